Background: an optimization exercise with open tools, aiming at small area and a short achievable clock period. Do not read the settings as production practice. Where RTL was checked, it was by simulation tests only, not by an equivalence proof against the original. The runs stand in the order in which they began. Some may have run side by side, so a run need not build on the results above it, and the first need not be the original design. Some runs may be left out. An edit can pass the tests and still lose a function that they never use. The RTL of runs 25 and 31 was laid out without a check of its function. Power is estimated from default activity; no workload was simulated.

--- flow/constraint.sdc ---
create_clock -name core_clock -period 8.5 [get_ports {clk}]
set_input_delay 1.7000 -clock core_clock [delete_from_list [all_inputs] [get_ports {clk}]]
set_output_delay 1.7000 -clock core_clock [all_outputs]
set_load 0.01 [all_outputs]
--- flow/run.sh ---
#!/bin/bash
# synth_recipe.tcl (not shown) runs the flow's synth.tcl, then flattens the netlist and writes it again
# the make line also repeats each setting of config.mk as NAME=value (left out here)
make -C /OpenROAD-flow-scripts/flow DESIGN_CONFIG=/design/flow/config.mk WORK_HOME=/design/flow/orfs CLKGATE_MAP_FILE= SYNTH_SCRIPT=/design/flow/synth_recipe.tcl finish
--- flow/design.v ---
`timescale 1ns / 1ps
module alu (input [7:0] b, a,
            input [3:0] opcode,
            output reg [7:0] y);
reg [7:0] o, an, n, x, add, sub, rsn;
always @* 
begin
    o   = a | b;
    an  = a & b;
    n   = ~a;
    x   = a ^ b;
    add = a + b;
    sub = a - b;
    rsn = a >> b;
    case (opcode)
        4'h0  :   y    = o;
        4'h1  :   y   = an;
        4'h2  :   y   = n;
        4'h3  :   y   = x;
        4'h4  :   y   = add;
        4'h5  :   y   = sub;
        4'h6  : y      = b;
        4'h7  : y = rsn;
        default: y            = 8'b0;
    endcase
end
endmodule 
`timescale 1ns / 1ps
module pc(input clk, reset, jump, freeze,
          input [7:0] jmpaddr,
          output reg [7:0] data);
always @(posedge clk)
begin
    if (reset == 1)
    begin
        data <= 8'b0;
    end
    else if (reset == 0)
    begin
        if (jump == 1)
            data <= jmpaddr;
        else
            data <= freeze? data : data + 1;
    end
end
endmodule
`timescale 1ns / 1ps
module regfile (input [1:0] readreg1, readreg2, writereg,
                input [7:0] data,
                input clk, reset, regwrite,
                output [7:0] read1, read2, v1, v2);
reg [7:0] registerfile [3:0];  
always @(negedge clk)
begin
    if (reset == 1)
    begin
        registerfile[2'd0] <= 8'b0;
        registerfile[2'd1] <= 8'b0;
        registerfile[2'd2] <= 8'b0;
        registerfile[2'd3] <= 8'b0;
    end
    else if (regwrite == 1)
        registerfile[writereg] <= data;
end
assign read1 = (regwrite && readreg1 == writereg)? data: registerfile[readreg1];
assign read2 = (regwrite && readreg2 == writereg)? data: registerfile[readreg2];
assign v1    = registerfile[0];
assign v2    = registerfile[1];
endmodule
`timescale 1ns / 1ps
module control (input clk, reset, interrupt,
                input [7:0] datamem_data, datamem_address, regfile_out1,
                input [7:0] regfile_out2, alu_out, usermem_data_in,
                output reg [3:0] alu_opcode,
                output reg [7:0] regfile_data, usermem_data_out,
                output reg [1:0] regfile_read1, regfile_read2, regfile_writereg,
                output reg [7:0] usermem_address, pc_jmpaddr,
                output reg rw, regfile_regwrite, pc_jump, pc_freeze);
    parameter state0 = 3'h0;
    parameter state1 = 3'h1;
    parameter state2 = 3'h2;
    parameter state3 = 3'h3;
    parameter state4 = 3'h4;
    parameter state5 = 3'h5;
    parameter state6 = 3'h6;
    reg [2:0] stage;
    reg [7:0] instruction_c;
    reg [7:0] instruction;
    reg [7:0] sp;
    reg is_onecyc, is_alu;
    reg eq;
    always @(*) 
    begin
        instruction_c = datamem_data;
        is_alu        = (instruction_c[7:4] <=  4'h7);
        is_onecyc     = (instruction_c[7:4] <=  4'hd);
        alu_opcode    = instruction_c[7:4];
        regfile_read1 = (stage == state0) ? instruction_c[3:2] : instruction[3:2];
        regfile_read2 = (stage == state0) ? instruction_c[1:0] : instruction[1:0];
        regfile_writereg = instruction[1:0];
        eq  = (regfile_out1 == regfile_out2);
        pc_freeze = (stage >= state4) ? 1 : 0;
    end
    always @(posedge clk) 
    begin
        regfile_regwrite <= 0;
        if (interrupt == 1)
        begin
            pc_jump    <= 1;
            pc_jmpaddr <= 8'hfd;
            stage      <= state2;
        end
        else if (reset == 1)
        begin
            sp                                                             <= 0;
            {instruction, regfile_data, usermem_data_out, usermem_address} <= 8'b0;
            {rw, regfile_regwrite}                                         <= 1'b0;
            pc_jump                                                        <= 1;
            pc_jmpaddr                                                     <= 8'b0;
            stage                                                          <= state2;
        end
        else if (stage == state0)
        begin
            rw          <= 0;
            instruction <= datamem_data;
            if (is_alu)
            begin
                rw               <= 0;
                regfile_regwrite <= 1;
                regfile_data     <= alu_out;
                stage            <= state0;
            end
            else if (is_alu == 0) 
            begin
                case (instruction_c[7:4])
                    4'h9  :
                    begin
                        pc_jmpaddr       <= regfile_out2;
                        regfile_regwrite <= 0;
                        pc_jump          <= 1;
                        stage            <= state2;
                    end
                    4'ha  :
                    begin
                        rw               <= 1;
                        sp               <= sp + 1;
                        usermem_address  <= sp;
                        usermem_data_out <= datamem_address;
                        pc_jmpaddr       <= regfile_out2;
                        regfile_regwrite <= 0;
                        pc_jump          <= 1;
                        stage            <= state2;
                    end
                    4'hb  :
                    begin
                        if (instruction_c[3:0] == 4'h0) 
                        begin
                            pc_jump          <= 1;
                            sp               <= sp - 1;
                            usermem_address  <= sp;
                            regfile_regwrite <= 0;
                            stage            <= state4;
                        end
                        else if (instruction_c[3:0] == 4'h1) 
                        begin
                            regfile_regwrite <= 1;
                            regfile_data     <= sp;
                            stage            <= state0;
                        end
                        else if (instruction_c[3:0] == 4'h2) 
                        begin
                            sp               <= sp - 1;
                            usermem_address  <= sp;
                            regfile_regwrite <= 1;
                            regfile_regwrite <= 0;
                            stage            <= state6;
                        end
                        else if (instruction_c[3:0] == 4'h4) 
                        begin
                            regfile_regwrite <= 0;
                            sp               <= regfile_out1;
                            stage            <= state0;
                        end
                        else if (instruction_c[3:0] == 4'h8) 
                        begin
                            rw               <= 1;
                            sp               <= sp + 1;
                            usermem_address  <= sp + 1;
                            usermem_data_out <= regfile_out1;
                            stage            <= state0;
                        end
                    end
                    4'hc  :
                    begin
                        regfile_regwrite <= 0;
                        if (eq)
                        begin
                            stage <= state3;
                        end
                        else
                            stage <= state0;
                    end
                    4'hd  :
                    begin
                        regfile_regwrite <= 0;
                        if (eq == 0)
                        begin
                            stage <= state3;
                        end
                        else
                            stage <= state0;
                    end
                    default:  stage <= state1;
                endcase
            end
        end
        else if (stage == state1)
        begin
            case (instruction[7:4])
                4'h8  :
                begin
                    rw               <= 0;
                    regfile_regwrite <= 1;
                    regfile_data     <= datamem_data;
                    stage            <= state0;
                end
                4'he  :
                begin
                    rw               <= 1;
                    regfile_regwrite <= 0;
                    usermem_address  <= datamem_data;
                    usermem_data_out <= regfile_out1;
                    stage            <= state0;
                end
                4'hf  :
                begin
                    rw               <= 0;
                    usermem_address  <= datamem_data;
                    regfile_regwrite <= 1;
                    stage            <= state5;
                end
            endcase
        end
        else if (stage == state2)
        begin
            rw          <= 0;
            instruction <= datamem_data;
            pc_jump     <= 0;
            stage       <= state0;
        end
        else if (stage == state3)
        begin
            if (is_onecyc)
                stage <= state0;
            else
                stage <= state2;
        end
        else if (stage == state4)
        begin
            rw         <= 0;
            pc_jmpaddr <= usermem_data_in;
            stage      <= state2;
        end
        else if (stage == state5)
        begin
            instruction  <= datamem_data;
            regfile_data <= usermem_data_in;
            stage        <= state0;
        end
        else if (stage == state6)
        begin
            instruction  <= datamem_data;
            regfile_data <= usermem_data_in;
            stage        <= state0;
        end
    end
endmodule 
`timescale 1ns / 1ps
module cpu(input clk, reset, interrupt,
           input [7:0] datamem_data, usermem_data_in,
           output [7:0] datamem_address, usermem_address, usermem_data_out,
           output rw,
           output [7:0] v1, v2);
    wire [1:0] regfile_read1, regfile_read2, regfile_writereg;
    wire [7:0] pc_jumpaddr, regfile_data, regfile_out1, regfile_out2;
    wire [7:0] alu_out;
    wire [3:0] alu_opcode;
    pc pc0(clk, reset, pc_jump, pc_freeze, pc_jumpaddr, datamem_address);
    regfile reg0(regfile_read1, regfile_read2, regfile_writereg,
                regfile_data, clk, reset, regfile_regwrite,regfile_out1, 
                regfile_out2,v1,v2);
    alu alu0(regfile_out1, regfile_out2, alu_opcode, alu_out);
    control cntrl0(clk, reset, interrupt, datamem_data, datamem_address, regfile_out1, regfile_out2,
                   alu_out, usermem_data_in, alu_opcode, regfile_data, usermem_data_out, 
                   regfile_read1, regfile_read2, regfile_writereg, usermem_address,
                   pc_jumpaddr, rw, regfile_regwrite, pc_jump, pc_freeze);
endmodule
--- flow/config.mk ---
export PLATFORM = sky130hd
export DESIGN_NAME = cpu
export DESIGN_NICKNAME = cpu
export VERILOG_FILES = /design/flow/design.v
export SDC_FILE = /design/flow/constraint.sdc
export NUM_CORES = 4
export LEC_CHECK = 0
export CAP_MARGIN = 20
export CORE_MARGIN = 2
export CORE_UTILIZATION = 40
export SLEW_MARGIN = 20
==> results of run 1 <==
==> stage by stage <==
step / instances / worst slack (ns) / utilization, % / area (um^2)
finish: 1145 / 0.630 / 48.0 / 8650
global route: 1145 / 0.415 / 48.0 / 8650
CTS: 1145 / 0.731 / 48.0 / 8650
detailed placement: 1098 / 0.772 / 45.7 / 8230
global placement: 1098 / 0.799 / 45.7 / 8230
floorplan: 837 / 0.986 / - / 7360
==> sequential cells by signal (all words and copies together) (netlist names), 3 cells and up <==
register,flops
cntrl0.instruction,8
cntrl0.pc_jmpaddr,8
cntrl0.regfile_data,8
cntrl0.sp,8
cntrl0.stage,3
cntrl0.usermem_address,8
cntrl0.usermem_data_out,8
pc0.data,8
reg0.registerfile,32
==> cells in the mapped netlist (5+ instances only) <==
library cell / n
clkbuf_1: 48
mux4_2: 7
nor2b_1: 18
xor2_1: 14
a31oi_1: 7
a221oi_1: 10
mux2i_1: 25
a21o_1: 7
edfxtp_1: 73
nand2_1: 69
buf_2: 6
o211ai_1: 8
a311oi_1: 9
o31ai_1: 5
a32oi_1: 9
or2_2: 6
ha_1: 27
nand2b_1: 5
nand4_1: 5
xnor2_1: 15
a21oi_1: 55
o21bai_1: 8
inv_1: 33
o21ai_0: 56
nor2_1: 88
a211oi_1: 20
dfxtp_1: 21
nand3_1: 26
or3_1: 5
o22ai_1: 8
and3_1: 17
nor3_1: 19
and2_1: 37
==> routing by layer <==
metal / up-vias / global-route usage, % / part of all wire (%) / wire [um]
met5: - / 0 / 0 / 0
met4: 0 / 9.84 / 3.3 / 810
met3: 50 / 4.96 / 8.0 / 1950
met2: 366 / 38.3 / 44 / 10800
met1: 3278 / 35.0 / 44 / 10900
li1: 3223 / - / - / -
==> kinds of logic (layout without fill, tap and decap cells) <==
family	Yosys count	count (layout)	share of synthesized area, %
flops	94	94	35.5
simple gates	316	316	21.6
compound gates	228	228	20.5
mux	42	42	8.23
fa+ha+maj	29	29	5.14
buf+inv	99	178	5.63
xor+xnor	29	29	3.45
==> power breakdown <==
part	internal (mW)	switching, mW	leakage (nW)
logic	0.154	0.226	2.19
registers	0.522	0.0272	0.904
clock network	0.240	0.238	0.317
total	0.916	0.492	3.41
==> cell type report <==
| cell class | instances | area (um^2) |
|---|---|---|
| flip-flops and latches | 94 | 2610 |
| clock inverters | 38 | 173 |
| well taps | 229 | 287 |
| clock buffers | 10 | 250 |
| multi-input cells | 644 | 4340 |
| fillers | 1760 | 9370 |
| repair buffers | 94 | 848 |
| inverters | 36 | 140 |
==> tightest hold or removal path, cell delays in order (launching register included) <==
cell and delay (ns):
dfxtp_1 0.33, a21oi_1 0.07, nor2_1 0.07
==> worst paths after layout <==
| path | to | slack, ns | from |
|---|---|---|---|
| worst max-delay path | cntrl0.regfile_data[6] | 0.63 | reg0.registerfile[2][0] |
| worst max register to register | cntrl0.regfile_data[6] | 0.63 | reg0.registerfile[2][0] |
| worst min register to register | pc0.data[5] | 0.50 | cntrl0.pc_jmpaddr[5] |
| worst min-delay path | pc0.data[5] | 0.50 | cntrl0.pc_jmpaddr[5] |
==> qor_table.md, run 1 <==
| Stage | Parameter | Reported |
|---|---|---|
| yosys | Distinct cells, synth | 73 |
| floorplanning | Standard-cell row count | 49 |
| yosys | Ys Warns | 7 |
| yosys | Area of the mapped netlist | 7360 um^2 |
| grt | Total track usage | 25.0% |
| run status | Result of the run | no timing/DRC/antenna violations |
| floorplanning | Starting utilization of the core area | 40.8% |
| floorplanning | Standard cell core area | 18000 um^2 |
| final layout | Leading cell type in the layout, fill and taps excluded | nor2_1 |
| worst hold path | Hold path depth | 2 |
| drt | DRT antenna net count | 0 |
| clock tree | Number of buffers added to fix hold violations after cts | 0 |
| sta | Actual transition at the worst max-transition pin | 1.10 ns |
| grt | Pin count of the biggest net entering global routing | 48 |
| floorplanning | Die Wd | 140 um |
| clock tree | Number of buffers added by the clock tree synthesis step | 9 |
| sta | RSZ-0062 raised after global routing | false |
| drt | Routed wire length per instance | 21.4 um |
| clock tree | H-tree Lvls | 3 |
| grt | Initial antenna violation count | 0 |
| floorplanning | Ports | 60 |
| yosys | Main area contributors after synthesis | edfxtp_1, dfxtp_1, ha_1, nor2_1, o21ai_0 |
| critical path | Critical path depth | 16 |
| yosys | #FFs+latches synth | 94 |
| power and ir drop | Leakage Power | 3.41 nW |
| floorplanning | Die Outline Area | 19500 um^2 |
| critical path | Largest fanout of any net on the critical path | 3 |
| drt | Count of vias placed by the detailed router | 6917 |
| yosys | Synthesized area divided by synthesized cell count | 8.79 um^2 |
| critical path | Worst path top cell family by delay | compound AO/OA/AOI/OAI gates |
| yosys | Top flip-flop cell by instance count after synthesis | edfxtp_1 |
| drt | Violation count after the first detailed-route iteration | 747 |
| sta | Worst max-slew margin expressed relative to the limit | 26.9% |
| power and ir drop | Worst-case vdd ir drop | 0.000111 V |
| drt | DRC violations left | 0 |
| worst hold path | Worst Hold Class | flip-flop to flip-flop |
| clock tree | Post-CTS setup buffers | 0 |
| critical path | Worst path buffer plus inverter count | 1 |
| sta | Worst clock skew | 0.0591 ns |
| yosys | Count of mapped cells out of synthesis | 837 |
| placement | Port Buf Inserts | 59 |
| grt | Total global routing overflow | 0 |
| clock tree | Worst skew pair latency | 0.42 ns |
| critical path | Data arrival time of the worst path | 7.98 ns |
| final layout | Area Overhead vs Synth | 17.6% |
| yosys | Number of flops mapped to enable cells by yosys | 73 |
| clock tree | Clock tree root buffer cell | clkbuf_16 |
| final layout | # diodes | 0 |
| flow run | Number of max-cap violations | 0 |
| drt | Wire length after detailed routing | 24.5 mm |
| yosys | Number of nets produced by synthesis | 885 |
| sta | Setup_tns | 0 ns |
| clock tree | Sink Count | 94 |
| sta | Final setup violation count | 0 |
| critical path | Depth of the most critical reg-to-reg path | 16 |
| critical path | Delay of the slowest cell on the worst path | 0.47 ns |
| power and ir drop | Power density normalized to cell area | 163 nW/um^2 |
| final layout | Commonest non-fill, non-tap cells in the layout | nor2_1, edfxtp_1, nand2_1 |
| yosys | Post-synthesis sequential area ratio | 35.5% |
| yosys | Area leader, netlist | edfxtp_1 |
| power and ir drop | Final Total Pwr | 1.41 mW |
| placement | Total half-perimeter wirelength after legalization and detailed placement | 17.8 mm |
| yosys | Area fraction of the dominant cell type after synthesis | 29.8% |
| clock tree | Clock transition at path regs | 0.08 ns |
| critical path | Crit path cell chain | and3_1 > a211oi_1 > a311oi_1 > a21oi_1 > ha_1 > inv_1 > fa_1 > a21o_1 > a21oi_1 > nor2b_1 > o21a_1 > o21ai_0 > o31ai_1 > xnor2_1 > a221oi_1 > a311oi_1 |
| floorplanning | Die Y | 140 um |
| sta | Final count of hold timing violations | 0 |
| drt | Pre-antenna DRT Iters | 5 |
| sta | Max Transition Viols Final | 0 |
| final layout | Share of post-route cells with drive strength above 1 | 9.72% |
| clock tree | Clock Path Buffers | 2 |
| critical path | Startpoint type of the worst setup path | flip-flop |
| critical path | Worst setup path category | flip-flop to flip-flop |
| drt | Vias per Instance | 6.04 |
| clock tree | Clock tree from TritonCTS | yes |
| critical path | CP endpoint kind | flip-flop |
| placement | Final Wtd Congestion | 0.929 |
| critical path | Required time of the critical path | 8.61 ns |
| critical path | Critical path's slowest cell | fa_1 |
| yosys | Async S/R FF share, synth | 0% |
| clock tree | Number of resized instances in the post-cts repair step | 0 |
| final layout | Number of nets in the layout | 959 |
| grt | Wire length of the first global-routing pass | 37.6 mm |
| grt | Vias in the first global route | 6467 |
| sta | Worst hold slack | 0.497 ns |
==> run 2, diff against run 1 <==
==> flow/design.v (replaced) <==
module alu (input [7:0] b, a,
            input [2:0] op,
            output reg [7:0] y);
wire [7:0] rsn = (|b[7:3]) ? 8'b0 : (a >> b[2:0]);
always @*
begin
    case (op)
        3'd0: y = a | b;
        3'd1: y = a & b;
        3'd2: y = ~a;
        3'd3: y = a ^ b;
        3'd4: y = a + b;
        3'd5: y = a - b;
        3'd6: y = b;
        default: y = rsn;
    endcase
end
endmodule
module pc (input clk, reset, jump, freeze,
           input [7:0] jmpaddr,
           output reg [7:0] data);
always @(posedge clk)
begin
    if (reset)
        data <= 8'b0;
    else if (jump)
        data <= jmpaddr;
    else if (!freeze)
        data <= data + 8'd1;
end
endmodule
module regfile (input clk, reset, we,
                input [1:0] wsel, rsel1, rsel2,
                input [7:0] wdata,
                output [7:0] read1, read2, v1, v2);
reg [7:0] r0, r1, r2, r3;
always @(posedge clk)
begin
    if (reset)
    begin
        r0 <= 8'b0;
        r1 <= 8'b0;
        r2 <= 8'b0;
        r3 <= 8'b0;
    end
    else if (we)
    begin
        case (wsel)
            2'd0: r0 <= wdata;
            2'd1: r1 <= wdata;
            2'd2: r2 <= wdata;
            default: r3 <= wdata;
        endcase
    end
end
function [7:0] sel4(input [1:0] s, input [7:0] x0, x1, x2, x3);
    case (s)
        2'd0: sel4 = x0;
        2'd1: sel4 = x1;
        2'd2: sel4 = x2;
        default: sel4 = x3;
    endcase
endfunction
assign read1 = sel4(rsel1, r0, r1, r2, r3);
assign read2 = sel4(rsel2, r0, r1, r2, r3);
assign v1    = reset ? 8'b0 : r0;
assign v2    = reset ? 8'b0 : r1;
endmodule
module control (input clk, reset, interrupt,
                input [7:0] datamem_data, datamem_address, usermem_data_in,
                input [7:0] read1, read2, alu_out,
                output [1:0] rsel1, rsel2, wsel,
                output reg we,
                output reg [7:0] wdata,
                output reg [7:0] usermem_address, usermem_data_out, pc_jmpaddr,
                output reg rw,
                output pc_jump, pc_freeze);
localparam S0   = 3'd0;   
localparam S1   = 3'd1;   
localparam S2J  = 3'd2;   
localparam S2S  = 3'd3;   
localparam S3   = 3'd4;   
localparam S4   = 3'd5;   
localparam S56  = 3'd6;   
reg [2:0] stage;
reg [7:0] sp;
reg [7:0] regdata;           
reg [3:0] ins;               
wire [7:0] dd = datamem_data;
wire s0  = (stage == S0);
wire s1  = (stage == S1);
wire [3:0] hi = dd[7:4];
wire eq = (read1 == read2);
wire ins_ld     = (ins[3:2] == 2'b00);
wire ins_st     = (ins[3:2] == 2'b10);
assign rsel1 = dd[3:2];
assign rsel2 = dd[1:0];
assign wsel  = s0 ? dd[1:0] : ins[1:0];
assign pc_jump   = (stage == S2J) || (stage == S4);
assign pc_freeze = (stage == S56);
always @*
begin
    we    = 1'b0;
    wdata = alu_out;
    if (!interrupt && !reset)
    begin
        if (s0)
        begin
            if (!dd[7])
                we = 1'b1;
            else if (dd == 8'hb1)
            begin
                we    = 1'b1;
                wdata = sp;
            end
        end
        else if (s1)
        begin
            we    = ins_ld || (ins[3:2] == 2'b11);
            wdata = ins_ld ? dd : regdata;
        end
    end
end
always @(posedge clk)
begin
    ins <= {dd[5:4], dd[1:0]};
    if (interrupt)
    begin
        pc_jmpaddr <= 8'hfd;
        stage      <= S2J;
    end
    else if (reset)
    begin
        sp               <= 8'b0;
        regdata          <= 8'b0;
        usermem_data_out <= 8'b0;
        usermem_address  <= 8'b0;
        rw               <= 1'b0;
        pc_jmpaddr       <= 8'b0;
        stage            <= S2J;
    end
    else
    begin
        case (stage)
        S0:
        begin
            rw <= 1'b0;
            usermem_data_out <= (!dd[6] && !dd[4]) ? datamem_address : read1;
            if (!dd[7])
            begin
                regdata <= alu_out;
                stage   <= S0;
            end
            else
            case (hi)
            4'h9:
            begin
                pc_jmpaddr <= read2;
                stage      <= S2J;
            end
            4'ha:
            begin
                rw              <= 1'b1;
                sp              <= sp + 8'd1;
                usermem_address <= sp;
                pc_jmpaddr      <= read2;
                stage           <= S2J;
            end
            4'hb:
            begin
                case (dd[3:0])
                4'h0:
                begin
                    sp              <= sp - 8'd1;
                    usermem_address <= sp;
                    stage           <= S4;
                end
                4'h1:
                begin
                    regdata <= sp;
                    stage   <= S0;
                end
                4'h2:
                begin
                    sp              <= sp - 8'd1;
                    usermem_address <= sp;
                    stage           <= S56;
                end
                4'h4:
                begin
                    sp    <= read1;
                    stage <= S0;
                end
                4'h8:
                begin
                    rw              <= 1'b1;
                    sp              <= sp + 8'd1;
                    usermem_address <= sp + 8'd1;
                    stage           <= S0;
                end
                default: stage <= S0;
                endcase
            end
            4'hc: stage <= eq ? S3 : S0;
            4'hd: stage <= eq ? S0 : S3;
            default: stage <= S1;
            endcase
        end
        S1:
        begin
            rw    <= ins_st;
            stage <= (ins[3:2] == 2'b11) ? S56 : S0;
            if (ins_ld)
                regdata <= dd;
            else
                usermem_address <= dd;
        end
        S3:
            stage <= (hi <= 4'hd) ? S0 : S2S;
        S4:
        begin
            rw         <= 1'b0;
            pc_jmpaddr <= usermem_data_in;
            stage      <= S2J;
        end
        S56:
        begin
            regdata <= usermem_data_in;
            stage   <= S0;
        end
        default:     
        begin
            rw    <= 1'b0;
            stage <= S0;
        end
        endcase
    end
end
endmodule
module cpu(input clk, reset, interrupt,
           input [7:0] datamem_data, usermem_data_in,
           output [7:0] datamem_address, usermem_address, usermem_data_out,
           output rw,
           output [7:0] v1, v2);
    wire [1:0] rsel1, rsel2, wsel;
    wire [7:0] pc_jumpaddr, wdata, read1, read2, alu_out;
    wire we, pc_jump, pc_freeze;
    pc pc0(clk, reset, pc_jump, pc_freeze, pc_jumpaddr, datamem_address);
    regfile reg0(clk, reset, we, wsel, rsel1, rsel2, wdata, read1, read2, v1, v2);
    alu alu0(read1, read2, datamem_data[6:4], alu_out);
    control cntrl0(clk, reset, interrupt, datamem_data, datamem_address, usermem_data_in,
                   read1, read2, alu_out, rsel1, rsel2, wsel, we, wdata,
                   usermem_address, usermem_data_out, pc_jumpaddr, rw, pc_jump, pc_freeze);
endmodule
==> run 2 against run 1 <==
Against the previous run: still clean; first-iteration DRC count rose by 4.0%; clock skew is 0.049 ns lower; utilization fell by 1.8 points; die area is 5.9% lower; via count is 3.1% lower; critical endpoint is now reg0.r1[1]; largest cell class unchanged.
==> qor_table.md, run 2 <==
| Stage | Parameter | Reported |
|---|---|---|
| critical path | Worst path buffer plus inverter count | 3 |
| clock tree | Clock transition at path regs | 0.07 ns |
| clock tree | H-tree Lvls | 3 |
| sta | Setup_tns | 0 ns |
| critical path | Required time of the critical path | 8.71 ns |
| placement | Port Buf Inserts | 59 |
| grt | Wire length of the first global-routing pass | 36.9 mm |
| drt | DRC violations left | 0 |
| final layout | Share of post-route cells with drive strength above 1 | 9.46% |
| yosys | Commonest cells in the netlist | nor2_1, nand2_1, a21oi_1 |
| yosys | Post-synthesis simple-gate area fraction | 21.3% |
| final layout | # diodes | 0 |
| floorplanning | Standard-cell row count | 48 |
| grt | Pin count of the biggest net entering global routing | 49 |
| yosys | Mux contribution to synthesized area | 11.4% |
| final layout | Final Core Density | 46.2% |
| drt | Count of vias placed by the detailed router | 6706 |
| final layout | Number of filler instances in the final layout | 1724 |
| yosys | Async S/R FF share, synth | 0% |
| placement | Inst Count DP | 1076 |
| drt | Routed wire length per instance | 21.9 um |
| yosys | Top flip-flop cell by instance count after synthesis | dfxtp_1 |
| flow run | Number of max-cap violations | 0 |
| drt | DRT antenna net count | 0 |
| yosys | Ys Warns | 4 |
| floorplanning | Ports | 60 |
| run status | Result of the run | no timing/DRC/antenna violations |
| critical path | Critical path's slowest cell | clkdlybuf4s50_1 |
| floorplanning | Standard cell core area | 17100 um^2 |
| yosys | Fraction of synthesized cell area in xor and xnor cells | 2.41% |
| yosys | Distinct cells, synth | 69 |
| final layout | Number of nets in the layout | 913 |
| critical path | Worst path top cell family by delay | multiplexers |
| critical path | Startpoint type of the worst setup path | primary input |
| yosys | Count of mapped cells out of synthesis | 844 |
| yosys | Main area contributors after synthesis | dfxtp_1, edfxtp_1, mux4_2, ha_1, nor2_1 |
| yosys | Library cell with the highest instance count after synthesis | nor2_1 |
| yosys | Share of synthesized cell area in full adder, half adder and majority cells | 6.01% |
| sta | Final worst-path cycle share | 67.5% |
| final layout | Non-Filler Instances | 1092 |
| yosys | Number of nets produced by synthesis | 895 |
| floorplanning | Starting utilization of the core area | 40.4% |
| yosys | #FFs+latches synth | 88 |
| yosys | Area fraction of the dominant cell type after synthesis | 15.9% |
| power and ir drop | Power density normalized to cell area | 131 nW/um^2 |
| sta | Final count of hold timing violations | 0 |
| grt | Vias in the first global route | 6190 |
| critical path | Worst setup path category | primary input to flip-flop |
| final layout | Leading cell type in the layout, fill and taps excluded | nor2_1 |
| yosys | Compound-Gate Fraction of Synth Area | 22.3% |
| critical path | Delay of the slowest cell on the worst path | 1.13 ns |
| drt | Pre-antenna DRT Iters | 5 |
| power and ir drop | Leakage Power | 2.80 nW |
| critical path | Largest fanout of any net on the critical path | 18 |
| sta | Actual transition at the worst max-transition pin | 1.00 ns |
| clock tree | Number of buffers added to fix hold violations after cts | 0 |
| clock tree | Worst skew pair latency | 0.36 ns |
| clock tree | Clock tree root buffer cell | clkbuf_16 |
| grt | Total global routing overflow | 0 |
| clock tree | Number of buffers added by the clock tree synthesis step | 9 |
| power and ir drop | Worst-case vdd ir drop | 0.0000989 V |
| floorplanning | Die Wd | 135 um |
| sta | Max Freq | 174 MHz |
| drt | Wire length after detailed routing | 24.0 mm |
| drt | Violation count after the first detailed-route iteration | 777 |
| critical path | Data arrival time of the worst path | 5.95 ns |
| yosys | Area of the mapped netlist | 6910 um^2 |
| floorplanning | Die Y | 135 um |
| final layout | Commonest non-fill, non-tap cells in the layout | nor2_1, nand2_1, a21oi_1 |
| placement | Final Wtd Congestion | 0.997 |
| critical path | CP endpoint kind | flip-flop |
| sta | Final setup violation count | 0 |
| sta | Max Transition Viols Final | 0 |
| yosys | Number of flops mapped to enable cells by yosys | 33 |
| drt | Vias per Instance | 6.14 |
| grt | Total track usage | 26.5% |
| sta | Worst max-slew margin expressed relative to the limit | 33.1% |
| clock tree | Clock tree from TritonCTS | yes |
| critical path | Crit path cell chain | clkdlybuf4s50_1 > mux4_2 > inv_1 > ha_1 > inv_1 > fa_1 > mux2_2 > mux4_2 > o311ai_1 > o21ai_0 |
| floorplanning | Die Outline Area | 18300 um^2 |
| clock tree | Post-CTS setup buffers | 0 |
| clock tree | Number of resized instances in the post-cts repair step | 0 |
| grt | Initial antenna violation count | 0 |
| worst hold path | Worst Hold Class | flip-flop to flip-flop |
| clock tree | Clock Path Buffers | 2 |
| yosys | Combinational family with the most area after synthesis | compound AO/OA/AOI/OAI gates |
| yosys | Synthesized area divided by synthesized cell count | 8.19 um^2 |
| placement | Total half-perimeter wirelength after legalization and detailed placement | 17.3 mm |
| sta | Worst clock skew | 0.0104 ns |
| yosys | Area leader, netlist | dfxtp_1 |
| sta | RSZ-0062 raised after global routing | false |
| sta | Time the worst path needs with I/O delays and setup | 5.74 ns |
| final layout | Area Overhead vs Synth | 14.4% |
| clock tree | Sink Count | 88 |
| yosys | Post-synthesis sequential area ratio | 30.3% |
==> run 2: cell count changes in the layout (fill, tap and decap cells not counted), moves of 13 or more <==
cell	before	now
and2_1	37	1
buf_4	35	13
mux4_2	7	20
inv_1	64	45
edfxtp_1	73	33
dfxtp_1	21	55
nand2_1	69	82
==> run 2: path summary, 6_finish.rpt <==
path / startpoint / slack, ns / to / cells after the start
hold / removal: reg0.r2[2] / 0.48 / reg0.r2[2] / 2
hold reg to reg: reg0.r2[2] / 0.48 / reg0.r2[2] / 2
setup / recovery: datamem_data[0] / 2.76 / reg0.r1[1] / 10
setup reg to reg: reg0.r3[1] / 4.95 / reg0.r1[3] / 10
==> run 2: where the power goes <==
part | total (mW) | internal, mW | switching [mW]
clock | 0.409 | 0.226 | 0.184
sequential | 0.468 | 0.454 | 0.0148
combinational | 0.156 | 0.0604 | 0.0959
==> run 2: stage by stage <==
stage	power [mW]	setup slack, ns	hold WS [ns]	area [um^2]
after floorplan	0.569	3.71	0.446	6910
after global placement	0.631	2.48	0.459	7610
after detailed placement	0.630	2.36	0.474	7610
after CTS	1.03	2.73	0.483	7910
after global routing	1.07	2.51	0.509	7910
final	1.03	2.76	0.482	7910
==> run 2: cell type report <==
| cell class | count | area, um^2 | share of cell area (%) |
|---|---|---|---|
| Tap cell | 225 | 282 | 3.56 |
| Inverter | 45 | 169 | 2.14 |
| Timing Repair Buffer | 72 | 678 | 8.57 |
| Clock inverter | 5 | 35.0 | 0.443 |
| Clock buffer | 11 | 264 | 3.34 |
| Sequential cell | 88 | 2090 | 26.5 |
| Multi-Input combinational cell | 646 | 4390 | 55.5 |
==> run 2: logic make-up (layout without fill, tap and decap cells) <==
| group | Yosys count | after routing |
|---|---|---|
| AND/OR/NAND/NOR | 305 | 305 |
| AO/OA/AOI/OAI | 238 | 238 |
| buffers and inverters | 110 | 133 |
| flip-flops | 88 | 88 |
| multiplexers | 52 | 52 |
| adder cells (fa/ha/maj) | 32 | 32 |
| XOR/XNOR | 19 | 19 |
==> run 2: routing by layer <==
| layer | track usage (%) | up-vias | wire, um |
|---|---|---|---|
| li1 | - | 3114 | - |
| met4 | 10.0 | 0 | 922 |
| met5 | 0 | - | 0 |
| met3 | 5.27 | 57 | 1980 |
| met1 | 36.9 | 3207 | 10600 |
| met2 | 40.6 | 328 | 10500 |
==> run 2: worst register-to-register path: stages, from the launching register on <==
cell and delay [ns]:
dfxtp_1 0.33, mux4_2 0.68, inv_1 0.27, ha_1 0.31, nor3b_1 0.27, nor4_1 0.11
a21o_1 0.18, a2111oi_0 0.58, nor3_1 0.17, o32a_1 0.40, o21ai_0 0.18
==> run 3, diff against run 2 <==
--- a/flow/config.mk
+++ b/flow/config.mk
@@ -8,4 +8,5 @@
 export CAP_MARGIN = 20
 export CORE_MARGIN = 2
 export CORE_UTILIZATION = 40
+export SETUP_SLACK_MARGIN = 4.0
 export SLEW_MARGIN = 20
==> run 3 against run 2 <==
Against the previous run: first-iteration DRC count is 2.8% lower; fmax is 30% higher; sequential share of layout area is 0.90 points lower; setup slack better by 1.3 ns; design area is 3.5% higher; clock power hardly changed; critical path type unchanged.
==> qor_table.md, run 3 <==
| Stage | Parameter | Reported |
|---|---|---|
| flow run | Number of max-cap violations | 0 |
| floorplanning | Ports | 60 |
| yosys | Top flip-flop cell by instance count after synthesis | dfxtp_1 |
| clock tree | Clock tree from TritonCTS | yes |
| power and ir drop | Power density normalized to cell area | 127 nW/um^2 |
| drt | Vias per Instance | 6.17 |
| floorplanning | Standard-cell row count | 48 |
| drt | Routed wire length per instance | 22.2 um |
| placement | Area of placed instances | 7620 um^2 |
| placement | Port Buf Inserts | 59 |
| yosys | Ys Warns | 4 |
| drt | Pre-antenna DRT Iters | 5 |
| final layout | Multi-input logic area | 4510 um^2 |
| clock tree | Clock transition at path regs | 0.08 ns |
| grt | Initial antenna violation count | 0 |
| yosys | Number of nets produced by synthesis | 895 |
| clock tree | H-tree Lvls | 3 |
| grt | Wire length of the first global-routing pass | 37.4 mm |
| critical path | Required time of the critical path | 8.72 ns |
| sta | Worst clock skew | 0.00991 ns |
| sta | Max Freq | 227 MHz |
| final layout | # diodes | 0 |
| yosys | Distinct cells, synth | 69 |
| drt | Wire length after detailed routing | 24.5 mm |
| yosys | Area leader, netlist | dfxtp_1 |
| final layout | Post-Layout Inst Area | 8190 um^2 |
| critical path | Largest fanout of any net on the critical path | 26 |
| final layout | Commonest non-fill, non-tap cells in the layout | nor2_1, nand2_1, a21oi_1 |
| yosys | Count of mapped cells out of synthesis | 844 |
| sta | Time the worst path needs with I/O delays and setup | 4.40 ns |
| drt | Count of vias placed by the detailed router | 6821 |
| yosys | Area of the mapped netlist | 6910 um^2 |
| clock tree | Worst skew pair latency | 0.37 ns |
| floorplanning | Die Y | 135 um |
| final layout | Area Overhead vs Synth | 18.5% |
| floorplanning | Starting utilization of the core area | 40.4% |
| yosys | #FFs+latches synth | 88 |
| sta | Max Transition Viols Final | 0 |
| drt | DRT antenna net count | 0 |
| drt | DRC violations left | 0 |
| yosys | Main area contributors after synthesis | dfxtp_1, edfxtp_1, mux4_2, ha_1, nor2_1 |
| grt | Vias in the first global route | 6261 |
| clock tree | Clock Path Buffers | 2 |
| run status | Result of the run | no timing/DRC/antenna violations |
| sta | Final count of hold timing violations | 0 |
| yosys | Synthesized area divided by synthesized cell count | 8.19 um^2 |
| final layout | Number of filler instances in the final layout | 1708 |
| final layout | Register cell area after layout | 2090 um^2 |
| sta | Worst max-slew margin expressed relative to the limit | 26.1% |
| critical path | Data arrival time of the worst path | 4.63 ns |
| worst hold path | Worst Hold Class | flip-flop to flip-flop |
| placement | Total half-perimeter wirelength after legalization and detailed placement | 17.4 mm |
| sta | Setup_tns | 0 ns |
| power and ir drop | Leakage Power | 3.02 nW |
| clock tree | Sink Count | 88 |
| sta | Final setup violation count | 0 |
| sta | Actual transition at the worst max-transition pin | 1.11 ns |
| grt | Total track usage | 27.2% |
| clock tree | Clock tree root buffer cell | clkbuf_16 |
| critical path | Worst setup path category | primary input to flip-flop |
| sta | RSZ-0062 raised after global routing | true |
| clock tree | Number of buffers added by the clock tree synthesis step | 9 |
| final layout | Share of post-route cells with drive strength above 1 | 14.0% |
| yosys | Commonest cells in the netlist | nor2_1, nand2_1, a21oi_1 |
| placement | Final Wtd Congestion | 1.00 |
| yosys | Post-synthesis sequential area ratio | 30.3% |
| yosys | Async S/R FF share, synth | 0% |
| critical path | Startpoint type of the worst setup path | primary input |
| final layout | Number of nets in the layout | 927 |
| yosys | Library cell with the highest instance count after synthesis | nor2_1 |
| yosys | Number of flops mapped to enable cells by yosys | 33 |
| floorplanning | Die Wd | 135 um |
| floorplanning | Die Outline Area | 18300 um^2 |
| sta | Final worst-path cycle share | 51.8% |
| yosys | Area fraction of the dominant cell type after synthesis | 15.9% |
| drt | Violation count after the first detailed-route iteration | 755 |
| grt | Total global routing overflow | 0 |
| power and ir drop | Worst-case vdd ir drop | 0.000108 V |
| final layout | Leading cell type in the layout, fill and taps excluded | nor2_1 |
| critical path | CP endpoint kind | flip-flop |
| grt | Pin count of the biggest net entering global routing | 49 |
| floorplanning | Standard cell core area | 17100 um^2 |
[run 3: kinds of logic (layout without fill, tap and decap cells)]
logic type                 Yosys count  in the layout  synth area share (%)
and+or+nand+nor                    305            305                  21.3
muxes                               52             52                  11.4
DFF                                 88             88                  30.3
buffers and inverters              110            147                  6.26
xor gates and xnor gates            19             19                  2.41
AOI/OAI and AO/OA                  238            238                  22.3
adders and majority gates           32             32                  6.01
[run 3: path summary, 6_finish.rpt]
path / from / to / slack [ns] / depth (start not counted)
max: datamem_data[6] / cntrl0.regdata[1] / 4.10 / 9
min: reg0.r2[2] / reg0.r2[2] / 0.49 / 2
max reg2reg: reg0.r0[4] / reg0.r3[5] / 5.35 / 9
min reg2reg: reg0.r2[2] / reg0.r2[2] / 0.49 / 2
[run 3: layout make-up]
type / instances / area share (%)
clock buffer: 9 / 2.75
clock inverter: 7 / 0.749
inverter: 45 / 2.09
multi-input combinational: 646 / 55.1
sequential: 88 / 25.6
tap: 225 / 3.44
timing repair buffer: 86 / 10.3
[run 3: routing by layer]
metal	vias up	GRT usage, %	routed length (um)
met5	-	0	0
met4	0	13.4	1180
met3	78	5.99	2090
met2	333	40.9	10700
met1	3266	37.0	10500
li1	3144	-	-
[run 3: where the power goes]
part / switching [mW] / internal, mW
Clock: 0.202 / 0.205
Sequential: 0.0148 / 0.453
Combinational: 0.0988 / 0.0658
Total: 0.315 / 0.724
[run 3: metrics by stage]
stage | hold slack, ns | setup slack [ns] | cells | power [mW] | util (%)
after floorplan | 0.446 | 4.00 | 844 | 0.571 | -
after global placement | 0.457 | 2.63 | 1075 | 0.631 | 44.5
after detailed placement | 0.476 | 2.55 | 1075 | 0.631 | 44.5
after CTS | 0.486 | 4.01 | 1102 | 1.04 | 47.1
after global routing | 0.526 | 3.96 | 1106 | 1.07 | 47.8
final | 0.485 | 4.10 | 1106 | 1.04 | 47.8
[run 3: critical path: stages]
cell	delay, ns
clkdlybuf4s50_1	0.45
buf_4	0.33
inv_1	0.39
nor3_1	0.35
nand2_1	0.15
nor4_1	0.72
nor3_1	0.13
a211o_1	0.26
a21oi_1	0.13
[run 3: repair_timing]
action / in CTS / in global routing
hold buffers: 0 / 0
hold endpoints to repair: 0 / 0
resized for setup: 49 / 24
pin swaps: 1 / 6
setup buffers: 10 / 4
endpoints found under the setup margin: 81 / 57
cloned: 1 / 0
==> run 4, diff against run 3 <==
==> flow/design.v (replaced) <==
module alu (input [7:0] b, a,
            input [2:0] op,
            output reg [7:0] y);
wire       sub = op[0];
wire [7:0] bx  = b ^ {8{sub}};
wire [7:0] sum = a + bx + {7'b0, sub};
wire [7:0] rsn = (|b[7:3]) ? 8'b0 : (a >> b[2:0]);
always @*
begin
    case (op)
        3'd0: y = a | b;
        3'd1: y = a & b;
        3'd2: y = ~a;
        3'd3: y = a ^ b;
        3'd4, 3'd5: y = sum;
        3'd6: y = b;
        default: y = rsn;
    endcase
end
endmodule
module pc (input clk, reset, jump, freeze,
           input [7:0] jmpaddr,
           output reg [7:0] data);
always @(posedge clk)
begin
    if (reset)
        data <= 8'b0;
    else if (jump)
        data <= jmpaddr;
    else if (!freeze)
        data <= data + 8'd1;
end
endmodule
module regfile (input clk, reset, we,
                input [1:0] wsel, rsel1, rsel2,
                input [7:0] wdata,
                output [7:0] read1, read2, v1, v2);
reg [7:0] r0, r1, r2, r3;
wire [7:0] d = reset ? 8'b0 : wdata;
always @(posedge clk)
begin
    if (reset || (we && wsel == 2'd0)) r0 <= d;
    if (reset || (we && wsel == 2'd1)) r1 <= d;
    if (reset || (we && wsel == 2'd2)) r2 <= d;
    if (reset || (we && wsel == 2'd3)) r3 <= d;
end
function [7:0] sel4(input [1:0] s, input [7:0] x0, x1, x2, x3);
    case (s)
        2'd0: sel4 = x0;
        2'd1: sel4 = x1;
        2'd2: sel4 = x2;
        default: sel4 = x3;
    endcase
endfunction
assign read1 = sel4(rsel1, r0, r1, r2, r3);
assign read2 = sel4(rsel2, r0, r1, r2, r3);
assign v1    = reset ? 8'b0 : r0;
assign v2    = reset ? 8'b0 : r1;
endmodule
module control (input clk, reset, interrupt,
                input [7:0] datamem_data, datamem_address, usermem_data_in,
                input [7:0] read1, read2, alu_out,
                output [1:0] rsel1, rsel2, wsel,
                output we,
                output [7:0] wdata,
                output reg [7:0] usermem_address, usermem_data_out, pc_jmpaddr,
                output reg rw,
                output pc_jump, pc_freeze);
localparam S0   = 3'd0;   
localparam S1   = 3'd1;   
localparam S2J  = 3'd2;   
localparam S2S  = 3'd3;   
localparam S3   = 3'd4;   
localparam S4   = 3'd5;   
localparam S56  = 3'd6;   
reg [2:0] stage;
reg [7:0] sp;
reg [7:0] regdata;           
reg [3:0] ins;               
wire [7:0] dd = datamem_data;
wire [3:0] hi = dd[7:4];
wire s0  = (stage == S0);
wire s1  = (stage == S1);
wire s4  = (stage == S4);
wire s56 = (stage == S56);
wire run = !interrupt && !reset;
wire rst = !interrupt && reset;   
wire eq  = (read1 == read2);
wire op_alu  = !dd[7];
wire op_jmp  = (hi == 4'h9);
wire op_call = (hi == 4'ha);
wire op_b    = (hi == 4'hb);
wire op_rts  = op_b && dd[3:0] == 4'h0;
wire op_stsp = op_b && dd[3:0] == 4'h1;
wire op_pop  = op_b && dd[3:0] == 4'h2;
wire op_ldsp = op_b && dd[3:0] == 4'h4;
wire op_push = op_b && dd[3:0] == 4'h8;
wire op_ieq  = (hi == 4'hc);
wire op_ine  = (hi == 4'hd);
wire op_two  = dd[7] && !dd[4] && !dd[5] && !dd[6] || (hi == 4'he) || (hi == 4'hf);
wire ins_ld  = (ins[3:2] == 2'b00);
wire ins_st  = (ins[3:2] == 2'b10);
wire ins_lum = (ins[3:2] == 2'b11);
assign rsel1 = dd[3:2];
assign rsel2 = dd[1:0];
assign wsel  = s1 ? ins[1:0] : dd[1:0];
assign pc_jump   = (stage == S2J) || s4;
assign pc_freeze = s56;
assign we    = !interrupt && ((s0 && (op_alu || op_stsp)) || (s1 && !ins_st));
assign wdata = s1 ? (ins_ld ? dd : regdata) : (dd[7] ? sp : alu_out);
wire       sp_dec = dd[4] && !dd[3];         
wire [7:0] sp_pm  = sp + {{7{sp_dec}}, 1'b1};
always @(posedge clk)
begin
    ins <= {dd[5:4], dd[1:0]};
    if (!interrupt && s0)
        usermem_data_out <= (!dd[6] && !dd[4]) ? datamem_address : read1;
    if (interrupt || reset || (s0 && (op_jmp || op_call)) || s4)
        pc_jmpaddr <= interrupt ? 8'hfd : reset ? 8'h00 : s4 ? usermem_data_in : read2;
    if (rst || (run && ((s0 && (op_alu || op_stsp)) || (s1 && ins_ld) || s56)))
        regdata <= reset ? 8'h00 : s56 ? usermem_data_in : wdata;
    if (rst || (run && s0 && (op_call || op_rts || op_pop || op_push || op_ldsp)))
        sp <= reset ? 8'h00 : op_ldsp ? read1 : sp_pm;
    if (rst || (run && ((s0 && (op_call || op_rts || op_pop || op_push)) || (s1 && !ins_ld))))
        usermem_address <= reset ? 8'h00 : s1 ? dd : op_push ? sp_pm : sp;
    if (!interrupt)
        rw <= !reset && ((s0 && (op_call || op_push)) || (s1 && ins_st));
    if (interrupt || reset)
        stage <= S2J;
    else
        case (stage)
        S0:
            if (op_jmp || op_call)                stage <= S2J;
            else if (op_rts)                      stage <= S4;
            else if (op_pop)                      stage <= S56;
            else if ((op_ieq && eq) || (op_ine && !eq)) stage <= S3;
            else if (op_two)                      stage <= S1;
            else                                  stage <= S0;
        S1:  stage <= ins_lum ? S56 : S0;
        S3:  stage <= (hi <= 4'hd) ? S0 : S2S;
        S4:  stage <= S2J;
        default: stage <= S0;     
        endcase
end
endmodule
module cpu(input clk, reset, interrupt,
           input [7:0] datamem_data, usermem_data_in,
           output [7:0] datamem_address, usermem_address, usermem_data_out,
           output rw,
           output [7:0] v1, v2);
    wire [1:0] rsel1, rsel2, wsel;
    wire [7:0] pc_jumpaddr, wdata, read1, read2, alu_out;
    wire we, pc_jump, pc_freeze;
    pc pc0(clk, reset, pc_jump, pc_freeze, pc_jumpaddr, datamem_address);
    regfile reg0(clk, reset, we, wsel, rsel1, rsel2, wdata, read1, read2, v1, v2);
    alu alu0(read1, read2, datamem_data[6:4], alu_out);
    control cntrl0(clk, reset, interrupt, datamem_data, datamem_address, usermem_data_in,
                   read1, read2, alu_out, rsel1, rsel2, wsel, we, wdata,
                   usermem_address, usermem_data_out, pc_jumpaddr, rw, pc_jump, pc_freeze);
endmodule
--- a/flow/config.mk
+++ b/flow/config.mk
@@ -8,5 +8,4 @@
 export CAP_MARGIN = 20
 export CORE_MARGIN = 2
 export CORE_UTILIZATION = 40
-export SETUP_SLACK_MARGIN = 4.0
 export SLEW_MARGIN = 20
==> run 4 against run 3 <==
Against the previous run: sequential share of layout area grew 8.6 points; clock skew shrank 0.00099 ns; design area shrank 11%; first-iteration DRC count shrank 19%; routed wire length shrank 17%; critical endpoint is now reg0.r1[6]; setup slack lost 1.3 ns; clock power shrank 3%.
==> qor_table.md, run 4 <==
| Stage | Parameter | Reported |
|---|---|---|
| critical path | CP endpoint kind | flip-flop |
| sta | Max Freq | 176 MHz |
| run status | Result of the run | no timing/DRC/antenna violations |
| grt | Total track usage | 24.9% |
| drt | Wire length after detailed routing | 20.4 mm |
| critical path | Critical path's slowest cell | clkdlybuf4s50_1 |
| drt | Routed wire length per instance | 22.7 um |
| drt | DRT antenna net count | 0 |
| final layout | Non-Filler Instances | 899 |
| power and ir drop | Logic gate share of total power | 28.5% |
| yosys | Fraction of synthesized cell area in xor and xnor cells | 2.63% |
| sta | Worst hold slack | 0.537 ns |
| clock tree | Worst skew pair latency | 0.35 ns |
| grt | Total global routing overflow | 0 |
| sta | Final count of hold timing violations | 0 |
| power and ir drop | Clock group share of total power | 30.5% |
| yosys | Library cell with the highest instance count after synthesis | edfxtp_1 |
| critical path | Crit path cell chain | clkdlybuf4s50_1 > mux4_1 > xnor2_1 > inv_1 > fa_1 > nand2b_1 > a21oi_1 > o22ai_1 > xnor2_1 > a211oi_1 > o22a_1 > nor2_1 |
| critical path | Delay of the slowest cell on the worst path | 0.99 ns |
| sta | Time the worst path needs with I/O delays and setup | 5.68 ns |
| yosys | Distinct cells, synth | 66 |
| sta | Final setup violation count | 0 |
| yosys | Number of flops mapped to enable cells by yosys | 73 |
| drt | Count of vias placed by the detailed router | 5427 |
| drt | Vias per Instance | 6.04 |
| critical path | Required time of the critical path | 8.55 ns |
| clock tree | Post-CTS setup buffers | 0 |
| sta | Worst max-slew margin expressed relative to the limit | 22.5% |
| sta | Setup_tns | 0 ns |
| critical path | Data arrival time of the worst path | 5.73 ns |
| power and ir drop | Sequential fraction of design power | 41.0% |
| clock tree | Number of buffers added to fix hold violations after cts | 0 |
| clock tree | Clock Path Buffers | 2 |
| yosys | Area fraction of the dominant cell type after synthesis | 34.6% |
| power and ir drop | Power density normalized to cell area | 177 nW/um^2 |
| yosys | Compound-Gate Fraction of Synth Area | 17.2% |
| floorplanning | Standard-cell row count | 45 |
| final layout | Leading cell type in the layout, fill and taps excluded | edfxtp_1 |
| flow run | Number of max-cap violations | 0 |
| final layout | # diodes | 0 |
| yosys | Main area contributors after synthesis | edfxtp_1, ha_1, mux2i_1, dfxtp_1, mux4_2 |
| drt | DRC violations left | 0 |
| sta | Max Transition Viols Final | 0 |
| yosys | Area leader, netlist | edfxtp_1 |
| yosys | Ys Warns | 4 |
| final layout | Number of filler instances in the final layout | 1445 |
| critical path | Startpoint type of the worst setup path | primary input |
| yosys | Post-synthesis sequential area ratio | 39.4% |
| critical path | Largest fanout of any net on the critical path | 14 |
| grt | Pin count of the biggest net entering global routing | 64 |
| power and ir drop | Internal portion of total power | 874 uW |
| worst hold path | Worst Hold Class | flip-flop to flip-flop |
| yosys | Count of mapped cells out of synthesis | 653 |
| clock tree | Sink Count | 88 |
| critical path | Library cell appearing most often on the critical path | xnor2_1 |
| power and ir drop | Net switching power of the design | 418 uW |
| clock tree | Number of resized instances in the post-cts repair step | 0 |
| sta | Actual transition at the worst max-transition pin | 1.16 ns |
| clock tree | Number of buffers added by the clock tree synthesis step | 9 |
| yosys | Async S/R FF share, synth | 0% |
| placement | Port Buf Inserts | 59 |
| final layout | Register cell area after layout | 2490 um^2 |
| final layout | Share of post-route cells with drive strength above 1 | 7.99% |
| placement | Inst Count DP | 883 |
| yosys | Combinational family with the most area after synthesis | simple AND/OR/NAND/NOR gates |
| floorplanning | Starting utilization of the core area | 41.3% |
| final layout | Multi-input logic area | 3530 um^2 |
| yosys | Post-synthesis simple-gate area fraction | 17.5% |
| sta | RSZ-0062 raised after global routing | false |
| floorplanning | Die Wd | 130 um |
| clock tree | Clock tree from TritonCTS | yes |
| clock tree | Clock tree root buffer cell | clkbuf_16 |
| yosys | Commonest cells in the netlist | edfxtp_1, nand2_1, o21ai_0 |
| grt | Initial antenna violation count | 0 |
| power and ir drop | Worst-case vdd ir drop | 0.000108 V |
| yosys | #FFs+latches synth | 88 |
| drt | Violation count after the first detailed-route iteration | 609 |
| power and ir drop | Final Total Pwr | 1.29 mW |
| final layout | Area Overhead vs Synth | 15.5% |
| final layout | Number of nets in the layout | 733 |
| yosys | Number of nets produced by synthesis | 703 |
| yosys | Mux contribution to synthesized area | 11.9% |
| final layout | Commonest non-fill, non-tap cells in the layout | edfxtp_1, clkdlybuf4s50_1, nand2_1 |
| grt | Wire length of the first global-routing pass | 31.2 mm |
| clock tree | Clock transition at path regs | 0.07 ns |
| power and ir drop | Switching Share | 32.4% |
| floorplanning | Die Outline Area | 16800 um^2 |
| grt | Vias in the first global route | 5213 |
| yosys | Synthesized area divided by synthesized cell count | 9.69 um^2 |
| drt | Pre-antenna DRT Iters | 7 |
| critical path | Worst setup path category | primary input to flip-flop |
| yosys | Area of the mapped netlist | 6330 um^2 |
| yosys | Top flip-flop cell by instance count after synthesis | edfxtp_1 |
| sta | Worst clock skew | 0.00892 ns |
| floorplanning | Die Y | 130 um |
| power and ir drop | Leakage Power | 2.73 nW |
| placement | Total half-perimeter wirelength after legalization and detailed placement | 14.4 mm |
| floorplanning | Standard cell core area | 15300 um^2 |
| floorplanning | Ports | 60 |
| yosys | Share of synthesized cell area in full adder, half adder and majority cells | 6.37% |
| final layout | Final Core Density | 47.7% |
| clock tree | H-tree Lvls | 3 |
| placement | Final Wtd Congestion | 0.930 |
| sta | Final worst-path cycle share | 66.8% |
==> run 4: final cells by class <==
type	count	share of cell area, %
well taps	211	3.61
clock buffers	12	3.53
multi-input cells	490	48.3
flip-flops and latches	88	34.1
repair buffers	66	8.67
inverters	28	1.44
clock inverters	4	0.343
==> run 4: cell families after synthesis <==
logic type	Yosys count
AO/OA/AOI/OAI	172
flip-flops	88
XOR/XNOR	19
multiplexers	51
AND/OR/NAND/NOR	217
buffers and inverters	75
adder cells (fa/ha/maj)	31
==> run 4: stage by stage <==
stage / setup WS (ns) / cell area, um^2
after floorplan: 3.72 / 6330
after global placement: 2.61 / 7020
after detailed placement: 2.51 / 7020
after CTS: 2.87 / 7310
after global routing: 2.54 / 7310
final: 2.82 / 7310
==> run 4: worst paths after layout <==
check / start / end / slack (ns) / cells after the start
hold reg to reg: pc0.data[7] / pc0.data[7] / 0.54 / 2
setup / recovery: datamem_data[2] / reg0.r1[6] / 2.82 / 12
setup reg to reg: reg0.r1[1] / reg0.r1[6] / 4.86 / 11
hold / removal: pc0.data[7] / pc0.data[7] / 0.54 / 2
==> run 4: layer usage <==
metal  share of wire [%]  vias up  track usage, %
li1                    -     2495               -
met1                  45     2641            36.4
met2                  45      268            38.3
met3                 7.8       23            4.67
met4                 1.7        0            6.64
met5                   0        -               0
==> run 4: power by group through the flow <==
stage | clock [mW] | sequential (mW) | combinational (mW)
3_3_place_gp | 0 | 0.536 | 0.357
6_report | 0.395 | 0.530 | 0.368
4_1_cts | 0.399 | 0.529 | 0.363
5_1_grt | 0.414 | 0.533 | 0.401
2_1_floorplan | 0 | 0.531 | 0.251
3_5_place_dp | 0 | 0.538 | 0.361
==> run 4: worst max-delay path: cells and delay by family <==
kind / cells / cell delay, ns
buffers and inverters: 2 / 1.10
AOI/OAI and AO/OA: 4 / 0.78
muxes: 1 / 0.95
adders and majority gates: 1 / 0.46
and+or+nand+nor: 2 / 0.29
xor gates and xnor gates: 2 / 0.44
==> run 5, diff against run 4 <==
--- a/flow/config.mk
+++ b/flow/config.mk
@@ -8,4 +8,5 @@
 export CAP_MARGIN = 20
 export CORE_MARGIN = 2
 export CORE_UTILIZATION = 40
+export SETUP_SLACK_MARGIN = 5.0
 export SLEW_MARGIN = 20
==> run 5 against run 4 <==
Against the previous run: still clean on timing, DRC and antenna; sequential share of layout area fell by 6.0 points; first-iteration DRC count fell by 11%; via count rose by 7.6%; clock power fell by 6.1%; sequential power barely moved; die area did not move; largest power group is now combinational logic.
==> qor_table.md, run 5 <==
| Stage | Parameter | Reported |
|---|---|---|
| final layout | Final Core Density | 57.9% |
| yosys | Area of the mapped netlist | 6330 um^2 |
| critical path | Crit path launch | datamem_data[2] |
| drt | Wire length after detailed routing | 22.7 mm |
| clock tree | H-tree Lvls | 3 |
| yosys | Number of nets produced by synthesis | 703 |
| sta | RSZ-0062 raised after global routing | true |
| floorplanning | Starting utilization of the core area | 41.3% |
| yosys | Number of flops mapped to enable cells by yosys | 73 |
| sta | Final setup violation count | 0 |
| critical path | Library cell appearing most often on the critical path | o311a_1 |
| sta | Final count of hold timing violations | 0 |
| critical path | Crit path cell chain | buf_16 > mux4_2 > xnor2_2 > inv_1 > fa_2 > o22ai_2 > a21oi_2 > o311a_1 > o31ai_2 > o311a_1 |
| placement | Inst Count DP | 884 |
| placement | Final Wtd Congestion | 0.937 |
| sta | Actual transition at the worst max-transition pin | 1.03 ns |
| drt | Count of vias placed by the detailed router | 5838 |
| grt | Pin count of the biggest net entering global routing | 45 |
| final layout | Non-Filler Instances | 966 |
| grt | Initial antenna violation count | 0 |
| final layout | Leading cell type in the layout, fill and taps excluded | edfxtp_1 |
| final layout | Post-Layout Inst Area | 8870 um^2 |
| yosys | Ys Warns | 4 |
| yosys | Async S/R FF share, synth | 0% |
| critical path | Delay of the slowest cell on the worst path | 0.56 ns |
| critical path | Largest fanout of any net on the critical path | 5 |
| drt | Routed wire length per instance | 23.5 um |
| clock tree | Number of buffers added by the clock tree synthesis step | 9 |
| floorplanning | Die Wd | 130 um |
| drt | Pre-antenna DRT Iters | 5 |
| critical path | Data arrival time of the worst path | 4.10 ns |
| sta | Max Freq | 249 MHz |
| run status | Result of the run | no timing/DRC/antenna violations |
| critical path | Setup crit end | reg0.r0[1] |
| placement | Worst slack after detailed placement | 2.80 ns |
| sta | Setup_tns | 0 ns |
| floorplanning | Die Outline Area | 16800 um^2 |
| critical path | Critical path depth | 10 |
| grt | Vias in the first global route | 5672 |
| final layout | Commonest non-fill, non-tap cells in the layout | edfxtp_1, buf_4, nand2_1 |
| critical path | End of the worst register-to-register path | reg0.r0[1] |
| power and ir drop | Leakage Power | 3.40 nW |
| yosys | Synthesized area divided by synthesized cell count | 9.69 um^2 |
| yosys | Library cell with the highest instance count after synthesis | edfxtp_1 |
| grt | Total global routing overflow | 0 |
| final layout | Share of post-route cells with drive strength above 1 | 31.8% |
| clock tree | Clock transition at path regs | 0.06 ns |
| yosys | Post-synthesis sequential area ratio | 39.4% |
| placement | Total half-perimeter wirelength after legalization and detailed placement | 14.5 mm |
| floorplanning | Ports | 60 |
| sta | Time the worst path needs with I/O delays and setup | 4.02 ns |
| yosys | #FFs+latches synth | 88 |
| drt | Vias per Instance | 6.04 |
| critical path | CP endpoint kind | flip-flop |
| yosys | Area fraction of the dominant cell type after synthesis | 34.6% |
| sta | Worst max-slew margin expressed relative to the limit | 31.4% |
| drt | Violation count after the first detailed-route iteration | 543 |
| final layout | # diodes | 0 |
| yosys | Area leader, netlist | edfxtp_1 |
| flow run | Number of max-cap violations | 0 |
| floorplanning | Standard-cell row count | 45 |
| clock tree | Sink Count | 88 |
| sta | Final Worst Setup Slack | 4.48 ns |
| clock tree | Clock Path Buffers | 2 |
| floorplanning | Standard cell core area | 15300 um^2 |
| grt | Total track usage | 27.8% |
| sta | Worst clock skew | 0.00595 ns |
| placement | Area of placed instances | 7330 um^2 |
| sta | Final worst-path cycle share | 47.3% |
| clock tree | Clock tree from TritonCTS | yes |
| drt | DRT antenna net count | 0 |
| critical path | Worst path buffer plus inverter count | 2 |
| clock tree | Clock tree root buffer cell | clkbuf_16 |
| critical path | Reg-to-reg startpoint | reg0.r0[1] |
| yosys | Commonest cells in the netlist | edfxtp_1, nand2_1, o21ai_0 |
| worst hold path | Worst Hold Class | flip-flop to flip-flop |
| critical path | Startpoint type of the worst setup path | primary input |
| clock tree | Worst skew pair latency | 0.35 ns |
| critical path | Critical path's slowest cell | mux4_2 |
| yosys | Top flip-flop cell by instance count after synthesis | edfxtp_1 |
| grt | Wire length of the first global-routing pass | 34.5 mm |
| critical path | Required time of the critical path | 8.58 ns |
| sta | Max Transition Viols Final | 0 |
| power and ir drop | Final Total Pwr | 1.44 mW |
| critical path | Worst setup path category | primary input to flip-flop |
| final layout | Area Overhead vs Synth | 40.3% |
| critical path | Depth of the most critical reg-to-reg path | 9 |
| final layout | Number of nets in the layout | 800 |
| yosys | Count of mapped cells out of synthesis | 653 |
| placement | Port Buf Inserts | 59 |
| critical path | Worst path top cell family by delay | compound AO/OA/AOI/OAI gates |
| yosys | Main area contributors after synthesis | edfxtp_1, ha_1, mux2i_1, dfxtp_1, mux4_2 |
| floorplanning | Die Y | 130 um |
| power and ir drop | Worst-case vdd ir drop | 0.000115 V |
| yosys | Distinct cells, synth | 66 |
| power and ir drop | Power density normalized to cell area | 162 nW/um^2 |
| critical path | Worst-case register-to-register setup slack | 5.53 ns |
| drt | DRC violations left | 0 |
| sta | Worst hold slack | 0.550 ns |
-- run 5: timing repair --
action,CTS,global route
cloned,7,2
gates resized for setup,196,36
pin swaps,37,31
buffers inserted,41,16
setup endpoints to repair,156,116
hold buffers,0,0
-- run 5: cell type report --
| cell class | instances | area, um^2 |
|---|---|---|
| clock inverter | 7 | 47.5 |
| fill | 1351 | 6440 |
| clock buffer | 9 | 225 |
| timing repair buffer | 133 | 1550 |
| multi-input combinational | 490 | 4180 |
| inverter | 28 | 115 |
| tap | 211 | 264 |
| sequential | 88 | 2490 |
-- run 5: report_power, final --
part	leakage (nW)	internal (mW)	switching, mW
registers	0.848	0.507	0.0234
clock network	0.133	0.198	0.173
logic	2.42	0.258	0.283
total	3.40	0.963	0.479
-- run 5: cell families (layout without fill, tap and decap cells) --
logic type	count (synthesis)	in the layout	share of synthesized area (%)
AO/OA/AOI/OAI	172	172	17.2
XOR/XNOR	19	19	2.63
adder cells (fa/ha/maj)	31	31	6.37
buffers and inverters	75	177	4.98
flip-flops	88	88	39.4
multiplexers	51	51	11.9
AND/OR/NAND/NOR	217	217	17.5
-- run 5: worst min path at each step --
stage          slack, ns         from  cells after the start          end
3_3_place_gp        0.53  pc0.data[7]                      2  pc0.data[7]
6_report            0.55  pc0.data[7]                      2  pc0.data[7]
5_1_grt             0.60  pc0.data[7]                      2  pc0.data[7]
3_5_place_dp        0.54  pc0.data[7]                      2  pc0.data[7]
2_1_floorplan       0.52  pc0.data[7]                      2  pc0.data[7]
4_1_cts             0.55  pc0.data[7]                      2  pc0.data[7]
-- run 5: metal layers --
layer	GRT usage [%]	up-vias	wire length (um)
met5	0	-	0
met4	10.9	0	1040
met3	4.63	68	1810
met2	45.6	309	10700
met1	36.9	2825	9140
li1	-	2636	-
-- run 5: tightest hold or removal path, stage by stage, from the launching register on --
cell	delay [ns]
dfxtp_1	0.35
o21ai_0	0.09
a21oi_1	0.06
==> run 6, diff against run 5 <==
--- a/flow/config.mk
+++ b/flow/config.mk
@@ -8,5 +8,5 @@
 export CAP_MARGIN = 20
 export CORE_MARGIN = 2
 export CORE_UTILIZATION = 40
-export SETUP_SLACK_MARGIN = 5.0
+export SETUP_SLACK_MARGIN = 4.0
 export SLEW_MARGIN = 20
==> run 6 against run 5 <==
Against the previous run: global-route usage down 2.3 points; highest routed layer unchanged; still clean on timing, DRC and antenna; synthesized cell count unchanged; utilization down 8.8 points.
==> qor_table.md, run 6 <==
| Stage | Parameter | Reported |
|---|---|---|
| clock tree | Worst skew pair latency | 0.36 ns |
| yosys | Async S/R FF share, synth | 0% |
| sta | Final count of hold timing violations | 0 |
| drt | Pre-antenna DRT Iters | 5 |
| power and ir drop | Worst-case vdd ir drop | 0.000138 V |
| grt | Initial antenna violation count | 0 |
| sta | Max Freq | 223 MHz |
| grt | Wire length of the first global-routing pass | 31.8 mm |
| sta | Setup_tns | 0 ns |
| final layout | Leading cell type in the layout, fill and taps excluded | edfxtp_1 |
| clock tree | Clock tree from TritonCTS | yes |
| yosys | Library cell with the highest instance count after synthesis | edfxtp_1 |
| critical path | Largest fanout of any net on the critical path | 63 |
| floorplanning | Starting utilization of the core area | 41.3% |
| final layout | Commonest non-fill, non-tap cells in the layout | edfxtp_1, nand2_1, o21ai_0 |
| drt | Vias per Instance | 6.08 |
| clock tree | H-tree Lvls | 3 |
| floorplanning | Standard-cell row count | 45 |
| sta | Final worst-path cycle share | 52.6% |
| power and ir drop | Power density normalized to cell area | 175 nW/um^2 |
| grt | Vias in the first global route | 5252 |
| yosys | #FFs+latches synth | 88 |
| critical path | Delay of the slowest cell on the worst path | 0.56 ns |
| floorplanning | Ports | 60 |
| clock tree | Number of buffers added by the clock tree synthesis step | 9 |
| yosys | Top flip-flop cell by instance count after synthesis | edfxtp_1 |
| critical path | Worst path top cell family by delay | buffers and inverters |
| final layout | Number of nets in the layout | 749 |
| final layout | Share of post-route cells with drive strength above 1 | 12.4% |
| critical path | Critical path's slowest cell | clkdlybuf4s50_1 |
| worst hold path | Worst Hold Class | flip-flop to flip-flop |
| sta | Worst max-slew margin expressed relative to the limit | 30.6% |
| drt | Wire length after detailed routing | 21.0 mm |
| drt | Violation count after the first detailed-route iteration | 614 |
| final layout | Number of filler instances in the final layout | 1441 |
| sta | Final Worst Setup Slack | 4.02 ns |
| critical path | Startpoint type of the worst setup path | primary input |
| clock tree | Clock transition at path regs | 0.06 ns |
| drt | DRT antenna net count | 0 |
| critical path | Data arrival time of the worst path | 2.78 ns |
| grt | Total global routing overflow | 0 |
| sta | Worst clock skew | 0.00783 ns |
| placement | Total half-perimeter wirelength after legalization and detailed placement | 14.8 mm |
| yosys | Commonest cells in the netlist | edfxtp_1, nand2_1, o21ai_0 |
| yosys | Post-synthesis sequential area ratio | 39.4% |
| final layout | Final Core Density | 49.2% |
| drt | DRC violations left | 0 |
| critical path | Worst setup path category | primary input to primary output |
| critical path | CP endpoint kind | primary output |
| drt | Routed wire length per instance | 23.0 um |
| run status | Result of the run | no timing/DRC/antenna violations |
| clock tree | Clock tree root buffer cell | clkbuf_16 |
| critical path | Crit path cell chain | buf_2 > buf_12 > nor2b_1 > clkdlybuf4s50_1 |
| placement | Worst slack after detailed placement | 2.71 ns |
| yosys | Area fraction of the dominant cell type after synthesis | 34.6% |
| yosys | Number of flops mapped to enable cells by yosys | 73 |
| critical path | Critical path depth | 4 |
| grt | Total track usage | 25.5% |
| sta | Actual transition at the worst max-transition pin | 1.04 ns |
| sta | RSZ-0062 raised after global routing | false |
| power and ir drop | Leakage Power | 2.90 nW |
| clock tree | Sink Count | 88 |
| drt | Count of vias placed by the detailed router | 5561 |
| yosys | Number of nets produced by synthesis | 703 |
| flow run | Number of max-cap violations | 0 |
| floorplanning | Die Wd | 130 um |
| floorplanning | Die Outline Area | 16800 um^2 |
| yosys | Area of the mapped netlist | 6330 um^2 |
| floorplanning | Standard cell core area | 15300 um^2 |
| clock tree | Clock Path Buffers | 2 |
| grt | Pin count of the biggest net entering global routing | 64 |
| final layout | Area Overhead vs Synth | 19.1% |
| placement | Port Buf Inserts | 59 |
| critical path | Depth of the most critical reg-to-reg path | 10 |
| placement | Final Wtd Congestion | 0.918 |
| final layout | # diodes | 0 |
| yosys | Count of mapped cells out of synthesis | 653 |
| yosys | Area leader, netlist | edfxtp_1 |
| critical path | Required time of the critical path | 6.80 ns |
| yosys | Synthesized area divided by synthesized cell count | 9.69 um^2 |
| sta | Max Transition Viols Final | 0 |
| sta | Final setup violation count | 0 |
| worst hold path | Hold path depth | 2 |
| floorplanning | Die Y | 130 um |
| critical path | Worst path buffer plus inverter count | 3 |
| yosys | Main area contributors after synthesis | edfxtp_1, ha_1, mux2i_1, dfxtp_1, mux4_2 |
| yosys | Ys Warns | 4 |
| yosys | Distinct cells, synth | 66 |
| sta | Time the worst path needs with I/O delays and setup | 4.48 ns |
==> run 6: cell counts after synthesis <==
No cell type changed its count.
==> run 6: cell type report <==
class	count	area, um^2	area share (%)
Clock inverter	7	63.8	0.847
Inverter	28	108	1.43
Multi-Input combinational cell	490	3570	47.3
Sequential cell	88	2490	33.1
Tap cell	211	264	3.50
Clock buffer	9	225	2.99
Timing Repair Buffer	82	815	10.8
==> run 6: logic make-up after synthesis <==
logic type,after synthesis,share of synthesized area [%]
compound gates,172,17.2
xor+xnor,19,2.63
simple gates,217,17.5
buf+inv,75,4.98
flops,88,39.4
fa+ha+maj,31,6.37
mux,51,11.9
==> run 6: power by group <==
part / internal, mW / total [mW] / switching, mW
Combinational: 0.166 / 0.398 / 0.232
Clock: 0.204 / 0.389 / 0.186
Sequential: 0.507 / 0.530 / 0.0228
==> run 6: metal layers <==
metal  GRT usage [%]  vias up  share of wire, %
met5               0        -                 0
met4            8.86        0               3.0
met3            5.33       36               8.5
met2            38.7      295                45
met1            36.3     2703                43
li1                -     2527                 -
==> run 6: repair_timing <==
item	in CTS	in global routing
gates resized for setup	25	16
pin swaps	1	3
endpoints found under the setup margin	78	43
hold buffers	0	0
setup buffers	5	8
cloned	0	1
==> run 6: per-stage QoR <==
step	cells	hold slack, ns	cell area, um^2	total power, mW
2_1_floorplan	653	0.523	6360	0.790
3_3_place_gp	884	0.508	7050	0.908
3_5_place_dp	884	0.547	7050	0.913
4_1_cts	905	0.558	7400	1.30
5_1_grt	915	0.584	7530	1.38
6_report	915	0.562	7530	1.32
==> run 6: worst min-delay path, delay by kind of cell, from the launching register on <==
family | cells | cell delay (ns)
compound gates | 2 | 0.17
flops | 1 | 0.34
==> run 6: final timing paths <==
check,start,endpoint,slack [ns]
max,reset,v1[2],4.02
min,pc0.data[7],pc0.data[7],0.56
max reg2reg,reg0.r0[2],reg0.r3[7],5.35
min reg2reg,pc0.data[7],pc0.data[7],0.56
==> run 7, diff against run 6 <==
--- a/flow/config.mk
+++ b/flow/config.mk
@@ -8,5 +8,5 @@
 export CAP_MARGIN = 20
 export CORE_MARGIN = 2
 export CORE_UTILIZATION = 40
-export SETUP_SLACK_MARGIN = 4.0
+export SETUP_SLACK_MARGIN = 4.4
 export SLEW_MARGIN = 20
==> run 7 against run 6 <==
Against the previous run: design area grew 6.6%; still clean; area after synthesis stayed put; critical endpoint is now cntrl0.regdata[5]; critical path depth grew 9; clock skew is 0.0034 ns higher; fmax is 7.3% higher.
==> qor_table.md, run 7 <==
| Stage | Parameter | Reported |
|---|---|---|
| drt | Count of vias placed by the detailed router | 5708 |
| grt | Wire length of the first global-routing pass | 32.4 mm |
| final layout | # diodes | 0 |
| final layout | Number of nets in the layout | 772 |
| yosys | Area fraction of the dominant cell type after synthesis | 34.6% |
| sta | Actual transition at the worst max-transition pin | 0.967 ns |
| power and ir drop | Worst-case vdd ir drop | 0.000122 V |
| final layout | Non-Filler Instances | 937 |
| final layout | Area Overhead vs Synth | 26.9% |
| placement | Total half-perimeter wirelength after legalization and detailed placement | 14.3 mm |
| floorplanning | Standard-cell row count | 45 |
| critical path | Data arrival time of the worst path | 4.26 ns |
| sta | Time the worst path needs with I/O delays and setup | 4.17 ns |
| worst hold path | Hold path depth | 2 |
| sta | Worst clock skew | 0.0113 ns |
| grt | Total global routing overflow | 0 |
| grt | Vias in the first global route | 5501 |
| grt | Initial antenna violation count | 0 |
| critical path | Critical path depth | 13 |
| run status | Result of the run | no timing/DRC/antenna violations |
| clock tree | Clock tree from TritonCTS | yes |
| yosys | Synthesized area divided by synthesized cell count | 9.69 um^2 |
| critical path | Critical path's slowest cell | mux4_2 |
| final layout | Number of filler instances in the final layout | 1387 |
| sta | Max Freq | 240 MHz |
| yosys | Number of nets produced by synthesis | 703 |
| drt | Violation count after the first detailed-route iteration | 598 |
| clock tree | Number of buffers added by the clock tree synthesis step | 9 |
| yosys | Distinct cells, synth | 66 |
| critical path | Worst setup path category | primary input to flip-flop |
| placement | Final Wtd Congestion | 0.949 |
| critical path | Required time of the critical path | 8.60 ns |
| placement | Port Buf Inserts | 59 |
| clock tree | Sink Count | 88 |
| yosys | Count of mapped cells out of synthesis | 653 |
| drt | Routed wire length per instance | 22.7 um |
| sta | Worst max-slew margin expressed relative to the limit | 35.3% |
| placement | Inst Count DP | 884 |
| critical path | CP endpoint kind | flip-flop |
| final layout | Commonest non-fill, non-tap cells in the layout | edfxtp_1, o21ai_0, nand2_1 |
| sta | RSZ-0062 raised after global routing | true |
| yosys | #FFs+latches synth | 88 |
| critical path | Delay of the slowest cell on the worst path | 0.57 ns |
| yosys | Commonest cells in the netlist | edfxtp_1, nand2_1, o21ai_0 |
| grt | Pin count of the biggest net entering global routing | 34 |
| clock tree | Clock Path Buffers | 2 |
| critical path | Library cell appearing most often on the critical path | nand3_1 |
| sta | Final setup violation count | 0 |
| yosys | Async S/R FF share, synth | 0% |
| sta | Final worst-path cycle share | 49.1% |
| drt | Pre-antenna DRT Iters | 5 |
| drt | DRT antenna net count | 0 |
| clock tree | H-tree Lvls | 3 |
| yosys | Library cell with the highest instance count after synthesis | edfxtp_1 |
| critical path | Worst path buffer plus inverter count | 4 |
| floorplanning | Die Outline Area | 16800 um^2 |
| power and ir drop | Leakage Power | 3.07 nW |
| grt | Total track usage | 25.7% |
| yosys | Number of flops mapped to enable cells by yosys | 73 |
| drt | Vias per Instance | 6.09 |
| clock tree | Worst skew pair latency | 0.35 ns |
| clock tree | Clock transition at path regs | 0.06 ns |
| yosys | Main area contributors after synthesis | edfxtp_1, ha_1, mux2i_1, dfxtp_1, mux4_2 |
| floorplanning | Die Wd | 130 um |
| yosys | Top flip-flop cell by instance count after synthesis | edfxtp_1 |
| final layout | Leading cell type in the layout, fill and taps excluded | edfxtp_1 |
| critical path | Worst path top cell family by delay | compound AO/OA/AOI/OAI gates |
| drt | Wire length after detailed routing | 21.3 mm |
| critical path | Startpoint type of the worst setup path | primary input |
| worst hold path | Worst Hold Class | flip-flop to flip-flop |
| power and ir drop | Power density normalized to cell area | 171 nW/um^2 |
| critical path | Crit path cell chain | buf_16 > buf_8 > buf_6 > mux4_2 > buf_4 > ha_1 > nand2b_1 > a32oi_1 > o211ai_1 > a211oi_1 > nand3_1 > nand3_1 > a21oi_1 |
| clock tree | Clock tree root buffer cell | clkbuf_16 |
| drt | DRC violations left | 0 |
| sta | Setup_tns | 0 ns |
| flow run | Number of max-cap violations | 0 |
| yosys | Area leader, netlist | edfxtp_1 |
| critical path | Depth of the most critical reg-to-reg path | 9 |
| yosys | Post-synthesis sequential area ratio | 39.4% |
| sta | Final count of hold timing violations | 0 |
| final layout | Share of post-route cells with drive strength above 1 | 22.7% |
| floorplanning | Die Y | 130 um |
| critical path | Largest fanout of any net on the critical path | 6 |
| floorplanning | Standard cell core area | 15300 um^2 |
| sta | Max Transition Viols Final | 0 |
| floorplanning | Starting utilization of the core area | 41.3% |
| yosys | Ys Warns | 4 |
| yosys | Area of the mapped netlist | 6330 um^2 |
| floorplanning | Ports | 60 |
-- run 7: cell counts after synthesis --
Identical to the previous run, type by type.
-- run 7: kinds of logic (layout without fill, tap and decap cells) --
logic type	count (synthesis)	count (layout)	synth area share [%]
adders and majority gates	31	31	6.37
DFF	88	88	39.4
xor gates and xnor gates	19	19	2.63
muxes	51	51	11.9
buffers and inverters	75	148	4.98
AOI/OAI and AO/OA	172	172	17.2
and+or+nand+nor	217	217	17.5
-- run 7: worst paths after layout --
| kind | startpoint | endpoint | slack, ns |
|---|---|---|---|
| max | datamem_data[2] | cntrl0.regdata[5] | 4.33 |
| min | pc0.data[7] | pc0.data[7] | 0.55 |
| max reg2reg | reg0.r1[1] | reg0.r1[1] | 5.45 |
| min reg2reg | pc0.data[7] | pc0.data[7] | 0.55 |
-- run 7: layout make-up --
cell class,count,area [um^2],share of cell area (%)
inverters,28,108,1.34
well taps,211,264,3.29
clock inverters,1,7.51,0.0935
clock buffers,14,254,3.16
multi-input cells,490,3860,48.1
repair buffers,105,1040,12.9
flip-flops and latches,88,2490,31.0
-- run 7: stage by stage --
stage / util [%] / total power [mW] / hold WS [ns] / cell area (um^2) / setup slack (ns)
6_report: 52.4 / 1.37 / 0.549 / 8030 / 4.33
5_1_grt: 52.4 / 1.43 / 0.590 / 8030 / 4.30
4_1_cts: 50.2 / 1.31 / 0.561 / 7680 / 4.39
3_5_place_dp: 46.6 / 0.923 / 0.551 / 7130 / 2.86
3_3_place_gp: 46.6 / 0.918 / 0.547 / 7130 / 2.91
2_1_floorplan: - / 0.805 / 0.523 / 6460 / 4.08
-- run 7: worst min-delay path, stage by stage (launching register included) --
cell and delay [ns]:
dfxtp_1 0.35, o21ai_0 0.09, a21oi_1 0.06
-- run 7: per-layer routing --
metal | vias up | share of wire (%) | track usage (%)
li1 | 2575 | - | -
met1 | 2779 | 41 | 33.9
met2 | 293 | 47 | 41.4
met3 | 61 | 8.3 | 5.54
met4 | 0 | 4.1 | 10.6
met5 | - | 0 | 0
-- run 7: power breakdown --
group / internal, mW / switching [mW]
clock: 0.205 / 0.159
combinational: 0.218 / 0.261
sequential: 0.507 / 0.0226
total: 0.930 / 0.443
-- run 7: what timing repair did --
| action | 4_1_cts | 5_1_grt |
|---|---|---|
| pin swaps | 4 | 22 |
| hold endpoints to repair | 0 | 0 |
| hold buffers | 0 | 0 |
| buffers inserted | 12 | 23 |
| endpoints found under the setup margin | 123 | 97 |
| gates cloned | 3 | 0 |
| resized for setup | 92 | 59 |
==> run 8, diff against run 7 <==
--- a/flow/config.mk
+++ b/flow/config.mk
@@ -7,6 +7,6 @@
 export LEC_CHECK = 0
 export CAP_MARGIN = 20
 export CORE_MARGIN = 2
-export CORE_UTILIZATION = 40
-export SETUP_SLACK_MARGIN = 4.4
+export CORE_UTILIZATION = 65
+export SETUP_SLACK_MARGIN = 4.0
 export SLEW_MARGIN = 20
==> run 8 against run 7 <==
Against the previous run: sequential power barely moved; worst hold slack improved by 0.0016 ns; count of clock-buffer cells in the layout fell by 4; critical endpoint is now v2[5]; non-clock buffer count is 35 lower; routed wire length fell by 11%; critical path depth decreased by 9; largest cell class unchanged; area after synthesis unchanged; via count shrank 0.39%; power is 12% lower.
==> qor_table.md, run 8 <==
| Stage | Parameter | Reported |
|---|---|---|
| sta | Max Freq | 223 MHz |
| power and ir drop | Switching Share | 33.5% |
| yosys | Main area contributors after synthesis | edfxtp_1, ha_1, mux2i_1, dfxtp_1, mux4_2 |
| yosys | Area fraction of the dominant cell type after synthesis | 34.6% |
| power and ir drop | Clock group share of total power | 24.5% |
| grt | Total track usage | 36.6% |
| drt | DRC violations left | 0 |
| grt | Total global routing overflow | 0 |
| yosys | Synthesized area divided by synthesized cell count | 9.69 um^2 |
| yosys | Mux contribution to synthesized area | 11.9% |
| placement | Total half-perimeter wirelength after legalization and detailed placement | 13.6 mm |
| grt | Initial antenna violation count | 0 |
| sta | Actual transition at the worst max-transition pin | 1.01 ns |
| floorplanning | Die Wd | 103 um |
| floorplanning | Die Outline Area | 10500 um^2 |
| placement | Inst Count DP | 804 |
| yosys | Commonest cells in the netlist | edfxtp_1, nand2_1, o21ai_0 |
| sta | Final setup violation count | 0 |
| power and ir drop | Power density normalized to cell area | 167 nW/um^2 |
| floorplanning | Die Y | 103 um |
| power and ir drop | Sequential fraction of design power | 43.9% |
| drt | Count of vias placed by the detailed router | 5686 |
| yosys | Async S/R FF share, synth | 0% |
| critical path | Required time of the critical path | 6.80 ns |
| yosys | Distinct cells, synth | 66 |
| yosys | Share of synthesized cell area in full adder, half adder and majority cells | 6.37% |
| drt | DRT antenna net count | 0 |
| drt | Violation count after the first detailed-route iteration | 744 |
| clock tree | Worst skew pair latency | 0.37 ns |
| final layout | Leading cell type in the layout, fill and taps excluded | edfxtp_1 |
| sta | Time the worst path needs with I/O delays and setup | 4.48 ns |
| floorplanning | Standard-cell row count | 36 |
| sta | Max Transition Viols Final | 0 |
| sta | Setup_tns | 0 ns |
| drt | Vias per Instance | 6.89 |
| yosys | Post-synthesis sequential area ratio | 39.4% |
| final layout | Commonest non-fill, non-tap cells in the layout | edfxtp_1, nand2_1, o21ai_0 |
| sta | RSZ-0062 raised after global routing | true |
| power and ir drop | Worst-case vdd ir drop | 0.000128 V |
| sta | Worst clock skew | 0.0154 ns |
| power and ir drop | Internal portion of total power | 801 uW |
| clock tree | Number of buffers added by the clock tree synthesis step | 9 |
| flow run | Number of max-cap violations | 0 |
| final layout | # diodes | 0 |
| final layout | Final Core Density | 75.2% |
| critical path | Worst setup path category | primary input to primary output |
| final layout | Area Overhead vs Synth | 14.0% |
| critical path | Crit path cell chain | buf_2 > buf_12 > nor2b_1 > clkdlybuf4s50_1 |
| clock tree | Clock Path Buffers | 2 |
| critical path | Largest fanout of any net on the critical path | 63 |
| yosys | #FFs+latches synth | 88 |
| clock tree | H-tree Lvls | 3 |
| placement | Port Buf Inserts | 59 |
| yosys | Compound-Gate Fraction of Synth Area | 17.2% |
| clock tree | Clock tree root buffer cell | clkbuf_8 |
| yosys | Count of mapped cells out of synthesis | 653 |
| run status | Result of the run | no timing/DRC/antenna violations |
| critical path | Startpoint type of the worst setup path | primary input |
| yosys | Area of the mapped netlist | 6330 um^2 |
| yosys | Library cell with the highest instance count after synthesis | edfxtp_1 |
| critical path | CP endpoint kind | primary output |
| drt | Pre-antenna DRT Iters | 5 |
| grt | Wire length of the first global-routing pass | 28.8 mm |
| clock tree | Clock transition at path regs | 0.09 ns |
| yosys | Post-synthesis simple-gate area fraction | 17.5% |
| placement | Final Wtd Congestion | 1.04 |
| critical path | Delay of the slowest cell on the worst path | 0.57 ns |
| clock tree | Clock tree from TritonCTS | yes |
| final layout | Number of nets in the layout | 737 |
| yosys | Number of flops mapped to enable cells by yosys | 73 |
| yosys | Combinational family with the most area after synthesis | simple AND/OR/NAND/NOR gates |
| sta | Final count of hold timing violations | 0 |
| drt | Routed wire length per instance | 23.0 um |
| final layout | Share of post-route cells with drive strength above 1 | 10.4% |
| final layout | Non-Filler Instances | 825 |
| power and ir drop | Leakage Power | 2.77 nW |
| floorplanning | Ports | 60 |
| drt | Wire length after detailed routing | 19.0 mm |
| floorplanning | Starting utilization of the core area | 65.9% |
| clock tree | Number of buffers added to fix hold violations after cts | 0 |
| critical path | Data arrival time of the worst path | 2.78 ns |
| grt | Vias in the first global route | 5202 |
| yosys | Top flip-flop cell by instance count after synthesis | edfxtp_1 |
| power and ir drop | Net switching power of the design | 404 uW |
| sta | Final worst-path cycle share | 52.7% |
| power and ir drop | Logic gate share of total power | 31.6% |
| yosys | Area leader, netlist | edfxtp_1 |
| grt | Pin count of the biggest net entering global routing | 64 |
| floorplanning | Standard cell core area | 9590 um^2 |
| clock tree | Sink Count | 88 |
| critical path | Critical path's slowest cell | clkdlybuf4s50_1 |
| sta | Worst max-slew margin expressed relative to the limit | 32.7% |
| yosys | Fraction of synthesized cell area in xor and xnor cells | 2.63% |
| worst hold path | Worst Hold Class | flip-flop to flip-flop |
| yosys | Number of nets produced by synthesis | 703 |
| yosys | Ys Warns | 4 |
==> run 8: cell counts after synthesis <==
Identical to the previous run, type by type.
==> run 8: path summary, 6_finish.rpt <==
check,start,endpoint,slack (ns),cells past startpoint
worst max-delay path,reset,v2[5],4.02,4
worst min-delay path,pc0.data[7],pc0.data[7],0.55,2
worst max register to register,reg0.r1[0],cntrl0.regdata[1],5.39,9
worst min register to register,pc0.data[7],pc0.data[7],0.55,2
==> run 8: stage by stage <==
step / power [mW] / area [um^2] / hold slack [ns] / worst slack, ns
6_report: 1.21 / 7210 / 0.551 / 4.02
5_1_grt: 1.25 / 7210 / 0.590 / 3.97
4_1_cts: 1.19 / 7180 / 0.544 / 4.00
3_5_place_dp: 0.902 / 6940 / 0.530 / 2.85
3_3_place_gp: 0.891 / 6940 / 0.519 / 2.90
2_1_floorplan: 0.790 / 6360 / 0.523 / 4.01
==> run 8: area by class of cell <==
| cell class | count | area, um^2 |
|---|---|---|
| flip-flops and latches | 88 | 2490 |
| clock buffers | 10 | 128 |
| well taps | 133 | 166 |
| fillers | 699 | 2380 |
| inverters | 28 | 105 |
| clock inverters | 6 | 66.3 |
| multi-input cells | 490 | 3570 |
| repair buffers | 70 | 691 |
==> run 8: repair_timing <==
item / 4_1_cts / 5_1_grt
buffers inserted: 4 / 1
endpoints found under the setup margin: 73 / 61
cloned: 0 / 0
resized for setup: 20 / 12
pin swaps: 0 / 0
==> run 8: routing by layer <==
| metal | vias up | routed length (um) | global-route usage, % |
|---|---|---|---|
| met5 | - | 0 | 0 |
| met4 | 0 | 740 | 15.1 |
| met3 | 58 | 2120 | 7.12 |
| met2 | 431 | 8960 | 58.6 |
| met1 | 2704 | 7130 | 49.1 |
| li1 | 2493 | - | - |
==> run 8: cells by family (layout without fill, tap and decap cells) <==
| logic type | Yosys count | after routing |
|---|---|---|
| AOI/OAI and AO/OA | 172 | 172 |
| buffers and inverters | 75 | 114 |
| and+or+nand+nor | 217 | 217 |
| muxes | 51 | 51 |
| DFF | 88 | 88 |
| adders and majority gates | 31 | 31 |
| xor gates and xnor gates | 19 | 19 |
==> run 8: power groups by stage <==
stage / logic (mW) / registers, mW / clock network (mW)
2_1_floorplan: 0.259 / 0.531 / 0
3_3_place_gp: 0.356 / 0.535 / 0
3_5_place_dp: 0.364 / 0.538 / 0
4_1_cts: 0.371 / 0.528 / 0.292
5_1_grt: 0.409 / 0.532 / 0.306
6_report: 0.380 / 0.529 / 0.295
==> run 8: critical path, delay by kind of cell <==
| kind | cells | cell delay, ns |
|---|---|---|
| simple gates | 1 | 0.16 |
| buf+inv | 3 | 0.88 |
==> run 9, diff against run 8 <==
--- a/flow/config.mk
+++ b/flow/config.mk
@@ -5,6 +5,7 @@
 export SDC_FILE = /design/flow/constraint.sdc
 export NUM_CORES = 4
 export LEC_CHECK = 0
+export ABC_AREA = 1
 export CAP_MARGIN = 20
 export CORE_MARGIN = 2
 export CORE_UTILIZATION = 65
==> run 9 against run 8 <==
Against the previous run: clock skew down 0.0016 ns; sequential power about the same; flip-flop and latch count unchanged; critical endpoint is now reg0.r2[5].
==> qor_table.md, run 9 <==
| Stage | Parameter | Reported |
|---|---|---|
| yosys | Area leader, netlist | edfxtp_1 |
| sta | Final count of hold timing violations | 0 |
| clock tree | Number of buffers added by the clock tree synthesis step | 9 |
| drt | DRT antenna net count | 0 |
| placement | Final Wtd Congestion | 1.06 |
| critical path | Critical path's slowest cell | ha_1 |
| yosys | Combinational family with the most area after synthesis | simple AND/OR/NAND/NOR gates |
| power and ir drop | Worst-case vdd ir drop | 0.000104 V |
| drt | Violation count after the first detailed-route iteration | 777 |
| drt | Total routed wire length on the met1 layer | 7.67 mm |
| floorplanning | Die Outline Area | 10500 um^2 |
| clock tree | Sink Count | 88 |
| critical path | Worst setup path category | primary input to flip-flop |
| drt | Count of vias placed by the detailed router | 6611 |
| final layout | Number of nets in the layout | 947 |
| drt | Vias per Instance | 6.39 |
| placement | Area of placed instances | 6950 um^2 |
| final layout | Commonest non-fill, non-tap cells in the layout | nand2_1, inv_1, o21ai_0 |
| critical path | Crit path cell chain | buf_6 > inv_2 > nor2_4 > buf_4 > nand2_1 > nand3_1 > nand2_1 > xor2_1 > ha_1 > nand2_1 > nor2_1 > nand3_1 > nand2_1 > a21oi_1 > o21ai_0 > nand3_1 > nand2_1 > a21oi_2 |
| sta | Max Freq | 226 MHz |
| power and ir drop | Switching Share | 36.1% |
| clock tree | Clock Path Buffers | 2 |
| yosys | Share of synthesized cell area in full adder, half adder and majority cells | 6.36% |
| power and ir drop | Sequential fraction of design power | 43.8% |
| clock tree | Clock transition at path regs | 0.10 ns |
| floorplanning | Standard cell core area | 9590 um^2 |
| drt | Uppermost routed layer | met4 |
| yosys | Number of nets produced by synthesis | 883 |
| power and ir drop | Internal portion of total power | 770 uW |
| yosys | Post-synthesis simple-gate area fraction | 23.8% |
| power and ir drop | Power density normalized to cell area | 163 nW/um^2 |
| sta | Setup_tns | 0 ns |
| yosys | Distinct cells, synth | 48 |
| final layout | Area Overhead vs Synth | 16.7% |
| sta | Worst max-slew margin expressed relative to the limit | 40.6% |
| grt | Pin count of the biggest net entering global routing | 49 |
| clock tree | Number of buffers added to fix hold violations after cts | 0 |
| yosys | Library cell with the highest instance count after synthesis | nand2_1 |
| power and ir drop | Final Total Pwr | 1.20 mW |
| power and ir drop | Leakage Power | 3.26 nW |
| final layout | Number of filler instances in the final layout | 680 |
| critical path | Startpoint type of the worst setup path | primary input |
| sta | Final setup violation count | 0 |
| grt | Initial antenna violation count | 0 |
| power and ir drop | Net switching power of the design | 434 uW |
| drt | Routed wire length per instance | 20.1 um |
| sta | Worst clock skew | 0.0137 ns |
| placement | Port Buf Inserts | 59 |
| yosys | Count of mapped cells out of synthesis | 833 |
| sta | RSZ-0062 raised after global routing | false |
| drt | Pre-antenna DRT Iters | 13 |
| grt | Vias in the first global route | 5853 |
| drt | Met2 wirelength from detailed routing | 9.34 mm |
| clock tree | Clock tree root buffer cell | clkbuf_8 |
| final layout | Post-Layout Inst Area | 7390 um^2 |
| yosys | Commonest cells in the netlist | nand2_1, inv_1, o21ai_0 |
| sta | Time the worst path needs with I/O delays and setup | 4.42 ns |
| sta | Actual transition at the worst max-transition pin | 0.889 ns |
| floorplanning | Die Y | 103 um |
| yosys | Synthesized area divided by synthesized cell count | 7.60 um^2 |
| yosys | Mux contribution to synthesized area | 0% |
| critical path | Worst path top cell family by delay | simple AND/OR/NAND/NOR gates |
| critical path | Worst path buffer plus inverter count | 3 |
| sta | Final worst-path cycle share | 52.0% |
| yosys | Post-synthesis sequential area ratio | 39.4% |
| placement | Total half-perimeter wirelength after legalization and detailed placement | 14.9 mm |
| critical path | Data arrival time of the worst path | 4.60 ns |
| clock tree | H-tree Lvls | 3 |
| sta | Max Transition Viols Final | 0 |
| yosys | Area of the mapped netlist | 6330 um^2 |
| yosys | Ys Warns | 4 |
| grt | Total global routing overflow | 0 |
| yosys | Area fraction of the dominant cell type after synthesis | 34.6% |
| clock tree | Clock tree from TritonCTS | yes |
| flow run | Number of max-cap violations | 0 |
| floorplanning | Ports | 60 |
| critical path | Delay of the slowest cell on the worst path | 0.35 ns |
| yosys | Number of flops mapped to enable cells by yosys | 73 |
| drt | Length of routed met3 wiring | 2.35 mm |
| floorplanning | Standard-cell row count | 36 |
| grt | Total track usage | 39.6% |
| yosys | #FFs+latches synth | 88 |
| final layout | Share of post-route cells with drive strength above 1 | 12.3% |
| power and ir drop | Clock group share of total power | 26.7% |
| final layout | # diodes | 0 |
| run status | Result of the run | no timing/DRC/antenna violations |
| yosys | Top flip-flop cell by instance count after synthesis | edfxtp_1 |
| drt | Wire length after detailed routing | 20.8 mm |
| critical path | Required time of the critical path | 8.68 ns |
| worst hold path | Worst Hold Class | flip-flop to flip-flop |
| yosys | Fraction of synthesized cell area in xor and xnor cells | 2.35% |
| power and ir drop | Logic gate share of total power | 29.5% |
| yosys | Compound-Gate Fraction of Synth Area | 18.1% |
| floorplanning | Starting utilization of the core area | 66.0% |
| critical path | Library cell appearing most often on the critical path | nand2_1 |
| yosys | Async S/R FF share, synth | 0% |
| clock tree | Worst skew pair latency | 0.39 ns |
| drt | DRC violations left | 0 |
| floorplanning | Die Wd | 103 um |
| grt | Wire length of the first global-routing pass | 31.0 mm |
| critical path | Largest fanout of any net on the critical path | 14 |
| critical path | CP endpoint kind | flip-flop |
| final layout | Leading cell type in the layout, fill and taps excluded | nand2_1 |
| yosys | Main area contributors after synthesis | edfxtp_1, nand2_1, o21ai_0, inv_1, ha_1 |
## run 9: cell count changes in the layout (fill, tap and decap cells not counted), moves of 16 or more
cell,change
nand2_1,+112
a21oi_1,+28
nand3_1,+39
inv_1,+81
nor2b_1,-25
a211oi_1,-16
o21ai_0,+32
mux2i_1,-31
## run 9: worst min-delay path, stage by stage (launching register included)
cell and delay (ns):
edfxtp_1 0.34, a21oi_1 0.06, a21oi_1 0.12
## run 9: layer usage
| layer | vias to the layer above | track usage, % |
|---|---|---|
| met4 | 0 | 22.2 |
| li1 | 2919 | - |
| met5 | - | 0 |
| met2 | 523 | 61.9 |
| met1 | 3044 | 50.9 |
| met3 | 125 | 8.88 |
## run 9: power by group through the flow
stage	Combinational, mW	Clock, mW	Sequential [mW]
2_1_floorplan	0.215	0	0.531
3_3_place_gp	0.314	0	0.535
3_5_place_dp	0.322	0	0.536
4_1_cts	0.329	0.315	0.527
5_1_grt	0.385	0.332	0.531
6_report	0.355	0.321	0.528
## run 9: worst paths after layout
check | start | endpoint | slack [ns] | cells after the start
worst max register to register | reg0.r2[1] | cntrl0.regdata[6] | 5.36 | 20
worst min-delay path | cntrl0.pc_jmpaddr[6] | pc0.data[6] | 0.55 | 2
worst min register to register | cntrl0.pc_jmpaddr[6] | pc0.data[6] | 0.55 | 2
worst max-delay path | datamem_data[2] | reg0.r2[5] | 4.08 | 18
## run 9: timing repair
action | CTS | global route
pin swaps | 2 | 6
cloned | 0 | 0
buffers inserted | 8 | 11
setup endpoints to repair | 75 | 55
resized for setup | 30 | 26
## run 9: final cells by class
type / instances / area, um^2 / share of cell area (%)
Clock inverter: 7 / 87.6 / 1.19
Clock buffer: 9 / 124 / 1.68
Tap cell: 133 / 166 / 2.25
Timing Repair Buffer: 82 / 754 / 10.2
Sequential cell: 88 / 2490 / 33.7
Multi-Input combinational cell: 592 / 3290 / 44.6
Inverter: 124 / 472 / 6.38
## run 9: kinds of logic (layout without fill, tap and decap cells)
| group | after synthesis | after routing |
|---|---|---|
| AND/OR/NAND/NOR | 338 | 338 |
| AO/OA/AOI/OAI | 206 | 206 |
| buffers and inverters | 153 | 222 |
| flip-flops | 88 | 88 |
| adder cells (fa/ha/maj) | 31 | 31 |
| XOR/XNOR | 17 | 17 |
## run 9: stage by stage
stage | util (%) | hold slack (ns) | instances | worst slack (ns)
3_5_place_dp | 72.4 | 0.525 | 1000 | 2.64
5_1_grt | 77.0 | 0.582 | 1035 | 3.91
4_1_cts | 75.5 | 0.542 | 1024 | 4.01
6_report | 77.0 | 0.555 | 1035 | 4.08
3_3_place_gp | 72.4 | 0.496 | 1000 | 2.83
2_1_floorplan | - | 0.484 | 833 | 4.12
==> run 10, diff against run 9 <==
==> flow/flow/run.sh (new file) <==
#!/bin/bash
# The standard layout (standard.sh, unchanged synthesis), with the
# port buffers inserted as plain buf cells instead of the default delay
# buffer cell. ORFS writes each step's full log under orfs/logs; the make
# output goes to layout.log here.
set -euo pipefail
bash standard.sh "BUFFER_PORTS_ARGS=-buffer_cell sky130_fd_sc_hd__buf_2" finish > layout.log 2>&1
==> flow/standard.sh (new file) <==
#!/bin/bash
# synth_recipe.tcl (not shown) runs the flow's synth.tcl, then flattens the netlist and writes it again
# the make line also repeats each setting of config.mk as NAME=value (left out here)
make -C /OpenROAD-flow-scripts/flow DESIGN_CONFIG=/design/flow/config.mk WORK_HOME=/design/flow/orfs CLKGATE_MAP_FILE= SYNTH_SCRIPT=/design/flow/synth_recipe.tcl "${@:-finish}"
--- a/flow/config.mk
+++ b/flow/config.mk
@@ -5,9 +5,8 @@
 export SDC_FILE = /design/flow/constraint.sdc
 export NUM_CORES = 4
 export LEC_CHECK = 0
-export ABC_AREA = 1
 export CAP_MARGIN = 20
 export CORE_MARGIN = 2
-export CORE_UTILIZATION = 65
+export CORE_UTILIZATION = 40
 export SETUP_SLACK_MARGIN = 4.0
 export SLEW_MARGIN = 20
removed: flow/run.sh
==> run 10 against run 9 <==
Against the previous run: synthesized cell count fell by 22%; die area rose by 60%; critical path depth down 9; still clean on timing, DRC and antenna; worst hold slack got worse by 0.024 ns.
==> qor_table.md, run 10 <==
| Stage | Parameter | Reported |
|---|---|---|
| run status | Result of the run | no timing/DRC/antenna violations |
| floorplanning | Die Wd | 130 um |
| sta | Actual transition at the worst max-transition pin | 1.06 ns |
| floorplanning | Standard-cell row count | 45 |
| floorplanning | Standard cell core area | 15300 um^2 |
| clock tree | Clock tree root buffer cell | clkbuf_16 |
| critical path | Largest fanout of any net on the critical path | 29 |
| placement | Inst Count DP | 882 |
| placement | Final Wtd Congestion | 0.973 |
| clock tree | Sink Count | 88 |
| grt | Wire length of the first global-routing pass | 29.9 mm |
| grt | Total track usage | 23.9% |
| clock tree | H-tree Lvls | 3 |
| drt | Met2 wirelength from detailed routing | 8.93 mm |
| placement | Port Buf Inserts | 59 |
| final layout | # diodes | 0 |
| yosys | Distinct cells, synth | 66 |
| final layout | Commonest non-fill, non-tap cells in the layout | edfxtp_1, buf_2, nand2_1 |
| critical path | CP endpoint kind | flip-flop |
| drt | Wire length after detailed routing | 19.8 mm |
| drt | DRC violations left | 0 |
| critical path | End of the worst register-to-register path | cntrl0.regdata[2] |
| yosys | Library cell with the highest instance count after synthesis | edfxtp_1 |
| final layout | Number of nets in the layout | 735 |
| final layout | Number of filler instances in the final layout | 1495 |
| sta | Final worst-path cycle share | 51.1% |
| critical path | Data arrival time of the worst path | 4.33 ns |
| sta | Worst max-slew margin expressed relative to the limit | 29.1% |
| sta | Max Transition Viols Final | 0 |
| sta | Final setup violation count | 0 |
| sta | Setup_tns | 0 ns |
| sta | RSZ-0062 raised after global routing | false |
| critical path | Worst setup path category | primary input to flip-flop |
| power and ir drop | Power density normalized to cell area | 181 nW/um^2 |
| sta | Worst hold slack | 0.530 ns |
| clock tree | Clock Path Buffers | 2 |
| yosys | Area leader, netlist | edfxtp_1 |
| critical path | Depth of the most critical reg-to-reg path | 10 |
| drt | Length of routed met3 wiring | 1.79 mm |
| final layout | Leading cell type in the layout, fill and taps excluded | edfxtp_1 |
| yosys | Number of flops mapped to enable cells by yosys | 73 |
| yosys | Async S/R FF share, synth | 0% |
| flow run | Number of max-cap violations | 0 |
| yosys | Post-synthesis sequential area ratio | 39.4% |
| drt | Violation count after the first detailed-route iteration | 556 |
| floorplanning | Die Outline Area | 16800 um^2 |
| floorplanning | Ports | 60 |
| yosys | Count of mapped cells out of synthesis | 653 |
| worst hold path | Hold path endpoint | pc0.data[7] |
| final layout | Non-Filler Instances | 901 |
| sta | Max Freq | 230 MHz |
| critical path | Required time of the critical path | 8.49 ns |
| grt | Pin count of the biggest net entering global routing | 48 |
| yosys | Top flip-flop cell by instance count after synthesis | edfxtp_1 |
| critical path | Worst-case register-to-register setup slack | 5.41 ns |
| placement | Total half-perimeter wirelength after legalization and detailed placement | 14.5 mm |
| clock tree | Number of buffers added to fix hold violations after cts | 0 |
| clock tree | Worst skew pair latency | 0.35 ns |
| yosys | Commonest cells in the netlist | edfxtp_1, nand2_1, o21ai_0 |
| grt | Total global routing overflow | 0 |
| power and ir drop | Worst-case vdd ir drop | 0.000117 V |
| drt | Uppermost routed layer | met4 |
| final layout | Area Overhead vs Synth | 11.9% |
| grt | Initial antenna violation count | 0 |
| yosys | Area of the mapped netlist | 6330 um^2 |
| power and ir drop | Final Total Pwr | 1.28 mW |
| critical path | Startpoint type of the worst setup path | primary input |
| yosys | Synthesized area divided by synthesized cell count | 9.69 um^2 |
| drt | Vias per Instance | 6.07 |
| drt | Total routed wire length on the met1 layer | 8.62 mm |
| drt | Count of vias placed by the detailed router | 5466 |
| drt | DRT antenna net count | 0 |
| worst hold path | Critical hold path startpoint | pc0.data[7] |
| sta | Final Worst Setup Slack | 4.16 ns |
| placement | Worst slack after detailed placement | 3.50 ns |
| yosys | Main area contributors after synthesis | edfxtp_1, ha_1, mux2i_1, dfxtp_1, mux4_2 |
| yosys | #FFs+latches synth | 88 |
| sta | Final count of hold timing violations | 0 |
| floorplanning | Starting utilization of the core area | 41.3% |
| worst hold path | Worst Hold Class | flip-flop to flip-flop |
| sta | Worst clock skew | 0.00781 ns |
| grt | Vias in the first global route | 5130 |
| yosys | Ys Warns | 4 |
| critical path | Reg-to-reg startpoint | reg0.r0[1] |
| power and ir drop | Leakage Power | 2.78 nW |
| clock tree | Clock tree from TritonCTS | yes |
| clock tree | Clock transition at path regs | 0.07 ns |
| yosys | Area fraction of the dominant cell type after synthesis | 34.6% |
| sta | Time the worst path needs with I/O delays and setup | 4.34 ns |
| drt | Pre-antenna DRT Iters | 5 |
| critical path | Crit path launch | datamem_data[4] |
| drt | Routed wire length per instance | 22.0 um |
| worst hold path | Hold path depth | 2 |
| yosys | Number of nets produced by synthesis | 703 |
| clock tree | Number of buffers added by the clock tree synthesis step | 9 |
| floorplanning | Die Y | 130 um |
| final layout | Share of post-route cells with drive strength above 1 | 18.1% |
-- run 10: cell type report --
class	instances	area [um^2]	share of cell area, %
clock buffers	10	229	3.23
multi-input cells	490	3560	50.3
clock inverters	6	58.8	0.831
flip-flops and latches	88	2490	35.2
inverters	28	105	1.48
repair buffers	68	368	5.20
well taps	211	264	3.73
-- run 10: kinds of logic after synthesis --
group / count (synthesis) / share of synthesized area (%)
buf+inv: 75 / 4.98
compound gates: 172 / 17.2
mux: 51 / 11.9
simple gates: 217 / 17.5
fa+ha+maj: 31 / 6.37
flops: 88 / 39.4
xor+xnor: 19 / 2.63
-- run 10: worst max-delay path by stage --
stage | end | slack, ns | cells past startpoint
final | cntrl0.sp[3] | 4.16 | 9
after global routing | cntrl0.sp[3] | 4.00 | 9
after CTS | reg0.r2[1] | 4.00 | 9
after detailed placement | cntrl0.regdata[2] | 3.50 | 10
after global placement | reg0.r2[2] | 3.63 | 10
after floorplan | reg0.r0[7] | 4.01 | 13
-- run 10: metal layers --
layer	track usage [%]	up-vias
li1	-	2499
met1	34.1	2637
met2	36.9	300
met3	4.10	30
met4	8.22	0
met5	0	-
-- run 10: stage by stage --
stage                     area (um^2)  utilization, %
final                            7080            46.2
after global routing             7080            46.2
after CTS                        7060            46.1
after detailed placement         6740            44.0
after global placement           6740            44.0
after floorplan                  6360               -
-- run 10: worst max-delay path, stage by stage --
cell and delay (ns):
buf_2 0.08, buf_4 0.32, nand2_1 0.23, nor4_1 0.36, nand3b_1 0.51, o21ai_0 0.34
nand2b_1 0.15, a21oi_1 0.12, a21oi_2 0.49
-- run 10: power breakdown --
part	total (mW)	switching (mW)	internal [mW]	leakage, nW
registers	0.528	0.0215	0.507	0.848
clock network	0.390	0.185	0.205	0.137
logic	0.363	0.222	0.141	1.79
total	1.28	0.429	0.853	2.78
-- run 10: what timing repair did --
action,CTS,global route
resized for setup,1,6
endpoints found under the setup margin,30,36
setup buffers,3,0
==> run 11, diff against run 10 <==
--- a/flow/config.mk
+++ b/flow/config.mk
@@ -8,5 +8,5 @@
 export CAP_MARGIN = 20
 export CORE_MARGIN = 2
 export CORE_UTILIZATION = 40
-export SETUP_SLACK_MARGIN = 4.0
+export SETUP_SLACK_MARGIN = 4.4
 export SLEW_MARGIN = 20
==> run 11 against run 10 <==
Against the previous run: critical path type unchanged; flip-flop and latch count unchanged; highest routed layer unchanged; register-to-register slack about the same; non-clock buffer count up 19; worst hold slack better by 0.032 ns; critical path depth up 3; first-iteration DRC count down 4.5%; power up 3.8%; largest power group unchanged.
==> qor_table.md, run 11 <==
| Stage | Parameter | Reported |
|---|---|---|
| run status | Result of the run | no timing/DRC/antenna violations |
| sta | Worst max-slew margin expressed relative to the limit | 32.3% |
| critical path | Data arrival time of the worst path | 4.22 ns |
| placement | Final Wtd Congestion | 1.00 |
| final layout | Area Overhead vs Synth | 17.7% |
| grt | Initial antenna violation count | 0 |
| clock tree | Clock Path Buffers | 2 |
| critical path | Required time of the critical path | 8.58 ns |
| grt | Total track usage | 24.6% |
| yosys | Library cell with the highest instance count after synthesis | edfxtp_1 |
| yosys | Post-synthesis sequential area ratio | 39.4% |
| sta | Setup_tns | 0 ns |
| yosys | Ys Warns | 4 |
| power and ir drop | Final Total Pwr | 1.33 mW |
| power and ir drop | Clock group share of total power | 28.7% |
| sta | Worst clock skew | 0.0106 ns |
| power and ir drop | Leakage Power | 2.92 nW |
| final layout | Register cell area after layout | 2490 um^2 |
| worst hold path | Critical hold path startpoint | pc0.data[1] |
| final layout | # diodes | 0 |
| critical path | Crit path launch | datamem_data[2] |
| floorplanning | Die Outline Area | 16800 um^2 |
| worst hold path | Hold path endpoint | pc0.data[1] |
| critical path | Reg-to-reg startpoint | reg0.r1[1] |
| sta | RSZ-0062 raised after global routing | true |
| grt | GR Util met3 | 4.80% |
| yosys | #FFs+latches synth | 88 |
| clock tree | Clock tree from TritonCTS | yes |
| floorplanning | Die Y | 130 um |
| critical path | End of the worst register-to-register path | cntrl0.regdata[7] |
| yosys | Count of mapped cells out of synthesis | 653 |
| grt | GR peak layer | met2 |
| critical path | Critical path's slowest cell | mux4_2 |
| yosys | Number of flops mapped to enable cells by yosys | 73 |
| yosys | Area of the mapped netlist | 6330 um^2 |
| power and ir drop | Logic gate share of total power | 31.6% |
| clock tree | H-tree Lvls | 3 |
| power and ir drop | Power density normalized to cell area | 179 nW/um^2 |
| clock tree | Number of buffers added to fix hold violations after cts | 0 |
| clock tree | Number of buffers added by the clock tree synthesis step | 9 |
| floorplanning | Die Wd | 130 um |
| floorplanning | Ports | 60 |
| sta | Final Worst Setup Slack | 4.36 ns |
| power and ir drop | Net switching power of the design | 450 uW |
| yosys | Distinct cells, synth | 66 |
| yosys | Synthesized area divided by synthesized cell count | 9.69 um^2 |
| critical path | Startpoint type of the worst setup path | primary input |
| yosys | Area fraction of the dominant cell type after synthesis | 34.6% |
| critical path | CP endpoint kind | flip-flop |
| yosys | Area leader, netlist | edfxtp_1 |
| placement | Worst slack after detailed placement | 3.48 ns |
| drt | Wire length after detailed routing | 20.6 mm |
| sta | Max Freq | 242 MHz |
| final layout | Number of filler instances in the final layout | 1457 |
| sta | Actual transition at the worst max-transition pin | 1.01 ns |
| critical path | Depth of the most critical reg-to-reg path | 11 |
| worst hold path | Hold path depth | 2 |
| yosys | Number of nets produced by synthesis | 703 |
| critical path | Largest fanout of any net on the critical path | 6 |
| critical path | Delay of the slowest cell on the worst path | 0.58 ns |
| yosys | Main area contributors after synthesis | edfxtp_1, ha_1, mux2i_1, dfxtp_1, mux4_2 |
| final layout | Share of post-route cells with drive strength above 1 | 24.3% |
| sta | Max Transition Viols Final | 0 |
| grt | Pin count of the biggest net entering global routing | 64 |
| power and ir drop | Worst-case vdd ir drop | 0.000137 V |
| critical path | Worst setup path category | primary input to flip-flop |
| sta | Final count of hold timing violations | 0 |
| drt | Vias per Instance | 6.12 |
| yosys | Commonest cells in the netlist | edfxtp_1, nand2_1, o21ai_0 |
| clock tree | Clock tree root buffer cell | clkbuf_16 |
| flow run | Number of max-cap violations | 0 |
| placement | Total half-perimeter wirelength after legalization and detailed placement | 14.1 mm |
| placement | Port Buf Inserts | 59 |
| critical path | Crit path cell chain | buf_16 > mux4_2 > xnor2_2 > buf_4 > ha_1 > a21oi_4 > a21o_1 > a21oi_2 > a311oi_2 > xnor2_1 > a211oi_2 > a21oi_1 |
| clock tree | Worst skew pair latency | 0.35 ns |
| final layout | Commonest non-fill, non-tap cells in the layout | edfxtp_1, buf_2, nand2_1 |
| drt | DRC violations left | 0 |
| floorplanning | Standard-cell row count | 45 |
| final layout | Multi-input logic area | 3730 um^2 |
| grt | GR met1 Demand/Resource | 32.6% |
| drt | Pre-antenna DRT Iters | 5 |
| power and ir drop | Internal portion of total power | 881 uW |
| yosys | Top flip-flop cell by instance count after synthesis | edfxtp_1 |
| floorplanning | Starting utilization of the core area | 41.3% |
| drt | Violation count after the first detailed-route iteration | 531 |
| sta | Final worst-path cycle share | 48.7% |
| floorplanning | Standard cell core area | 15300 um^2 |
| final layout | Number of nets in the layout | 754 |
| grt | Vias in the first global route | 5288 |
| clock tree | Sink Count | 88 |
| drt | DRT antenna net count | 0 |
| grt | Wire length of the first global-routing pass | 31.1 mm |
| grt | Met2 GRT Util | 39.5% |
| grt | Total global routing overflow | 0 |
| worst hold path | Worst Hold Class | flip-flop to flip-flop |
| clock tree | Clock transition at path regs | 0.07 ns |
| yosys | Async S/R FF share, synth | 0% |
| drt | Routed wire length per instance | 22.4 um |
| power and ir drop | Switching Share | 33.8% |
| drt | Count of vias placed by the detailed router | 5630 |
| final layout | Leading cell type in the layout, fill and taps excluded | edfxtp_1 |
| critical path | Worst-case register-to-register setup slack | 5.42 ns |
| sta | Time the worst path needs with I/O delays and setup | 4.14 ns |
| power and ir drop | Sequential fraction of design power | 39.7% |
| sta | Final setup violation count | 0 |
## run 11: worst max path at each step
stage / to / depth (start not counted)
floorplan: reg0.r0[1] / 12
global placement: reg0.r0[6] / 11
detailed placement: reg0.r0[6] / 11
CTS: reg0.r2[1] / 10
global route: reg0.r2[1] / 10
finish: cntrl0.regdata[7] / 12
## run 11: worst max-delay path, delay by kind of cell
family	cells	cell delay (ns)
buffers and inverters	2	0.26
adder cells (fa/ha/maj)	1	0.21
AO/OA/AOI/OAI	6	1.15
XOR/XNOR	2	0.32
multiplexers	1	0.58
## run 11: timing repair
item	in CTS	in global routing
cloned	0	0
buffers inserted	11	12
endpoints found under the setup margin	73	57
resized for setup	16	26
hold endpoints to repair	0	0
pin swaps	3	22
## run 11: stage by stage
stage               util (%)  cell area (um^2)  hold WS (ns)  cells
global placement        44.5              6820         0.541    881
CTS                     47.3              7240         0.575    908
floorplan                  -              6460         0.523    653
finish                  48.6              7450         0.562    920
detailed placement      44.5              6820         0.560    881
global route            48.6              7450         0.596    920
## run 11: area by class of cell
class / instances / share of cell area, %
clock buffers: 9 / 3.02
clock inverters: 7 / 0.723
inverters: 28 / 1.41
multi-input cells: 490 / 50.0
flip-flops and latches: 88 / 33.5
well taps: 211 / 3.55
repair buffers: 87 / 7.78
## run 11: cell families after synthesis
kind of cell / after synthesis / share of synthesized area [%]
AOI/OAI and AO/OA: 172 / 17.2
xor gates and xnor gates: 19 / 2.63
adders and majority gates: 31 / 6.37
buffers and inverters: 75 / 4.98
DFF: 88 / 39.4
muxes: 51 / 11.9
and+or+nand+nor: 217 / 17.5
## run 11: layer usage
layer,up-vias,share of wire (%)
li1,2542,-
met1,2715,41
met2,323,46
met3,50,8.6
met4,0,4.1
met5,-,0
## run 11: power by group through the flow
stage	Sequential, mW	Clock (mW)	Combinational [mW]
floorplan	0.531	0	0.274
global placement	0.536	0	0.365
detailed placement	0.537	0	0.369
CTS	0.528	0.385	0.389
global route	0.532	0.403	0.452
finish	0.528	0.381	0.421
==> run 12, diff against run 11 <==
--- a/flow/config.mk
+++ b/flow/config.mk
@@ -8,5 +8,6 @@
 export CAP_MARGIN = 20
 export CORE_MARGIN = 2
 export CORE_UTILIZATION = 40
-export SETUP_SLACK_MARGIN = 4.4
+export CTS_BUF_LIST = sky130_fd_sc_hd__clkbuf_8
+export SETUP_SLACK_MARGIN = 4.0
 export SLEW_MARGIN = 20
==> run 12 against run 11 <==
Against the previous run: setup slack worse by 0.18 ns; area after synthesis stayed put; still clean on timing, DRC and antenna; worst hold slack worse by 0.028 ns; combinational power is 14% lower; power is 12% lower; via count is 2.7% lower; final cell count is 2.0% lower.
==> qor_table.md, run 12 <==
| Stage | Parameter | Reported |
|---|---|---|
| final layout | Post-Layout Inst Area | 6980 um^2 |
| final layout | Number of nets in the layout | 736 |
| placement | Area of placed instances | 6740 um^2 |
| critical path | CP endpoint kind | flip-flop |
| floorplanning | Standard cell core area | 15300 um^2 |
| critical path | Worst-case register-to-register setup slack | 5.41 ns |
| sta | Worst max-slew margin expressed relative to the limit | 28.0% |
| final layout | Leading cell type in the layout, fill and taps excluded | edfxtp_1 |
| clock tree | H-tree Lvls | 3 |
| sta | Final count of hold timing violations | 0 |
| yosys | Area leader, netlist | edfxtp_1 |
| floorplanning | Ports | 60 |
| grt | Total global routing overflow | 0 |
| yosys | Distinct cells, synth | 66 |
| floorplanning | Die Outline Area | 16800 um^2 |
| yosys | Area of the mapped netlist | 6330 um^2 |
| drt | Pre-antenna DRT Iters | 6 |
| grt | Pin count of the biggest net entering global routing | 48 |
| clock tree | Number of buffers added by the clock tree synthesis step | 9 |
| yosys | Area fraction of the dominant cell type after synthesis | 34.6% |
| final layout | Share of post-route cells with drive strength above 1 | 18.2% |
| critical path | Depth of the most critical reg-to-reg path | 10 |
| critical path | End of the worst register-to-register path | cntrl0.regdata[2] |
| floorplanning | Die Y | 130 um |
| drt | Violation count after the first detailed-route iteration | 652 |
| yosys | Commonest cells in the netlist | edfxtp_1, nand2_1, o21ai_0 |
| grt | Initial antenna violation count | 0 |
| yosys | #FFs+latches synth | 88 |
| sta | Final worst-path cycle share | 50.7% |
| floorplanning | Standard-cell row count | 45 |
| placement | Port Buf Inserts | 59 |
| clock tree | Clock tree root buffer cell | clkbuf_8 |
| clock tree | Clock transition at path regs | 0.10 ns |
| yosys | Number of flops mapped to enable cells by yosys | 73 |
| yosys | Library cell with the highest instance count after synthesis | edfxtp_1 |
| sta | Worst clock skew | 0.0134 ns |
| clock tree | Clock Path Buffers | 2 |
| sta | Final Worst Setup Slack | 4.19 ns |
| yosys | Synthesized area divided by synthesized cell count | 9.69 um^2 |
| final layout | Commonest non-fill, non-tap cells in the layout | edfxtp_1, buf_2, nand2_1 |
| critical path | Startpoint type of the worst setup path | primary input |
| power and ir drop | Internal portion of total power | 760 uW |
| drt | Count of vias placed by the detailed router | 5480 |
| worst hold path | Critical hold path startpoint | pc0.data[7] |
| grt | Vias in the first global route | 5146 |
| yosys | Count of mapped cells out of synthesis | 653 |
| clock tree | Clock tree from TritonCTS | yes |
| power and ir drop | Switching Share | 35.4% |
| sta | Time the worst path needs with I/O delays and setup | 4.31 ns |
| yosys | Top flip-flop cell by instance count after synthesis | edfxtp_1 |
| worst hold path | Hold path depth | 2 |
| yosys | Number of nets produced by synthesis | 703 |
| sta | Actual transition at the worst max-transition pin | 1.08 ns |
| clock tree | Worst skew pair latency | 0.37 ns |
| floorplanning | Starting utilization of the core area | 41.3% |
| sta | Max Transition Viols Final | 0 |
| floorplanning | Die Wd | 130 um |
| yosys | Ys Warns | 4 |
| critical path | Library cell appearing most often on the critical path | o2111ai_1 |
| critical path | Reg-to-reg startpoint | reg0.r0[1] |
| power and ir drop | Logic gate share of total power | 30.9% |
| clock tree | Sink Count | 88 |
| final layout | Number of filler instances in the final layout | 1503 |
| critical path | Required time of the critical path | 8.64 ns |
| sta | Final setup violation count | 0 |
| drt | Wire length after detailed routing | 19.9 mm |
| placement | Worst slack after detailed placement | 3.50 ns |
| critical path | Data arrival time of the worst path | 4.45 ns |
| drt | DRC violations left | 0 |
| power and ir drop | Worst-case vdd ir drop | 0.000146 V |
| drt | Routed wire length per instance | 22.0 um |
| final layout | # diodes | 0 |
| power and ir drop | Leakage Power | 2.74 nW |
| sta | Max Freq | 232 MHz |
| grt | Wire length of the first global-routing pass | 30.0 mm |
| drt | DRT antenna net count | 0 |
| worst hold path | Worst Hold Class | flip-flop to flip-flop |
| flow run | Number of max-cap violations | 0 |
| critical path | Worst setup path category | primary input to flip-flop |
| yosys | Post-synthesis sequential area ratio | 39.4% |
| power and ir drop | Sequential fraction of design power | 44.8% |
| yosys | Main area contributors after synthesis | edfxtp_1, ha_1, mux2i_1, dfxtp_1, mux4_2 |
| critical path | Crit path cell chain | clkbuf_4 > mux4_2 > xnor2_2 > inv_1 > fa_2 > nand2b_4 > a31oi_1 > o2111ai_1 > o2111ai_1 > o211ai_1 > o21ba_2 |
| power and ir drop | Net switching power of the design | 417 uW |
| placement | Total half-perimeter wirelength after legalization and detailed placement | 14.5 mm |
| critical path | Critical path's slowest cell | mux4_2 |
| final layout | Area Overhead vs Synth | 10.4% |
| final layout | Register cell area after layout | 2490 um^2 |
| worst hold path | Hold path endpoint | pc0.data[7] |
| yosys | Async S/R FF share, synth | 0% |
| grt | Total track usage | 23.8% |
| sta | RSZ-0062 raised after global routing | false |
| sta | Setup_tns | 0 ns |
| critical path | Largest fanout of any net on the critical path | 13 |
| final layout | Multi-input logic area | 3560 um^2 |
| placement | Final Wtd Congestion | 0.973 |
| critical path | Delay of the slowest cell on the worst path | 0.60 ns |
| power and ir drop | Clock group share of total power | 24.2% |
| sta | Worst hold slack | 0.534 ns |
| power and ir drop | Power density normalized to cell area | 169 nW/um^2 |
| drt | Vias per Instance | 6.08 |
| run status | Result of the run | no timing/DRC/antenna violations |
run 12: worst max-delay path by stage:
stage                          from                 to  slack, ns  cells past startpoint
floorplan           datamem_data[2]         reg0.r0[7]       4.01                     13
global placement    datamem_data[2]         reg0.r2[2]       3.63                     10
detailed placement  datamem_data[2]  cntrl0.regdata[2]       3.50                     10
CTS                 datamem_data[4]       cntrl0.sp[3]       4.03                      9
global route        datamem_data[2]  cntrl0.regdata[2]       4.03                     11
finish              datamem_data[2]  cntrl0.regdata[2]       4.19                     11
run 12: logic make-up after synthesis:
kind of cell / after synthesis / synth area share [%]
and+or+nand+nor: 217 / 17.5
AOI/OAI and AO/OA: 172 / 17.2
DFF: 88 / 39.4
buffers and inverters: 75 / 4.98
muxes: 51 / 11.9
adders and majority gates: 31 / 6.37
xor gates and xnor gates: 19 / 2.63
run 12: timing repair:
item                                   in CTS  in global routing
setup endpoints to repair                  22                 38
gates resized for setup                     0                  6
hold buffers                                0                  0
buffers inserted                            4                  0
endpoints found under the hold margin       0                  0
run 12: layer usage:
layer	vias up	global-route usage [%]	share of wire (%)
met3	35	4.31	7.9
met5	-	0	0
li1	2490	-	-
met4	0	7.53	2.7
met1	2663	33.9	44
met2	292	37.2	45
run 12: critical path: cells and delay by family:
| kind | cells | cell delay, ns |
|---|---|---|
| muxes | 1 | 0.60 |
| and+or+nand+nor | 1 | 0.16 |
| adders and majority gates | 1 | 0.41 |
| buffers and inverters | 2 | 0.36 |
| xor gates and xnor gates | 1 | 0.17 |
| AOI/OAI and AO/OA | 5 | 1.05 |
run 12: area by class of cell:
class / count / share of cell area, %
clock inverters: 7 / 0.896
multi-input cells: 490 / 51.0
repair buffers: 69 / 5.37
flip-flops and latches: 88 / 35.7
inverters: 28 / 1.50
well taps: 211 / 3.78
clock buffers: 9 / 1.77
run 12: power by group through the flow:
| stage | clock network, mW | logic (mW) | registers [mW] |
|---|---|---|---|
| finish | 0.285 | 0.364 | 0.528 |
| global route | 0.305 | 0.396 | 0.531 |
| CTS | 0.289 | 0.358 | 0.527 |
| detailed placement | 0 | 0.352 | 0.537 |
| global placement | 0 | 0.346 | 0.536 |
| floorplan | 0 | 0.259 | 0.531 |
run 12: stage by stage:
step	std cells	total power [mW]	utilization, %
floorplan	653	0.790	-
global placement	882	0.882	44.0
detailed placement	882	0.889	44.0
CTS	902	1.17	45.4
global route	902	1.23	45.6
finish	902	1.18	45.6
==> run 13, diff against run 12 <==
--- a/flow/design.v
+++ b/flow/design.v
@@ -3,7 +3,44 @@
             output reg [7:0] y);
 wire       sub = op[0];
 wire [7:0] bx  = b ^ {8{sub}};
-wire [7:0] sum = a + bx + {7'b0, sub};
+wire [7:0] p0  = a ^ bx;
+wire [7:0] g0  = a & bx;
+wire [7:0] g1, p1, g2, p2, g3;
+assign g1[0] = g0[0] | (p0[0] & sub);
+assign p1[0] = 1'b0;
+genvar i;
+generate
+    for (i = 1; i < 8; i = i + 1)
+    begin : l1
+        assign g1[i] = g0[i] | (p0[i] & (i == 1 ? g1[0] : g0[i-1]));
+        assign p1[i] = p0[i] & p0[i-1];
+    end
+    for (i = 0; i < 8; i = i + 1)
+    begin : l2
+        if (i < 2)
+        begin : lo
+            assign g2[i] = g1[i];
+            assign p2[i] = 1'b0;
+        end
+        else
+        begin : hi
+            assign g2[i] = g1[i] | (p1[i] & g1[i-2]);
+            assign p2[i] = p1[i] & p1[i-2];
+        end
+    end
+    for (i = 0; i < 8; i = i + 1)
+    begin : l3
+        if (i < 4)
+        begin : lo
+            assign g3[i] = g2[i];
+        end
+        else
+        begin : hi
+            assign g3[i] = g2[i] | (p2[i] & g2[i-4]);
+        end
+    end
+endgenerate
+wire [7:0] sum = p0 ^ {g3[6:0], sub};
 wire [7:0] rsn = (|b[7:3]) ? 8'b0 : (a >> b[2:0]);
 always @*
 begin
@@ -109,7 +146,17 @@
 assign we    = !interrupt && ((s0 && (op_alu || op_stsp)) || (s1 && !ins_st));
 assign wdata = s1 ? (ins_ld ? dd : regdata) : (dd[7] ? sp : alu_out);
 wire       sp_dec = dd[4] && !dd[3];         
-wire [7:0] sp_pm  = sp + {{7{sp_dec}}, 1'b1};
+wire [7:0] sp_x   = sp ^ {8{sp_dec}};    
+wire [7:0] sp_t;
+assign sp_t[0] = 1'b1;
+genvar k;
+generate
+    for (k = 1; k < 8; k = k + 1)
+    begin : spt
+        assign sp_t[k] = sp_t[k-1] & sp_x[k-1];
+    end
+endgenerate
+wire [7:0] sp_pm  = sp ^ sp_t;
 always @(posedge clk)
 begin
     ins <= {dd[5:4], dd[1:0]};
--- a/flow/config.mk
+++ b/flow/config.mk
@@ -7,7 +7,7 @@
 export LEC_CHECK = 0
 export CAP_MARGIN = 20
 export CORE_MARGIN = 2
-export CORE_UTILIZATION = 40
+export CORE_UTILIZATION = 55
 export CTS_BUF_LIST = sky130_fd_sc_hd__clkbuf_8
 export SETUP_SLACK_MARGIN = 4.0
 export SLEW_MARGIN = 20
==> run 13 against run 12 <==
Against the previous run: still clean; via count shrank 0.86%; global-route usage grew 7.0 points; count of clock-buffer cells in the layout grew 2; flip-flop and latch count unchanged; power shrank 0.17%; clock skew is 0.0020 ns lower; final cell count down 6.4%; routed wire length decreased by 5.3%; first-iteration DRC count decreased by 0.61%; non-clock buffer count up 9; synthesized cell count increased by 1.1%; area after synthesis is 1.2% lower; critical path type unchanged.
==> qor_table.md, run 13 <==
| Stage | Parameter | Reported |
|---|---|---|
| critical path | Worst setup path category | primary input to flip-flop |
| yosys | Number of flops mapped to enable cells by yosys | 73 |
| power and ir drop | Power density normalized to cell area | 170 nW/um^2 |
| placement | Port Buf Inserts | 59 |
| power and ir drop | Clock group share of total power | 25.0% |
| critical path | Largest fanout of any net on the critical path | 13 |
| critical path | Setup crit end | reg0.r3[5] |
| floorplanning | Die Wd | 111 um |
| critical path | Depth of the most critical reg-to-reg path | 8 |
| clock tree | Number of buffers added by the clock tree synthesis step | 9 |
| run status | Result of the run | no timing/DRC/antenna violations |
| yosys | Commonest cells in the netlist | edfxtp_1, nor2_1, nand2_1 |
| drt | DRT antenna net count | 0 |
| clock tree | Clock tree root buffer cell | clkbuf_8 |
| clock tree | Worst skew pair latency | 0.37 ns |
| sta | Max Transition Viols Final | 0 |
| power and ir drop | Worst-case vdd ir drop | 0.000139 V |
| critical path | End of the worst register-to-register path | reg0.r3[5] |
| final layout | Leading cell type in the layout, fill and taps excluded | edfxtp_1 |
| sta | Max Freq | 228 MHz |
| critical path | Reg-to-reg startpoint | reg0.r1[5] |
| sta | Final worst-path cycle share | 51.6% |
| clock tree | Clock transition at path regs | 0.08 ns |
| power and ir drop | Switching Share | 32.4% |
| yosys | Library cell with the highest instance count after synthesis | edfxtp_1 |
| final layout | Number of nets in the layout | 742 |
| power and ir drop | Sequential fraction of design power | 44.9% |
| critical path | CP endpoint kind | flip-flop |
| final layout | Area Overhead vs Synth | 10.4% |
| yosys | Distinct cells, synth | 66 |
| final layout | # diodes | 0 |
| critical path | Startpoint type of the worst setup path | primary input |
| sta | Worst max-slew margin expressed relative to the limit | 33.1% |
| clock tree | Clock Path Buffers | 2 |
| clock tree | H-tree Lvls | 3 |
| yosys | Compound-Gate Fraction of Synth Area | 17.0% |
| grt | Pin count of the biggest net entering global routing | 44 |
| drt | Pre-antenna DRT Iters | 5 |
| final layout | Post-Layout Inst Area | 6910 um^2 |
| power and ir drop | Logic gate share of total power | 30.1% |
| yosys | Main area contributors after synthesis | edfxtp_1, mux4_2, mux2i_1, dfxtp_1, ha_1 |
| yosys | Synthesized area divided by synthesized cell count | 9.47 um^2 |
| yosys | Area leader, netlist | edfxtp_1 |
| floorplanning | Standard-cell row count | 38 |
| placement | Area of placed instances | 6570 um^2 |
| drt | Violation count after the first detailed-route iteration | 648 |
| flow run | Number of max-cap violations | 0 |
| yosys | Ys Warns | 4 |
| sta | Actual transition at the worst max-transition pin | 1.00 ns |
| worst hold path | Worst Hold Class | flip-flop to flip-flop |
| yosys | Count of mapped cells out of synthesis | 660 |
| critical path | Crit path launch | datamem_data[2] |
| clock tree | Sink Count | 88 |
| critical path | Data arrival time of the worst path | 4.47 ns |
| drt | Count of vias placed by the detailed router | 5433 |
| grt | Wire length of the first global-routing pass | 28.9 mm |
| grt | Vias in the first global route | 5123 |
| clock tree | Number of buffers added to fix hold violations after cts | 0 |
| yosys | Area fraction of the dominant cell type after synthesis | 35.1% |
| sta | Final count of hold timing violations | 0 |
| grt | Total global routing overflow | 0 |
| yosys | Combinational family with the most area after synthesis | simple AND/OR/NAND/NOR gates |
| power and ir drop | Net switching power of the design | 381 uW |
| sta | RSZ-0062 raised after global routing | false |
| floorplanning | Ports | 60 |
| floorplanning | Die Y | 111 um |
| drt | Wire length after detailed routing | 18.8 mm |
| floorplanning | Starting utilization of the core area | 56.9% |
| yosys | Area of the mapped netlist | 6250 um^2 |
| drt | DRC violations left | 0 |
| yosys | Post-synthesis simple-gate area fraction | 18.6% |
| yosys | #FFs+latches synth | 88 |
| floorplanning | Die Outline Area | 12200 um^2 |
| yosys | Mux contribution to synthesized area | 11.4% |
| grt | Initial antenna violation count | 1 |
| placement | Total half-perimeter wirelength after legalization and detailed placement | 13.5 mm |
| critical path | Worst-case register-to-register setup slack | 5.28 ns |
| sta | Final setup violation count | 0 |
| final layout | Non-Filler Instances | 844 |
| clock tree | Clock tree from TritonCTS | yes |
| sta | Worst clock skew | 0.0114 ns |
| placement | Final Wtd Congestion | 0.918 |
| power and ir drop | Internal portion of total power | 794 uW |
| final layout | Commonest non-fill, non-tap cells in the layout | edfxtp_1, nor2_1, nand2_1 |
| floorplanning | Standard cell core area | 11000 um^2 |
| yosys | Async S/R FF share, synth | 0% |
| yosys | Fraction of synthesized cell area in xor and xnor cells | 3.50% |
| power and ir drop | Leakage Power | 2.73 nW |
| drt | Vias per Instance | 6.44 |
| grt | Total track usage | 30.9% |
| placement | Inst Count DP | 813 |
| sta | Setup_tns | 0 ns |
| sta | Time the worst path needs with I/O delays and setup | 4.39 ns |
| yosys | Share of synthesized cell area in full adder, half adder and majority cells | 4.92% |
| yosys | Number of nets produced by synthesis | 703 |
| yosys | Top flip-flop cell by instance count after synthesis | edfxtp_1 |
| critical path | Required time of the critical path | 8.59 ns |
| yosys | Post-synthesis sequential area ratio | 39.9% |
| drt | Routed wire length per instance | 22.3 um |
| final layout | Share of post-route cells with drive strength above 1 | 19.0% |
-- run 13: cell families (layout without fill, tap and decap cells) --
group | Yosys count | after routing
compound gates | 164 | 164
xor+xnor | 25 | 25
fa+ha+maj | 24 | 24
buf+inv | 75 | 119
flops | 88 | 88
mux | 50 | 50
simple gates | 234 | 234
-- run 13: area by class of cell --
type | instances | area, um^2
flip-flops and latches | 88 | 2490
repair buffers | 78 | 453
clock inverters | 5 | 50.0
well taps | 140 | 175
clock buffers | 11 | 151
multi-input cells | 497 | 3490
inverters | 25 | 93.8
fillers | 931 | 4080
-- run 13: metrics by stage --
stage	worst slack, ns	hold WS [ns]	util, %	total power [mW]
floorplan	3.95	0.503	-	0.768
global placement	3.36	0.505	59.8	0.861
detailed placement	3.30	0.529	59.8	0.867
CTS	4.05	0.543	61.7	1.16
global route	4.02	0.593	62.9	1.23
finish	4.11	0.547	62.9	1.17
-- run 13: how the worst min path moves through the flow --
stage                     cells past startpoint     endpoint            startpoint
after floorplan                               2  pc0.data[0]  cntrl0.pc_jmpaddr[0]
after global placement                        2  pc0.data[7]           pc0.data[7]
after detailed placement                      2  pc0.data[7]           pc0.data[7]
after CTS                                     2  pc0.data[7]           pc0.data[7]
after global routing                          2  pc0.data[7]           pc0.data[7]
final                                         2  pc0.data[7]           pc0.data[7]
-- run 13: critical path, stage by stage --
cell,delay [ns]
buf_6,0.17
mux4_1,0.73
xor2_1,0.21
ha_1,0.40
mux2i_1,0.35
o221ai_1,0.17
o21ai_0,0.32
o211ai_1,0.20
nor2b_1,0.21
-- run 13: what timing repair did --
action / 4_1_cts / 5_1_grt
setup buffers: 1 / 14
gates cloned: 0 / 0
pin swaps: 0 / 1
gates resized for setup: 4 / 5
endpoints found under the setup margin: 44 / 47
-- run 13: per-layer routing --
| layer | vias to the layer above | global-route usage, % | routed length [um] |
|---|---|---|---|
| li1 | 2530 | - | - |
| met1 | 2623 | 42.5 | 8000 |
| met2 | 242 | 48.5 | 8800 |
| met3 | 38 | 7.41 | 1530 |
| met4 | 0 | 9.92 | 493 |
| met5 | - | 0 | 0 |
-- run 13: power by group through the flow --
stage	Combinational [mW]	Clock [mW]	Sequential (mW)
2_1_floorplan	0.238	0	0.530
3_3_place_gp	0.327	0	0.535
3_5_place_dp	0.331	0	0.536
4_1_cts	0.334	0.297	0.527
5_1_grt	0.383	0.315	0.531
6_report	0.353	0.294	0.527
==> run 14, diff against run 13 <==
--- a/flow/config.mk
+++ b/flow/config.mk
@@ -5,9 +5,10 @@
 export SDC_FILE = /design/flow/constraint.sdc
 export NUM_CORES = 4
 export LEC_CHECK = 0
+export ABC_AREA = 1
 export CAP_MARGIN = 20
 export CORE_MARGIN = 2
-export CORE_UTILIZATION = 55
+export CORE_UTILIZATION = 40
 export CTS_BUF_LIST = sky130_fd_sc_hd__clkbuf_8
 export SETUP_SLACK_MARGIN = 4.0
 export SLEW_MARGIN = 20
==> run 14 against run 13 <==
Against the previous run: critical path depth is 5 lower; utilization decreased by 16 points; still clean on timing, DRC and antenna; critical path type is now primary input to primary output; first-iteration DRC count is 3.4% higher.
==> qor_table.md, run 14 <==
| Stage | Parameter | Reported |
|---|---|---|
| worst hold path | Worst Hold Class | flip-flop to flip-flop |
| grt | Vias in the first global route | 5488 |
| drt | Count of vias placed by the detailed router | 6130 |
| yosys | Number of nets produced by synthesis | 874 |
| yosys | #FFs+latches synth | 88 |
| critical path | Worst-case register-to-register setup slack | 5.26 ns |
| clock tree | Number of buffers added to fix hold violations after cts | 0 |
| grt | GR peak layer | met2 |
| clock tree | Number of buffers added by the clock tree synthesis step | 9 |
| worst hold path | Critical hold path startpoint | cntrl0.pc_jmpaddr[6] |
| sta | Final worst-path cycle share | 50.7% |
| sta | Time the worst path needs with I/O delays and setup | 4.31 ns |
| critical path | Required time of the critical path | 6.80 ns |
| grt | Initial antenna violation count | 0 |
| worst hold path | Hold path depth | 2 |
| clock tree | Sink Count | 88 |
| final layout | Share of post-route cells with drive strength above 1 | 14.9% |
| clock tree | Worst skew pair latency | 0.38 ns |
| yosys | Mux contribution to synthesized area | 0% |
| critical path | Reg-to-reg startpoint | cntrl0.stage[0] |
| final layout | Number of nets in the layout | 945 |
| final layout | Leading cell type in the layout, fill and taps excluded | nand2_1 |
| sta | Setup_tns | 0 ns |
| critical path | Data arrival time of the worst path | 2.61 ns |
| drt | DRC violations left | 0 |
| yosys | Area fraction of the dominant cell type after synthesis | 35.5% |
| grt | Met2 GRT Util | 40.1% |
| yosys | Synthesized area divided by synthesized cell count | 7.44 um^2 |
| power and ir drop | Worst-case vdd ir drop | 0.000129 V |
| yosys | Distinct cells, synth | 48 |
| final layout | # diodes | 0 |
| sta | Actual transition at the worst max-transition pin | 1.03 ns |
| floorplanning | Die Y | 128 um |
| critical path | Largest fanout of any net on the critical path | 53 |
| final layout | Commonest non-fill, non-tap cells in the layout | nand2_1, inv_1, o21ai_0 |
| clock tree | Clock tree from TritonCTS | yes |
| yosys | Main area contributors after synthesis | edfxtp_1, nand2_1, inv_1, o21ai_0, nand3_1 |
| floorplanning | Starting utilization of the core area | 40.8% |
| sta | Max Freq | 232 MHz |
| yosys | Async S/R FF share, synth | 0% |
| power and ir drop | Power density normalized to cell area | 162 nW/um^2 |
| yosys | Area of the mapped netlist | 6180 um^2 |
| worst hold path | Hold path endpoint | pc0.data[6] |
| floorplanning | Die Outline Area | 16500 um^2 |
| yosys | Share of synthesized cell area in full adder, half adder and majority cells | 4.98% |
| floorplanning | Die Wd | 128 um |
| clock tree | H-tree Lvls | 3 |
| grt | GR met1 Demand/Resource | 33.6% |
| grt | Wire length of the first global-routing pass | 31.2 mm |
| drt | Wire length after detailed routing | 20.6 mm |
| yosys | Count of mapped cells out of synthesis | 831 |
| critical path | Worst setup path category | primary input to primary output |
| drt | Routed wire length per instance | 18.8 um |
| sta | Worst max-slew margin expressed relative to the limit | 31.1% |
| clock tree | Clock transition at path regs | 0.08 ns |
| critical path | Startpoint type of the worst setup path | primary input |
| yosys | Commonest cells in the netlist | nand2_1, inv_1, o21ai_0 |
| grt | Pin count of the biggest net entering global routing | 54 |
| placement | Total half-perimeter wirelength after legalization and detailed placement | 15.1 mm |
| yosys | Number of flops mapped to enable cells by yosys | 73 |
| critical path | End of the worst register-to-register path | reg0.r1[6] |
| grt | GR Util met3 | 5.05% |
| grt | Total track usage | 25.3% |
| floorplanning | Standard-cell row count | 45 |
| yosys | Compound-Gate Fraction of Synth Area | 18.0% |
| sta | Final count of hold timing violations | 0 |
| floorplanning | Standard cell core area | 15100 um^2 |
| placement | Port Buf Inserts | 59 |
| power and ir drop | Leakage Power | 3.29 nW |
| final layout | Area Overhead vs Synth | 14.3% |
| yosys | Top flip-flop cell by instance count after synthesis | edfxtp_1 |
| sta | Max Transition Viols Final | 0 |
| sta | RSZ-0062 raised after global routing | false |
| yosys | Library cell with the highest instance count after synthesis | nand2_1 |
| yosys | Fraction of synthesized cell area in xor and xnor cells | 2.69% |
| sta | Final Worst Setup Slack | 4.19 ns |
| sta | Worst clock skew | 0.0109 ns |
| yosys | Combinational family with the most area after synthesis | simple AND/OR/NAND/NOR gates |
| clock tree | Clock tree root buffer cell | clkbuf_8 |
| run status | Result of the run | no timing/DRC/antenna violations |
| drt | Pre-antenna DRT Iters | 5 |
| sta | Final setup violation count | 0 |
| yosys | Post-synthesis simple-gate area fraction | 23.7% |
| floorplanning | Ports | 60 |
| flow run | Number of max-cap violations | 0 |
| yosys | Ys Warns | 4 |
| drt | Violation count after the first detailed-route iteration | 670 |
| critical path | Depth of the most critical reg-to-reg path | 8 |
| yosys | Post-synthesis sequential area ratio | 40.3% |
| grt | Total global routing overflow | 0 |
| placement | Worst slack after detailed placement | 3.53 ns |
| clock tree | Clock Path Buffers | 2 |
| placement | Final Wtd Congestion | 0.998 |
| drt | DRT antenna net count | 0 |
| critical path | CP endpoint kind | primary output |
| yosys | Area leader, netlist | edfxtp_1 |
| drt | Vias per Instance | 5.60 |
[run 14: where the power goes]
| part | internal [mW] | leakage [nW] | total (mW) | switching [mW] |
|---|---|---|---|---|
| Sequential | 0.504 | 0.848 | 0.525 | 0.0211 |
| Clock | 0.143 | 0.106 | 0.304 | 0.161 |
| Combinational | 0.104 | 2.34 | 0.313 | 0.209 |
| Total | 0.751 | 3.29 | 1.14 | 0.391 |
[run 14: critical path: stages]
cell and delay [ns]:
buf_2 0.08, buf_4 0.49, nor2_1 0.12, buf_2 0.17
[run 14: layout make-up]
class,count,area (um^2)
clock inverter,6,60.1
timing repair buffer,85,512
fill,1569,8080
multi-input combinational,581,3110
clock buffer,10,138
tap,188,235
sequential,88,2490
inverter,137,517
[run 14: timing repair]
| action | 4_1_cts | 5_1_grt |
|---|---|---|
| endpoints found under the setup margin | 9 | 27 |
| pin swaps | 0 | 7 |
| gates cloned | 0 | 1 |
| buffers inserted | 0 | 19 |
| resized for setup | 2 | 19 |
[run 14: cells by family (layout without fill, tap and decap cells)]
family	count (synthesis)	count (layout)
simple gates	337	338
compound gates	200	200
buf+inv	163	238
flops	88	88
fa+ha+maj	24	24
xor+xnor	19	19
[run 14: metal layers]
layer / wire, um / vias to the layer above / share of wire, %
met4: 856 / 0 / 4.2
met2: 9410 / 313 / 46
met1: 8660 / 2831 / 42
li1: - / 2923 / -
met5: 0 / - / 0
met3: 1680 / 63 / 8.2
[run 14: stage by stage]
stage          hold WS (ns)  utilization (%)  cells  area, um^2  total power, mW
6_report              0.555             46.7   1095        7070             1.14
5_1_grt               0.594             46.7   1095        7070             1.20
4_1_cts               0.558             45.3   1075        6860             1.12
3_5_place_dp          0.540             43.9   1059        6650            0.823
3_3_place_gp          0.537             43.9   1059        6650            0.824
2_1_floorplan         0.495                -    831        6180            0.726
[run 14: worst max path at each step]
stage                               start           endpoint  slack (ns)
after CTS                 datamem_data[3]         reg0.r3[6]        4.07
after detailed placement  datamem_data[3]         reg0.r0[6]        3.53
after global placement    datamem_data[3]         reg0.r1[6]        3.57
after floorplan           datamem_data[2]  cntrl0.regdata[6]        4.10
after global routing      datamem_data[2]  cntrl0.regdata[6]        3.97
final                               reset              v2[5]        4.19
==> run 15, diff against run 14 <==
--- a/flow/config.mk
+++ b/flow/config.mk
@@ -5,7 +5,6 @@
 export SDC_FILE = /design/flow/constraint.sdc
 export NUM_CORES = 4
 export LEC_CHECK = 0
-export ABC_AREA = 1
 export CAP_MARGIN = 20
 export CORE_MARGIN = 2
 export CORE_UTILIZATION = 40
==> run 15 against run 14 <==
Against the previous run: utilization down 1.3 points; global-route usage down 1.6 points; sequential share of layout area up 0.71 points; area after synthesis up 1.2%; combinational power up 11%; synthesized cell count down 21%; non-clock buffer count down 17; final cell count down 17%; power up 4.3%; design area down 2.0%; flip-flop and latch count unchanged; sequential power about the same; largest cell class unchanged.
==> qor_table.md, run 15 <==
| Stage | Parameter | Reported |
|---|---|---|
| final layout | Share of post-route cells with drive strength above 1 | 18.2% |
| yosys | Library cell with the highest instance count after synthesis | edfxtp_1 |
| yosys | #FFs+latches synth | 88 |
| flow run | Number of max-cap violations | 0 |
| critical path | Crit path cell chain | buf_4 > buf_6 > nor2b_1 > buf_2 |
| critical path | Largest fanout of any net on the critical path | 38 |
| sta | Actual transition at the worst max-transition pin | 1.07 ns |
| power and ir drop | Power density normalized to cell area | 172 nW/um^2 |
| power and ir drop | Final Total Pwr | 1.19 mW |
| sta | Final setup violation count | 0 |
| clock tree | Clock Path Buffers | 2 |
| drt | DRT antenna net count | 0 |
| sta | Max Freq | 226 MHz |
| grt | Pin count of the biggest net entering global routing | 39 |
| grt | Initial antenna violation count | 0 |
| yosys | Main area contributors after synthesis | edfxtp_1, mux4_2, mux2i_1, dfxtp_1, ha_1 |
| yosys | Post-synthesis sequential area ratio | 39.9% |
| yosys | Distinct cells, synth | 66 |
| sta | Time the worst path needs with I/O delays and setup | 4.42 ns |
| final layout | Area Overhead vs Synth | 10.8% |
| drt | DRC violations left | 0 |
| critical path | Reg-to-reg startpoint | reg0.r1[2] |
| sta | Max Transition Viols Final | 0 |
| final layout | # diodes | 0 |
| floorplanning | Die Outline Area | 16700 um^2 |
| sta | Setup_tns | 0 ns |
| yosys | Number of flops mapped to enable cells by yosys | 73 |
| sta | Worst clock skew | 0.0138 ns |
| critical path | Worst setup path category | primary input to primary output |
| final layout | Number of nets in the layout | 732 |
| run status | Result of the run | no timing/DRC/antenna violations |
| placement | Final Wtd Congestion | 0.976 |
| yosys | Count of mapped cells out of synthesis | 660 |
| critical path | Worst-case register-to-register setup slack | 5.33 ns |
| clock tree | Sink Count | 88 |
| floorplanning | Die Wd | 129 um |
| placement | Port Buf Inserts | 59 |
| yosys | Area of the mapped netlist | 6250 um^2 |
| yosys | Number of nets produced by synthesis | 703 |
| clock tree | H-tree Lvls | 3 |
| critical path | End of the worst register-to-register path | cntrl0.regdata[6] |
| critical path | Startpoint type of the worst setup path | primary input |
| yosys | Top flip-flop cell by instance count after synthesis | edfxtp_1 |
| critical path | Depth of the most critical reg-to-reg path | 10 |
| final layout | Multi-input logic area | 3500 um^2 |
| critical path | Worst path top cell family by delay | buffers and inverters |
| yosys | Area leader, netlist | edfxtp_1 |
| power and ir drop | Leakage Power | 2.69 nW |
| power and ir drop | Worst-case vdd ir drop | 0.000112 V |
| critical path | Delay of the slowest cell on the worst path | 0.37 ns |
| drt | Vias per Instance | 5.99 |
| clock tree | Number of buffers added by the clock tree synthesis step | 9 |
| sta | Final worst-path cycle share | 52.0% |
| final layout | Commonest non-fill, non-tap cells in the layout | edfxtp_1, nor2_1, nand2_1 |
| worst hold path | Worst Hold Class | flip-flop to flip-flop |
| drt | Routed wire length per instance | 21.4 um |
| clock tree | Clock tree from TritonCTS | yes |
| floorplanning | Standard-cell row count | 45 |
| clock tree | Clock transition at path regs | 0.09 ns |
| drt | Count of vias placed by the detailed router | 5419 |
| critical path | Worst path buffer plus inverter count | 3 |
| drt | Wire length after detailed routing | 19.3 mm |
| critical path | Data arrival time of the worst path | 2.72 ns |
| grt | Vias in the first global route | 5121 |
| critical path | Required time of the critical path | 6.80 ns |
| sta | RSZ-0062 raised after global routing | false |
| drt | Violation count after the first detailed-route iteration | 508 |
| floorplanning | Standard cell core area | 15300 um^2 |
| grt | Wire length of the first global-routing pass | 29.9 mm |
| final layout | Register cell area after layout | 2490 um^2 |
| yosys | Area fraction of the dominant cell type after synthesis | 35.1% |
| critical path | CP endpoint kind | primary output |
| drt | Pre-antenna DRT Iters | 5 |
| floorplanning | Ports | 60 |
| yosys | Async S/R FF share, synth | 0% |
| placement | Total half-perimeter wirelength after legalization and detailed placement | 13.8 mm |
| clock tree | Clock tree root buffer cell | clkbuf_8 |
| clock tree | Worst skew pair latency | 0.38 ns |
| worst hold path | Hold path endpoint | pc0.data[7] |
| critical path | Critical path's slowest cell | buf_4 |
| floorplanning | Starting utilization of the core area | 41.0% |
| yosys | Synthesized area divided by synthesized cell count | 9.47 um^2 |
| sta | Worst max-slew margin expressed relative to the limit | 28.6% |
| worst hold path | Critical hold path startpoint | pc0.data[7] |
| yosys | Ys Warns | 4 |
| worst hold path | Hold path depth | 2 |
| grt | Total track usage | 23.7% |
| floorplanning | Die Y | 129 um |
| final layout | Leading cell type in the layout, fill and taps excluded | edfxtp_1 |
| yosys | Commonest cells in the netlist | edfxtp_1, nor2_1, nand2_1 |
| final layout | Number of filler instances in the final layout | 1469 |
| sta | Final count of hold timing violations | 0 |
| grt | Total global routing overflow | 0 |
-- run 15: changes by cell type in the layout (fill, tap and decap cells not counted), sizes merged, moves of 12 or more --
cell    previous run  this run
mux4               0        16
nor3               6        23
mux2i              0        31
nand3             67        15
a211oi             5        17
o22ai             14         2
nor2b              0        23
buf               84        68
nand2            178        58
inv              137        27
o21ai            101        44
-- run 15: layer usage --
| layer | wire length [um] | track usage [%] |
|---|---|---|
| met5 | 0 | 0 |
| met3 | 1540 | 4.21 |
| met2 | 8770 | 37.0 |
| met1 | 8290 | 32.7 |
| met4 | 745 | 9.53 |
-- run 15: worst min-delay path, cell delays in order (launching register included) --
cell     delay (ns)
dfxtp_1        0.35
o21ai_0        0.08
a21oi_1        0.06
-- run 15: repair_timing --
| action | 4_1_cts | 5_1_grt |
|---|---|---|
| endpoints found under the setup margin | 65 | 72 |
| setup buffers | 3 | 2 |
| hold buffers | 0 | 0 |
| pin swaps | 0 | 0 |
| cloned | 0 | 0 |
| gates resized for setup | 3 | 9 |
-- run 15: worst max-delay path by stage --
| stage | start | to | slack [ns] | cells after the start |
|---|---|---|---|---|
| 2_1_floorplan | datamem_data[2] | reg0.r0[6] | 3.95 | 12 |
| 3_3_place_gp | datamem_data[2] | cntrl0.regdata[6] | 3.44 | 11 |
| 3_5_place_dp | datamem_data[2] | reg0.r1[6] | 3.37 | 11 |
| 4_1_cts | datamem_data[4] | cntrl0.sp[1] | 3.97 | 8 |
| 5_1_grt | datamem_data[4] | reg0.r2[1] | 4.01 | 8 |
| 6_report | reset | v1[5] | 4.08 | 4 |
-- run 15: report_power, final --
| part | switching, mW | internal (mW) |
|---|---|---|
| clock network | 0.155 | 0.162 |
| logic | 0.215 | 0.133 |
| registers | 0.0215 | 0.505 |
-- run 15: per-stage QoR --
stage          hold slack [ns]  cell area [um^2]  std cells  worst slack [ns]  utilization, %
3_5_place_dp             0.511              6660        884              3.37            43.6
2_1_floorplan            0.503              6280        660              3.95               -
3_3_place_gp             0.507              6660        884              3.44            43.6
5_1_grt                  0.546              6930        905              4.01            45.4
4_1_cts                  0.523              6890        903              3.97            45.1
6_report                 0.530              6930        905              4.08            45.4
-- run 15: area by class of cell --
| cell class | count | area share (%) |
|---|---|---|
| clock buffers | 9 | 1.79 |
| well taps | 211 | 3.81 |
| inverters | 25 | 1.35 |
| repair buffers | 68 | 5.40 |
| flip-flops and latches | 88 | 36.0 |
| multi-input cells | 497 | 50.5 |
| clock inverters | 7 | 1.17 |
-- run 15: cells by family after synthesis --
family          synth area share, %
simple gates                   18.6
compound gates                 17.0
flops                          39.9
buf+inv                        4.70
mux                            11.4
xor+xnor                       3.50
fa+ha+maj                      4.92
==> run 16, diff against run 15 <==
--- a/flow/design.v
+++ b/flow/design.v
@@ -1,12 +1,8 @@
-module alu (input [7:0] b, a,
-            input [2:0] op,
-            output reg [7:0] y);
-wire       sub = op[0];
-wire [7:0] bx  = b ^ {8{sub}};
-wire [7:0] p0  = a ^ bx;
-wire [7:0] g0  = a & bx;
+module ksadd (input [7:0] a, b, input cin, output [7:0] s);
+wire [7:0] p0 = a ^ b;
+wire [7:0] g0 = a & b;
 wire [7:0] g1, p1, g2, p2, g3;
-assign g1[0] = g0[0] | (p0[0] & sub);
+assign g1[0] = g0[0] | (p0[0] & cin);
 assign p1[0] = 1'b0;
 genvar i;
 generate
@@ -40,7 +36,14 @@
         end
     end
 endgenerate
-wire [7:0] sum = p0 ^ {g3[6:0], sub};
+assign s = p0 ^ {g3[6:0], cin};
+endmodule
+module alu (input [7:0] b, a,
+            input [2:0] op,
+            output reg [7:0] y);
+wire [7:0] add, sub;
+ksadd add0(a, b, 1'b0, add);
+ksadd sub0(a, ~b, 1'b1, sub);
 wire [7:0] rsn = (|b[7:3]) ? 8'b0 : (a >> b[2:0]);
 always @*
 begin
@@ -49,7 +52,8 @@
         3'd1: y = a & b;
         3'd2: y = ~a;
         3'd3: y = a ^ b;
-        3'd4, 3'd5: y = sum;
+        3'd4: y = add;
+        3'd5: y = sub;
         3'd6: y = b;
         default: y = rsn;
     endcase
==> flow/flow/run.sh (replaced) <==
#!/bin/bash
# The standard layout (standard.sh) with two changes: the port
# buffers are plain buf cells instead of the default delay-buffer cell, and
# Yosys does not map adders to the library's fixed half/full-adder cells
# (ABC maps that logic with the rest). Registers are untouched. ORFS writes
# each step's full log under orfs/logs; make's output goes to layout.log.
set -euo pipefail
bash standard.sh "ADDER_MAP_FILE=" "BUFFER_PORTS_ARGS=-buffer_cell sky130_fd_sc_hd__buf_2" finish > layout.log 2>&1
==> run 16 against run 15 <==
Against the previous run: area after synthesis fell by 1.9%; final cell count fell by 4.4%; utilization rose by 0.23 points; still clean on timing, DRC and antenna; critical endpoint is now reg0.r1[5].
==> qor_table.md, run 16 <==
| Stage | Parameter | Reported |
|---|---|---|
| flow run | Number of max-cap violations | 0 |
| power and ir drop | Power density normalized to cell area | 175 nW/um^2 |
| clock tree | Clock tree root buffer cell | clkbuf_8 |
| sta | Worst clock skew | 0.0141 ns |
| sta | Final worst-path cycle share | 52.2% |
| floorplanning | Die Wd | 128 um |
| yosys | Area fraction of the dominant cell type after synthesis | 35.7% |
| grt | Total global routing overflow | 0 |
| worst hold path | Worst Hold Class | flip-flop to flip-flop |
| critical path | CP endpoint kind | flip-flop |
| final layout | Number of nets in the layout | 690 |
| yosys | Commonest cells in the netlist | edfxtp_1, nor2_1, a21oi_1 |
| clock tree | H-tree Lvls | 3 |
| grt | Wire length of the first global-routing pass | 29.4 mm |
| floorplanning | Die Y | 128 um |
| yosys | Area leader, netlist | edfxtp_1 |
| power and ir drop | Worst-case vdd ir drop | 0.000129 V |
| clock tree | Number of buffers added by the clock tree synthesis step | 9 |
| final layout | Area Overhead vs Synth | 12.2% |
| grt | Total track usage | 23.7% |
| sta | Final setup violation count | 0 |
| floorplanning | Standard cell core area | 15100 um^2 |
| sta | Max Transition Viols Final | 0 |
| yosys | #FFs+latches synth | 88 |
| drt | Violation count after the first detailed-route iteration | 629 |
| yosys | Distinct cells, synth | 64 |
| drt | Pre-antenna DRT Iters | 6 |
| yosys | Library cell with the highest instance count after synthesis | edfxtp_1 |
| yosys | Top flip-flop cell by instance count after synthesis | edfxtp_1 |
| drt | Wire length after detailed routing | 19.6 mm |
| yosys | Area of the mapped netlist | 6140 um^2 |
| critical path | Required time of the critical path | 8.64 ns |
| grt | Vias in the first global route | 5048 |
| placement | Worst slack after detailed placement | 3.27 ns |
| clock tree | Number of buffers added to fix hold violations after cts | 0 |
| sta | Worst max-slew margin expressed relative to the limit | 38.9% |
| critical path | Startpoint type of the worst setup path | primary input |
| final layout | Number of filler instances in the final layout | 1444 |
| yosys | Synthesized area divided by synthesized cell count | 9.60 um^2 |
| placement | Port Buf Inserts | 59 |
| sta | Final Worst Setup Slack | 4.07 ns |
| floorplanning | Die Outline Area | 16300 um^2 |
| power and ir drop | Final Total Pwr | 1.21 mW |
| clock tree | Clock tree from TritonCTS | yes |
| drt | DRT antenna net count | 0 |
| sta | Time the worst path needs with I/O delays and setup | 4.43 ns |
| drt | Vias per Instance | 6.36 |
| grt | Pin count of the biggest net entering global routing | 78 |
| critical path | Worst setup path category | primary input to flip-flop |
| sta | Setup_tns | 0 ns |
| clock tree | Clock transition at path regs | 0.09 ns |
| yosys | Async S/R FF share, synth | 0% |
| final layout | Non-Filler Instances | 865 |
| clock tree | Worst skew pair latency | 0.38 ns |
| drt | Count of vias placed by the detailed router | 5499 |
| run status | Result of the run | no timing/DRC/antenna violations |
| grt | Initial antenna violation count | 0 |
| yosys | Ys Warns | 4 |
| final layout | Share of post-route cells with drive strength above 1 | 20.9% |
| yosys | Count of mapped cells out of synthesis | 639 |
| power and ir drop | Leakage Power | 2.54 nW |
| clock tree | Clock Path Buffers | 2 |
| drt | DRC violations left | 0 |
| clock tree | Sink Count | 88 |
| floorplanning | Ports | 60 |
| placement | Inst Count DP | 834 |
| placement | Area of placed instances | 6440 um^2 |
| sta | Final count of hold timing violations | 0 |
| sta | Worst hold slack | 0.527 ns |
| yosys | Number of flops mapped to enable cells by yosys | 73 |
| yosys | Number of nets produced by synthesis | 658 |
| placement | Final Wtd Congestion | 0.936 |
| sta | Max Freq | 226 MHz |
| critical path | Largest fanout of any net on the critical path | 16 |
| drt | Routed wire length per instance | 22.7 um |
| floorplanning | Standard-cell row count | 45 |
| final layout | Post-Layout Inst Area | 6890 um^2 |
| yosys | Main area contributors after synthesis | edfxtp_1, mux4_2, dfxtp_1, mux2i_1, nor2_1 |
| sta | RSZ-0062 raised after global routing | false |
| yosys | Post-synthesis sequential area ratio | 40.6% |
| critical path | Data arrival time of the worst path | 4.58 ns |
| final layout | Final Core Density | 45.6% |
| floorplanning | Starting utilization of the core area | 40.7% |
| final layout | Leading cell type in the layout, fill and taps excluded | edfxtp_1 |
| placement | Total half-perimeter wirelength after legalization and detailed placement | 13.4 mm |
| sta | Actual transition at the worst max-transition pin | 0.913 ns |
| final layout | Commonest non-fill, non-tap cells in the layout | edfxtp_1, nor2_1, buf_2 |
run 16: changes by cell type in the layout (fill, tap and decap cells not counted), moves of 7 or more:
cell | before | now
a31o_2 | 7 | 0
inv_1 | 26 | 10
xnor2_1 | 11 | 24
nor3_1 | 23 | 13
ha_1 | 23 | 0
nand2_1 | 58 | 42
run 16: final cells by class:
| class | count | area (um^2) | share of cell area [%] |
|---|---|---|---|
| well taps | 188 | 235 | 3.42 |
| repair buffers | 74 | 429 | 6.23 |
| flip-flops and latches | 88 | 2490 | 36.2 |
| inverters | 10 | 41.3 | 0.600 |
| clock inverters | 5 | 78.8 | 1.14 |
| multi-input cells | 488 | 3460 | 50.2 |
| clock buffers | 11 | 151 | 2.20 |
| diodes | 1 | 2.50 | 0.0363 |
run 16: what timing repair did:
action	in CTS	in global routing
setup endpoints to repair	18	57
gates resized for setup	6	6
cloned	1	1
buffers inserted	4	8
pin swaps	0	1
run 16: power breakdown:
part           leakage (nW)  internal, mW  total, mW  switching (mW)
Sequential            0.848         0.504      0.527          0.0233
Clock                 0.121         0.181      0.340           0.159
Combinational          1.57         0.134      0.340           0.206
Total                  2.54         0.819       1.21           0.389
run 16: cells by family (layout without fill, tap and decap cells):
family	after synthesis	in the layout	synth area share, %
simple gates	219	219	18.0
compound gates	175	175	18.5
mux	53	55	12.5
buf+inv	65	100	4.67
fa+ha+maj	5	5	0.877
flops	88	88	40.6
other cells	0	1	0
xor+xnor	34	34	4.85
run 16: final timing paths:
kind                                 startpoint          end  slack, ns  cells past startpoint
worst max-delay path            datamem_data[0]   reg0.r1[5]       4.07                     10
worst min-delay path                pc0.data[7]  pc0.data[7]       0.53                      2
worst max register to register       reg0.r0[0]   reg0.r1[5]       5.23                      9
worst min register to register      pc0.data[7]  pc0.data[7]       0.53                      2
run 16: metal layers:
| metal | track usage (%) | vias up | routed length [um] |
|---|---|---|---|
| met5 | 0 | - | 0 |
| met4 | 9.24 | 0 | 514 |
| li1 | - | 2452 | - |
| met3 | 3.92 | 41 | 1760 |
| met1 | 33.5 | 2689 | 8460 |
| met2 | 36.5 | 317 | 8900 |
run 16: worst max-delay path, stage by stage:
cell	delay [ns]
buf_4	0.24
mux4_2	0.67
a221oi_1	0.34
a211oi_1	0.12
maj3_2	0.34
maj3_1	0.37
xnor2_1	0.13
o21ai_0	0.22
a31oi_2	0.10
nor3_2	0.35
==> run 17, diff against run 16 <==
--- a/flow/design.v
+++ b/flow/design.v
@@ -1,8 +1,12 @@
-module ksadd (input [7:0] a, b, input cin, output [7:0] s);
-wire [7:0] p0 = a ^ b;
-wire [7:0] g0 = a & b;
+module alu (input [7:0] b, a,
+            input [2:0] op,
+            output reg [7:0] y);
+wire       sub = op[0];
+wire [7:0] bx  = b ^ {8{sub}};
+wire [7:0] p0  = a ^ bx;
+wire [7:0] g0  = a & bx;
 wire [7:0] g1, p1, g2, p2, g3;
-assign g1[0] = g0[0] | (p0[0] & cin);
+assign g1[0] = g0[0] | (p0[0] & sub);
 assign p1[0] = 1'b0;
 genvar i;
 generate
@@ -36,14 +40,7 @@
         end
     end
 endgenerate
-assign s = p0 ^ {g3[6:0], cin};
-endmodule
-module alu (input [7:0] b, a,
-            input [2:0] op,
-            output reg [7:0] y);
-wire [7:0] add, sub;
-ksadd add0(a, b, 1'b0, add);
-ksadd sub0(a, ~b, 1'b1, sub);
+wire [7:0] sum = p0 ^ {g3[6:0], sub};
 wire [7:0] rsn = (|b[7:3]) ? 8'b0 : (a >> b[2:0]);
 always @*
 begin
@@ -52,8 +49,7 @@
         3'd1: y = a & b;
         3'd2: y = ~a;
         3'd3: y = a ^ b;
-        3'd4: y = add;
-        3'd5: y = sub;
+        3'd4, 3'd5: y = sum;
         3'd6: y = b;
         default: y = rsn;
     endcase
==> flow/flow/run.sh (replaced) <==
#!/bin/bash
# The standard layout (standard.sh, unchanged synthesis), with the
# port buffers inserted as plain buf cells instead of the default delay
# buffer cell. ORFS writes each step's full log under orfs/logs; the make
# output goes to layout.log here.
set -euo pipefail
bash standard.sh "BUFFER_PORTS_ARGS=-buffer_cell sky130_fd_sc_hd__buf_1" finish > layout.log 2>&1
--- a/flow/config.mk
+++ b/flow/config.mk
@@ -7,7 +7,8 @@
 export LEC_CHECK = 0
 export CAP_MARGIN = 20
 export CORE_MARGIN = 2
-export CORE_UTILIZATION = 40
+export CORE_UTILIZATION = 55
 export CTS_BUF_LIST = sky130_fd_sc_hd__clkbuf_8
+export CTS_CLUSTER_SIZE = 30
 export SETUP_SLACK_MARGIN = 4.0
 export SLEW_MARGIN = 20
==> run 17 against run 16 <==
Against the previous run: critical path depth grew 1; synthesized cell count grew 3.3%; final cell count decreased by 2.5%; first-iteration DRC count increased by 4.8%; flip-flop and latch count stayed put; combinational power grew 3%; clock skew increased by 0.00082 ns; non-clock buffer count is 3 higher; die area is 25% lower; utilization rose by 17 points; fmax increased by 0.22%; largest power group unchanged; highest routed layer unchanged.
==> qor_table.md, run 17 <==
| Stage | Parameter | Reported |
|---|---|---|
| drt | Met2 wirelength from detailed routing | 8.96 mm |
| critical path | Reg-to-reg startpoint | reg0.r0[2] |
| grt | Wire length of the first global-routing pass | 29.5 mm |
| yosys | Count of mapped cells out of synthesis | 660 |
| final layout | Share of post-route cells with drive strength above 1 | 11.0% |
| yosys | Area leader, netlist | edfxtp_1 |
| final layout | Commonest non-fill, non-tap cells in the layout | edfxtp_1, nor2_1, nand2_1 |
| sta | Max Freq | 226 MHz |
| grt | Vias in the first global route | 5201 |
| sta | RSZ-0062 raised after global routing | false |
| clock tree | Sink Count | 88 |
| sta | Worst clock skew | 0.0149 ns |
| yosys | Library cell with the highest instance count after synthesis | edfxtp_1 |
| critical path | Crit path launch | datamem_data[1] |
| clock tree | Number of buffers added to fix hold violations after cts | 0 |
| drt | Wire length after detailed routing | 19.2 mm |
| placement | Final Wtd Congestion | 0.945 |
| drt | Violation count after the first detailed-route iteration | 659 |
| floorplanning | Standard-cell row count | 38 |
| sta | Final setup violation count | 0 |
| clock tree | Clock transition at path regs | 0.09 ns |
| drt | Length of routed met3 wiring | 1.78 mm |
| final layout | # diodes | 0 |
| grt | Initial antenna violation count | 0 |
| worst hold path | Worst Hold Class | flip-flop to flip-flop |
| drt | DRC violations left | 0 |
| clock tree | Worst skew pair latency | 0.38 ns |
| yosys | Number of nets produced by synthesis | 703 |
| clock tree | Clock tree root buffer cell | clkbuf_8 |
| grt | Total global routing overflow | 0 |
| critical path | Data arrival time of the worst path | 4.49 ns |
| clock tree | H-tree Lvls | 3 |
| power and ir drop | Final Total Pwr | 1.18 mW |
| yosys | #FFs+latches synth | 88 |
| drt | Routed wire length per instance | 22.8 um |
| drt | Uppermost routed layer | met4 |
| yosys | Number of flops mapped to enable cells by yosys | 73 |
| sta | Worst max-slew margin expressed relative to the limit | 30.7% |
| power and ir drop | Leakage Power | 2.56 nW |
| yosys | Post-synthesis sequential area ratio | 39.9% |
| drt | Pre-antenna DRT Iters | 5 |
| critical path | Required time of the critical path | 8.56 ns |
| yosys | Main area contributors after synthesis | edfxtp_1, mux4_2, mux2i_1, dfxtp_1, ha_1 |
| flow run | Number of max-cap violations | 0 |
| worst hold path | Critical hold path startpoint | pc0.data[0] |
| final layout | Area Overhead vs Synth | 9.44% |
| sta | Setup_tns | 0 ns |
| sta | Final worst-path cycle share | 52.0% |
| critical path | Worst setup path category | primary input to flip-flop |
| yosys | Async S/R FF share, synth | 0% |
| run status | Result of the run | no timing/DRC/antenna violations |
| clock tree | Clock tree from TritonCTS | yes |
| critical path | Largest fanout of any net on the critical path | 16 |
| sta | Final count of hold timing violations | 0 |
| floorplanning | Standard cell core area | 11000 um^2 |
| final layout | Leading cell type in the layout, fill and taps excluded | edfxtp_1 |
| yosys | Distinct cells, synth | 66 |
| floorplanning | Starting utilization of the core area | 56.9% |
| placement | Port Buf Inserts | 59 |
| sta | Max Transition Viols Final | 0 |
| clock tree | Number of buffers added by the clock tree synthesis step | 9 |
| sta | Actual transition at the worst max-transition pin | 1.04 ns |
| yosys | Commonest cells in the netlist | edfxtp_1, nor2_1, nand2_1 |
| drt | Vias per Instance | 6.55 |
| critical path | CP endpoint kind | flip-flop |
| yosys | Synthesized area divided by synthesized cell count | 9.47 um^2 |
| critical path | Startpoint type of the worst setup path | primary input |
| floorplanning | Ports | 60 |
| final layout | Number of nets in the layout | 741 |
| grt | Pin count of the biggest net entering global routing | 76 |
| yosys | Top flip-flop cell by instance count after synthesis | edfxtp_1 |
| yosys | Area fraction of the dominant cell type after synthesis | 35.1% |
| floorplanning | Die Outline Area | 12200 um^2 |
| drt | Total routed wire length on the met1 layer | 7.94 mm |
| drt | DRT antenna net count | 0 |
| sta | Time the worst path needs with I/O delays and setup | 4.42 ns |
| floorplanning | Die Wd | 111 um |
| grt | Total track usage | 31.2% |
| power and ir drop | Power density normalized to cell area | 173 nW/um^2 |
| drt | Count of vias placed by the detailed router | 5518 |
| floorplanning | Die Y | 111 um |
| placement | Total half-perimeter wirelength after legalization and detailed placement | 13.5 mm |
| yosys | Ys Warns | 4 |
| yosys | Area of the mapped netlist | 6250 um^2 |
| clock tree | Clock Path Buffers | 2 |
| power and ir drop | Worst-case vdd ir drop | 0.000139 V |
==> run 17: cell types whose count changed after synthesis, sizes merged, moves of 7 or more <==
cell,change
a31o,+7
ha,+23
inv,+14
nand2,+16
nor3,+8
xnor2,-13
==> run 17: metal layers <==
metal / global-route usage (%) / vias to the layer above
met5: 0 / -
met4: 12.8 / 0
met3: 7.19 / 37
met2: 48.3 / 300
met1: 42.5 / 2653
li1: - / 2528
==> run 17: what timing repair did <==
item | 4_1_cts | 5_1_grt
gates resized for setup | 10 | 8
gates cloned | 0 | 0
pin swaps | 0 | 1
endpoints found under the setup margin | 41 | 49
buffers inserted | 2 | 10
==> run 17: logic make-up (layout without fill, tap and decap cells) <==
logic type	after synthesis	count (layout)	share of synthesized area, %
and+or+nand+nor	234	234	18.6
AOI/OAI and AO/OA	164	164	17.0
DFF	88	88	39.9
buffers and inverters	75	118	4.70
muxes	50	50	11.4
xor gates and xnor gates	25	25	3.50
adders and majority gates	24	24	4.92
==> run 17: final cells by class <==
type	instances	area, um^2
flip-flops and latches	88	2490
clock buffers	9	124
clock inverters	7	78.8
repair buffers	77	379
fillers	948	4140
well taps	140	175
inverters	25	93.8
multi-input cells	497	3500
==> run 17: worst paths after layout <==
kind | endpoint | slack [ns] | cells after the start
setup / recovery | reg0.r2[6] | 4.08 | 11
setup reg to reg | reg0.r2[6] | 5.31 | 10
hold / removal | pc0.data[0] | 0.55 | 2
hold reg to reg | pc0.data[0] | 0.55 | 2
==> run 17: metrics by stage <==
step           area, um^2  instances  setup WS, ns  utilization (%)  hold WS, ns
2_1_floorplan        6280        660          3.95                -        0.503
6_report             6840        843          4.08             62.3        0.548
3_3_place_gp         6520        815          2.99             59.4        0.512
4_1_cts              6750        833          4.02             61.5        0.546
3_5_place_dp         6520        815          2.91             59.4        0.533
5_1_grt              6840        843          4.01             62.3        0.585
==> run 17: where the power goes <==
part           internal [mW]  leakage, nW  total [mW]  switching [mW]
Sequential             0.505        0.848       0.527          0.0223
Clock                  0.161        0.108       0.309           0.148
Combinational          0.132         1.61       0.349           0.217
Total                  0.798         2.56        1.18           0.387
==> run 17: worst max-delay path: stages <==
cell and delay, ns:
clkdlybuf4s15_2 0.48, mux4_2 0.51, mux2i_1 0.24, fa_1 0.25
nor2b_1 0.06, o21a_1 0.19, o211a_1 0.22, or3_1 0.31
a31o_2 0.26, a21oi_2 0.16, nor2_1 0.10
==> run 18, diff against run 17 <==
--- a/flow/design.v
+++ b/flow/design.v
@@ -1,12 +1,8 @@
-module alu (input [7:0] b, a,
-            input [2:0] op,
-            output reg [7:0] y);
-wire       sub = op[0];
-wire [7:0] bx  = b ^ {8{sub}};
-wire [7:0] p0  = a ^ bx;
-wire [7:0] g0  = a & bx;
+module ksadd (input [7:0] a, b, input cin, output [7:0] s);
+wire [7:0] p0 = a ^ b;
+wire [7:0] g0 = a & b;
 wire [7:0] g1, p1, g2, p2, g3;
-assign g1[0] = g0[0] | (p0[0] & sub);
+assign g1[0] = g0[0] | (p0[0] & cin);
 assign p1[0] = 1'b0;
 genvar i;
 generate
@@ -40,7 +36,14 @@
         end
     end
 endgenerate
-wire [7:0] sum = p0 ^ {g3[6:0], sub};
+assign s = p0 ^ {g3[6:0], cin};
+endmodule
+module alu (input [7:0] b, a,
+            input [2:0] op,
+            output reg [7:0] y);
+wire [7:0] add, sub;
+ksadd add0(a, b, 1'b0, add);
+ksadd sub0(a, ~b, 1'b1, sub);
 wire [7:0] rsn = (|b[7:3]) ? 8'b0 : (a >> b[2:0]);
 always @*
 begin
@@ -49,7 +52,8 @@
         3'd1: y = a & b;
         3'd2: y = ~a;
         3'd3: y = a ^ b;
-        3'd4, 3'd5: y = sum;
+        3'd4: y = add;
+        3'd5: y = sub;
         3'd6: y = b;
         default: y = rsn;
     endcase
==> flow/flow/run.sh (replaced) <==
#!/bin/bash
# The standard layout (standard.sh) with two changes: the port
# buffers are plain buf cells instead of the default delay-buffer cell, and
# Yosys does not map adders to the library's fixed half/full-adder cells
# (ABC maps that logic with the rest). Registers are untouched. ORFS writes
# each step's full log under orfs/logs; make's output goes to layout.log.
set -euo pipefail
bash standard.sh "ADDER_MAP_FILE=" "BUFFER_PORTS_ARGS=-buffer_cell sky130_fd_sc_hd__buf_1" finish > layout.log 2>&1
==> run 18 against run 17 <==
Against the previous run: register-to-register slack gained 0.04 ns; utilization shrank 0.53 points; setup slack gained 0.0013 ns; routed wire length shrank 1.7%; count of clock-buffer cells in the layout is the same; area after synthesis shrank 1.9%; final cell count shrank 2.8%; sequential share of layout area grew 0.80 points; via count shrank 2.4%; largest power group unchanged.
==> qor_table.md, run 18 <==
| Stage | Parameter | Reported |
|---|---|---|
| flow run | Number of max-cap violations | 0 |
| critical path | Data arrival time of the worst path | 4.62 ns |
| critical path | Depth of the most critical reg-to-reg path | 7 |
| final layout | Commonest non-fill, non-tap cells in the layout | edfxtp_1, nor2_1, buf_1 |
| drt | Total routed wire length on the met1 layer | 8.23 mm |
| yosys | Async S/R FF share, synth | 0% |
| critical path | Required time of the critical path | 8.69 ns |
| sta | Final count of hold timing violations | 0 |
| sta | Final Worst Setup Slack | 4.08 ns |
| sta | Worst max-slew margin expressed relative to the limit | 27.3% |
| clock tree | Clock tree root buffer cell | clkbuf_8 |
| worst hold path | Hold path endpoint | pc0.data[4] |
| sta | Max Freq | 226 MHz |
| yosys | Library cell with the highest instance count after synthesis | edfxtp_1 |
| yosys | Post-synthesis sequential area ratio | 40.6% |
| yosys | Number of flops mapped to enable cells by yosys | 73 |
| sta | RSZ-0062 raised after global routing | true |
| drt | Met2 wirelength from detailed routing | 8.38 mm |
| yosys | Commonest cells in the netlist | edfxtp_1, nor2_1, a21oi_1 |
| grt | Pin count of the biggest net entering global routing | 47 |
| final layout | Share of post-route cells with drive strength above 1 | 12.5% |
| clock tree | Worst skew pair latency | 0.39 ns |
| yosys | Main area contributors after synthesis | edfxtp_1, mux4_2, dfxtp_1, mux2i_1, nor2_1 |
| final layout | Number of filler instances in the final layout | 926 |
| yosys | Synthesized area divided by synthesized cell count | 9.60 um^2 |
| worst hold path | Critical hold path startpoint | pc0.data[4] |
| drt | DRC violations left | 0 |
| floorplanning | Ports | 60 |
| sta | Time the worst path needs with I/O delays and setup | 4.42 ns |
| power and ir drop | Leakage Power | 2.36 nW |
| clock tree | Sink Count | 88 |
| drt | DRT antenna net count | 0 |
| critical path | Reg-to-reg startpoint | reg0.r3[0] |
| grt | Wire length of the first global-routing pass | 28.2 mm |
| drt | Length of routed met3 wiring | 1.63 mm |
| grt | Total track usage | 32.2% |
| critical path | Worst-case register-to-register setup slack | 5.35 ns |
| floorplanning | Die Wd | 110 um |
| critical path | Startpoint type of the worst setup path | primary input |
| final layout | # diodes | 0 |
| sta | Final setup violation count | 0 |
| grt | Total global routing overflow | 0 |
| yosys | Distinct cells, synth | 64 |
| run status | Result of the run | no timing/DRC/antenna violations |
| yosys | Area of the mapped netlist | 6140 um^2 |
| yosys | Number of nets produced by synthesis | 658 |
| drt | Count of vias placed by the detailed router | 5384 |
| placement | Total half-perimeter wirelength after legalization and detailed placement | 13.0 mm |
| placement | Final Wtd Congestion | 1.00 |
| floorplanning | Die Y | 110 um |
| final layout | Number of nets in the layout | 693 |
| clock tree | Clock Path Buffers | 2 |
| yosys | Area leader, netlist | edfxtp_1 |
| drt | Wire length after detailed routing | 18.9 mm |
| placement | Worst slack after detailed placement | 3.11 ns |
| sta | Actual transition at the worst max-transition pin | 1.09 ns |
| clock tree | Number of buffers added to fix hold violations after cts | 0 |
| worst hold path | Hold path depth | 2 |
| floorplanning | Standard-cell row count | 38 |
| grt | Initial antenna violation count | 0 |
| final layout | Area Overhead vs Synth | 9.16% |
| critical path | CP endpoint kind | flip-flop |
| critical path | End of the worst register-to-register path | reg0.r2[0] |
| power and ir drop | Power density normalized to cell area | 173 nW/um^2 |
| sta | Max Transition Viols Final | 0 |
| final layout | Leading cell type in the layout, fill and taps excluded | edfxtp_1 |
| grt | Vias in the first global route | 4873 |
| yosys | Top flip-flop cell by instance count after synthesis | edfxtp_1 |
| drt | Vias per Instance | 6.57 |
| sta | Setup_tns | 0 ns |
| drt | Uppermost routed layer | met4 |
| sta | Worst clock skew | 0.0153 ns |
| clock tree | H-tree Lvls | 3 |
| clock tree | Number of buffers added by the clock tree synthesis step | 9 |
| floorplanning | Starting utilization of the core area | 56.6% |
| power and ir drop | Worst-case vdd ir drop | 0.000149 V |
| yosys | Area fraction of the dominant cell type after synthesis | 35.7% |
| clock tree | Clock tree from TritonCTS | yes |
| yosys | Count of mapped cells out of synthesis | 639 |
| yosys | #FFs+latches synth | 88 |
| drt | Pre-antenna DRT Iters | 6 |
| worst hold path | Worst Hold Class | flip-flop to flip-flop |
| floorplanning | Standard cell core area | 10800 um^2 |
| floorplanning | Die Outline Area | 12000 um^2 |
| placement | Port Buf Inserts | 59 |
| drt | Violation count after the first detailed-route iteration | 570 |
| yosys | Ys Warns | 4 |
| critical path | Worst setup path category | primary input to flip-flop |
| drt | Routed wire length per instance | 23.1 um |
| clock tree | Clock transition at path regs | 0.09 ns |
| critical path | Largest fanout of any net on the critical path | 20 |
| sta | Final worst-path cycle share | 52.0% |
[run 18: cell count changes in the layout (fill, tap and decap cells not counted), moves of 6 or more]
cell and change:
xnor2_1 +13, inv_1 -15, nor3_1 -10, ha_1 -23
nand2_1 -16, mux2_2 +6, a31o_2 -7
[run 18: metal layers]
layer  GRT usage [%]  up-vias
met5               0        -
met4            13.8        0
met3            7.35       61
met2            47.9      292
met1            45.2     2565
li1                -     2466
[run 18: critical path: stages]
cell and delay (ns):
clkdlybuf4s15_2 0.48, mux4_2 0.63, a21oi_1 0.21, a211oi_1 0.12
maj3_2 0.34, maj3_1 0.37, xnor2_1 0.13, o21ai_0 0.16
a31oi_1 0.10, o41ai_2 0.37
[run 18: cell type report]
type | count | area (um^2) | area share [%]
clock inverter | 7 | 70.1 | 1.05
multi-input combinational | 487 | 3400 | 50.8
clock buffer | 9 | 124 | 1.85
tap | 140 | 175 | 2.62
inverter | 10 | 37.5 | 0.560
sequential | 88 | 2490 | 37.2
timing repair buffer | 78 | 398 | 5.94
[run 18: what timing repair did]
| item | CTS | global route |
|---|---|---|
| buffers inserted | 2 | 9 |
| endpoints found under the hold margin | 0 | 0 |
| cloned | 1 | 0 |
| endpoints found under the setup margin | 54 | 25 |
| gates resized for setup | 12 | 5 |
[run 18: how the worst max path moves through the flow]
stage / end / start / depth (start not counted) / slack, ns
2_1_floorplan: reg0.r0[7] / datamem_data[0] / 10 / 4.18
3_3_place_gp: reg0.r1[5] / datamem_data[2] / 10 / 3.21
3_5_place_dp: reg0.r0[5] / datamem_data[2] / 10 / 3.11
4_1_cts: cntrl0.regdata[5] / datamem_data[2] / 10 / 4.00
5_1_grt: cntrl0.regdata[5] / datamem_data[0] / 11 / 3.95
6_report: cntrl0.regdata[5] / datamem_data[3] / 10 / 4.08
[run 18: per-stage QoR]
step	power [mW]	cell area, um^2	utilization (%)	hold slack [ns]	instances
after detailed placement	0.841	6340	58.5	0.530	791
after global placement	0.839	6340	58.5	0.508	791
after floorplan	0.760	6140	-	0.503	639
after CTS	1.14	6620	61.0	0.545	810
final	1.16	6700	61.8	0.549	819
after global routing	1.20	6700	61.8	0.593	819
[run 18: power breakdown]
part           total, mW  internal (mW)  switching [mW]
clock network      0.302          0.136           0.165
registers          0.526          0.504          0.0226
logic              0.332          0.130           0.202
total               1.16          0.770           0.389
[run 18: logic make-up (layout without fill, tap and decap cells)]
logic type,after synthesis,count (layout),share of synthesized area (%)
compound gates,175,175,18.5
xor+xnor,34,34,4.85
fa+ha+maj,5,5,0.877
buf+inv,65,104,4.67
flops,88,88,40.6
mux,53,54,12.5
simple gates,219,219,18.0
==> run 19, diff against run 18 <==
--- a/flow/flow/run.sh
+++ b/flow/flow/run.sh
@@ -5,4 +5,4 @@
 # (ABC maps that logic with the rest). Registers are untouched. ORFS writes
 # each step's full log under orfs/logs; make's output goes to layout.log.
 set -euo pipefail
-bash standard.sh "ADDER_MAP_FILE=" "BUFFER_PORTS_ARGS=-buffer_cell sky130_fd_sc_hd__buf_1" finish > layout.log 2>&1
+bash standard.sh "ADDER_MAP_FILE=" "BUFFER_PORTS_ARGS=-buffer_cell sky130_fd_sc_hd__buf_2" finish > layout.log 2>&1
--- a/flow/config.mk
+++ b/flow/config.mk
@@ -9,6 +9,5 @@
 export CORE_MARGIN = 2
 export CORE_UTILIZATION = 55
 export CTS_BUF_LIST = sky130_fd_sc_hd__clkbuf_8
-export CTS_CLUSTER_SIZE = 30
-export SETUP_SLACK_MARGIN = 4.0
+export SETUP_SLACK_MARGIN = 4.3
 export SLEW_MARGIN = 20
==> run 19 against run 18 <==
Against the previous run: routed wire length increased by 1.1%; critical path depth down 2; clock power shrank 6.6%; combinational power is 13% higher; area after synthesis is the same; critical path type unchanged; critical endpoint is now reg0.r3[0].
==> qor_table.md, run 19 <==
| Stage | Parameter | Reported |
|---|---|---|
| critical path | Startpoint type of the worst setup path | primary input |
| worst hold path | Critical hold path startpoint | pc0.data[4] |
| final layout | Number of nets in the layout | 713 |
| drt | Wire length after detailed routing | 19.1 mm |
| yosys | Top flip-flop cell by instance count after synthesis | edfxtp_1 |
| grt | Total global routing overflow | 0 |
| floorplanning | Die Wd | 110 um |
| critical path | Largest fanout of any net on the critical path | 16 |
| sta | Final worst-path cycle share | 48.7% |
| clock tree | Sink Count | 88 |
| floorplanning | Ports | 60 |
| clock tree | Worst skew pair latency | 0.38 ns |
| yosys | Number of flops mapped to enable cells by yosys | 73 |
| placement | Total half-perimeter wirelength after legalization and detailed placement | 12.8 mm |
| power and ir drop | Leakage Power | 2.68 nW |
| drt | Violation count after the first detailed-route iteration | 668 |
| final layout | Commonest non-fill, non-tap cells in the layout | edfxtp_1, nor2_1, buf_2 |
| clock tree | H-tree Lvls | 3 |
| sta | Actual transition at the worst max-transition pin | 0.911 ns |
| final layout | Area Overhead vs Synth | 15.4% |
| final layout | # diodes | 0 |
| sta | Setup_tns | 0 ns |
| floorplanning | Die Outline Area | 12000 um^2 |
| drt | Count of vias placed by the detailed router | 5566 |
| yosys | Ys Warns | 4 |
| worst hold path | Worst Hold Class | flip-flop to flip-flop |
| sta | Max Transition Viols Final | 0 |
| critical path | Worst setup path category | primary input to flip-flop |
| drt | Pre-antenna DRT Iters | 5 |
| drt | Routed wire length per instance | 22.8 um |
| grt | Total track usage | 32.6% |
| grt | GR peak layer | met2 |
| clock tree | Number of buffers added by the clock tree synthesis step | 9 |
| grt | GR met1 Demand/Resource | 46.0% |
| floorplanning | Standard-cell row count | 38 |
| yosys | Area fraction of the dominant cell type after synthesis | 35.7% |
| clock tree | Clock tree root buffer cell | clkbuf_8 |
| critical path | Reg-to-reg startpoint | reg0.r3[1] |
| sta | Final Worst Setup Slack | 4.36 ns |
| drt | DRT antenna net count | 0 |
| sta | Worst clock skew | 0.0135 ns |
| run status | Result of the run | no timing/DRC/antenna violations |
| sta | Final setup violation count | 0 |
| sta | Worst max-slew margin expressed relative to the limit | 39.2% |
| final layout | Share of post-route cells with drive strength above 1 | 24.6% |
| yosys | Post-synthesis sequential area ratio | 40.6% |
| critical path | Required time of the critical path | 8.60 ns |
| power and ir drop | Worst-case vdd ir drop | 0.000162 V |
| floorplanning | Starting utilization of the core area | 56.6% |
| critical path | CP endpoint kind | flip-flop |
| worst hold path | Hold path depth | 2 |
| clock tree | Clock tree from TritonCTS | yes |
| critical path | Data arrival time of the worst path | 4.24 ns |
| floorplanning | Standard cell core area | 10800 um^2 |
| critical path | Worst-case register-to-register setup slack | 5.42 ns |
| placement | Final Wtd Congestion | 0.970 |
| yosys | Distinct cells, synth | 64 |
| worst hold path | Hold path endpoint | pc0.data[4] |
| grt | Met2 GRT Util | 48.1% |
| power and ir drop | Power density normalized to cell area | 167 nW/um^2 |
| grt | Wire length of the first global-routing pass | 28.6 mm |
| grt | Pin count of the biggest net entering global routing | 49 |
| clock tree | Clock transition at path regs | 0.08 ns |
| sta | Time the worst path needs with I/O delays and setup | 4.14 ns |
| grt | GR Util met3 | 7.11% |
| clock tree | Clock Path Buffers | 2 |
| yosys | Number of nets produced by synthesis | 658 |
| yosys | Main area contributors after synthesis | edfxtp_1, mux4_2, dfxtp_1, mux2i_1, nor2_1 |
| drt | Vias per Instance | 6.63 |
| power and ir drop | Final Total Pwr | 1.18 mW |
| clock tree | Number of buffers added to fix hold violations after cts | 0 |
| grt | Vias in the first global route | 4924 |
| yosys | Library cell with the highest instance count after synthesis | edfxtp_1 |
| floorplanning | Die Y | 110 um |
| grt | Initial antenna violation count | 0 |
| sta | Final count of hold timing violations | 0 |
| drt | DRC violations left | 0 |
| sta | Worst hold slack | 0.537 ns |
| yosys | Area leader, netlist | edfxtp_1 |
| yosys | Commonest cells in the netlist | edfxtp_1, nor2_1, a21oi_1 |
| yosys | #FFs+latches synth | 88 |
| yosys | Area of the mapped netlist | 6140 um^2 |
| placement | Port Buf Inserts | 59 |
| flow run | Number of max-cap violations | 0 |
| critical path | Depth of the most critical reg-to-reg path | 10 |
| sta | Max Freq | 242 MHz |
| final layout | Leading cell type in the layout, fill and taps excluded | edfxtp_1 |
| placement | Worst slack after detailed placement | 3.53 ns |
| yosys | Synthesized area divided by synthesized cell count | 9.60 um^2 |
| yosys | Count of mapped cells out of synthesis | 639 |
| yosys | Async S/R FF share, synth | 0% |
| critical path | End of the worst register-to-register path | reg0.r3[5] |
| sta | RSZ-0062 raised after global routing | true |
[run 19: cell counts after synthesis]
No cell type changed its count.
[run 19: worst max-delay path, cell delays in order]
cell and delay (ns):
buf_8 0.17, mux4_2 0.64, buf_12 0.19, mux2i_1 0.15
mux4_2 0.48, o211ai_1 0.19, o21ai_0 0.16, a311oi_1 0.56
[run 19: worst max path at each step]
stage / endpoint / slack, ns / startpoint
after global placement: reg0.r0[5] / 3.62 / datamem_data[2]
after global routing: reg0.r0[0] / 4.26 / datamem_data[2]
after detailed placement: reg0.r1[5] / 3.53 / datamem_data[2]
after CTS: reg0.r1[6] / 4.28 / datamem_data[0]
final: reg0.r3[0] / 4.36 / datamem_data[2]
after floorplan: reg0.r0[7] / 4.32 / datamem_data[0]
[run 19: cells by family (layout without fill, tap and decap cells)]
group	count (synthesis)	in the layout	synth area share, %
compound gates	175	175	18.5
xor+xnor	34	34	4.85
fa+ha+maj	5	5	0.877
buf+inv	65	123	4.67
flops	88	88	40.6
mux	53	55	12.5
simple gates	219	219	18.0
[run 19: final cells by class]
type | instances | area [um^2]
inverter | 10 | 41.3
timing repair buffer | 97 | 664
tap | 140 | 175
sequential | 88 | 2490
multi-input combinational | 488 | 3520
clock buffer | 9 | 124
clock inverter | 7 | 63.8
fill | 876 | 3760
[run 19: power by group]
group          internal (mW)  total, mW  leakage (nW)  switching, mW
Combinational          0.158      0.375          1.73          0.217
Clock                  0.133      0.282        0.0978          0.149
Sequential             0.504      0.526         0.848         0.0222
[run 19: what timing repair did]
| item | 4_1_cts | 5_1_grt |
|---|---|---|
| resized for setup | 10 | 23 |
| pin swaps | 0 | 2 |
| setup buffers | 16 | 18 |
| endpoints found under the setup margin | 61 | 100 |
| cloned | 2 | 1 |
[run 19: stage by stage]
stage	instances	area, um^2	util (%)
3_5_place_dp	786	6420	59.2
6_report	839	7080	65.3
2_1_floorplan	639	6180	-
4_1_cts	820	6830	63.0
3_3_place_gp	786	6420	59.2
5_1_grt	839	7080	65.3
[run 19: routing by layer]
| layer | up-vias | routed length (um) |
|---|---|---|
| li1 | 2502 | - |
| met1 | 2662 | 7780 |
| met2 | 341 | 8680 |
| met3 | 61 | 1850 |
| met4 | 0 | 790 |
| met5 | - | 0 |
==> run 20, diff against run 19 <==
--- a/flow/config.mk
+++ b/flow/config.mk
@@ -7,7 +7,8 @@
 export LEC_CHECK = 0
 export CAP_MARGIN = 20
 export CORE_MARGIN = 2
-export CORE_UTILIZATION = 55
+export CORE_UTILIZATION = 65
 export CTS_BUF_LIST = sky130_fd_sc_hd__clkbuf_8
+export CTS_CLUSTER_SIZE = 30
 export SETUP_SLACK_MARGIN = 4.3
 export SLEW_MARGIN = 20
==> run 20 against run 19 <==
Against the previous run: still clean; count of clock-buffer cells in the layout grew 1; highest routed layer unchanged; global-route usage grew 5.5 points; routed wire length increased by 1.6%; utilization grew 11 points; fmax decreased by 1.3%; clock power is 8.5% higher.
==> qor_table.md, run 20 <==
| Stage | Parameter | Reported |
|---|---|---|
| yosys | Ys Warns | 4 |
| sta | Time the worst path needs with I/O delays and setup | 4.20 ns |
| critical path | Crit path cell chain | buf_2 > mux4_2 > buf_4 > a31oi_1 > o21ai_0 > a21oi_1 > o211a_1 > xnor2_1 > o221a_1 > o22a_1 > a211oi_2 |
| power and ir drop | Leakage Power | 2.62 nW |
| critical path | Startpoint type of the worst setup path | primary input |
| final layout | Number of filler instances in the final layout | 630 |
| sta | Final count of hold timing violations | 0 |
| floorplanning | Die Y | 101 um |
| sta | RSZ-0062 raised after global routing | true |
| sta | Worst hold slack | 0.530 ns |
| grt | Wire length of the first global-routing pass | 29.1 mm |
| clock tree | Clock transition at path regs | 0.09 ns |
| clock tree | Clock Path Buffers | 2 |
| clock tree | Sink Count | 88 |
| critical path | Delay of the slowest cell on the worst path | 0.39 ns |
| yosys | Top flip-flop cell by instance count after synthesis | edfxtp_1 |
| placement | Total half-perimeter wirelength after legalization and detailed placement | 12.5 mm |
| worst hold path | Hold path depth | 2 |
| drt | Pre-antenna DRT Iters | 8 |
| yosys | Area leader, netlist | edfxtp_1 |
| floorplanning | Die Outline Area | 10200 um^2 |
| sta | Max Freq | 238 MHz |
| floorplanning | Die Wd | 101 um |
| floorplanning | Standard cell core area | 9200 um^2 |
| sta | Final setup violation count | 0 |
| placement | Worst slack after detailed placement | 3.59 ns |
| drt | Vias per Instance | 7.24 |
| yosys | Commonest cells in the netlist | edfxtp_1, nor2_1, a21oi_1 |
| clock tree | Clock tree root buffer cell | clkbuf_8 |
| final layout | Share of post-route cells with drive strength above 1 | 24.5% |
| critical path | Largest fanout of any net on the critical path | 16 |
| critical path | Critical path depth | 11 |
| drt | Routed wire length per instance | 24.2 um |
| floorplanning | Standard-cell row count | 35 |
| yosys | Library cell with the highest instance count after synthesis | edfxtp_1 |
| yosys | Count of mapped cells out of synthesis | 639 |
| clock tree | Worst skew pair latency | 0.37 ns |
| sta | Worst max-slew margin expressed relative to the limit | 34.8% |
| sta | Final worst-path cycle share | 49.4% |
| power and ir drop | Power density normalized to cell area | 173 nW/um^2 |
| drt | Count of vias placed by the detailed router | 5803 |
| critical path | Depth of the most critical reg-to-reg path | 10 |
| final layout | Leading cell type in the layout, fill and taps excluded | edfxtp_1 |
| clock tree | Number of buffers added to fix hold violations after cts | 0 |
| drt | DRC violations left | 0 |
| sta | Setup_tns | 0 ns |
| power and ir drop | Final Total Pwr | 1.21 mW |
| yosys | Post-synthesis sequential area ratio | 40.6% |
| final layout | # diodes | 0 |
| grt | Pin count of the biggest net entering global routing | 47 |
| clock tree | Clock tree from TritonCTS | yes |
| critical path | Critical path's slowest cell | mux4_2 |
| critical path | Worst setup path category | primary input to flip-flop |
| yosys | Area fraction of the dominant cell type after synthesis | 35.7% |
| yosys | #FFs+latches synth | 88 |
| floorplanning | Ports | 60 |
| yosys | Synthesized area divided by synthesized cell count | 9.60 um^2 |
| power and ir drop | Worst-case vdd ir drop | 0.000141 V |
| worst hold path | Worst Hold Class | flip-flop to flip-flop |
| critical path | CP endpoint kind | flip-flop |
| yosys | Area of the mapped netlist | 6140 um^2 |
| grt | Vias in the first global route | 5216 |
| floorplanning | Starting utilization of the core area | 66.7% |
| clock tree | H-tree Lvls | 3 |
| placement | Port Buf Inserts | 59 |
| drt | Violation count after the first detailed-route iteration | 756 |
| final layout | Area Overhead vs Synth | 14.0% |
| critical path | Worst path buffer plus inverter count | 2 |
| critical path | Worst path top cell family by delay | compound AO/OA/AOI/OAI gates |
| placement | Final Wtd Congestion | 1.00 |
| yosys | Main area contributors after synthesis | edfxtp_1, mux4_2, dfxtp_1, mux2i_1, nor2_1 |
| critical path | Required time of the critical path | 8.68 ns |
| sta | Worst clock skew | 0.0259 ns |
| sta | Actual transition at the worst max-transition pin | 0.977 ns |
| critical path | Data arrival time of the worst path | 4.38 ns |
| flow run | Number of max-cap violations | 0 |
| final layout | Commonest non-fill, non-tap cells in the layout | edfxtp_1, nor2_1, buf_2 |
| sta | Max Transition Viols Final | 0 |
| yosys | Number of nets produced by synthesis | 658 |
| run status | Result of the run | no timing/DRC/antenna violations |
| final layout | Number of nets in the layout | 705 |
| drt | DRT antenna net count | 0 |
| yosys | Async S/R FF share, synth | 0% |
| yosys | Number of flops mapped to enable cells by yosys | 73 |
| clock tree | Number of buffers added by the clock tree synthesis step | 9 |
| sta | Final Worst Setup Slack | 4.30 ns |
| grt | Total track usage | 38.1% |
| drt | Wire length after detailed routing | 19.4 mm |
| grt | Initial antenna violation count | 0 |
| yosys | Distinct cells, synth | 64 |
| grt | Total global routing overflow | 0 |
## run 20: cells by family (layout without fill, tap and decap cells)
kind of cell / Yosys count / count (layout) / synth area share [%]
xor+xnor: 34 / 34 / 4.85
fa+ha+maj: 5 / 5 / 0.877
simple gates: 219 / 219 / 18.0
buf+inv: 65 / 115 / 4.67
mux: 53 / 55 / 12.5
flops: 88 / 88 / 40.6
compound gates: 175 / 175 / 18.5
## run 20: final cells by class
class / instances / area, um^2 / share of cell area [%]
Timing Repair Buffer: 89 / 571 / 8.16
Clock inverter: 6 / 66.3 / 0.948
Clock buffer: 10 / 138 / 1.97
Sequential cell: 88 / 2490 / 35.6
Tap cell: 111 / 139 / 1.99
Multi-Input combinational cell: 488 / 3550 / 50.7
Inverter: 10 / 41.3 / 0.590
## run 20: report_power, final
group | internal, mW | switching, mW | total (mW)
Clock | 0.145 | 0.161 | 0.306
Combinational | 0.153 | 0.223 | 0.375
Sequential | 0.504 | 0.0241 | 0.528
Total | 0.801 | 0.408 | 1.21
## run 20: per-layer routing
metal,wire length [um],track usage (%),up-vias
li1,-,-,2488
met1,6850,51.6,2708
met2,8790,57.6,518
met3,2870,10.1,89
met4,896,18.2,0
met5,0,0,-
## run 20: worst paths after layout
| path | from | slack [ns] | endpoint |
|---|---|---|---|
| min | pc0.data[7] | 0.53 | pc0.data[7] |
| min reg2reg | pc0.data[7] | 0.53 | pc0.data[7] |
| max reg2reg | reg0.r0[2] | 5.39 | cntrl0.regdata[6] |
| max | datamem_data[3] | 4.30 | cntrl0.regdata[6] |
## run 20: per-stage QoR
step	cells	area, um^2	utilization [%]
3_3_place_gp	757	6380	69.4
4_1_cts	795	6870	74.7
3_5_place_dp	757	6380	69.4
6_report	802	6990	76.1
2_1_floorplan	639	6180	-
5_1_grt	802	6990	76.1
## run 20: repair_timing
action / 4_1_cts / 5_1_grt
pin swaps: 0 / 5
endpoints found under the setup margin: 96 / 60
buffers inserted: 20 / 7
gates resized for setup: 16 / 19
gates cloned: 2 / 0
endpoints found under the hold margin: 0 / 0
## run 20: worst register-to-register path: cells and delay by family, from the launching register on
family          cells  cell delay [ns]
compound gates      7             1.40
flops               1             0.49
mux                 1             0.60
buf+inv             1             0.19
xor+xnor            1             0.14
==> run 21, diff against run 20 <==
==> flow/flow/run.sh (replaced) <==
#!/bin/bash
set -euo pipefail
W=$(pwd)
cat > "$W/flow_synth.tcl" <<EOT
proc abc {args} {
  set i [lsearch -exact \$args -script]
  if {\$i >= 0} { set args [lreplace \$args \$i [expr {\$i + 1}] -script $W/flow/abc.script] }
  puts "flow: abc \$args"
  yosys abc {*}\$args
}
source $W/synth_recipe.tcl
EOT
bash standard.sh "SYNTH_SCRIPT=$W/flow_synth.tcl" "ADDER_MAP_FILE=" \
  "BUFFER_PORTS_ARGS=-buffer_cell sky130_fd_sc_hd__buf_2" finish > layout.log 2>&1
==> flow/flow/abc.script (new file) <==
strash
&get -n
&fraig -x
&put
scorr
dc2
strash
dch -f
&get -n
&nf -R 1000
&put
--- a/flow/config.mk
+++ b/flow/config.mk
@@ -7,7 +7,7 @@
 export LEC_CHECK = 0
 export CAP_MARGIN = 20
 export CORE_MARGIN = 2
-export CORE_UTILIZATION = 65
+export CORE_UTILIZATION = 55
 export CTS_BUF_LIST = sky130_fd_sc_hd__clkbuf_8
 export CTS_CLUSTER_SIZE = 30
 export SETUP_SLACK_MARGIN = 4.3
==> run 21 against run 20 <==
Against the previous run: critical endpoint is now reg0.r1[7]; still clean on timing, DRC and antenna; area after synthesis shrank 11%; register-to-register slack lost 0.54 ns; sequential share of layout area shrank 1.5 points; global-route usage shrank 0.44 points; die area grew 5.3%.
==> qor_table.md, run 21 <==
| Stage | Parameter | Reported |
|---|---|---|
| sta | RSZ-0062 raised after global routing | true |
| yosys | #FFs+latches synth | 88 |
| placement | Port Buf Inserts | 59 |
| clock tree | Clock Path Buffers | 2 |
| final layout | Share of post-route cells with drive strength above 1 | 29.6% |
| yosys | Number of flops mapped to enable cells by yosys | 73 |
| grt | Initial antenna violation count | 0 |
| final layout | Commonest non-fill, non-tap cells in the layout | nor2_1, buf_4, edfxtp_1 |
| grt | Total track usage | 37.7% |
| critical path | Crit path launch | datamem_data[0] |
| clock tree | Clock tree root buffer cell | clkbuf_8 |
| sta | Max Freq | 215 MHz |
| clock tree | Clock transition at path regs | 0.09 ns |
| sta | Final worst-path cycle share | 54.7% |
| sta | Worst max-slew margin expressed relative to the limit | 31.1% |
| critical path | Delay of the slowest cell on the worst path | 0.59 ns |
| yosys | Distinct cells, synth | 50 |
| critical path | Reg-to-reg startpoint | reg0.r1[1] |
| floorplanning | Ports | 60 |
| clock tree | Worst skew pair latency | 0.37 ns |
| drt | Pre-antenna DRT Iters | 10 |
| clock tree | Number of buffers added by the clock tree synthesis step | 9 |
| critical path | Required time of the critical path | 8.59 ns |
| drt | Vias per Instance | 6.74 |
| yosys | Number of nets produced by synthesis | 638 |
| final layout | Area Overhead vs Synth | 33.3% |
| floorplanning | Starting utilization of the core area | 56.3% |
| power and ir drop | Final Total Pwr | 1.27 mW |
| yosys | Post-synthesis sequential area ratio | 45.5% |
| critical path | Crit path cell chain | buf_12 > mux4_2 > xnor2_4 > or2_1 > nand2_2 > o21ai_2 > o21ai_2 > o21bai_1 > nand2b_4 > o21ai_2 > and2_4 > nor2_4 > o21ai_2 > xor2_1 > nand2_1 > nand3b_1 > a222oi_1 > nor2_1 |
| critical path | Largest fanout of any net on the critical path | 6 |
| yosys | Top flip-flop cell by instance count after synthesis | edfxtp_1 |
| critical path | Worst setup path category | primary input to flip-flop |
| clock tree | Clock tree from TritonCTS | yes |
| yosys | Count of mapped cells out of synthesis | 619 |
| yosys | Synthesized area divided by synthesized cell count | 8.85 um^2 |
| drt | Routed wire length per instance | 22.8 um |
| critical path | Data arrival time of the worst path | 4.74 ns |
| sta | Time the worst path needs with I/O delays and setup | 4.65 ns |
| grt | Pin count of the biggest net entering global routing | 75 |
| power and ir drop | Leakage Power | 2.85 nW |
| power and ir drop | Logic gate share of total power | 31.0% |
| drt | DRC violations left | 0 |
| flow run | Number of max-cap violations | 0 |
| final layout | # diodes | 0 |
| drt | DRT antenna net count | 0 |
| power and ir drop | Net switching power of the design | 407 uW |
| yosys | Commonest cells in the netlist | nor2_1, edfxtp_1, nand2_1 |
| drt | Violation count after the first detailed-route iteration | 886 |
| final layout | Leading cell type in the layout, fill and taps excluded | nor2_1 |
| floorplanning | Standard-cell row count | 36 |
| critical path | Startpoint type of the worst setup path | primary input |
| critical path | Critical path's slowest cell | mux4_2 |
| floorplanning | Standard cell core area | 9730 um^2 |
| power and ir drop | Sequential fraction of design power | 41.7% |
| critical path | Library cell appearing most often on the critical path | o21ai_2 |
| clock tree | Sink Count | 88 |
| placement | Total half-perimeter wirelength after legalization and detailed placement | 13.6 mm |
| grt | Wire length of the first global-routing pass | 31.2 mm |
| critical path | Worst path top cell family by delay | simple AND/OR/NAND/NOR gates |
| final layout | Final Core Density | 75.1% |
| power and ir drop | Power density normalized to cell area | 173 nW/um^2 |
| power and ir drop | Internal portion of total power | 860 uW |
| yosys | Area leader, netlist | edfxtp_1 |
| yosys | Area of the mapped netlist | 5480 um^2 |
| yosys | Main area contributors after synthesis | edfxtp_1, nor2_1, dfxtp_1, nand2_1, a21oi_1 |
| critical path | Worst path buffer plus inverter count | 1 |
| sta | Actual transition at the worst max-transition pin | 1.03 ns |
| sta | Worst clock skew | 0.0121 ns |
| placement | Final Wtd Congestion | 1.02 |
| final layout | Number of nets in the layout | 792 |
| sta | Setup_tns | 0 ns |
| yosys | Library cell with the highest instance count after synthesis | nor2_1 |
| yosys | Area fraction of the dominant cell type after synthesis | 40.0% |
| drt | Wire length after detailed routing | 20.8 mm |
| clock tree | H-tree Lvls | 3 |
| placement | Inst Count DP | 823 |
| worst hold path | Critical hold path startpoint | pc0.data[6] |
| run status | Result of the run | no timing/DRC/antenna violations |
| grt | Total global routing overflow | 0 |
| sta | Final count of hold timing violations | 0 |
| yosys | Ys Warns | 4 |
| sta | Worst hold slack | 0.537 ns |
| final layout | Non-Filler Instances | 911 |
| power and ir drop | Clock group share of total power | 27.3% |
| floorplanning | Die Y | 104 um |
| power and ir drop | Switching Share | 32.1% |
| floorplanning | Die Wd | 104 um |
| worst hold path | Worst Hold Class | flip-flop to flip-flop |
| critical path | CP endpoint kind | flip-flop |
| power and ir drop | Worst-case vdd ir drop | 0.000137 V |
| floorplanning | Die Outline Area | 10800 um^2 |
| yosys | Async S/R FF share, synth | 0% |
| grt | Vias in the first global route | 5630 |
| sta | Max Transition Viols Final | 0 |
| drt | Count of vias placed by the detailed router | 6141 |
| sta | Final setup violation count | 0 |
==> run 21: cell count changes after synthesis, moves of 7 or more <==
cell / delta
nor2_1: +51
clkinv_1: +16
mux4_2: -17
a222oi_1: +13
and2_0: +8
nand2_1: +30
mux2i_1: -16
buf_2: -7
clkbuf_1: -41
mux2_2: -9
inv_1: -10
xnor2_1: -13
==> run 21: cell families (layout without fill, tap and decap cells) <==
family,count (synthesis),in the layout,synth area share [%]
AND/OR/NAND/NOR,287,287,23.8
AO/OA/AOI/OAI,199,199,24.5
flip-flops,88,88,45.5
XOR/XNOR,17,17,2.72
buffers and inverters,16,175,1.10
multiplexers,12,12,2.44
==> run 21: repair_timing <==
item / CTS / global route
cloned: 0 / 0
hold buffers: 0 / 0
pin swaps: 31 / 31
setup endpoints to repair: 73 / 74
resized for setup: 71 / 42
setup buffers: 51 / 20
==> run 21: routing by layer <==
metal  track usage [%]  vias to the layer above  wire (um)
met5                 0                        -          0
met4              21.1                        0       1320
met3              9.06                      135       2600
met2              57.9                      534       9340
met1              48.9                     2806       7520
li1                  -                     2666          -
==> run 21: cell type report <==
| cell class | count | area [um^2] |
|---|---|---|
| multi-input combinational | 515 | 3310 |
| sequential | 88 | 2490 |
| fill | 730 | 2430 |
| timing repair buffer | 143 | 1030 |
| tap | 133 | 166 |
| clock buffer | 9 | 124 |
| clock inverter | 7 | 111 |
| inverter | 16 | 60.1 |
==> run 21: per-stage QoR <==
| stage | cell area [um^2] | worst slack (ns) |
|---|---|---|
| 4_1_cts | 6970 | 4.06 |
| 3_3_place_gp | 6090 | 2.94 |
| 3_5_place_dp | 6090 | 2.82 |
| 2_1_floorplan | 5540 | 3.79 |
| 6_report | 7300 | 3.85 |
| 5_1_grt | 7300 | 3.73 |
==> run 21: final timing paths <==
kind / end / slack (ns) / cells after the start
max: reg0.r1[7] / 3.85 / 18
min: pc0.data[6] / 0.54 / 2
max reg2reg: reg0.r1[7] / 4.85 / 17
min reg2reg: pc0.data[6] / 0.54 / 2
==> run 21: power by group through the flow <==
stage | Sequential [mW] | Clock [mW] | Combinational [mW]
2_1_floorplan | 0.530 | 0 | 0.160
3_3_place_gp | 0.535 | 0 | 0.260
3_5_place_dp | 0.535 | 0 | 0.262
4_1_cts | 0.527 | 0.346 | 0.333
5_1_grt | 0.531 | 0.361 | 0.411
6_report | 0.528 | 0.346 | 0.393
==> run 21: worst register-to-register path, delay by kind of cell (launching register included) <==
kind / cells / cell delay (ns)
xor gates and xnor gates: 2 / 0.35
muxes: 1 / 0.58
AOI/OAI and AO/OA: 6 / 0.91
and+or+nand+nor: 8 / 1.10
DFF: 1 / 0.44
==> run 22, diff against run 21 <==
==> flow/flow/abc.script (replaced) <==
strash
dch
&get -n
&dch -f
&nf -a
&put
==> run 22 against run 21 <==
Against the previous run: power rose by 0.50%; flip-flop and latch count unchanged; final cell count is 0.99% lower; design area is 3.8% higher; setup slack better by 0.35 ns; largest cell class unchanged; highest routed layer unchanged.
==> qor_table.md, run 22 <==
| Stage | Parameter | Reported |
|---|---|---|
| worst hold path | Worst Hold Class | flip-flop to flip-flop |
| grt | Vias in the first global route | 5482 |
| sta | Final Worst Setup Slack | 4.20 ns |
| drt | Count of vias placed by the detailed router | 6130 |
| clock tree | Worst skew pair latency | 0.38 ns |
| drt | DRC violations left | 0 |
| clock tree | Clock tree root buffer cell | clkbuf_8 |
| yosys | Ys Warns | 4 |
| drt | DRT antenna net count | 0 |
| floorplanning | Standard-cell row count | 37 |
| final layout | Leading cell type in the layout, fill and taps excluded | nor2_1 |
| sta | Setup_tns | 0 ns |
| final layout | Non-Filler Instances | 902 |
| drt | Vias per Instance | 6.80 |
| floorplanning | Die Outline Area | 11300 um^2 |
| floorplanning | Standard cell core area | 10200 um^2 |
| clock tree | Clock Path Buffers | 2 |
| sta | RSZ-0062 raised after global routing | true |
| sta | Max Freq | 232 MHz |
| yosys | Synthesized area divided by synthesized cell count | 9.12 um^2 |
| floorplanning | Ports | 60 |
| clock tree | Clock tree from TritonCTS | yes |
| final layout | Commonest non-fill, non-tap cells in the layout | nor2_1, edfxtp_1, buf_2 |
| sta | Time the worst path needs with I/O delays and setup | 4.30 ns |
| yosys | Top flip-flop cell by instance count after synthesis | edfxtp_1 |
| yosys | Area of the mapped netlist | 5750 um^2 |
| sta | Worst clock skew | 0.0137 ns |
| clock tree | Clock transition at path regs | 0.10 ns |
| power and ir drop | Worst-case vdd ir drop | 0.000152 V |
| yosys | Main area contributors after synthesis | edfxtp_1, nor2_1, dfxtp_1, a211oi_1, a21oi_1 |
| yosys | Commonest cells in the netlist | nor2_1, edfxtp_1, nand2_1 |
| clock tree | Number of buffers added by the clock tree synthesis step | 9 |
| flow run | Number of max-cap violations | 0 |
| grt | Pin count of the biggest net entering global routing | 45 |
| grt | Total global routing overflow | 0 |
| yosys | Library cell with the highest instance count after synthesis | nor2_1 |
| sta | Final worst-path cycle share | 50.6% |
| yosys | Async S/R FF share, synth | 0% |
| sta | Final count of hold timing violations | 0 |
| critical path | Largest fanout of any net on the critical path | 13 |
| grt | Wire length of the first global-routing pass | 30.6 mm |
| yosys | Area leader, netlist | edfxtp_1 |
| placement | Worst slack after detailed placement | 3.02 ns |
| final layout | Number of nets in the layout | 780 |
| drt | Pre-antenna DRT Iters | 9 |
| placement | Total half-perimeter wirelength after legalization and detailed placement | 13.0 mm |
| yosys | #FFs+latches synth | 88 |
| power and ir drop | Final Total Pwr | 1.27 mW |
| placement | Inst Count DP | 830 |
| drt | Violation count after the first detailed-route iteration | 923 |
| floorplanning | Starting utilization of the core area | 56.2% |
| clock tree | Number of buffers added to fix hold violations after cts | 0 |
| clock tree | Sink Count | 88 |
| placement | Area of placed instances | 6320 um^2 |
| final layout | Share of post-route cells with drive strength above 1 | 25.7% |
| sta | Worst max-slew margin expressed relative to the limit | 31.0% |
| critical path | Startpoint type of the worst setup path | primary input |
| yosys | Number of nets produced by synthesis | 650 |
| drt | Routed wire length per instance | 23.3 um |
| yosys | Distinct cells, synth | 55 |
| placement | Port Buf Inserts | 59 |
| drt | Wire length after detailed routing | 21.0 mm |
| critical path | Required time of the critical path | 8.69 ns |
| critical path | Worst setup path category | primary input to flip-flop |
| yosys | Count of mapped cells out of synthesis | 631 |
| floorplanning | Die Y | 106 um |
| sta | Actual transition at the worst max-transition pin | 1.03 ns |
| yosys | Number of flops mapped to enable cells by yosys | 73 |
| placement | Final Wtd Congestion | 1.03 |
| clock tree | H-tree Lvls | 3 |
| grt | Initial antenna violation count | 0 |
| run status | Result of the run | no timing/DRC/antenna violations |
| sta | Final setup violation count | 0 |
| power and ir drop | Leakage Power | 2.86 nW |
| sta | Max Transition Viols Final | 0 |
| final layout | Post-Layout Inst Area | 7580 um^2 |
| critical path | CP endpoint kind | flip-flop |
| final layout | Area Overhead vs Synth | 31.8% |
| yosys | Post-synthesis sequential area ratio | 43.3% |
| grt | Total track usage | 35.7% |
| yosys | Area fraction of the dominant cell type after synthesis | 38.1% |
| floorplanning | Die Wd | 106 um |
| critical path | Data arrival time of the worst path | 4.50 ns |
| final layout | # diodes | 0 |
| power and ir drop | Power density normalized to cell area | 168 nW/um^2 |
## run 22: kinds of logic after synthesis
logic type,synth area share [%]
flip-flops,43.3
multiplexers,4.39
buffers and inverters,1.17
AND/OR/NAND/NOR,22.9
XOR/XNOR,3.81
AO/OA/AOI/OAI,24.3
adder cells (fa/ha/maj),0.174
## run 22: critical path: stages
cell	delay (ns)
bufbuf_16	0.26
o21a_1	0.20
o32a_4	0.41
or4_4	0.62
a2111oi_2	0.34
a2111oi_1	0.10
a221oi_1	0.48
a221oi_2	0.10
nor2_1	0.27
## run 22: area by class of cell
type	count	area [um^2]
Tap cell	136	170
Clock inverter	7	76.3
Multi-Input combinational cell	525	3610
Clock buffer	9	124
Timing Repair Buffer	119	1040
Inverter	18	68.8
Fill cell	711	2650
Sequential cell	88	2490
## run 22: what timing repair did
action,4_1_cts,5_1_grt
setup endpoints to repair,69,56
setup buffers,34,15
cloned,3,4
gates resized for setup,72,29
pin swaps,22,13
## run 22: per-stage QoR
| step | util [%] | hold slack, ns |
|---|---|---|
| after floorplan | - | 0.492 |
| after global placement | 61.8 | 0.519 |
| after detailed placement | 61.8 | 0.523 |
| after CTS | 70.6 | 0.536 |
| after global routing | 74.1 | 0.577 |
| final | 74.1 | 0.538 |
## run 22: worst paths after layout
kind                            end            startpoint  cells past startpoint  slack, ns
setup / recovery         reg0.r2[2]       datamem_data[2]                      9       4.20
hold / removal          pc0.data[4]  cntrl0.pc_jmpaddr[4]                      2       0.54
setup reg to reg  cntrl0.regdata[5]            reg0.r0[1]                     11       5.23
hold reg to reg         pc0.data[4]  cntrl0.pc_jmpaddr[4]                      2       0.54
## run 22: per-layer routing
metal	GRT usage, %	vias up	share of wire (%)
met3	7.91	114	13
met2	53.7	488	44
met1	49.4	2826	38
li1	-	2702	-
met5	0	-	0
met4	16.3	0	5.5
## run 22: power breakdown
group	internal [mW]	switching [mW]	total [mW]	leakage, nW
registers	0.504	0.0239	0.527	0.848
logic	0.191	0.240	0.432	1.90
clock network	0.140	0.174	0.313	0.108
total	0.835	0.438	1.27	2.86
==> run 23, diff against run 22 <==
==> flow/flow/abc.script (replaced) <==
strash
dch
&get -n
&nf -R 1000
&put
==> run 23 against run 22 <==
Against the previous run: still clean on timing, DRC and antenna; utilization increased by 1.5 points; synthesized cell count increased by 4.0%; largest cell class unchanged; highest routed layer unchanged; non-clock buffer count increased by 1.
==> qor_table.md, run 23 <==
| Stage | Parameter | Reported |
|---|---|---|
| yosys | Async S/R FF share, synth | 0% |
| clock tree | Worst skew pair latency | 0.38 ns |
| power and ir drop | Net switching power of the design | 426 uW |
| yosys | Commonest cells in the netlist | nor2_1, nand2_1, edfxtp_1 |
| clock tree | Clock tree from TritonCTS | yes |
| yosys | Area of the mapped netlist | 5590 um^2 |
| yosys | Main area contributors after synthesis | edfxtp_1, nor2_1, nand2_1, dfxtp_1, a21oi_1 |
| yosys | Number of flops mapped to enable cells by yosys | 73 |
| floorplanning | Standard-cell row count | 36 |
| critical path | Largest fanout of any net on the critical path | 19 |
| drt | Violation count after the first detailed-route iteration | 847 |
| sta | Setup_tns | 0 ns |
| sta | Worst clock skew | 0.0115 ns |
| floorplanning | Standard cell core area | 9820 um^2 |
| yosys | Number of nets produced by synthesis | 675 |
| yosys | Ys Warns | 4 |
| clock tree | Clock transition at path regs | 0.09 ns |
| drt | Routed wire length per instance | 22.8 um |
| critical path | Depth of the most critical reg-to-reg path | 4 |
| clock tree | H-tree Lvls | 3 |
| floorplanning | Starting utilization of the core area | 57.0% |
| final layout | Number of filler instances in the final layout | 696 |
| power and ir drop | Switching Share | 34.7% |
| critical path | Setup crit end | cntrl0.regdata[6] |
| power and ir drop | Internal portion of total power | 802 uW |
| final layout | Leading cell type in the layout, fill and taps excluded | nor2_1 |
| critical path | Worst path buffer plus inverter count | 4 |
| drt | DRC violations left | 0 |
| critical path | Worst setup path category | primary input to flip-flop |
| grt | Initial antenna violation count | 0 |
| final layout | Commonest non-fill, non-tap cells in the layout | nor2_1, nand2_1, edfxtp_1 |
| placement | Total half-perimeter wirelength after legalization and detailed placement | 13.1 mm |
| yosys | Area leader, netlist | edfxtp_1 |
| sta | Worst max-slew margin expressed relative to the limit | 24.6% |
| power and ir drop | Power density normalized to cell area | 165 nW/um^2 |
| grt | Total track usage | 36.4% |
| sta | Final worst-path cycle share | 51.1% |
| run status | Result of the run | no timing/DRC/antenna violations |
| power and ir drop | Sequential fraction of design power | 43.0% |
| final layout | Number of nets in the layout | 807 |
| yosys | Count of mapped cells out of synthesis | 656 |
| yosys | Library cell with the highest instance count after synthesis | nor2_1 |
| critical path | Required time of the critical path | 8.60 ns |
| sta | Time the worst path needs with I/O delays and setup | 4.34 ns |
| drt | Length of routed met3 wiring | 2.81 mm |
| final layout | Multi-input logic area | 3620 um^2 |
| yosys | Distinct cells, synth | 46 |
| critical path | Critical path depth | 16 |
| sta | Final Worst Setup Slack | 4.16 ns |
| yosys | Area fraction of the dominant cell type after synthesis | 39.2% |
| placement | Final Wtd Congestion | 0.966 |
| yosys | Top flip-flop cell by instance count after synthesis | edfxtp_1 |
| critical path | Delay of the slowest cell on the worst path | 0.40 ns |
| sta | Max Freq | 230 MHz |
| sta | Max Transition Viols Final | 0 |
| grt | Pin count of the biggest net entering global routing | 75 |
| power and ir drop | Logic gate share of total power | 32.2% |
| final layout | # diodes | 0 |
| power and ir drop | Leakage Power | 2.74 nW |
| critical path | CP endpoint kind | flip-flop |
| drt | Pre-antenna DRT Iters | 9 |
| grt | Total global routing overflow | 0 |
| final layout | Share of post-route cells with drive strength above 1 | 28.1% |
| final layout | Register cell area after layout | 2490 um^2 |
| grt | Vias in the first global route | 5631 |
| worst hold path | Worst Hold Class | flip-flop to flip-flop |
| critical path | Worst-case register-to-register setup slack | 4.95 ns |
| yosys | Post-synthesis sequential area ratio | 44.6% |
| power and ir drop | Worst-case vdd ir drop | 0.000146 V |
| sta | Actual transition at the worst max-transition pin | 1.12 ns |
| clock tree | Clock Path Buffers | 2 |
| drt | DRT antenna net count | 0 |
| final layout | Area Overhead vs Synth | 32.7% |
| flow run | Number of max-cap violations | 0 |
| power and ir drop | Clock group share of total power | 24.8% |
| drt | Total routed wire length on the met1 layer | 7.82 mm |
| drt | Vias per Instance | 6.96 |
| clock tree | Clock tree root buffer cell | clkbuf_8 |
| placement | Worst slack after detailed placement | 2.72 ns |
| floorplanning | Die Outline Area | 11000 um^2 |
| floorplanning | Die Y | 105 um |
| critical path | Startpoint type of the worst setup path | primary input |
| critical path | End of the worst register-to-register path | cntrl0.regdata[5] |
| sta | Final setup violation count | 0 |
| clock tree | Number of buffers added by the clock tree synthesis step | 9 |
| critical path | Library cell appearing most often on the critical path | nand2_2 |
| floorplanning | Die Wd | 105 um |
| yosys | #FFs+latches synth | 88 |
| critical path | Reg-to-reg startpoint | cntrl0.stage[0] |
| critical path | Critical path's slowest cell | a222oi_1 |
| sta | Final count of hold timing violations | 0 |
| critical path | Crit path launch | datamem_data[1] |
| sta | RSZ-0062 raised after global routing | true |
| drt | Count of vias placed by the detailed router | 6448 |
| grt | Wire length of the first global-routing pass | 31.0 mm |
| placement | Port Buf Inserts | 59 |
| clock tree | Sink Count | 88 |
| floorplanning | Ports | 60 |
| drt | Met2 wirelength from detailed routing | 9.21 mm |
| critical path | Worst path top cell family by delay | compound AO/OA/AOI/OAI gates |
| drt | Wire length after detailed routing | 21.1 mm |
| drt | Uppermost routed layer | met4 |
| critical path | Crit path cell chain | buf_8 > nor2_4 > nand2_2 > a31oi_4 > buf_6 > inv_2 > nand2_2 > and2_4 > o21a_1 > nor3_2 > a311oi_2 > xnor2_1 > o2111ai_2 > a222oi_1 > buf_4 > a211oi_2 |
| critical path | Data arrival time of the worst path | 4.44 ns |
| yosys | Synthesized area divided by synthesized cell count | 8.53 um^2 |
## run 23: cell types whose count changed in the layout (fill, tap and decap cells not counted), sizes merged, moves of 8 or more
cell   before  now
a31oi       4   20
nand2      54   86
nor2      115  129
nor3b       9    0
o21a       11    3
o21ai      39   48
## run 23: kinds of logic after synthesis
kind of cell	count (synthesis)	share of synthesized area [%]
AND/OR/NAND/NOR	309	24.4
AO/OA/AOI/OAI	218	25.3
flip-flops	88	44.6
XOR/XNOR	18	2.82
multiplexers	12	2.26
buffers and inverters	11	0.738
## run 23: worst min path at each step
stage                                    start           to  slack (ns)  cells after the start
final                     cntrl0.pc_jmpaddr[4]  pc0.data[4]        0.54                      2
after global routing      cntrl0.pc_jmpaddr[4]  pc0.data[4]        0.55                      2
after CTS                 cntrl0.pc_jmpaddr[4]  pc0.data[4]        0.54                      2
after detailed placement           pc0.data[3]  pc0.data[3]        0.53                      2
after global placement             pc0.data[3]  pc0.data[3]        0.52                      2
after floorplan           cntrl0.pc_jmpaddr[2]  pc0.data[2]        0.49                      2
## run 23: per-layer routing
layer	GRT usage, %	vias to the layer above
li1	-	2769
met1	48.7	2975
met2	56.2	577
met3	8.61	127
met4	16.7	0
met5	0	-
## run 23: repair_timing
| item | CTS | global route |
|---|---|---|
| hold buffers | 0 | 0 |
| pin swaps | 23 | 32 |
| setup endpoints to repair | 73 | 58 |
| resized for setup | 81 | 43 |
| cloned | 1 | 0 |
| setup buffers | 35 | 18 |
## run 23: tightest hold or removal path: cells and delay by family (launching register included)
family,cells,cell delay (ns)
flops,1,0.36
simple gates,1,0.07
compound gates,1,0.06
## run 23: final cells by class
type | instances | share of cell area, %
inverter | 11 | 0.607
tap | 133 | 2.24
multi-input combinational | 558 | 48.8
clock inverter | 7 | 1.08
sequential | 88 | 33.6
timing repair buffer | 120 | 12.1
clock buffer | 9 | 1.67
## run 23: stage by stage
stage / util, % / hold slack [ns] / std cells / power, mW / cell area, um^2
6_report: 75.6 / 0.539 / 926 / 1.23 / 7420
5_1_grt: 75.6 / 0.550 / 926 / 1.26 / 7420
4_1_cts: 72.2 / 0.542 / 908 / 1.17 / 7090
3_5_place_dp: 63.7 / 0.527 / 856 / 0.810 / 6260
3_3_place_gp: 63.7 / 0.522 / 856 / 0.807 / 6260
2_1_floorplan: - / 0.489 / 656 / 0.708 / 5740
## run 23: power groups by stage
stage / Combinational, mW / Sequential, mW / Clock [mW]
5_1_grt: 0.414 / 0.530 / 0.319
3_3_place_gp: 0.273 / 0.534 / 0
4_1_cts: 0.342 / 0.525 / 0.304
6_report: 0.395 / 0.528 / 0.305
2_1_floorplan: 0.179 / 0.529 / 0
3_5_place_dp: 0.275 / 0.534 / 0
==> run 24, diff against run 23 <==
==> flow/flow/run.sh (replaced) <==
#!/bin/bash
# The standard layout (standard.sh) with two changes: the port
# buffers are plain buf cells instead of the default delay-buffer cell, and
# Yosys does not map adders to the library's fixed half/full-adder cells
# (ABC maps that logic with the rest). Registers are untouched. ORFS writes
# each step's full log under orfs/logs; make's output goes to layout.log.
set -euo pipefail
bash standard.sh "ADDER_MAP_FILE=" "BUFFER_PORTS_ARGS=-buffer_cell sky130_fd_sc_hd__buf_2" finish > layout.log 2>&1
--- a/flow/config.mk
+++ b/flow/config.mk
@@ -10,5 +10,6 @@
 export CORE_UTILIZATION = 55
 export CTS_BUF_LIST = sky130_fd_sc_hd__clkbuf_8
 export CTS_CLUSTER_SIZE = 30
+export PLACE_DENSITY = 0.8
 export SETUP_SLACK_MARGIN = 4.3
 export SLEW_MARGIN = 20
removed: flow/flow/abc.script
==> run 24 against run 23 <==
Against the previous run: critical endpoint is now reg0.r3[2]; setup slack improved by 0.16 ns; design area decreased by 5.5%; largest cell class unchanged; critical path depth decreased by 7; clock skew increased by 0.0060 ns; sequential share of layout area increased by 2.0 points.
==> qor_table.md, run 24 <==
| Stage | Parameter | Reported |
|---|---|---|
| worst hold path | Worst Hold Class | flip-flop to flip-flop |
| power and ir drop | Clock group share of total power | 26.5% |
| sta | Setup_tns | 0 ns |
| drt | Routed wire length per instance | 22.9 um |
| floorplanning | Die Outline Area | 12000 um^2 |
| critical path | Setup crit end | reg0.r3[2] |
| clock tree | Clock tree root buffer cell | clkbuf_8 |
| yosys | Ys Warns | 4 |
| yosys | Post-synthesis sequential area ratio | 40.6% |
| drt | Wire length after detailed routing | 19.0 mm |
| clock tree | Sink Count | 88 |
| critical path | End of the worst register-to-register path | reg0.r3[2] |
| critical path | CP endpoint kind | flip-flop |
| floorplanning | Standard cell core area | 10800 um^2 |
| clock tree | Clock tree from TritonCTS | yes |
| final layout | # diodes | 0 |
| sta | Actual transition at the worst max-transition pin | 0.953 ns |
| grt | Total track usage | 32.8% |
| yosys | Distinct cells, synth | 64 |
| clock tree | H-tree Lvls | 3 |
| final layout | Post-Layout Inst Area | 7020 um^2 |
| critical path | Largest fanout of any net on the critical path | 16 |
| final layout | Final Core Density | 64.7% |
| placement | Port Buf Inserts | 59 |
| drt | Vias per Instance | 6.81 |
| grt | Wire length of the first global-routing pass | 29.0 mm |
| power and ir drop | Net switching power of the design | 396 uW |
| power and ir drop | Power density normalized to cell area | 173 nW/um^2 |
| yosys | Commonest cells in the netlist | edfxtp_1, nor2_1, a21oi_1 |
| yosys | Top flip-flop cell by instance count after synthesis | edfxtp_1 |
| yosys | Area leader, netlist | edfxtp_1 |
| floorplanning | Die Wd | 110 um |
| yosys | Library cell with the highest instance count after synthesis | edfxtp_1 |
| sta | Time the worst path needs with I/O delays and setup | 4.18 ns |
| grt | Pin count of the biggest net entering global routing | 56 |
| sta | Worst max-slew margin expressed relative to the limit | 36.4% |
| sta | Final setup violation count | 0 |
| critical path | Required time of the critical path | 8.71 ns |
| clock tree | Clock Path Buffers | 2 |
| yosys | Number of nets produced by synthesis | 658 |
| clock tree | Worst skew pair latency | 0.39 ns |
| drt | DRC violations left | 0 |
| grt | Total global routing overflow | 0 |
| yosys | Main area contributors after synthesis | edfxtp_1, mux4_2, dfxtp_1, mux2i_1, nor2_1 |
| worst hold path | Critical hold path startpoint | pc0.data[7] |
| clock tree | Number of buffers added by the clock tree synthesis step | 9 |
| final layout | Share of post-route cells with drive strength above 1 | 24.1% |
| yosys | Async S/R FF share, synth | 0% |
| yosys | Number of flops mapped to enable cells by yosys | 73 |
| sta | Max Transition Viols Final | 0 |
| sta | Final worst-path cycle share | 49.2% |
| sta | RSZ-0062 raised after global routing | true |
| drt | Violation count after the first detailed-route iteration | 937 |
| placement | Total half-perimeter wirelength after legalization and detailed placement | 12.5 mm |
| critical path | Data arrival time of the worst path | 4.40 ns |
| sta | Max Freq | 239 MHz |
| power and ir drop | Leakage Power | 2.64 nW |
| final layout | Area Overhead vs Synth | 14.3% |
| final layout | Leading cell type in the layout, fill and taps excluded | edfxtp_1 |
| critical path | Crit path launch | datamem_data[3] |
| sta | Final count of hold timing violations | 0 |
| placement | Final Wtd Congestion | 1.01 |
| critical path | Startpoint type of the worst setup path | primary input |
| floorplanning | Die Y | 110 um |
| power and ir drop | Logic gate share of total power | 30.1% |
| final layout | Register cell area after layout | 2490 um^2 |
| power and ir drop | Worst-case vdd ir drop | 0.000139 V |
| drt | Count of vias placed by the detailed router | 5674 |
| yosys | Count of mapped cells out of synthesis | 639 |
| clock tree | Clock transition at path regs | 0.09 ns |
| sta | Worst clock skew | 0.0175 ns |
| final layout | Number of filler instances in the final layout | 885 |
| critical path | Reg-to-reg startpoint | reg0.r0[0] |
| flow run | Number of max-cap violations | 0 |
| placement | Area of placed instances | 6420 um^2 |
| final layout | Multi-input logic area | 3510 um^2 |
| floorplanning | Standard-cell row count | 38 |
| yosys | #FFs+latches synth | 88 |
| critical path | Depth of the most critical reg-to-reg path | 9 |
| floorplanning | Ports | 60 |
| yosys | Area of the mapped netlist | 6140 um^2 |
| power and ir drop | Switching Share | 32.6% |
| final layout | Commonest non-fill, non-tap cells in the layout | edfxtp_1, nor2_1, buf_2 |
| grt | Initial antenna violation count | 0 |
| drt | Pre-antenna DRT Iters | 6 |
| power and ir drop | Sequential fraction of design power | 43.4% |
| yosys | Synthesized area divided by synthesized cell count | 9.60 um^2 |
| critical path | Worst-case register-to-register setup slack | 5.41 ns |
| critical path | Worst setup path category | primary input to flip-flop |
| run status | Result of the run | no timing/DRC/antenna violations |
| power and ir drop | Internal portion of total power | 820 uW |
| final layout | Number of nets in the layout | 708 |
| drt | DRT antenna net count | 0 |
| grt | Vias in the first global route | 5317 |
| yosys | Area fraction of the dominant cell type after synthesis | 35.7% |
| floorplanning | Starting utilization of the core area | 56.6% |
==> run 24: cell types whose count changed after synthesis, sizes merged, moves of 14 or more <==
cell	change
nor2	-59
mux2i	+19
clkbuf	+41
buf	+14
mux4	+18
nand2	-44
==> run 24: final cells by class <==
| class | instances | share of cell area (%) |
|---|---|---|
| Multi-Input combinational cell | 488 | 50.0 |
| Inverter | 10 | 0.589 |
| Timing Repair Buffer | 92 | 8.40 |
| Sequential cell | 88 | 35.5 |
| Clock inverter | 6 | 1.19 |
| Clock buffer | 9 | 1.77 |
| Tap cell | 140 | 2.50 |
==> run 24: metrics by stage <==
stage / setup slack, ns / total power [mW] / hold slack (ns) / std cells
CTS: 4.30 / 1.19 / 0.527 / 820
floorplan: 4.32 / 0.765 / 0.503 / 639
global route: 4.29 / 1.26 / 0.566 / 833
finish: 4.32 / 1.22 / 0.531 / 833
global placement: 3.57 / 0.839 / 0.509 / 786
detailed placement: 3.54 / 0.847 / 0.513 / 786
==> run 24: cells by family (layout without fill, tap and decap cells) <==
group | count (synthesis) | count (layout) | share of synthesized area (%)
adder cells (fa/ha/maj) | 5 | 5 | 0.877
AND/OR/NAND/NOR | 219 | 219 | 18.0
buffers and inverters | 65 | 117 | 4.67
XOR/XNOR | 34 | 34 | 4.85
multiplexers | 53 | 55 | 12.5
AO/OA/AOI/OAI | 175 | 175 | 18.5
flip-flops | 88 | 88 | 40.6
==> run 24: worst max-delay path, stage by stage <==
cell,delay [ns]
buf_2,0.36
mux4_2,0.44
or4_4,0.58
nor2_4,0.13
nand3_2,0.11
o221ai_1,0.24
a21oi_1,0.11
a311oi_2,0.41
nor2b_2,0.30
==> run 24: per-layer routing <==
layer	vias to the layer above	share of wire, %	wire length, um	GRT usage, %
li1	2503	-	-	-
met5	-	0	0	0
met3	77	13	2420	10.8
met2	423	46	8830	50.8
met1	2671	37	7010	41.9
met4	0	4.1	784	14.4
==> run 24: power groups by stage <==
stage	clock, mW	sequential (mW)	combinational, mW
5_1_grt	0.340	0.530	0.390
2_1_floorplan	0	0.528	0.237
3_5_place_dp	0	0.534	0.313
6_report	0.322	0.528	0.366
3_3_place_gp	0	0.532	0.308
4_1_cts	0.323	0.526	0.337
==> run 24: how the worst min path moves through the flow <==
stage                       end  cells past startpoint
CTS                 pc0.data[7]                      2
global placement    pc0.data[0]                      2
global route        pc0.data[7]                      2
finish              pc0.data[7]                      2
detailed placement  pc0.data[7]                      2
floorplan           pc0.data[0]                      2
==> run 24: timing repair <==
action                                  in CTS  in global routing
setup buffers                               17                 13
pin swaps                                    0                  7
hold buffers                                 0                  0
gates resized for setup                     13                 15
cloned                                       2                  0
endpoints found under the setup margin      58                 92
==> run 25, diff against run 24 <==
--- a/flow/design.v
+++ b/flow/design.v
@@ -40,11 +40,12 @@
 endmodule
 module alu (input [7:0] b, a,
             input [2:0] op,
+            input b_big,         
             output reg [7:0] y);
 wire [7:0] add, sub;
 ksadd add0(a, b, 1'b0, add);
 ksadd sub0(a, ~b, 1'b1, sub);
-wire [7:0] rsn = (|b[7:3]) ? 8'b0 : (a >> b[2:0]);
+wire [7:0] rsn = b_big ? 8'b0 : (a >> b[2:0]);
 always @*
 begin
     case (op)
@@ -75,7 +76,8 @@
 module regfile (input clk, reset, we,
                 input [1:0] wsel, rsel1, rsel2,
                 input [7:0] wdata,
-                output [7:0] read1, read2, v1, v2);
+                output [7:0] read1, read2, v1, v2,
+                output read1_big);    
 reg [7:0] r0, r1, r2, r3;
 wire [7:0] d = reset ? 8'b0 : wdata;
 always @(posedge clk)
@@ -94,6 +96,8 @@
     endcase
 endfunction
 assign read1 = sel4(rsel1, r0, r1, r2, r3);
+wire [3:0] big = {|r3[7:3], |r2[7:3], |r1[7:3], |r0[7:3]};
+assign read1_big = big[rsel1];
 assign read2 = sel4(rsel2, r0, r1, r2, r3);
 assign v1    = reset ? 8'b0 : r0;
 assign v2    = reset ? 8'b0 : r1;
@@ -201,10 +205,10 @@
            output [7:0] v1, v2);
     wire [1:0] rsel1, rsel2, wsel;
     wire [7:0] pc_jumpaddr, wdata, read1, read2, alu_out;
-    wire we, pc_jump, pc_freeze;
+    wire we, pc_jump, pc_freeze, read1_big;
     pc pc0(clk, reset, pc_jump, pc_freeze, pc_jumpaddr, datamem_address);
-    regfile reg0(clk, reset, we, wsel, rsel1, rsel2, wdata, read1, read2, v1, v2);
-    alu alu0(read1, read2, datamem_data[6:4], alu_out);
+    regfile reg0(clk, reset, we, wsel, rsel1, rsel2, wdata, read1, read2, v1, v2, read1_big);
+    alu alu0(read1, read2, datamem_data[6:4], read1_big, alu_out);
     control cntrl0(clk, reset, interrupt, datamem_data, datamem_address, usermem_data_in,
                    read1, read2, alu_out, rsel1, rsel2, wsel, we, wdata,
                    usermem_address, usermem_data_out, pc_jumpaddr, rw, pc_jump, pc_freeze);
==> run 25 against run 24 <==
Against the previous run: fmax is 1.2% higher; die area is 3.8% higher; non-clock buffer count is 11 lower; clock skew is 0.0021 ns higher; count of clock-buffer cells in the layout stayed put; critical path type unchanged.
==> qor_table.md, run 25 <==
| Stage | Parameter | Reported |
|---|---|---|
| yosys | Number of flops mapped to enable cells by yosys | 73 |
| clock tree | Number of buffers added by the clock tree synthesis step | 9 |
| final layout | Area Overhead vs Synth | 12.3% |
| drt | Violation count after the first detailed-route iteration | 694 |
| worst hold path | Worst Hold Class | flip-flop to flip-flop |
| power and ir drop | Power density normalized to cell area | 171 nW/um^2 |
| yosys | Post-synthesis simple-gate area fraction | 19.6% |
| floorplanning | Standard cell core area | 11400 um^2 |
| yosys | Share of synthesized cell area in full adder, half adder and majority cells | 0.844% |
| yosys | Ys Warns | 4 |
| drt | Pre-antenna DRT Iters | 5 |
| final layout | Share of post-route cells with drive strength above 1 | 22.1% |
| power and ir drop | Leakage Power | 2.68 nW |
| final layout | Commonest non-fill, non-tap cells in the layout | edfxtp_1, nor2_1, buf_2 |
| critical path | Largest fanout of any net on the critical path | 19 |
| final layout | Leading cell type in the layout, fill and taps excluded | edfxtp_1 |
| yosys | #FFs+latches synth | 88 |
| final layout | # diodes | 0 |
| floorplanning | Starting utilization of the core area | 56.1% |
| final layout | Number of filler instances in the final layout | 977 |
| yosys | Distinct cells, synth | 74 |
| clock tree | Worst skew pair latency | 0.39 ns |
| drt | Wire length after detailed routing | 20.3 mm |
| critical path | Worst setup path category | primary input to flip-flop |
| final layout | Number of nets in the layout | 725 |
| sta | Setup_tns | 0 ns |
| final layout | Final Core Density | 63.0% |
| yosys | Count of mapped cells out of synthesis | 668 |
| placement | Port Buf Inserts | 59 |
| floorplanning | Ports | 60 |
| clock tree | Clock Path Buffers | 2 |
| clock tree | Clock tree from TritonCTS | yes |
| floorplanning | Standard-cell row count | 39 |
| yosys | Top flip-flop cell by instance count after synthesis | edfxtp_1 |
| placement | Final Wtd Congestion | 0.965 |
| critical path | Required time of the critical path | 8.61 ns |
| yosys | Post-synthesis sequential area ratio | 39.1% |
| clock tree | H-tree Lvls | 3 |
| grt | Pin count of the biggest net entering global routing | 76 |
| yosys | Fraction of synthesized cell area in xor and xnor cells | 4.65% |
| worst hold path | Critical hold path startpoint | pc0.data[4] |
| drt | DRT antenna net count | 0 |
| clock tree | Number of buffers added to fix hold violations after cts | 0 |
| final layout | Post-Layout Inst Area | 7160 um^2 |
| yosys | Area of the mapped netlist | 6370 um^2 |
| yosys | Library cell with the highest instance count after synthesis | edfxtp_1 |
| run status | Result of the run | no timing/DRC/antenna violations |
| placement | Area of placed instances | 6620 um^2 |
| sta | Final setup violation count | 0 |
| yosys | Compound-Gate Fraction of Synth Area | 17.4% |
| clock tree | Clock transition at path regs | 0.09 ns |
| critical path | Crit path launch | datamem_data[2] |
| yosys | Mux contribution to synthesized area | 13.5% |
| critical path | Startpoint type of the worst setup path | primary input |
| placement | Worst slack after detailed placement | 3.33 ns |
| clock tree | Sink Count | 88 |
| grt | Total track usage | 32.7% |
| sta | Final Worst Setup Slack | 4.37 ns |
| sta | Worst max-slew margin expressed relative to the limit | 38.9% |
| floorplanning | Die Outline Area | 12500 um^2 |
| power and ir drop | Worst-case vdd ir drop | 0.000147 V |
| yosys | Combinational family with the most area after synthesis | simple AND/OR/NAND/NOR gates |
| placement | Total half-perimeter wirelength after legalization and detailed placement | 13.9 mm |
| sta | Worst clock skew | 0.0196 ns |
| yosys | Commonest cells in the netlist | edfxtp_1, nor2_1, nand2_1 |
| sta | RSZ-0062 raised after global routing | false |
| grt | Initial antenna violation count | 1 |
| grt | Wire length of the first global-routing pass | 31.3 mm |
| floorplanning | Die Y | 112 um |
| clock tree | Clock tree root buffer cell | clkbuf_8 |
| yosys | Async S/R FF share, synth | 0% |
| sta | Final count of hold timing violations | 0 |
| grt | Total global routing overflow | 0 |
| floorplanning | Die Wd | 112 um |
| sta | Time the worst path needs with I/O delays and setup | 4.13 ns |
| drt | Vias per Instance | 6.87 |
| critical path | Reg-to-reg startpoint | reg0.r3[0] |
| grt | Vias in the first global route | 5570 |
| yosys | Synthesized area divided by synthesized cell count | 9.54 um^2 |
| sta | Final worst-path cycle share | 48.6% |
| drt | DRC violations left | 0 |
| yosys | Area fraction of the dominant cell type after synthesis | 34.4% |
| yosys | Number of nets produced by synthesis | 687 |
| yosys | Area leader, netlist | edfxtp_1 |
| yosys | Main area contributors after synthesis | edfxtp_1, mux4_2, mux2i_1, dfxtp_1, nor2_1 |
| drt | Count of vias placed by the detailed router | 5867 |
| flow run | Number of max-cap violations | 0 |
| critical path | CP endpoint kind | flip-flop |
| sta | Actual transition at the worst max-transition pin | 0.917 ns |
| critical path | Data arrival time of the worst path | 4.24 ns |
| sta | Max Transition Viols Final | 0 |
| power and ir drop | Final Total Pwr | 1.22 mW |
| sta | Max Freq | 242 MHz |
| drt | Routed wire length per instance | 23.8 um |
==> run 25: cell types whose count changed in the layout (fill, tap and decap cells not counted), sizes merged, moves of 6 or more <==
cell and delta:
nand2 +9, mux2i +8, or2 +7, buf -12, xnor2 -6, o21ai -6
==> run 25: worst max-delay path, stage by stage <==
cell and delay (ns):
buf_12 0.15, mux4_2 0.57, buf_4 0.20, mux2i_2 0.26, mux2i_1 0.19, mux2_2 0.30
a21oi_1 0.16, o21ai_0 0.13, a31oi_2 0.40, a211oi_1 0.17
==> run 25: worst paths after layout <==
kind / endpoint / slack (ns) / depth (start not counted)
hold reg to reg: pc0.data[4] / 0.55 / 2
hold / removal: pc0.data[4] / 0.55 / 2
setup / recovery: cntrl0.regdata[0] / 4.37 / 10
setup reg to reg: cntrl0.regdata[0] / 5.36 / 9
==> run 25: area by class of cell <==
cell class	instances	area [um^2]	area share [%]
tap	143	179	2.50
multi-input combinational	515	3750	52.3
timing repair buffer	81	503	7.03
clock buffer	9	124	1.73
clock inverter	7	72.6	1.01
inverter	11	41.3	0.577
sequential	88	2490	34.8
==> run 25: routing by layer <==
metal | global-route usage, % | routed length [um]
met1 | 43.2 | 7950
met3 | 8.00 | 2210
met2 | 52.1 | 9510
met5 | 0 | 0
met4 | 13.5 | 657
==> run 25: through the flow <==
stage | hold WS (ns) | cells
detailed placement | 0.541 | 818
finish | 0.551 | 854
CTS | 0.553 | 853
floorplan | 0.502 | 668
global route | 0.576 | 854
global placement | 0.513 | 818
==> run 25: timing repair <==
action                     in CTS  in global routing
gates cloned                    2                  0
resized for setup              13                 16
pin swaps                       1                  2
setup endpoints to repair      73                 70
buffers inserted               17                  1
==> run 25: logic make-up (layout without fill, tap and decap cells) <==
logic type / Yosys count / count (layout)
AO/OA/AOI/OAI: 168 / 168
AND/OR/NAND/NOR: 244 / 244
XOR/XNOR: 33 / 33
multiplexers: 63 / 65
buffers and inverters: 67 / 108
adder cells (fa/ha/maj): 5 / 5
flip-flops: 88 / 88
==> run 25: where the power goes <==
| part | switching [mW] | internal [mW] |
|---|---|---|
| combinational | 0.232 | 0.157 |
| sequential | 0.0290 | 0.505 |
| clock | 0.165 | 0.136 |
| total | 0.427 | 0.798 |
==> run 26, diff against run 25 <==
==> flow/design.v: back to that of run 13 <==
==> flow/flow/run.sh (replaced) <==
#!/bin/bash
set -euo pipefail
W=$(pwd)
cat > "$W/flow_synth.tcl" <<EOT
proc abc {args} {
  set i [lsearch -exact \$args -script]
  if {\$i >= 0} { set args [lreplace \$args \$i [expr {\$i + 1}] -script $W/flow/abc.script] }
  puts "flow: abc \$args"
  yosys abc {*}\$args
}
source $W/synth_recipe.tcl
EOT
bash standard.sh "SYNTH_SCRIPT=$W/flow_synth.tcl" "ADDER_MAP_FILE=" \
  "BUFFER_PORTS_ARGS=-buffer_cell sky130_fd_sc_hd__buf_2" finish > layout.log 2>&1
==> flow/flow/abc.script (new file) <==
strash
dch
map -D 2000
topo
buffer -p
upsize -D 2000
dnsize -D 2000
stime -p
==> run 26 against run 25 <==
Against the previous run: sequential power decreased by 3%; routed wire length shrank 3.9%; first-iteration DRC count fell by 0.14%; critical path depth up 10; global-route usage up 2.1 points; via count rose by 1.9%; utilization grew 5.9 points; clock skew up 0.0016 ns; clock power grew 4%; synthesized cell count rose by 10%; flip-flop and latch count stayed put; largest cell class unchanged; largest power group unchanged.
==> qor_table.md, run 26 <==
| Stage | Parameter | Reported |
|---|---|---|
| run status | Result of the run | no timing/DRC/antenna violations |
| critical path | Reg-to-reg startpoint | reg0.r2[1] |
| clock tree | Clock tree from TritonCTS | yes |
| sta | Worst clock skew | 0.0212 ns |
| yosys | Number of flops mapped to enable cells by yosys | 73 |
| clock tree | Clock transition at path regs | 0.10 ns |
| power and ir drop | Worst-case vdd ir drop | 0.000140 V |
| clock tree | Number of buffers added to fix hold violations after cts | 0 |
| placement | Port Buf Inserts | 59 |
| sta | Max Transition Viols Final | 0 |
| critical path | Setup crit end | reg0.r0[6] |
| yosys | Async S/R FF share, synth | 0% |
| final layout | Commonest non-fill, non-tap cells in the layout | o21ai_0, nand2_1, nor2_1, inv_1, edfxtp_1 |
| placement | Worst slack after detailed placement | 3.44 ns |
| yosys | Ys Warns | 4 |
| placement | Area of placed instances | 6120 um^2 |
| drt | DRC violations left | 0 |
| critical path | Delay of the slowest cell on the worst path | 0.29 ns |
| yosys | Post-synthesis sequential area ratio | 43.7% |
| yosys | Distinct cells, synth | 50 |
| grt | Wire length of the first global-routing pass | 29.5 mm |
| worst hold path | Critical hold path startpoint | pc0.data[4] |
| floorplanning | Standard cell core area | 10200 um^2 |
| drt | Pre-antenna DRT Iters | 8 |
| yosys | Synthesized area divided by synthesized cell count | 7.77 um^2 |
| sta | Final worst-path cycle share | 49.6% |
| critical path | Startpoint type of the worst setup path | primary input |
| critical path | Crit path cell chain | buf_8 > inv_2 > nor2_4 > buf_12 > nand2_1 > o211ai_1 > o21ai_1 > buf_4 > inv_2 > nand2_2 > inv_1 > nor2_1 > nand2_2 > o311ai_4 > a21oi_1 > o21ai_1 > o2111ai_1 > o221ai_1 > o221a_2 > nor2_1 |
| flow run | Number of max-cap violations | 0 |
| grt | Total global routing overflow | 0 |
| sta | Max Freq | 237 MHz |
| final layout | Post-Layout Inst Area | 7010 um^2 |
| critical path | Worst setup path category | primary input to flip-flop |
| yosys | Top flip-flop cell by instance count after synthesis | edfxtp_1 |
| critical path | Depth of the most critical reg-to-reg path | 18 |
| final layout | Share of post-route cells with drive strength above 1 | 23.3% |
| yosys | Number of nets produced by synthesis | 754 |
| placement | Inst Count DP | 911 |
| yosys | Main area contributors after synthesis | edfxtp_1, o21ai_0, nor2_1, nand2_1, inv_1 |
| final layout | Non-Filler Instances | 959 |
| critical path | Worst path top cell family by delay | compound AO/OA/AOI/OAI gates |
| critical path | Largest fanout of any net on the critical path | 13 |
| critical path | CP endpoint kind | flip-flop |
| grt | Total track usage | 34.8% |
| floorplanning | Die Outline Area | 11200 um^2 |
| final layout | # diodes | 0 |
| final layout | Leading cell type in the layout, fill and taps excluded | o21ai_0 |
| sta | Final setup violation count | 0 |
| worst hold path | Hold path depth | 2 |
| critical path | Crit path launch | datamem_data[0] |
| clock tree | Clock tree root buffer cell | clkbuf_8 |
| placement | Final Wtd Congestion | 1.07 |
| critical path | Critical path's slowest cell | o311ai_4 |
| critical path | Required time of the critical path | 8.59 ns |
| floorplanning | Die Wd | 106 um |
| worst hold path | Worst Hold Class | flip-flop to flip-flop |
| drt | Wire length after detailed routing | 19.5 mm |
| clock tree | Worst skew pair latency | 0.39 ns |
| grt | Pin count of the biggest net entering global routing | 44 |
| clock tree | Clock Path Buffers | 2 |
| drt | Routed wire length per instance | 20.4 um |
| critical path | Worst path buffer plus inverter count | 6 |
| power and ir drop | Leakage Power | 2.83 nW |
| drt | Vias per Instance | 6.23 |
| sta | Final Worst Setup Slack | 4.29 ns |
| clock tree | Sink Count | 88 |
| floorplanning | Die Y | 106 um |
| sta | Time the worst path needs with I/O delays and setup | 4.21 ns |
| yosys | Area fraction of the dominant cell type after synthesis | 38.4% |
| yosys | #FFs+latches synth | 88 |
| sta | Setup_tns | 0 ns |
| critical path | End of the worst register-to-register path | reg0.r0[5] |
| drt | DRT antenna net count | 0 |
| sta | Worst hold slack | 0.532 ns |
| sta | Worst max-slew margin expressed relative to the limit | 33.0% |
| sta | RSZ-0062 raised after global routing | true |
| sta | Actual transition at the worst max-transition pin | 1.00 ns |
| floorplanning | Starting utilization of the core area | 56.1% |
| yosys | Library cell with the highest instance count after synthesis | o21ai_0 |
| critical path | Data arrival time of the worst path | 4.31 ns |
| floorplanning | Standard-cell row count | 37 |
| drt | Count of vias placed by the detailed router | 5979 |
| placement | Total half-perimeter wirelength after legalization and detailed placement | 13.7 mm |
| critical path | Worst-case register-to-register setup slack | 5.44 ns |
| final layout | Number of nets in the layout | 837 |
| power and ir drop | Power density normalized to cell area | 167 nW/um^2 |
| yosys | Commonest cells in the netlist | o21ai_0, nor2_1, nand2_1 |
| grt | Initial antenna violation count | 0 |
| yosys | Area leader, netlist | edfxtp_1 |
| yosys | Area of the mapped netlist | 5710 um^2 |
| floorplanning | Ports | 60 |
| drt | Violation count after the first detailed-route iteration | 693 |
| sta | Final count of hold timing violations | 0 |
| yosys | Count of mapped cells out of synthesis | 735 |
| grt | Vias in the first global route | 5360 |
| clock tree | Number of buffers added by the clock tree synthesis step | 9 |
| clock tree | H-tree Lvls | 3 |
| critical path | Critical path depth | 20 |
| final layout | Area Overhead vs Synth | 22.8% |
-- run 26: metal layers --
layer  vias up  track usage [%]  part of all wire, %
met1      2751             44.6                   38
met3        69             8.16                   10
met4         0             19.9                  5.1
li1       2748                -                    -
met5         -                0                    0
met2       411             54.0                   47
-- run 26: how the worst min path moves through the flow --
stage | endpoint
after global placement | pc0.data[1]
after CTS | pc0.data[4]
final | pc0.data[4]
after global routing | pc0.data[4]
after floorplan | pc0.data[1]
after detailed placement | pc0.data[4]
-- run 26: repair_timing --
action	in CTS	in global routing
buffers inserted	12	19
pin swaps	5	19
resized for setup	26	73
gates cloned	0	1
setup endpoints to repair	80	64
-- run 26: cells by family (layout without fill, tap and decap cells) --
logic type,Yosys count,after routing,synth area share (%)
AO/OA/AOI/OAI,262,262,27.9
flip-flops,88,88,43.7
multiplexers,1,1,0.175
buffers and inverters,129,217,8.72
AND/OR/NAND/NOR,240,240,17.2
XOR/XNOR,15,15,2.30
-- run 26: tightest hold or removal path, stage by stage (launching register included) --
cell and delay, ns:
dfxtp_1 0.34, inv_1 0.07, a221oi_1 0.08
-- run 26: power by group --
group / internal (mW) / switching (mW) / leakage [nW] / total (mW)
sequential: 0.502 / 0.0167 / 0.849 / 0.519
clock: 0.142 / 0.171 / 0.100 / 0.313
combinational: 0.116 / 0.225 / 1.88 / 0.341
total: 0.760 / 0.413 / 2.83 / 1.17
-- run 26: stage by stage --
step	power [mW]	utilization, %
2_1_floorplan	0.706	-
3_3_place_gp	0.793	60.0
3_5_place_dp	0.796	60.0
4_1_cts	1.12	64.0
5_1_grt	1.22	68.8
6_report	1.17	68.8
-- run 26: layout make-up --
cell class / instances / area, um^2
clock buffers: 9 / 124
inverters: 103 / 399
multi-input cells: 518 / 3080
well taps: 136 / 170
repair buffers: 98 / 654
fillers: 849 / 3180
flip-flops and latches: 88 / 2490
clock inverters: 7 / 85.1
==> run 27, diff against run 26 <==
--- a/flow/design.v
+++ b/flow/design.v
@@ -1,12 +1,8 @@
-module alu (input [7:0] b, a,
-            input [2:0] op,
-            output reg [7:0] y);
-wire       sub = op[0];
-wire [7:0] bx  = b ^ {8{sub}};
-wire [7:0] p0  = a ^ bx;
-wire [7:0] g0  = a & bx;
+module ksadd (input [7:0] a, b, input cin, output [7:0] s);
+wire [7:0] p0 = a ^ b;
+wire [7:0] g0 = a & b;
 wire [7:0] g1, p1, g2, p2, g3;
-assign g1[0] = g0[0] | (p0[0] & sub);
+assign g1[0] = g0[0] | (p0[0] & cin);
 assign p1[0] = 1'b0;
 genvar i;
 generate
@@ -40,7 +36,14 @@
         end
     end
 endgenerate
-wire [7:0] sum = p0 ^ {g3[6:0], sub};
+assign s = p0 ^ {g3[6:0], cin};
+endmodule
+module alu (input [7:0] b, a,
+            input [2:0] op,
+            output reg [7:0] y);
+wire [7:0] add, sub;
+ksadd add0(a, b, 1'b0, add);
+ksadd sub0(a, ~b, 1'b1, sub);
 wire [7:0] rsn = (|b[7:3]) ? 8'b0 : (a >> b[2:0]);
 always @*
 begin
@@ -49,7 +52,8 @@
         3'd1: y = a & b;
         3'd2: y = ~a;
         3'd3: y = a ^ b;
-        3'd4, 3'd5: y = sum;
+        3'd4: y = add;
+        3'd5: y = sub;
         3'd6: y = b;
         default: y = rsn;
     endcase
==> run 27 against run 26 <==
Against the previous run: worst hold slack got worse by 0.015 ns; largest power group unchanged; count of clock-buffer cells in the layout did not move; critical path depth decreased by 2; fmax up 0.40%; flip-flop and latch count is the same; critical path type unchanged; critical endpoint is now reg0.r2[7]; synthesized cell count fell by 1.5%; sequential power is 0.8% higher; still clean; design area increased by 4.9%.
==> qor_table.md, run 27 <==
| Stage | Parameter | Reported |
|---|---|---|
| yosys | #FFs+latches synth | 88 |
| flow run | Number of max-cap violations | 0 |
| critical path | Startpoint type of the worst setup path | primary input |
| grt | Total global routing overflow | 0 |
| power and ir drop | Leakage Power | 2.95 nW |
| final layout | # diodes | 0 |
| final layout | Multi-input logic area | 3320 um^2 |
| power and ir drop | Power density normalized to cell area | 166 nW/um^2 |
| final layout | Number of nets in the layout | 844 |
| yosys | Area of the mapped netlist | 5880 um^2 |
| yosys | Top flip-flop cell by instance count after synthesis | edfxtp_1 |
| grt | Vias in the first global route | 5489 |
| critical path | Delay of the slowest cell on the worst path | 0.31 ns |
| critical path | Required time of the critical path | 8.62 ns |
| sta | Worst clock skew | 0.0206 ns |
| placement | Final Wtd Congestion | 1.07 |
| yosys | Post-synthesis sequential area ratio | 42.4% |
| grt | Pin count of the biggest net entering global routing | 44 |
| yosys | Async S/R FF share, synth | 0% |
| critical path | Library cell appearing most often on the critical path | nor2_4 |
| yosys | Area fraction of the dominant cell type after synthesis | 37.3% |
| drt | Routed wire length per instance | 22.3 um |
| sta | Time the worst path needs with I/O delays and setup | 4.20 ns |
| run status | Result of the run | no timing/DRC/antenna violations |
| sta | Actual transition at the worst max-transition pin | 0.870 ns |
| critical path | Worst setup path category | primary input to flip-flop |
| floorplanning | Standard-cell row count | 37 |
| sta | Final setup violation count | 0 |
| floorplanning | Ports | 60 |
| final layout | Area Overhead vs Synth | 25.1% |
| power and ir drop | Sequential fraction of design power | 42.8% |
| critical path | Worst path buffer plus inverter count | 5 |
| clock tree | Clock transition at path regs | 0.10 ns |
| clock tree | Number of buffers added by the clock tree synthesis step | 9 |
| worst hold path | Worst Hold Class | flip-flop to flip-flop |
| sta | Max Transition Viols Final | 0 |
| drt | Wire length after detailed routing | 21.5 mm |
| power and ir drop | Internal portion of total power | 758 uW |
| yosys | Distinct cells, synth | 48 |
| yosys | Library cell with the highest instance count after synthesis | o21ai_0 |
| sta | Max Freq | 238 MHz |
| critical path | Data arrival time of the worst path | 4.31 ns |
| critical path | Largest fanout of any net on the critical path | 8 |
| drt | DRC violations left | 0 |
| final layout | Number of filler instances in the final layout | 815 |
| sta | Final worst-path cycle share | 49.4% |
| floorplanning | Die Wd | 107 um |
| final layout | Share of post-route cells with drive strength above 1 | 30.7% |
| floorplanning | Standard cell core area | 10400 um^2 |
| final layout | Commonest non-fill, non-tap cells in the layout | o21ai_0, nand2_1, inv_1 |
| yosys | Number of nets produced by synthesis | 743 |
| critical path | CP endpoint kind | flip-flop |
| power and ir drop | Clock group share of total power | 24.2% |
| clock tree | Worst skew pair latency | 0.40 ns |
| placement | Total half-perimeter wirelength after legalization and detailed placement | 15.0 mm |
| drt | Pre-antenna DRT Iters | 9 |
| floorplanning | Die Y | 107 um |
| clock tree | H-tree Lvls | 3 |
| critical path | Critical path's slowest cell | a221oi_4 |
| yosys | Commonest cells in the netlist | o21ai_0, nand2_1, inv_1 |
| drt | Violation count after the first detailed-route iteration | 969 |
| placement | Port Buf Inserts | 59 |
| yosys | Number of flops mapped to enable cells by yosys | 73 |
| drt | Vias per Instance | 6.51 |
| sta | Worst max-slew margin expressed relative to the limit | 42.0% |
| clock tree | Clock Path Buffers | 2 |
| drt | Count of vias placed by the detailed router | 6291 |
| yosys | Main area contributors after synthesis | edfxtp_1, o21ai_0, nand2_1, inv_1, a21oi_1 |
| drt | DRT antenna net count | 0 |
| floorplanning | Starting utilization of the core area | 56.7% |
| power and ir drop | Logic gate share of total power | 33.0% |
| power and ir drop | Net switching power of the design | 463 uW |
| clock tree | Clock tree from TritonCTS | yes |
| grt | Wire length of the first global-routing pass | 30.5 mm |
| sta | RSZ-0062 raised after global routing | false |
| clock tree | Sink Count | 88 |
| yosys | Area leader, netlist | edfxtp_1 |
| sta | Final count of hold timing violations | 0 |
| yosys | Count of mapped cells out of synthesis | 724 |
| final layout | Final Core Density | 70.9% |
| grt | Total track usage | 35.0% |
| yosys | Synthesized area divided by synthesized cell count | 8.12 um^2 |
| grt | Initial antenna violation count | 0 |
| sta | Setup_tns | 0 ns |
| clock tree | Clock tree root buffer cell | clkbuf_8 |
| floorplanning | Die Outline Area | 11500 um^2 |
| critical path | Crit path cell chain | buf_6 > inv_4 > nor2_4 > buf_4 > a221oi_4 > o21ai_2 > inv_2 > nor2_4 > nor2_4 > inv_2 > nand2_1 > o2111ai_2 > xor2_1 > nand2_1 > o2111ai_2 > o221ai_1 > o221a_2 > nor2_2 |
| critical path | Worst path top cell family by delay | compound AO/OA/AOI/OAI gates |
| final layout | Register cell area after layout | 2490 um^2 |
| power and ir drop | Switching Share | 37.9% |
| yosys | Ys Warns | 4 |
| final layout | Leading cell type in the layout, fill and taps excluded | o21ai_0 |
| power and ir drop | Worst-case vdd ir drop | 0.000148 V |
## run 27: changes by cell type after synthesis, sizes merged, moves of 5 or more
cell / change
nor2: -12
o21ai: -20
a221oi: +5
buf: -5
a21oi: +9
a22oi: +8
o22ai: +5
## run 27: final cells by class
type,count,share of cell area (%)
tap,136,2.31
timing repair buffer,112,10.3
clock inverter,7,0.851
inverter,107,5.84
clock buffer,9,1.68
sequential,88,33.9
multi-input combinational,507,45.1
## run 27: repair_timing
action                                 in CTS  in global routing
hold buffers                                0                  0
pin swaps                                   4                 30
setup endpoints to repair                  61                 48
cloned                                      0                  0
resized for setup                          20                 90
buffers inserted                            9                 36
endpoints found under the hold margin       0                  0
## run 27: kinds of logic (layout without fill, tap and decap cells)
family	Yosys count	after routing	share of synthesized area (%)
AOI/OAI and AO/OA	271	271	29.9
muxes	1	1	0.170
and+or+nand+nor	222	222	17.2
buffers and inverters	129	235	8.37
xor gates and xnor gates	13	13	1.94
DFF	88	88	42.4
## run 27: metal layers
layer  GRT usage, %  share of wire [%]  vias to the layer above
li1               -                  -                     2777
met1           45.4                 37                     2901
met2           56.2                 45                      495
met3           8.41                 12                      118
met4           14.5                5.7                        0
met5              0                  0                        -
## run 27: through the flow
step                      setup WS (ns)  std cells  total power [mW]  area, um^2  hold slack [ns]
after floorplan                    4.51        724             0.729        5880            0.446
after detailed placement           3.53        905             0.826        6310            0.482
after global routing               4.20        966              1.26        7350            0.552
after global placement             3.44        905             0.827        6310            0.470
after CTS                          4.28        930              1.12        6650            0.519
final                              4.30        966              1.22        7350            0.517
## run 27: worst paths after layout
kind                        startpoint     endpoint  slack (ns)  cells past startpoint
hold reg to reg   cntrl0.pc_jmpaddr[1]  pc0.data[1]        0.52                      2
hold / removal    cntrl0.pc_jmpaddr[1]  pc0.data[1]        0.52                      2
setup / recovery       datamem_data[3]   reg0.r2[7]        4.30                     18
setup reg to reg            reg0.r2[1]   reg0.r3[6]        5.51                     13
## run 27: power groups by stage
stage                     combinational (mW)  clock [mW]  sequential [mW]
after CTS                              0.313       0.292            0.520
after detailed placement               0.296           0            0.529
after floorplan                        0.201           0            0.528
after global routing                   0.425       0.309            0.525
final                                  0.403       0.295            0.523
after global placement                 0.299           0            0.528
## run 27: worst min-delay path, cell delays in order (launching register included)
cell	delay [ns]
edfxtp_1	0.35
a21oi_1	0.06
nor2_1	0.07
==> run 28, diff against run 27 <==
==> flow/flow/run.sh (replaced) <==
#!/bin/bash
# The standard layout (standard.sh) with two changes: the port
# buffers are plain buf cells instead of the default delay-buffer cell, and
# Yosys does not map adders to the library's fixed half/full-adder cells
# (ABC maps that logic with the rest). Registers are untouched. ORFS writes
# each step's full log under orfs/logs; make's output goes to layout.log.
set -euo pipefail
bash standard.sh "ADDER_MAP_FILE=" "BUFFER_PORTS_ARGS=-buffer_cell sky130_fd_sc_hd__buf_2" finish > layout.log 2>&1
--- a/flow/config.mk
+++ b/flow/config.mk
@@ -11,5 +11,5 @@
 export CTS_BUF_LIST = sky130_fd_sc_hd__clkbuf_8
 export CTS_CLUSTER_SIZE = 30
 export PLACE_DENSITY = 0.8
-export SETUP_SLACK_MARGIN = 4.3
+export SETUP_SLACK_MARGIN = 4.5
 export SLEW_MARGIN = 20
removed: flow/flow/abc.script
==> run 28 against run 27 <==
Against the previous run: via count decreased by 5.6%; setup slack improved by 0.16 ns; clock power about the same; routed wire length decreased by 5.7%; final cell count decreased by 11%; synthesized cell count decreased by 12%; die area increased by 4.2%; sequential share of layout area decreased by 0.51 points; design area increased by 1.5%; power increased by 2.1%; critical endpoint is now cntrl0.regdata[7]; largest cell class unchanged; largest power group unchanged.
==> qor_table.md, run 28 <==
| Stage | Parameter | Reported |
|---|---|---|
| run status | Result of the run | no timing/DRC/antenna violations |
| clock tree | Sink Count | 88 |
| critical path | Reg-to-reg startpoint | reg0.r0[4] |
| floorplanning | Die Wd | 110 um |
| yosys | Count of mapped cells out of synthesis | 639 |
| yosys | Ys Warns | 4 |
| critical path | Crit path launch | datamem_data[3] |
| yosys | Area fraction of the dominant cell type after synthesis | 35.7% |
| placement | Total half-perimeter wirelength after legalization and detailed placement | 12.7 mm |
| drt | Routed wire length per instance | 23.6 um |
| floorplanning | Starting utilization of the core area | 56.6% |
| critical path | Data arrival time of the worst path | 4.21 ns |
| yosys | Async S/R FF share, synth | 0% |
| yosys | Library cell with the highest instance count after synthesis | edfxtp_1 |
| yosys | Commonest cells in the netlist | edfxtp_1, nor2_1, a21oi_1 |
| power and ir drop | Sequential fraction of design power | 42.4% |
| sta | Final worst-path cycle share | 47.5% |
| drt | Vias per Instance | 6.92 |
| critical path | CP endpoint kind | flip-flop |
| yosys | Area of the mapped netlist | 6140 um^2 |
| grt | Vias in the first global route | 5281 |
| power and ir drop | Clock group share of total power | 23.5% |
| sta | Worst max-slew margin expressed relative to the limit | 38.3% |
| final layout | Post-Layout Inst Area | 7470 um^2 |
| grt | Total global routing overflow | 0 |
| sta | Final setup violation count | 0 |
| floorplanning | Ports | 60 |
| drt | Wire length after detailed routing | 20.3 mm |
| flow run | Number of max-cap violations | 0 |
| sta | Worst clock skew | 0.0117 ns |
| floorplanning | Die Outline Area | 12000 um^2 |
| critical path | Worst setup path category | primary input to flip-flop |
| power and ir drop | Final Total Pwr | 1.25 mW |
| yosys | Number of flops mapped to enable cells by yosys | 73 |
| clock tree | Number of buffers added to fix hold violations after cts | 0 |
| critical path | Startpoint type of the worst setup path | primary input |
| sta | Worst hold slack | 0.540 ns |
| drt | DRT antenna net count | 0 |
| grt | Wire length of the first global-routing pass | 29.9 mm |
| sta | Max Freq | 248 MHz |
| yosys | Number of nets produced by synthesis | 658 |
| yosys | Post-synthesis sequential area ratio | 40.6% |
| floorplanning | Standard cell core area | 10800 um^2 |
| clock tree | Clock Path Buffers | 2 |
| clock tree | Number of buffers added by the clock tree synthesis step | 9 |
| sta | Final count of hold timing violations | 0 |
| drt | Count of vias placed by the detailed router | 5936 |
| sta | Max Transition Viols Final | 0 |
| clock tree | H-tree Lvls | 3 |
| final layout | Final Core Density | 68.9% |
| clock tree | Clock tree from TritonCTS | yes |
| yosys | Distinct cells, synth | 64 |
| placement | Port Buf Inserts | 59 |
| clock tree | Worst skew pair latency | 0.38 ns |
| final layout | Share of post-route cells with drive strength above 1 | 29.9% |
| clock tree | Clock transition at path regs | 0.09 ns |
| final layout | Area Overhead vs Synth | 21.7% |
| final layout | Leading cell type in the layout, fill and taps excluded | edfxtp_1 |
| final layout | # diodes | 0 |
| yosys | Top flip-flop cell by instance count after synthesis | edfxtp_1 |
| drt | Violation count after the first detailed-route iteration | 1033 |
| worst hold path | Critical hold path startpoint | pc0.data[7] |
| floorplanning | Die Y | 110 um |
| floorplanning | Standard-cell row count | 38 |
| worst hold path | Worst Hold Class | flip-flop to flip-flop |
| critical path | Largest fanout of any net on the critical path | 16 |
| yosys | Synthesized area divided by synthesized cell count | 9.60 um^2 |
| sta | Actual transition at the worst max-transition pin | 0.926 ns |
| final layout | Number of nets in the layout | 732 |
| placement | Final Wtd Congestion | 1.03 |
| sta | Setup_tns | 0 ns |
| clock tree | Clock tree root buffer cell | clkbuf_8 |
| sta | Final Worst Setup Slack | 4.47 ns |
| power and ir drop | Power density normalized to cell area | 167 nW/um^2 |
| power and ir drop | Logic gate share of total power | 34.0% |
| power and ir drop | Leakage Power | 2.84 nW |
| power and ir drop | Switching Share | 33.6% |
| final layout | Number of filler instances in the final layout | 800 |
| placement | Inst Count DP | 786 |
| placement | Area of placed instances | 6440 um^2 |
| power and ir drop | Internal portion of total power | 827 uW |
| power and ir drop | Net switching power of the design | 419 uW |
| yosys | Area leader, netlist | edfxtp_1 |
| final layout | Non-Filler Instances | 858 |
| grt | Total track usage | 33.8% |
| drt | Pre-antenna DRT Iters | 8 |
| yosys | #FFs+latches synth | 88 |
| sta | Time the worst path needs with I/O delays and setup | 4.03 ns |
| final layout | Commonest non-fill, non-tap cells in the layout | edfxtp_1, nor2_1, buf_2 |
| yosys | Main area contributors after synthesis | edfxtp_1, mux4_2, dfxtp_1, mux2i_1, nor2_1 |
| power and ir drop | Worst-case vdd ir drop | 0.000146 V |
| critical path | Required time of the critical path | 8.67 ns |
| drt | DRC violations left | 0 |
| sta | RSZ-0062 raised after global routing | true |
| placement | Worst slack after detailed placement | 3.57 ns |
| grt | Initial antenna violation count | 0 |
| grt | Pin count of the biggest net entering global routing | 39 |
-- run 28: cell types whose count changed after synthesis, sizes merged, moves of 12 or more --
| cell | change |
|---|---|
| a211oi | +12 |
| mux4 | +18 |
| a21oi | -19 |
| nor2b | +27 |
| inv | -97 |
| nor2 | -20 |
| o22ai | -12 |
| o21ai | -62 |
| nand2 | -57 |
| clkbuf | +20 |
| xnor2 | +24 |
| buf | +13 |
| mux2i | +25 |
-- run 28: per-layer routing --
| metal | GRT usage, % | part of all wire, % | vias to the layer above |
|---|---|---|---|
| li1 | - | - | 2544 |
| met1 | 43.5 | 35 | 2808 |
| met2 | 54.1 | 46 | 484 |
| met3 | 9.01 | 14 | 100 |
| met4 | 14.1 | 5.1 | 0 |
| met5 | 0 | 0 | - |
-- run 28: cells by family (layout without fill, tap and decap cells) --
group / Yosys count / after routing / share of synthesized area, %
flops: 88 / 88 / 40.6
mux: 53 / 55 / 12.5
buf+inv: 65 / 142 / 4.67
compound gates: 175 / 175 / 18.5
xor+xnor: 34 / 34 / 4.85
fa+ha+maj: 5 / 5 / 0.877
simple gates: 219 / 219 / 18.0
-- run 28: final timing paths --
path                                     endpoint  slack, ns  cells after the start
worst min register to register        pc0.data[7]       0.54                      2
worst max-delay path            cntrl0.regdata[7]       4.47                     10
worst min-delay path                  pc0.data[7]       0.54                      2
worst max register to register  cntrl0.regdata[7]       5.50                      9
-- run 28: final cells by class --
| class | instances | area (um^2) | share of cell area, % |
|---|---|---|---|
| Multi-Input combinational cell | 488 | 3660 | 49.1 |
| Sequential cell | 88 | 2490 | 33.4 |
| Timing Repair Buffer | 116 | 896 | 12.0 |
| Tap cell | 140 | 175 | 2.35 |
| Clock buffer | 9 | 124 | 1.66 |
| Clock inverter | 7 | 73.8 | 0.989 |
| Inverter | 10 | 41.3 | 0.553 |
-- run 28: power by group through the flow --
stage               Combinational, mW  Clock, mW  Sequential (mW)
finish                          0.424      0.293            0.529
global route                    0.446      0.308            0.531
CTS                             0.363      0.297            0.527
detailed placement              0.315          0            0.535
global placement                0.311          0            0.533
floorplan                       0.243          0            0.528
-- run 28: worst max-delay path, cell delays in order --
cell and delay (ns):
clkbuf_4 0.26, mux4_2 0.46, or4_4 0.56, nor2_4 0.17
nand3_4 0.12, nor2_4 0.19, a21oi_2 0.08, o211ai_1 0.15
nor3_4 0.11, o41ai_2 0.39
-- run 28: repair_timing --
action | CTS | global route
setup endpoints to repair | 113 | 95
buffers inserted | 32 | 19
pin swaps | 2 | 10
gates resized for setup | 16 | 42
gates cloned | 4 | 1
==> run 29, diff against run 28 <==
--- a/flow/config.mk
+++ b/flow/config.mk
@@ -11,5 +11,5 @@
 export CTS_BUF_LIST = sky130_fd_sc_hd__clkbuf_8
 export CTS_CLUSTER_SIZE = 30
 export PLACE_DENSITY = 0.8
-export SETUP_SLACK_MARGIN = 4.5
+export SETUP_SLACK_MARGIN = 4.7
 export SLEW_MARGIN = 20
==> run 29 against run 28 <==
Against the previous run: still clean on timing, DRC and antenna; non-clock buffer count fell by 5; global-route usage rose by 1.0 points; clock power fell by 7.5%; setup slack improved by 0.074 ns; sequential share of layout area fell by 0.92 points; critical path depth fell by 6; first-iteration DRC count fell by 20%; largest cell class unchanged.
==> qor_table.md, run 29 <==
| Stage | Parameter | Reported |
|---|---|---|
| run status | Result of the run | no timing/DRC/antenna violations |
| flow run | Number of max-cap violations | 0 |
| final layout | Area Overhead vs Synth | 25.1% |
| power and ir drop | Leakage Power | 2.88 nW |
| critical path | Largest fanout of any net on the critical path | 7 |
| sta | Actual transition at the worst max-transition pin | 0.968 ns |
| grt | Initial antenna violation count | 0 |
| grt | Total track usage | 34.8% |
| critical path | Data arrival time of the worst path | 2.26 ns |
| worst hold path | Worst Hold Class | flip-flop to flip-flop |
| yosys | Number of nets produced by synthesis | 658 |
| floorplanning | Die Outline Area | 12000 um^2 |
| drt | Count of vias placed by the detailed router | 5871 |
| grt | Vias in the first global route | 5520 |
| clock tree | Worst skew pair latency | 0.39 ns |
| final layout | Non-Filler Instances | 853 |
| sta | Max Freq | 252 MHz |
| yosys | Number of flops mapped to enable cells by yosys | 73 |
| clock tree | Clock tree root buffer cell | clkbuf_8 |
| critical path | Startpoint type of the worst setup path | primary input |
| floorplanning | Standard-cell row count | 38 |
| sta | RSZ-0062 raised after global routing | true |
| yosys | Main area contributors after synthesis | edfxtp_1, mux4_2, dfxtp_1, mux2i_1, nor2_1 |
| placement | Inst Count DP | 786 |
| yosys | Library cell with the highest instance count after synthesis | edfxtp_1 |
| sta | Max Transition Viols Final | 0 |
| yosys | Area leader, netlist | edfxtp_1 |
| yosys | Commonest cells in the netlist | edfxtp_1, nor2_1, a21oi_1 |
| final layout | Commonest non-fill, non-tap cells in the layout | edfxtp_1, nor2_1, buf_2 |
| drt | Routed wire length per instance | 23.8 um |
| drt | DRT antenna net count | 0 |
| grt | Wire length of the first global-routing pass | 30.8 mm |
| drt | DRC violations left | 0 |
| clock tree | Sink Count | 88 |
| sta | Final setup violation count | 0 |
| clock tree | Clock tree from TritonCTS | yes |
| sta | Final count of hold timing violations | 0 |
| critical path | CP endpoint kind | primary output |
| yosys | #FFs+latches synth | 88 |
| placement | Total half-perimeter wirelength after legalization and detailed placement | 12.5 mm |
| sta | Setup_tns | 0 ns |
| placement | Port Buf Inserts | 59 |
| yosys | Top flip-flop cell by instance count after synthesis | edfxtp_1 |
| clock tree | Number of buffers added by the clock tree synthesis step | 9 |
| yosys | Count of mapped cells out of synthesis | 639 |
| drt | Violation count after the first detailed-route iteration | 830 |
| yosys | Area of the mapped netlist | 6140 um^2 |
| final layout | Leading cell type in the layout, fill and taps excluded | edfxtp_1 |
| power and ir drop | Worst-case vdd ir drop | 0.000144 V |
| floorplanning | Starting utilization of the core area | 56.6% |
| grt | Total global routing overflow | 0 |
| clock tree | Clock transition at path regs | 0.10 ns |
| yosys | Distinct cells, synth | 64 |
| critical path | Worst setup path category | primary input to primary output |
| clock tree | Clock Path Buffers | 2 |
| grt | Pin count of the biggest net entering global routing | 39 |
| yosys | Synthesized area divided by synthesized cell count | 9.60 um^2 |
| yosys | Area fraction of the dominant cell type after synthesis | 35.7% |
| floorplanning | Die Y | 110 um |
| sta | Worst max-slew margin expressed relative to the limit | 35.5% |
| floorplanning | Ports | 60 |
| placement | Final Wtd Congestion | 0.988 |
| power and ir drop | Power density normalized to cell area | 162 nW/um^2 |
| sta | Worst clock skew | 0.0154 ns |
| final layout | Share of post-route cells with drive strength above 1 | 32.7% |
| yosys | Ys Warns | 4 |
| drt | Pre-antenna DRT Iters | 6 |
| drt | Wire length after detailed routing | 20.3 mm |
| yosys | Post-synthesis sequential area ratio | 40.6% |
| clock tree | H-tree Lvls | 3 |
| sta | Time the worst path needs with I/O delays and setup | 3.96 ns |
| drt | Vias per Instance | 6.88 |
| sta | Final worst-path cycle share | 46.6% |
| floorplanning | Standard cell core area | 10800 um^2 |
| final layout | Number of nets in the layout | 727 |
| yosys | Async S/R FF share, synth | 0% |
| critical path | Required time of the critical path | 6.80 ns |
| floorplanning | Die Wd | 110 um |
| final layout | # diodes | 0 |
## run 29: cell type report
type	count	area, um^2
multi-input combinational	488	3820
fill	784	3160
sequential	88	2490
timing repair buffer	111	978
tap	140	175
clock buffer	9	124
clock inverter	7	50.0
inverter	10	41.3
## run 29: path summary, 6_finish.rpt
check / startpoint / endpoint / slack (ns) / cells past startpoint
max reg2reg: reg0.r3[0] / cntrl0.regdata[6] / 5.51 / 10
max: reset / v1[2] / 4.54 / 4
min reg2reg: pc0.data[4] / pc0.data[4] / 0.56 / 2
min: pc0.data[4] / pc0.data[4] / 0.56 / 2
## run 29: where the power goes
group	switching, mW	total (mW)	leakage (nW)	internal [mW]
sequential	0.0250	0.529	0.848	0.504
clock	0.165	0.271	0.0860	0.106
combinational	0.246	0.446	1.95	0.200
## run 29: timing repair
item                                    in CTS  in global routing
endpoints found under the setup margin     113                109
resized for setup                           69                 41
setup buffers                               38                  6
gates cloned                                 7                  0
hold buffers                                 0                  0
pin swaps                                   24                 14
## run 29: per-layer routing
| layer | vias up | wire [um] | track usage (%) |
|---|---|---|---|
| li1 | 2535 | - | - |
| met5 | - | 0 | 0 |
| met1 | 2828 | 7700 | 45.6 |
| met2 | 411 | 9580 | 55.8 |
| met4 | 0 | 953 | 15.9 |
| met3 | 97 | 2120 | 7.11 |
## run 29: kinds of logic after synthesis
logic type	Yosys count	share of synthesized area, %
mux	53	12.5
flops	88	40.6
xor+xnor	34	4.85
fa+ha+maj	5	0.877
simple gates	219	18.0
buf+inv	65	4.67
compound gates	175	18.5
## run 29: worst max-delay path, stage by stage
cell	delay, ns
buf_12	0.12
buf_16	0.14
nor2b_1	0.14
buf_2	0.16
## run 29: through the flow
step,setup WS (ns),cell area [um^2],hold WS [ns],utilization (%),power [mW]
final,4.54,7680,0.557,70.8,1.25
after global routing,4.52,7680,0.584,70.8,1.29
after floorplan,4.37,6260,0.503,-,0.774
after global placement,3.63,6450,0.512,59.5,0.840
after detailed placement,3.55,6450,0.543,59.5,0.848
after CTS,4.60,7450,0.557,68.8,1.20
==> run 30, diff against run 29 <==
--- a/flow/design.v
+++ b/flow/design.v
@@ -1,8 +1,12 @@
-module ksadd (input [7:0] a, b, input cin, output [7:0] s);
-wire [7:0] p0 = a ^ b;
-wire [7:0] g0 = a & b;
+module alu (input [7:0] b, a,
+            input [2:0] op,
+            output reg [7:0] y);
+wire       sub = op[0];
+wire [7:0] bx  = b ^ {8{sub}};
+wire [7:0] p0  = a ^ bx;
+wire [7:0] g0  = a & bx;
 wire [7:0] g1, p1, g2, p2, g3;
-assign g1[0] = g0[0] | (p0[0] & cin);
+assign g1[0] = g0[0] | (p0[0] & sub);
 assign p1[0] = 1'b0;
 genvar i;
 generate
@@ -36,14 +40,7 @@
         end
     end
 endgenerate
-assign s = p0 ^ {g3[6:0], cin};
-endmodule
-module alu (input [7:0] b, a,
-            input [2:0] op,
-            output reg [7:0] y);
-wire [7:0] add, sub;
-ksadd add0(a, b, 1'b0, add);
-ksadd sub0(a, ~b, 1'b1, sub);
+wire [7:0] sum = p0 ^ {g3[6:0], sub};
 wire [7:0] rsn = (|b[7:3]) ? 8'b0 : (a >> b[2:0]);
 always @*
 begin
@@ -52,8 +49,7 @@
         3'd1: y = a & b;
         3'd2: y = ~a;
         3'd3: y = a ^ b;
-        3'd4: y = add;
-        3'd5: y = sub;
+        3'd4, 3'd5: y = sum;
         3'd6: y = b;
         default: y = rsn;
     endcase
--- a/flow/config.mk
+++ b/flow/config.mk
@@ -11,5 +11,5 @@
 export CTS_BUF_LIST = sky130_fd_sc_hd__clkbuf_8
 export CTS_CLUSTER_SIZE = 30
 export PLACE_DENSITY = 0.8
-export SETUP_SLACK_MARGIN = 4.7
+export SETUP_SLACK_MARGIN = 4.3
 export SLEW_MARGIN = 20
==> run 30 against run 29 <==
Against the previous run: utilization down 3.2 points; flip-flop and latch count unchanged; worst hold slack worse by 0.014 ns; combinational power down 6.3%; global-route usage down 3.0 points; critical path depth up 6; routed wire length about the same; sequential share of layout area up 1.1 points; fmax down 12%; design area down 3.2%; still clean; area after synthesis up 2.1%; register-to-register slack worse by 0.51 ns.
==> qor_table.md, run 30 <==
| Stage | Parameter | Reported |
|---|---|---|
| run status | Result of the run | no timing/DRC/antenna violations |
| clock tree | Clock tree root buffer cell | clkbuf_8 |
| sta | Worst clock skew | 0.0114 ns |
| grt | Vias in the first global route | 5337 |
| power and ir drop | Sequential fraction of design power | 40.6% |
| yosys | Area fraction of the dominant cell type after synthesis | 35.0% |
| critical path | CP endpoint kind | flip-flop |
| final layout | Multi-input logic area | 3720 um^2 |
| worst hold path | Hold path endpoint | pc0.data[7] |
| yosys | #FFs+latches synth | 88 |
| power and ir drop | Net switching power of the design | 429 uW |
| worst hold path | Critical hold path startpoint | pc0.data[7] |
| sta | Final count of hold timing violations | 0 |
| yosys | Distinct cells, synth | 66 |
| sta | RSZ-0062 raised after global routing | true |
| drt | Violation count after the first detailed-route iteration | 775 |
| final layout | Commonest non-fill, non-tap cells in the layout | edfxtp_1, nor2_1, nand2_1 |
| clock tree | Clock transition at path regs | 0.10 ns |
| critical path | Data arrival time of the worst path | 4.62 ns |
| final layout | Post-Layout Inst Area | 7430 um^2 |
| placement | Worst slack after detailed placement | 3.22 ns |
| sta | Actual transition at the worst max-transition pin | 0.923 ns |
| critical path | Worst-case register-to-register setup slack | 5.00 ns |
| sta | Setup_tns | 0 ns |
| power and ir drop | Power density normalized to cell area | 175 nW/um^2 |
| power and ir drop | Worst-case vdd ir drop | 0.000128 V |
| critical path | Worst setup path category | primary input to flip-flop |
| drt | DRT antenna net count | 0 |
| floorplanning | Die Wd | 111 um |
| yosys | Main area contributors after synthesis | edfxtp_1, mux4_2, dfxtp_1, nor2_1, a21oi_1 |
| sta | Final worst-path cycle share | 53.1% |
| floorplanning | Die Outline Area | 12300 um^2 |
| grt | Pin count of the biggest net entering global routing | 41 |
| power and ir drop | Logic gate share of total power | 32.2% |
| grt | Total track usage | 31.8% |
| grt | Total global routing overflow | 0 |
| clock tree | Number of buffers added to fix hold violations after cts | 0 |
| critical path | End of the worst register-to-register path | cntrl0.regdata[6] |
| power and ir drop | Internal portion of total power | 867 uW |
| drt | DRC violations left | 0 |
| final layout | Area Overhead vs Synth | 18.6% |
| critical path | Crit path cell chain | buf_16 > mux4_2 > a211oi_4 > nor3_4 > a31oi_1 > a21oi_2 > o32a_1 > or4_4 > a31oi_4 > a211oi_2 |
| floorplanning | Starting utilization of the core area | 57.0% |
| sta | Time the worst path needs with I/O delays and setup | 4.51 ns |
| floorplanning | Ports | 60 |
| final layout | Leading cell type in the layout, fill and taps excluded | edfxtp_1 |
| flow run | Number of max-cap violations | 0 |
| clock tree | Clock tree from TritonCTS | yes |
| final layout | Number of filler instances in the final layout | 863 |
| critical path | Startpoint type of the worst setup path | primary input |
| yosys | Synthesized area divided by synthesized cell count | 9.21 um^2 |
| critical path | Required time of the critical path | 8.61 ns |
| drt | Wire length after detailed routing | 20.3 mm |
| clock tree | Worst skew pair latency | 0.39 ns |
| critical path | Worst path buffer plus inverter count | 1 |
| critical path | Reg-to-reg startpoint | reg0.r1[0] |
| worst hold path | Worst Hold Class | flip-flop to flip-flop |
| grt | Initial antenna violation count | 0 |
| critical path | Delay of the slowest cell on the worst path | 0.64 ns |
| sta | Final setup violation count | 0 |
| yosys | Count of mapped cells out of synthesis | 680 |
| power and ir drop | Leakage Power | 2.76 nW |
| floorplanning | Die Y | 111 um |
| worst hold path | Hold path depth | 2 |
| power and ir drop | Final Total Pwr | 1.30 mW |
| critical path | Critical path depth | 10 |
| final layout | # diodes | 0 |
| critical path | Worst path top cell family by delay | compound AO/OA/AOI/OAI gates |
| critical path | Largest fanout of any net on the critical path | 7 |
| drt | Routed wire length per instance | 23.2 um |
| yosys | Number of nets produced by synthesis | 699 |
| clock tree | H-tree Lvls | 3 |
| yosys | Number of flops mapped to enable cells by yosys | 73 |
| power and ir drop | Switching Share | 33.1% |
| drt | Count of vias placed by the detailed router | 5931 |
| final layout | Register cell area after layout | 2490 um^2 |
| clock tree | Clock Path Buffers | 2 |
| sta | Max Transition Viols Final | 0 |
| clock tree | Number of buffers added by the clock tree synthesis step | 9 |
| critical path | Depth of the most critical reg-to-reg path | 9 |
| placement | Total half-perimeter wirelength after legalization and detailed placement | 13.4 mm |
| placement | Area of placed instances | 6600 um^2 |
| yosys | Post-synthesis sequential area ratio | 39.8% |
| sta | Final Worst Setup Slack | 3.99 ns |
| yosys | Area of the mapped netlist | 6260 um^2 |
| yosys | Commonest cells in the netlist | edfxtp_1, nor2_1, nand2_1 |
| yosys | Async S/R FF share, synth | 0% |
| floorplanning | Standard-cell row count | 38 |
| final layout | Share of post-route cells with drive strength above 1 | 26.0% |
| critical path | Critical path's slowest cell | mux4_2 |
| final layout | Number of nets in the layout | 753 |
| yosys | Area leader, netlist | edfxtp_1 |
| sta | Max Freq | 221 MHz |
| power and ir drop | Clock group share of total power | 27.2% |
| sta | Worst hold slack | 0.543 ns |
| clock tree | Sink Count | 88 |
| sta | Worst max-slew margin expressed relative to the limit | 38.2% |
| placement | Port Buf Inserts | 59 |
| placement | Final Wtd Congestion | 0.979 |
| yosys | Top flip-flop cell by instance count after synthesis | edfxtp_1 |
| floorplanning | Standard cell core area | 11000 um^2 |
| grt | Wire length of the first global-routing pass | 30.1 mm |
| yosys | Ys Warns | 4 |
| drt | Vias per Instance | 6.76 |
| yosys | Library cell with the highest instance count after synthesis | edfxtp_1 |
| drt | Pre-antenna DRT Iters | 6 |
-- run 30: cell count changes after synthesis, sizes merged, moves of 4 or more --
cell	delta
o21ai	-6
nor3	+4
a31o	+4
clkbuf	+8
mux2i	-11
a31oi	+4
nand2	+14
-- run 30: cells by family after synthesis --
family                     count (synthesis)  synth area share, %
and+or+nand+nor                          243                 19.3
adders and majority gates                  2                0.320
buffers and inverters                     76                 4.89
DFF                                       88                 39.8
xor gates and xnor gates                  38                 5.31
AOI/OAI and AO/OA                        191                 20.0
muxes                                     42                 10.4
-- run 30: final cells by class --
type | instances | share of cell area, %
Multi-Input combinational cell | 517 | 50.1
Clock inverter | 6 | 1.45
Timing Repair Buffer | 104 | 10.1
Tap cell | 140 | 2.36
Clock buffer | 9 | 1.67
Sequential cell | 88 | 33.5
Inverter | 14 | 0.842
-- run 30: what timing repair did --
item,CTS,global route
gates resized for setup,30,21
pin swaps,6,17
gates cloned,1,0
endpoints found under the setup margin,89,83
buffers inserted,13,30
-- run 30: through the flow --
stage	utilization [%]	instances
CTS	64.4	848
global placement	60.0	819
detailed placement	60.0	819
floorplan	-	680
finish	67.6	878
global route	67.6	878
-- run 30: worst max path at each step --
stage | startpoint | end | slack (ns)
global route | datamem_data[0] | cntrl0.regdata[6] | 4.01
CTS | datamem_data[0] | cntrl0.regdata[6] | 4.17
global placement | datamem_data[2] | cntrl0.regdata[6] | 3.33
floorplan | datamem_data[2] | reg0.r0[6] | 4.04
detailed placement | datamem_data[2] | cntrl0.regdata[6] | 3.22
finish | datamem_data[0] | cntrl0.regdata[6] | 3.99
-- run 30: tightest hold or removal path, cell delays in order (launching register included) --
cell and delay, ns:
dfxtp_1 0.36, o21ai_0 0.08, a21oi_1 0.06
-- run 30: layer usage --
layer / track usage, % / share of wire, % / vias up
li1: - / - / 2647
met4: 15.8 / 4.6 / 0
met3: 5.85 / 11 / 80
met1: 43.2 / 38 / 2789
met5: 0 / 0 / -
met2: 49.2 / 46 / 415
-- run 30: power groups by stage --
stage	Sequential, mW	Clock (mW)	Combinational, mW
3_3_place_gp	0.532	0	0.335
3_5_place_dp	0.535	0	0.340
5_1_grt	0.530	0.372	0.442
4_1_cts	0.526	0.353	0.370
2_1_floorplan	0.530	0	0.257
6_report	0.527	0.352	0.418
==> run 31, diff against run 30 <==
--- a/flow/design.v
+++ b/flow/design.v
@@ -1,7 +1,9 @@
 module alu (input [7:0] b, a,
             input [2:0] op,
-            output reg [7:0] y);
-wire       sub = op[0];
+            input cmp,           
+            output reg [7:0] y,
+            output eq);          
+wire       sub = op[0] | cmp;
 wire [7:0] bx  = b ^ {8{sub}};
 wire [7:0] p0  = a ^ bx;
 wire [7:0] g0  = a & bx;
@@ -40,6 +42,7 @@
         end
     end
 endgenerate
+assign eq = &p0;       
 wire [7:0] sum = p0 ^ {g3[6:0], sub};
 wire [7:0] rsn = (|b[7:3]) ? 8'b0 : (a >> b[2:0]);
 always @*
@@ -97,6 +100,7 @@
 module control (input clk, reset, interrupt,
                 input [7:0] datamem_data, datamem_address, usermem_data_in,
                 input [7:0] read1, read2, alu_out,
+                input eq,
                 output [1:0] rsel1, rsel2, wsel,
                 output we,
                 output [7:0] wdata,
@@ -122,7 +126,6 @@
 wire s56 = (stage == S56);
 wire run = !interrupt && !reset;
 wire rst = !interrupt && reset;   
-wire eq  = (read1 == read2);
 wire op_alu  = !dd[7];
 wire op_jmp  = (hi == 4'h9);
 wire op_call = (hi == 4'ha);
@@ -197,11 +200,11 @@
            output [7:0] v1, v2);
     wire [1:0] rsel1, rsel2, wsel;
     wire [7:0] pc_jumpaddr, wdata, read1, read2, alu_out;
-    wire we, pc_jump, pc_freeze;
+    wire we, pc_jump, pc_freeze, eq;
     pc pc0(clk, reset, pc_jump, pc_freeze, pc_jumpaddr, datamem_address);
     regfile reg0(clk, reset, we, wsel, rsel1, rsel2, wdata, read1, read2, v1, v2);
-    alu alu0(read1, read2, datamem_data[6:4], alu_out);
+    alu alu0(read1, read2, datamem_data[6:4], datamem_data[7], alu_out, eq);
     control cntrl0(clk, reset, interrupt, datamem_data, datamem_address, usermem_data_in,
-                   read1, read2, alu_out, rsel1, rsel2, wsel, we, wdata,
+                   read1, read2, alu_out, eq, rsel1, rsel2, wsel, we, wdata,
                    usermem_address, usermem_data_out, pc_jumpaddr, rw, pc_jump, pc_freeze);
 endmodule
==> run 31 against run 30 <==
Against the previous run: still clean; routed wire length increased by 0.32%; register-to-register slack improved by 0.39 ns; final cell count increased by 0.11%; non-clock buffer count decreased by 3; largest cell class unchanged.
==> qor_table.md, run 31 <==
| Stage | Parameter | Reported |
|---|---|---|
| final layout | Leading cell type in the layout, fill and taps excluded | nor2_1 |
| critical path | Crit path cell chain | buf_16 > buf_4 > mux4_2 > buf_6 > xor2_1 > or4_4 > nor3_4 > xnor2_2 > nor3_2 > o21ai_1 > a2111oi_2 |
| yosys | Combinational family with the most area after synthesis | simple AND/OR/NAND/NOR gates |
| worst hold path | Worst Hold Class | flip-flop to flip-flop |
| floorplanning | Die Y | 112 um |
| yosys | Area of the mapped netlist | 6370 um^2 |
| sta | Setup_tns | 0 ns |
| drt | Count of vias placed by the detailed router | 6009 |
| sta | RSZ-0062 raised after global routing | true |
| yosys | Compound-Gate Fraction of Synth Area | 16.9% |
| power and ir drop | Power density normalized to cell area | 177 nW/um^2 |
| yosys | Synthesized area divided by synthesized cell count | 9.40 um^2 |
| clock tree | Worst skew pair latency | 0.39 ns |
| placement | Total half-perimeter wirelength after legalization and detailed placement | 13.2 mm |
| final layout | Commonest non-fill, non-tap cells in the layout | nor2_1, edfxtp_1, nand2_1, buf_2, a21oi_1 |
| final layout | Non-Filler Instances | 879 |
| critical path | Data arrival time of the worst path | 4.45 ns |
| yosys | Post-synthesis simple-gate area fraction | 19.3% |
| clock tree | Number of buffers added by the clock tree synthesis step | 9 |
| yosys | Library cell with the highest instance count after synthesis | nor2_1 |
| drt | DRT antenna net count | 0 |
| sta | Max Freq | 240 MHz |
| sta | Final Worst Setup Slack | 4.34 ns |
| critical path | Critical path's slowest cell | mux4_2 |
| grt | Total global routing overflow | 0 |
| yosys | Commonest cells in the netlist | nor2_1, edfxtp_1, nand2_1 |
| final layout | Number of filler instances in the final layout | 938 |
| sta | Time the worst path needs with I/O delays and setup | 4.16 ns |
| critical path | Worst-case register-to-register setup slack | 5.39 ns |
| final layout | # diodes | 0 |
| clock tree | H-tree Lvls | 3 |
| sta | Final count of hold timing violations | 0 |
| sta | Worst max-slew margin expressed relative to the limit | 35.7% |
| floorplanning | Starting utilization of the core area | 56.1% |
| sta | Final worst-path cycle share | 48.9% |
| grt | Vias in the first global route | 5474 |
| placement | Final Wtd Congestion | 1.00 |
| floorplanning | Standard cell core area | 11400 um^2 |
| grt | Wire length of the first global-routing pass | 31.2 mm |
| floorplanning | Standard-cell row count | 39 |
| sta | Actual transition at the worst max-transition pin | 0.964 ns |
| grt | Total track usage | 32.3% |
| yosys | Ys Warns | 4 |
| yosys | Area fraction of the dominant cell type after synthesis | 34.4% |
| clock tree | Clock transition at path regs | 0.10 ns |
| placement | Port Buf Inserts | 59 |
| power and ir drop | Leakage Power | 2.75 nW |
| yosys | Mux contribution to synthesized area | 13.3% |
| clock tree | Sink Count | 88 |
| yosys | #FFs+latches synth | 88 |
| final layout | Register cell area after layout | 2490 um^2 |
| yosys | Count of mapped cells out of synthesis | 678 |
| grt | Pin count of the biggest net entering global routing | 78 |
| drt | Pre-antenna DRT Iters | 6 |
| drt | DRC violations left | 0 |
| critical path | Startpoint type of the worst setup path | primary input |
| yosys | Share of synthesized cell area in full adder, half adder and majority cells | 0% |
| critical path | CP endpoint kind | flip-flop |
| placement | Worst slack after detailed placement | 3.40 ns |
| floorplanning | Die Outline Area | 12500 um^2 |
| yosys | Distinct cells, synth | 68 |
| final layout | Area Overhead vs Synth | 14.1% |
| final layout | Share of post-route cells with drive strength above 1 | 24.2% |
| critical path | Worst setup path category | primary input to flip-flop |
| yosys | Fraction of synthesized cell area in xor and xnor cells | 6.56% |
| clock tree | Clock tree root buffer cell | clkbuf_8 |
| floorplanning | Die Wd | 112 um |
| yosys | Top flip-flop cell by instance count after synthesis | edfxtp_1 |
| drt | Wire length after detailed routing | 20.4 mm |
| drt | Vias per Instance | 6.84 |
| clock tree | Clock tree from TritonCTS | yes |
| floorplanning | Ports | 60 |
| drt | Violation count after the first detailed-route iteration | 764 |
| sta | Final setup violation count | 0 |
| final layout | Number of nets in the layout | 750 |
| power and ir drop | Worst-case vdd ir drop | 0.000135 V |
| sta | Worst clock skew | 0.0150 ns |
| yosys | Number of nets produced by synthesis | 697 |
| placement | Inst Count DP | 822 |
| grt | Initial antenna violation count | 0 |
| clock tree | Clock Path Buffers | 2 |
| run status | Result of the run | no timing/DRC/antenna violations |
| critical path | Required time of the critical path | 8.79 ns |
| yosys | Post-synthesis sequential area ratio | 39.1% |
| flow run | Number of max-cap violations | 0 |
| yosys | Area leader, netlist | edfxtp_1 |
| yosys | Main area contributors after synthesis | edfxtp_1, mux4_2, mux2i_1, dfxtp_1, nor2_1 |
| drt | Routed wire length per instance | 23.2 um |
| yosys | Number of flops mapped to enable cells by yosys | 73 |
| sta | Max Transition Viols Final | 0 |
| final layout | Multi-input logic area | 3700 um^2 |
| critical path | Largest fanout of any net on the critical path | 13 |
| yosys | Async S/R FF share, synth | 0% |
| critical path | Delay of the slowest cell on the worst path | 0.63 ns |
[run 31: cell families after synthesis]
family / Yosys count
muxes: 61
xor gates and xnor gates: 46
AOI/OAI and AO/OA: 167
DFF: 88
and+or+nand+nor: 244
buffers and inverters: 72
[run 31: what timing repair did]
item | in CTS | in global routing
gates resized for setup | 13 | 25
endpoints found under the setup margin | 81 | 71
hold buffers | 0 | 0
pin swaps | 2 | 12
setup buffers | 17 | 22
cloned | 2 | 0
[run 31: final timing paths]
check,start,end,cells past startpoint
max reg2reg,reg0.r0[0],reg0.r0[1],9
min reg2reg,pc0.data[7],pc0.data[7],2
max,datamem_data[2],cntrl0.stage[2],11
min,pc0.data[7],pc0.data[7],2
[run 31: metal layers]
layer / global-route usage, % / share of wire, %
met1: 42.5 / 38
met2: 50.5 / 46
met3: 8.27 / 12
met4: 14.8 / 4.3
met5: 0 / 0
[run 31: final cells by class]
cell class / count / share of cell area [%]
repair buffers: 101 / 9.08
inverters: 11 / 0.568
multi-input cells: 520 / 50.8
clock inverters: 7 / 1.08
flip-flops and latches: 88 / 34.3
clock buffers: 9 / 1.70
well taps: 143 / 2.46
[run 31: per-stage QoR]
stage | util, % | total power [mW] | cell area (um^2) | hold WS, ns
floorplan | - | 0.812 | 6370 | 0.502
global placement | 58.0 | 0.901 | 6600 | 0.500
detailed placement | 58.0 | 0.911 | 6600 | 0.513
CTS | 61.7 | 1.24 | 7010 | 0.527
global route | 64.0 | 1.33 | 7270 | 0.562
finish | 64.0 | 1.29 | 7270 | 0.531
[run 31: where the power goes]
group          switching [mW]  internal [mW]  leakage (nW)
registers              0.0255          0.507         0.848
logic                   0.259          0.186          1.80
clock network           0.171          0.140        0.0998
total                   0.456          0.833          2.75
[run 31: worst max-delay path: cells and delay by family]
kind,cells,cell delay (ns)
compound gates,2,0.42
xor+xnor,2,0.29
buf+inv,3,0.42
mux,1,0.63
simple gates,3,0.96
==> run 32, diff against run 31 <==
==> flow/design.v: back to that of run 16 <==
--- a/flow/config.mk
+++ b/flow/config.mk
@@ -11,5 +11,5 @@
 export CTS_BUF_LIST = sky130_fd_sc_hd__clkbuf_8
 export CTS_CLUSTER_SIZE = 30
 export PLACE_DENSITY = 0.8
-export SETUP_SLACK_MARGIN = 4.3
+export SETUP_SLACK_MARGIN = 4.2
 export SLEW_MARGIN = 20
==> run 32 against run 31 <==
Against the previous run: still clean; power shrank 6.1%; critical path depth is the same; final cell count shrank 6.0%; fmax shrank 3.3%; clock power grew 9.7%; global-route usage shrank 1.5 points; critical path type unchanged; highest routed layer unchanged.
==> qor_table.md, run 32 <==
| Stage | Parameter | Reported |
|---|---|---|
| power and ir drop | Net switching power of the design | 393 uW |
| sta | Final count of hold timing violations | 0 |
| critical path | Required time of the critical path | 8.63 ns |
| clock tree | Worst skew pair latency | 0.39 ns |
| drt | DRT antenna net count | 0 |
| power and ir drop | Sequential fraction of design power | 43.6% |
| yosys | Main area contributors after synthesis | edfxtp_1, mux4_2, dfxtp_1, mux2i_1, nor2_1 |
| drt | Pre-antenna DRT Iters | 6 |
| floorplanning | Die Wd | 110 um |
| power and ir drop | Power density normalized to cell area | 175 nW/um^2 |
| placement | Total half-perimeter wirelength after legalization and detailed placement | 12.6 mm |
| yosys | Async S/R FF share, synth | 0% |
| floorplanning | Die Outline Area | 12000 um^2 |
| clock tree | Number of buffers added by the clock tree synthesis step | 9 |
| drt | Wire length after detailed routing | 18.7 mm |
| sta | Final worst-path cycle share | 50.6% |
| sta | Actual transition at the worst max-transition pin | 0.938 ns |
| critical path | Startpoint type of the worst setup path | primary input |
| final layout | Share of post-route cells with drive strength above 1 | 22.3% |
| placement | Worst slack after detailed placement | 3.38 ns |
| yosys | Number of nets produced by synthesis | 658 |
| flow run | Number of max-cap violations | 0 |
| grt | Total global routing overflow | 0 |
| clock tree | Clock transition at path regs | 0.09 ns |
| sta | Final setup violation count | 0 |
| final layout | Number of nets in the layout | 700 |
| yosys | Post-synthesis sequential area ratio | 40.6% |
| floorplanning | Die Y | 110 um |
| grt | Wire length of the first global-routing pass | 27.4 mm |
| power and ir drop | Worst-case vdd ir drop | 0.000179 V |
| run status | Result of the run | no timing/DRC/antenna violations |
| clock tree | Clock Path Buffers | 2 |
| yosys | Library cell with the highest instance count after synthesis | edfxtp_1 |
| yosys | #FFs+latches synth | 88 |
| grt | Initial antenna violation count | 0 |
| floorplanning | Starting utilization of the core area | 56.6% |
| drt | Count of vias placed by the detailed router | 5594 |
| clock tree | Sink Count | 88 |
| power and ir drop | Clock group share of total power | 28.1% |
| drt | Routed wire length per instance | 22.6 um |
| critical path | Worst setup path category | primary input to flip-flop |
| sta | Worst max-slew margin expressed relative to the limit | 37.5% |
| grt | Total track usage | 30.8% |
| final layout | # diodes | 0 |
| floorplanning | Standard-cell row count | 38 |
| final layout | Commonest non-fill, non-tap cells in the layout | edfxtp_1, nor2_1, buf_2 |
| power and ir drop | Switching Share | 32.5% |
| drt | DRC violations left | 0 |
| clock tree | H-tree Lvls | 3 |
| yosys | Area of the mapped netlist | 6140 um^2 |
| sta | Max Transition Viols Final | 0 |
| yosys | Number of flops mapped to enable cells by yosys | 73 |
| placement | Port Buf Inserts | 59 |
| clock tree | Number of buffers added to fix hold violations after cts | 0 |
| placement | Final Wtd Congestion | 0.971 |
| final layout | Leading cell type in the layout, fill and taps excluded | edfxtp_1 |
| sta | Final Worst Setup Slack | 4.20 ns |
| sta | RSZ-0062 raised after global routing | true |
| yosys | Commonest cells in the netlist | edfxtp_1, nor2_1, a21oi_1 |
| yosys | Area fraction of the dominant cell type after synthesis | 35.7% |
| floorplanning | Standard cell core area | 10800 um^2 |
| final layout | Area Overhead vs Synth | 12.5% |
| final layout | Number of filler instances in the final layout | 900 |
| critical path | Data arrival time of the worst path | 4.43 ns |
| sta | Time the worst path needs with I/O delays and setup | 4.30 ns |
| yosys | Distinct cells, synth | 64 |
| yosys | Top flip-flop cell by instance count after synthesis | edfxtp_1 |
| critical path | Largest fanout of any net on the critical path | 16 |
| sta | Setup_tns | 0 ns |
| drt | Violation count after the first detailed-route iteration | 886 |
| clock tree | Clock tree from TritonCTS | yes |
| floorplanning | Ports | 60 |
| yosys | Area leader, netlist | edfxtp_1 |
| critical path | CP endpoint kind | flip-flop |
| yosys | Count of mapped cells out of synthesis | 639 |
| drt | Vias per Instance | 6.77 |
| sta | Worst clock skew | 0.0177 ns |
| sta | Max Freq | 233 MHz |
| clock tree | Clock tree root buffer cell | clkbuf_8 |
| yosys | Ys Warns | 4 |
| power and ir drop | Logic gate share of total power | 28.3% |
| power and ir drop | Internal portion of total power | 817 uW |
| grt | Pin count of the biggest net entering global routing | 78 |
| grt | Vias in the first global route | 4898 |
| worst hold path | Worst Hold Class | flip-flop to flip-flop |
| power and ir drop | Leakage Power | 2.59 nW |
| yosys | Synthesized area divided by synthesized cell count | 9.60 um^2 |
[run 32: cell types whose count changed after synthesis, sizes merged, moves of 6 or more]
cell / change
mux2i: -6
nand2: -13
nor2: -7
nor3: -8
o21ai: +6
xnor2: -11
[run 32: metrics by stage]
| step | util [%] | instance area (um^2) | total power [mW] | hold WS (ns) | cells |
|---|---|---|---|---|---|
| 6_report | 63.7 | 6900 | 1.21 | 0.543 | 826 |
| 5_1_grt | 63.7 | 6900 | 1.25 | 0.575 | 826 |
| 4_1_cts | 61.9 | 6720 | 1.18 | 0.544 | 808 |
| 3_5_place_dp | 58.9 | 6390 | 0.844 | 0.526 | 786 |
| 3_3_place_gp | 58.9 | 6390 | 0.838 | 0.506 | 786 |
| 2_1_floorplan | - | 6140 | 0.761 | 0.503 | 639 |
[run 32: worst paths after layout]
| kind | start | to | slack (ns) | cells past startpoint |
|---|---|---|---|---|
| worst min register to register | cntrl0.pc_jmpaddr[0] | pc0.data[0] | 0.54 | 2 |
| worst max-delay path | datamem_data[2] | reg0.r1[5] | 4.20 | 11 |
| worst min-delay path | cntrl0.pc_jmpaddr[0] | pc0.data[0] | 0.54 | 2 |
| worst max register to register | reg0.r3[1] | reg0.r1[5] | 5.32 | 10 |
[run 32: routing by layer]
metal / part of all wire, % / vias up / track usage, %
li1: - / 2472 / -
met1: 40 / 2639 / 42.5
met2: 45 / 431 / 47.8
met3: 11 / 52 / 6.64
met4: 3.4 / 0 / 11.4
met5: 0 / - / 0
[run 32: timing repair]
item | in CTS | in global routing
resized for setup | 8 | 9
buffers inserted | 5 | 17
pin swaps | 1 | 2
gates cloned | 1 | 1
setup endpoints to repair | 48 | 97
[run 32: critical path: stages]
cell	delay, ns
buf_6	0.19
mux4_2	0.61
a221oi_1	0.30
a211oi_1	0.12
maj3_2	0.35
maj3_1	0.37
xnor2_1	0.14
o21ai_0	0.10
a31oi_1	0.29
nor3_2	0.09
buf_4	0.17
[run 32: logic make-up (layout without fill, tap and decap cells)]
group,count (synthesis),count (layout),share of synthesized area (%)
XOR/XNOR,34,34,4.85
AO/OA/AOI/OAI,175,175,18.5
adder cells (fa/ha/maj),5,5,0.877
AND/OR/NAND/NOR,219,219,18.0
multiplexers,53,55,12.5
flip-flops,88,88,40.6
buffers and inverters,65,110,4.67
[run 32: layout make-up]
cell class	count	area, um^2	share of cell area (%)
Clock buffer	10	138	1.99
Clock inverter	6	92.6	1.34
Tap cell	140	175	2.54
Multi-Input combinational cell	488	3460	50.1
Sequential cell	88	2490	36.1
Timing Repair Buffer	84	503	7.29
Inverter	10	41.3	0.598
[run 32: power groups by stage]
stage,Clock (mW),Combinational [mW],Sequential [mW]
2_1_floorplan,0,0.232,0.528
4_1_cts,0.339,0.319,0.525
3_5_place_dp,0,0.310,0.534
3_3_place_gp,0,0.307,0.532
6_report,0.340,0.342,0.527
5_1_grt,0.358,0.363,0.530
==> run 33, diff against run 32 <==
--- a/flow/config.mk
+++ b/flow/config.mk
@@ -7,9 +7,9 @@
 export LEC_CHECK = 0
 export CAP_MARGIN = 20
 export CORE_MARGIN = 2
-export CORE_UTILIZATION = 55
+export CORE_UTILIZATION = 65
 export CTS_BUF_LIST = sky130_fd_sc_hd__clkbuf_8
 export CTS_CLUSTER_SIZE = 30
 export PLACE_DENSITY = 0.8
-export SETUP_SLACK_MARGIN = 4.2
+export SETUP_SLACK_MARGIN = 4.3
 export SLEW_MARGIN = 20
==> run 33 against run 32 <==
Against the previous run: still clean on timing, DRC and antenna; global-route usage rose by 8.1 points; utilization rose by 12 points; critical path depth fell by 3; combinational power rose by 6.4%; first-iteration DRC count fell by 22%; routed wire length rose by 5.3%; fmax rose by 2.6%.
==> qor_table.md, run 33 <==
| Stage | Parameter | Reported |
|---|---|---|
| sta | Final setup violation count | 0 |
| floorplanning | Ports | 60 |
| final layout | Leading cell type in the layout, fill and taps excluded | edfxtp_1 |
| placement | Total half-perimeter wirelength after legalization and detailed placement | 12.8 mm |
| power and ir drop | Leakage Power | 2.61 nW |
| floorplanning | Starting utilization of the core area | 66.7% |
| clock tree | Clock transition at path regs | 0.09 ns |
| flow run | Number of max-cap violations | 0 |
| critical path | Startpoint type of the worst setup path | primary input |
| critical path | Worst setup path category | primary input to flip-flop |
| yosys | Synthesized area divided by synthesized cell count | 9.60 um^2 |
| critical path | CP endpoint kind | flip-flop |
| yosys | Compound-Gate Fraction of Synth Area | 18.5% |
| sta | RSZ-0062 raised after global routing | true |
| yosys | Combinational family with the most area after synthesis | compound AO/OA/AOI/OAI gates |
| floorplanning | Standard-cell row count | 35 |
| drt | Wire length after detailed routing | 19.7 mm |
| clock tree | Worst skew pair latency | 0.37 ns |
| yosys | Top flip-flop cell by instance count after synthesis | edfxtp_1 |
| grt | Initial antenna violation count | 0 |
| final layout | Area Overhead vs Synth | 13.2% |
| sta | Max Freq | 239 MHz |
| yosys | #FFs+latches synth | 88 |
| yosys | Area of the mapped netlist | 6140 um^2 |
| critical path | Required time of the critical path | 8.61 ns |
| final layout | Commonest non-fill, non-tap cells in the layout | edfxtp_1, nor2_1, buf_2 |
| floorplanning | Standard cell core area | 9200 um^2 |
| power and ir drop | Final Total Pwr | 1.18 mW |
| drt | DRT antenna net count | 0 |
| yosys | Post-synthesis simple-gate area fraction | 18.0% |
| clock tree | Clock Path Buffers | 2 |
| final layout | Post-Layout Inst Area | 6940 um^2 |
| floorplanning | Die Wd | 101 um |
| sta | Setup_tns | 0 ns |
| floorplanning | Die Y | 101 um |
| grt | Total track usage | 38.8% |
| grt | Wire length of the first global-routing pass | 29.5 mm |
| yosys | Library cell with the highest instance count after synthesis | edfxtp_1 |
| drt | Count of vias placed by the detailed router | 5687 |
| critical path | Data arrival time of the worst path | 4.30 ns |
| drt | DRC violations left | 0 |
| sta | Final count of hold timing violations | 0 |
| drt | Routed wire length per instance | 24.6 um |
| final layout | Number of filler instances in the final layout | 655 |
| power and ir drop | Switching Share | 35.3% |
| yosys | Area leader, netlist | edfxtp_1 |
| sta | Actual transition at the worst max-transition pin | 1.03 ns |
| sta | Worst clock skew | 0.0158 ns |
| placement | Area of placed instances | 6390 um^2 |
| final layout | Share of post-route cells with drive strength above 1 | 24.3% |
| final layout | Non-Filler Instances | 802 |
| yosys | Ys Warns | 4 |
| worst hold path | Worst Hold Class | flip-flop to flip-flop |
| yosys | Count of mapped cells out of synthesis | 639 |
| sta | Worst max-slew margin expressed relative to the limit | 31.2% |
| clock tree | Number of buffers added to fix hold violations after cts | 0 |
| clock tree | Clock tree from TritonCTS | yes |
| yosys | Mux contribution to synthesized area | 12.5% |
| floorplanning | Die Outline Area | 10200 um^2 |
| sta | Max Transition Viols Final | 0 |
| power and ir drop | Power density normalized to cell area | 169 nW/um^2 |
| run status | Result of the run | no timing/DRC/antenna violations |
| placement | Port Buf Inserts | 59 |
| yosys | Share of synthesized cell area in full adder, half adder and majority cells | 0.877% |
| yosys | Area fraction of the dominant cell type after synthesis | 35.7% |
| yosys | Fraction of synthesized cell area in xor and xnor cells | 4.85% |
| placement | Inst Count DP | 758 |
| final layout | Number of nets in the layout | 705 |
| drt | Pre-antenna DRT Iters | 8 |
| final layout | # diodes | 0 |
| grt | Vias in the first global route | 5223 |
| critical path | Largest fanout of any net on the critical path | 17 |
| power and ir drop | Sequential fraction of design power | 45.0% |
| power and ir drop | Net switching power of the design | 415 uW |
| placement | Final Wtd Congestion | 1.01 |
| power and ir drop | Logic gate share of total power | 30.9% |
| yosys | Commonest cells in the netlist | edfxtp_1, nor2_1, a21oi_1 |
| clock tree | H-tree Lvls | 3 |
| yosys | Post-synthesis sequential area ratio | 40.6% |
| clock tree | Number of buffers added by the clock tree synthesis step | 9 |
| drt | Vias per Instance | 7.09 |
| grt | Total global routing overflow | 0 |
| sta | Final worst-path cycle share | 49.3% |
| yosys | Number of nets produced by synthesis | 658 |
| yosys | Async S/R FF share, synth | 0% |
| grt | Pin count of the biggest net entering global routing | 78 |
| drt | Violation count after the first detailed-route iteration | 690 |
| sta | Worst hold slack | 0.543 ns |
| power and ir drop | Clock group share of total power | 24.0% |
| yosys | Distinct cells, synth | 64 |
| sta | Time the worst path needs with I/O delays and setup | 4.19 ns |
| power and ir drop | Worst-case vdd ir drop | 0.000155 V |
| power and ir drop | Internal portion of total power | 761 uW |
| yosys | Main area contributors after synthesis | edfxtp_1, mux4_2, dfxtp_1, mux2i_1, nor2_1 |
| clock tree | Sink Count | 88 |
| clock tree | Clock tree root buffer cell | clkbuf_8 |
| yosys | Number of flops mapped to enable cells by yosys | 73 |
==> run 33: cell counts after synthesis <==
No cell type changed its count.
==> run 33: final cells by class <==
type	count	area [um^2]	share of cell area, %
multi-input cells	489	3540	51.0
flip-flops and latches	88	2490	35.9
repair buffers	88	553	7.97
well taps	111	139	2.00
clock buffers	9	124	1.78
clock inverters	7	55.1	0.793
inverters	10	41.3	0.595
==> run 33: critical path: stages <==
cell	delay [ns]
buf_8	0.18
mux4_2	0.65
buf_4	0.18
mux2i_1	0.12
mux4_2	0.46
o211ai_1	0.17
o21ai_0	0.28
a311oi_2	0.55
==> run 33: cell families (layout without fill, tap and decap cells) <==
logic type / count (synthesis) / count (layout)
buffers and inverters: 65 / 114
XOR/XNOR: 34 / 34
adder cells (fa/ha/maj): 5 / 5
flip-flops: 88 / 88
AND/OR/NAND/NOR: 219 / 219
AO/OA/AOI/OAI: 175 / 175
multiplexers: 53 / 56
==> run 33: repair_timing <==
item                       CTS  global route
setup endpoints to repair   72           112
gates cloned                 3             0
pin swaps                    0             6
setup buffers               14            11
resized for setup           10            19
==> run 33: per-layer routing <==
layer / GRT usage (%) / vias to the layer above / wire length, um
met5: 0 / - / 0
met2: 59.1 / 418 / 9090
met1: 54.8 / 2695 / 7280
met3: 9.04 / 79 / 2480
li1: - / 2495 / -
met4: 14.6 / 0 / 838
==> run 33: final timing paths <==
check	end	startpoint	slack, ns	cells after the start
worst max register to register	reg0.r1[0]	reg0.r3[0]	5.36	7
worst max-delay path	reg0.r1[0]	datamem_data[2]	4.31	8
worst min register to register	pc0.data[7]	pc0.data[7]	0.54	2
worst min-delay path	pc0.data[7]	pc0.data[7]	0.54	2
==> run 33: through the flow <==
stage	utilization [%]	worst slack, ns
CTS	73.8	4.26
detailed placement	69.5	3.59
floorplan	-	4.32
global route	75.5	4.27
global placement	69.5	3.63
finish	75.5	4.31
==> run 33: power by group through the flow <==
stage | Sequential [mW] | Clock [mW] | Combinational [mW]
final | 0.530 | 0.283 | 0.364
after global routing | 0.532 | 0.297 | 0.385
after CTS | 0.528 | 0.279 | 0.338
after detailed placement | 0.535 | 0 | 0.316
after global placement | 0.533 | 0 | 0.313
after floorplan | 0.528 | 0 | 0.237
==> run 34, diff against run 33 <==
--- a/flow/config.mk
+++ b/flow/config.mk
@@ -11,5 +11,5 @@
 export CTS_BUF_LIST = sky130_fd_sc_hd__clkbuf_8
 export CTS_CLUSTER_SIZE = 30
 export PLACE_DENSITY = 0.8
-export SETUP_SLACK_MARGIN = 4.3
+export SETUP_SLACK_MARGIN = 4.4
 export SLEW_MARGIN = 20
==> run 34 against run 33 <==
Against the previous run: routed wire length grew 2.5%; sequential power is essentially flat; count of clock-buffer cells in the layout is the same; design area grew 1.2%; area after synthesis is the same; final cell count grew 0.75%; largest cell class unchanged; die area is the same; synthesized cell count is the same; clock skew grew 0.0030 ns.
==> qor_table.md, run 34 <==
| Stage | Parameter | Reported |
|---|---|---|
| run status | Result of the run | no timing/DRC/antenna violations |
| drt | Wire length after detailed routing | 20.2 mm |
| grt | Initial antenna violation count | 0 |
| yosys | Area fraction of the dominant cell type after synthesis | 35.7% |
| critical path | Depth of the most critical reg-to-reg path | 9 |
| sta | Setup_tns | 0 ns |
| yosys | Count of mapped cells out of synthesis | 639 |
| placement | Final Wtd Congestion | 1.02 |
| power and ir drop | Power density normalized to cell area | 168 nW/um^2 |
| grt | Vias in the first global route | 5219 |
| critical path | Data arrival time of the worst path | 4.20 ns |
| sta | Final Worst Setup Slack | 4.40 ns |
| critical path | Reg-to-reg startpoint | reg0.r3[1] |
| sta | Final setup violation count | 0 |
| yosys | Main area contributors after synthesis | edfxtp_1, mux4_2, dfxtp_1, mux2i_1, nor2_1 |
| power and ir drop | Leakage Power | 2.64 nW |
| yosys | Area of the mapped netlist | 6140 um^2 |
| yosys | Async S/R FF share, synth | 0% |
| sta | RSZ-0062 raised after global routing | true |
| sta | Max Transition Viols Final | 0 |
| grt | Total track usage | 38.7% |
| critical path | Required time of the critical path | 8.60 ns |
| drt | Vias per Instance | 7.22 |
| clock tree | Number of buffers added by the clock tree synthesis step | 9 |
| clock tree | Sink Count | 88 |
| final layout | Final Core Density | 76.4% |
| placement | Total half-perimeter wirelength after legalization and detailed placement | 12.7 mm |
| critical path | CP endpoint kind | flip-flop |
| yosys | Number of nets produced by synthesis | 658 |
| yosys | #FFs+latches synth | 88 |
| critical path | Crit path cell chain | buf_12 > mux4_2 > nor3b_2 > a2bb2oi_2 > o211ai_1 > a31oi_2 > xor2_1 > o221a_1 > o22a_1 > a211oi_2 |
| final layout | Share of post-route cells with drive strength above 1 | 25.1% |
| floorplanning | Die Wd | 101 um |
| floorplanning | Die Y | 101 um |
| worst hold path | Critical hold path startpoint | pc0.data[7] |
| floorplanning | Starting utilization of the core area | 66.7% |
| critical path | Largest fanout of any net on the critical path | 17 |
| yosys | Distinct cells, synth | 64 |
| final layout | Post-Layout Inst Area | 7030 um^2 |
| final layout | # diodes | 0 |
| yosys | Top flip-flop cell by instance count after synthesis | edfxtp_1 |
| worst hold path | Worst Hold Class | flip-flop to flip-flop |
| drt | Violation count after the first detailed-route iteration | 806 |
| floorplanning | Standard-cell row count | 35 |
| clock tree | Clock Path Buffers | 2 |
| clock tree | Clock transition at path regs | 0.10 ns |
| drt | Count of vias placed by the detailed router | 5837 |
| placement | Worst slack after detailed placement | 3.63 ns |
| sta | Final count of hold timing violations | 0 |
| sta | Actual transition at the worst max-transition pin | 0.973 ns |
| yosys | Post-synthesis sequential area ratio | 40.6% |
| final layout | Commonest non-fill, non-tap cells in the layout | edfxtp_1, nor2_1, buf_2 |
| critical path | End of the worst register-to-register path | cntrl0.regdata[6] |
| drt | Pre-antenna DRT Iters | 7 |
| critical path | Worst-case register-to-register setup slack | 5.37 ns |
| yosys | Area leader, netlist | edfxtp_1 |
| drt | DRT antenna net count | 0 |
| placement | Port Buf Inserts | 59 |
| clock tree | Clock tree from TritonCTS | yes |
| worst hold path | Hold path depth | 2 |
| final layout | Number of nets in the layout | 711 |
| grt | Total global routing overflow | 0 |
| floorplanning | Die Outline Area | 10200 um^2 |
| yosys | Commonest cells in the netlist | edfxtp_1, nor2_1, a21oi_1 |
| power and ir drop | Worst-case vdd ir drop | 0.000143 V |
| grt | Wire length of the first global-routing pass | 29.8 mm |
| critical path | Delay of the slowest cell on the worst path | 0.61 ns |
| placement | Area of placed instances | 6390 um^2 |
| sta | Worst clock skew | 0.0187 ns |
| yosys | Synthesized area divided by synthesized cell count | 9.60 um^2 |
| clock tree | H-tree Lvls | 3 |
| sta | Worst hold slack | 0.508 ns |
| flow run | Number of max-cap violations | 0 |
| yosys | Number of flops mapped to enable cells by yosys | 73 |
| clock tree | Worst skew pair latency | 0.38 ns |
| drt | Routed wire length per instance | 25.0 um |
| grt | Pin count of the biggest net entering global routing | 78 |
| sta | Max Freq | 244 MHz |
| worst hold path | Hold path endpoint | pc0.data[7] |
| sta | Final worst-path cycle share | 48.3% |
| sta | Worst max-slew margin expressed relative to the limit | 35.1% |
| critical path | Startpoint type of the worst setup path | primary input |
| critical path | Worst setup path category | primary input to flip-flop |
| yosys | Ys Warns | 4 |
| final layout | Leading cell type in the layout, fill and taps excluded | edfxtp_1 |
| floorplanning | Standard cell core area | 9200 um^2 |
| power and ir drop | Final Total Pwr | 1.18 mW |
| clock tree | Number of buffers added to fix hold violations after cts | 0 |
| yosys | Library cell with the highest instance count after synthesis | edfxtp_1 |
| placement | Inst Count DP | 757 |
| critical path | Critical path's slowest cell | mux4_2 |
| final layout | Area Overhead vs Synth | 14.5% |
| sta | Time the worst path needs with I/O delays and setup | 4.10 ns |
| drt | DRC violations left | 0 |
| floorplanning | Ports | 60 |
| clock tree | Clock tree root buffer cell | clkbuf_8 |
| final layout | Non-Filler Instances | 808 |
-- run 34: cell counts after synthesis --
Identical to the previous run, type by type.
-- run 34: kinds of logic after synthesis --
| logic type | after synthesis | synth area share, % |
|---|---|---|
| AO/OA/AOI/OAI | 175 | 18.5 |
| adder cells (fa/ha/maj) | 5 | 0.877 |
| multiplexers | 53 | 12.5 |
| flip-flops | 88 | 40.6 |
| XOR/XNOR | 34 | 4.85 |
| AND/OR/NAND/NOR | 219 | 18.0 |
| buffers and inverters | 65 | 4.67 |
-- run 34: per-layer routing --
layer	GRT usage (%)	part of all wire [%]
met1	55.2	37
met2	57.5	44
met3	8.28	13
met4	17.3	5.7
met5	0	0
-- run 34: timing repair --
| action | 4_1_cts | 5_1_grt |
|---|---|---|
| cloned | 2 | 2 |
| pin swaps | 2 | 3 |
| setup endpoints to repair | 113 | 89 |
| buffers inserted | 24 | 7 |
| gates resized for setup | 11 | 25 |
-- run 34: critical path, delay by kind of cell --
family / cells / cell delay, ns
compound gates: 6 / 1.33
xor+xnor: 1 / 0.17
buf+inv: 1 / 0.15
mux: 1 / 0.61
simple gates: 1 / 0.24
-- run 34: worst max path at each step --
stage	end	slack, ns	depth (start not counted)	from
global route	cntrl0.regdata[6]	4.35	11	datamem_data[2]
detailed placement	reg0.r0[5]	3.63	9	datamem_data[4]
global placement	reg0.r3[5]	3.62	9	datamem_data[4]
floorplan	reg0.r0[5]	4.36	11	datamem_data[0]
CTS	reg0.r3[5]	4.25	10	datamem_data[2]
finish	cntrl0.regdata[6]	4.40	10	datamem_data[0]
-- run 34: final cells by class --
type	count	area, um^2
fill	630	2170
tap	111	139
clock inverter	7	48.8
sequential	88	2490
timing repair buffer	93	611
clock buffer	9	124
multi-input combinational	490	3570
inverter	10	41.3
-- run 34: where the power goes --
| part | internal [mW] | switching [mW] | leakage (nW) |
|---|---|---|---|
| sequential | 0.504 | 0.0259 | 0.848 |
| combinational | 0.155 | 0.221 | 1.71 |
| clock | 0.106 | 0.167 | 0.0847 |
| total | 0.766 | 0.413 | 2.64 |
==> run 35, diff against run 34 <==
--- a/flow/config.mk
+++ b/flow/config.mk
@@ -7,9 +7,9 @@
 export LEC_CHECK = 0
 export CAP_MARGIN = 20
 export CORE_MARGIN = 2
-export CORE_UTILIZATION = 65
+export CORE_UTILIZATION = 75
 export CTS_BUF_LIST = sky130_fd_sc_hd__clkbuf_8
 export CTS_CLUSTER_SIZE = 30
-export PLACE_DENSITY = 0.8
+export PLACE_DENSITY = 0.85
 export SETUP_SLACK_MARGIN = 4.4
 export SLEW_MARGIN = 20
==> run 35 against run 34 <==
Against the previous run: area after synthesis is the same; synthesized cell count is the same; the run now fails in global routing.
==> qor_table.md, run 35 <==
| Stage | Parameter | Reported |
|---|---|---|
| yosys | Commonest cells in the netlist | edfxtp_1, nor2_1, a21oi_1 |
| yosys | Area fraction of the dominant cell type after synthesis | 35.7% |
| run status | Result of the run | aborted with a tool error |
| grt | Pin count of the biggest net entering global routing | 41 |
| placement | Port Buf Inserts | 59 |
| yosys | Fraction of synthesized cell area in xor and xnor cells | 4.85% |
| sta | Pin category terminating the worst setup path after the last repair | register input |
| floorplanning | Standard-cell row count | 32 |
| yosys | #FFs+latches synth | 88 |
| yosys | Ys Warns | 4 |
| yosys | Top flip-flop cell by instance count after synthesis | edfxtp_1 |
| yosys | Async S/R FF share, synth | 0% |
| clock tree | Number of buffers added by the clock tree synthesis step | 9 |
| yosys | Post-synthesis sequential area ratio | 40.6% |
| yosys | Library cell with the highest instance count after synthesis | edfxtp_1 |
| yosys | Area leader, netlist | edfxtp_1 |
| yosys | Number of flops mapped to enable cells by yosys | 73 |
| placement | Worst slack after detailed placement | 3.57 ns |
| run status | Error text reported by the tool | [ERROR GRT-0232] Routing congestion too high. Check the congestion heatmap in the GUI. |
| yosys | Post-synthesis simple-gate area fraction | 18.0% |
| clock tree | Clock Path Buffers | 2 |
| grt | Total track usage | 73.9% |
| yosys | Count of mapped cells out of synthesis | 639 |
| placement | Final Wtd Congestion | 0.974 |
| yosys | Area of the mapped netlist | 6140 um^2 |
| sta | Last worst endpoint in the global-route repair_timing | cntrl0.sp[2]$_SDFFCE_PP0P_/DE |
| floorplanning | Ports | 60 |
| yosys | Mux contribution to synthesized area | 12.5% |
| yosys | Share of synthesized cell area in full adder, half adder and majority cells | 0.877% |
| clock tree | Number of buffers added to fix hold violations after cts | 0 |
| grt | Total global routing overflow | 5 |
| yosys | Distinct cells, synth | 64 |
| placement | Total half-perimeter wirelength after legalization and detailed placement | 12.8 mm |
| clock tree | H-tree Lvls | 3 |
| clock tree | Sink Count | 88 |
| floorplanning | Die Wd | 94.5 um |
| floorplanning | Starting utilization of the core area | 78.6% |
| floorplanning | Die Y | 94.5 um |
| yosys | Synthesized area divided by synthesized cell count | 9.60 um^2 |
| clock tree | Clock tree root buffer cell | clkbuf_8 |
| yosys | Number of nets produced by synthesis | 658 |
| yosys | Main area contributors after synthesis | edfxtp_1, mux4_2, dfxtp_1, mux2i_1, nor2_1 |
| yosys | Combinational family with the most area after synthesis | compound AO/OA/AOI/OAI gates |
| run status | Last stage reached | global routing |
| yosys | Compound-Gate Fraction of Synth Area | 18.5% |
## run 35: cell counts after synthesis
No cell type changed its count.
## run 35: layer usage
layer / overflow / global-route usage [%]
met1: 0 / 76.7
met2: 1 / 88.0
met3: 0 / 60.8
met4: 4 / 69.6
met5: 0 / 23.2
## run 35: worst max-delay path by stage
stage                      end
detailed placement  reg0.r1[5]
floorplan           reg0.r0[5]
CTS                      v2[6]
global placement    reg0.r2[5]
## run 35: repair_timing
action | in CTS
setup buffers | 23
gates cloned | 3
endpoints found under the setup margin | 74
gates resized for setup | 25
endpoints found under the hold margin | 0
## run 35: power by group through the flow
| stage | Combinational [mW] | Clock (mW) | Sequential, mW |
|---|---|---|---|
| 2_1_floorplan | 0.240 | 0 | 0.528 |
| 3_3_place_gp | 0.306 | 0 | 0.531 |
| 3_5_place_dp | 0.315 | 0 | 0.534 |
| 4_1_cts | 0.352 | 0.316 | 0.528 |
## run 35: per-stage QoR
step,instances,instance area (um^2),power (mW)
global placement,748,6380,0.836
floorplan,639,6210,0.768
CTS,790,6950,1.20
detailed placement,748,6380,0.849
## run 35: cells by family after synthesis
family                   count (synthesis)
adder cells (fa/ha/maj)                  5
AO/OA/AOI/OAI                          175
AND/OR/NAND/NOR                        219
XOR/XNOR                                34
buffers and inverters                   65
flip-flops                              88
multiplexers                            53
==> run 36, diff against run 35 <==
--- a/flow/config.mk
+++ b/flow/config.mk
@@ -7,9 +7,9 @@
 export LEC_CHECK = 0
 export CAP_MARGIN = 20
 export CORE_MARGIN = 2
-export CORE_UTILIZATION = 75
-export CTS_BUF_LIST = sky130_fd_sc_hd__clkbuf_8
+export CORE_UTILIZATION = 65
+export CTS_BUF_LIST = sky130_fd_sc_hd__clkbuf_4 sky130_fd_sc_hd__clkbuf_8
 export CTS_CLUSTER_SIZE = 30
-export PLACE_DENSITY = 0.85
+export PLACE_DENSITY = 0.8
 export SETUP_SLACK_MARGIN = 4.4
 export SLEW_MARGIN = 20
==> run 36 against run 35 <==
Against the previous run: now clean on timing, DRC and antenna; synthesized cell count stayed put; area after synthesis unchanged.
==> qor_table.md, run 36 <==
| Stage | Parameter | Reported |
|---|---|---|
| yosys | Library cell with the highest instance count after synthesis | edfxtp_1 |
| critical path | Critical path's slowest cell | mux4_2 |
| sta | Actual transition at the worst max-transition pin | 0.922 ns |
| grt | Total track usage | 38.7% |
| sta | RSZ-0062 raised after global routing | true |
| clock tree | H-tree Lvls | 3 |
| yosys | Commonest cells in the netlist | edfxtp_1, nor2_1, a21oi_1 |
| critical path | Largest fanout of any net on the critical path | 17 |
| yosys | Main area contributors after synthesis | edfxtp_1, mux4_2, dfxtp_1, mux2i_1, nor2_1 |
| drt | DRT antenna net count | 0 |
| floorplanning | Die Wd | 101 um |
| sta | Final Worst Setup Slack | 4.41 ns |
| final layout | Leading cell type in the layout, fill and taps excluded | edfxtp_1 |
| drt | Violation count after the first detailed-route iteration | 809 |
| yosys | Area leader, netlist | edfxtp_1 |
| floorplanning | Ports | 60 |
| yosys | Async S/R FF share, synth | 0% |
| yosys | Number of flops mapped to enable cells by yosys | 73 |
| clock tree | Sink Count | 88 |
| critical path | Required time of the critical path | 8.69 ns |
| placement | Inst Count DP | 757 |
| yosys | Count of mapped cells out of synthesis | 639 |
| clock tree | Number of buffers added by the clock tree synthesis step | 9 |
| yosys | Synthesized area divided by synthesized cell count | 9.60 um^2 |
| drt | Routed wire length per instance | 24.7 um |
| power and ir drop | Worst-case vdd ir drop | 0.000142 V |
| placement | Area of placed instances | 6390 um^2 |
| critical path | CP endpoint kind | flip-flop |
| yosys | Distinct cells, synth | 64 |
| grt | Total global routing overflow | 0 |
| yosys | #FFs+latches synth | 88 |
| drt | Wire length after detailed routing | 20.0 mm |
| drt | Pre-antenna DRT Iters | 5 |
| yosys | Top flip-flop cell by instance count after synthesis | edfxtp_1 |
| grt | Pin count of the biggest net entering global routing | 78 |
| floorplanning | Starting utilization of the core area | 66.7% |
| yosys | Area fraction of the dominant cell type after synthesis | 35.7% |
| placement | Total half-perimeter wirelength after legalization and detailed placement | 12.7 mm |
| floorplanning | Die Outline Area | 10200 um^2 |
| placement | Final Wtd Congestion | 1.02 |
| clock tree | Clock tree root buffer cell | clkbuf_8 |
| yosys | Post-synthesis sequential area ratio | 40.6% |
| grt | Initial antenna violation count | 0 |
| sta | Worst hold slack | 0.510 ns |
| final layout | Number of filler instances in the final layout | 628 |
| clock tree | Clock tree from TritonCTS | yes |
| grt | Wire length of the first global-routing pass | 29.8 mm |
| power and ir drop | Leakage Power | 2.64 nW |
| sta | Worst max-slew margin expressed relative to the limit | 38.5% |
| critical path | Crit path cell chain | buf_12 > mux4_2 > or4_4 > nor2_4 > nand3_2 > nor2_4 > a21oi_1 > o221a_1 > o22a_1 > a211oi_2 |
| clock tree | Clock transition at path regs | 0.09 ns |
| final layout | Share of post-route cells with drive strength above 1 | 25.5% |
| final layout | Post-Layout Inst Area | 7050 um^2 |
| critical path | Worst setup path category | primary input to flip-flop |
| critical path | Data arrival time of the worst path | 4.29 ns |
| sta | Max Transition Viols Final | 0 |
| final layout | Non-Filler Instances | 810 |
| sta | Worst clock skew | 0.0174 ns |
| sta | Max Freq | 244 MHz |
| sta | Time the worst path needs with I/O delays and setup | 4.09 ns |
| critical path | Delay of the slowest cell on the worst path | 0.60 ns |
| yosys | Area of the mapped netlist | 6140 um^2 |
| flow run | Number of max-cap violations | 0 |
| clock tree | Number of buffers added to fix hold violations after cts | 0 |
| clock tree | Worst skew pair latency | 0.38 ns |
| critical path | Startpoint type of the worst setup path | primary input |
| floorplanning | Standard-cell row count | 35 |
| grt | Vias in the first global route | 5203 |
| power and ir drop | Power density normalized to cell area | 168 nW/um^2 |
| drt | DRC violations left | 0 |
| sta | Final worst-path cycle share | 48.1% |
| yosys | Ys Warns | 4 |
| drt | Vias per Instance | 7.22 |
| sta | Final count of hold timing violations | 0 |
| clock tree | Clock Path Buffers | 2 |
| sta | Setup_tns | 0 ns |
| power and ir drop | Final Total Pwr | 1.18 mW |
| placement | Port Buf Inserts | 59 |
| final layout | Area Overhead vs Synth | 14.8% |
| final layout | Final Core Density | 76.6% |
| worst hold path | Worst Hold Class | flip-flop to flip-flop |
| floorplanning | Standard cell core area | 9200 um^2 |
| final layout | Number of nets in the layout | 712 |
| floorplanning | Die Y | 101 um |
| drt | Count of vias placed by the detailed router | 5845 |
| run status | Result of the run | no timing/DRC/antenna violations |
| sta | Final setup violation count | 0 |
| placement | Worst slack after detailed placement | 3.63 ns |
| final layout | Commonest non-fill, non-tap cells in the layout | edfxtp_1, nor2_1, buf_2 |
| yosys | Number of nets produced by synthesis | 658 |
| critical path | Library cell appearing most often on the critical path | nor2_4 |
run 36: cell counts after synthesis:
No cell type changed its count.
run 36: logic make-up (layout without fill, tap and decap cells):
kind of cell             count (synthesis)  after routing  share of synthesized area, %
AO/OA/AOI/OAI                          175            175                          18.5
XOR/XNOR                                34             34                          4.85
adder cells (fa/ha/maj)                  5              5                         0.877
buffers and inverters                   65            120                          4.67
flip-flops                              88             88                          40.6
multiplexers                            53             57                          12.5
other                                    0              1                             0
AND/OR/NAND/NOR                        219            219                          18.0
run 36: where the power goes:
group | switching [mW] | internal [mW]
clock network | 0.164 | 0.111
registers | 0.0262 | 0.504
logic | 0.220 | 0.157
total | 0.410 | 0.771
run 36: metal layers:
layer  share of wire, %  global-route usage (%)
met2                 44                    58.1
met1                 37                    54.7
met5                  0                       0
met4                5.1                    16.4
met3                 13                    8.76
run 36: repair_timing:
item / 4_1_cts / 5_1_grt
cloned: 2 / 2
setup endpoints to repair: 113 / 89
resized for setup: 11 / 27
pin swaps: 2 / 6
buffers inserted: 24 / 8
run 36: worst max-delay path, delay by kind of cell:
kind / cells / cell delay [ns]
buf+inv: 1 / 0.15
compound gates: 4 / 0.82
simple gates: 4 / 1.01
mux: 1 / 0.60
run 36: worst paths after layout:
check                        from  cells past startpoint  slack (ns)           endpoint
setup reg to reg       reg0.r0[0]                      9        5.43         reg0.r3[5]
hold reg to reg       pc0.data[7]                      2        0.51        pc0.data[7]
setup / recovery  datamem_data[2]                     10        4.41  cntrl0.regdata[6]
hold / removal        pc0.data[7]                      2        0.51        pc0.data[7]
run 36: area by class of cell:
cell class / instances / area, um^2 / area share (%)
Inverter: 10 / 41.3 / 0.586
Timing Repair Buffer: 94 / 618 / 8.77
Antenna cell: 1 / 2.50 / 0.0355
Multi-Input combinational cell: 490 / 3580 / 50.8
Sequential cell: 88 / 2490 / 35.4
Tap cell: 111 / 139 / 1.97
Clock inverter: 6 / 45.0 / 0.639
Clock buffer: 10 / 131 / 1.86
==> run 37, diff against run 36 <==
--- a/flow/config.mk
+++ b/flow/config.mk
@@ -8,8 +8,8 @@
 export CAP_MARGIN = 20
 export CORE_MARGIN = 2
 export CORE_UTILIZATION = 65
-export CTS_BUF_LIST = sky130_fd_sc_hd__clkbuf_4 sky130_fd_sc_hd__clkbuf_8
+export CTS_BUF_LIST = sky130_fd_sc_hd__clkbuf_8
 export CTS_CLUSTER_SIZE = 30
-export PLACE_DENSITY = 0.8
+export PLACE_DENSITY = 0.9
 export SETUP_SLACK_MARGIN = 4.4
 export SLEW_MARGIN = 20
==> run 37 against run 36 <==
Against the previous run: clock power is 9.1% higher; clock skew is 0.0032 ns lower; worst hold slack better by 0.038 ns; utilization is 0.068 points lower; sequential power hardly changed; still clean on timing, DRC and antenna.
==> qor_table.md, run 37 <==
| Stage | Parameter | Reported |
|---|---|---|
| run status | Result of the run | no timing/DRC/antenna violations |
| yosys | Count of mapped cells out of synthesis | 639 |
| yosys | Number of nets produced by synthesis | 658 |
| drt | Wire length after detailed routing | 19.5 mm |
| yosys | Commonest cells in the netlist | edfxtp_1, nor2_1, a21oi_1 |
| placement | Final Wtd Congestion | 1.07 |
| critical path | Crit path launch | reset |
| drt | DRC violations left | 0 |
| grt | Initial antenna violation count | 0 |
| sta | Final count of hold timing violations | 0 |
| floorplanning | Standard cell core area | 9200 um^2 |
| final layout | Number of filler instances in the final layout | 618 |
| clock tree | Number of buffers added to fix hold violations after cts | 0 |
| yosys | Synthesized area divided by synthesized cell count | 9.60 um^2 |
| clock tree | Sink Count | 88 |
| grt | Total global routing overflow | 0 |
| drt | Routed wire length per instance | 24.2 um |
| drt | Pre-antenna DRT Iters | 8 |
| power and ir drop | Power density normalized to cell area | 171 nW/um^2 |
| floorplanning | Die Outline Area | 10200 um^2 |
| grt | Total track usage | 37.4% |
| power and ir drop | Leakage Power | 2.66 nW |
| final layout | Commonest non-fill, non-tap cells in the layout | edfxtp_1, nor2_1, buf_2 |
| sta | Worst max-slew margin expressed relative to the limit | 40.3% |
| final layout | Final Core Density | 76.5% |
| drt | Violation count after the first detailed-route iteration | 1006 |
| placement | Total half-perimeter wirelength after legalization and detailed placement | 12.2 mm |
| clock tree | Clock Path Buffers | 2 |
| yosys | Number of flops mapped to enable cells by yosys | 73 |
| critical path | Largest fanout of any net on the critical path | 39 |
| sta | Final setup violation count | 0 |
| final layout | Leading cell type in the layout, fill and taps excluded | edfxtp_1 |
| clock tree | Worst skew pair latency | 0.36 ns |
| floorplanning | Standard-cell row count | 35 |
| floorplanning | Starting utilization of the core area | 66.7% |
| placement | Port Buf Inserts | 59 |
| clock tree | Clock transition at path regs | 0.08 ns |
| yosys | #FFs+latches synth | 88 |
| drt | Count of vias placed by the detailed router | 5949 |
| placement | Area of placed instances | 6390 um^2 |
| flow run | Number of max-cap violations | 0 |
| sta | Final worst-path cycle share | 47.9% |
| worst hold path | Worst Hold Class | flip-flop to flip-flop |
| clock tree | H-tree Lvls | 3 |
| grt | Wire length of the first global-routing pass | 28.8 mm |
| sta | RSZ-0062 raised after global routing | true |
| sta | Setup_tns | 0 ns |
| clock tree | Clock tree root buffer cell | clkbuf_8 |
| yosys | Library cell with the highest instance count after synthesis | edfxtp_1 |
| worst hold path | Critical hold path startpoint | pc0.data[4] |
| sta | Worst clock skew | 0.0141 ns |
| final layout | Number of nets in the layout | 709 |
| drt | DRT antenna net count | 0 |
| yosys | Distinct cells, synth | 64 |
| floorplanning | Ports | 60 |
| yosys | Area of the mapped netlist | 6140 um^2 |
| yosys | Main area contributors after synthesis | edfxtp_1, mux4_2, dfxtp_1, mux2i_1, nor2_1 |
| grt | Vias in the first global route | 5221 |
| drt | Vias per Instance | 7.38 |
| floorplanning | Die Y | 101 um |
| yosys | Area fraction of the dominant cell type after synthesis | 35.7% |
| yosys | Post-synthesis sequential area ratio | 40.6% |
| final layout | # diodes | 0 |
| yosys | Area leader, netlist | edfxtp_1 |
| yosys | Async S/R FF share, synth | 0% |
| floorplanning | Die Wd | 101 um |
| sta | Max Transition Viols Final | 0 |
| power and ir drop | Worst-case vdd ir drop | 0.000127 V |
| sta | Actual transition at the worst max-transition pin | 0.896 ns |
| clock tree | Number of buffers added by the clock tree synthesis step | 9 |
| critical path | CP endpoint kind | primary output |
| critical path | Worst setup path category | primary input to primary output |
| sta | Max Freq | 246 MHz |
| critical path | Data arrival time of the worst path | 2.37 ns |
| grt | Pin count of the biggest net entering global routing | 78 |
| final layout | Share of post-route cells with drive strength above 1 | 24.5% |
| final layout | Post-Layout Inst Area | 7040 um^2 |
| clock tree | Clock tree from TritonCTS | yes |
| yosys | Ys Warns | 4 |
| final layout | Area Overhead vs Synth | 14.7% |
| critical path | Reg-to-reg startpoint | reg0.r3[1] |
| critical path | Required time of the critical path | 6.80 ns |
| sta | Time the worst path needs with I/O delays and setup | 4.07 ns |
| yosys | Top flip-flop cell by instance count after synthesis | edfxtp_1 |
| critical path | Startpoint type of the worst setup path | primary input |
==> run 37: through the flow <==
step	worst slack, ns	power, mW	hold WS [ns]	cells
detailed placement	3.70	0.842	0.533	757
floorplan	4.36	0.768	0.503	639
finish	4.43	1.20	0.548	806
CTS	4.40	1.16	0.540	795
global route	4.34	1.24	0.567	806
global placement	3.77	0.832	0.504	757
==> run 37: logic make-up after synthesis <==
family,count (synthesis),share of synthesized area [%]
muxes,53,12.5
xor gates and xnor gates,34,4.85
AOI/OAI and AO/OA,175,18.5
adders and majority gates,5,0.877
DFF,88,40.6
and+or+nand+nor,219,18.0
buffers and inverters,65,4.67
==> run 37: power breakdown <==
group / switching [mW] / total, mW / internal (mW)
Clock: 0.160 / 0.300 / 0.140
Sequential: 0.0260 / 0.530 / 0.504
Combinational: 0.215 / 0.371 / 0.156
==> run 37: what timing repair did <==
item / 4_1_cts / 5_1_grt
buffers inserted: 19 / 10
pin swaps: 1 / 4
resized for setup: 10 / 22
endpoints found under the setup margin: 96 / 94
cloned: 3 / 1
==> run 37: per-layer routing <==
metal / global-route usage, % / routed length (um) / vias up
met4: 16.8 / 1080 / 0
met1: 51.4 / 7000 / 2762
met3: 7.80 / 2610 / 132
met5: 0 / 0 / -
li1: - / - / 2502
met2: 57.7 / 8820 / 553
==> run 37: worst paths after layout <==
path	endpoint	slack [ns]	cells past startpoint
max	v1[5]	4.43	4
min	pc0.data[4]	0.55	2
max reg2reg	reg0.r2[5]	5.43	9
min reg2reg	pc0.data[4]	0.55	2
==> run 37: layout make-up <==
| cell class | instances | area (um^2) | share of cell area, % |
|---|---|---|---|
| clock buffer | 9 | 124 | 1.76 |
| sequential | 88 | 2490 | 35.4 |
| inverter | 10 | 41.3 | 0.587 |
| clock inverter | 7 | 77.6 | 1.10 |
| tap | 111 | 139 | 1.97 |
| timing repair buffer | 92 | 621 | 8.82 |
| multi-input combinational | 489 | 3540 | 50.4 |
==> run 37: critical path, stage by stage <==
cell     delay [ns]
buf_2          0.15
buf_16         0.19
nor2b_1        0.16
buf_2          0.15
==> run 38, diff against run 37 <==
--- a/flow/config.mk
+++ b/flow/config.mk
@@ -7,9 +7,9 @@
 export LEC_CHECK = 0
 export CAP_MARGIN = 20
 export CORE_MARGIN = 2
-export CORE_UTILIZATION = 65
+export CORE_UTILIZATION = 60
 export CTS_BUF_LIST = sky130_fd_sc_hd__clkbuf_8
 export CTS_CLUSTER_SIZE = 30
-export PLACE_DENSITY = 0.9
+export PLACE_DENSITY = 0.8
 export SETUP_SLACK_MARGIN = 4.4
 export SLEW_MARGIN = 20
==> run 38 against run 37 <==
Against the previous run: critical path type is now primary input to flip-flop; synthesized cell count did not move; worst hold slack got worse by 0.00050 ns; largest power group unchanged; sequential share of layout area rose by 0.11 points; still clean on timing, DRC and antenna; first-iteration DRC count fell by 14%.
==> qor_table.md, run 38 <==
| Stage | Parameter | Reported |
|---|---|---|
| final layout | Area Overhead vs Synth | 14.4% |
| critical path | Required time of the critical path | 8.60 ns |
| yosys | Area of the mapped netlist | 6140 um^2 |
| yosys | Commonest cells in the netlist | edfxtp_1, nor2_1, a21oi_1 |
| grt | GR peak layer | met2 |
| flow run | Number of max-cap violations | 0 |
| floorplanning | Standard-cell row count | 36 |
| power and ir drop | Logic gate share of total power | 31.7% |
| critical path | Worst path top cell family by delay | multiplexers |
| power and ir drop | Switching Share | 34.0% |
| sta | Actual transition at the worst max-transition pin | 0.884 ns |
| placement | Final Wtd Congestion | 1.04 |
| drt | Wire length after detailed routing | 19.1 mm |
| yosys | Synthesized area divided by synthesized cell count | 9.60 um^2 |
| final layout | Register cell area after layout | 2490 um^2 |
| yosys | Post-synthesis sequential area ratio | 40.6% |
| grt | GR met1 Demand/Resource | 45.7% |
| final layout | Share of post-route cells with drive strength above 1 | 24.0% |
| grt | Vias in the first global route | 5238 |
| power and ir drop | Clock group share of total power | 22.2% |
| grt | GR Util met3 | 9.11% |
| sta | Setup_tns | 0 ns |
| final layout | Multi-input logic area | 3540 um^2 |
| yosys | Count of mapped cells out of synthesis | 639 |
| final layout | Leading cell type in the layout, fill and taps excluded | edfxtp_1 |
| yosys | Share of synthesized cell area in full adder, half adder and majority cells | 0.877% |
| sta | Worst hold slack | 0.547 ns |
| floorplanning | Starting utilization of the core area | 62.2% |
| critical path | Startpoint type of the worst setup path | primary input |
| floorplanning | Standard cell core area | 9860 um^2 |
| grt | Pin count of the biggest net entering global routing | 78 |
| final layout | Number of filler instances in the final layout | 717 |
| drt | DRT antenna net count | 0 |
| critical path | Largest fanout of any net on the critical path | 9 |
| yosys | Number of nets produced by synthesis | 658 |
| run status | Result of the run | no timing/DRC/antenna violations |
| worst hold path | Worst Hold Class | flip-flop to flip-flop |
| final layout | Post-Layout Inst Area | 7020 um^2 |
| yosys | Async S/R FF share, synth | 0% |
| power and ir drop | Sequential fraction of design power | 46.1% |
| clock tree | Clock Path Buffers | 2 |
| clock tree | Worst skew pair latency | 0.38 ns |
| yosys | Library cell with the highest instance count after synthesis | edfxtp_1 |
| clock tree | Number of buffers added to fix hold violations after cts | 0 |
| critical path | CP endpoint kind | flip-flop |
| clock tree | Clock transition at path regs | 0.08 ns |
| power and ir drop | Internal portion of total power | 756 uW |
| floorplanning | Die Y | 105 um |
| sta | Max Transition Viols Final | 0 |
| final layout | Commonest non-fill, non-tap cells in the layout | edfxtp_1, nor2_1, buf_2 |
| floorplanning | Die Outline Area | 11100 um^2 |
| placement | Area of placed instances | 6420 um^2 |
| sta | Time the worst path needs with I/O delays and setup | 4.11 ns |
| critical path | Data arrival time of the worst path | 4.21 ns |
| yosys | Distinct cells, synth | 64 |
| sta | RSZ-0062 raised after global routing | true |
| yosys | Top flip-flop cell by instance count after synthesis | edfxtp_1 |
| power and ir drop | Leakage Power | 2.64 nW |
| sta | Max Freq | 243 MHz |
| power and ir drop | Net switching power of the design | 390 uW |
| grt | Met2 GRT Util | 52.0% |
| critical path | Worst setup path category | primary input to flip-flop |
| yosys | #FFs+latches synth | 88 |
| grt | Wire length of the first global-routing pass | 28.7 mm |
| yosys | Ys Warns | 4 |
| grt | Total track usage | 33.9% |
| yosys | Main area contributors after synthesis | edfxtp_1, mux4_2, dfxtp_1, mux2i_1, nor2_1 |
| drt | Vias per Instance | 7.00 |
| drt | DRC violations left | 0 |
| floorplanning | Ports | 60 |
| yosys | Post-synthesis simple-gate area fraction | 18.0% |
| yosys | Compound-Gate Fraction of Synth Area | 18.5% |
| clock tree | Clock tree from TritonCTS | yes |
| drt | Pre-antenna DRT Iters | 8 |
| yosys | Area leader, netlist | edfxtp_1 |
| critical path | Worst path buffer plus inverter count | 2 |
| critical path | Critical path's slowest cell | mux4_2 |
| placement | Port Buf Inserts | 59 |
| floorplanning | Die Wd | 105 um |
| critical path | Crit path cell chain | buf_16 > buf_4 > mux4_2 > mux4_2 > mux2_2 > a21oi_1 > a2111oi_0 > a21oi_1 > nor2_1 |
| drt | Count of vias placed by the detailed router | 5771 |
| placement | Total half-perimeter wirelength after legalization and detailed placement | 12.4 mm |
| clock tree | H-tree Lvls | 3 |
| clock tree | Sink Count | 88 |
| yosys | Combinational family with the most area after synthesis | compound AO/OA/AOI/OAI gates |
| yosys | Number of flops mapped to enable cells by yosys | 73 |
| power and ir drop | Worst-case vdd ir drop | 0.000137 V |
| grt | Initial antenna violation count | 0 |
| yosys | Mux contribution to synthesized area | 12.5% |
| sta | Worst clock skew | 0.0205 ns |
| sta | Worst max-slew margin expressed relative to the limit | 40.8% |
| sta | Final worst-path cycle share | 48.3% |
| critical path | Delay of the slowest cell on the worst path | 0.64 ns |
| grt | Total global routing overflow | 0 |
| final layout | Number of nets in the layout | 705 |
| sta | Final count of hold timing violations | 0 |
| clock tree | Number of buffers added by the clock tree synthesis step | 9 |
| drt | Violation count after the first detailed-route iteration | 865 |
| clock tree | Clock tree root buffer cell | clkbuf_8 |
| drt | Routed wire length per instance | 23.1 um |
| yosys | Area fraction of the dominant cell type after synthesis | 35.7% |
| yosys | Fraction of synthesized cell area in xor and xnor cells | 4.85% |
| sta | Final setup violation count | 0 |
| power and ir drop | Power density normalized to cell area | 163 nW/um^2 |
-- run 38: cell counts after synthesis --
Identical to the previous run, type by type.
-- run 38: worst min-delay path: cells and delay by family, from the launching register on --
kind            cells  cell delay [ns]
flops               1             0.36
compound gates      2             0.15
-- run 38: area by class of cell --
class                           count  share of cell area, %
Clock buffer                        9                   1.77
Multi-Input combinational cell    488                   50.4
Inverter                           10                  0.588
Tap cell                          133                   2.37
Antenna cell                        1                 0.0357
Timing Repair Buffer               89                   8.81
Clock inverter                      7                  0.481
Sequential cell                    88                   35.5
-- run 38: worst paths after layout --
kind	from	end	slack, ns	cells after the start
max	datamem_data[0]	reg0.r3[1]	4.39	9
min	pc0.data[7]	pc0.data[7]	0.55	2
min reg2reg	pc0.data[7]	pc0.data[7]	0.55	2
max reg2reg	reg0.r0[1]	cntrl0.regdata[5]	5.35	9
-- run 38: cell families (layout without fill, tap and decap cells) --
group,count (synthesis),count (layout)
flops,88,88
mux,53,55
fa+ha+maj,5,5
xor+xnor,34,34
buf+inv,65,115
other cells,0,1
simple gates,219,219
compound gates,175,175
-- run 38: what timing repair did --
action | CTS | global route
endpoints found under the setup margin | 97 | 103
pin swaps | 2 | 3
gates resized for setup | 13 | 20
buffers inserted | 15 | 11
cloned | 2 | 1
endpoints found under the hold margin | 0 | 0
-- run 38: metrics by stage --
stage | utilization, % | std cells | setup WS [ns] | power, mW
6_report | 71.1 | 825 | 4.39 | 1.15
5_1_grt | 71.1 | 824 | 4.33 | 1.19
4_1_cts | 69.0 | 812 | 4.40 | 1.11
3_5_place_dp | 65.1 | 779 | 3.61 | 0.846
3_3_place_gp | 65.1 | 779 | 3.68 | 0.840
2_1_floorplan | - | 639 | 4.36 | 0.768
-- run 38: power by group through the flow --
stage               clock network [mW]  logic, mW  registers (mW)
global placement                     0      0.308           0.532
global route                     0.272      0.383           0.531
detailed placement                   0      0.312           0.534
CTS                              0.251      0.334           0.526
finish                           0.254      0.364           0.528
floorplan                            0      0.240           0.528
-- run 38: routing by layer --
metal	up-vias	share of wire, %
li1	2494	-
met1	2720	37
met2	451	45
met3	106	13
met4	0	5.2
met5	-	0

-- static timing again, ports no longer ideal --
In the flow no input, the clock included, has a driving cell. The finished layouts below were timed again as built, in two steps. Step 1 sets driving cells, clkbuf_16 on the clock port and buf_2 on the other inputs (assumed; they add their load-dependent delay and slew). Step 2, shift: input delay + t, output delay - t, t = (earliest + latest rising clock arrival at the registers) / 2. This alone moves slack from input paths to output paths. Slacks: ideal / step 1 / step 2; pairs: ideal / step 1.
run | t, ns | setup slack, ns | worst hold slack (ns) | latest minus earliest clock arrival (ns) | pins driven straight from the clock port
run 2 | 0.396 | 2.763 / 2.782 / 2.387 | 0.482 / 0.482 / 0.482 | 0.011 / 0.011 | 1
run 3 | 0.407 | 4.099 / 4.110 / 3.703 | 0.485 / 0.485 / 0.485 | 0.010 / 0.010 | 1
run 4 | 0.393 | 2.820 / 2.842 / 2.450 | 0.537 / 0.537 / 0.537 | 0.008 / 0.009 | 1
run 5 | 0.389 | 4.482 / 4.342 / 3.953 | 0.550 / 0.550 / 0.550 | 0.006 / 0.006 | 1
run 6 | 0.395 | 4.025 / 4.005 / 3.798 | 0.562 / 0.562 / 0.562 | 0.008 / 0.008 | 1
run 7 | 0.387 | 4.330 / 4.277 / 3.890 | 0.549 / 0.549 / 0.549 | 0.012 / 0.013 | 1
run 8 | 0.396 | 4.020 / 4.001 / 3.738 | 0.551 / 0.551 / 0.551 | 0.015 / 0.016 | 1
run 9 | 0.417 | 4.079 / 4.072 / 3.655 | 0.555 / 0.555 / 0.555 | 0.014 / 0.014 | 1
run 10 | 0.387 | 4.161 / 4.181 / 3.794 | 0.530 / 0.530 / 0.530 | 0.008 / 0.008 | 1
run 11 | 0.384 | 4.364 / 4.318 / 3.934 | 0.562 / 0.562 / 0.562 | 0.011 / 0.011 | 1
run 12 | 0.402 | 4.187 / 4.194 / 3.792 | 0.534 / 0.534 / 0.534 | 0.014 / 0.014 | 1
run 13 | 0.403 | 4.114 / 4.111 / 3.708 | 0.547 / 0.547 / 0.547 | 0.011 / 0.012 | 1
run 14 | 0.413 | 4.193 / 4.165 / 3.839 | 0.555 / 0.555 / 0.555 | 0.012 / 0.012 | 1
run 15 | 0.404 | 4.079 / 4.052 / 3.710 | 0.530 / 0.530 / 0.530 | 0.014 / 0.014 | 1
run 16 | 0.414 | 4.066 / 4.080 / 3.666 | 0.527 / 0.527 / 0.527 | 0.014 / 0.014 | 1
run 17 | 0.406 | 4.076 / 4.063 / 3.679 | 0.548 / 0.548 / 0.548 | 0.015 / 0.016 | 1
run 18 | 0.421 | 4.077 / 4.063 / 3.666 | 0.549 / 0.549 / 0.549 | 0.015 / 0.015 | 1
run 19 | 0.408 | 4.359 / 4.339 / 3.931 | 0.537 / 0.537 / 0.537 | 0.014 / 0.014 | 1
run 20 | 0.389 | 4.304 / 4.297 / 3.908 | 0.530 / 0.530 / 0.530 | 0.026 / 0.026 | 1
run 21 | 0.397 | 3.851 / 3.823 / 3.426 | 0.537 / 0.537 / 0.537 | 0.012 / 0.012 | 1
run 22 | 0.404 | 4.197 / 4.059 / 3.655 | 0.538 / 0.538 / 0.538 | 0.015 / 0.014 | 1
run 23 | 0.409 | 4.160 / 4.132 / 3.723 | 0.539 / 0.539 / 0.539 | 0.013 / 0.012 | 1
run 24 | 0.413 | 4.316 / 4.318 / 3.905 | 0.531 / 0.531 / 0.531 | 0.017 / 0.018 | 1
run 25 | 0.418 | 4.366 / 4.333 / 3.915 | 0.551 / 0.551 / 0.551 | 0.019 / 0.020 | 1
run 26 | 0.419 | 4.288 / 4.281 / 3.862 | 0.532 / 0.532 / 0.532 | 0.021 / 0.022 | 1
run 27 | 0.427 | 4.304 / 4.301 / 3.874 | 0.517 / 0.517 / 0.517 | 0.020 / 0.020 | 1
run 28 | 0.409 | 4.465 / 4.334 / 3.925 | 0.540 / 0.540 / 0.540 | 0.012 / 0.012 | 1
run 29 | 0.423 | 4.539 / 4.463 / 4.040 | 0.557 / 0.557 / 0.557 | 0.015 / 0.016 | 1
run 30 | 0.417 | 3.985 / 3.924 / 3.507 | 0.543 / 0.543 / 0.543 | 0.012 / 0.011 | 1
run 31 | 0.416 | 4.342 / 4.296 / 3.880 | 0.531 / 0.531 / 0.531 | 0.015 / 0.015 | 1
run 32 | 0.412 | 4.200 / 4.192 / 3.780 | 0.543 / 0.543 / 0.543 | 0.018 / 0.018 | 1
run 33 | 0.403 | 4.308 / 4.288 / 3.885 | 0.543 / 0.543 / 0.543 | 0.017 / 0.018 | 1
run 34 | 0.404 | 4.395 / 4.348 / 3.944 | 0.508 / 0.508 / 0.508 | 0.019 / 0.018 | 1
run 36 | 0.403 | 4.409 / 4.355 / 3.951 | 0.510 / 0.510 / 0.510 | 0.018 / 0.017 | 1
run 37 | 0.391 | 4.427 / 4.405 / 4.016 | 0.548 / 0.548 / 0.548 | 0.014 / 0.014 | 1
run 38 | 0.399 | 4.391 / 4.343 / 3.943 | 0.547 / 0.547 / 0.547 | 0.021 / 0.021 | 1
After both steps every run listed still meets setup and hold. The setup slack of run 22, which loses most, moves by -0.138 ns with the drivers and by -0.542 ns with both steps.
